Context: an optimization exercise on an open-source flow, tuned for small area, a short achievable clock period and few clock cycles. The choices shown serve that exercise and are no tape-out recipe. RTL that was checked went through simulation tests only; none was proved equivalent to the original. Order is by start time. A run may have started before the one above it ended, and the first run may already hold edits. Not every run is shown, and edits may drop behaviour that the tests do not exercise. Only the layout flow was run in run 10; the RTL was not checked for function there. Power and IR drop assume default switching activity.

--- design/flow/run.sh ---
#!/bin/bash
# synth_recipe.tcl (not shown) runs the flow's synth.tcl, then flattens the netlist and writes it again
# the make line also repeats each setting of config.mk as NAME=value (left out here)
make -C /OpenROAD-flow-scripts/flow DESIGN_CONFIG=/design/flow/config.mk WORK_HOME=/design/flow/orfs CLKGATE_MAP_FILE= SYNTH_SCRIPT=/design/flow/synth_recipe.tcl finish
--- design/flow/config.mk ---
export PLATFORM = sky130hd
export DESIGN_NAME = sqrt
export DESIGN_NICKNAME = sqrt
export VERILOG_FILES = /design/flow/design.v
export SDC_FILE = /design/flow/constraint.sdc
export NUM_CORES = 4
export LEC_CHECK = 0
export CAP_MARGIN = 20
export CORE_MARGIN = 2
export CORE_UTILIZATION = 40
export CTS_CLUSTER_DIAMETER = 60
export CTS_CLUSTER_SIZE = 20
export PLACE_DENSITY = 0.6
export SLEW_MARGIN = 20
--- design/flow/constraint.sdc ---
create_clock -name core_clock -period 30.0 [get_ports {clk}]
set_input_delay 6.0000 -clock core_clock [delete_from_list [all_inputs] [get_ports {clk}]]
set_output_delay 6.0000 -clock core_clock [all_outputs]
set_load 0.01 [all_outputs]
--- design/flow/design.v ---
module sqrt
  #( parameter I_WIDTH = 16,
               F_WIDTH = 16)
  (input [I_WIDTH+F_WIDTH-1:0] N_in,
   output reg [I_WIDTH+F_WIDTH-1:0] out,
   input clk, rst, in_valid,
   output reg out_valid, ready
  );
  parameter IDLE = 0,
            ITERATE = 1,
            DONE = 2;
  reg [1:0] state;
  reg [I_WIDTH+F_WIDTH-1:0] X;
  wire [I_WIDTH+2*F_WIDTH-1:0] X_in;
  wire [I_WIDTH+2*F_WIDTH-1:0] X2;
  reg [I_WIDTH+F_WIDTH-1:0] N;
  wire [I_WIDTH+2*F_WIDTH-1:0] NX2; 
  wire [I_WIDTH+F_WIDTH-1:0] R;
  reg [I_WIDTH+F_WIDTH-1:0] R_old;
  reg [I_WIDTH+F_WIDTH-1:0] approx;
  wire [I_WIDTH+2*F_WIDTH-1:0] out_in;
  always @ (*) begin
    if (N_in > 32'h4000_0000)
      approx = 32'h0000_0100;
    else if (N_in <= 32'h4000_0000 && N_in > 32'h1000_0000)
      approx = 32'h0000_0200;
    else if (N_in <= 32'h1000_0000 && N_in > 32'h0400_0000)
      approx = 32'h0000_0400;
    else if (N_in <= 32'h0400_0000 && N_in > 32'h0100_0000)
      approx = 32'h0000_0800;
    else if (N_in <= 32'h0100_0000 && N_in > 32'h0040_0000)
      approx = 32'h0000_1000;
    else if (N_in <= 32'h0040_0000 && N_in > 32'h0010_0000)
      approx = 32'h0000_2000;
    else if (N_in <= 32'h0010_0000 && N_in > 32'h0004_0000)
      approx = 32'h0000_4000;
    else if (N_in <= 32'h0004_0000 && N_in > 32'h0001_0000)
      approx = 32'h0000_8000;
    else if (N_in <= 32'h0001_0000 && N_in > 32'h0000_4000)
      approx = 32'h0001_0000;
    else if (N_in <= 32'h0000_4000 && N_in > 32'h000_1000)
      approx = 32'h0002_0000;
    else if (N_in <= 32'h0000_1000 && N_in > 32'h0000_0400)
      approx = 32'h0004_0000;
    else if (N_in <= 32'h0000_0400 && N_in > 32'h0000_0100)
      approx = 32'h0008_0000;
    else if (N_in <= 32'h0000_0100 && N_in > 32'h0000_0040)
      approx = 32'h0010_0000;
    else if (N_in <= 32'h0000_0040 && N_in > 32'h0000_0010)
      approx = 32'h0020_0000;
    else if (N_in <= 32'h0000_0010 && N_in > 32'h0000_0004)
      approx = 32'h0040_0000;
    else
      approx = 32'h0080_0000;
  end
  assign X2 = X*X;
  assign NX2 = N*X2[I_WIDTH+2*F_WIDTH-1 -: I_WIDTH+F_WIDTH];
  assign R = 32'h0003_0000 - NX2[I_WIDTH+2*F_WIDTH-1 -: I_WIDTH+F_WIDTH];
  assign X_in = (X>>1)*R;
  assign out_in = N*X;
  always @ (posedge clk) begin
    case (state)
    IDLE : begin
	  N <= N_in;
      X <= approx;
      R_old <= 32'h0003_0000;
    end
    ITERATE : begin
      if (R <= R_old) begin
        X <= X_in[I_WIDTH+2*F_WIDTH-1 -: I_WIDTH+F_WIDTH];
        R_old <= R;
      end
    end
    endcase
  end
  always @ (posedge clk) begin
    if (rst) begin
      state <= IDLE;
    end
    else begin
      case (state)
      IDLE : begin
        if (in_valid) begin
          if (N_in == 0) begin
            state <= DONE;
            out <= 0;
          end
          else
            state <= ITERATE;  
        end
      end
      ITERATE : begin     
        if (R > R_old || X_in[I_WIDTH+2*F_WIDTH-1 -: I_WIDTH+F_WIDTH] == X)
          state <= DONE;
        out <= out_in[I_WIDTH+2*F_WIDTH-1 -: I_WIDTH+F_WIDTH];
      end
      DONE : begin
        state <= IDLE;
      end
      endcase
    end
  end
  always @ (*) begin
    ready = 0;
    out_valid = 0;
    case (state) 
     IDLE : ready = 1;
     DONE : out_valid = 1;  
    endcase 
  end
endmodule
==> impl_metrics.py, run 1 <==
metrics = {
    "cts": {
        "cts_resized": 0,
        "clk_latency_ps": 570,
        "numCtsBuffers": 17,
        "clockBufferDepth": 2,
        "cts_root_buf": "clkbuf_16",
        "clkTransAtPathRegs_ps": 90,
        "cts_tree": "built",
        "htree_levels": 4,
        "cts.sinks": 130,
        "ctsHoldBuffers": 0,
        "post_cts_buffers": 0,
    },
    "yosys": {
        "synth_top_area_frac": 0.5353,
        "avgSynthCellArea_sq_um": 9.050,
        "synth_fa_ha_area_frac": 0.6191,
        "synth_area_leaders": "fa_1, inv_1, ha_1",
        "netlist_instances": 12460,
        "synth_top_family_by_area": "adder cells",
        "synthFlopType": "edfxtp_1",
        "yosysUniqueCellTypes": 98,
        "synth-async-reset-ratio": 0,
        "yosys_warnings": 1,
        "yosys_register_bits": 130,
        "syn_nets": 16270,
        "synth_compound_area_frac": 0.03146,
        "syn-cell-area_sq_mm": 0.1128,
        "synth-simple-area-share": 0.1564,
        "synth.largest_area_cell": "fa_1",
        "synth_mux_area_frac": 0.001098,
        "yosysSeqAreaShare": 0.03443,
        "synth_edf_count": 128,
        "synth_xor_area_frac": 0.02369,
    },
    "detailed_routing": {
        "wl_um": 349100,
        "vias_per_cell": 5.136,
        "drc": 0,
        "drtAntennaViolNets": 0,
        "vias": 81320,
        "drt_pass1_iterations": 7,
        "drtIter0Drc": 6334,
        "wire_per_inst_um": 22.05,
    },
    "timing": {
        "worst_slew_pin_slew_ps": 1226,
        "finalSetupTns_ps": 0,
        "fin_crit_sh": 0.9147,
        "drv_slew": 0,
        "setup_violations": 0,
        "relSlewSlack": 0.1740,
        "fin_skew_ps": 49.40,
        "fmax_mhz": 36.44,
        "hold_violations": 0,
        "min_period_ps": 27440,
        "layout_setup_ws_ps": 2558,
        "rsz0062_at_grt": "false",
    },
    "critical_path": {
        "startpoint_type": "flop",
        "worstPathRequired_ps": 30480,
        "worstSetupPathType": "flop to flop",
        "cpMostUsedCell": "fa_1",
        "cpMaxStageDelayCell": "edfxtp_1",
        "crit_path_max_fanout": 44,
        "crit_path_max_incr_delay_ps": 900,
        "cp-end-kind": "flop",
        "worstPathArrival_ps": 27920,
    },
    "final_layout": {
        "fin_nets": 15890,
        "final_cell_mix": "inv_1, fa_1, nand2_1",
        "drive_gt1_frac": 0.03100,
        "syn_to_final_growth_pct": 5.031,
        "layout_commonest_cell": "inv_1",
    },
    "placement": {
        "dpl.hpwl_um": 274600,
        "portBuffers": 68,
        "post-place-ws_ps": 2796,
        "routabilityCongestion": 0.9641,
    },
    "floorplanning": {
        "die-area_sq_mm": 0.2862,
        "design.core.area_sq_mm": 0.2799,
        "die_width_um": 535,
        "io_pins": 69,
        "initial_core_util": 0.4030,
        "die_y_um": 535,
        "rows": 194,
    },
    "global_route": {
        "grtUsageTotal": 0.2533,
        "grt_max_degree": 89,
        "antenna_found_initial": 27,
        "grt_pass1_vias": 88020,
        "grt_pass1_wl_um": 545000,
        "grt-ovfl-total": 0,
        "use_met1": 0.3346,
        "grt_util_met3": 0.04941,
        "busiest_layer": "met2",
        "groute.layer.met2.usage": 0.4070,
    },
    "run": {
        "cap_violations": 0,
    },
    "outcome": {
        "status": "timing/DRC/antenna clean",
    },
    "min_path": {
        "worstHoldPathType": "flop to flop",
    },
}
[stage by stage]
| stage | hold slack (ps) | cells | util | area [sq um] |
|---|---|---|---|---|
| 5_1_grt | 530.9 | 15830 | 0.4232 | 118400 |
| 3_3_place_gp | 487.7 | 15790 | 0.4212 | 117900 |
| 4_1_cts | 492.5 | 15820 | 0.4231 | 118400 |
| 2_1_floorplan | 443.1 | 12460 | - | 112800 |
| 6_report | 492.3 | 15830 | 0.4233 | 118500 |
| 3_5_place_dp | 480.8 | 15790 | 0.4212 | 117900 |
[routing by layer]
metal | routed length [um] | part of all wire | vias up
met1 | 140400 | 0.40 | 42630
met3 | 29990 | 0.086 | 617
met5 | 73 | 0.00021 | -
met4 | 17580 | 0.050 | 12
met2 | 161000 | 0.46 | 3304
li1 | - | - | 34750
[logic make-up (layout without fill, tap and decap cells)]
family	after synthesis	in the layout
other cells	0	13
simple gates	3735	3735
xor+xnor	280	280
mux	12	12
flops	130	130
compound gates	517	517
buf+inv	4018	3650
fa+ha+maj	3771	3771
[path summary, 6_finish.rpt]
| kind | startpoint | endpoint | slack, ps | cells after the start |
|---|---|---|---|---|
| worst max-delay path | X[10] | state[0] | 2560 | 89 |
| worst min-delay path | state[0] | state[0] | 490 | 2 |
| worst max register to register | X[10] | state[0] | 2560 | 89 |
| worst min register to register | state[0] | state[0] | 490 | 2 |
[Yosys cell counts (all sizes together), types with 15 or more instances]
| library cell | n |
|---|---|
| inv | 3319 |
| fa | 3016 |
| nand2 | 2106 |
| and2 | 1088 |
| ha | 755 |
| clkbuf | 664 |
| nor2 | 178 |
| xnor2 | 175 |
| a21oi | 143 |
| edfxtp | 128 |
| xor2 | 90 |
| o21ai | 87 |
| a21o | 78 |
| nor3 | 55 |
| and3 | 53 |
| nand3 | 48 |
| nor2b | 43 |
| nand4 | 37 |
| nand2b | 33 |
| nor4 | 29 |
| buf | 28 |
| o21a | 24 |
| o21bai | 24 |
| a211oi | 21 |
| a31oi | 21 |
| or2 | 15 |
[state kept, by name (all words and copies together) (netlist names)]
signal  flops
N          32
R_old      32
X          32
out        32
state       2
[layout make-up]
class	count	area (sq um)
clock buffers	17	425.4
well taps	3724	4659
clock inverters	14	131.4
flip-flops and latches	130	3884
fillers	27660	161400
repair buffers	293	2445
inverters	3326	12480
multi-input cells	8315	94400
diodes	13	32.53
[worst max-delay path, delay by kind of cell, from the launching register on]
kind / cells / cell delay [ps]
AOI/OAI and AO/OA: 25 / 6300
xor gates and xnor gates: 2 / 230
adders and majority gates: 27 / 12320
buffers and inverters: 12 / 2090
DFF: 1 / 900
and+or+nand+nor: 23 / 5370
Testbench counts, summed over its fixed seeds: cycles 16,064.
Power of run 1 is left out: the tool's default activity adds up to more than one toggle a clock period on the data nets, which glitch-free logic cannot reach.
==> run 2: changes to the inputs <==
==> design/flow/design.v (replaced) <==
module sqrt
  #( parameter I_WIDTH = 16,
               F_WIDTH = 16)
  (input [I_WIDTH+F_WIDTH-1:0] N_in,
   output reg [I_WIDTH+F_WIDTH-1:0] out,
   input clk, rst, in_valid,
   output reg out_valid, ready
  );
  reg st_m, st_t, st_s, st_f;
  reg a_p, a_n, a_np;           
  reg b_n, b_p, b_xh, b_x;      
  reg [31:0] N;
  reg        nsmall;            
  reg [24:0] X;
  reg [31:0] P;                 
  reg [17:0] R_old;
  reg [24:0] approx;
  reg [31:0] approx_sq;
  always @ (*) begin
    if      (N_in > 32'h4000_0000) begin approx = 25'h000_0100; approx_sq = 32'h0000_0001; end
    else if (N_in > 32'h1000_0000) begin approx = 25'h000_0200; approx_sq = 32'h0000_0004; end
    else if (N_in > 32'h0400_0000) begin approx = 25'h000_0400; approx_sq = 32'h0000_0010; end
    else if (N_in > 32'h0100_0000) begin approx = 25'h000_0800; approx_sq = 32'h0000_0040; end
    else if (N_in > 32'h0040_0000) begin approx = 25'h000_1000; approx_sq = 32'h0000_0100; end
    else if (N_in > 32'h0010_0000) begin approx = 25'h000_2000; approx_sq = 32'h0000_0400; end
    else if (N_in > 32'h0004_0000) begin approx = 25'h000_4000; approx_sq = 32'h0000_1000; end
    else if (N_in > 32'h0001_0000) begin approx = 25'h000_8000; approx_sq = 32'h0000_4000; end
    else if (N_in > 32'h0000_4000) begin approx = 25'h001_0000; approx_sq = 32'h0001_0000; end
    else if (N_in > 32'h0000_1000) begin approx = 25'h002_0000; approx_sq = 32'h0004_0000; end
    else if (N_in > 32'h0000_0400) begin approx = 25'h004_0000; approx_sq = 32'h0010_0000; end
    else if (N_in > 32'h0000_0100) begin approx = 25'h008_0000; approx_sq = 32'h0040_0000; end
    else if (N_in > 32'h0000_0040) begin approx = 25'h010_0000; approx_sq = 32'h0100_0000; end
    else if (N_in > 32'h0000_0010) begin approx = 25'h020_0000; approx_sq = 32'h0400_0000; end
    else if (N_in > 32'h0000_0004) begin approx = 25'h040_0000; approx_sq = 32'h1000_0000; end
    else                           begin approx = 25'h080_0000; approx_sq = 32'h4000_0000; end
  end
  wire [31:0] R    = 32'h0003_0000 - P;
  wire        cont = (R <= {14'd0, R_old});
  wire        same = (P == {7'd0, X});
  wire [31:0] ma = ({32{a_p}}  & P)
                 | ({32{a_n}}  & N)
                 | ({32{a_np}} & {14'd0, ~P[17:0]});
  wire [24:0] mb = ({25{b_n}}  & N[24:0])
                 | ({25{b_p}}  & P[24:0])
                 | ({25{b_xh}} & {1'b0, X[24:1]})
                 | ({25{b_x}}  & X);
  wire [47:0] tcorr = a_np ? ({24'd0, X[24:1]} - {8'd0, X[24:1], 16'd0}) : 48'd0;
  wire [47:0] prod  = ma * mb + tcorr;
  wire fin = ~(st_m | st_t | st_s);    
  wire acc = fin & in_valid;
  always @ (posedge clk) begin
    if (st_m) P <= prod[47:16];
    if (st_t && cont) begin P <= prod[47:16]; R_old <= R[17:0]; end
    if (st_s) begin X <= P[24:0]; P <= prod[47:16]; end
    if (st_f) out <= prod[47:16];
    if (acc) begin
      N      <= N_in;
      nsmall <= (N_in[31:25] == 7'd0);
      X      <= approx;
      P      <= approx_sq;
      R_old  <= 18'h3_0000;
    end
  end
  reg nm, nt, ns, nf, nsm;
  always @ (*) begin
    nm = 1'b0; nt = 1'b0; ns = 1'b0; nf = 1'b0;
    nsm = nsmall;
    if (st_m) nt = 1'b1;
    if (st_t) begin if (cont) ns = 1'b1; else nf = 1'b1; end
    if (st_s) begin if (same) nf = 1'b1; else nm = 1'b1; end
    if (acc) begin
      nsm = (N_in[31:25] == 7'd0);
      if (N_in == 32'd0) nf = 1'b1; else nm = 1'b1;
    end
  end
  always @ (posedge clk) begin
    if (rst) begin
      st_m <= 1'b0; st_t <= 1'b0; st_s <= 1'b0; st_f <= 1'b0;
      a_p <= 1'b0; a_n <= 1'b0; a_np <= 1'b0;
      b_n <= 1'b0; b_p <= 1'b0; b_xh <= 1'b0; b_x <= 1'b0;
      ready     <= 1'b1;
      out_valid <= 1'b0;
    end else begin
      st_m <= nm; st_t <= nt; st_s <= ns; st_f <= nf;
      ready <= ~(nm | nt | ns);
      out_valid <= st_f;
      a_p  <= (nm & nsm) | ns;
      a_n  <= (nm & ~nsm) | nf;
      a_np <= nt;
      b_n  <= nm & nsm;
      b_p  <= (nm & ~nsm) | ns;
      b_xh <= nt;
      b_x  <= nf;
    end
  end
endmodule
==> run 2 against run 1 <==
Against the previous run:
- via count fell by 68%
- register-to-register slack improved by 18000 ps
- first-iteration DRC count fell by 59%
- routed wire length fell by 68%
- flip-flop and latch count rose by 20
- non-clock buffer count fell by 149
- global-route usage rose by 1.8 points
- count of clock-buffer cells in the layout rose by 5
- final cell count fell by 70%
- utilization rose by 0.95 points
- critical path type unchanged
- largest cell class unchanged
==> impl_metrics.py, run 2 <==
metrics = {
    "critical_path": {
        "worstPathRequired_ps": 30190,
        "crit_path_max_incr_delay_ps": 800,
        "crit_path_max_fanout": 36,
        "startpoint_type": "flop",
        "worstSetupPathType": "flop to flop",
        "cpMostUsedCell": "fa_1",
        "crit_family": "adder cells",
        "worstPathArrival_ps": 9800,
        "reg2reg_from": "b_xh",
        "r2r-end": "P[20]",
        "crit_buf_inv": 8,
        "reg2reg_depth": 28,
        "cpMaxStageDelayCell": "a221o_1",
        "r2r_slack_ps": 20400,
        "cp-end-kind": "flop",
    },
    "floorplanning": {
        "die_width_um": 290.5,
        "initial_core_util": 0.4017,
        "die-area_sq_mm": 0.08436,
        "rows": 105,
        "design.core.area_sq_mm": 0.08172,
        "die_y_um": 290.5,
        "io_pins": 69,
    },
    "yosys": {
        "yosys_register_bits": 150,
        "syn_nets": 4573,
        "synth-simple-area-share": 0.1600,
        "syn-cell-area_sq_mm": 0.03282,
        "synthFlopType": "edfxtp_1",
        "synth_top_family_by_area": "adder cells",
        "yosys_warnings": 1,
        "synth_edf_count": 121,
        "yosysMostFrequentCell": "inv_1",
        "synth.largest_area_cell": "fa_1",
        "synth_mux_area_frac": 0.004956,
        "synth_xor_area_frac": 0.02928,
        "netlist_instances": 3668,
        "synth_compound_area_frac": 0.06877,
        "avgSynthCellArea_sq_um": 8.948,
        "synth-async-reset-ratio": 0,
        "synth_fa_ha_area_frac": 0.4917,
        "synth_top_area_frac": 0.4269,
        "yosysUniqueCellTypes": 76,
        "yosys-top-cells-count": "inv_1, fa_1, nor2_1",
        "synth_area_leaders": "fa_1, edfxtp_1, inv_1",
        "yosysSeqAreaShare": 0.1284,
    },
    "global_route": {
        "antenna_found_initial": 2,
        "grt_pass1_vias": 26930,
        "grt-ovfl-total": 0,
        "grtUsageTotal": 0.2711,
        "grt_max_degree": 65,
        "grt_pass1_wl_um": 171400,
    },
    "detailed_routing": {
        "vias_per_cell": 5.492,
        "drt_pass1_iterations": 8,
        "drtAntennaViolNets": 0,
        "vias": 25860,
        "wire_per_inst_um": 23.55,
        "wl_um": 110900,
        "drtIter0Drc": 2567,
        "drc": 0,
    },
    "power": {
        "power_density_mw_per_mm2": 44.50,
        "power_uw": 1574,
        "leakagePower_uw": 0.01664,
        "ir_drop_v": 0.00004726,
    },
    "placement": {
        "routabilityCongestion": 0.9511,
        "portBuffers": 68,
        "dpl.hpwl_um": 88560,
        "post-place-cells": 4676,
    },
    "final_layout": {
        "layout_commonest_cell": "inv_1",
        "top_regs": "N (32), P (32), out (32)",
        "fill_cells": 8104,
        "final_cell_mix": "inv_1, fa_1, nor2_1",
        "fin_nets": 4530,
        "regArea_sq_mm": 0.004218,
        "multi_input_comb_area_sq_mm": 0.02492,
        "finalNonFillerCells": 4709,
        "drive_gt1_frac": 0.04261,
        "syn_to_final_growth_pct": 7.738,
    },
    "cts": {
        "cts_tree": "built",
        "ctsHoldBuffers": 0,
        "clockBufferDepth": 2,
        "clkTransAtPathRegs_ps": 60,
        "post_cts_buffers": 0,
        "clk_latency_ps": 440,
        "htree_levels": 4,
        "numCtsBuffers": 17,
        "cts_root_buf": "clkbuf_16",
        "cts.sinks": 150,
        "cts_resized": 0,
    },
    "outcome": {
        "status": "timing/DRC/antenna clean",
    },
    "timing": {
        "relSlewSlack": 0.1941,
        "min_period_ps": 9605,
        "fin_skew_ps": 7.356,
        "setup_violations": 0,
        "worst_slew_pin_slew_ps": 1209,
        "finalSetupTns_ps": 0,
        "drv_slew": 0,
        "hold_violations": 0,
        "fmax_mhz": 104.1,
        "rsz0062_at_grt": "false",
        "fin_crit_sh": 0.3202,
    },
    "min_path": {
        "hold_path_end": "R_old[17]",
        "hold_path_startpoint": "R_old[17]",
        "min_path_cells": 2,
        "worstHoldPathType": "flop to flop",
    },
    "run": {
        "cap_violations": 0,
    },
}
## run 2: cell types whose count changed after synthesis, moves of 484 or more
cell,previous run,this run
nand2_1,2106,439
clkbuf_1,664,180
inv_1,3318,799
and2_1,1086,42
ha_1,755,170
fa_1,3016,700
## run 2: per-layer routing
| metal | vias to the layer above | wire (um) | global-route usage |
|---|---|---|---|
| li1 | 11050 | - | - |
| met1 | 13200 | 45720 | 0.3762 |
| met2 | 1378 | 48830 | 0.4154 |
| met3 | 224 | 11070 | 0.05583 |
| met4 | 2 | 5257 | 0.1102 |
| met5 | - | 13 | 0 |
## run 2: layout make-up
class,count,area share
multi-input cells,2513,0.7047
flip-flops and latches,150,0.1193
inverters,799,0.08481
well taps,1070,0.03786
repair buffers,144,0.03549
clock buffers,22,0.01369
clock inverters,10,0.004140
diodes,1,0.00007076
## run 2: power breakdown
part | total (uW) | leakage, uW | switching (uW) | internal [uW]
registers | 373 | 0.00141 | 89.6 | 284
logic | 970 | 0.0149 | 636 | 334
clock network | 231 | 0.000306 | 90.3 | 140
total | 1570 | 0.0166 | 816 | 758
## run 2: per-stage QoR
stage | setup slack (ps) | hold WS [ps] | util | instance area (sq um)
after floorplan | 20730 | 437.4 | - | 32820
after global placement | 20420 | 452.6 | 0.4249 | 34720
after detailed placement | 20280 | 460.8 | 0.4250 | 34730
after CTS | 20640 | 468.8 | 0.4327 | 35360
after global routing | 20100 | 480.2 | 0.4327 | 35360
final | 20400 | 467.4 | 0.4328 | 35360
## run 2: cell families after synthesis
logic type                 after synthesis
and+or+nand+nor                       1209
AOI/OAI and AO/OA                      313
muxes                                   16
xor gates and xnor gates               105
adders and majority gates              870
DFF                                    150
buffers and inverters                 1005
## run 2: worst max path at each step
stage,from,endpoint,slack [ps],depth (start not counted)
floorplan,b_x,P[20],20730,31
detailed placement,N_in[11],X[20],20280,10
CTS,b_xh,P[20],20640,29
global route,b_xh,P[25],20100,29
global placement,N_in[11],X[20],20420,10
finish,b_xh,P[20],20400,28
## run 2: worst reg2reg max path: cells and delay by family (launching register included)
| family | cells | cell delay, ps |
|---|---|---|
| buffers and inverters | 8 | 1080 |
| flip-flops | 1 | 310 |
| adder cells (fa/ha/maj) | 8 | 4050 |
| XOR/XNOR | 1 | 170 |
| AND/OR/NAND/NOR | 4 | 1140 |
| AO/OA/AOI/OAI | 7 | 2640 |
Testbench counts for the RTL of run 2, summed over its fixed seeds: cycles 37,066.
==> run 3: changes to the inputs <==
==> design/flow/config.mk (replaced) <==
export PLATFORM = sky130hd
export DESIGN_NAME = sqrt
export DESIGN_NICKNAME = sqrt
export VERILOG_FILES = /design/flow/design.v
export SDC_FILE = /design/flow/constraint.sdc
export NUM_CORES = 4
export LEC_CHECK = 0
export CAP_MARGIN = 50
export CORE_MARGIN = 2
export CORE_UTILIZATION = 40
export CTS_CLUSTER_DIAMETER = 60
export CTS_CLUSTER_SIZE = 20
export PLACE_DENSITY = 0.6
export SLEW_MARGIN = 60
==> run 3 against run 2 <==
Against the previous run:
- clock skew increased by 3.9 ps
- total power increased by 0.51%
- count of clock-buffer cells in the layout decreased by 4
- combinational power increased by 2.9%
- final cell count increased by 0.34%
- fmax increased by 3.0%
- clock power decreased by 6%
- sequential share of layout area decreased by 0.095 points
- first-iteration DRC count increased by 5.6%
- critical path depth decreased by 17
- global-route usage about the same
- synthesized cell count unchanged
- largest cell class unchanged
==> impl_metrics.py, run 3 <==
metrics = {
    "critical_path": {
        "crit_path_max_fanout": 7,
        "cp-end-kind": "flop",
        "reg2reg_from": "b_xh",
        "worstPathArrival_ps": 9640,
        "cpMaxStageDelayCell": "clkdlybuf4s50_1",
        "crit_path_max_incr_delay_ps": 590,
        "worstPathRequired_ps": 30310,
        "startpoint_type": "input port",
        "reg2reg_depth": 31,
        "path_cells": "clkdlybuf4s50_1 > or4_1 > or3_1 > nor2_1 > nand2_1 > o41ai_1 > nand2_1 > or2_1 > nor2_2 > nand3_1 > a21bo_1",
        "worstSetupPathType": "input port to flop",
        "crit_buf_inv": 1,
        "crit_family": "simple AND/OR/NAND/NOR gates",
        "r2r-end": "P[20]",
        "cpMostUsedCell": "nand2_1",
        "r2r_slack_ps": 20810,
    },
    "floorplanning": {
        "rows": 105,
        "initial_core_util": 0.4017,
        "die_width_um": 290.5,
        "die_y_um": 290.5,
        "io_pins": 69,
        "die-area_sq_mm": 0.08436,
        "design.core.area_sq_mm": 0.08172,
    },
    "timing": {
        "layout_setup_ws_ps": 20680,
        "fin_skew_ps": 11.29,
        "relSlewSlack": 0.5763,
        "worst_slew_pin_slew_ps": 635.5,
        "rsz0062_at_grt": "false",
        "fin_crit_sh": 0.3108,
        "fmax_mhz": 107.2,
        "finalSetupTns_ps": 0,
        "hold_violations": 0,
        "drv_slew": 0,
        "min_period_ps": 9324,
        "setup_violations": 0,
    },
    "min_path": {
        "min_path_cells": 2,
        "hold_path_startpoint": "R_old[1]",
        "worstHoldPathType": "flop to flop",
        "hold_path_end": "R_old[1]",
    },
    "cts": {
        "cts_resized": 0,
        "numCtsBuffers": 17,
        "cts.sinks": 150,
        "post_cts_buffers": 0,
        "clkTransAtPathRegs_ps": 60,
        "clk_latency_ps": 440,
        "clockBufferDepth": 2,
        "cts_tree": "built",
        "htree_levels": 4,
        "ctsHoldBuffers": 0,
        "cts_root_buf": "clkbuf_16",
    },
    "global_route": {
        "grt_pass1_wl_um": 171700,
        "grt-ovfl-total": 0,
        "antenna_found_initial": 0,
        "grtUsageTotal": 0.2715,
        "grt_max_degree": 65,
        "grt_pass1_vias": 27130,
    },
    "detailed_routing": {
        "wire_per_inst_um": 23.49,
        "drtAntennaViolNets": 0,
        "drtIter0Drc": 2711,
        "vias_per_cell": 5.470,
        "drc": 0,
        "vias": 25850,
        "wl_um": 111000,
        "drt_pass1_iterations": 6,
    },
    "final_layout": {
        "layout_commonest_cell": "inv_1",
        "top_regs": "N (32), P (32), out (32)",
        "syn_to_final_growth_pct": 8.604,
        "final_cell_mix": "inv_1, fa_1, nor2_1",
        "drive_gt1_frac": 0.06240,
        "fin_area_sq_mm": 0.03565,
        "finalNonFillerCells": 4725,
        "fin_nets": 4546,
    },
    "placement": {
        "routabilityCongestion": 0.9511,
        "portBuffers": 68,
        "dpl.hpwl_um": 89120,
        "post-place-cells": 4687,
        "placed_area_sq_mm": 0.03500,
        "post-place-ws_ps": 20380,
    },
    "power": {
        "switchingPower_uw": 827.0,
        "pwr-share-clk": 0.137,
        "leakagePower_uw": 0.01676,
        "comb_power_share": 0.631,
        "seq_power_share": 0.232,
        "power_uw": 1582,
        "ir_drop_v": 0.00005014,
        "sw_frac_of_total": 0.5229,
        "power_density_mw_per_mm2": 44.37,
        "cell_internal_pwr_uw": 754.6,
    },
    "yosys": {
        "synthFlopType": "edfxtp_1",
        "synth_edf_count": 121,
        "yosysMostFrequentCell": "inv_1",
        "yosys-top-cells-count": "inv_1, fa_1, nor2_1",
        "yosysUniqueCellTypes": 76,
        "avgSynthCellArea_sq_um": 8.948,
        "synth_top_area_frac": 0.4269,
        "synth_area_leaders": "fa_1, edfxtp_1, inv_1",
        "syn-cell-area_sq_mm": 0.03282,
        "yosysSeqAreaShare": 0.1284,
        "yosys_warnings": 1,
        "synth-async-reset-ratio": 0,
        "synth.largest_area_cell": "fa_1",
        "syn_nets": 4573,
        "yosys_register_bits": 150,
        "netlist_instances": 3668,
    },
    "run": {
        "cap_violations": 0,
    },
    "outcome": {
        "status": "timing/DRC/antenna clean",
    },
}
run 3: cell count changes in the layout (fill, tap and decap cells not counted), moves of 6 or more:
cell and delta:
a221o_2 +17, a22oi_2 +6, a22o_1 -10, a22oi_1 -6, a22o_2 +10, a221o_1 -17, buf_2 +8
run 3: worst register-to-register path: cells and delay by family (launching register included):
family	cells	cell delay, ps
adder cells (fa/ha/maj)	8	4020
AND/OR/NAND/NOR	5	1260
XOR/XNOR	1	170
buffers and inverters	10	1510
AO/OA/AOI/OAI	7	1710
flip-flops	1	300
run 3: stage by stage:
stage	utilization	hold slack [ps]
6_report	0.4362	470.7
5_1_grt	0.4362	497.9
4_1_cts	0.4354	472.8
3_5_place_dp	0.4283	460.1
3_3_place_gp	0.4249	452.6
2_1_floorplan	-	437.4
run 3: final cells by class:
cell class / instances / area, sq um
diodes: 1 / 2.502
inverters: 799 / 2999
fillers: 8109 / 46070
well taps: 1070 / 1339
clock inverters: 14 / 150.1
repair buffers: 160 / 1368
clock buffers: 18 / 429.2
multi-input cells: 2513 / 25140
flip-flops and latches: 150 / 4218
run 3: how the worst max path moves through the flow:
stage                  start     to  slack (ps)  cells after the start
CTS                 N_in[11]  P[20]       20790                     11
global placement    N_in[11]  X[20]       20420                     10
finish               N_in[8]  P[20]       20680                     11
detailed placement  N_in[11]  P[20]       20380                     11
global route            b_xh  P[20]       20410                     31
floorplan                b_x  P[20]       20730                     31
run 3: cell families (layout without fill, tap and decap cells):
kind of cell,count (synthesis),after routing,share of synthesized area
buffers and inverters,1005,991,0.1168
adder cells (fa/ha/maj),870,870,0.4917
XOR/XNOR,105,105,0.02928
multiplexers,16,16,0.004955
AND/OR/NAND/NOR,1209,1209,0.1600
flip-flops,150,150,0.1284
other,0,1,0
AO/OA/AOI/OAI,313,313,0.06877
run 3: per-layer routing:
metal  track usage  up-vias  part of all wire
met1        0.3797    13200              0.41
met5             0        -                 0
met4        0.1056        0             0.044
li1              -    11100                 -
met3       0.05170      221             0.096
met2        0.4183     1330              0.45
run 3: power by group through the flow:
| stage | Sequential [uW] | Combinational (uW) | Clock (uW) |
|---|---|---|---|
| 2_1_floorplan | 299 | 660 | 0 |
| 3_3_place_gp | 373 | 939 | 0 |
| 3_5_place_dp | 372 | 968 | 0 |
| 4_1_cts | 368 | 976 | 218 |
| 5_1_grt | 370 | 1090 | 226 |
| 6_report | 368 | 998 | 216 |
==> run 4: changes to the inputs <==
==> design/flow/config.mk (replaced) <==
export PLATFORM = sky130hd
export DESIGN_NAME = sqrt
export DESIGN_NICKNAME = sqrt
export VERILOG_FILES = /design/flow/design.v
export SDC_FILE = /design/flow/constraint.sdc
export NUM_CORES = 4
export LEC_CHECK = 0
export CAP_MARGIN = 80
export CORE_MARGIN = 2
export CORE_UTILIZATION = 40
export CTS_CLUSTER_DIAMETER = 60
export CTS_CLUSTER_SIZE = 20
export PLACE_DENSITY = 0.6
export SLEW_MARGIN = 85
==> run 4 against run 3 <==
Against the previous run:
- synthesized area is the same
- hold slack improved by 3.4 ps
- still clean
- largest power group unchanged
- count of clock-buffer cells in the layout is 2 higher
- critical path depth grew 34
- clock power up 2%
- synthesized cell count stayed put
==> impl_metrics.py, run 4 <==
metrics = {
    "outcome": {
        "status": "timing/DRC/antenna clean",
    },
    "cts": {
        "htree_levels": 4,
        "cts_resized": 0,
        "numCtsBuffers": 17,
        "clkTransAtPathRegs_ps": 60,
        "post_cts_buffers": 0,
        "clockBufferDepth": 2,
        "ctsHoldBuffers": 0,
        "cts.sinks": 150,
        "cts_root_buf": "clkbuf_16",
        "cts_tree": "built",
        "clk_latency_ps": 440,
    },
    "power": {
        "ir_drop_v": 0.00004726,
        "power_density_mw_per_mm2": 46.93,
        "leakagePower_uw": 0.01930,
    },
    "yosys": {
        "avgSynthCellArea_sq_um": 8.948,
        "synth-async-reset-ratio": 0,
        "synth_area_leaders": "fa_1, edfxtp_1, inv_1",
        "synth.largest_area_cell": "fa_1",
        "yosys_register_bits": 150,
        "synth_edf_count": 121,
        "yosysMostFrequentCell": "inv_1",
        "yosys-top-cells-count": "inv_1, fa_1, nor2_1",
        "synthFlopType": "edfxtp_1",
        "yosysSeqAreaShare": 0.1284,
        "netlist_instances": 3668,
        "syn_nets": 4573,
        "syn-cell-area_sq_mm": 0.03282,
        "synth_top_area_frac": 0.4269,
        "yosys_warnings": 1,
        "yosysUniqueCellTypes": 76,
    },
    "final_layout": {
        "top_regs": "N (32), P (32), out (32)",
        "fin_area_sq_mm": 0.04194,
        "final_cell_mix": "inv_1, fa_1, nor2_1",
        "regArea_sq_mm": 0.004220,
        "diodes": 0,
        "fin_nets": 5017,
        "syn_to_final_growth_pct": 27.79,
        "layout_commonest_cell": "inv_1",
        "fill_cells": 7176,
        "multi_input_comb_area_sq_mm": 0.02782,
        "drive_gt1_frac": 0.2007,
    },
    "detailed_routing": {
        "drtIter0Drc": 3002,
        "drc": 0,
        "drtAntennaViolNets": 0,
        "wire_per_inst_um": 23.18,
        "vias_per_cell": 5.512,
        "vias": 28640,
        "wl_um": 120400,
        "drt_pass1_iterations": 6,
    },
    "placement": {
        "portBuffers": 68,
        "placed_area_sq_mm": 0.04002,
        "post-place-ws_ps": 17420,
        "routabilityCongestion": 0.9511,
        "dpl.hpwl_um": 98880,
    },
    "floorplanning": {
        "initial_core_util": 0.4017,
        "die_y_um": 290.5,
        "io_pins": 69,
        "die-area_sq_mm": 0.08436,
        "design.core.area_sq_mm": 0.08172,
        "rows": 105,
        "die_width_um": 290.5,
    },
    "global_route": {
        "grt_pass1_vias": 29770,
        "antenna_found_initial": 1,
        "grt_max_degree": 26,
        "grtUsageTotal": 0.2855,
        "grt_pass1_wl_um": 182000,
        "grt-ovfl-total": 0,
    },
    "critical_path": {
        "crit_buf_inv": 20,
        "worstSetupPathType": "flop to flop",
        "reg2reg_from": "X[18]",
        "worstPathArrival_ps": 14500,
        "cpMaxStageDelayCell": "fa_1",
        "worstPathRequired_ps": 30200,
        "startpoint_type": "flop",
        "crit_family": "buffers and inverters",
        "cp-end-kind": "flop",
        "cpMostUsedCell": "clkdlybuf4s50_1",
        "crit_start": "X[18]",
        "crit_path_max_incr_delay_ps": 560,
        "crit_path_max_fanout": 5,
    },
    "timing": {
        "rsz0062_at_grt": "false",
        "worst_slew_pin_slew_ps": 305.4,
        "min_period_ps": 14310,
        "relSlewSlack": 0.7964,
        "layout_setup_ws_ps": 15690,
        "fmax_mhz": 69.89,
        "hold_violations": 0,
        "setup_violations": 0,
        "drv_slew": 0,
        "fin_crit_sh": 0.4769,
        "finalSetupTns_ps": 0,
        "fin_skew_ps": 8.413,
    },
    "min_path": {
        "worstHoldPathType": "flop to flop",
        "hold_path_startpoint": "nsmall",
    },
    "run": {
        "cap_violations": 0,
    },
}
==> run 4: cell counts after synthesis <==
Identical to the previous run, type by type.
==> run 4: cell type report <==
cell class / instances / share of cell area
multi-input cells: 2513 / 0.6632
clock buffers: 20 / 0.01041
clock inverters: 12 / 0.003699
repair buffers: 631 / 0.1185
flip-flops and latches: 150 / 0.1006
inverters: 799 / 0.07168
well taps: 1070 / 0.03192
==> run 4: layer usage <==
| metal | up-vias | global-route usage | part of all wire |
|---|---|---|---|
| li1 | 12030 | - | - |
| met1 | 14460 | 0.3820 | 0.38 |
| met2 | 1730 | 0.4372 | 0.44 |
| met3 | 411 | 0.06263 | 0.11 |
| met4 | 2 | 0.1466 | 0.065 |
| met5 | - | 0 | 0.000058 |
==> run 4: path summary, 6_finish.rpt <==
check | slack [ps] | cells after the start | end
worst max-delay path | 15690 | 45 | P[31]
worst min-delay path | 470 | 2 | nsmall
worst min register to register | 470 | 2 | nsmall
worst max register to register | 15690 | 45 | P[31]
==> run 4: logic make-up after synthesis <==
family | count (synthesis) | share of synthesized area
buffers and inverters | 1005 | 0.1168
multiplexers | 16 | 0.004955
AO/OA/AOI/OAI | 313 | 0.06877
AND/OR/NAND/NOR | 1209 | 0.1600
adder cells (fa/ha/maj) | 870 | 0.4917
flip-flops | 150 | 0.1284
XOR/XNOR | 105 | 0.02928
==> run 4: report_power, final <==
group / internal [uW] / switching [uW]
clock network: 131 / 90.2
logic: 564 / 877
registers: 282 / 24.8
==> run 4: worst register-to-register path, delay by kind of cell (launching register included) <==
kind | cells | cell delay [ps]
adder cells (fa/ha/maj) | 7 | 3100
AO/OA/AOI/OAI | 11 | 1750
flip-flops | 1 | 360
AND/OR/NAND/NOR | 6 | 1180
buffers and inverters | 20 | 7550
XOR/XNOR | 1 | 120
==> run 4: per-stage QoR <==
step	total power (uW)	instances	utilization	hold WS, ps
final	1969	5195	0.5133	474.2
after global routing	2074	5195	0.5133	492.7
after CTS	1839	5148	0.4970	472.5
after detailed placement	1608	5116	0.4897	460.0
after global placement	1312	4675	0.4249	452.6
after floorplan	959.5	3668	-	437.4
==> run 5: changes to the inputs <==
--- a/design/flow/design.v
+++ b/design/flow/design.v
@@ -7,13 +7,13 @@
    output reg out_valid, ready
   );
   reg st_m, st_t, st_s, st_f;
-  reg a_p, a_n, a_np;           
-  reg b_n, b_p, b_xh, b_x;      
   reg [31:0] N;
   reg        nsmall;            
   reg [24:0] X;
-  reg [31:0] P;                 
   reg [17:0] R_old;
+  reg [31:0] ma;
+  reg [24:0] mb;
+  reg        hz;                
   reg [24:0] approx;
   reg [31:0] approx_sq;
   always @ (*) begin
@@ -34,63 +34,77 @@
     else if (N_in > 32'h0000_0004) begin approx = 25'h040_0000; approx_sq = 32'h1000_0000; end
     else                           begin approx = 25'h080_0000; approx_sq = 32'h4000_0000; end
   end
-  wire [31:0] R    = 32'h0003_0000 - P;
-  wire        cont = (R <= {14'd0, R_old});
-  wire        same = (P == {7'd0, X});
-  wire [31:0] ma = ({32{a_p}}  & P)
-                 | ({32{a_n}}  & N)
-                 | ({32{a_np}} & {14'd0, ~P[17:0]});
-  wire [24:0] mb = ({25{b_n}}  & N[24:0])
-                 | ({25{b_p}}  & P[24:0])
-                 | ({25{b_xh}} & {1'b0, X[24:1]})
-                 | ({25{b_x}}  & X);
-  wire [47:0] tcorr = a_np ? ({24'd0, X[24:1]} - {8'd0, X[24:1], 16'd0}) : 48'd0;
-  wire [47:0] prod  = ma * mb + tcorr;
+  wire [17:0] nx2_lo = ~ma[17:0];
+  wire [17:0] R      = 18'h3_0000 - nx2_lo;
+  wire        cont   = hz && (nx2_lo <= 18'h3_0000) && (R <= R_old);
+  wire        same   = (ma == {7'd0, X});
+  wire [47:0] c_lo = {24'd0, mb[23:0] & {24{st_t}}};
+  wire [47:0] c_hi = {{8{st_t}}, ~mb[23:0] & {24{st_t}}, 16'd0};
+  wire [47:0] c_1  = {31'd0, st_t, 16'd0};
+  wire [47:0] prod = ma * mb + c_lo + c_hi + c_1;
   wire fin = ~(st_m | st_t | st_s);    
   wire acc = fin & in_valid;
   always @ (posedge clk) begin
-    if (st_m) P <= prod[47:16];
-    if (st_t && cont) begin P <= prod[47:16]; R_old <= R[17:0]; end
-    if (st_s) begin X <= P[24:0]; P <= prod[47:16]; end
+    if (st_m) begin
+      ma <= {14'd0, ~prod[33:16]};
+      mb <= {1'b0, X[24:1]};
+      hz <= (prod[47:34] == 14'd0);
+    end
+    if (st_t) begin
+      if (cont) begin
+        R_old <= R;
+        ma    <= prod[47:16];
+        mb    <= prod[40:16];
+      end else begin
+        ma    <= N;
+        mb    <= X;
+      end
+    end
+    if (st_s) begin
+      X <= ma[24:0];
+      if (same) begin
+        ma <= N;
+        mb <= X;
+      end else if (nsmall) begin
+        ma <= prod[47:16];
+        mb <= N[24:0];
+      end else begin
+        ma <= N;
+        mb <= prod[40:16];
+      end
+    end
     if (st_f) out <= prod[47:16];
     if (acc) begin
       N      <= N_in;
       nsmall <= (N_in[31:25] == 7'd0);
       X      <= approx;
-      P      <= approx_sq;
       R_old  <= 18'h3_0000;
+      if (N_in[31:25] == 7'd0) begin
+        ma <= approx_sq;
+        mb <= N_in[24:0];
+      end else begin
+        ma <= N_in;
+        mb <= approx_sq[24:0];
+      end
     end
   end
-  reg nm, nt, ns, nf, nsm;
+  reg nm, nt, ns, nf;
   always @ (*) begin
     nm = 1'b0; nt = 1'b0; ns = 1'b0; nf = 1'b0;
-    nsm = nsmall;
     if (st_m) nt = 1'b1;
     if (st_t) begin if (cont) ns = 1'b1; else nf = 1'b1; end
     if (st_s) begin if (same) nf = 1'b1; else nm = 1'b1; end
-    if (acc) begin
-      nsm = (N_in[31:25] == 7'd0);
-      if (N_in == 32'd0) nf = 1'b1; else nm = 1'b1;
-    end
+    if (acc) begin if (N_in == 32'd0) nf = 1'b1; else nm = 1'b1; end
   end
   always @ (posedge clk) begin
     if (rst) begin
       st_m <= 1'b0; st_t <= 1'b0; st_s <= 1'b0; st_f <= 1'b0;
-      a_p <= 1'b0; a_n <= 1'b0; a_np <= 1'b0;
-      b_n <= 1'b0; b_p <= 1'b0; b_xh <= 1'b0; b_x <= 1'b0;
       ready     <= 1'b1;
       out_valid <= 1'b0;
     end else begin
       st_m <= nm; st_t <= nt; st_s <= ns; st_f <= nf;
       ready <= ~(nm | nt | ns);
       out_valid <= st_f;
-      a_p  <= (nm & nsm) | ns;
-      a_n  <= (nm & ~nsm) | nf;
-      a_np <= nt;
-      b_n  <= nm & nsm;
-      b_p  <= (nm & ~nsm) | ns;
-      b_xh <= nt;
-      b_x  <= nf;
     end
   end
 endmodule
==> design/flow/config.mk (replaced) <==
export PLATFORM = sky130hd
export DESIGN_NAME = sqrt
export DESIGN_NICKNAME = sqrt
export VERILOG_FILES = /design/flow/design.v
export SDC_FILE = /design/flow/constraint.sdc
export NUM_CORES = 4
export LEC_CHECK = 0
export CAP_MARGIN = 50
export CORE_MARGIN = 2
export CORE_UTILIZATION = 40
export CTS_CLUSTER_DIAMETER = 60
export CTS_CLUSTER_SIZE = 20
export PLACE_DENSITY = 0.6
export SLEW_MARGIN = 60
==> run 5 against run 4 <==
Against the previous run:
- final cell count decreased by 1.7%
- hold slack got worse by 9.3 ps
- clock skew increased by 2.7 ps
- register-to-register slack improved by 5800 ps
- synthesized area increased by 8.6%
- synthesized cell count increased by 8.0%
- global-route usage decreased by 3.8 points
- setup slack improved by 5100 ps
==> impl_metrics.py, run 5 <==
metrics = {
    "final_layout": {
        "fill_cells": 8750,
        "top_regs": "N (32), ma (32), out (32)",
        "fin_nets": 4885,
        "syn_to_final_growth_pct": 8.609,
        "multi_input_comb_area_sq_mm": 0.02686,
        "regArea_sq_mm": 0.004932,
        "fin_area_sq_mm": 0.03872,
        "layout_commonest_cell": "inv_1",
        "drive_gt1_frac": 0.05258,
        "final_cell_mix": "inv_1, fa_1, nand2_1",
    },
    "global_route": {
        "grt_pass1_wl_um": 171800,
        "antenna_found_initial": 2,
        "grtUsageTotal": 0.2476,
        "grt-ovfl-total": 0,
        "grt_max_degree": 63,
        "grt_pass1_vias": 29210,
    },
    "critical_path": {
        "startpoint_type": "input port",
        "path_cells": "clkdlybuf4s50_1 > or4_4 > or4_4 > nor3_1 > nand3_1 > or3_1 > a21oi_1 > or4b_1 > a21oi_1 > a211o_1",
        "crit_buf_inv": 1,
        "crit_path_max_fanout": 6,
        "cpMaxStageDelayCell": "or4_4",
        "worstPathRequired_ps": 30200,
        "crit_path_max_incr_delay_ps": 630,
        "worstSetupPathType": "input port to flop",
        "crit_family": "simple AND/OR/NAND/NOR gates",
        "worstPathArrival_ps": 9400,
        "cp-end-kind": "flop",
    },
    "floorplanning": {
        "die-area_sq_mm": 0.09153,
        "die_width_um": 302.5,
        "rows": 109,
        "die_y_um": 302.5,
        "initial_core_util": 0.4034,
        "io_pins": 69,
        "design.core.area_sq_mm": 0.08837,
    },
    "yosys": {
        "synth_fa_ha_area_frac": 0.4741,
        "synth-simple-area-share": 0.1632,
        "avgSynthCellArea_sq_um": 9.002,
        "synthFlopType": "edfxtp_1",
        "yosys_register_bits": 172,
        "syn_nets": 4921,
        "yosysUniqueCellTypes": 72,
        "yosysSeqAreaShare": 0.1381,
        "yosys-top-cells-count": "inv_1, fa_1, nand2_1",
        "yosys_warnings": 1,
        "syn-cell-area_sq_mm": 0.03565,
        "yosysMostFrequentCell": "inv_1",
        "synth_mux_area_frac": 0.01102,
        "synth_area_leaders": "fa_1, edfxtp_1, inv_1",
        "synth_edf_count": 148,
        "synth-async-reset-ratio": 0,
        "synth_top_area_frac": 0.3976,
        "synth_top_family_by_area": "adder cells",
        "netlist_instances": 3960,
        "synth.largest_area_cell": "fa_1",
        "synth_xor_area_frac": 0.02113,
        "synth_compound_area_frac": 0.07388,
    },
    "cts": {
        "cts_root_buf": "clkbuf_16",
        "cts_tree": "built",
        "cts.sinks": 172,
        "ctsHoldBuffers": 0,
        "post_cts_buffers": 0,
        "clockBufferDepth": 2,
        "htree_levels": 4,
        "clk_latency_ps": 450,
        "clkTransAtPathRegs_ps": 80,
        "cts_resized": 0,
        "numCtsBuffers": 17,
    },
    "timing": {
        "setup_violations": 0,
        "worst_slew_pin_slew_ps": 648.1,
        "drv_slew": 0,
        "fin_crit_sh": 0.3066,
        "finalSetupTns_ps": 0,
        "layout_setup_ws_ps": 20800,
        "min_period_ps": 9198,
        "relSlewSlack": 0.5658,
        "rsz0062_at_grt": "false",
        "hold_violations": 0,
        "fin_skew_ps": 11.11,
        "fmax_mhz": 108.7,
    },
    "placement": {
        "dpl.hpwl_um": 79060,
        "portBuffers": 68,
        "routabilityCongestion": 0.9267,
        "placed_area_sq_mm": 0.03801,
        "post-place-ws_ps": 20410,
    },
    "detailed_routing": {
        "vias_per_cell": 5.332,
        "drtIter0Drc": 2164,
        "vias": 27220,
        "drt_pass1_iterations": 8,
        "drc": 0,
        "wire_per_inst_um": 21.05,
        "drtAntennaViolNets": 0,
        "wl_um": 107500,
    },
    "min_path": {
        "worstHoldPathType": "flop to flop",
    },
    "outcome": {
        "status": "timing/DRC/antenna clean",
    },
    "run": {
        "cap_violations": 0,
    },
}
run 5: cell count changes after synthesis, moves of 25 or more:
| cell | previous run | this run |
|---|---|---|
| nor2_1 | 503 | 100 |
| and2_1 | 42 | 340 |
| nand2_1 | 439 | 606 |
| inv_1 | 799 | 896 |
| o21ai_0 | 34 | 84 |
| ha_1 | 170 | 218 |
| a21oi_1 | 56 | 103 |
| clkbuf_1 | 180 | 214 |
| a21o_1 | 45 | 13 |
| edfxtp_1 | 121 | 148 |
| a211oi_1 | 5 | 30 |
run 5: kinds of logic after synthesis:
logic type | after synthesis
flops | 172
simple gates | 1215
xor+xnor | 86
mux | 38
buf+inv | 1125
compound gates | 398
fa+ha+maj | 926
run 5: metal layers:
metal,routed length (um),global-route usage,vias to the layer above
met5,19,0,-
met4,3779,0.07894,2
met3,9119,0.04748,194
met2,49620,0.3962,1084
met1,44970,0.3400,13970
li1,-,-,11970
run 5: worst register-to-register path, cell delays in order, from the launching register on:
cell and delay (ps):
edfxtp_1 560, buf_4 550, nand2_1 170, fa_1 520, inv_1 50, fa_1 500, inv_1 50, fa_1 470
inv_1 60, fa_1 530, fa_1 550, fa_1 560, inv_1 60, fa_1 570, inv_1 60, ha_1 460
and4_1 310, a221oi_1 350, buf_1 230, nand3_1 150, o211ai_1 400, a2111oi_0 210, nor3_2 460, inv_1 120
nor4_1 220, and4b_1 210
run 5: path summary, 6_finish.rpt:
check | startpoint | end | slack (ps) | depth (start not counted)
max | N_in[3] | mb[4] | 20800 | 10
min | R_old[1] | R_old[1] | 460 | 2
min reg2reg | R_old[1] | R_old[1] | 460 | 2
max reg2reg | mb[17] | hz | 21490 | 25
run 5: final cells by class:
type / instances / share of cell area
tap: 1165 / 0.03765
timing repair buffer: 171 / 0.03855
multi-input combinational: 2663 / 0.6937
clock inverter: 15 / 0.004330
inverter: 899 / 0.08715
clock buffer: 17 / 0.01099
sequential: 172 / 0.1274
antenna: 4 / 0.0002585
run 5: through the flow:
step | instances | util | hold slack, ps
after floorplan | 3960 | - | 436.3
after global placement | 5038 | 0.4242 | 443.1
after detailed placement | 5068 | 0.4300 | 457.6
after CTS | 5100 | 0.4368 | 468.2
after global routing | 5103 | 0.4380 | 489.4
final | 5106 | 0.4381 | 464.9
Testbench counts for the RTL of run 5, summed over its fixed seeds: cycles 37,066.
Power of run 5 is not shown: default switching activity piles up to over one toggle a cycle in this logic, so the estimate is an artifact.
==> run 6: changes to the inputs <==
==> design/flow/design.v (replaced) <==
module sqrt
  #( parameter I_WIDTH = 16,
               F_WIDTH = 16)
  (input [I_WIDTH+F_WIDTH-1:0] N_in,
   output reg [I_WIDTH+F_WIDTH-1:0] out,
   input clk, rst, in_valid,
   output reg out_valid, ready
  );
  reg st_i, st_m, st_t, st_s, st_f;
  reg [31:0] N;
  reg        nsmall;            
  reg [24:0] X;
  reg [17:0] R_old;
  reg [31:0] ma;
  reg [24:0] mb;
  reg [3:0] j;
  always @ (*) begin
    if      (N > 32'h4000_0000) j = 4'd15;
    else if (N > 32'h1000_0000) j = 4'd14;
    else if (N > 32'h0400_0000) j = 4'd13;
    else if (N > 32'h0100_0000) j = 4'd12;
    else if (N > 32'h0040_0000) j = 4'd11;
    else if (N > 32'h0010_0000) j = 4'd10;
    else if (N > 32'h0004_0000) j = 4'd9;
    else if (N > 32'h0001_0000) j = 4'd8;
    else if (N > 32'h0000_4000) j = 4'd7;
    else if (N > 32'h0000_1000) j = 4'd6;
    else if (N > 32'h0000_0400) j = 4'd5;
    else if (N > 32'h0000_0100) j = 4'd4;
    else if (N > 32'h0000_0040) j = 4'd3;
    else if (N > 32'h0000_0010) j = 4'd2;
    else if (N > 32'h0000_0004) j = 4'd1;
    else                        j = 4'd0;
  end
  wire [45:0] n_sh  = {N, 14'd0} >> {j, 1'b0};
  wire [17:0] R0    = 18'h3_0000 - n_sh[17:0];
  wire [23:0] x1_sh = {R0, 6'd0} >> j;
  wire [24:0] x0    = 25'h080_0000 >> j;
  wire [17:0] nx2_lo = ~ma[17:0];
  wire [17:0] R      = 18'h3_0000 - nx2_lo;
  wire        cont   = (nx2_lo <= 18'h3_0000) && (R <= R_old);
  wire        same   = (ma == {7'd0, X});
  wire [47:0] c_lo = {24'd0, mb[23:0] & {24{st_t}}};
  wire [47:0] c_hi = {{8{st_t}}, ~mb[23:0] & {24{st_t}}, 16'd0};
  wire [47:0] c_1  = {31'd0, st_t, 16'd0};
  wire [47:0] prod = ma * mb + c_lo + c_hi + c_1;
  wire fin = ~(st_i | st_m | st_t | st_s);    
  wire acc = fin & in_valid;
  always @ (posedge clk) begin
    if (st_m) begin
      ma <= {14'd0, ~prod[33:16]};
      mb <= {1'b0, X[24:1]};
    end
    if (st_t) begin
      if (cont) begin
        R_old <= R;
        ma    <= prod[47:16];
        mb    <= prod[40:16];
      end else begin
        ma    <= N;
        mb    <= X;
      end
    end
    if (st_s) begin
      X <= ma[24:0];
      if (same) begin
        ma <= N;
        mb <= X;
      end else if (nsmall) begin
        ma <= prod[47:16];
        mb <= N[24:0];
      end else begin
        ma <= N;
        mb <= prod[40:16];
      end
    end
    if (st_f) out <= prod[47:16];
    if (st_i) begin
      X     <= x0;
      R_old <= R0;
      ma    <= {8'd0, x1_sh};
      mb    <= {1'b0, x1_sh};
    end
    if (fin) begin
      N      <= N_in;
      nsmall <= (N_in[31:25] == 7'd0);
      ma     <= 32'd0;
    end
  end
  reg ni, nm, nt, ns, nf;
  always @ (*) begin
    ni = 1'b0; nm = 1'b0; nt = 1'b0; ns = 1'b0; nf = 1'b0;
    if (st_i) ns = 1'b1;
    if (st_m) nt = 1'b1;
    if (st_t) begin if (cont) ns = 1'b1; else nf = 1'b1; end
    if (st_s) begin if (same) nf = 1'b1; else nm = 1'b1; end
    if (acc) begin if (N_in == 32'd0) nf = 1'b1; else ni = 1'b1; end
  end
  always @ (posedge clk) begin
    if (rst) begin
      st_i <= 1'b0; st_m <= 1'b0; st_t <= 1'b0; st_s <= 1'b0; st_f <= 1'b0;
      ready     <= 1'b1;
      out_valid <= 1'b0;
    end else begin
      st_i <= ni; st_m <= nm; st_t <= nt; st_s <= ns; st_f <= nf;
      ready <= ~(ni | nm | nt | ns);
      out_valid <= st_f;
    end
  end
endmodule
==> run 6 against run 5 <==
Against the previous run:
- still clean on timing, DRC and antenna
- hold slack improved by 110 ps
- synthesized area increased by 4.9%
- via count increased by 7.6%
- critical path depth increased by 21
- register-to-register slack got worse by 810 ps
- non-clock buffer count increased by 16
- largest cell class unchanged
==> impl_metrics.py, run 6 <==
metrics = {
    "placement": {
        "dpl.hpwl_um": 88280,
        "portBuffers": 68,
        "routabilityCongestion": 0.9075,
        "post-place-ws_ps": 20750,
    },
    "timing": {
        "fin_crit_sh": 0.3107,
        "hold_violations": 0,
        "fmax_mhz": 107.3,
        "relSlewSlack": 0.5553,
        "setup_violations": 0,
        "fin_skew_ps": 22.91,
        "rsz0062_at_grt": "false",
        "worst_slew_pin_slew_ps": 667.1,
        "finalSetupTns_ps": 0,
        "layout_setup_ws_ps": 20680,
        "drv_slew": 0,
        "min_period_ps": 9320,
    },
    "critical_path": {
        "r2r-end": "ma[31]",
        "crit_buf_inv": 7,
        "worstPathArrival_ps": 9710,
        "cpMostUsedCell": "fa_1",
        "crit_path_max_fanout": 21,
        "endpoint": "ma[31]",
        "startpoint_type": "flop",
        "cpMaxStageDelayCell": "dfxtp_1",
        "worstSetupPathType": "flop to flop",
        "r2r_slack_ps": 20680,
        "cp-end-kind": "flop",
        "crit_path_max_incr_delay_ps": 670,
        "worstPathRequired_ps": 30390,
        "reg2reg_from": "ma[11]",
        "crit_family": "adder cells",
        "crit_cells": 31,
        "crit_start": "ma[11]",
        "reg2reg_depth": 31,
    },
    "yosys": {
        "synthFlopType": "edfxtp_1",
        "synth.largest_area_cell": "fa_1",
        "yosysSeqAreaShare": 0.1274,
        "yosys-top-cells-count": "inv_1, fa_1, nand2_1",
        "synth_compound_area_frac": 0.09194,
        "netlist_instances": 4210,
        "synth-async-reset-ratio": 0,
        "synth-simple-area-share": 0.1634,
        "yosysUniqueCellTypes": 99,
        "synth_top_family_by_area": "adder cells",
        "yosys_register_bits": 172,
        "syn-cell-area_sq_mm": 0.03740,
        "synth_area_leaders": "fa_1, edfxtp_1, inv_1",
        "synth_top_area_frac": 0.3790,
        "avgSynthCellArea_sq_um": 8.883,
        "synth_mux_area_frac": 0.02570,
        "synth_fa_ha_area_frac": 0.4523,
        "synth_xor_area_frac": 0.02342,
        "yosys_warnings": 1,
        "yosysMostFrequentCell": "inv_1",
        "synth_edf_count": 132,
        "syn_nets": 5172,
    },
    "cts": {
        "htree_levels": 4,
        "cts_resized": 0,
        "cts_root_buf": "clkbuf_16",
        "post_cts_buffers": 0,
        "numCtsBuffers": 17,
        "cts_tree": "built",
        "cts.sinks": 172,
        "ctsHoldBuffers": 0,
        "clk_latency_ps": 510,
        "clkTransAtPathRegs_ps": 80,
        "clockBufferDepth": 2,
    },
    "final_layout": {
        "fill_cells": 9188,
        "regArea_sq_mm": 0.004782,
        "layout_commonest_cell": "inv_1",
        "top_regs": "N (32), ma (32), out (32)",
        "utilization": 0.4355,
        "multi_input_comb_area_sq_mm": 0.02869,
        "drive_gt1_frac": 0.06524,
        "syn_to_final_growth_pct": 8.348,
        "final_cell_mix": "inv_1, fa_1, nand2_1",
        "fin_nets": 5103,
    },
    "run": {
        "cap_violations": 0,
    },
    "min_path": {
        "worstHoldPathType": "flop to flop",
    },
    "floorplanning": {
        "die-area_sq_mm": 0.09595,
        "die_width_um": 309.8,
        "design.core.area_sq_mm": 0.09305,
        "die_y_um": 309.8,
        "initial_core_util": 0.4019,
        "rows": 112,
        "io_pins": 69,
    },
    "detailed_routing": {
        "wire_per_inst_um": 21.49,
        "drt_pass1_iterations": 8,
        "drtIter0Drc": 2523,
        "wl_um": 116300,
        "drtAntennaViolNets": 0,
        "vias": 29310,
        "vias_per_cell": 5.418,
        "drc": 0,
    },
    "outcome": {
        "status": "timing/DRC/antenna clean",
    },
    "global_route": {
        "grtUsageTotal": 0.2526,
        "grt_max_degree": 56,
        "grt-ovfl-total": 0,
        "grt_pass1_wl_um": 183000,
        "antenna_found_initial": 3,
        "grt_pass1_vias": 30430,
    },
}
==> run 6: cell types whose count changed in the layout (fill, tap and decap cells not counted), sizes merged, moves of 27 or more <==
cell	change
nor2	+52
mux2i	+52
xor2	+27
and2	-70
inv	-35
nand2	+47
==> run 6: worst reg2reg max path, delay by kind of cell (launching register included) <==
family          cells  cell delay, ps
buf+inv             7             690
compound gates     13            3660
fa+ha+maj           8            3820
simple gates        2             290
xor+xnor            1             100
flops               1             670
==> run 6: cell families after synthesis <==
family | after synthesis
buffers and inverters | 1141
muxes | 91
and+or+nand+nor | 1296
adders and majority gates | 927
xor gates and xnor gates | 100
AOI/OAI and AO/OA | 483
DFF | 172
==> run 6: routing by layer <==
metal  GRT usage  wire length, um
met4     0.09561             4309
met5           0                0
met1      0.3431            48600
met3     0.04345             9050
met2      0.4043            54310
==> run 6: final cells by class <==
| class | instances | share of cell area |
|---|---|---|
| timing repair buffer | 187 | 0.04020 |
| tap | 1254 | 0.03872 |
| clock inverter | 15 | 0.004169 |
| multi-input combinational | 2897 | 0.7081 |
| inverter | 866 | 0.08022 |
| antenna | 1 | 0.00006176 |
| clock buffer | 17 | 0.01050 |
| sequential | 172 | 0.1180 |
==> run 6: worst min path at each step <==
stage | start | to | slack, ps | depth (start not counted)
after floorplan | st_m | st_t | 450 | 2
after global placement | st_m | st_t | 500 | 2
after detailed placement | st_m | st_t | 540 | 2
after CTS | st_f | out[11] | 570 | 0
after global routing | st_f | out[11] | 580 | 0
final | st_f | out[31] | 570 | 0
==> run 6: through the flow <==
step | instances | cell area, sq um | hold slack, ps
finish | 5409 | 40520 | 570.7
global route | 5408 | 40520 | 584.5
CTS | 5402 | 40320 | 571.2
detailed placement | 5370 | 39730 | 539.7
global placement | 5345 | 39280 | 504.3
floorplan | 4210 | 37400 | 451.6
Testbench counts for the RTL of run 6, summed over its fixed seeds: cycles 35,079.
Power of run 6 is not shown: the default activity estimate is doubtful for this run.
==> run 7: too many edits to list; what changed since run 6 <==
design/flow/design.v: 110 -> 2063 lines; modules unchanged: 0
  sqrt: edited, 110 -> 108 lines
  mul32x25: new, 1955 lines, shown in part
==> module sqrt, changes in run 7 <==
@@ -40,10 +40,8 @@
   wire [17:0] R      = 18'h3_0000 - nx2_lo;
   wire        cont   = (nx2_lo <= 18'h3_0000) && (R <= R_old);
   wire        same   = (ma == {7'd0, X});
-  wire [47:0] c_lo = {24'd0, mb[23:0] & {24{st_t}}};
-  wire [47:0] c_hi = {{8{st_t}}, ~mb[23:0] & {24{st_t}}, 16'd0};
-  wire [47:0] c_1  = {31'd0, st_t, 16'd0};
-  wire [47:0] prod = ma * mb + c_lo + c_hi + c_1;
+  wire [47:0] prod;
+  mul32x25 mul (.a(ma), .b(mb), .t(st_t), .p(prod));
   wire fin = ~(st_i | st_m | st_t | st_s);    
   wire acc = fin & in_valid;
   always @ (posedge clk) begin
==> module mul32x25 as of run 7, first 36 of 1955 lines <==
module mul32x25(input [31:0] a, input [24:0] b, input t, output [47:0] p);
  wire one0 = b[0] ^ 1'b0;
  wire two0 = (b[1] & ~b[0] & ~1'b0) | (~b[1] & b[0] & 1'b0);
  wire neg0 = b[1] & ~(b[0] & 1'b0);
  wire [32:0] xa0 = {1'b0, a} ^ {33{neg0}};
  wire p1 = (one0 & xa0[0]) | (two0 & neg0);
  wire p2 = (one0 & xa0[1]) | (two0 & xa0[0]);
  wire p3 = (one0 & xa0[2]) | (two0 & xa0[1]);
  wire p4 = (one0 & xa0[3]) | (two0 & xa0[2]);
  wire p5 = (one0 & xa0[4]) | (two0 & xa0[3]);
  wire p6 = (one0 & xa0[5]) | (two0 & xa0[4]);
  wire p7 = (one0 & xa0[6]) | (two0 & xa0[5]);
  wire p8 = (one0 & xa0[7]) | (two0 & xa0[6]);
  wire p9 = (one0 & xa0[8]) | (two0 & xa0[7]);
  wire p10 = (one0 & xa0[9]) | (two0 & xa0[8]);
  wire p11 = (one0 & xa0[10]) | (two0 & xa0[9]);
  wire p12 = (one0 & xa0[11]) | (two0 & xa0[10]);
  wire p13 = (one0 & xa0[12]) | (two0 & xa0[11]);
  wire p14 = (one0 & xa0[13]) | (two0 & xa0[12]);
  wire p15 = (one0 & xa0[14]) | (two0 & xa0[13]);
  wire p16 = (one0 & xa0[15]) | (two0 & xa0[14]);
  wire p17 = (one0 & xa0[16]) | (two0 & xa0[15]);
  wire p18 = (one0 & xa0[17]) | (two0 & xa0[16]);
  wire p19 = (one0 & xa0[18]) | (two0 & xa0[17]);
  wire p20 = (one0 & xa0[19]) | (two0 & xa0[18]);
  wire p21 = (one0 & xa0[20]) | (two0 & xa0[19]);
  wire p22 = (one0 & xa0[21]) | (two0 & xa0[20]);
  wire p23 = (one0 & xa0[22]) | (two0 & xa0[21]);
  wire p24 = (one0 & xa0[23]) | (two0 & xa0[22]);
  wire p25 = (one0 & xa0[24]) | (two0 & xa0[23]);
  wire p26 = (one0 & xa0[25]) | (two0 & xa0[24]);
  wire p27 = (one0 & xa0[26]) | (two0 & xa0[25]);
  wire p28 = (one0 & xa0[27]) | (two0 & xa0[26]);
  wire p29 = (one0 & xa0[28]) | (two0 & xa0[27]);
  wire p30 = (one0 & xa0[29]) | (two0 & xa0[28]);
  wire p31 = (one0 & xa0[30]) | (two0 & xa0[29]);
==> run 7 against run 6 <==
Against the previous run:
- still clean on timing, DRC and antenna
- routed wire length increased by 8.0%
- non-clock buffer count increased by 21
- utilization increased by 0.96 points
- via count decreased by 2.1%
- hold slack got worse by 9.0 ps
- die area decreased by 16%
- critical path type unchanged
==> impl_metrics.py, run 7 <==
metrics = {
    "min_path": {
        "hold_path_startpoint": "ma[15]",
        "worstHoldPathType": "flop to flop",
        "hold_path_end": "X[15]",
        "min_path_cells": 1,
    },
    "floorplanning": {
        "initial_core_util": 0.4051,
        "rows": 102,
        "die_width_um": 284.6,
        "design.core.area_sq_mm": 0.07772,
        "io_pins": 69,
        "die-area_sq_mm": 0.08098,
        "die_y_um": 284.6,
    },
    "detailed_routing": {
        "wire_per_inst_um": 26.97,
        "wl_um": 125500,
        "drc": 0,
        "drt_pass1_iterations": 7,
        "vias_per_cell": 6.166,
        "vias": 28700,
        "drtAntennaViolNets": 0,
        "drtIter0Drc": 3989,
    },
    "run": {
        "cap_violations": 0,
    },
    "yosys": {
        "synthFlopType": "edfxtp_1",
        "yosysSeqAreaShare": 0.1513,
        "syn_nets": 4199,
        "synth-async-reset-ratio": 0,
        "synth_edf_count": 132,
        "avgSynthCellArea_sq_um": 8.587,
        "synth_area_leaders": "fa_1, edfxtp_1, xnor2_1",
        "yosys_register_bits": 172,
        "syn-cell-area_sq_mm": 0.03149,
        "netlist_instances": 3667,
        "yosysUniqueCellTypes": 94,
        "yosys-top-cells-count": "inv_1, fa_1, xnor2_1",
        "yosys_warnings": 1,
        "yosysMostFrequentCell": "inv_1",
        "synth.largest_area_cell": "fa_1",
        "synth_top_area_frac": 0.2371,
    },
    "critical_path": {
        "r2r_slack_ps": 20700,
        "crit_path_max_incr_delay_ps": 510,
        "cp-end-kind": "flop",
        "crit_family": "adder cells",
        "crit_buf_inv": 9,
        "cpMaxStageDelayCell": "a221oi_1",
        "reg2reg_depth": 32,
        "crit_path_max_fanout": 44,
        "worstSetupPathType": "flop to flop",
        "worstPathArrival_ps": 9480,
        "reg2reg_from": "mb[1]",
        "startpoint_type": "flop",
        "worstPathRequired_ps": 30190,
        "cpMostUsedCell": "fa_1",
        "r2r-end": "mb[12]",
    },
    "global_route": {
        "grt_pass1_wl_um": 186200,
        "grt_max_degree": 69,
        "antenna_found_initial": 5,
        "grt-ovfl-total": 0,
        "grt_pass1_vias": 28450,
        "grtUsageTotal": 0.3079,
    },
    "final_layout": {
        "fin_nets": 4130,
        "fill_cells": 7710,
        "regArea_sq_mm": 0.004785,
        "multi_input_comb_area_sq_mm": 0.02410,
        "top_regs": "N (32), ma (32), out (32)",
        "drive_gt1_frac": 0.09222,
        "final_cell_mix": "inv_1, fa_1, xnor2_1",
        "layout_commonest_cell": "inv_1",
        "syn_to_final_growth_pct": 9.838,
    },
    "timing": {
        "fin_skew_ps": 25.08,
        "finalSetupTns_ps": 0,
        "min_period_ps": 9298,
        "worst_slew_pin_slew_ps": 626.0,
        "setup_violations": 0,
        "drv_slew": 0,
        "relSlewSlack": 0.5818,
        "fin_crit_sh": 0.3099,
        "rsz0062_at_grt": "false",
        "hold_violations": 0,
        "fmax_mhz": 107.5,
    },
    "cts": {
        "clockBufferDepth": 2,
        "cts.sinks": 172,
        "numCtsBuffers": 17,
        "cts_root_buf": "clkbuf_16",
        "ctsHoldBuffers": 0,
        "htree_levels": 4,
        "post_cts_buffers": 0,
        "cts_resized": 0,
        "clk_latency_ps": 470,
        "cts_tree": "built",
        "clkTransAtPathRegs_ps": 80,
    },
    "placement": {
        "routabilityCongestion": 1.005,
        "portBuffers": 68,
        "dpl.hpwl_um": 94780,
    },
    "outcome": {
        "status": "timing/DRC/antenna clean",
    },
}
run 7: changes by cell type after synthesis, moves of 95 or more:
cell,change
fa_1,-335
o22ai_1,+173
xnor2_1,+311
a22oi_1,+106
nand2_1,-432
inv_1,-363
and2_1,-240
ha_1,-95
run 7: metal layers:
metal,vias to the layer above,global-route usage,part of all wire
met1,14020,0.4031,0.39
li1,12380,-,-
met4,2,0.1786,0.070
met2,1858,0.4713,0.43
met3,443,0.06340,0.11
met5,-,0,0.000088
run 7: layout make-up:
| type | count | area share |
|---|---|---|
| sequential | 172 | 0.1383 |
| timing repair buffer | 208 | 0.05318 |
| clock inverter | 14 | 0.005101 |
| antenna | 3 | 0.0002171 |
| tap | 1040 | 0.03762 |
| inverter | 516 | 0.05625 |
| multi-input combinational | 2683 | 0.6969 |
| clock buffer | 18 | 0.01241 |
run 7: cells by family after synthesis:
group / Yosys count / share of synthesized area
DFF: 172 / 0.1513
muxes: 101 / 0.03354
and+or+nand+nor: 710 / 0.1092
AOI/OAI and AO/OA: 936 / 0.1990
adders and majority gates: 497 / 0.2864
buffers and inverters: 812 / 0.09842
xor gates and xnor gates: 439 / 0.1221
run 7: how the worst max path moves through the flow:
stage | depth (start not counted) | end | from
after global placement | 37 | ma[31] | mb[1]
after global routing | 37 | ma[31] | mb[1]
after detailed placement | 37 | ma[31] | mb[1]
final | 32 | mb[12] | mb[1]
after floorplan | 32 | ma[31] | mb[19]
after CTS | 37 | ma[31] | mb[1]
run 7: per-stage QoR:
step / hold WS (ps) / setup WS [ps] / utilization / std cells / cell area, sq um
global route: 597.3 / 20210 / 0.4449 / 4651 / 34580
finish: 561.7 / 20700 / 0.4450 / 4654 / 34590
detailed placement: 546.1 / 20680 / 0.4341 / 4613 / 33740
CTS: 563.3 / 20640 / 0.4419 / 4645 / 34350
global placement: 539.1 / 20540 / 0.4280 / 4591 / 33270
floorplan: 457.5 / 22030 / - / 3667 / 31490
Testbench counts for the RTL of run 7, summed over its fixed seeds: cycles 35,079.
Power of run 7 is not shown: default switching activity piles up to over one toggle a cycle in this logic, so the estimate is an artifact.
==> run 8: changes to the inputs <==
==> design/flow/config.mk (replaced) <==
export PLATFORM = sky130hd
export DESIGN_NAME = sqrt
export DESIGN_NICKNAME = sqrt
export VERILOG_FILES = /design/flow/design.v
export SDC_FILE = /design/flow/constraint.sdc
export NUM_CORES = 4
export LEC_CHECK = 0
export CAP_MARGIN = 20
export CORE_MARGIN = 2
export CORE_UTILIZATION = 40
export CTS_CLUSTER_DIAMETER = 60
export CTS_CLUSTER_SIZE = 20
export PLACE_DENSITY = 0.6
export SLEW_MARGIN = 20
==> run 8 against run 7 <==
Against the previous run:
- still clean
- critical path depth up 4
- utilization down 0.89 points
- global-route usage down 0.088 points
- flip-flop and latch count unchanged
- design area down 2.0%
- die area unchanged
- register-to-register slack worse by 310 ps
- fmax down 3.2%
- hold slack better by 8.4 ps
- count of clock-buffer cells in the layout unchanged
==> impl_metrics.py, run 8 <==
metrics = {
    "outcome": {
        "status": "timing/DRC/antenna clean",
    },
    "placement": {
        "dpl.hpwl_um": 94040,
        "portBuffers": 68,
        "post-place-ws_ps": 20490,
        "routabilityCongestion": 1.005,
    },
    "global_route": {
        "grt_pass1_wl_um": 185800,
        "antenna_found_initial": 5,
        "grt-ovfl-total": 0,
        "grt_max_degree": 69,
        "grtUsageTotal": 0.3070,
        "grt_pass1_vias": 28440,
    },
    "timing": {
        "fin_skew_ps": 24.32,
        "worst_slew_pin_slew_ps": 1242,
        "drv_slew": 0,
        "fin_hold_ws_ps": 570.1,
        "min_period_ps": 9610,
        "layout_setup_ws_ps": 20390,
        "rsz0062_at_grt": "false",
        "hold_violations": 0,
        "relSlewSlack": 0.1660,
        "setup_violations": 0,
        "finalSetupTns_ps": 0,
        "fmax_mhz": 104.1,
        "fin_crit_sh": 0.3203,
    },
    "detailed_routing": {
        "wl_um": 125100,
        "drtAntennaViolNets": 0,
        "wire_per_inst_um": 27.05,
        "vias_per_cell": 6.157,
        "drt_pass1_iterations": 9,
        "met3WireLength_um": 13560,
        "wl_met1_um": 48650,
        "drc": 0,
        "vias": 28470,
        "met2_wirelength_um": 54360,
        "drtIter0Drc": 3613,
        "top_layer_used": "met5",
    },
    "critical_path": {
        "startpoint_type": "flop",
        "r2r-end": "ma[31]",
        "cpMaxStageDelayCell": "o31ai_1",
        "crit_path_max_incr_delay_ps": 570,
        "cpMostUsedCell": "fa_1",
        "r2r_slack_ps": 20390,
        "reg2reg_depth": 36,
        "worstSetupPathType": "flop to flop",
        "worstPathArrival_ps": 9940,
        "worstPathRequired_ps": 30330,
        "reg2reg_from": "mb[1]",
        "cp-end-kind": "flop",
        "crit_path_max_fanout": 44,
    },
    "yosys": {
        "yosysSeqAreaShare": 0.1513,
        "avgSynthCellArea_sq_um": 8.587,
        "yosys_register_bits": 172,
        "yosysUniqueCellTypes": 94,
        "yosysMostFrequentCell": "inv_1",
        "synth_top_area_frac": 0.2371,
        "yosys_warnings": 1,
        "synth.largest_area_cell": "fa_1",
        "syn_nets": 4199,
        "yosys-top-cells-count": "inv_1, fa_1, xnor2_1",
        "syn-cell-area_sq_mm": 0.03149,
        "synth-async-reset-ratio": 0,
        "synth_area_leaders": "fa_1, edfxtp_1, xnor2_1",
        "synthFlopType": "edfxtp_1",
        "netlist_instances": 3667,
        "synth_edf_count": 132,
    },
    "floorplanning": {
        "die_y_um": 284.6,
        "initial_core_util": 0.4051,
        "io_pins": 69,
        "die-area_sq_mm": 0.08098,
        "die_width_um": 284.6,
        "design.core.area_sq_mm": 0.07772,
        "rows": 102,
    },
    "run": {
        "cap_violations": 0,
    },
    "cts": {
        "htree_levels": 4,
        "clockBufferDepth": 2,
        "cts.sinks": 172,
        "cts_root_buf": "clkbuf_16",
        "clkTransAtPathRegs_ps": 80,
        "clk_latency_ps": 460,
        "cts_resized": 0,
        "ctsHoldBuffers": 0,
        "post_cts_buffers": 0,
        "numCtsBuffers": 17,
        "cts_tree": "built",
    },
    "final_layout": {
        "fill_cells": 7702,
        "syn_to_final_growth_pct": 7.641,
        "top_regs": "N (32), ma (32), out (32)",
        "final_cell_mix": "inv_1, fa_1, xnor2_1",
        "drive_gt1_frac": 0.06669,
        "layout_commonest_cell": "inv_1",
        "fin_nets": 4103,
    },
    "min_path": {
        "hold_path_end": "mb[24]",
        "min_path_cells": 2,
        "worstHoldPathType": "flop to flop",
        "hold_path_startpoint": "mb[24]",
    },
}
-- run 8: cell counts after synthesis --
No cell type changed its count.
-- run 8: worst max-delay path by stage --
stage | startpoint | endpoint | slack, ps | depth (start not counted)
2_1_floorplan | mb[19] | ma[31] | 22030 | 32
3_3_place_gp | mb[1] | ma[31] | 20540 | 37
3_5_place_dp | mb[3] | ma[31] | 20490 | 31
4_1_cts | mb[3] | ma[31] | 20420 | 31
5_1_grt | mb[1] | ma[31] | 19770 | 36
6_report | mb[1] | ma[31] | 20390 | 36
-- run 8: final cells by class --
class                   instances  area [sq um]  share of cell area
clock inverters                14         171.4            0.005057
well taps                    1040          1301             0.03839
multi-input cells            2683         23740              0.7005
flip-flops and latches        172          4775              0.1409
repair buffers                181          1536             0.04533
inverters                     516          1937             0.05714
clock buffers                  18         429.2             0.01266
diodes                          1         2.502          0.00007383
-- run 8: worst max-delay path, delay by kind of cell (launching register included) --
family	cells	cell delay (ps)
AOI/OAI and AO/OA	13	3480
adders and majority gates	8	2960
buffers and inverters	9	1850
and+or+nand+nor	4	520
DFF	1	320
xor gates and xnor gates	2	320
-- run 8: logic make-up after synthesis --
logic type / share of synthesized area
XOR/XNOR: 0.1221
flip-flops: 0.1513
AND/OR/NAND/NOR: 0.1092
multiplexers: 0.03354
adder cells (fa/ha/maj): 0.2864
buffers and inverters: 0.09842
AO/OA/AOI/OAI: 0.1990
-- run 8: per-stage QoR --
stage                 util  instance area, sq um  std cells
global route        0.4361                 33890       4624
CTS                 0.4360                 33880       4624
global placement    0.4280                 33270       4591
detailed placement  0.4282                 33280       4592
floorplan                -                 31490       3667
finish              0.4361                 33900       4625
-- run 8: layer usage --
metal  GRT usage  up-vias
li1            -    12310
met1      0.3969    13880
met2      0.4713     1851
met3     0.06982      428
met4      0.1770        2
met5           0        -
Power of run 8 is left out for the same reason.
==> run 9: changes to the inputs <==
--- a/design/flow/design.v
+++ b/design/flow/design.v
@@ -2,7 +2,7 @@
   #( parameter I_WIDTH = 16,
                F_WIDTH = 16)
   (input [I_WIDTH+F_WIDTH-1:0] N_in,
-   output reg [I_WIDTH+F_WIDTH-1:0] out,
+   output [I_WIDTH+F_WIDTH-1:0] out,
    input clk, rst, in_valid,
    output reg out_valid, ready
   );
@@ -12,7 +12,8 @@
   reg [24:0] X;
   reg [17:0] R_old;
   reg [31:0] ma;
-  reg [24:0] mb;
+  reg [12:0] mb_one, mb_two;    
+  reg [11:0] mb_neg;
   reg [3:0] j;
   always @ (*) begin
     if      (N > 32'h4000_0000) j = 4'd15;
@@ -40,49 +41,52 @@
   wire [17:0] R      = 18'h3_0000 - nx2_lo;
   wire        cont   = (nx2_lo <= 18'h3_0000) && (R <= R_old);
   wire        same   = (ma == {7'd0, X});
+  assign out = ma;
   wire [47:0] prod;
-  mul32x25 mul (.a(ma), .b(mb), .t(st_t), .p(prod));
+  mul32x25 mul (.a(ma), .one(mb_one), .two(mb_two), .neg(mb_neg), .h(X[24:1]), .t(st_t), .p(prod));
+  function [37:0] booth;
+    input [24:0] v;
+    reg [26:0] w;
+    integer k;
+    begin
+      w = {1'b0, v, 1'b0};
+      for (k = 0; k < 13; k = k + 1) begin
+        booth[k]      = w[2*k+1] ^ w[2*k];
+        booth[13 + k] = (w[2*k+2] & ~w[2*k+1] & ~w[2*k]) | (~w[2*k+2] & w[2*k+1] & w[2*k]);
+        if (k < 12) booth[26 + k] = w[2*k+2] & ~(w[2*k+1] & w[2*k]);
+      end
+    end
+  endfunction
   wire fin = ~(st_i | st_m | st_t | st_s);    
   wire acc = fin & in_valid;
+  wire a_prod  = (st_t & cont) | (st_s & ~same & nsmall) | st_f;
+  wire a_nprod = st_m;
+  wire a_n     = (st_t & ~cont) | (st_s & (same | ~nsmall));
+  wire b_prod  = (st_t & cont) | (st_s & ~same & ~nsmall);
+  wire b_h     = st_m;
+  wire b_x     = (st_t & ~cont) | (st_s & same);
+  wire b_n     = st_s & ~same & nsmall;
+  wire [31:0] ma_early = ({32{a_n}} & N) | ({32{st_i}} & {8'd0, x1_sh});
+  wire [31:0] ma_next  = ({32{a_prod}} & prod[47:16]) | ({32{a_nprod}} & {14'd0, ~prod[33:16]}) | ma_early;
+  wire [24:0] mb_early = ({25{b_h}} & {1'b0, X[24:1]}) | ({25{b_x}} & X) | ({25{b_n}} & N[24:0])
+                       | ({25{st_i}} & {1'b0, x1_sh});
+  wire [37:0] bd_early = booth(mb_early);
+  wire [37:0] bd_prod  = booth(prod[40:16]);
+  wire [37:0] bd_next  = ({38{b_prod}} & bd_prod) | bd_early;
   always @ (posedge clk) begin
-    if (st_m) begin
-      ma <= {14'd0, ~prod[33:16]};
-      mb <= {1'b0, X[24:1]};
-    end
-    if (st_t) begin
-      if (cont) begin
-        R_old <= R;
-        ma    <= prod[47:16];
-        mb    <= prod[40:16];
-      end else begin
-        ma    <= N;
-        mb    <= X;
-      end
-    end
-    if (st_s) begin
-      X <= ma[24:0];
-      if (same) begin
-        ma <= N;
-        mb <= X;
-      end else if (nsmall) begin
-        ma <= prod[47:16];
-        mb <= N[24:0];
-      end else begin
-        ma <= N;
-        mb <= prod[40:16];
-      end
-    end
-    if (st_f) out <= prod[47:16];
+    ma     <= ma_next;
+    mb_one <= bd_next[12:0];
+    mb_two <= bd_next[25:13];
+    mb_neg <= bd_next[37:26];
+    if (st_t && cont) R_old <= R;
+    if (st_s) X <= ma[24:0];
     if (st_i) begin
       X     <= x0;
       R_old <= R0;
-      ma    <= {8'd0, x1_sh};
-      mb    <= {1'b0, x1_sh};
     end
     if (fin) begin
       N      <= N_in;
       nsmall <= (N_in[31:25] == 7'd0);
-      ma     <= 32'd0;
     end
   end
   reg ni, nm, nt, ns, nf;
@@ -106,10 +110,10 @@
     end
   end
 endmodule
-module mul32x25(input [31:0] a, input [24:0] b, input t, output [47:0] p);
-  wire one0 = b[0] ^ 1'b0;
-  wire two0 = (b[1] & ~b[0] & ~1'b0) | (~b[1] & b[0] & 1'b0);
-  wire neg0 = b[1] & ~(b[0] & 1'b0);
+module mul32x25(input [31:0] a, input [12:0] one, input [12:0] two, input [11:0] neg, input [23:0] h, input t, output [47:0] p);
+  wire one0 = one[0];
+  wire two0 = two[0];
+  wire neg0 = neg[0];
   wire [32:0] xa0 = {1'b0, a} ^ {33{neg0}};
   wire p1 = (one0 & xa0[0]) | (two0 & neg0);
   wire p2 = (one0 & xa0[1]) | (two0 & xa0[0]);
@@ -145,9 +149,9 @@
   wire p32 = (one0 & xa0[31]) | (two0 & xa0[30]);
   wire p33 = (one0 & xa0[32]) | (two0 & xa0[31]);
   wire s34 = ~neg0;
-  wire one1 = b[2] ^ b[1];
-  wire two1 = (b[3] & ~b[2] & ~b[1]) | (~b[3] & b[2] & b[1]);
-  wire neg1 = b[3] & ~(b[2] & b[1]);
+  wire one1 = one[1];
+  wire two1 = two[1];
+  wire neg1 = neg[1];
   wire [32:0] xa1 = {1'b0, a} ^ {33{neg1}};
   wire p35 = (one1 & xa1[0]) | (two1 & neg1);
   wire p36 = (one1 & xa1[1]) | (two1 & xa1[0]);
@@ -183,9 +187,9 @@
   wire p66 = (one1 & xa1[31]) | (two1 & xa1[30]);
   wire p67 = (one1 & xa1[32]) | (two1 & xa1[31]);
   wire s68 = ~neg1;
-  wire one2 = b[4] ^ b[3];
-  wire two2 = (b[5] & ~b[4] & ~b[3]) | (~b[5] & b[4] & b[3]);
-  wire neg2 = b[5] & ~(b[4] & b[3]);
+  wire one2 = one[2];
+  wire two2 = two[2];
+  wire neg2 = neg[2];
   wire [32:0] xa2 = {1'b0, a} ^ {33{neg2}};
   wire p69 = (one2 & xa2[0]) | (two2 & neg2);
   wire p70 = (one2 & xa2[1]) | (two2 & xa2[0]);
@@ -221,9 +225,9 @@
   wire p100 = (one2 & xa2[31]) | (two2 & xa2[30]);
   wire p101 = (one2 & xa2[32]) | (two2 & xa2[31]);
   wire s102 = ~neg2;
-  wire one3 = b[6] ^ b[5];
-  wire two3 = (b[7] & ~b[6] & ~b[5]) | (~b[7] & b[6] & b[5]);
-  wire neg3 = b[7] & ~(b[6] & b[5]);
+  wire one3 = one[3];
+  wire two3 = two[3];
+  wire neg3 = neg[3];
   wire [32:0] xa3 = {1'b0, a} ^ {33{neg3}};
   wire p103 = (one3 & xa3[0]) | (two3 & neg3);
   wire p104 = (one3 & xa3[1]) | (two3 & xa3[0]);
@@ -259,9 +263,9 @@
   wire p134 = (one3 & xa3[31]) | (two3 & xa3[30]);
   wire p135 = (one3 & xa3[32]) | (two3 & xa3[31]);
   wire s136 = ~neg3;
-  wire one4 = b[8] ^ b[7];
-  wire two4 = (b[9] & ~b[8] & ~b[7]) | (~b[9] & b[8] & b[7]);
-  wire neg4 = b[9] & ~(b[8] & b[7]);
+  wire one4 = one[4];
+  wire two4 = two[4];
+  wire neg4 = neg[4];
   wire [32:0] xa4 = {1'b0, a} ^ {33{neg4}};
   wire p137 = (one4 & xa4[0]) | (two4 & neg4);
   wire p138 = (one4 & xa4[1]) | (two4 & xa4[0]);
@@ -297,9 +301,9 @@
   wire p168 = (one4 & xa4[31]) | (two4 & xa4[30]);
   wire p169 = (one4 & xa4[32]) | (two4 & xa4[31]);
   wire s170 = ~neg4;
-  wire one5 = b[10] ^ b[9];
-  wire two5 = (b[11] & ~b[10] & ~b[9]) | (~b[11] & b[10] & b[9]);
-  wire neg5 = b[11] & ~(b[10] & b[9]);
+  wire one5 = one[5];
+  wire two5 = two[5];
+  wire neg5 = neg[5];
   wire [32:0] xa5 = {1'b0, a} ^ {33{neg5}};
   wire p171 = (one5 & xa5[0]) | (two5 & neg5);
   wire p172 = (one5 & xa5[1]) | (two5 & xa5[0]);
@@ -335,9 +339,9 @@
   wire p202 = (one5 & xa5[31]) | (two5 & xa5[30]);
   wire p203 = (one5 & xa5[32]) | (two5 & xa5[31]);
   wire s204 = ~neg5;
-  wire one6 = b[12] ^ b[11];
-  wire two6 = (b[13] & ~b[12] & ~b[11]) | (~b[13] & b[12] & b[11]);
-  wire neg6 = b[13] & ~(b[12] & b[11]);
+  wire one6 = one[6];
+  wire two6 = two[6];
+  wire neg6 = neg[6];
   wire [32:0] xa6 = {1'b0, a} ^ {33{neg6}};
   wire p205 = (one6 & xa6[0]) | (two6 & neg6);
   wire p206 = (one6 & xa6[1]) | (two6 & xa6[0]);
@@ -373,9 +377,9 @@
   wire p236 = (one6 & xa6[31]) | (two6 & xa6[30]);
   wire p237 = (one6 & xa6[32]) | (two6 & xa6[31]);
   wire s238 = ~neg6;
-  wire one7 = b[14] ^ b[13];
-  wire two7 = (b[15] & ~b[14] & ~b[13]) | (~b[15] & b[14] & b[13]);
-  wire neg7 = b[15] & ~(b[14] & b[13]);
+  wire one7 = one[7];
+  wire two7 = two[7];
+  wire neg7 = neg[7];
   wire [32:0] xa7 = {1'b0, a} ^ {33{neg7}};
   wire p239 = (one7 & xa7[0]) | (two7 & neg7);
   wire p240 = (one7 & xa7[1]) | (two7 & xa7[0]);
@@ -411,9 +415,9 @@
   wire p270 = (one7 & xa7[31]) | (two7 & xa7[30]);
   wire p271 = (one7 & xa7[32]) | (two7 & xa7[31]);
   wire s272 = ~neg7;
-  wire one8 = b[16] ^ b[15];
-  wire two8 = (b[17] & ~b[16] & ~b[15]) | (~b[17] & b[16] & b[15]);
-  wire neg8 = b[17] & ~(b[16] & b[15]);
+  wire one8 = one[8];
+  wire two8 = two[8];
+  wire neg8 = neg[8];
   wire [32:0] xa8 = {1'b0, a} ^ {33{neg8}};
   wire p273 = (one8 & xa8[0]) | (two8 & neg8);
   wire p274 = (one8 & xa8[1]) | (two8 & xa8[0]);
@@ -447,9 +451,9 @@
   wire p302 = (one8 & xa8[29]) | (two8 & xa8[28]);
   wire p303 = (one8 & xa8[30]) | (two8 & xa8[29]);
   wire p304 = (one8 & xa8[31]) | (two8 & xa8[30]);
-  wire one9 = b[18] ^ b[17];
-  wire two9 = (b[19] & ~b[18] & ~b[17]) | (~b[19] & b[18] & b[17]);
-  wire neg9 = b[19] & ~(b[18] & b[17]);
+  wire one9 = one[9];
+  wire two9 = two[9];
+  wire neg9 = neg[9];
   wire [32:0] xa9 = {1'b0, a} ^ {33{neg9}};
   wire p305 = (one9 & xa9[0]) | (two9 & neg9);
   wire p306 = (one9 & xa9[1]) | (two9 & xa9[0]);
@@ -481,9 +485,9 @@
   wire p332 = (one9 & xa9[27]) | (two9 & xa9[26]);
   wire p333 = (one9 & xa9[28]) | (two9 & xa9[27]);
   wire p334 = (one9 & xa9[29]) | (two9 & xa9[28]);
-  wire one10 = b[20] ^ b[19];
-  wire two10 = (b[21] & ~b[20] & ~b[19]) | (~b[21] & b[20] & b[19]);
-  wire neg10 = b[21] & ~(b[20] & b[19]);
+  wire one10 = one[10];
+  wire two10 = two[10];
+  wire neg10 = neg[10];
   wire [32:0] xa10 = {1'b0, a} ^ {33{neg10}};
   wire p335 = (one10 & xa10[0]) | (two10 & neg10);
   wire p336 = (one10 & xa10[1]) | (two10 & xa10[0]);
@@ -513,9 +517,9 @@
   wire p360 = (one10 & xa10[25]) | (two10 & xa10[24]);
   wire p361 = (one10 & xa10[26]) | (two10 & xa10[25]);
   wire p362 = (one10 & xa10[27]) | (two10 & xa10[26]);
-  wire one11 = b[22] ^ b[21];
-  wire two11 = (b[23] & ~b[22] & ~b[21]) | (~b[23] & b[22] & b[21]);
-  wire neg11 = b[23] & ~(b[22] & b[21]);
+  wire one11 = one[11];
+  wire two11 = two[11];
+  wire neg11 = neg[11];
   wire [32:0] xa11 = {1'b0, a} ^ {33{neg11}};
   wire p363 = (one11 & xa11[0]) | (two11 & neg11);
   wire p364 = (one11 & xa11[1]) | (two11 & xa11[0]);
@@ -543,9 +547,9 @@
   wire p386 = (one11 & xa11[23]) | (two11 & xa11[22]);
   wire p387 = (one11 & xa11[24]) | (two11 & xa11[23]);
   wire p388 = (one11 & xa11[25]) | (two11 & xa11[24]);
-  wire one12 = b[24] ^ b[23];
-  wire two12 = (1'b0 & ~b[24] & ~b[23]) | (~1'b0 & b[24] & b[23]);
-  wire neg12 = 1'b0 & ~(b[24] & b[23]);
+  wire one12 = one[12];
+  wire two12 = two[12];
+  wire neg12 = 1'b0;
   wire [32:0] xa12 = {1'b0, a};
   wire p389 = (one12 & xa12[0]) | (two12 & neg12);
   wire p390 = (one12 & xa12[1]) | (two12 & xa12[0]);
@@ -571,54 +575,54 @@
   wire p410 = (one12 & xa12[21]) | (two12 & xa12[20]);
   wire p411 = (one12 & xa12[22]) | (two12 & xa12[21]);
   wire p412 = (one12 & xa12[23]) | (two12 & xa12[22]);
-  wire e413 = b[0] & t;
-  wire e414 = ~b[0] & t;
-  wire e415 = b[1] & t;
-  wire e416 = ~b[1] & t;
-  wire e417 = b[2] & t;
-  wire e418 = ~b[2] & t;
-  wire e419 = b[3] & t;
-  wire e420 = ~b[3] & t;
-  wire e421 = b[4] & t;
-  wire e422 = ~b[4] & t;
-  wire e423 = b[5] & t;
-  wire e424 = ~b[5] & t;
-  wire e425 = b[6] & t;
-  wire e426 = ~b[6] & t;
-  wire e427 = b[7] & t;
-  wire e428 = ~b[7] & t;
-  wire e429 = b[8] & t;
-  wire e430 = ~b[8] & t;
-  wire e431 = b[9] & t;
-  wire e432 = ~b[9] & t;
-  wire e433 = b[10] & t;
-  wire e434 = ~b[10] & t;
-  wire e435 = b[11] & t;
-  wire e436 = ~b[11] & t;
-  wire e437 = b[12] & t;
-  wire e438 = ~b[12] & t;
-  wire e439 = b[13] & t;
-  wire e440 = ~b[13] & t;
-  wire e441 = b[14] & t;
-  wire e442 = ~b[14] & t;
-  wire e443 = b[15] & t;
-  wire e444 = ~b[15] & t;
-  wire e445 = b[16] & t;
-  wire e446 = ~b[16] & t;
-  wire e447 = b[17] & t;
-  wire e448 = ~b[17] & t;
-  wire e449 = b[18] & t;
-  wire e450 = ~b[18] & t;
-  wire e451 = b[19] & t;
-  wire e452 = ~b[19] & t;
-  wire e453 = b[20] & t;
-  wire e454 = ~b[20] & t;
-  wire e455 = b[21] & t;
-  wire e456 = ~b[21] & t;
-  wire e457 = b[22] & t;
-  wire e458 = ~b[22] & t;
-  wire e459 = b[23] & t;
-  wire e460 = ~b[23] & t;
+  wire e413 = h[0] & t;
+  wire e414 = ~h[0] & t;
+  wire e415 = h[1] & t;
+  wire e416 = ~h[1] & t;
+  wire e417 = h[2] & t;
+  wire e418 = ~h[2] & t;
+  wire e419 = h[3] & t;
+  wire e420 = ~h[3] & t;
+  wire e421 = h[4] & t;
+  wire e422 = ~h[4] & t;
+  wire e423 = h[5] & t;
+  wire e424 = ~h[5] & t;
+  wire e425 = h[6] & t;
+  wire e426 = ~h[6] & t;
+  wire e427 = h[7] & t;
+  wire e428 = ~h[7] & t;
+  wire e429 = h[8] & t;
+  wire e430 = ~h[8] & t;
+  wire e431 = h[9] & t;
+  wire e432 = ~h[9] & t;
+  wire e433 = h[10] & t;
+  wire e434 = ~h[10] & t;
+  wire e435 = h[11] & t;
+  wire e436 = ~h[11] & t;
+  wire e437 = h[12] & t;
+  wire e438 = ~h[12] & t;
+  wire e439 = h[13] & t;
+  wire e440 = ~h[13] & t;
+  wire e441 = h[14] & t;
+  wire e442 = ~h[14] & t;
+  wire e443 = h[15] & t;
+  wire e444 = ~h[15] & t;
+  wire e445 = h[16] & t;
+  wire e446 = ~h[16] & t;
+  wire e447 = h[17] & t;
+  wire e448 = ~h[17] & t;
+  wire e449 = h[18] & t;
+  wire e450 = ~h[18] & t;
+  wire e451 = h[19] & t;
+  wire e452 = ~h[19] & t;
+  wire e453 = h[20] & t;
+  wire e454 = ~h[20] & t;
+  wire e455 = h[21] & t;
+  wire e456 = ~h[21] & t;
+  wire e457 = h[22] & t;
+  wire e458 = ~h[22] & t;
+  wire e459 = h[23] & t;
+  wire e460 = ~h[23] & t;
   wire hs461 = neg10 ^ e422;
   wire hc462 = neg10 & e422;
   wire hs463 = e424 ^ e455;
==> design/flow/config.mk (replaced) <==
export PLATFORM = sky130hd
export DESIGN_NAME = sqrt
export DESIGN_NICKNAME = sqrt
export VERILOG_FILES = /design/flow/design.v
export SDC_FILE = /design/flow/constraint.sdc
export NUM_CORES = 4
export LEC_CHECK = 0
export CAP_MARGIN = 50
export CORE_MARGIN = 2
export CORE_UTILIZATION = 40
export CTS_CLUSTER_DIAMETER = 60
export CTS_CLUSTER_SIZE = 20
export PLACE_DENSITY = 0.6
export SLEW_MARGIN = 60
==> run 9 against run 8 <==
Against the previous run:
- still clean
- global-route usage fell by 1.2 points
- synthesized area decreased by 0.63%
- count of clock-buffer cells in the layout fell by 1
- register-to-register slack improved by 1600 ps
- final cell count shrank 2.7%
- critical path depth down 34
- first-iteration DRC count rose by 3.3%
- setup slack better by 1400 ps
- clock skew shrank 11 ps
- design area down 0.59%
- hold slack worse by 78 ps
- via count increased by 3.3%
- critical endpoint is now out[19]
- largest cell class unchanged
==> impl_metrics.py, run 9 <==
metrics = {
    "floorplanning": {
        "die-area_sq_mm": 0.08048,
        "rows": 102,
        "die_y_um": 283.7,
        "die_width_um": 283.7,
        "design.core.area_sq_mm": 0.07747,
        "initial_core_util": 0.4039,
        "io_pins": 69,
    },
    "final_layout": {
        "diodes": 0,
        "drive_gt1_frac": 0.09283,
        "fill_cells": 7695,
        "final_cell_mix": "inv_1, fa_1, xor2_1",
        "fin_nets": 3980,
        "top_regs": "N (32), ma (32), X (25)",
        "syn_to_final_growth_pct": 7.690,
        "layout_commonest_cell": "inv_1",
        "utilization": 0.4350,
    },
    "global_route": {
        "grtUsageTotal": 0.2954,
        "use_met1": 0.4056,
        "antenna_found_initial": 2,
        "grt_pass1_wl_um": 183400,
        "busiest_layer": "met2",
        "groute.layer.met2.usage": 0.4510,
        "grt_util_met3": 0.06013,
        "grt_pass1_vias": 28490,
        "grt-ovfl-total": 0,
        "grt_max_degree": 69,
    },
    "detailed_routing": {
        "drc": 0,
        "wl_um": 121100,
        "drtIter0Drc": 3733,
        "vias": 29400,
        "drt_pass1_iterations": 12,
        "wire_per_inst_um": 26.92,
        "vias_per_cell": 6.537,
        "drtAntennaViolNets": 0,
    },
    "timing": {
        "fmax_mhz": 121.9,
        "worst_slew_pin_slew_ps": 639.3,
        "hold_violations": 0,
        "setup_violations": 0,
        "relSlewSlack": 0.5738,
        "drv_slew": 0,
        "fin_crit_sh": 0.2734,
        "rsz0062_at_grt": "false",
        "fin_skew_ps": 13.10,
        "finalSetupTns_ps": 0,
        "min_period_ps": 8202,
    },
    "yosys": {
        "synth-async-reset-ratio": 0,
        "yosysSeqAreaShare": 0.1222,
        "synth_top_area_frac": 0.2386,
        "yosysUniqueCellTypes": 100,
        "synth_top_family_by_area": "adder cells",
        "syn_nets": 4157,
        "synth_mux_area_frac": 0.02419,
        "avgSynthCellArea_sq_um": 8.639,
        "yosys_register_bits": 153,
        "synth_area_leaders": "fa_1, edfxtp_1, xor2_1",
        "yosysMostFrequentCell": "inv_1",
        "synth_compound_area_frac": 0.2655,
        "netlist_instances": 3622,
        "syn-cell-area_sq_mm": 0.03129,
        "synth-simple-area-share": 0.1081,
        "synthFlopType": "dfxtp_1",
        "yosys-top-cells-count": "inv_1, fa_1, clkbuf_1",
        "yosys_warnings": 1,
        "synth.largest_area_cell": "fa_1",
        "synth_fa_ha_area_frac": 0.2894,
        "synth_xor_area_frac": 0.08813,
        "synth_edf_count": 76,
    },
    "critical_path": {
        "crit_start": "ma[19]",
        "crit_path_max_fanout": 16,
        "reg2reg_from": "ma[20]",
        "r2r-end": "ma[15]",
        "startpoint_type": "flop",
        "endpoint": "out[19]",
        "worstSetupPathType": "flop to output pin",
        "worstPathRequired_ps": 24000,
        "worstPathArrival_ps": 2200,
        "reg2reg_depth": 27,
        "r2r_slack_ps": 21990,
        "cp-end-kind": "output pin",
    },
    "run": {
        "cap_violations": 0,
    },
    "cts": {
        "post_cts_buffers": 0,
        "cts_resized": 0,
        "cts_tree": "built",
        "clkTransAtPathRegs_ps": 70,
        "htree_levels": 4,
        "clockBufferDepth": 2,
        "cts.sinks": 153,
        "ctsHoldBuffers": 0,
        "numCtsBuffers": 17,
        "clk_latency_ps": 460,
        "cts_root_buf": "clkbuf_16",
    },
    "placement": {
        "routabilityCongestion": 0.9615,
        "portBuffers": 68,
        "dpl.hpwl_um": 88450,
    },
    "min_path": {
        "min_path_cells": 1,
        "worstHoldPathType": "flop to flop",
    },
    "outcome": {
        "status": "timing/DRC/antenna clean",
    },
}
[run 9: cell count changes after synthesis, sizes merged, moves of 79 or more]
cell    previous run  this run
a221oi            13       104
a22o              34       147
xor2              74       243
a21oi            192       113
o22ai            190        49
xnor2            365        71
[run 9: how the worst min path moves through the flow]
stage                     start   endpoint  slack [ps]
after floorplan            st_f  out_valid         430
after global placement     st_f  out_valid         470
after detailed placement   st_f  out_valid         480
after CTS                  st_f  out_valid         490
after global routing       st_f  out_valid         510
final                      st_f  out_valid         490
[run 9: cell families (layout without fill, tap and decap cells)]
group	after synthesis	count (layout)
buffers and inverters	834	670
multiplexers	73	73
AO/OA/AOI/OAI	1052	1052
AND/OR/NAND/NOR	696	696
XOR/XNOR	314	314
adder cells (fa/ha/maj)	500	500
flip-flops	153	153
[run 9: worst max-delay path, stage by stage, from the launching register on]
cell	delay, ps
dfxtp_1	650
buf_4	430
clkdlybuf4s50_1	650
[run 9: area by class of cell]
class | instances | area [sq um] | share of cell area
tap | 1040 | 1301 | 0.03862
sequential | 153 | 3864 | 0.1147
clock buffer | 17 | 425.4 | 0.01262
timing repair buffer | 182 | 1628 | 0.04831
clock inverter | 15 | 176.4 | 0.005236
inverter | 456 | 1720 | 0.05106
multi-input combinational | 2635 | 24580 | 0.7295
[run 9: routing by layer]
layer / routed length [um] / up-vias
li1: - / 12510
met1: 48800 / 14550
met2: 53360 / 1990
met3: 13440 / 340
met4: 5468 / 4
met5: 27 / -
[run 9: metrics by stage]
stage               instance area (sq um)  std cells  worst slack [ps]  hold slack, ps
floorplan                           31290       3622             22570           430.9
global placement                    32560       4445             21970           473.2
detailed placement                  32880       4453             21890           479.1
CTS                                 33480       4485             21790           494.3
global route                        33700       4498             21540           512.5
finish                              33700       4498             21800           491.7
Testbench counts for the RTL of run 9, summed over its fixed seeds: cycles 35,079.
Power of run 9 is not shown: the default activity estimate is doubtful for this run.
==> run 10: changes to the inputs <==
--- a/design/flow/design.v
+++ b/design/flow/design.v
@@ -61,12 +61,13 @@
   wire acc = fin & in_valid;
   wire a_prod  = (st_t & cont) | (st_s & ~same & nsmall) | st_f;
   wire a_nprod = st_m;
-  wire a_n     = (st_t & ~cont) | (st_s & (same | ~nsmall));
+  wire nzero   = (N == 32'd0);
+  wire a_n     = (st_t & ~cont) | (st_s & (same | ~nsmall)) | (st_i & nzero);
   wire b_prod  = (st_t & cont) | (st_s & ~same & ~nsmall);
   wire b_h     = st_m;
   wire b_x     = (st_t & ~cont) | (st_s & same);
   wire b_n     = st_s & ~same & nsmall;
-  wire [31:0] ma_early = ({32{a_n}} & N) | ({32{st_i}} & {8'd0, x1_sh});
+  wire [31:0] ma_early = ({32{a_n}} & N) | ({32{st_i & ~nzero}} & {8'd0, x1_sh});
   wire [31:0] ma_next  = ({32{a_prod}} & prod[47:16]) | ({32{a_nprod}} & {14'd0, ~prod[33:16]}) | ma_early;
   wire [24:0] mb_early = ({25{b_h}} & {1'b0, X[24:1]}) | ({25{b_x}} & X) | ({25{b_n}} & N[24:0])
                        | ({25{st_i}} & {1'b0, x1_sh});
@@ -92,11 +93,11 @@
   reg ni, nm, nt, ns, nf;
   always @ (*) begin
     ni = 1'b0; nm = 1'b0; nt = 1'b0; ns = 1'b0; nf = 1'b0;
-    if (st_i) ns = 1'b1;
+    if (st_i) begin if (nzero) nf = 1'b1; else ns = 1'b1; end
     if (st_m) nt = 1'b1;
     if (st_t) begin if (cont) ns = 1'b1; else nf = 1'b1; end
     if (st_s) begin if (same) nf = 1'b1; else nm = 1'b1; end
-    if (acc) begin if (N_in == 32'd0) nf = 1'b1; else ni = 1'b1; end
+    if (acc) ni = 1'b1;
   end
   always @ (posedge clk) begin
     if (rst) begin
--- a/design/flow/config.mk
+++ b/design/flow/config.mk
@@ -7,8 +7,8 @@
 export LEC_CHECK = 0
 export CAP_MARGIN = 50
 export CORE_MARGIN = 2
-export CORE_UTILIZATION = 40
+export CORE_UTILIZATION = 60
 export CTS_CLUSTER_DIAMETER = 60
 export CTS_CLUSTER_SIZE = 20
-export PLACE_DENSITY = 0.6
+export PLACE_DENSITY = 0.7
 export SLEW_MARGIN = 60
==> run 10 against run 9 <==
Against the previous run:
- still clean on timing, DRC and antenna
- fmax shrank 0.46%
- final cell count shrank 4.9%
- global-route usage grew 18 points
- synthesized area grew 1.8%
- first-iteration DRC count grew 31%
- setup slack lost 38 ps
- hold slack gained 47 ps
- utilization grew 21 points
- clock skew grew 5.7 ps
==> impl_metrics.py, run 10 <==
metrics = {
    "detailed_routing": {
        "wire_per_inst_um": 30.70,
        "wl_um": 131400,
        "drtAntennaViolNets": 0,
        "drt_pass1_iterations": 9,
        "vias_per_cell": 7.481,
        "vias": 32010,
        "drtIter0Drc": 4908,
        "drc": 0,
    },
    "global_route": {
        "grt_pass1_vias": 31480,
        "grt_max_degree": 61,
        "antenna_found_initial": 7,
        "grt_pass1_wl_um": 194700,
        "grtUsageTotal": 0.4745,
        "grt-ovfl-total": 0,
    },
    "cts": {
        "clk_latency_ps": 460,
        "cts_resized": 0,
        "clockBufferDepth": 2,
        "htree_levels": 4,
        "numCtsBuffers": 17,
        "cts_tree": "built",
        "cts_root_buf": "clkbuf_16",
        "post_cts_buffers": 0,
        "ctsHoldBuffers": 0,
        "clkTransAtPathRegs_ps": 80,
        "cts.sinks": 153,
    },
    "final_layout": {
        "fill_cells": 4523,
        "fin_nets": 4114,
        "final_cell_mix": "inv_1, fa_1, nor2_1",
        "top_regs": "N (32), ma (32), X (25)",
        "syn_to_final_growth_pct": 6.486,
        "utilization": 0.6457,
        "fin_area_sq_mm": 0.03393,
        "drive_gt1_frac": 0.09456,
        "layout_commonest_cell": "inv_1",
    },
    "placement": {
        "routabilityCongestion": 1.004,
        "placed_area_sq_mm": 0.03305,
        "dpl.hpwl_um": 93290,
        "portBuffers": 68,
    },
    "timing": {
        "min_period_ps": 8240,
        "fin_hold_ws_ps": 538.5,
        "rsz0062_at_grt": "false",
        "finalSetupTns_ps": 0,
        "drv_slew": 0,
        "fin_crit_sh": 0.2747,
        "setup_violations": 0,
        "relSlewSlack": 0.5800,
        "worst_slew_pin_slew_ps": 630.0,
        "fmax_mhz": 121.4,
        "hold_violations": 0,
        "fin_skew_ps": 18.80,
    },
    "yosys": {
        "synth-async-reset-ratio": 0,
        "yosys-top-cells-count": "inv_1, fa_1, clkbuf_1",
        "yosys_register_bits": 153,
        "avgSynthCellArea_sq_um": 8.455,
        "syn_nets": 4311,
        "yosysMostFrequentCell": "inv_1",
        "yosysUniqueCellTypes": 103,
        "synth_top_area_frac": 0.2343,
        "synth.largest_area_cell": "fa_1",
        "synth_area_leaders": "fa_1, edfxtp_1, inv_1",
        "synthFlopType": "dfxtp_1",
        "yosysSeqAreaShare": 0.1200,
        "netlist_instances": 3769,
        "syn-cell-area_sq_mm": 0.03187,
        "synth_edf_count": 76,
        "yosys_warnings": 1,
    },
    "floorplanning": {
        "die-area_sq_mm": 0.05497,
        "die_y_um": 234.5,
        "rows": 84,
        "die_width_um": 234.5,
        "io_pins": 69,
        "initial_core_util": 0.6064,
        "design.core.area_sq_mm": 0.05255,
    },
    "critical_path": {
        "crit_family": "buffers and inverters",
        "crit_buf_inv": 2,
        "startpoint_type": "flop",
        "cp-end-kind": "output pin",
        "cpMaxStageDelayCell": "clkdlybuf4s50_1",
        "worstSetupPathType": "flop to output pin",
        "crit_path_max_incr_delay_ps": 650,
        "worstPathRequired_ps": 24000,
        "crit_path_max_fanout": 27,
        "worstPathArrival_ps": 2240,
        "path_cells": "buf_4 > clkdlybuf4s50_1",
    },
    "run": {
        "cap_violations": 0,
    },
    "min_path": {
        "worstHoldPathType": "flop to flop",
    },
    "outcome": {
        "status": "timing/DRC/antenna clean",
    },
}
run 10: cell count changes after synthesis, moves of 29 or more:
cell,before,now
a22o_1,147,118
o22ai_1,47,106
xor2_1,243,190
clkbuf_1,290,327
o21ai_0,94,144
a22oi_1,150,118
run 10: cell type report:
type                    count  area [sq um]  share of cell area
clock inverters            14         162.7            0.004794
flip-flops and latches    153          3859              0.1137
clock buffers              18         429.2             0.01265
multi-input cells        2728         25070              0.7389
repair buffers            198          1742             0.05133
inverters                 474          1790             0.05277
well taps                 688         860.8             0.02537
diodes                      6         15.01           0.0004425
run 10: stage by stage:
stage	setup slack (ps)	cells
finish	21760	4279
CTS	21830	4264
global placement	21690	4212
floorplan	23050	3769
global route	21560	4273
detailed placement	21930	4232
run 10: cells by family after synthesis:
kind of cell               after synthesis  synth area share
and+or+nand+nor                        721            0.1124
DFF                                    153            0.1200
buffers and inverters                  888            0.1064
adders and majority gates              507            0.2869
AOI/OAI and AO/OA                     1186            0.2835
muxes                                   63           0.02132
xor gates and xnor gates               251           0.06942
run 10: layer usage:
metal / GRT usage / share of wire
met2: 0.7066 / 0.43
met1: 0.5985 / 0.36
met5: 0.0008929 / 0.00019
met3: 0.1570 / 0.14
met4: 0.2862 / 0.075
run 10: path summary, 6_finish.rpt:
| path | startpoint | depth (start not counted) | slack (ps) | end |
|---|---|---|---|---|
| setup / recovery | ma[13] | 2 | 21760 | out[13] |
| hold / removal | st_f | 1 | 540 | out_valid |
| setup reg to reg | ma[4] | 28 | 22020 | ma[31] |
| hold reg to reg | st_f | 1 | 540 | out_valid |
Power of run 10 is not shown: default switching activity piles up to over one toggle a cycle in this logic, so the estimate is an artifact.
--- run 11: outline of the changes from run 10 ---
design/flow/design.v: 2068 -> 1943 lines; modules unchanged: 0
  sqrt: edited, 113 -> 114 lines
  mul32x25: edited, 1955 -> 1829 lines, shown in part
==> module sqrt, changes in run 11 <==
@@ -13,7 +13,7 @@
   reg [17:0] R_old;
   reg [31:0] ma;
   reg [12:0] mb_one, mb_two;    
-  reg [11:0] mb_neg;
+  reg [12:0] mb_neg;
   reg [3:0] j;
   always @ (*) begin
     if      (N > 32'h4000_0000) j = 4'd15;
@@ -37,15 +37,15 @@
   wire [17:0] R0    = 18'h3_0000 - n_sh[17:0];
   wire [23:0] x1_sh = {R0, 6'd0} >> j;
   wire [24:0] x0    = 25'h080_0000 >> j;
-  wire [17:0] nx2_lo = ~ma[17:0];
-  wire [17:0] R      = 18'h3_0000 - nx2_lo;
-  wire        cont   = (nx2_lo <= 18'h3_0000) && (R <= R_old);
+  wire [17:0] R      = ma[17:0];
+  wire        cont   = (R <= R_old);
   wire        same   = (ma == {7'd0, X});
   assign out = ma;
   wire [47:0] prod;
-  mul32x25 mul (.a(ma), .one(mb_one), .two(mb_two), .neg(mb_neg), .h(X[24:1]), .t(st_t), .p(prod));
-  function [37:0] booth;
+  mul32x25 mul (.a(ma), .one(mb_one), .two(mb_two), .neg(mb_neg), .m(st_m), .p(prod));
+  function [38:0] booth;
     input [24:0] v;
+    input        n;
     reg [26:0] w;
     integer k;
     begin
@@ -53,7 +53,7 @@
       for (k = 0; k < 13; k = k + 1) begin
         booth[k]      = w[2*k+1] ^ w[2*k];
         booth[13 + k] = (w[2*k+2] & ~w[2*k+1] & ~w[2*k]) | (~w[2*k+2] & w[2*k+1] & w[2*k]);
-        if (k < 12) booth[26 + k] = w[2*k+2] & ~(w[2*k+1] & w[2*k]);
+        booth[26 + k] = (w[2*k+2] & ~(w[2*k+1] & w[2*k])) ^ (n & (booth[k] | booth[13 + k]));
       end
     end
   endfunction
@@ -68,17 +68,18 @@
   wire b_x     = (st_t & ~cont) | (st_s & same);
   wire b_n     = st_s & ~same & nsmall;
   wire [31:0] ma_early = ({32{a_n}} & N) | ({32{st_i & ~nzero}} & {8'd0, x1_sh});
-  wire [31:0] ma_next  = ({32{a_prod}} & prod[47:16]) | ({32{a_nprod}} & {14'd0, ~prod[33:16]}) | ma_early;
+  wire [31:0] ma_next  = ({32{a_prod}} & prod[47:16]) | ({32{a_nprod}} & {14'd0, prod[33:16]}) | ma_early;
   wire [24:0] mb_early = ({25{b_h}} & {1'b0, X[24:1]}) | ({25{b_x}} & X) | ({25{b_n}} & N[24:0])
                        | ({25{st_i}} & {1'b0, x1_sh});
-  wire [37:0] bd_early = booth(mb_early);
-  wire [37:0] bd_prod  = booth(prod[40:16]);
-  wire [37:0] bd_next  = ({38{b_prod}} & bd_prod) | bd_early;
+  wire        b_neg    = st_s & ~same;      
+  wire [38:0] bd_early = booth(mb_early, b_neg);
+  wire [38:0] bd_prod  = booth(prod[40:16], b_neg);
+  wire [38:0] bd_next  = ({39{b_prod}} & bd_prod) | bd_early;
   always @ (posedge clk) begin
     ma     <= ma_next;
     mb_one <= bd_next[12:0];
     mb_two <= bd_next[25:13];
-    mb_neg <= bd_next[37:26];
+    mb_neg <= bd_next[38:26];
     if (st_t && cont) R_old <= R;
     if (st_s) X <= ma[24:0];
     if (st_i) begin
==> module mul32x25 as of run 11, first 37 of 1829 lines <==
module mul32x25(input [31:0] a, input [12:0] one, input [12:0] two, input [12:0] neg, input m, output [47:0] p);
  wire one0 = one[0];
  wire two0 = two[0];
  wire neg0 = neg[0];
  wire [32:0] xa0 = {1'b0, a} ^ {33{neg0}};
  wire p1 = (one0 & xa0[0]) | (two0 & neg0);
  wire p2 = (one0 & xa0[1]) | (two0 & xa0[0]);
  wire p3 = (one0 & xa0[2]) | (two0 & xa0[1]);
  wire p4 = (one0 & xa0[3]) | (two0 & xa0[2]);
  wire p5 = (one0 & xa0[4]) | (two0 & xa0[3]);
  wire p6 = (one0 & xa0[5]) | (two0 & xa0[4]);
  wire p7 = (one0 & xa0[6]) | (two0 & xa0[5]);
  wire p8 = (one0 & xa0[7]) | (two0 & xa0[6]);
  wire p9 = (one0 & xa0[8]) | (two0 & xa0[7]);
  wire p10 = (one0 & xa0[9]) | (two0 & xa0[8]);
  wire p11 = (one0 & xa0[10]) | (two0 & xa0[9]);
  wire p12 = (one0 & xa0[11]) | (two0 & xa0[10]);
  wire p13 = (one0 & xa0[12]) | (two0 & xa0[11]);
  wire p14 = (one0 & xa0[13]) | (two0 & xa0[12]);
  wire p15 = (one0 & xa0[14]) | (two0 & xa0[13]);
  wire p16 = (one0 & xa0[15]) | (two0 & xa0[14]);
  wire p17 = (one0 & xa0[16]) | (two0 & xa0[15]);
  wire p18 = (one0 & xa0[17]) | (two0 & xa0[16]);
  wire p19 = (one0 & xa0[18]) | (two0 & xa0[17]);
  wire p20 = (one0 & xa0[19]) | (two0 & xa0[18]);
  wire p21 = (one0 & xa0[20]) | (two0 & xa0[19]);
  wire p22 = (one0 & xa0[21]) | (two0 & xa0[20]);
  wire p23 = (one0 & xa0[22]) | (two0 & xa0[21]);
  wire p24 = (one0 & xa0[23]) | (two0 & xa0[22]);
  wire p25 = (one0 & xa0[24]) | (two0 & xa0[23]);
  wire p26 = (one0 & xa0[25]) | (two0 & xa0[24]);
  wire p27 = (one0 & xa0[26]) | (two0 & xa0[25]);
  wire p28 = (one0 & xa0[27]) | (two0 & xa0[26]);
  wire p29 = (one0 & xa0[28]) | (two0 & xa0[27]);
  wire p30 = (one0 & xa0[29]) | (two0 & xa0[28]);
  wire p31 = (one0 & xa0[30]) | (two0 & xa0[29]);
  wire p32 = (one0 & xa0[31]) | (two0 & xa0[30]);
--- a/design/flow/config.mk
+++ b/design/flow/config.mk
@@ -7,8 +7,8 @@
 export LEC_CHECK = 0
 export CAP_MARGIN = 50
 export CORE_MARGIN = 2
-export CORE_UTILIZATION = 60
+export CORE_UTILIZATION = 40
 export CTS_CLUSTER_DIAMETER = 60
 export CTS_CLUSTER_SIZE = 20
-export PLACE_DENSITY = 0.7
+export PLACE_DENSITY = 0.6
 export SLEW_MARGIN = 60
==> run 11 against run 10 <==
Against the previous run:
- critical path depth rose by 20
- fmax is 0.99% lower
- critical endpoint is now mb_neg[5]
- first-iteration DRC count is 23% lower
==> impl_metrics.py, run 11 <==
metrics = {
    "cts": {
        "cts_root_buf": "clkbuf_16",
        "post_cts_buffers": 0,
        "cts_resized": 0,
        "clockBufferDepth": 2,
        "htree_levels": 4,
        "cts.sinks": 154,
        "numCtsBuffers": 17,
        "cts_tree": "built",
        "ctsHoldBuffers": 0,
        "clkTransAtPathRegs_ps": 80,
        "clk_latency_ps": 490,
    },
    "critical_path": {
        "worstSetupPathType": "flop to flop",
        "startpoint_type": "flop",
        "worstPathRequired_ps": 30370,
        "crit_path_max_fanout": 50,
        "crit_start": "N[3]",
        "reg2reg_from": "N[3]",
        "cp-end-kind": "flop",
        "r2r_slack_ps": 21680,
        "worstPathArrival_ps": 8700,
    },
    "detailed_routing": {
        "drt_pass1_iterations": 9,
        "vias": 29560,
        "drc": 0,
        "drtIter0Drc": 3783,
        "vias_per_cell": 6.551,
        "drtAntennaViolNets": 0,
        "wl_um": 123700,
        "wire_per_inst_um": 27.41,
    },
    "global_route": {
        "antenna_found_initial": 3,
        "busiest_layer": "met2",
        "grt_util_met3": 0.07323,
        "grt_max_degree": 68,
        "grt-ovfl-total": 0,
        "groute.layer.met2.usage": 0.4596,
        "grt_pass1_wl_um": 183300,
        "grt_pass1_vias": 28690,
        "use_met1": 0.3881,
        "grtUsageTotal": 0.2989,
    },
    "placement": {
        "post-place-ws_ps": 21880,
        "dpl.hpwl_um": 90910,
        "portBuffers": 68,
        "routabilityCongestion": 0.9733,
    },
    "floorplanning": {
        "initial_core_util": 0.4041,
        "io_pins": 69,
        "die_width_um": 283.8,
        "die-area_sq_mm": 0.08052,
        "design.core.area_sq_mm": 0.07747,
        "rows": 102,
        "die_y_um": 283.8,
    },
    "final_layout": {
        "fin_nets": 3965,
        "final_cell_mix": "inv_1, fa_1, xor2_1",
        "top_regs": "N (32), ma (32), X (25)",
        "drive_gt1_frac": 0.09769,
        "fill_cells": 7684,
        "layout_commonest_cell": "inv_1",
        "regArea_sq_mm": 0.003881,
        "multi_input_comb_area_sq_mm": 0.02471,
        "syn_to_final_growth_pct": 8.009,
    },
    "timing": {
        "fin_crit_sh": 0.2774,
        "setup_violations": 0,
        "fmax_mhz": 120.2,
        "min_period_ps": 8322,
        "worst_slew_pin_slew_ps": 648.4,
        "fin_skew_ps": 17.62,
        "drv_slew": 0,
        "relSlewSlack": 0.5677,
        "layout_setup_ws_ps": 21680,
        "finalSetupTns_ps": 0,
        "rsz0062_at_grt": "false",
        "hold_violations": 0,
    },
    "yosys": {
        "yosysUniqueCellTypes": 111,
        "yosys_register_bits": 154,
        "yosysMostFrequentCell": "inv_1",
        "netlist_instances": 3611,
        "syn_nets": 4119,
        "synthFlopType": "dfxtp_1",
        "synth.largest_area_cell": "fa_1",
        "synth-async-reset-ratio": 0,
        "synth_edf_count": 76,
        "yosysSeqAreaShare": 0.1228,
        "syn-cell-area_sq_mm": 0.03131,
        "avgSynthCellArea_sq_um": 8.670,
        "yosys-top-cells-count": "inv_1, fa_1, xor2_1",
        "yosys_warnings": 1,
        "synth_top_area_frac": 0.2161,
        "synth_area_leaders": "fa_1, xor2_1, edfxtp_1",
    },
    "run": {
        "cap_violations": 0,
    },
    "outcome": {
        "status": "timing/DRC/antenna clean",
    },
    "min_path": {
        "worstHoldPathType": "flop to flop",
        "hold_path_startpoint": "st_f",
    },
}
run 11: changes by cell type in the layout (fill, tap and decap cells not counted), sizes merged, moves of 54 or more:
| cell | change |
|---|---|
| nor2 | -68 |
| inv | -54 |
| xor2 | +147 |
| a22o | +69 |
| a221oi | -57 |
| o22ai | -96 |
run 11: final timing paths:
check	endpoint	cells after the start
worst max-delay path	mb_neg[5]	22
worst min register to register	out_valid	1
worst max register to register	mb_neg[5]	22
worst min-delay path	out_valid	1
run 11: worst max-delay path: stages (launching register included):
cell and delay (ps):
edfxtp_1 660, or4_1 710, or4_1 640, o41ai_4 520, a211oi_2 190, nor3_4 240, buf_6 450, mux4_2 620
mux2i_4 250, nor2_1 70, a21oi_1 200, ha_1 370, o211a_2 320, nand2_2 110, nor4_1 440, o32ai_1 140
nor2_1 460, mux2i_4 160, a211oi_2 410, o31ai_4 120, ha_1 390, or3_1 380, a221o_1 320
run 11: metrics by stage:
step	instances	utilization	instance area, sq um	hold slack [ps]
4_1_cts	4502	0.4344	33650	558.9
3_5_place_dp	4470	0.4263	33030	531.5
3_3_place_gp	4449	0.4211	32630	538.7
5_1_grt	4510	0.4364	33810	566.6
2_1_floorplan	3611	-	31310	430.9
6_report	4512	0.4365	33810	571.6
run 11: metal layers:
metal,vias up,wire (um),share of wire
met1,14590,49190,0.40
met3,420,13310,0.11
met2,1924,54290,0.44
li1,12630,-,-
met4,0,6892,0.056
met5,-,0,0
run 11: cell families (layout without fill, tap and decap cells):
family | count (synthesis) | after routing | share of synthesized area
AND/OR/NAND/NOR | 646 | 646 | 0.1027
flip-flops | 154 | 154 | 0.1228
multiplexers | 47 | 47 | 0.01714
AO/OA/AOI/OAI | 1119 | 1119 | 0.2816
buffers and inverters | 780 | 639 | 0.09608
other | 0 | 2 | 0
XOR/XNOR | 392 | 392 | 0.1097
adder cells (fa/ha/maj) | 473 | 473 | 0.2701
run 11: cell type report:
class / instances / share of cell area
sequential: 154 / 0.1148
timing repair buffer: 192 / 0.05106
tap: 1040 / 0.03848
inverter: 415 / 0.04618
clock buffer: 17 / 0.01258
clock inverter: 15 / 0.005957
antenna: 2 / 0.0001480
multi-input combinational: 2677 / 0.7308
Testbench counts for the RTL of run 11, summed over its fixed seeds: cycles 35,140.
Power of run 11 is not shown: the default activity estimate is doubtful for this run.
==> run 12: changes to the inputs <==
--- a/design/flow/design.v
+++ b/design/flow/design.v
@@ -53,7 +53,7 @@
       for (k = 0; k < 13; k = k + 1) begin
         booth[k]      = w[2*k+1] ^ w[2*k];
         booth[13 + k] = (w[2*k+2] & ~w[2*k+1] & ~w[2*k]) | (~w[2*k+2] & w[2*k+1] & w[2*k]);
-        booth[26 + k] = (w[2*k+2] & ~(w[2*k+1] & w[2*k])) ^ (n & (booth[k] | booth[13 + k]));
+        booth[26 + k] = n ? (~w[2*k+2] & (w[2*k+1] | w[2*k])) : (w[2*k+2] & ~(w[2*k+1] & w[2*k]));
       end
     end
   endfunction
==> run 12 against run 11 <==
Against the previous run:
- final cell count fell by 6.8%
- utilization shrank 0.10 points
- first-iteration DRC count shrank 14%
- non-clock buffer count down 21
- largest cell class unchanged
==> impl_metrics.py, run 12 <==
metrics = {
    "yosys": {
        "netlist_instances": 3343,
        "avgSynthCellArea_sq_um": 8.902,
        "syn-cell-area_sq_mm": 0.02976,
        "synth_top_area_frac": 0.2274,
        "syn_nets": 3873,
        "synth_edf_count": 76,
        "synth.largest_area_cell": "fa_1",
        "yosys-top-cells-count": "inv_1, xor2_1, fa_1",
        "synthFlopType": "dfxtp_1",
        "yosys_warnings": 1,
        "yosysSeqAreaShare": 0.1292,
        "yosysUniqueCellTypes": 96,
        "synth_area_leaders": "fa_1, xor2_1, edfxtp_1",
        "yosysMostFrequentCell": "inv_1",
        "yosys_register_bits": 154,
        "synth-async-reset-ratio": 0,
    },
    "run": {
        "cap_violations": 0,
    },
    "detailed_routing": {
        "wl_um": 110500,
        "wire_per_inst_um": 26.29,
        "drc": 0,
        "vias": 26470,
        "drtIter0Drc": 3246,
        "vias_per_cell": 6.296,
        "drtAntennaViolNets": 0,
        "drt_pass1_iterations": 10,
    },
    "placement": {
        "dpl.hpwl_um": 83350,
        "portBuffers": 68,
        "routabilityCongestion": 0.9726,
        "post-place-cells": 4168,
    },
    "cts": {
        "cts_resized": 0,
        "clk_latency_ps": 500,
        "cts_root_buf": "clkbuf_16",
        "cts_tree": "built",
        "post_cts_buffers": 0,
        "clkTransAtPathRegs_ps": 70,
        "ctsHoldBuffers": 0,
        "clockBufferDepth": 2,
        "htree_levels": 4,
        "cts.sinks": 154,
        "numCtsBuffers": 17,
    },
    "critical_path": {
        "startpoint_type": "flop",
        "crit_start": "ma[17]",
        "cpMostUsedCell": "fa_1",
        "crit_path_max_incr_delay_ps": 620,
        "worstPathRequired_ps": 30370,
        "worstSetupPathType": "flop to flop",
        "cp-end-kind": "flop",
        "crit_path_max_fanout": 11,
        "reg2reg_from": "ma[17]",
        "crit_family": "compound AO/OA/AOI/OAI gates",
        "worstPathArrival_ps": 8660,
        "cpMaxStageDelayCell": "dfxtp_1",
        "crit_buf_inv": 3,
    },
    "global_route": {
        "antenna_found_initial": 0,
        "grt_max_degree": 62,
        "grtUsageTotal": 0.2857,
        "grt_pass1_vias": 25880,
        "grt_pass1_wl_um": 167000,
        "grt-ovfl-total": 0,
    },
    "final_layout": {
        "top_regs": "N (32), ma (32), X (25)",
        "drive_gt1_frac": 0.08375,
        "fin_nets": 3753,
        "final_cell_mix": "inv_1, xor2_1, fa_1",
        "syn_to_final_growth_pct": 8.388,
        "layout_commonest_cell": "inv_1",
        "diodes": 0,
        "utilization": 0.4355,
        "finalNonFillerCells": 4205,
    },
    "floorplanning": {
        "initial_core_util": 0.4018,
        "die_width_um": 276.8,
        "io_pins": 69,
        "design.core.area_sq_mm": 0.07407,
        "rows": 100,
        "die_y_um": 276.8,
        "die-area_sq_mm": 0.07660,
    },
    "timing": {
        "drv_slew": 0,
        "fin_hold_ws_ps": 503.2,
        "min_period_ps": 8290,
        "hold_violations": 0,
        "fin_skew_ps": 14.33,
        "finalSetupTns_ps": 0,
        "fin_crit_sh": 0.2763,
        "worst_slew_pin_slew_ps": 619.5,
        "fmax_mhz": 120.6,
        "rsz0062_at_grt": "false",
        "setup_violations": 0,
        "relSlewSlack": 0.5870,
    },
    "min_path": {
        "hold_path_startpoint": "st_f",
        "worstHoldPathType": "flop to flop",
    },
    "outcome": {
        "status": "timing/DRC/antenna clean",
    },
}
==> run 12: final timing paths <==
path,to,slack [ps],depth (start not counted)
worst min-delay path,out_valid,500,1
worst max-delay path,ma[31],21710,28
worst max register to register,ma[31],21710,28
worst min register to register,out_valid,500,1
==> run 12: through the flow <==
step | area, sq um | setup slack [ps]
2_1_floorplan | 29760 | 22460
3_3_place_gp | 31160 | 21450
3_5_place_dp | 31490 | 21570
4_1_cts | 32090 | 21530
5_1_grt | 32260 | 21310
6_report | 32260 | 21710
==> run 12: worst reg2reg max path: cells and delay by family, from the launching register on <==
kind / cells / cell delay (ps)
and+or+nand+nor: 1 / 190
adders and majority gates: 6 / 2550
xor gates and xnor gates: 2 / 270
DFF: 1 / 620
buffers and inverters: 3 / 510
AOI/OAI and AO/OA: 16 / 4070
==> run 12: cell type report <==
type	instances	area, sq um
sequential	154	3887
tap	969	1212
clock inverter	14	178.9
timing repair buffer	171	1556
fill	7336	41820
multi-input combinational	2444	23360
inverter	435	1633
clock buffer	18	429.2
==> run 12: cells by family after synthesis <==
family                   count (synthesis)  synth area share
XOR/XNOR                               445            0.1310
buffers and inverters                  745           0.09535
AO/OA/AOI/OAI                          916            0.2408
flip-flops                             154            0.1292
adder cells (fa/ha/maj)                495            0.2934
AND/OR/NAND/NOR                        529           0.08985
multiplexers                            59           0.02047
==> run 12: metal layers <==
layer  GRT usage  vias up  share of wire
met3     0.06538      251           0.10
met4      0.1028        0          0.037
li1            -    11470              -
met5           0        -              0
met1      0.3904    13260           0.42
met2      0.4421     1491           0.44
Testbench counts for the RTL of run 12, summed over its fixed seeds: cycles 35,140.
Power of run 12 is not shown: the default activity estimate is doubtful for this run.
## Run 13: large edit since run 12, in outline
design/flow/design.v: 1943 -> 1930 lines; modules unchanged: 0
  sqrt: edited, 114 -> 115 lines
  mul32x25: edited, 1829 -> 1815 lines, shown in part
==> module sqrt, changes in run 13 <==
@@ -13,7 +13,7 @@
   reg [17:0] R_old;
   reg [31:0] ma;
   reg [12:0] mb_one, mb_two;    
-  reg [12:0] mb_neg;
+  reg [11:0] mb_neg;
   reg [3:0] j;
   always @ (*) begin
     if      (N > 32'h4000_0000) j = 4'd15;
@@ -43,7 +43,7 @@
   assign out = ma;
   wire [47:0] prod;
   mul32x25 mul (.a(ma), .one(mb_one), .two(mb_two), .neg(mb_neg), .m(st_m), .p(prod));
-  function [38:0] booth;
+  function [37:0] booth;
     input [24:0] v;
     input        n;
     reg [26:0] w;
@@ -53,7 +53,8 @@
       for (k = 0; k < 13; k = k + 1) begin
         booth[k]      = w[2*k+1] ^ w[2*k];
         booth[13 + k] = (w[2*k+2] & ~w[2*k+1] & ~w[2*k]) | (~w[2*k+2] & w[2*k+1] & w[2*k]);
-        booth[26 + k] = n ? (~w[2*k+2] & (w[2*k+1] | w[2*k])) : (w[2*k+2] & ~(w[2*k+1] & w[2*k]));
+        if (k < 12)
+          booth[26 + k] = n ? (~w[2*k+2] & (w[2*k+1] | w[2*k])) : (w[2*k+2] & ~(w[2*k+1] & w[2*k]));
       end
     end
   endfunction
@@ -72,14 +73,14 @@
   wire [24:0] mb_early = ({25{b_h}} & {1'b0, X[24:1]}) | ({25{b_x}} & X) | ({25{b_n}} & N[24:0])
                        | ({25{st_i}} & {1'b0, x1_sh});
   wire        b_neg    = st_s & ~same;      
-  wire [38:0] bd_early = booth(mb_early, b_neg);
-  wire [38:0] bd_prod  = booth(prod[40:16], b_neg);
-  wire [38:0] bd_next  = ({39{b_prod}} & bd_prod) | bd_early;
+  wire [37:0] bd_early = booth(mb_early, b_neg);
+  wire [37:0] bd_prod  = booth(prod[40:16], b_neg);
+  wire [37:0] bd_next  = ({38{b_prod}} & bd_prod) | bd_early;
   always @ (posedge clk) begin
     ma     <= ma_next;
     mb_one <= bd_next[12:0];
     mb_two <= bd_next[25:13];
-    mb_neg <= bd_next[38:26];
+    mb_neg <= bd_next[37:26];
     if (st_t && cont) R_old <= R;
     if (st_s) X <= ma[24:0];
     if (st_i) begin
@@ -88,7 +89,7 @@
     end
     if (fin) begin
       N      <= N_in;
-      nsmall <= (N_in[31:25] == 7'd0);
+      nsmall <= (N_in[31:23] == 9'd0);
     end
   end
   reg ni, nm, nt, ns, nf;
==> module mul32x25 as of run 13, first 37 of 1815 lines <==
module mul32x25(input [31:0] a, input [12:0] one, input [12:0] two, input [11:0] neg, input m, output [47:0] p);
  wire one0 = one[0];
  wire two0 = two[0];
  wire neg0 = neg[0];
  wire [32:0] xa0 = {1'b0, a} ^ {33{neg0}};
  wire p1 = (one0 & xa0[0]) | (two0 & neg0);
  wire p2 = (one0 & xa0[1]) | (two0 & xa0[0]);
  wire p3 = (one0 & xa0[2]) | (two0 & xa0[1]);
  wire p4 = (one0 & xa0[3]) | (two0 & xa0[2]);
  wire p5 = (one0 & xa0[4]) | (two0 & xa0[3]);
  wire p6 = (one0 & xa0[5]) | (two0 & xa0[4]);
  wire p7 = (one0 & xa0[6]) | (two0 & xa0[5]);
  wire p8 = (one0 & xa0[7]) | (two0 & xa0[6]);
  wire p9 = (one0 & xa0[8]) | (two0 & xa0[7]);
  wire p10 = (one0 & xa0[9]) | (two0 & xa0[8]);
  wire p11 = (one0 & xa0[10]) | (two0 & xa0[9]);
  wire p12 = (one0 & xa0[11]) | (two0 & xa0[10]);
  wire p13 = (one0 & xa0[12]) | (two0 & xa0[11]);
  wire p14 = (one0 & xa0[13]) | (two0 & xa0[12]);
  wire p15 = (one0 & xa0[14]) | (two0 & xa0[13]);
  wire p16 = (one0 & xa0[15]) | (two0 & xa0[14]);
  wire p17 = (one0 & xa0[16]) | (two0 & xa0[15]);
  wire p18 = (one0 & xa0[17]) | (two0 & xa0[16]);
  wire p19 = (one0 & xa0[18]) | (two0 & xa0[17]);
  wire p20 = (one0 & xa0[19]) | (two0 & xa0[18]);
  wire p21 = (one0 & xa0[20]) | (two0 & xa0[19]);
  wire p22 = (one0 & xa0[21]) | (two0 & xa0[20]);
  wire p23 = (one0 & xa0[22]) | (two0 & xa0[21]);
  wire p24 = (one0 & xa0[23]) | (two0 & xa0[22]);
  wire p25 = (one0 & xa0[24]) | (two0 & xa0[23]);
  wire p26 = (one0 & xa0[25]) | (two0 & xa0[24]);
  wire p27 = (one0 & xa0[26]) | (two0 & xa0[25]);
  wire p28 = (one0 & xa0[27]) | (two0 & xa0[26]);
  wire p29 = (one0 & xa0[28]) | (two0 & xa0[27]);
  wire p30 = (one0 & xa0[29]) | (two0 & xa0[28]);
  wire p31 = (one0 & xa0[30]) | (two0 & xa0[29]);
  wire p32 = (one0 & xa0[31]) | (two0 & xa0[30]);
==> run 13 against run 12 <==
Against the previous run:
- flip-flop and latch count fell by 1
- setup slack got worse by 55 ps
- critical path depth shrank 26
- via count rose by 14%
- first-iteration DRC count up 31%
- sequential share of layout area fell by 0.46 points
- critical path type is now flop to output pin
- highest routed layer is now met5
- global-route usage grew 3.0 points
- utilization shrank 0.34 points
==> impl_metrics.py, run 13 <==
metrics = {
    "min_path": {
        "min_path_cells": 1,
        "hold_path_startpoint": "st_f",
        "worstHoldPathType": "flop to flop",
        "hold_path_end": "out_valid",
    },
    "final_layout": {
        "drive_gt1_frac": 0.1018,
        "top_regs": "N (32), ma (32), X (25)",
        "fin_nets": 3965,
        "layout_commonest_cell": "inv_1",
        "syn_to_final_growth_pct": 7.374,
        "fill_cells": 7637,
        "utilization": 0.4320,
        "regArea_sq_mm": 0.003866,
        "final_cell_mix": "inv_1, fa_1, nand2_1",
        "multi_input_comb_area_sq_mm": 0.02413,
    },
    "run": {
        "cap_violations": 0,
    },
    "timing": {
        "fmax_mhz": 119.8,
        "fin_hold_ws_ps": 502.4,
        "worst_slew_pin_slew_ps": 662.0,
        "drv_slew": 0,
        "hold_violations": 0,
        "min_period_ps": 8345,
        "relSlewSlack": 0.5531,
        "finalSetupTns_ps": 0,
        "fin_crit_sh": 0.2782,
        "fin_skew_ps": 14.27,
        "layout_setup_ws_ps": 21660,
        "setup_violations": 0,
        "rsz0062_at_grt": "false",
    },
    "yosys": {
        "synth_top_area_frac": 0.2184,
        "syn-cell-area_sq_mm": 0.03107,
        "yosysUniqueCellTypes": 117,
        "synth_area_leaders": "fa_1, edfxtp_1, ha_1",
        "synthFlopType": "dfxtp_1",
        "yosysMostFrequentCell": "inv_1",
        "avgSynthCellArea_sq_um": 8.512,
        "synth.largest_area_cell": "fa_1",
        "synth-async-reset-ratio": 0,
        "synth_edf_count": 76,
        "yosysSeqAreaShare": 0.1231,
        "yosys_warnings": 1,
        "syn_nets": 4171,
        "netlist_instances": 3650,
        "yosys_register_bits": 153,
        "yosys-top-cells-count": "inv_1, fa_1, clkbuf_1",
    },
    "cts": {
        "ctsHoldBuffers": 0,
        "clkTransAtPathRegs_ps": 70,
        "post_cts_buffers": 0,
        "cts_resized": 0,
        "cts_tree": "built",
        "numCtsBuffers": 17,
        "cts.sinks": 153,
        "clk_latency_ps": 450,
        "clockBufferDepth": 2,
        "htree_levels": 4,
        "cts_root_buf": "clkbuf_16",
    },
    "critical_path": {
        "worstPathArrival_ps": 2340,
        "crit_path_max_fanout": 22,
        "r2r-end": "ma[31]",
        "reg2reg_depth": 28,
        "worstSetupPathType": "flop to output pin",
        "worstPathRequired_ps": 24000,
        "cp-end-kind": "output pin",
        "reg2reg_from": "ma[16]",
        "startpoint_type": "flop",
        "r2r_slack_ps": 22030,
    },
    "floorplanning": {
        "io_pins": 69,
        "die_width_um": 282.7,
        "die-area_sq_mm": 0.07991,
        "rows": 102,
        "initial_core_util": 0.4024,
        "design.core.area_sq_mm": 0.07721,
        "die_y_um": 282.7,
    },
    "global_route": {
        "grt-ovfl-total": 0,
        "grt_max_degree": 68,
        "antenna_found_initial": 1,
        "grt_pass1_vias": 29210,
        "grt_pass1_wl_um": 190200,
        "grtUsageTotal": 0.3156,
    },
    "detailed_routing": {
        "drtIter0Drc": 4239,
        "wire_per_inst_um": 28.38,
        "vias_per_cell": 6.736,
        "drtAntennaViolNets": 0,
        "drt_pass1_iterations": 10,
        "vias": 30300,
        "drc": 0,
        "wl_um": 127700,
    },
    "placement": {
        "portBuffers": 68,
        "post-place-ws_ps": 22250,
        "routabilityCongestion": 0.9696,
        "dpl.hpwl_um": 88910,
    },
    "outcome": {
        "status": "timing/DRC/antenna clean",
    },
}
==> run 13: cell count changes after synthesis, moves of 66 or more <==
cell      delta
nor2_1     +119
clkbuf_1   +103
a22o_1     -147
o22ai_1     +66
a221o_1     +77
a221oi_1   +139
xor2_1     -242
==> run 13: area by class of cell <==
type | count | share of cell area
antenna | 1 | 0.00007502
clock buffer | 19 | 0.01298
clock inverter | 13 | 0.004351
inverter | 446 | 0.05049
multi-input combinational | 2633 | 0.7235
sequential | 153 | 0.1159
tap | 1040 | 0.03901
timing repair buffer | 193 | 0.05371
==> run 13: worst max path at each step <==
stage | startpoint | end | slack (ps) | cells past startpoint
floorplan | ma[17] | ma[31] | 23110 | 31
global placement | ma[13] | ma[31] | 22020 | 29
detailed placement | ma[21] | out[21] | 22250 | 2
CTS | ma[21] | out[21] | 21760 | 2
global route | mb_two[0] | mb_neg[10] | 21670 | 29
finish | ma[21] | out[21] | 21660 | 2
==> run 13: layer usage <==
layer / track usage / share of wire / wire, um
met1: 0.4277 / 0.40 / 50690
met2: 0.4784 / 0.43 / 55330
met3: 0.08110 / 0.12 / 15820
met4: 0.1275 / 0.046 / 5816
met5: 0 / 0.00010 / 13
==> run 13: cell families (layout without fill, tap and decap cells) <==
kind of cell             Yosys count  in the layout  synth area share
multiplexers                      76             76           0.02674
buffers and inverters            864            671            0.1074
AO/OA/AOI/OAI                   1177           1177            0.3004
other                              0              1                 0
AND/OR/NAND/NOR                  694            694            0.1077
adder cells (fa/ha/maj)          486            486            0.2776
XOR/XNOR                         200            200           0.05707
flip-flops                       153            153            0.1231
==> run 13: critical path: stages (launching register included) <==
cell and delay, ps:
dfxtp_1 670, buf_4 550, clkdlybuf4s50_1 680
==> run 13: metrics by stage <==
stage / area, sq um / std cells
final: 33360 / 4498
after global routing: 33360 / 4497
after CTS: 33050 / 4484
after detailed placement: 32470 / 4452
after global placement: 32270 / 4449
after floorplan: 31070 / 3650
Testbench counts for the RTL of run 13, summed over its fixed seeds: cycles 35,140.
Power of run 13 is not shown: the default activity estimate is doubtful for this run.
==> run 14: changes to the inputs <==
--- a/design/flow/design.v
+++ b/design/flow/design.v
@@ -1344,587 +1344,262 @@
   wire [47:0] rb = {fs1173, fs1171, fs1169, fs1167, fs1165, fs1163, fs1161, fs1159, fs1157, fs1155, fs1153, fs1151, fs1149, fs1147, fs1145, fs1143, fs1141, fs1139, fs1137, fs1135, fs1133, fs1131, fs1129, fs1127, fs1125, fs1123, fs1121, fs1119, fs1117, fs1115, fs1113, fs1111, fs1109, fs1107, fs1105, fs1103, fs1101, fs1099, fs1097, fs1095, fs1093, fs1091, fs1089, fs1087, fs1085, fs1083, hs1081, p1};
   wire [47:0] kg0 = ra & rb;
   wire [47:0] kp0 = ra ^ rb;
-  wire [47:0] kg1, kp1;
-  assign kg1[0] = kg0[0];
-  assign kp1[0] = kp0[0];
-  assign kg1[1] = kg0[1] | (kp0[1] & kg0[0]);
-  assign kp1[1] = kp0[1] & kp0[0];
-  assign kg1[2] = kg0[2] | (kp0[2] & kg0[1]);
-  assign kp1[2] = kp0[2] & kp0[1];
-  assign kg1[3] = kg0[3] | (kp0[3] & kg0[2]);
-  assign kp1[3] = kp0[3] & kp0[2];
-  assign kg1[4] = kg0[4] | (kp0[4] & kg0[3]);
-  assign kp1[4] = kp0[4] & kp0[3];
-  assign kg1[5] = kg0[5] | (kp0[5] & kg0[4]);
-  assign kp1[5] = kp0[5] & kp0[4];
-  assign kg1[6] = kg0[6] | (kp0[6] & kg0[5]);
-  assign kp1[6] = kp0[6] & kp0[5];
-  assign kg1[7] = kg0[7] | (kp0[7] & kg0[6]);
-  assign kp1[7] = kp0[7] & kp0[6];
-  assign kg1[8] = kg0[8] | (kp0[8] & kg0[7]);
-  assign kp1[8] = kp0[8] & kp0[7];
-  assign kg1[9] = kg0[9] | (kp0[9] & kg0[8]);
-  assign kp1[9] = kp0[9] & kp0[8];
-  assign kg1[10] = kg0[10] | (kp0[10] & kg0[9]);
-  assign kp1[10] = kp0[10] & kp0[9];
-  assign kg1[11] = kg0[11] | (kp0[11] & kg0[10]);
-  assign kp1[11] = kp0[11] & kp0[10];
-  assign kg1[12] = kg0[12] | (kp0[12] & kg0[11]);
-  assign kp1[12] = kp0[12] & kp0[11];
-  assign kg1[13] = kg0[13] | (kp0[13] & kg0[12]);
-  assign kp1[13] = kp0[13] & kp0[12];
-  assign kg1[14] = kg0[14] | (kp0[14] & kg0[13]);
-  assign kp1[14] = kp0[14] & kp0[13];
-  assign kg1[15] = kg0[15] | (kp0[15] & kg0[14]);
-  assign kp1[15] = kp0[15] & kp0[14];
-  assign kg1[16] = kg0[16] | (kp0[16] & kg0[15]);
-  assign kp1[16] = kp0[16] & kp0[15];
-  assign kg1[17] = kg0[17] | (kp0[17] & kg0[16]);
-  assign kp1[17] = kp0[17] & kp0[16];
-  assign kg1[18] = kg0[18] | (kp0[18] & kg0[17]);
-  assign kp1[18] = kp0[18] & kp0[17];
-  assign kg1[19] = kg0[19] | (kp0[19] & kg0[18]);
-  assign kp1[19] = kp0[19] & kp0[18];
-  assign kg1[20] = kg0[20] | (kp0[20] & kg0[19]);
-  assign kp1[20] = kp0[20] & kp0[19];
-  assign kg1[21] = kg0[21] | (kp0[21] & kg0[20]);
-  assign kp1[21] = kp0[21] & kp0[20];
-  assign kg1[22] = kg0[22] | (kp0[22] & kg0[21]);
-  assign kp1[22] = kp0[22] & kp0[21];
-  assign kg1[23] = kg0[23] | (kp0[23] & kg0[22]);
-  assign kp1[23] = kp0[23] & kp0[22];
-  assign kg1[24] = kg0[24] | (kp0[24] & kg0[23]);
-  assign kp1[24] = kp0[24] & kp0[23];
-  assign kg1[25] = kg0[25] | (kp0[25] & kg0[24]);
-  assign kp1[25] = kp0[25] & kp0[24];
-  assign kg1[26] = kg0[26] | (kp0[26] & kg0[25]);
-  assign kp1[26] = kp0[26] & kp0[25];
-  assign kg1[27] = kg0[27] | (kp0[27] & kg0[26]);
-  assign kp1[27] = kp0[27] & kp0[26];
-  assign kg1[28] = kg0[28] | (kp0[28] & kg0[27]);
-  assign kp1[28] = kp0[28] & kp0[27];
-  assign kg1[29] = kg0[29] | (kp0[29] & kg0[28]);
-  assign kp1[29] = kp0[29] & kp0[28];
-  assign kg1[30] = kg0[30] | (kp0[30] & kg0[29]);
-  assign kp1[30] = kp0[30] & kp0[29];
-  assign kg1[31] = kg0[31] | (kp0[31] & kg0[30]);
-  assign kp1[31] = kp0[31] & kp0[30];
-  assign kg1[32] = kg0[32] | (kp0[32] & kg0[31]);
-  assign kp1[32] = kp0[32] & kp0[31];
-  assign kg1[33] = kg0[33] | (kp0[33] & kg0[32]);
-  assign kp1[33] = kp0[33] & kp0[32];
-  assign kg1[34] = kg0[34] | (kp0[34] & kg0[33]);
-  assign kp1[34] = kp0[34] & kp0[33];
-  assign kg1[35] = kg0[35] | (kp0[35] & kg0[34]);
-  assign kp1[35] = kp0[35] & kp0[34];
-  assign kg1[36] = kg0[36] | (kp0[36] & kg0[35]);
-  assign kp1[36] = kp0[36] & kp0[35];
-  assign kg1[37] = kg0[37] | (kp0[37] & kg0[36]);
-  assign kp1[37] = kp0[37] & kp0[36];
-  assign kg1[38] = kg0[38] | (kp0[38] & kg0[37]);
-  assign kp1[38] = kp0[38] & kp0[37];
-  assign kg1[39] = kg0[39] | (kp0[39] & kg0[38]);
-  assign kp1[39] = kp0[39] & kp0[38];
-  assign kg1[40] = kg0[40] | (kp0[40] & kg0[39]);
-  assign kp1[40] = kp0[40] & kp0[39];
-  assign kg1[41] = kg0[41] | (kp0[41] & kg0[40]);
-  assign kp1[41] = kp0[41] & kp0[40];
-  assign kg1[42] = kg0[42] | (kp0[42] & kg0[41]);
-  assign kp1[42] = kp0[42] & kp0[41];
-  assign kg1[43] = kg0[43] | (kp0[43] & kg0[42]);
-  assign kp1[43] = kp0[43] & kp0[42];
-  assign kg1[44] = kg0[44] | (kp0[44] & kg0[43]);
-  assign kp1[44] = kp0[44] & kp0[43];
-  assign kg1[45] = kg0[45] | (kp0[45] & kg0[44]);
-  assign kp1[45] = kp0[45] & kp0[44];
-  assign kg1[46] = kg0[46] | (kp0[46] & kg0[45]);
-  assign kp1[46] = kp0[46] & kp0[45];
-  assign kg1[47] = kg0[47] | (kp0[47] & kg0[46]);
-  assign kp1[47] = kp0[47] & kp0[46];
-  wire [47:0] kg2, kp2;
-  assign kg2[0] = kg1[0];
-  assign kp2[0] = kp1[0];
-  assign kg2[1] = kg1[1];
-  assign kp2[1] = kp1[1];
-  assign kg2[2] = kg1[2] | (kp1[2] & kg1[0]);
-  assign kp2[2] = kp1[2] & kp1[0];
-  assign kg2[3] = kg1[3] | (kp1[3] & kg1[1]);
-  assign kp2[3] = kp1[3] & kp1[1];
-  assign kg2[4] = kg1[4] | (kp1[4] & kg1[2]);
-  assign kp2[4] = kp1[4] & kp1[2];
-  assign kg2[5] = kg1[5] | (kp1[5] & kg1[3]);
-  assign kp2[5] = kp1[5] & kp1[3];
-  assign kg2[6] = kg1[6] | (kp1[6] & kg1[4]);
-  assign kp2[6] = kp1[6] & kp1[4];
-  assign kg2[7] = kg1[7] | (kp1[7] & kg1[5]);
-  assign kp2[7] = kp1[7] & kp1[5];
-  assign kg2[8] = kg1[8] | (kp1[8] & kg1[6]);
-  assign kp2[8] = kp1[8] & kp1[6];
-  assign kg2[9] = kg1[9] | (kp1[9] & kg1[7]);
-  assign kp2[9] = kp1[9] & kp1[7];
-  assign kg2[10] = kg1[10] | (kp1[10] & kg1[8]);
-  assign kp2[10] = kp1[10] & kp1[8];
-  assign kg2[11] = kg1[11] | (kp1[11] & kg1[9]);
-  assign kp2[11] = kp1[11] & kp1[9];
-  assign kg2[12] = kg1[12] | (kp1[12] & kg1[10]);
-  assign kp2[12] = kp1[12] & kp1[10];
-  assign kg2[13] = kg1[13] | (kp1[13] & kg1[11]);
-  assign kp2[13] = kp1[13] & kp1[11];
-  assign kg2[14] = kg1[14] | (kp1[14] & kg1[12]);
-  assign kp2[14] = kp1[14] & kp1[12];
-  assign kg2[15] = kg1[15] | (kp1[15] & kg1[13]);
-  assign kp2[15] = kp1[15] & kp1[13];
-  assign kg2[16] = kg1[16] | (kp1[16] & kg1[14]);
-  assign kp2[16] = kp1[16] & kp1[14];
-  assign kg2[17] = kg1[17] | (kp1[17] & kg1[15]);
-  assign kp2[17] = kp1[17] & kp1[15];
-  assign kg2[18] = kg1[18] | (kp1[18] & kg1[16]);
-  assign kp2[18] = kp1[18] & kp1[16];
-  assign kg2[19] = kg1[19] | (kp1[19] & kg1[17]);
-  assign kp2[19] = kp1[19] & kp1[17];
-  assign kg2[20] = kg1[20] | (kp1[20] & kg1[18]);
-  assign kp2[20] = kp1[20] & kp1[18];
-  assign kg2[21] = kg1[21] | (kp1[21] & kg1[19]);
-  assign kp2[21] = kp1[21] & kp1[19];
-  assign kg2[22] = kg1[22] | (kp1[22] & kg1[20]);
-  assign kp2[22] = kp1[22] & kp1[20];
-  assign kg2[23] = kg1[23] | (kp1[23] & kg1[21]);
-  assign kp2[23] = kp1[23] & kp1[21];
-  assign kg2[24] = kg1[24] | (kp1[24] & kg1[22]);
-  assign kp2[24] = kp1[24] & kp1[22];
-  assign kg2[25] = kg1[25] | (kp1[25] & kg1[23]);
-  assign kp2[25] = kp1[25] & kp1[23];
-  assign kg2[26] = kg1[26] | (kp1[26] & kg1[24]);
-  assign kp2[26] = kp1[26] & kp1[24];
-  assign kg2[27] = kg1[27] | (kp1[27] & kg1[25]);
-  assign kp2[27] = kp1[27] & kp1[25];
-  assign kg2[28] = kg1[28] | (kp1[28] & kg1[26]);
-  assign kp2[28] = kp1[28] & kp1[26];
-  assign kg2[29] = kg1[29] | (kp1[29] & kg1[27]);
-  assign kp2[29] = kp1[29] & kp1[27];
-  assign kg2[30] = kg1[30] | (kp1[30] & kg1[28]);
-  assign kp2[30] = kp1[30] & kp1[28];
-  assign kg2[31] = kg1[31] | (kp1[31] & kg1[29]);
-  assign kp2[31] = kp1[31] & kp1[29];
-  assign kg2[32] = kg1[32] | (kp1[32] & kg1[30]);
-  assign kp2[32] = kp1[32] & kp1[30];
-  assign kg2[33] = kg1[33] | (kp1[33] & kg1[31]);
-  assign kp2[33] = kp1[33] & kp1[31];
-  assign kg2[34] = kg1[34] | (kp1[34] & kg1[32]);
-  assign kp2[34] = kp1[34] & kp1[32];
-  assign kg2[35] = kg1[35] | (kp1[35] & kg1[33]);
-  assign kp2[35] = kp1[35] & kp1[33];
-  assign kg2[36] = kg1[36] | (kp1[36] & kg1[34]);
-  assign kp2[36] = kp1[36] & kp1[34];
-  assign kg2[37] = kg1[37] | (kp1[37] & kg1[35]);
-  assign kp2[37] = kp1[37] & kp1[35];
-  assign kg2[38] = kg1[38] | (kp1[38] & kg1[36]);
-  assign kp2[38] = kp1[38] & kp1[36];
-  assign kg2[39] = kg1[39] | (kp1[39] & kg1[37]);
-  assign kp2[39] = kp1[39] & kp1[37];
-  assign kg2[40] = kg1[40] | (kp1[40] & kg1[38]);
-  assign kp2[40] = kp1[40] & kp1[38];
-  assign kg2[41] = kg1[41] | (kp1[41] & kg1[39]);
-  assign kp2[41] = kp1[41] & kp1[39];
-  assign kg2[42] = kg1[42] | (kp1[42] & kg1[40]);
-  assign kp2[42] = kp1[42] & kp1[40];
-  assign kg2[43] = kg1[43] | (kp1[43] & kg1[41]);
-  assign kp2[43] = kp1[43] & kp1[41];
-  assign kg2[44] = kg1[44] | (kp1[44] & kg1[42]);
-  assign kp2[44] = kp1[44] & kp1[42];
-  assign kg2[45] = kg1[45] | (kp1[45] & kg1[43]);
-  assign kp2[45] = kp1[45] & kp1[43];
-  assign kg2[46] = kg1[46] | (kp1[46] & kg1[44]);
-  assign kp2[46] = kp1[46] & kp1[44];
-  assign kg2[47] = kg1[47] | (kp1[47] & kg1[45]);
-  assign kp2[47] = kp1[47] & kp1[45];
-  wire [47:0] kg3, kp3;
-  assign kg3[0] = kg2[0];
-  assign kp3[0] = kp2[0];
-  assign kg3[1] = kg2[1];
-  assign kp3[1] = kp2[1];
-  assign kg3[2] = kg2[2];
-  assign kp3[2] = kp2[2];
-  assign kg3[3] = kg2[3];
-  assign kp3[3] = kp2[3];
-  assign kg3[4] = kg2[4] | (kp2[4] & kg2[0]);
-  assign kp3[4] = kp2[4] & kp2[0];
-  assign kg3[5] = kg2[5] | (kp2[5] & kg2[1]);
-  assign kp3[5] = kp2[5] & kp2[1];
-  assign kg3[6] = kg2[6] | (kp2[6] & kg2[2]);
-  assign kp3[6] = kp2[6] & kp2[2];
-  assign kg3[7] = kg2[7] | (kp2[7] & kg2[3]);
-  assign kp3[7] = kp2[7] & kp2[3];
-  assign kg3[8] = kg2[8] | (kp2[8] & kg2[4]);
-  assign kp3[8] = kp2[8] & kp2[4];
-  assign kg3[9] = kg2[9] | (kp2[9] & kg2[5]);
-  assign kp3[9] = kp2[9] & kp2[5];
-  assign kg3[10] = kg2[10] | (kp2[10] & kg2[6]);
-  assign kp3[10] = kp2[10] & kp2[6];
-  assign kg3[11] = kg2[11] | (kp2[11] & kg2[7]);
-  assign kp3[11] = kp2[11] & kp2[7];
-  assign kg3[12] = kg2[12] | (kp2[12] & kg2[8]);
-  assign kp3[12] = kp2[12] & kp2[8];
-  assign kg3[13] = kg2[13] | (kp2[13] & kg2[9]);
-  assign kp3[13] = kp2[13] & kp2[9];
-  assign kg3[14] = kg2[14] | (kp2[14] & kg2[10]);
-  assign kp3[14] = kp2[14] & kp2[10];
-  assign kg3[15] = kg2[15] | (kp2[15] & kg2[11]);
-  assign kp3[15] = kp2[15] & kp2[11];
-  assign kg3[16] = kg2[16] | (kp2[16] & kg2[12]);
-  assign kp3[16] = kp2[16] & kp2[12];
-  assign kg3[17] = kg2[17] | (kp2[17] & kg2[13]);
-  assign kp3[17] = kp2[17] & kp2[13];
-  assign kg3[18] = kg2[18] | (kp2[18] & kg2[14]);
-  assign kp3[18] = kp2[18] & kp2[14];
-  assign kg3[19] = kg2[19] | (kp2[19] & kg2[15]);
-  assign kp3[19] = kp2[19] & kp2[15];
-  assign kg3[20] = kg2[20] | (kp2[20] & kg2[16]);
-  assign kp3[20] = kp2[20] & kp2[16];
-  assign kg3[21] = kg2[21] | (kp2[21] & kg2[17]);
-  assign kp3[21] = kp2[21] & kp2[17];
-  assign kg3[22] = kg2[22] | (kp2[22] & kg2[18]);
-  assign kp3[22] = kp2[22] & kp2[18];
-  assign kg3[23] = kg2[23] | (kp2[23] & kg2[19]);
-  assign kp3[23] = kp2[23] & kp2[19];
-  assign kg3[24] = kg2[24] | (kp2[24] & kg2[20]);
-  assign kp3[24] = kp2[24] & kp2[20];
-  assign kg3[25] = kg2[25] | (kp2[25] & kg2[21]);
-  assign kp3[25] = kp2[25] & kp2[21];
-  assign kg3[26] = kg2[26] | (kp2[26] & kg2[22]);
-  assign kp3[26] = kp2[26] & kp2[22];
-  assign kg3[27] = kg2[27] | (kp2[27] & kg2[23]);
-  assign kp3[27] = kp2[27] & kp2[23];
-  assign kg3[28] = kg2[28] | (kp2[28] & kg2[24]);
-  assign kp3[28] = kp2[28] & kp2[24];
-  assign kg3[29] = kg2[29] | (kp2[29] & kg2[25]);
-  assign kp3[29] = kp2[29] & kp2[25];
-  assign kg3[30] = kg2[30] | (kp2[30] & kg2[26]);
-  assign kp3[30] = kp2[30] & kp2[26];
-  assign kg3[31] = kg2[31] | (kp2[31] & kg2[27]);
-  assign kp3[31] = kp2[31] & kp2[27];
-  assign kg3[32] = kg2[32] | (kp2[32] & kg2[28]);
-  assign kp3[32] = kp2[32] & kp2[28];
-  assign kg3[33] = kg2[33] | (kp2[33] & kg2[29]);
-  assign kp3[33] = kp2[33] & kp2[29];
-  assign kg3[34] = kg2[34] | (kp2[34] & kg2[30]);
-  assign kp3[34] = kp2[34] & kp2[30];
-  assign kg3[35] = kg2[35] | (kp2[35] & kg2[31]);
-  assign kp3[35] = kp2[35] & kp2[31];
-  assign kg3[36] = kg2[36] | (kp2[36] & kg2[32]);
-  assign kp3[36] = kp2[36] & kp2[32];
-  assign kg3[37] = kg2[37] | (kp2[37] & kg2[33]);
-  assign kp3[37] = kp2[37] & kp2[33];
-  assign kg3[38] = kg2[38] | (kp2[38] & kg2[34]);
-  assign kp3[38] = kp2[38] & kp2[34];
-  assign kg3[39] = kg2[39] | (kp2[39] & kg2[35]);
-  assign kp3[39] = kp2[39] & kp2[35];
-  assign kg3[40] = kg2[40] | (kp2[40] & kg2[36]);
-  assign kp3[40] = kp2[40] & kp2[36];
-  assign kg3[41] = kg2[41] | (kp2[41] & kg2[37]);
-  assign kp3[41] = kp2[41] & kp2[37];
-  assign kg3[42] = kg2[42] | (kp2[42] & kg2[38]);
-  assign kp3[42] = kp2[42] & kp2[38];
-  assign kg3[43] = kg2[43] | (kp2[43] & kg2[39]);
-  assign kp3[43] = kp2[43] & kp2[39];
-  assign kg3[44] = kg2[44] | (kp2[44] & kg2[40]);
-  assign kp3[44] = kp2[44] & kp2[40];
-  assign kg3[45] = kg2[45] | (kp2[45] & kg2[41]);
-  assign kp3[45] = kp2[45] & kp2[41];
-  assign kg3[46] = kg2[46] | (kp2[46] & kg2[42]);
-  assign kp3[46] = kp2[46] & kp2[42];
-  assign kg3[47] = kg2[47] | (kp2[47] & kg2[43]);
-  assign kp3[47] = kp2[47] & kp2[43];
-  wire [47:0] kg4, kp4;
-  assign kg4[0] = kg3[0];
-  assign kp4[0] = kp3[0];
-  assign kg4[1] = kg3[1];
-  assign kp4[1] = kp3[1];
-  assign kg4[2] = kg3[2];
-  assign kp4[2] = kp3[2];
-  assign kg4[3] = kg3[3];
-  assign kp4[3] = kp3[3];
-  assign kg4[4] = kg3[4];
-  assign kp4[4] = kp3[4];
-  assign kg4[5] = kg3[5];
-  assign kp4[5] = kp3[5];
-  assign kg4[6] = kg3[6];
-  assign kp4[6] = kp3[6];
-  assign kg4[7] = kg3[7];
-  assign kp4[7] = kp3[7];
-  assign kg4[8] = kg3[8] | (kp3[8] & kg3[0]);
-  assign kp4[8] = kp3[8] & kp3[0];
-  assign kg4[9] = kg3[9] | (kp3[9] & kg3[1]);
-  assign kp4[9] = kp3[9] & kp3[1];
-  assign kg4[10] = kg3[10] | (kp3[10] & kg3[2]);
-  assign kp4[10] = kp3[10] & kp3[2];
-  assign kg4[11] = kg3[11] | (kp3[11] & kg3[3]);
-  assign kp4[11] = kp3[11] & kp3[3];
-  assign kg4[12] = kg3[12] | (kp3[12] & kg3[4]);
-  assign kp4[12] = kp3[12] & kp3[4];
-  assign kg4[13] = kg3[13] | (kp3[13] & kg3[5]);
-  assign kp4[13] = kp3[13] & kp3[5];
-  assign kg4[14] = kg3[14] | (kp3[14] & kg3[6]);
-  assign kp4[14] = kp3[14] & kp3[6];
-  assign kg4[15] = kg3[15] | (kp3[15] & kg3[7]);
-  assign kp4[15] = kp3[15] & kp3[7];
-  assign kg4[16] = kg3[16] | (kp3[16] & kg3[8]);
-  assign kp4[16] = kp3[16] & kp3[8];
-  assign kg4[17] = kg3[17] | (kp3[17] & kg3[9]);
-  assign kp4[17] = kp3[17] & kp3[9];
-  assign kg4[18] = kg3[18] | (kp3[18] & kg3[10]);
-  assign kp4[18] = kp3[18] & kp3[10];
-  assign kg4[19] = kg3[19] | (kp3[19] & kg3[11]);
-  assign kp4[19] = kp3[19] & kp3[11];
-  assign kg4[20] = kg3[20] | (kp3[20] & kg3[12]);
-  assign kp4[20] = kp3[20] & kp3[12];
-  assign kg4[21] = kg3[21] | (kp3[21] & kg3[13]);
-  assign kp4[21] = kp3[21] & kp3[13];
-  assign kg4[22] = kg3[22] | (kp3[22] & kg3[14]);
-  assign kp4[22] = kp3[22] & kp3[14];
-  assign kg4[23] = kg3[23] | (kp3[23] & kg3[15]);
-  assign kp4[23] = kp3[23] & kp3[15];
-  assign kg4[24] = kg3[24] | (kp3[24] & kg3[16]);
-  assign kp4[24] = kp3[24] & kp3[16];
-  assign kg4[25] = kg3[25] | (kp3[25] & kg3[17]);
-  assign kp4[25] = kp3[25] & kp3[17];
-  assign kg4[26] = kg3[26] | (kp3[26] & kg3[18]);
-  assign kp4[26] = kp3[26] & kp3[18];
-  assign kg4[27] = kg3[27] | (kp3[27] & kg3[19]);
-  assign kp4[27] = kp3[27] & kp3[19];
-  assign kg4[28] = kg3[28] | (kp3[28] & kg3[20]);
-  assign kp4[28] = kp3[28] & kp3[20];
-  assign kg4[29] = kg3[29] | (kp3[29] & kg3[21]);
-  assign kp4[29] = kp3[29] & kp3[21];
-  assign kg4[30] = kg3[30] | (kp3[30] & kg3[22]);
-  assign kp4[30] = kp3[30] & kp3[22];
-  assign kg4[31] = kg3[31] | (kp3[31] & kg3[23]);
-  assign kp4[31] = kp3[31] & kp3[23];
-  assign kg4[32] = kg3[32] | (kp3[32] & kg3[24]);
-  assign kp4[32] = kp3[32] & kp3[24];
-  assign kg4[33] = kg3[33] | (kp3[33] & kg3[25]);
-  assign kp4[33] = kp3[33] & kp3[25];
-  assign kg4[34] = kg3[34] | (kp3[34] & kg3[26]);
-  assign kp4[34] = kp3[34] & kp3[26];
-  assign kg4[35] = kg3[35] | (kp3[35] & kg3[27]);
-  assign kp4[35] = kp3[35] & kp3[27];
-  assign kg4[36] = kg3[36] | (kp3[36] & kg3[28]);
-  assign kp4[36] = kp3[36] & kp3[28];
-  assign kg4[37] = kg3[37] | (kp3[37] & kg3[29]);
-  assign kp4[37] = kp3[37] & kp3[29];
-  assign kg4[38] = kg3[38] | (kp3[38] & kg3[30]);
-  assign kp4[38] = kp3[38] & kp3[30];
-  assign kg4[39] = kg3[39] | (kp3[39] & kg3[31]);
-  assign kp4[39] = kp3[39] & kp3[31];
-  assign kg4[40] = kg3[40] | (kp3[40] & kg3[32]);
-  assign kp4[40] = kp3[40] & kp3[32];
-  assign kg4[41] = kg3[41] | (kp3[41] & kg3[33]);
-  assign kp4[41] = kp3[41] & kp3[33];
-  assign kg4[42] = kg3[42] | (kp3[42] & kg3[34]);
-  assign kp4[42] = kp3[42] & kp3[34];
-  assign kg4[43] = kg3[43] | (kp3[43] & kg3[35]);
-  assign kp4[43] = kp3[43] & kp3[35];
-  assign kg4[44] = kg3[44] | (kp3[44] & kg3[36]);
-  assign kp4[44] = kp3[44] & kp3[36];
-  assign kg4[45] = kg3[45] | (kp3[45] & kg3[37]);
-  assign kp4[45] = kp3[45] & kp3[37];
-  assign kg4[46] = kg3[46] | (kp3[46] & kg3[38]);
-  assign kp4[46] = kp3[46] & kp3[38];
-  assign kg4[47] = kg3[47] | (kp3[47] & kg3[39]);
-  assign kp4[47] = kp3[47] & kp3[39];
-  wire [47:0] kg5, kp5;
-  assign kg5[0] = kg4[0];
-  assign kp5[0] = kp4[0];
-  assign kg5[1] = kg4[1];
-  assign kp5[1] = kp4[1];
-  assign kg5[2] = kg4[2];
-  assign kp5[2] = kp4[2];
-  assign kg5[3] = kg4[3];
-  assign kp5[3] = kp4[3];
-  assign kg5[4] = kg4[4];
-  assign kp5[4] = kp4[4];
-  assign kg5[5] = kg4[5];
-  assign kp5[5] = kp4[5];
-  assign kg5[6] = kg4[6];
-  assign kp5[6] = kp4[6];
-  assign kg5[7] = kg4[7];
-  assign kp5[7] = kp4[7];
-  assign kg5[8] = kg4[8];
-  assign kp5[8] = kp4[8];
-  assign kg5[9] = kg4[9];
-  assign kp5[9] = kp4[9];
-  assign kg5[10] = kg4[10];
-  assign kp5[10] = kp4[10];
-  assign kg5[11] = kg4[11];
-  assign kp5[11] = kp4[11];
-  assign kg5[12] = kg4[12];
-  assign kp5[12] = kp4[12];
-  assign kg5[13] = kg4[13];
-  assign kp5[13] = kp4[13];
-  assign kg5[14] = kg4[14];
-  assign kp5[14] = kp4[14];
-  assign kg5[15] = kg4[15];
-  assign kp5[15] = kp4[15];
-  assign kg5[16] = kg4[16] | (kp4[16] & kg4[0]);
-  assign kp5[16] = kp4[16] & kp4[0];
-  assign kg5[17] = kg4[17] | (kp4[17] & kg4[1]);
-  assign kp5[17] = kp4[17] & kp4[1];
-  assign kg5[18] = kg4[18] | (kp4[18] & kg4[2]);
-  assign kp5[18] = kp4[18] & kp4[2];
-  assign kg5[19] = kg4[19] | (kp4[19] & kg4[3]);
-  assign kp5[19] = kp4[19] & kp4[3];
-  assign kg5[20] = kg4[20] | (kp4[20] & kg4[4]);
-  assign kp5[20] = kp4[20] & kp4[4];
-  assign kg5[21] = kg4[21] | (kp4[21] & kg4[5]);
-  assign kp5[21] = kp4[21] & kp4[5];
-  assign kg5[22] = kg4[22] | (kp4[22] & kg4[6]);
-  assign kp5[22] = kp4[22] & kp4[6];
-  assign kg5[23] = kg4[23] | (kp4[23] & kg4[7]);
-  assign kp5[23] = kp4[23] & kp4[7];
-  assign kg5[24] = kg4[24] | (kp4[24] & kg4[8]);
-  assign kp5[24] = kp4[24] & kp4[8];
-  assign kg5[25] = kg4[25] | (kp4[25] & kg4[9]);
-  assign kp5[25] = kp4[25] & kp4[9];
-  assign kg5[26] = kg4[26] | (kp4[26] & kg4[10]);
-  assign kp5[26] = kp4[26] & kp4[10];
-  assign kg5[27] = kg4[27] | (kp4[27] & kg4[11]);
-  assign kp5[27] = kp4[27] & kp4[11];
-  assign kg5[28] = kg4[28] | (kp4[28] & kg4[12]);
-  assign kp5[28] = kp4[28] & kp4[12];
-  assign kg5[29] = kg4[29] | (kp4[29] & kg4[13]);
-  assign kp5[29] = kp4[29] & kp4[13];
-  assign kg5[30] = kg4[30] | (kp4[30] & kg4[14]);
-  assign kp5[30] = kp4[30] & kp4[14];
-  assign kg5[31] = kg4[31] | (kp4[31] & kg4[15]);
-  assign kp5[31] = kp4[31] & kp4[15];
-  assign kg5[32] = kg4[32] | (kp4[32] & kg4[16]);
-  assign kp5[32] = kp4[32] & kp4[16];
-  assign kg5[33] = kg4[33] | (kp4[33] & kg4[17]);
-  assign kp5[33] = kp4[33] & kp4[17];
-  assign kg5[34] = kg4[34] | (kp4[34] & kg4[18]);
-  assign kp5[34] = kp4[34] & kp4[18];
-  assign kg5[35] = kg4[35] | (kp4[35] & kg4[19]);
-  assign kp5[35] = kp4[35] & kp4[19];
-  assign kg5[36] = kg4[36] | (kp4[36] & kg4[20]);
-  assign kp5[36] = kp4[36] & kp4[20];
-  assign kg5[37] = kg4[37] | (kp4[37] & kg4[21]);
-  assign kp5[37] = kp4[37] & kp4[21];
-  assign kg5[38] = kg4[38] | (kp4[38] & kg4[22]);
-  assign kp5[38] = kp4[38] & kp4[22];
-  assign kg5[39] = kg4[39] | (kp4[39] & kg4[23]);
-  assign kp5[39] = kp4[39] & kp4[23];
-  assign kg5[40] = kg4[40] | (kp4[40] & kg4[24]);
-  assign kp5[40] = kp4[40] & kp4[24];
-  assign kg5[41] = kg4[41] | (kp4[41] & kg4[25]);
-  assign kp5[41] = kp4[41] & kp4[25];
-  assign kg5[42] = kg4[42] | (kp4[42] & kg4[26]);
-  assign kp5[42] = kp4[42] & kp4[26];
-  assign kg5[43] = kg4[43] | (kp4[43] & kg4[27]);
-  assign kp5[43] = kp4[43] & kp4[27];
-  assign kg5[44] = kg4[44] | (kp4[44] & kg4[28]);
-  assign kp5[44] = kp4[44] & kp4[28];
-  assign kg5[45] = kg4[45] | (kp4[45] & kg4[29]);
-  assign kp5[45] = kp4[45] & kp4[29];
-  assign kg5[46] = kg4[46] | (kp4[46] & kg4[30]);
-  assign kp5[46] = kp4[46] & kp4[30];
-  assign kg5[47] = kg4[47] | (kp4[47] & kg4[31]);
-  assign kp5[47] = kp4[47] & kp4[31];
-  wire [47:0] kg6, kp6;
-  assign kg6[0] = kg5[0];
-  assign kp6[0] = kp5[0];
-  assign kg6[1] = kg5[1];
-  assign kp6[1] = kp5[1];
-  assign kg6[2] = kg5[2];
-  assign kp6[2] = kp5[2];
-  assign kg6[3] = kg5[3];
-  assign kp6[3] = kp5[3];
-  assign kg6[4] = kg5[4];
-  assign kp6[4] = kp5[4];
-  assign kg6[5] = kg5[5];
-  assign kp6[5] = kp5[5];
-  assign kg6[6] = kg5[6];
-  assign kp6[6] = kp5[6];
-  assign kg6[7] = kg5[7];
-  assign kp6[7] = kp5[7];
-  assign kg6[8] = kg5[8];
-  assign kp6[8] = kp5[8];
-  assign kg6[9] = kg5[9];
-  assign kp6[9] = kp5[9];
-  assign kg6[10] = kg5[10];
-  assign kp6[10] = kp5[10];
-  assign kg6[11] = kg5[11];
-  assign kp6[11] = kp5[11];
-  assign kg6[12] = kg5[12];
-  assign kp6[12] = kp5[12];
-  assign kg6[13] = kg5[13];
-  assign kp6[13] = kp5[13];
-  assign kg6[14] = kg5[14];
-  assign kp6[14] = kp5[14];
-  assign kg6[15] = kg5[15];
-  assign kp6[15] = kp5[15];
-  assign kg6[16] = kg5[16];
-  assign kp6[16] = kp5[16];
-  assign kg6[17] = kg5[17];
-  assign kp6[17] = kp5[17];
-  assign kg6[18] = kg5[18];
-  assign kp6[18] = kp5[18];
-  assign kg6[19] = kg5[19];
-  assign kp6[19] = kp5[19];
-  assign kg6[20] = kg5[20];
-  assign kp6[20] = kp5[20];
-  assign kg6[21] = kg5[21];
-  assign kp6[21] = kp5[21];
-  assign kg6[22] = kg5[22];
-  assign kp6[22] = kp5[22];
-  assign kg6[23] = kg5[23];
-  assign kp6[23] = kp5[23];
-  assign kg6[24] = kg5[24];
-  assign kp6[24] = kp5[24];
-  assign kg6[25] = kg5[25];
-  assign kp6[25] = kp5[25];
-  assign kg6[26] = kg5[26];
-  assign kp6[26] = kp5[26];
-  assign kg6[27] = kg5[27];
-  assign kp6[27] = kp5[27];
-  assign kg6[28] = kg5[28];
-  assign kp6[28] = kp5[28];
-  assign kg6[29] = kg5[29];
-  assign kp6[29] = kp5[29];
-  assign kg6[30] = kg5[30];
-  assign kp6[30] = kp5[30];
-  assign kg6[31] = kg5[31];
-  assign kp6[31] = kp5[31];
-  assign kg6[32] = kg5[32] | (kp5[32] & kg5[0]);
-  assign kp6[32] = kp5[32] & kp5[0];
-  assign kg6[33] = kg5[33] | (kp5[33] & kg5[1]);
-  assign kp6[33] = kp5[33] & kp5[1];
-  assign kg6[34] = kg5[34] | (kp5[34] & kg5[2]);
-  assign kp6[34] = kp5[34] & kp5[2];
-  assign kg6[35] = kg5[35] | (kp5[35] & kg5[3]);
-  assign kp6[35] = kp5[35] & kp5[3];
-  assign kg6[36] = kg5[36] | (kp5[36] & kg5[4]);
-  assign kp6[36] = kp5[36] & kp5[4];
-  assign kg6[37] = kg5[37] | (kp5[37] & kg5[5]);
-  assign kp6[37] = kp5[37] & kp5[5];
-  assign kg6[38] = kg5[38] | (kp5[38] & kg5[6]);
-  assign kp6[38] = kp5[38] & kp5[6];
-  assign kg6[39] = kg5[39] | (kp5[39] & kg5[7]);
-  assign kp6[39] = kp5[39] & kp5[7];
-  assign kg6[40] = kg5[40] | (kp5[40] & kg5[8]);
-  assign kp6[40] = kp5[40] & kp5[8];
-  assign kg6[41] = kg5[41] | (kp5[41] & kg5[9]);
-  assign kp6[41] = kp5[41] & kp5[9];
-  assign kg6[42] = kg5[42] | (kp5[42] & kg5[10]);
-  assign kp6[42] = kp5[42] & kp5[10];
-  assign kg6[43] = kg5[43] | (kp5[43] & kg5[11]);
-  assign kp6[43] = kp5[43] & kp5[11];
-  assign kg6[44] = kg5[44] | (kp5[44] & kg5[12]);
-  assign kp6[44] = kp5[44] & kp5[12];
-  assign kg6[45] = kg5[45] | (kp5[45] & kg5[13]);
-  assign kp6[45] = kp5[45] & kp5[13];
-  assign kg6[46] = kg5[46] | (kp5[46] & kg5[14]);
-  assign kp6[46] = kp5[46] & kp5[14];
-  assign kg6[47] = kg5[47] | (kp5[47] & kg5[15]);
-  assign kp6[47] = kp5[47] & kp5[15];
-  assign p = kp0 ^ {kg6[46:0], 1'b0};
+  wire cg1 = kg0[1] | (kp0[1] & kg0[0]);
+  wire cp1 = kp0[1] & kp0[0];
+  wire cg2 = kg0[3] | (kp0[3] & kg0[2]);
+  wire cp2 = kp0[3] & kp0[2];
+  wire cg3 = kg0[5] | (kp0[5] & kg0[4]);
+  wire cp3 = kp0[5] & kp0[4];
+  wire cg4 = kg0[7] | (kp0[7] & kg0[6]);
+  wire cp4 = kp0[7] & kp0[6];
+  wire cg5 = kg0[9] | (kp0[9] & kg0[8]);
+  wire cp5 = kp0[9] & kp0[8];
+  wire cg6 = kg0[11] | (kp0[11] & kg0[10]);
+  wire cp6 = kp0[11] & kp0[10];
+  wire cg7 = kg0[13] | (kp0[13] & kg0[12]);
+  wire cp7 = kp0[13] & kp0[12];
+  wire cg8 = kg0[15] | (kp0[15] & kg0[14]);
+  wire cp8 = kp0[15] & kp0[14];
+  wire cg9 = kg0[17] | (kp0[17] & kg0[16]);
+  wire cp9 = kp0[17] & kp0[16];
+  wire cg10 = kg0[19] | (kp0[19] & kg0[18]);
+  wire cp10 = kp0[19] & kp0[18];
+  wire cg11 = kg0[21] | (kp0[21] & kg0[20]);
+  wire cp11 = kp0[21] & kp0[20];
+  wire cg12 = kg0[23] | (kp0[23] & kg0[22]);
+  wire cp12 = kp0[23] & kp0[22];
+  wire cg13 = kg0[25] | (kp0[25] & kg0[24]);
+  wire cp13 = kp0[25] & kp0[24];
+  wire cg14 = kg0[27] | (kp0[27] & kg0[26]);
+  wire cp14 = kp0[27] & kp0[26];
+  wire cg15 = kg0[29] | (kp0[29] & kg0[28]);
+  wire cp15 = kp0[29] & kp0[28];
+  wire cg16 = kg0[31] | (kp0[31] & kg0[30]);
+  wire cp16 = kp0[31] & kp0[30];
+  wire cg17 = kg0[33] | (kp0[33] & kg0[32]);
+  wire cp17 = kp0[33] & kp0[32];
+  wire cg18 = kg0[35] | (kp0[35] & kg0[34]);
+  wire cp18 = kp0[35] & kp0[34];
+  wire cg19 = kg0[37] | (kp0[37] & kg0[36]);
+  wire cp19 = kp0[37] & kp0[36];
+  wire cg20 = kg0[39] | (kp0[39] & kg0[38]);
+  wire cp20 = kp0[39] & kp0[38];
+  wire cg21 = kg0[41] | (kp0[41] & kg0[40]);
+  wire cp21 = kp0[41] & kp0[40];
+  wire cg22 = kg0[43] | (kp0[43] & kg0[42]);
+  wire cp22 = kp0[43] & kp0[42];
+  wire cg23 = kg0[45] | (kp0[45] & kg0[44]);
+  wire cp23 = kp0[45] & kp0[44];
+  wire cg24 = kg0[47] | (kp0[47] & kg0[46]);
+  wire cp24 = kp0[47] & kp0[46];
+  wire cg25 = kg0[2] | (kp0[2] & cg1);
+  wire cp25 = kp0[2] & cp1;
+  wire cg26 = cg2 | (cp2 & cg1);
+  wire cp26 = cp2 & cp1;
+  wire cg27 = kg0[6] | (kp0[6] & cg3);
+  wire cp27 = kp0[6] & cp3;
+  wire cg28 = cg4 | (cp4 & cg3);
+  wire cp28 = cp4 & cp3;
+  wire cg29 = kg0[10] | (kp0[10] & cg5);
+  wire cp29 = kp0[10] & cp5;
+  wire cg30 = cg6 | (cp6 & cg5);
+  wire cp30 = cp6 & cp5;
+  wire cg31 = kg0[14] | (kp0[14] & cg7);
+  wire cp31 = kp0[14] & cp7;
+  wire cg32 = cg8 | (cp8 & cg7);
+  wire cp32 = cp8 & cp7;
+  wire cg33 = kg0[18] | (kp0[18] & cg9);
+  wire cp33 = kp0[18] & cp9;
+  wire cg34 = cg10 | (cp10 & cg9);
+  wire cp34 = cp10 & cp9;
+  wire cg35 = kg0[22] | (kp0[22] & cg11);
+  wire cp35 = kp0[22] & cp11;
+  wire cg36 = cg12 | (cp12 & cg11);
+  wire cp36 = cp12 & cp11;
+  wire cg37 = kg0[26] | (kp0[26] & cg13);
+  wire cp37 = kp0[26] & cp13;
+  wire cg38 = cg14 | (cp14 & cg13);
+  wire cp38 = cp14 & cp13;
+  wire cg39 = kg0[30] | (kp0[30] & cg15);
+  wire cp39 = kp0[30] & cp15;
+  wire cg40 = cg16 | (cp16 & cg15);
+  wire cp40 = cp16 & cp15;
+  wire cg41 = kg0[34] | (kp0[34] & cg17);
+  wire cp41 = kp0[34] & cp17;
+  wire cg42 = cg18 | (cp18 & cg17);
+  wire cp42 = cp18 & cp17;
+  wire cg43 = kg0[38] | (kp0[38] & cg19);
+  wire cp43 = kp0[38] & cp19;
+  wire cg44 = cg20 | (cp20 & cg19);
+  wire cp44 = cp20 & cp19;
+  wire cg45 = kg0[42] | (kp0[42] & cg21);
+  wire cp45 = kp0[42] & cp21;
+  wire cg46 = cg22 | (cp22 & cg21);
+  wire cp46 = cp22 & cp21;
+  wire cg47 = kg0[46] | (kp0[46] & cg23);
+  wire cp47 = kp0[46] & cp23;
+  wire cg48 = cg24 | (cp24 & cg23);
+  wire cp48 = cp24 & cp23;
+  wire cg49 = kg0[4] | (kp0[4] & cg26);
+  wire cp49 = kp0[4] & cp26;
+  wire cg50 = cg3 | (cp3 & cg26);
+  wire cp50 = cp3 & cp26;
+  wire cg51 = cg27 | (cp27 & cg26);
+  wire cp51 = cp27 & cp26;
+  wire cg52 = cg28 | (cp28 & cg26);
+  wire cp52 = cp28 & cp26;
+  wire cg53 = kg0[12] | (kp0[12] & cg30);
+  wire cp53 = kp0[12] & cp30;
+  wire cg54 = cg7 | (cp7 & cg30);
+  wire cp54 = cp7 & cp30;
+  wire cg55 = cg31 | (cp31 & cg30);
+  wire cp55 = cp31 & cp30;
+  wire cg56 = cg32 | (cp32 & cg30);
+  wire cp56 = cp32 & cp30;
+  wire cg57 = kg0[20] | (kp0[20] & cg34);
+  wire cp57 = kp0[20] & cp34;
+  wire cg58 = cg11 | (cp11 & cg34);
+  wire cp58 = cp11 & cp34;
+  wire cg59 = cg35 | (cp35 & cg34);
+  wire cp59 = cp35 & cp34;
+  wire cg60 = cg36 | (cp36 & cg34);
+  wire cp60 = cp36 & cp34;
+  wire cg61 = kg0[28] | (kp0[28] & cg38);
+  wire cp61 = kp0[28] & cp38;
+  wire cg62 = cg15 | (cp15 & cg38);
+  wire cp62 = cp15 & cp38;
+  wire cg63 = cg39 | (cp39 & cg38);
+  wire cp63 = cp39 & cp38;
+  wire cg64 = cg40 | (cp40 & cg38);
+  wire cp64 = cp40 & cp38;
+  wire cg65 = kg0[36] | (kp0[36] & cg42);
+  wire cp65 = kp0[36] & cp42;
+  wire cg66 = cg19 | (cp19 & cg42);
+  wire cp66 = cp19 & cp42;
+  wire cg67 = cg43 | (cp43 & cg42);
+  wire cp67 = cp43 & cp42;
+  wire cg68 = cg44 | (cp44 & cg42);
+  wire cp68 = cp44 & cp42;
+  wire cg69 = kg0[44] | (kp0[44] & cg46);
+  wire cp69 = kp0[44] & cp46;
+  wire cg70 = cg23 | (cp23 & cg46);
+  wire cp70 = cp23 & cp46;
+  wire cg71 = cg47 | (cp47 & cg46);
+  wire cp71 = cp47 & cp46;
+  wire cg72 = cg48 | (cp48 & cg46);
+  wire cp72 = cp48 & cp46;
+  wire cg73 = kg0[8] | (kp0[8] & cg52);
+  wire cp73 = kp0[8] & cp52;
+  wire cg74 = cg5 | (cp5 & cg52);
+  wire cp74 = cp5 & cp52;
+  wire cg75 = cg29 | (cp29 & cg52);
+  wire cp75 = cp29 & cp52;
+  wire cg76 = cg30 | (cp30 & cg52);
+  wire cp76 = cp30 & cp52;
+  wire cg77 = cg53 | (cp53 & cg52);
+  wire cp77 = cp53 & cp52;
+  wire cg78 = cg54 | (cp54 & cg52);
+  wire cp78 = cp54 & cp52;
+  wire cg79 = cg55 | (cp55 & cg52);
+  wire cp79 = cp55 & cp52;
+  wire cg80 = cg56 | (cp56 & cg52);
+  wire cp80 = cp56 & cp52;
+  wire cg81 = kg0[24] | (kp0[24] & cg60);
+  wire cp81 = kp0[24] & cp60;
+  wire cg82 = cg13 | (cp13 & cg60);
+  wire cp82 = cp13 & cp60;
+  wire cg83 = cg37 | (cp37 & cg60);
+  wire cp83 = cp37 & cp60;
+  wire cg84 = cg38 | (cp38 & cg60);
+  wire cp84 = cp38 & cp60;
+  wire cg85 = cg61 | (cp61 & cg60);
+  wire cp85 = cp61 & cp60;
+  wire cg86 = cg62 | (cp62 & cg60);
+  wire cp86 = cp62 & cp60;
+  wire cg87 = cg63 | (cp63 & cg60);
+  wire cp87 = cp63 & cp60;
+  wire cg88 = cg64 | (cp64 & cg60);
+  wire cp88 = cp64 & cp60;
+  wire cg89 = kg0[40] | (kp0[40] & cg68);
+  wire cp89 = kp0[40] & cp68;
+  wire cg90 = cg21 | (cp21 & cg68);
+  wire cp90 = cp21 & cp68;
+  wire cg91 = cg45 | (cp45 & cg68);
+  wire cp91 = cp45 & cp68;
+  wire cg92 = cg46 | (cp46 & cg68);
+  wire cp92 = cp46 & cp68;
+  wire cg93 = cg69 | (cp69 & cg68);
+  wire cp93 = cp69 & cp68;
+  wire cg94 = cg70 | (cp70 & cg68);
+  wire cp94 = cp70 & cp68;
+  wire cg95 = cg71 | (cp71 & cg68);
+  wire cp95 = cp71 & cp68;
+  wire cg96 = cg72 | (cp72 & cg68);
+  wire cp96 = cp72 & cp68;
+  wire cg97 = kg0[16] | (kp0[16] & cg80);
+  wire cp97 = kp0[16] & cp80;
+  wire cg98 = cg9 | (cp9 & cg80);
+  wire cp98 = cp9 & cp80;
+  wire cg99 = cg33 | (cp33 & cg80);
+  wire cp99 = cp33 & cp80;
+  wire cg100 = cg34 | (cp34 & cg80);
+  wire cp100 = cp34 & cp80;
+  wire cg101 = cg57 | (cp57 & cg80);
+  wire cp101 = cp57 & cp80;
+  wire cg102 = cg58 | (cp58 & cg80);
+  wire cp102 = cp58 & cp80;
+  wire cg103 = cg59 | (cp59 & cg80);
+  wire cp103 = cp59 & cp80;
+  wire cg104 = cg60 | (cp60 & cg80);
+  wire cp104 = cp60 & cp80;
+  wire cg105 = cg81 | (cp81 & cg80);
+  wire cp105 = cp81 & cp80;
+  wire cg106 = cg82 | (cp82 & cg80);
+  wire cp106 = cp82 & cp80;
+  wire cg107 = cg83 | (cp83 & cg80);
+  wire cp107 = cp83 & cp80;
+  wire cg108 = cg84 | (cp84 & cg80);
+  wire cp108 = cp84 & cp80;
+  wire cg109 = cg85 | (cp85 & cg80);
+  wire cp109 = cp85 & cp80;
+  wire cg110 = cg86 | (cp86 & cg80);
+  wire cp110 = cp86 & cp80;
+  wire cg111 = cg87 | (cp87 & cg80);
+  wire cp111 = cp87 & cp80;
+  wire cg112 = cg88 | (cp88 & cg80);
+  wire cp112 = cp88 & cp80;
+  wire cg113 = kg0[32] | (kp0[32] & cg112);
+  wire cp113 = kp0[32] & cp112;
+  wire cg114 = cg17 | (cp17 & cg112);
+  wire cp114 = cp17 & cp112;
+  wire cg115 = cg41 | (cp41 & cg112);
+  wire cp115 = cp41 & cp112;
+  wire cg116 = cg42 | (cp42 & cg112);
+  wire cp116 = cp42 & cp112;
+  wire cg117 = cg65 | (cp65 & cg112);
+  wire cp117 = cp65 & cp112;
+  wire cg118 = cg66 | (cp66 & cg112);
+  wire cp118 = cp66 & cp112;
+  wire cg119 = cg67 | (cp67 & cg112);
+  wire cp119 = cp67 & cp112;
+  wire cg120 = cg68 | (cp68 & cg112);
+  wire cp120 = cp68 & cp112;
+  wire cg121 = cg89 | (cp89 & cg112);
+  wire cp121 = cp89 & cp112;
+  wire cg122 = cg90 | (cp90 & cg112);
+  wire cp122 = cp90 & cp112;
+  wire cg123 = cg91 | (cp91 & cg112);
+  wire cp123 = cp91 & cp112;
+  wire cg124 = cg92 | (cp92 & cg112);
+  wire cp124 = cp92 & cp112;
+  wire cg125 = cg93 | (cp93 & cg112);
+  wire cp125 = cp93 & cp112;
+  wire cg126 = cg94 | (cp94 & cg112);
+  wire cp126 = cp94 & cp112;
+  wire cg127 = cg95 | (cp95 & cg112);
+  wire cp127 = cp95 & cp112;
+  wire cg128 = cg96 | (cp96 & cg112);
+  wire cp128 = cp96 & cp112;
+  wire [47:0] cy = {cg128, cg127, cg126, cg125, cg124, cg123, cg122, cg121, cg120, cg119, cg118, cg117, cg116, cg115, cg114, cg113, cg112, cg111, cg110, cg109, cg108, cg107, cg106, cg105, cg104, cg103, cg102, cg101, cg100, cg99, cg98, cg97, cg80, cg79, cg78, cg77, cg76, cg75, cg74, cg73, cg52, cg51, cg50, cg49, cg26, cg25, cg1, kg0[0]};
+  assign p = kp0 ^ {cy[46:0], 1'b0};
 endmodule
==> run 14 against run 13 <==
Against the previous run:
- clock skew rose by 7.5 ps
- critical path type unchanged
- fmax increased by 0.90%
- flip-flop and latch count unchanged
- count of clock-buffer cells in the layout decreased by 1
- sequential share of layout area increased by 0.34 points
- critical path depth unchanged
- die area down 2.6%
- highest routed layer unchanged
- still clean on timing, DRC and antenna
- largest cell class unchanged
==> impl_metrics.py, run 14 <==
metrics = {
    "floorplanning": {
        "io_pins": 69,
        "rows": 100,
        "die_y_um": 279.0,
        "design.core.area_sq_mm": 0.07470,
        "die_width_um": 279.0,
        "die-area_sq_mm": 0.07782,
        "initial_core_util": 0.4048,
    },
    "cts": {
        "cts_tree": "built",
        "ctsHoldBuffers": 0,
        "clkTransAtPathRegs_ps": 80,
        "cts.sinks": 153,
        "cts_resized": 0,
        "numCtsBuffers": 17,
        "post_cts_buffers": 0,
        "clockBufferDepth": 2,
        "cts_root_buf": "clkbuf_16",
        "clk_latency_ps": 460,
        "htree_levels": 4,
    },
    "yosys": {
        "yosys-top-cells-count": "inv_1, fa_1, clkbuf_1",
        "synth.largest_area_cell": "fa_1",
        "synth_area_leaders": "fa_1, edfxtp_1, xor2_1",
        "avgSynthCellArea_sq_um": 8.755,
        "netlist_instances": 3454,
        "yosys_warnings": 1,
        "syn-cell-area_sq_mm": 0.03024,
        "synth_top_area_frac": 0.2257,
        "yosysSeqAreaShare": 0.1264,
        "synthFlopType": "dfxtp_1",
        "yosys_register_bits": 153,
        "syn_nets": 3977,
        "synth-async-reset-ratio": 0,
        "synth_edf_count": 76,
        "yosysMostFrequentCell": "inv_1",
        "yosysUniqueCellTypes": 104,
    },
    "final_layout": {
        "layout_commonest_cell": "inv_1",
        "syn_to_final_growth_pct": 7.282,
        "fin_area_sq_mm": 0.03244,
        "fill_cells": 7379,
        "multi_input_comb_area_sq_mm": 0.02352,
        "regArea_sq_mm": 0.003870,
        "finalNonFillerCells": 4265,
        "fin_nets": 3805,
        "final_cell_mix": "inv_1, fa_1, xor2_1",
        "top_regs": "N (32), ma (32), X (25)",
        "drive_gt1_frac": 0.1041,
    },
    "min_path": {
        "hold_path_end": "out_valid",
        "worstHoldPathType": "flop to flop",
        "hold_path_startpoint": "st_f",
        "min_path_cells": 1,
    },
    "critical_path": {
        "reg2reg_from": "ma[14]",
        "cpMaxStageDelayCell": "clkdlybuf4s50_1",
        "reg2reg_depth": 30,
        "worstPathArrival_ps": 2270,
        "cp-end-kind": "output pin",
        "crit_path_max_fanout": 22,
        "worstSetupPathType": "flop to output pin",
        "crit_start": "ma[22]",
        "crit_path_max_incr_delay_ps": 700,
        "worstPathRequired_ps": 24000,
        "startpoint_type": "flop",
        "r2r-end": "mb_neg[11]",
        "path_cells": "buf_4 > clkdlybuf4s50_1",
        "r2r_slack_ps": 21760,
    },
    "timing": {
        "rsz0062_at_grt": "false",
        "fin_crit_sh": 0.2757,
        "hold_violations": 0,
        "fin_skew_ps": 21.81,
        "min_period_ps": 8270,
        "drv_slew": 0,
        "setup_violations": 0,
        "worst_slew_pin_slew_ps": 620.2,
        "fin_hold_ws_ps": 544.9,
        "fmax_mhz": 120.9,
        "finalSetupTns_ps": 0,
        "relSlewSlack": 0.5850,
    },
    "detailed_routing": {
        "drc": 0,
        "vias": 28320,
        "drtAntennaViolNets": 0,
        "drtIter0Drc": 4042,
        "wl_um": 119800,
        "wire_per_inst_um": 28.09,
        "drt_pass1_iterations": 6,
        "vias_per_cell": 6.640,
    },
    "global_route": {
        "grt_max_degree": 68,
        "grt_pass1_wl_um": 179900,
        "antenna_found_initial": 3,
        "grt_pass1_vias": 27610,
        "grt-ovfl-total": 0,
        "grtUsageTotal": 0.3045,
    },
    "placement": {
        "dpl.hpwl_um": 85890,
        "post-place-cells": 4226,
        "portBuffers": 68,
        "routabilityCongestion": 0.9637,
        "placed_area_sq_mm": 0.03176,
    },
    "outcome": {
        "status": "timing/DRC/antenna clean",
    },
    "run": {
        "cap_violations": 0,
    },
}
[run 14: logic make-up after synthesis]
family,count (synthesis),synth area share
AO/OA/AOI/OAI,1068,0.2831
XOR/XNOR,296,0.08573
AND/OR/NAND/NOR,578,0.09587
buffers and inverters,819,0.1041
adder cells (fa/ha/maj),488,0.2866
multiplexers,52,0.01820
flip-flops,153,0.1264
[run 14: final cells by class]
class	instances	area share
Timing Repair Buffer	181	0.04910
Clock inverter	14	0.004050
Clock buffer	18	0.01323
Sequential cell	153	0.1193
Multi-Input combinational cell	2482	0.7249
Inverter	447	0.05195
Tap cell	969	0.03737
Antenna cell	1	0.00007713
[run 14: metrics by stage]
| step | worst slack, ps | utilization |
|---|---|---|
| after floorplan | 22660 | - |
| after global placement | 21720 | 0.4210 |
| after detailed placement | 22000 | 0.4252 |
| after CTS | 21780 | 0.4327 |
| after global routing | 21300 | 0.4343 |
| final | 21730 | 0.4343 |
[run 14: worst max-delay path by stage]
stage	to	slack, ps	cells past startpoint
after floorplan	mb_neg[11]	22660	29
after global placement	mb_neg[11]	21720	29
after detailed placement	mb_neg[11]	22000	30
after CTS	out[6]	21780	2
after global routing	mb_neg[11]	21300	29
final	out[22]	21730	2
[run 14: critical path: cells and delay by family (launching register included)]
family                 cells  cell delay, ps
buffers and inverters      2            1220
DFF                        1             580
[run 14: layer usage]
metal,track usage,wire length [um]
met1,0.4145,48370
met2,0.4658,52380
met3,0.07815,14090
met4,0.1107,4900
met5,0,56
Testbench counts for the RTL of run 14, summed over its fixed seeds: cycles 35,140.
Power of run 14 is not shown: the default activity estimate is doubtful for this run.
==> run 15: changes to the inputs <==
--- a/design/flow/config.mk
+++ b/design/flow/config.mk
@@ -7,8 +7,8 @@
 export LEC_CHECK = 0
 export CAP_MARGIN = 50
 export CORE_MARGIN = 2
-export CORE_UTILIZATION = 40
+export CORE_UTILIZATION = 50
 export CTS_CLUSTER_DIAMETER = 60
 export CTS_CLUSTER_SIZE = 20
-export PLACE_DENSITY = 0.6
+export PLACE_DENSITY = 0.72
 export SLEW_MARGIN = 60
==> run 15 against run 14 <==
Against the previous run:
- still clean
- global-route usage is 5.5 points higher
- utilization is 10 points higher
- synthesized area stayed put
- final cell count is 4.5% lower
- sequential share of layout area is 0.084 points higher
- critical path depth stayed put
- fmax is 0.40% lower
- routed wire length is 5.2% lower
- hold slack worse by 41 ps
==> impl_metrics.py, run 15 <==
metrics = {
    "yosys": {
        "synth-async-reset-ratio": 0,
        "yosys-top-cells-count": "inv_1, fa_1, clkbuf_1",
        "yosys_register_bits": 153,
        "syn_nets": 3977,
        "synth_area_leaders": "fa_1, edfxtp_1, xor2_1",
        "avgSynthCellArea_sq_um": 8.755,
        "syn-cell-area_sq_mm": 0.03024,
        "yosysSeqAreaShare": 0.1264,
        "yosys_warnings": 1,
        "synthFlopType": "dfxtp_1",
        "yosysMostFrequentCell": "inv_1",
        "synth_edf_count": 76,
        "synth.largest_area_cell": "fa_1",
        "synth_top_area_frac": 0.2257,
        "netlist_instances": 3454,
        "yosysUniqueCellTypes": 104,
    },
    "cts": {
        "ctsHoldBuffers": 0,
        "cts_tree": "built",
        "cts.sinks": 153,
        "htree_levels": 4,
        "clkTransAtPathRegs_ps": 70,
        "cts_root_buf": "clkbuf_16",
        "post_cts_buffers": 0,
        "clk_latency_ps": 450,
        "cts_resized": 0,
        "numCtsBuffers": 17,
        "clockBufferDepth": 2,
    },
    "floorplanning": {
        "die-area_sq_mm": 0.06246,
        "initial_core_util": 0.5038,
        "die_width_um": 249.9,
        "io_pins": 69,
        "design.core.area_sq_mm": 0.06002,
        "rows": 90,
        "die_y_um": 249.9,
    },
    "final_layout": {
        "top_regs": "N (32), ma (32), X (25)",
        "diodes": 0,
        "finalNonFillerCells": 4073,
        "drive_gt1_frac": 0.1015,
        "syn_to_final_growth_pct": 6.533,
        "final_cell_mix": "inv_1, fa_1, xor2_1",
        "fill_cells": 5503,
        "fin_area_sq_mm": 0.03222,
        "layout_commonest_cell": "inv_1",
        "fin_nets": 3801,
    },
    "critical_path": {
        "path_cells": "buf_4 > clkdlybuf4s50_1",
        "crit_path_max_fanout": 20,
        "crit_path_max_incr_delay_ps": 690,
        "worstPathRequired_ps": 24000,
        "cp-end-kind": "output pin",
        "cpMaxStageDelayCell": "dfxtp_1",
        "startpoint_type": "flop",
        "worstSetupPathType": "flop to output pin",
        "worstPathArrival_ps": 2300,
    },
    "timing": {
        "fin_skew_ps": 13.50,
        "worst_slew_pin_slew_ps": 664.2,
        "layout_setup_ws_ps": 21700,
        "relSlewSlack": 0.5557,
        "hold_violations": 0,
        "finalSetupTns_ps": 0,
        "rsz0062_at_grt": "false",
        "fmax_mhz": 120.4,
        "min_period_ps": 8303,
        "setup_violations": 0,
        "fin_crit_sh": 0.2768,
        "drv_slew": 0,
    },
    "placement": {
        "placed_area_sq_mm": 0.03144,
        "portBuffers": 68,
        "post-place-cells": 4035,
        "dpl.hpwl_um": 82520,
        "routabilityCongestion": 0.9879,
        "post-place-ws_ps": 21850,
    },
    "detailed_routing": {
        "drc": 0,
        "wire_per_inst_um": 27.88,
        "vias_per_cell": 7.068,
        "drtAntennaViolNets": 0,
        "drtIter0Drc": 4448,
        "vias": 28790,
        "drt_pass1_iterations": 11,
        "wl_um": 113500,
    },
    "global_route": {
        "grt-ovfl-total": 0,
        "grt_max_degree": 64,
        "antenna_found_initial": 2,
        "grtUsageTotal": 0.3591,
        "grt_pass1_vias": 27870,
        "grt_pass1_wl_um": 172300,
    },
    "min_path": {
        "worstHoldPathType": "flop to flop",
    },
    "outcome": {
        "status": "timing/DRC/antenna clean",
    },
    "run": {
        "cap_violations": 0,
    },
}
-- run 15: logic make-up after synthesis --
group                    share of synthesized area
multiplexers                               0.01820
buffers and inverters                       0.1041
XOR/XNOR                                   0.08573
adder cells (fa/ha/maj)                     0.2866
AND/OR/NAND/NOR                            0.09587
AO/OA/AOI/OAI                               0.2831
flip-flops                                  0.1264
-- run 15: per-layer routing --
metal / vias up / GRT usage / routed length (um)
li1: 12060 / - / -
met1: 13870 / 0.4780 / 42180
met4: 2 / 0.1768 / 6940
met5: - / 0 / 10
met3: 495 / 0.1068 / 16750
met2: 2355 / 0.5312 / 47660
-- run 15: metrics by stage --
| step | util | hold slack (ps) |
|---|---|---|
| after floorplan | - | 438.8 |
| after global placement | 0.5194 | 488.9 |
| after detailed placement | 0.5238 | 492.0 |
| after CTS | 0.5334 | 494.6 |
| after global routing | 0.5368 | 504.9 |
| final | 0.5368 | 503.7 |
-- run 15: final timing paths --
| check | from | to | slack [ps] | cells past startpoint |
|---|---|---|---|---|
| worst max-delay path | ma[22] | out[22] | 21700 | 2 |
| worst min-delay path | st_f | out_valid | 500 | 1 |
| worst max register to register | ma[14] | mb_neg[11] | 21810 | 30 |
| worst min register to register | st_f | out_valid | 500 | 1 |
-- run 15: critical path: cells and delay by family (launching register included) --
family | cells | cell delay, ps
flip-flops | 1 | 690
buffers and inverters | 2 | 1150
-- run 15: cell type report --
| type | count | area [sq um] | area share |
|---|---|---|---|
| Multi-Input combinational cell | 2482 | 23550 | 0.7311 |
| Sequential cell | 153 | 3870 | 0.1201 |
| Inverter | 447 | 1685 | 0.05231 |
| Timing Repair Buffer | 177 | 1549 | 0.04808 |
| Tap cell | 782 | 978.4 | 0.03037 |
| Clock buffer | 19 | 475.5 | 0.01476 |
| Clock inverter | 13 | 105.1 | 0.003262 |
Power of run 15 is left out: the tool's default activity adds up to more than one toggle a clock period on the data nets, which glitch-free logic cannot reach.
==> run 16: changes to the inputs <==
--- a/design/flow/design.v
+++ b/design/flow/design.v
@@ -39,10 +39,11 @@
   wire [24:0] x0    = 25'h080_0000 >> j;
   wire [17:0] R      = ma[17:0];
   wire        cont   = (R <= R_old);
-  wire        same   = (ma == {7'd0, X});
   assign out = ma;
   wire [47:0] prod;
-  mul32x25 mul (.a(ma), .one(mb_one), .two(mb_two), .neg(mb_neg), .m(st_m), .p(prod));
+  wire        same;
+  mul32x25 mul (.a(ma), .one(mb_one), .two(mb_two), .neg(mb_neg), .m(st_m), .k({7'd0, X}),
+                .p(prod), .eq(same));
   function [37:0] booth;
     input [24:0] v;
     input        n;
@@ -60,19 +61,22 @@
   endfunction
   wire fin = ~(st_i | st_m | st_t | st_s);    
   wire acc = fin & in_valid;
-  wire a_prod  = (st_t & cont) | (st_s & ~same & nsmall) | st_f;
+  wire a_prod  = (st_s & nsmall) | st_f;
+  wire a_t     = st_t & cont;           
   wire a_nprod = st_m;
   wire nzero   = (N == 32'd0);
-  wire a_n     = (st_t & ~cont) | (st_s & (same | ~nsmall)) | (st_i & nzero);
-  wire b_prod  = (st_t & cont) | (st_s & ~same & ~nsmall);
+  wire a_n     = (st_t & ~cont) | (st_s & ~nsmall) | (st_i & nzero);
+  wire b_prod  = (st_t & cont) | (st_s & ~nsmall);
   wire b_h     = st_m;
-  wire b_x     = (st_t & ~cont) | (st_s & same);
-  wire b_n     = st_s & ~same & nsmall;
+  wire b_x     = st_t & ~cont;
+  wire b_n     = st_s & nsmall;
   wire [31:0] ma_early = ({32{a_n}} & N) | ({32{st_i & ~nzero}} & {8'd0, x1_sh});
-  wire [31:0] ma_next  = ({32{a_prod}} & prod[47:16]) | ({32{a_nprod}} & {14'd0, prod[33:16]}) | ma_early;
+  wire [31:0] ma_t     = same ? N : prod[47:16];
+  wire [31:0] ma_next  = ({32{a_t}} & ma_t) | ({32{a_prod}} & prod[47:16])
+                       | ({32{a_nprod}} & {14'd0, prod[33:16]}) | ma_early;
   wire [24:0] mb_early = ({25{b_h}} & {1'b0, X[24:1]}) | ({25{b_x}} & X) | ({25{b_n}} & N[24:0])
                        | ({25{st_i}} & {1'b0, x1_sh});
-  wire        b_neg    = st_s & ~same;      
+  wire        b_neg    = st_s;              
   wire [37:0] bd_early = booth(mb_early, b_neg);
   wire [37:0] bd_prod  = booth(prod[40:16], b_neg);
   wire [37:0] bd_next  = ({38{b_prod}} & bd_prod) | bd_early;
@@ -97,8 +101,8 @@
     ni = 1'b0; nm = 1'b0; nt = 1'b0; ns = 1'b0; nf = 1'b0;
     if (st_i) begin if (nzero) nf = 1'b1; else ns = 1'b1; end
     if (st_m) nt = 1'b1;
-    if (st_t) begin if (cont) ns = 1'b1; else nf = 1'b1; end
-    if (st_s) begin if (same) nf = 1'b1; else nm = 1'b1; end
+    if (st_t) begin if (cont && !same) ns = 1'b1; else nf = 1'b1; end
+    if (st_s) nm = 1'b1;
     if (acc) ni = 1'b1;
   end
   always @ (posedge clk) begin
@@ -113,7 +117,7 @@
     end
   end
 endmodule
-module mul32x25(input [31:0] a, input [12:0] one, input [12:0] two, input [11:0] neg, input m, output [47:0] p);
+module mul32x25(input [31:0] a, input [12:0] one, input [12:0] two, input [11:0] neg, input m, input [31:0] k, output [47:0] p, output eq);
   wire one0 = one[0];
   wire two0 = two[0];
   wire neg0 = neg[0];
@@ -1602,4 +1606,7 @@
   wire cp128 = cp96 & cp112;
   wire [47:0] cy = {cg128, cg127, cg126, cg125, cg124, cg123, cg122, cg121, cg120, cg119, cg118, cg117, cg116, cg115, cg114, cg113, cg112, cg111, cg110, cg109, cg108, cg107, cg106, cg105, cg104, cg103, cg102, cg101, cg100, cg99, cg98, cg97, cg80, cg79, cg78, cg77, cg76, cg75, cg74, cg73, cg52, cg51, cg50, cg49, cg26, cg25, cg1, kg0[0]};
   assign p = kp0 ^ {cy[46:0], 1'b0};
+  wire [31:0] ez = kp0[47:16] ^ k;
+  wire [30:0] et = kg0[46:16] | (kp0[46:16] & ~k[30:0]);
+  assign eq = (ez[0] == cy[15]) & (ez[31:1] == et);
 endmodule
--- a/design/flow/config.mk
+++ b/design/flow/config.mk
@@ -7,8 +7,8 @@
 export LEC_CHECK = 0
 export CAP_MARGIN = 50
 export CORE_MARGIN = 2
-export CORE_UTILIZATION = 50
+export CORE_UTILIZATION = 40
 export CTS_CLUSTER_DIAMETER = 60
 export CTS_CLUSTER_SIZE = 20
-export PLACE_DENSITY = 0.72
+export PLACE_DENSITY = 0.6
 export SLEW_MARGIN = 60
==> run 16 against run 15 <==
Against the previous run:
- still clean
- routed wire length is 9.7% higher
- critical path depth is the same
- global-route usage fell by 4.7 points
- via count grew 0.79%
- final cell count rose by 8.7%
- die area grew 27%
==> impl_metrics.py, run 16 <==
metrics = {
    "outcome": {
        "status": "timing/DRC/antenna clean",
    },
    "final_layout": {
        "layout_commonest_cell": "inv_1",
        "fin_nets": 3937,
        "syn_to_final_growth_pct": 7.207,
        "final_cell_mix": "inv_1, fa_1, xor2_1",
        "top_regs": "N (32), ma (32), X (25)",
        "drive_gt1_frac": 0.08804,
    },
    "yosys": {
        "synth_fa_ha_area_frac": 0.2989,
        "synth_area_leaders": "fa_1, edfxtp_1, xor2_1",
        "synth_xor_area_frac": 0.08745,
        "yosysSeqAreaShare": 0.1237,
        "syn-cell-area_sq_mm": 0.03092,
        "yosysUniqueCellTypes": 106,
        "yosys-top-cells-count": "inv_1, fa_1, clkbuf_1",
        "synth_top_area_frac": 0.2370,
        "netlist_instances": 3544,
        "synth.largest_area_cell": "fa_1",
        "yosysMostFrequentCell": "inv_1",
        "synth-async-reset-ratio": 0,
        "yosys_warnings": 1,
        "yosys_register_bits": 153,
        "synthFlopType": "dfxtp_1",
        "synth_top_family_by_area": "adder cells",
        "synth_edf_count": 76,
        "avgSynthCellArea_sq_um": 8.725,
        "syn_nets": 4098,
        "synth_compound_area_frac": 0.2761,
        "synth_mux_area_frac": 0.01012,
        "synth-simple-area-share": 0.09947,
    },
    "critical_path": {
        "crit_cells": 2,
        "crit_buf_inv": 2,
        "endpoint": "out[13]",
        "r2r_slack_ps": 21810,
        "cpMaxStageDelayCell": "dfxtp_1",
        "reg2reg_depth": 32,
        "crit_family": "buffers and inverters",
        "reg2reg_from": "ma[13]",
        "crit_start": "ma[13]",
        "crit_path_max_incr_delay_ps": 680,
        "path_cells": "buf_4 > clkdlybuf4s50_1",
        "worstPathArrival_ps": 2250,
        "r2r-end": "mb_neg[11]",
        "startpoint_type": "flop",
        "crit_path_max_fanout": 23,
        "worstPathRequired_ps": 24000,
        "worstSetupPathType": "flop to output pin",
        "cp-end-kind": "output pin",
    },
    "timing": {
        "fin_crit_sh": 0.2749,
        "min_period_ps": 8248,
        "fin_hold_ws_ps": 575.4,
        "worst_slew_pin_slew_ps": 645.3,
        "hold_violations": 0,
        "rsz0062_at_grt": "false",
        "finalSetupTns_ps": 0,
        "drv_slew": 0,
        "relSlewSlack": 0.5694,
        "setup_violations": 0,
        "fin_skew_ps": 24.13,
        "fmax_mhz": 121.2,
    },
    "cts": {
        "htree_levels": 4,
        "cts.sinks": 153,
        "clkTransAtPathRegs_ps": 70,
        "ctsHoldBuffers": 0,
        "cts_root_buf": "clkbuf_16",
        "clk_latency_ps": 460,
        "numCtsBuffers": 17,
        "cts_tree": "built",
        "cts_resized": 0,
        "post_cts_buffers": 0,
        "clockBufferDepth": 2,
    },
    "floorplanning": {
        "die-area_sq_mm": 0.07954,
        "io_pins": 69,
        "rows": 101,
        "design.core.area_sq_mm": 0.07620,
        "die_y_um": 282.0,
        "die_width_um": 282.0,
        "initial_core_util": 0.4058,
    },
    "global_route": {
        "grt-ovfl-total": 0,
        "antenna_found_initial": 1,
        "grt_pass1_wl_um": 185600,
        "grt_pass1_vias": 28350,
        "grtUsageTotal": 0.3124,
        "grt_max_degree": 68,
    },
    "detailed_routing": {
        "drt_pass1_iterations": 8,
        "wire_per_inst_um": 28.13,
        "vias_per_cell": 6.554,
        "drtAntennaViolNets": 0,
        "wl_um": 124600,
        "drc": 0,
        "drtIter0Drc": 4323,
        "vias": 29010,
    },
    "run": {
        "cap_violations": 0,
    },
    "placement": {
        "dpl.hpwl_um": 88750,
        "portBuffers": 68,
        "routabilityCongestion": 0.9852,
    },
    "min_path": {
        "worstHoldPathType": "flop to flop",
    },
}
[run 16: cell count changes in the layout (fill, tap and decap cells not counted), moves of 14 or more]
cell and delta:
inv_1 +33, nand2_1 +23, a2bb2oi_1 -14, o21ai_0 +20
nor2_1 -14, fa_1 +25, a21oi_1 +21, mux2i_1 -15
[run 16: worst min path at each step]
stage               cells past startpoint  slack, ps  start        end
floorplan                               1        430   st_f  out_valid
global placement                        1        540   st_f  out_valid
detailed placement                      1        540   st_f  out_valid
CTS                                     1        550   st_f  out_valid
global route                            1        550   st_f  out_valid
finish                                  1        580   st_f  out_valid
[run 16: cells by family (layout without fill, tap and decap cells)]
group | count (synthesis) | count (layout)
flip-flops | 153 | 153
XOR/XNOR | 307 | 307
AO/OA/AOI/OAI | 1098 | 1098
buffers and inverters | 841 | 693
adder cells (fa/ha/maj) | 519 | 519
other | 0 | 1
AND/OR/NAND/NOR | 597 | 597
multiplexers | 29 | 29
[run 16: per-stage QoR]
| step | utilization | setup slack, ps | cells | instance area (sq um) |
|---|---|---|---|---|
| after global placement | 0.4230 | 21600 | 4383 | 32230 |
| after CTS | 0.4338 | 21800 | 4421 | 33060 |
| final | 0.4350 | 21750 | 4427 | 33150 |
| after floorplan | - | 22720 | 3544 | 30920 |
| after detailed placement | 0.4258 | 22010 | 4389 | 32440 |
| after global routing | 0.4350 | 21390 | 4426 | 33150 |
[run 16: area by class of cell]
type | count | area [sq um]
antenna | 1 | 2.502
clock buffer | 18 | 439.2
clock inverter | 14 | 172.7
fill | 7592 | 43050
inverter | 487 | 1846
multi-input combinational | 2550 | 23990
sequential | 153 | 3856
tap | 1030 | 1289
timing repair buffer | 174 | 1550
[run 16: layer usage]
| layer | vias up | part of all wire | global-route usage |
|---|---|---|---|
| met2 | 1933 | 0.44 | 0.4753 |
| li1 | 12310 | - | - |
| met5 | - | 0.00011 | 0 |
| met3 | 389 | 0.12 | 0.07475 |
| met1 | 14380 | 0.39 | 0.4187 |
| met4 | 2 | 0.054 | 0.1451 |
Testbench counts for the RTL of run 16, summed over its fixed seeds: cycles 34,118.
Power of run 16 is left out for the same reason.
==> run 17: changes to the inputs <==
--- a/design/flow/design.v
+++ b/design/flow/design.v
@@ -37,13 +37,11 @@
   wire [17:0] R0    = 18'h3_0000 - n_sh[17:0];
   wire [23:0] x1_sh = {R0, 6'd0} >> j;
   wire [24:0] x0    = 25'h080_0000 >> j;
-  wire [17:0] R      = ma[17:0];
-  wire        cont   = (R <= R_old);
   assign out = ma;
   wire [47:0] prod;
-  wire        same;
+  wire        same, cont;
   mul32x25 mul (.a(ma), .one(mb_one), .two(mb_two), .neg(mb_neg), .m(st_m), .k({7'd0, X}),
-                .p(prod), .eq(same));
+                .r(R_old), .p(prod), .eq(same), .le(cont));
   function [37:0] booth;
     input [24:0] v;
     input        n;
@@ -62,30 +60,29 @@
   wire fin = ~(st_i | st_m | st_t | st_s);    
   wire acc = fin & in_valid;
   wire a_prod  = (st_s & nsmall) | st_f;
-  wire a_t     = st_t & cont;           
-  wire a_nprod = st_m;
   wire nzero   = (N == 32'd0);
-  wire a_n     = (st_t & ~cont) | (st_s & ~nsmall) | (st_i & nzero);
-  wire b_prod  = (st_t & cont) | (st_s & ~nsmall);
-  wire b_h     = st_m;
-  wire b_x     = st_t & ~cont;
+  wire a_n     = (st_s & ~nsmall) | (st_i & nzero);
+  wire b_prod  = st_t | (st_s & ~nsmall);
   wire b_n     = st_s & nsmall;
   wire [31:0] ma_early = ({32{a_n}} & N) | ({32{st_i & ~nzero}} & {8'd0, x1_sh});
   wire [31:0] ma_t     = same ? N : prod[47:16];
-  wire [31:0] ma_next  = ({32{a_t}} & ma_t) | ({32{a_prod}} & prod[47:16])
-                       | ({32{a_nprod}} & {14'd0, prod[33:16]}) | ma_early;
-  wire [24:0] mb_early = ({25{b_h}} & {1'b0, X[24:1]}) | ({25{b_x}} & X) | ({25{b_n}} & N[24:0])
-                       | ({25{st_i}} & {1'b0, x1_sh});
+  wire [31:0] ma_m     = cont ? {14'd0, prod[33:16]} : N;
+  wire [31:0] ma_next  = ({32{st_t}} & ma_t) | ({32{st_m}} & ma_m) | ({32{a_prod}} & prod[47:16])
+                       | ma_early;
+  wire [24:0] mb_early = ({25{b_n}} & N[24:0]) | ({25{st_i}} & {1'b0, x1_sh});
   wire        b_neg    = st_s;              
   wire [37:0] bd_early = booth(mb_early, b_neg);
   wire [37:0] bd_prod  = booth(prod[40:16], b_neg);
-  wire [37:0] bd_next  = ({38{b_prod}} & bd_prod) | bd_early;
+  wire [37:0] bd_h     = booth({1'b0, X[24:1]}, 1'b0);
+  wire [37:0] bd_x     = booth(X, 1'b0);
+  wire [37:0] bd_next  = ({38{b_prod}} & bd_prod) | bd_early
+                       | ({38{st_m & cont}} & bd_h) | ({38{st_m & ~cont}} & bd_x);
   always @ (posedge clk) begin
     ma     <= ma_next;
     mb_one <= bd_next[12:0];
     mb_two <= bd_next[25:13];
     mb_neg <= bd_next[37:26];
-    if (st_t && cont) R_old <= R;
+    if (st_m && cont) R_old <= prod[33:16];
     if (st_s) X <= ma[24:0];
     if (st_i) begin
       X     <= x0;
@@ -100,8 +97,8 @@
   always @ (*) begin
     ni = 1'b0; nm = 1'b0; nt = 1'b0; ns = 1'b0; nf = 1'b0;
     if (st_i) begin if (nzero) nf = 1'b1; else ns = 1'b1; end
-    if (st_m) nt = 1'b1;
-    if (st_t) begin if (cont && !same) ns = 1'b1; else nf = 1'b1; end
+    if (st_m) begin if (cont) nt = 1'b1; else nf = 1'b1; end
+    if (st_t) begin if (same) nf = 1'b1; else ns = 1'b1; end
     if (st_s) nm = 1'b1;
     if (acc) ni = 1'b1;
   end
@@ -117,7 +114,7 @@
     end
   end
 endmodule
-module mul32x25(input [31:0] a, input [12:0] one, input [12:0] two, input [11:0] neg, input m, input [31:0] k, output [47:0] p, output eq);
+module mul32x25(input [31:0] a, input [12:0] one, input [12:0] two, input [11:0] neg, input m, input [31:0] k, input [17:0] r, output [47:0] p, output eq, output le);
   wire one0 = one[0];
   wire two0 = two[0];
   wire neg0 = neg[0];
@@ -1609,4 +1606,45 @@
   wire [31:0] ez = kp0[47:16] ^ k;
   wire [30:0] et = kg0[46:16] | (kp0[46:16] & ~k[30:0]);
   assign eq = (ez[0] == cy[15]) & (ez[31:1] == et);
+  wire [17:0] lx = r ^ ~ra[33:16] ^ ~rb[33:16];
+  wire [17:0] ly = (r & ~ra[33:16]) | (r & ~rb[33:16]) | (~ra[33:16] & ~rb[33:16]);
+  wire [17:0] lb = {ly[16:0], 1'b1};
+  wire [17:0] lg = lx & lb;
+  wire [17:0] lp = lx ^ lb;
+  wire tg1 = lg[17] | (lp[17] & lg[16]);
+  wire tp1 = lp[17] & lp[16];
+  wire tg2 = tg1 | (tp1 & lg[15]);
+  wire tp2 = tp1 & lp[15];
+  wire tg3 = lg[14] | (lp[14] & lg[13]);
+  wire tp3 = lp[14] & lp[13];
+  wire tg4 = tg2 | (tp2 & tg3);
+  wire tp4 = tp2 & tp3;
+  wire tg5 = lg[12] | (lp[12] & lg[11]);
+  wire tp5 = lp[12] & lp[11];
+  wire tg6 = lg[10] | (lp[10] & lg[9]);
+  wire tp6 = lp[10] & lp[9];
+  wire tg7 = tg5 | (tp5 & tg6);
+  wire tp7 = tp5 & tp6;
+  wire tg8 = tg4 | (tp4 & tg7);
+  wire tp8 = tp4 & tp7;
+  wire tg9 = lg[8] | (lp[8] & lg[7]);
+  wire tp9 = lp[8] & lp[7];
+  wire tg10 = tg9 | (tp9 & lg[6]);
+  wire tp10 = tp9 & lp[6];
+  wire tg11 = lg[5] | (lp[5] & lg[4]);
+  wire tp11 = lp[5] & lp[4];
+  wire tg12 = tg10 | (tp10 & tg11);
+  wire tp12 = tp10 & tp11;
+  wire tg13 = lg[3] | (lp[3] & lg[2]);
+  wire tp13 = lp[3] & lp[2];
+  wire tg14 = lg[1] | (lp[1] & lg[0]);
+  wire tp14 = lp[1] & lp[0];
+  wire tg15 = tg13 | (tp13 & tg14);
+  wire tp15 = tp13 & tp14;
+  wire tg16 = tg12 | (tp12 & tg15);
+  wire tp16 = tp12 & tp15;
+  wire tg17 = tg8 | (tp8 & tg16);
+  wire tp17 = tp8 & tp16;
+  wire c18 = tg17 | (tp17 & ~cy[15]);
+  assign le = (ly[17] & c18) | (cy[33] & (ly[17] ^ c18));
 endmodule
==> run 17 against run 16 <==
Against the previous run:
- count of clock-buffer cells in the layout is 1 lower
- fmax is 9.3% lower
- synthesized cell count is 8.4% higher
- final cell count is 7.5% higher
- first-iteration DRC count is 19% lower
- via count is 6.7% higher
- die area is 7.1% higher
- synthesized area is 7.2% higher
- global-route usage is 0.86 points lower
- critical path type is now flop to flop
- largest cell class unchanged
==> impl_metrics.py, run 17 <==
metrics = {
    "min_path": {
        "hold_path_end": "out_valid",
        "min_path_cells": 1,
        "hold_path_startpoint": "st_f",
        "worstHoldPathType": "flop to flop",
    },
    "floorplanning": {
        "rows": 105,
        "die-area_sq_mm": 0.08518,
        "design.core.area_sq_mm": 0.08211,
        "die_y_um": 291.9,
        "io_pins": 69,
        "initial_core_util": 0.4036,
        "die_width_um": 291.9,
    },
    "final_layout": {
        "drive_gt1_frac": 0.08869,
        "fin_area_sq_mm": 0.03572,
        "layout_commonest_cell": "inv_1",
        "diodes": 0,
        "syn_to_final_growth_pct": 7.777,
        "final_cell_mix": "inv_1, fa_1, xor2_1",
        "top_regs": "N (32), ma (32), X (25)",
        "fin_nets": 4314,
        "finalNonFillerCells": 4757,
    },
    "yosys": {
        "yosys_register_bits": 153,
        "netlist_instances": 3840,
        "yosys-top-cells-count": "inv_1, fa_1, clkbuf_1",
        "synth.largest_area_cell": "fa_1",
        "avgSynthCellArea_sq_um": 8.631,
        "synth_edf_count": 76,
        "synth_area_leaders": "fa_1, ha_1, edfxtp_1",
        "syn_nets": 4480,
        "yosysUniqueCellTypes": 106,
        "yosysMostFrequentCell": "inv_1",
        "synth_top_area_frac": 0.2319,
        "yosysSeqAreaShare": 0.1154,
        "synth-async-reset-ratio": 0,
        "synthFlopType": "dfxtp_1",
        "syn-cell-area_sq_mm": 0.03314,
        "yosys_warnings": 1,
    },
    "critical_path": {
        "r2r-end": "ma[2]",
        "worstPathArrival_ps": 9460,
        "worstPathRequired_ps": 30370,
        "cp-end-kind": "flop",
        "reg2reg_depth": 34,
        "cpMaxStageDelayCell": "fa_1",
        "r2r_slack_ps": 20910,
        "startpoint_type": "flop",
        "reg2reg_from": "mb_two[4]",
        "crit_path_max_fanout": 53,
        "crit_path_max_incr_delay_ps": 610,
        "worstSetupPathType": "flop to flop",
        "cpMostUsedCell": "fa_1",
    },
    "cts": {
        "clkTransAtPathRegs_ps": 80,
        "post_cts_buffers": 0,
        "clockBufferDepth": 2,
        "numCtsBuffers": 17,
        "cts_tree": "built",
        "htree_levels": 4,
        "clk_latency_ps": 480,
        "cts_resized": 0,
        "cts_root_buf": "clkbuf_16",
        "ctsHoldBuffers": 0,
        "cts.sinks": 153,
    },
    "global_route": {
        "groute.layer.met2.usage": 0.4659,
        "use_met1": 0.4159,
        "grtUsageTotal": 0.3038,
        "grt_max_degree": 69,
        "grt_util_met3": 0.06850,
        "grt_pass1_vias": 29550,
        "antenna_found_initial": 3,
        "grt_pass1_wl_um": 195900,
        "grt-ovfl-total": 0,
        "busiest_layer": "met2",
    },
    "timing": {
        "finalSetupTns_ps": 0,
        "fmax_mhz": 110.0,
        "rsz0062_at_grt": "false",
        "fin_hold_ws_ps": 493.1,
        "relSlewSlack": 0.5791,
        "worst_slew_pin_slew_ps": 626.8,
        "min_period_ps": 9095,
        "hold_violations": 0,
        "setup_violations": 0,
        "fin_skew_ps": 15.95,
        "drv_slew": 0,
        "fin_crit_sh": 0.3032,
    },
    "placement": {
        "portBuffers": 68,
        "post-place-cells": 4719,
        "dpl.hpwl_um": 97220,
        "routabilityCongestion": 0.9573,
        "placed_area_sq_mm": 0.03496,
    },
    "run": {
        "cap_violations": 0,
    },
    "detailed_routing": {
        "vias_per_cell": 6.505,
        "wl_um": 131200,
        "drtIter0Drc": 3516,
        "vias": 30950,
        "wire_per_inst_um": 27.58,
        "drt_pass1_iterations": 7,
        "drc": 0,
        "drtAntennaViolNets": 0,
    },
    "outcome": {
        "status": "timing/DRC/antenna clean",
    },
}
## run 17: changes by cell type after synthesis, moves of 25 or more
cell / before / now
a221oi_1: 76 / 105
a22o_1: 156 / 131
clkbuf_1: 271 / 310
ha_1: 153 / 221
mux2i_1: 18 / 50
nor2_1: 101 / 174
o211ai_1: 13 / 46
o22ai_1: 24 / 82
## run 17: how the worst max path moves through the flow
| stage | from | to | slack (ps) | cells past startpoint |
|---|---|---|---|---|
| after floorplan | ma[13] | R_old[0] | 22120 | 33 |
| after global placement | mb_two[4] | R_old[16] | 20380 | 32 |
| after detailed placement | mb_two[5] | ma[2] | 21000 | 34 |
| after CTS | mb_two[5] | ma[2] | 20980 | 34 |
| after global routing | ma[13] | ma[0] | 20480 | 35 |
| final | mb_two[4] | ma[2] | 20910 | 34 |
## run 17: cells by family after synthesis
group | after synthesis | synth area share
compound gates | 1152 | 0.2678
simple gates | 702 | 0.1036
fa+ha+maj | 605 | 0.3154
buf+inv | 875 | 0.1009
flops | 153 | 0.1154
mux | 63 | 0.02020
xor+xnor | 290 | 0.07664
## run 17: area by class of cell
type / instances / area, sq um
Tap cell: 1070 / 1339
Fill cell: 8077 / 46390
Timing Repair Buffer: 201 / 1737
Clock buffer: 17 / 425.4
Multi-Input combinational cell: 2812 / 26340
Sequential cell: 153 / 3851
Inverter: 489 / 1842
Clock inverter: 15 / 190.2
## run 17: stage by stage
stage / util / setup WS [ps]
2_1_floorplan: - / 22120
3_3_place_gp: 0.4200 / 20380
3_5_place_dp: 0.4258 / 21000
4_1_cts: 0.4333 / 20980
5_1_grt: 0.4350 / 20480
6_report: 0.4350 / 20910
## run 17: layer usage
metal	vias up	wire length, um
li1	13400	-
met1	15240	53100
met2	1937	57690
met3	369	14690
met4	2	5694
met5	-	11
## run 17: worst max-delay path, delay by kind of cell, from the launching register on
| family | cells | cell delay (ps) |
|---|---|---|
| AO/OA/AOI/OAI | 13 | 2860 |
| adder cells (fa/ha/maj) | 7 | 2980 |
| buffers and inverters | 5 | 1630 |
| flip-flops | 1 | 320 |
| AND/OR/NAND/NOR | 9 | 1090 |
Testbench counts for the RTL of run 17, summed over its fixed seeds: cycles 33,216.
Power of run 17 is left out for the same reason.
==> run 18: changes to the inputs <==
==> design/flow/design.v: back to that of run 16 <==
==> design/flow/flow/run.sh (new file) <==
#!/bin/bash
# The standard layout, with one change to synthesis: Yosys's synth runs without its quick
# abc pass (SYNTH_ARGS = -noabc). The full adders that extract_fa then finds in the multiplier's
# carry-save tree keep the polarity the RTL gives them, which saves the inverters that otherwise
# sit between them. Everything else (the final abc, registers, floorplan, power grid, placement,
# clock tree, routing) is the standard flow's.
set -euo pipefail
work="$(cd "$(dirname "$0")/.." && pwd)"
cd "$work"
echo 'export SYNTH_ARGS = -noabc' >> config.mk
bash standard.sh > "$work/standard.log" 2>&1
==> design/flow/standard.sh (new file) <==
#!/bin/bash
# synth_recipe.tcl (not shown) runs the flow's synth.tcl, then flattens the netlist and writes it again
# the make line also repeats each setting of config.mk as NAME=value (left out here)
make -C /OpenROAD-flow-scripts/flow DESIGN_CONFIG=/design/flow/config.mk WORK_HOME=/design/flow/orfs CLKGATE_MAP_FILE= SYNTH_SCRIPT=/design/flow/synth_recipe.tcl "${@:-finish}"
--- a/design/flow/config.mk
+++ b/design/flow/config.mk
@@ -12,3 +12,4 @@
 export CTS_CLUSTER_SIZE = 20
 export PLACE_DENSITY = 0.6
 export SLEW_MARGIN = 60
+export SYNTH_ARGS = -noabc
removed: design/flow/run.sh
==> run 18 against run 17 <==
Against the previous run:
- still clean
- hold slack improved by 65 ps
- global-route usage barely moved
- setup slack improved by 160 ps
- count of clock-buffer cells in the layout rose by 3
- critical path depth shrank 7
- critical endpoint is now ma[30]
==> impl_metrics.py, run 18 <==
metrics = {
    "final_layout": {
        "fill_cells": 7335,
        "drive_gt1_frac": 0.09280,
        "top_regs": "N (32), ma (32), X (25)",
        "layout_commonest_cell": "fa_1",
        "final_cell_mix": "fa_1, xor2_1, a22o_1",
        "diodes": 0,
        "syn_to_final_growth_pct": 8.699,
        "fin_nets": 3666,
        "utilization": 0.4378,
        "fin_area_sq_mm": 0.03254,
    },
    "placement": {
        "routabilityCongestion": 0.9776,
        "placed_area_sq_mm": 0.03173,
        "portBuffers": 68,
        "dpl.hpwl_um": 88230,
        "post-place-ws_ps": 21030,
    },
    "global_route": {
        "grt_pass1_vias": 27590,
        "grt_pass1_wl_um": 178900,
        "busiest_layer": "met2",
        "groute.layer.met2.usage": 0.4711,
        "grt_max_degree": 68,
        "use_met1": 0.4144,
        "grtUsageTotal": 0.3041,
        "antenna_found_initial": 1,
        "grt-ovfl-total": 0,
        "grt_util_met3": 0.06477,
    },
    "timing": {
        "fin_crit_sh": 0.2979,
        "fin_skew_ps": 19.33,
        "setup_violations": 0,
        "fmax_mhz": 111.9,
        "drv_slew": 0,
        "layout_setup_ws_ps": 21060,
        "hold_violations": 0,
        "finalSetupTns_ps": 0,
        "rsz0062_at_grt": "false",
        "worst_slew_pin_slew_ps": 636.5,
        "min_period_ps": 8936,
        "relSlewSlack": 0.5720,
    },
    "cts": {
        "post_cts_buffers": 0,
        "clkTransAtPathRegs_ps": 80,
        "htree_levels": 4,
        "ctsHoldBuffers": 0,
        "numCtsBuffers": 17,
        "cts_root_buf": "clkbuf_16",
        "cts_resized": 0,
        "clockBufferDepth": 2,
        "cts_tree": "built",
        "clk_latency_ps": 460,
        "cts.sinks": 153,
    },
    "yosys": {
        "synth.largest_area_cell": "fa_1",
        "netlist_instances": 3235,
        "yosys_warnings": 1,
        "yosys-top-cells-count": "fa_1, xor2_1, clkbuf_1",
        "syn_nets": 3789,
        "yosysUniqueCellTypes": 111,
        "yosysSeqAreaShare": 0.1277,
        "synth_edf_count": 76,
        "synth_top_area_frac": 0.2448,
        "synth_area_leaders": "fa_1, xor2_1, a22o_1",
        "synthFlopType": "dfxtp_1",
        "syn-cell-area_sq_mm": 0.02993,
        "synth-async-reset-ratio": 0,
        "yosys_register_bits": 153,
        "yosysMostFrequentCell": "fa_1",
        "avgSynthCellArea_sq_um": 9.253,
    },
    "floorplanning": {
        "die_y_um": 277.6,
        "die-area_sq_mm": 0.07704,
        "die_width_um": 277.6,
        "design.core.area_sq_mm": 0.07432,
        "initial_core_util": 0.4028,
        "io_pins": 69,
        "rows": 100,
    },
    "outcome": {
        "status": "timing/DRC/antenna clean",
    },
    "run": {
        "cap_violations": 0,
    },
    "critical_path": {
        "crit_path_max_fanout": 21,
        "worstSetupPathType": "flop to flop",
        "worstPathArrival_ps": 9280,
        "crit_buf_inv": 4,
        "cpMaxStageDelayCell": "a2111oi_0",
        "crit_family": "compound AO/OA/AOI/OAI gates",
        "cpMostUsedCell": "fa_1",
        "startpoint_type": "flop",
        "crit_path_max_incr_delay_ps": 590,
        "cp-end-kind": "flop",
        "worstPathRequired_ps": 30350,
    },
    "detailed_routing": {
        "vias_per_cell": 6.837,
        "drt_pass1_iterations": 9,
        "drc": 0,
        "vias": 27990,
        "drtIter0Drc": 3656,
        "wire_per_inst_um": 29.07,
        "wl_um": 119000,
        "drtAntennaViolNets": 0,
    },
    "min_path": {
        "worstHoldPathType": "flop to flop",
    },
}
## run 18: final cells by class
cell class,instances,area (sq um),area share
inverters,188,705.7,0.02169
multi-input cells,2560,24420,0.7506
well taps,969,1212,0.03726
clock buffers,20,457.9,0.01407
clock inverters,12,153.9,0.004730
repair buffers,192,1732,0.05322
flip-flops and latches,153,3854,0.1184
## run 18: per-layer routing
metal | part of all wire | wire length [um] | vias up
met5 | 0.00010 | 12 | -
met4 | 0.044 | 5229 | 2
met3 | 0.11 | 12860 | 353
met2 | 0.45 | 53320 | 1888
met1 | 0.40 | 47580 | 13910
li1 | - | - | 11840
## run 18: worst paths after layout
check | start | endpoint | slack [ps] | cells past startpoint
max | ma[5] | ma[30] | 21060 | 27
min | st_f | out_valid | 560 | 1
max reg2reg | ma[5] | ma[30] | 21060 | 27
min reg2reg | st_f | out_valid | 560 | 1
## run 18: per-stage QoR
stage | cells | hold slack, ps
after floorplan | 3235 | 430.9
after global placement | 4036 | 550.6
after detailed placement | 4051 | 545.5
after CTS | 4083 | 549.9
after global routing | 4094 | 565.6
final | 4094 | 557.8
## run 18: worst register-to-register path, cell delays in order, from the launching register on
cell	delay, ps
dfxtp_1	330
buf_4	360
clkinv_1	540
a22oi_1	330
a21oi_1	140
fa_1	540
fa_1	460
fa_1	490
fa_1	490
ha_1	320
a21o_1	160
a21o_1	160
a21oi_1	160
o21ai_0	140
a21oi_1	460
o21ai_0	320
a2111oi_0	590
buf_4	240
o211a_1	240
o311ai_2	200
o41ai_4	290
buf_2	250
o21ai_1	150
o41a_1	390
a211oi_1	440
nor2b_1	100
or3_1	320
a32o_1	240
## run 18: logic make-up (layout without fill, tap and decap cells)
family	Yosys count	in the layout	synth area share
AOI/OAI and AO/OA	1124	1124	0.2910
and+or+nand+nor	548	548	0.09505
buffers and inverters	522	412	0.06692
adders and majority gates	519	519	0.3087
xor gates and xnor gates	328	328	0.09597
DFF	153	153	0.1277
muxes	41	41	0.01455
Testbench counts for the RTL of run 18, summed over its fixed seeds: cycles 34,118.
Power of run 18 is left out for the same reason.
==> run 19: changes to the inputs <==
==> design/flow/design.v: back to that of run 14 <==
==> run 19 against run 18 <==
Against the previous run:
- design area is 4.2% lower
- critical endpoint is now ma[31]
- hold slack got worse by 56 ps
- fmax grew 5.3%
- count of clock-buffer cells in the layout decreased by 3
- routed wire length decreased by 3.1%
- highest routed layer is now met4
- non-clock buffer count is 5 lower
- die area down 4.2%
- utilization about the same
- clock skew shrank 3.5 ps
- setup slack improved by 450 ps
- global-route usage up 0.41 points
- via count down 2.4%
==> impl_metrics.py, run 19 <==
metrics = {
    "yosys": {
        "syn_nets": 3620,
        "synth_mux_area_frac": 0.01314,
        "yosysUniqueCellTypes": 110,
        "yosys_register_bits": 153,
        "synth_fa_ha_area_frac": 0.3023,
        "synth-async-reset-ratio": 0,
        "synth_top_family_by_area": "adder cells",
        "synth_edf_count": 76,
        "yosysMostFrequentCell": "fa_1",
        "avgSynthCellArea_sq_um": 9.257,
        "syn-cell-area_sq_mm": 0.02867,
        "synth_xor_area_frac": 0.1010,
        "synth.largest_area_cell": "fa_1",
        "synthFlopType": "dfxtp_1",
        "synth-simple-area-share": 0.09493,
        "yosysSeqAreaShare": 0.1334,
        "yosys-top-cells-count": "fa_1, xor2_1, a22o_1",
        "synth_compound_area_frac": 0.2921,
        "yosys_warnings": 1,
        "netlist_instances": 3097,
        "synth_top_area_frac": 0.2381,
        "synth_area_leaders": "fa_1, xor2_1, a22o_1",
    },
    "placement": {
        "routabilityCongestion": 0.9662,
        "dpl.hpwl_um": 83980,
        "portBuffers": 68,
    },
    "critical_path": {
        "crit_buf_inv": 2,
        "worstSetupPathType": "flop to flop",
        "cpMaxStageDelayCell": "fa_1",
        "worstPathRequired_ps": 30350,
        "crit_family": "compound AO/OA/AOI/OAI gates",
        "crit_path_max_fanout": 20,
        "cp-end-kind": "flop",
        "worstPathArrival_ps": 8830,
        "crit_path_max_incr_delay_ps": 620,
        "r2r_slack_ps": 21510,
        "reg2reg_from": "ma[8]",
        "r2r-end": "ma[31]",
        "startpoint_type": "flop",
        "reg2reg_depth": 26,
        "cpMostUsedCell": "fa_1",
    },
    "floorplanning": {
        "initial_core_util": 0.4024,
        "rows": 98,
        "design.core.area_sq_mm": 0.07124,
        "die-area_sq_mm": 0.07383,
        "die_y_um": 271.7,
        "die_width_um": 271.7,
        "io_pins": 69,
    },
    "detailed_routing": {
        "wire_per_inst_um": 29.30,
        "drt_pass1_iterations": 12,
        "drtIter0Drc": 3759,
        "vias": 27320,
        "drtAntennaViolNets": 0,
        "wl_um": 115300,
        "drc": 0,
        "vias_per_cell": 6.944,
    },
    "cts": {
        "clockBufferDepth": 2,
        "cts_root_buf": "clkbuf_16",
        "cts_resized": 0,
        "post_cts_buffers": 0,
        "ctsHoldBuffers": 0,
        "cts_tree": "built",
        "clkTransAtPathRegs_ps": 70,
        "htree_levels": 4,
        "clk_latency_ps": 460,
        "cts.sinks": 153,
        "numCtsBuffers": 17,
    },
    "min_path": {
        "min_path_cells": 1,
        "worstHoldPathType": "flop to flop",
        "hold_path_end": "out_valid",
        "hold_path_startpoint": "st_f",
    },
    "final_layout": {
        "layout_commonest_cell": "fa_1",
        "top_regs": "N (32), ma (32), X (25)",
        "drive_gt1_frac": 0.1006,
        "fin_nets": 3493,
        "utilization": 0.4373,
        "fill_cells": 6854,
        "syn_to_final_growth_pct": 8.677,
        "final_cell_mix": "fa_1, xor2_1, a22o_1",
    },
    "timing": {
        "fin_hold_ws_ps": 501.8,
        "hold_violations": 0,
        "finalSetupTns_ps": 0,
        "setup_violations": 0,
        "fin_skew_ps": 15.82,
        "fmax_mhz": 117.8,
        "fin_crit_sh": 0.2828,
        "relSlewSlack": 0.5753,
        "worst_slew_pin_slew_ps": 634.1,
        "rsz0062_at_grt": "false",
        "drv_slew": 0,
        "min_period_ps": 8485,
    },
    "outcome": {
        "status": "timing/DRC/antenna clean",
    },
    "run": {
        "cap_violations": 0,
    },
    "global_route": {
        "grtUsageTotal": 0.3082,
        "grt_pass1_wl_um": 175100,
        "grt-ovfl-total": 0,
        "grt_pass1_vias": 27830,
        "grt_max_degree": 65,
        "antenna_found_initial": 2,
    },
}
run 19: cell count changes in the layout (fill, tap and decap cells not counted), moves of 8 or more:
cell	delta
nor3_1	+9
o21ai_0	+24
inv_1	-53
or4_1	-10
a22oi_1	+12
a21oi_2	+8
o221ai_1	-14
o22ai_1	-8
mux2i_1	-8
fa_1	-25
a21oi_1	-9
nand2_1	-21
nor2b_1	+8
run 19: cell type report:
cell class              count  area (sq um)  area share
repair buffers            187          1674     0.05374
clock inverters            15         128.9    0.004137
well taps                 950          1189     0.03815
inverters                 138         518.0     0.01663
diodes                      1         2.502  0.00008032
multi-input cells        2473         23350      0.7495
clock buffers              17         425.4     0.01365
flip-flops and latches    153          3867      0.1241
run 19: how the worst max path moves through the flow:
| stage | from | endpoint | depth (start not counted) |
|---|---|---|---|
| 6_report | ma[8] | ma[31] | 26 |
| 5_1_grt | ma[8] | ma[31] | 26 |
| 4_1_cts | ma[8] | ma[31] | 26 |
| 3_5_place_dp | ma[8] | ma[31] | 26 |
| 3_3_place_gp | mb_neg[1] | ma[31] | 25 |
| 2_1_floorplan | mb_neg[0] | ma[31] | 27 |
run 19: cell families (layout without fill, tap and decap cells):
family          Yosys count  count (layout)
compound gates         1101            1101
simple gates            521             521
fa+ha+maj               488             488
buf+inv                 471             357
xor+xnor                329             329
flops                   153             153
mux                      34              34
other cells               0               1
run 19: through the flow:
stage | instances | worst slack [ps] | cell area (sq um)
finish | 3934 | 21510 | 31150
global route | 3933 | 21270 | 31150
CTS | 3929 | 21390 | 30980
detailed placement | 3897 | 21450 | 30420
global placement | 3876 | 20720 | 30010
floorplan | 3097 | 22030 | 28670
run 19: layer usage:
layer  global-route usage  wire, um  vias up
met5                    0         0        -
met2               0.4687     50800     1976
li1                     -         -    11350
met1               0.4112     44930    13580
met4               0.1523      6100        0
met3              0.07121     13450      412
run 19: worst reg2reg max path: stages (launching register included):
cell and delay (ps):
dfxtp_1 440, buf_4 430, clkinv_1 580, a22oi_1 320, a21oi_1 140, fa_1 620
fa_1 460, fa_1 460, fa_1 500, fa_1 500, ha_1 390, a21oi_1 180
o22ai_1 100, nor2_1 210, o21ai_0 120, nand2_1 100, a31oi_1 200, o41ai_2 500
o21ai_0 230, or4_1 490, o2111a_1 190, o21a_1 200, o21a_1 240, o41ai_2 340
o21bai_1 140, xnor2_1 140, a22o_1 190
Testbench counts for the RTL of run 19, summed over its fixed seeds: cycles 35,140.
Power of run 19 is not shown: the default activity estimate is doubtful for this run.
==> run 20: changes to the inputs <==
==> design/flow/design.v: back to that of run 16 <==
==> design/flow/run.sh (new file) <==
#!/bin/bash
# synth_recipe.tcl (not shown) runs the flow's synth.tcl, then flattens the netlist and writes it again
# the make line also repeats each setting of config.mk as NAME=value (left out here)
make -C /OpenROAD-flow-scripts/flow DESIGN_CONFIG=/design/flow/config.mk WORK_HOME=/design/flow/orfs CLKGATE_MAP_FILE= SYNTH_SCRIPT=/design/flow/synth_recipe.tcl finish
--- a/design/flow/config.mk
+++ b/design/flow/config.mk
@@ -7,9 +7,8 @@
 export LEC_CHECK = 0
 export CAP_MARGIN = 50
 export CORE_MARGIN = 2
-export CORE_UTILIZATION = 40
+export CORE_UTILIZATION = 50
 export CTS_CLUSTER_DIAMETER = 60
 export CTS_CLUSTER_SIZE = 20
-export PLACE_DENSITY = 0.6
+export PLACE_DENSITY = 0.72
 export SLEW_MARGIN = 60
-export SYNTH_ARGS = -noabc
removed: design/flow/flow/run.sh
removed: design/flow/standard.sh
==> run 20 against run 19 <==
Against the previous run:
- synthesized area increased by 7.9%
- fmax is 2.8% higher
- flip-flop and latch count unchanged
- final cell count is 6.3% higher
- critical path type is now flop to output pin
- non-clock buffer count is 19 lower
- count of clock-buffer cells in the layout grew 2
- first-iteration DRC count is 15% higher
- register-to-register slack gained 310 ps
- via count is 6.1% higher
- clock skew decreased by 3.0 ps
- setup slack gained 230 ps
==> impl_metrics.py, run 20 <==
metrics = {
    "detailed_routing": {
        "wire_per_inst_um": 27.20,
        "drtIter0Drc": 4331,
        "wl_um": 113700,
        "vias": 28990,
        "drtAntennaViolNets": 0,
        "vias_per_cell": 6.935,
        "drc": 0,
        "drt_pass1_iterations": 10,
    },
    "floorplanning": {
        "die_width_um": 252.7,
        "design.core.area_sq_mm": 0.06137,
        "die_y_um": 252.7,
        "io_pins": 69,
        "die-area_sq_mm": 0.06384,
        "rows": 91,
        "initial_core_util": 0.5038,
    },
    "yosys": {
        "synth_edf_count": 76,
        "yosys-top-cells-count": "inv_1, fa_1, clkbuf_1",
        "yosys_warnings": 1,
        "synth-async-reset-ratio": 0,
        "yosysUniqueCellTypes": 106,
        "synthFlopType": "dfxtp_1",
        "syn_nets": 4098,
        "netlist_instances": 3544,
        "synth_area_leaders": "fa_1, edfxtp_1, xor2_1",
        "yosysMostFrequentCell": "inv_1",
        "syn-cell-area_sq_mm": 0.03092,
        "synth_top_area_frac": 0.2370,
        "avgSynthCellArea_sq_um": 8.725,
        "yosysSeqAreaShare": 0.1237,
        "synth.largest_area_cell": "fa_1",
        "yosys_register_bits": 153,
    },
    "cts": {
        "htree_levels": 4,
        "cts_resized": 0,
        "cts_tree": "built",
        "clockBufferDepth": 2,
        "post_cts_buffers": 0,
        "cts_root_buf": "clkbuf_16",
        "clkTransAtPathRegs_ps": 80,
        "clk_latency_ps": 450,
        "cts.sinks": 153,
        "ctsHoldBuffers": 0,
        "numCtsBuffers": 17,
    },
    "final_layout": {
        "drive_gt1_frac": 0.08673,
        "syn_to_final_growth_pct": 5.880,
        "diodes": 0,
        "layout_commonest_cell": "inv_1",
        "fin_nets": 3931,
        "final_cell_mix": "inv_1, fa_1, xor2_1",
        "top_regs": "N (32), ma (32), X (25)",
    },
    "run": {
        "cap_violations": 0,
    },
    "timing": {
        "rsz0062_at_grt": "false",
        "fmax_mhz": 121.2,
        "min_period_ps": 8251,
        "fin_skew_ps": 12.82,
        "relSlewSlack": 0.5688,
        "fin_crit_sh": 0.2750,
        "setup_violations": 0,
        "worst_slew_pin_slew_ps": 645.9,
        "finalSetupTns_ps": 0,
        "hold_violations": 0,
        "drv_slew": 0,
    },
    "placement": {
        "dpl.hpwl_um": 82920,
        "routabilityCongestion": 1.026,
        "portBuffers": 68,
    },
    "critical_path": {
        "cpMaxStageDelayCell": "dfxtp_1",
        "crit_buf_inv": 2,
        "crit_path_max_fanout": 20,
        "crit_cells": 2,
        "worstPathArrival_ps": 2250,
        "cp-end-kind": "output pin",
        "startpoint_type": "flop",
        "crit_family": "buffers and inverters",
        "worstPathRequired_ps": 24000,
        "crit_path_max_incr_delay_ps": 740,
        "path_cells": "buf_4 > clkdlybuf4s50_1",
        "worstSetupPathType": "flop to output pin",
        "reg2reg_depth": 31,
    },
    "global_route": {
        "grt_util_met3": 0.1153,
        "busiest_layer": "met2",
        "grt-ovfl-total": 0,
        "grt_pass1_vias": 28100,
        "grt_pass1_wl_um": 172500,
        "grt_max_degree": 69,
        "groute.layer.met2.usage": 0.5352,
        "use_met1": 0.4590,
        "grtUsageTotal": 0.3556,
        "antenna_found_initial": 0,
    },
    "outcome": {
        "status": "timing/DRC/antenna clean",
    },
    "min_path": {
        "worstHoldPathType": "flop to flop",
        "min_path_cells": 1,
    },
}
## run 20: changes by cell type after synthesis, sizes merged, moves of 26 or more
cell | previous run | this run
inv | 117 | 476
a22o | 275 | 156
nand2 | 112 | 204
o221ai | 11 | 94
a221o | 16 | 87
a221oi | 117 | 80
a21oi | 178 | 145
xor2 | 286 | 260
## run 20: kinds of logic after synthesis
family	synth area share
xor+xnor	0.08745
simple gates	0.09947
flops	0.1237
mux	0.01012
buf+inv	0.1043
fa+ha+maj	0.2989
compound gates	0.2761
## run 20: path summary, 6_finish.rpt
path                                start         end  slack, ps
worst max-delay path               ma[13]     out[13]      21750
worst min-delay path                 st_f   out_valid        560
worst max register to register  mb_neg[5]  mb_neg[11]      21820
worst min register to register       st_f   out_valid        560
## run 20: worst reg2reg max path: cells and delay by family, from the launching register on
kind / cells / cell delay, ps
DFF: 1 / 700
xor gates and xnor gates: 2 / 380
and+or+nand+nor: 3 / 390
AOI/OAI and AO/OA: 14 / 2720
buffers and inverters: 5 / 870
adders and majority gates: 7 / 3050
## run 20: layout make-up
type,count,area (sq um)
Fill cell,5586,28630
Tap cell,790,988.4
Inverter,487,1834
Clock buffer,19,464.2
Timing Repair Buffer,168,1473
Clock inverter,13,103.9
Multi-Input combinational cell,2550,24030
Sequential cell,153,3842
## run 20: through the flow
step                      cell area [sq um]  hold slack, ps  worst slack, ps  utilization  cells
after floorplan                       30920           430.9            22720            -   3544
after global placement                31910           529.1            21800       0.5199   4140
after detailed placement              32070           531.3            22110       0.5226   4144
after CTS                             32640           546.4            21810       0.5319   4176
after global routing                  32740           540.3            21510       0.5334   4180
final                                 32740           560.3            21750       0.5334   4180
## run 20: metal layers
layer,vias up,wire length [um],share of wire
li1,12280,-,-
met2,2182,49280,0.43
met5,-,55,0.00048
met3,433,16000,0.14
met4,2,6233,0.055
met1,14090,42120,0.37
Testbench counts for the RTL of run 20, summed over its fixed seeds: cycles 34,118.
Power of run 20 is left out: the tool's default activity adds up to more than one toggle a clock period on the data nets, which glitch-free logic cannot reach.
==> run 21: changes to the inputs <==
--- a/design/flow/design.v
+++ b/design/flow/design.v
@@ -12,6 +12,7 @@
   reg [24:0] X;
   reg [17:0] R_old;
   reg [31:0] ma;
+  reg [31:0] man;               
   reg [12:0] mb_one, mb_two;    
   reg [11:0] mb_neg;
   reg [3:0] j;
@@ -42,7 +43,7 @@
   assign out = ma;
   wire [47:0] prod;
   wire        same;
-  mul32x25 mul (.a(ma), .one(mb_one), .two(mb_two), .neg(mb_neg), .m(st_m), .k({7'd0, X}),
+  mul32x25 mul (.a(ma), .an(man), .one(mb_one), .two(mb_two), .neg(mb_neg), .m(st_m), .k({7'd0, X}),
                 .p(prod), .eq(same));
   function [37:0] booth;
     input [24:0] v;
@@ -82,6 +83,7 @@
   wire [37:0] bd_next  = ({38{b_prod}} & bd_prod) | bd_early;
   always @ (posedge clk) begin
     ma     <= ma_next;
+    man    <= ~ma_next;
     mb_one <= bd_next[12:0];
     mb_two <= bd_next[25:13];
     mb_neg <= bd_next[37:26];
@@ -117,471 +119,471 @@
     end
   end
 endmodule
-module mul32x25(input [31:0] a, input [12:0] one, input [12:0] two, input [11:0] neg, input m, input [31:0] k, output [47:0] p, output eq);
+module mul32x25(input [31:0] a, input [31:0] an, input [12:0] one, input [12:0] two, input [11:0] neg, input m, input [31:0] k, output [47:0] p, output eq);
   wire one0 = one[0];
   wire two0 = two[0];
   wire neg0 = neg[0];
-  wire [32:0] xa0 = {1'b0, a} ^ {33{neg0}};
-  wire p1 = (one0 & xa0[0]) | (two0 & neg0);
-  wire p2 = (one0 & xa0[1]) | (two0 & xa0[0]);
-  wire p3 = (one0 & xa0[2]) | (two0 & xa0[1]);
-  wire p4 = (one0 & xa0[3]) | (two0 & xa0[2]);
-  wire p5 = (one0 & xa0[4]) | (two0 & xa0[3]);
-  wire p6 = (one0 & xa0[5]) | (two0 & xa0[4]);
-  wire p7 = (one0 & xa0[6]) | (two0 & xa0[5]);
-  wire p8 = (one0 & xa0[7]) | (two0 & xa0[6]);
-  wire p9 = (one0 & xa0[8]) | (two0 & xa0[7]);
-  wire p10 = (one0 & xa0[9]) | (two0 & xa0[8]);
-  wire p11 = (one0 & xa0[10]) | (two0 & xa0[9]);
-  wire p12 = (one0 & xa0[11]) | (two0 & xa0[10]);
-  wire p13 = (one0 & xa0[12]) | (two0 & xa0[11]);
-  wire p14 = (one0 & xa0[13]) | (two0 & xa0[12]);
-  wire p15 = (one0 & xa0[14]) | (two0 & xa0[13]);
-  wire p16 = (one0 & xa0[15]) | (two0 & xa0[14]);
-  wire p17 = (one0 & xa0[16]) | (two0 & xa0[15]);
-  wire p18 = (one0 & xa0[17]) | (two0 & xa0[16]);
-  wire p19 = (one0 & xa0[18]) | (two0 & xa0[17]);
-  wire p20 = (one0 & xa0[19]) | (two0 & xa0[18]);
-  wire p21 = (one0 & xa0[20]) | (two0 & xa0[19]);
-  wire p22 = (one0 & xa0[21]) | (two0 & xa0[20]);
-  wire p23 = (one0 & xa0[22]) | (two0 & xa0[21]);
-  wire p24 = (one0 & xa0[23]) | (two0 & xa0[22]);
-  wire p25 = (one0 & xa0[24]) | (two0 & xa0[23]);
-  wire p26 = (one0 & xa0[25]) | (two0 & xa0[24]);
-  wire p27 = (one0 & xa0[26]) | (two0 & xa0[25]);
-  wire p28 = (one0 & xa0[27]) | (two0 & xa0[26]);
-  wire p29 = (one0 & xa0[28]) | (two0 & xa0[27]);
-  wire p30 = (one0 & xa0[29]) | (two0 & xa0[28]);
-  wire p31 = (one0 & xa0[30]) | (two0 & xa0[29]);
-  wire p32 = (one0 & xa0[31]) | (two0 & xa0[30]);
-  wire p33 = (one0 & xa0[32]) | (two0 & xa0[31]);
+  wire s1p0 = one0 & ~neg0, s1n0 = one0 & neg0, s2p0 = two0 & ~neg0, s2n0 = two0 & neg0;
+  wire p1 = (s1p0 & a[0]) | (s1n0 & an[0]) | s2n0;
+  wire p2 = (s1p0 & a[1]) | (s1n0 & an[1]) | (s2p0 & a[0]) | (s2n0 & an[0]);
+  wire p3 = (s1p0 & a[2]) | (s1n0 & an[2]) | (s2p0 & a[1]) | (s2n0 & an[1]);
+  wire p4 = (s1p0 & a[3]) | (s1n0 & an[3]) | (s2p0 & a[2]) | (s2n0 & an[2]);
+  wire p5 = (s1p0 & a[4]) | (s1n0 & an[4]) | (s2p0 & a[3]) | (s2n0 & an[3]);
+  wire p6 = (s1p0 & a[5]) | (s1n0 & an[5]) | (s2p0 & a[4]) | (s2n0 & an[4]);
+  wire p7 = (s1p0 & a[6]) | (s1n0 & an[6]) | (s2p0 & a[5]) | (s2n0 & an[5]);
+  wire p8 = (s1p0 & a[7]) | (s1n0 & an[7]) | (s2p0 & a[6]) | (s2n0 & an[6]);
+  wire p9 = (s1p0 & a[8]) | (s1n0 & an[8]) | (s2p0 & a[7]) | (s2n0 & an[7]);
+  wire p10 = (s1p0 & a[9]) | (s1n0 & an[9]) | (s2p0 & a[8]) | (s2n0 & an[8]);
+  wire p11 = (s1p0 & a[10]) | (s1n0 & an[10]) | (s2p0 & a[9]) | (s2n0 & an[9]);
+  wire p12 = (s1p0 & a[11]) | (s1n0 & an[11]) | (s2p0 & a[10]) | (s2n0 & an[10]);
+  wire p13 = (s1p0 & a[12]) | (s1n0 & an[12]) | (s2p0 & a[11]) | (s2n0 & an[11]);
+  wire p14 = (s1p0 & a[13]) | (s1n0 & an[13]) | (s2p0 & a[12]) | (s2n0 & an[12]);
+  wire p15 = (s1p0 & a[14]) | (s1n0 & an[14]) | (s2p0 & a[13]) | (s2n0 & an[13]);
+  wire p16 = (s1p0 & a[15]) | (s1n0 & an[15]) | (s2p0 & a[14]) | (s2n0 & an[14]);
+  wire p17 = (s1p0 & a[16]) | (s1n0 & an[16]) | (s2p0 & a[15]) | (s2n0 & an[15]);
+  wire p18 = (s1p0 & a[17]) | (s1n0 & an[17]) | (s2p0 & a[16]) | (s2n0 & an[16]);
+  wire p19 = (s1p0 & a[18]) | (s1n0 & an[18]) | (s2p0 & a[17]) | (s2n0 & an[17]);
+  wire p20 = (s1p0 & a[19]) | (s1n0 & an[19]) | (s2p0 & a[18]) | (s2n0 & an[18]);
+  wire p21 = (s1p0 & a[20]) | (s1n0 & an[20]) | (s2p0 & a[19]) | (s2n0 & an[19]);
+  wire p22 = (s1p0 & a[21]) | (s1n0 & an[21]) | (s2p0 & a[20]) | (s2n0 & an[20]);
+  wire p23 = (s1p0 & a[22]) | (s1n0 & an[22]) | (s2p0 & a[21]) | (s2n0 & an[21]);
+  wire p24 = (s1p0 & a[23]) | (s1n0 & an[23]) | (s2p0 & a[22]) | (s2n0 & an[22]);
+  wire p25 = (s1p0 & a[24]) | (s1n0 & an[24]) | (s2p0 & a[23]) | (s2n0 & an[23]);
+  wire p26 = (s1p0 & a[25]) | (s1n0 & an[25]) | (s2p0 & a[24]) | (s2n0 & an[24]);
+  wire p27 = (s1p0 & a[26]) | (s1n0 & an[26]) | (s2p0 & a[25]) | (s2n0 & an[25]);
+  wire p28 = (s1p0 & a[27]) | (s1n0 & an[27]) | (s2p0 & a[26]) | (s2n0 & an[26]);
+  wire p29 = (s1p0 & a[28]) | (s1n0 & an[28]) | (s2p0 & a[27]) | (s2n0 & an[27]);
+  wire p30 = (s1p0 & a[29]) | (s1n0 & an[29]) | (s2p0 & a[28]) | (s2n0 & an[28]);
+  wire p31 = (s1p0 & a[30]) | (s1n0 & an[30]) | (s2p0 & a[29]) | (s2n0 & an[29]);
+  wire p32 = (s1p0 & a[31]) | (s1n0 & an[31]) | (s2p0 & a[30]) | (s2n0 & an[30]);
+  wire p33 = s1n0 | (s2p0 & a[31]) | (s2n0 & an[31]);
   wire s34 = ~neg0;
   wire one1 = one[1];
   wire two1 = two[1];
   wire neg1 = neg[1];
-  wire [32:0] xa1 = {1'b0, a} ^ {33{neg1}};
-  wire p35 = (one1 & xa1[0]) | (two1 & neg1);
-  wire p36 = (one1 & xa1[1]) | (two1 & xa1[0]);
-  wire p37 = (one1 & xa1[2]) | (two1 & xa1[1]);
-  wire p38 = (one1 & xa1[3]) | (two1 & xa1[2]);
-  wire p39 = (one1 & xa1[4]) | (two1 & xa1[3]);
-  wire p40 = (one1 & xa1[5]) | (two1 & xa1[4]);
-  wire p41 = (one1 & xa1[6]) | (two1 & xa1[5]);
-  wire p42 = (one1 & xa1[7]) | (two1 & xa1[6]);
-  wire p43 = (one1 & xa1[8]) | (two1 & xa1[7]);
-  wire p44 = (one1 & xa1[9]) | (two1 & xa1[8]);
-  wire p45 = (one1 & xa1[10]) | (two1 & xa1[9]);
-  wire p46 = (one1 & xa1[11]) | (two1 & xa1[10]);
-  wire p47 = (one1 & xa1[12]) | (two1 & xa1[11]);
-  wire p48 = (one1 & xa1[13]) | (two1 & xa1[12]);
-  wire p49 = (one1 & xa1[14]) | (two1 & xa1[13]);
-  wire p50 = (one1 & xa1[15]) | (two1 & xa1[14]);
-  wire p51 = (one1 & xa1[16]) | (two1 & xa1[15]);
-  wire p52 = (one1 & xa1[17]) | (two1 & xa1[16]);
-  wire p53 = (one1 & xa1[18]) | (two1 & xa1[17]);
-  wire p54 = (one1 & xa1[19]) | (two1 & xa1[18]);
-  wire p55 = (one1 & xa1[20]) | (two1 & xa1[19]);
-  wire p56 = (one1 & xa1[21]) | (two1 & xa1[20]);
-  wire p57 = (one1 & xa1[22]) | (two1 & xa1[21]);
-  wire p58 = (one1 & xa1[23]) | (two1 & xa1[22]);
-  wire p59 = (one1 & xa1[24]) | (two1 & xa1[23]);
-  wire p60 = (one1 & xa1[25]) | (two1 & xa1[24]);
-  wire p61 = (one1 & xa1[26]) | (two1 & xa1[25]);
-  wire p62 = (one1 & xa1[27]) | (two1 & xa1[26]);
-  wire p63 = (one1 & xa1[28]) | (two1 & xa1[27]);
-  wire p64 = (one1 & xa1[29]) | (two1 & xa1[28]);
-  wire p65 = (one1 & xa1[30]) | (two1 & xa1[29]);
-  wire p66 = (one1 & xa1[31]) | (two1 & xa1[30]);
-  wire p67 = (one1 & xa1[32]) | (two1 & xa1[31]);
+  wire s1p1 = one1 & ~neg1, s1n1 = one1 & neg1, s2p1 = two1 & ~neg1, s2n1 = two1 & neg1;
+  wire p35 = (s1p1 & a[0]) | (s1n1 & an[0]) | s2n1;
+  wire p36 = (s1p1 & a[1]) | (s1n1 & an[1]) | (s2p1 & a[0]) | (s2n1 & an[0]);
+  wire p37 = (s1p1 & a[2]) | (s1n1 & an[2]) | (s2p1 & a[1]) | (s2n1 & an[1]);
+  wire p38 = (s1p1 & a[3]) | (s1n1 & an[3]) | (s2p1 & a[2]) | (s2n1 & an[2]);
+  wire p39 = (s1p1 & a[4]) | (s1n1 & an[4]) | (s2p1 & a[3]) | (s2n1 & an[3]);
+  wire p40 = (s1p1 & a[5]) | (s1n1 & an[5]) | (s2p1 & a[4]) | (s2n1 & an[4]);
+  wire p41 = (s1p1 & a[6]) | (s1n1 & an[6]) | (s2p1 & a[5]) | (s2n1 & an[5]);
+  wire p42 = (s1p1 & a[7]) | (s1n1 & an[7]) | (s2p1 & a[6]) | (s2n1 & an[6]);
+  wire p43 = (s1p1 & a[8]) | (s1n1 & an[8]) | (s2p1 & a[7]) | (s2n1 & an[7]);
+  wire p44 = (s1p1 & a[9]) | (s1n1 & an[9]) | (s2p1 & a[8]) | (s2n1 & an[8]);
+  wire p45 = (s1p1 & a[10]) | (s1n1 & an[10]) | (s2p1 & a[9]) | (s2n1 & an[9]);
+  wire p46 = (s1p1 & a[11]) | (s1n1 & an[11]) | (s2p1 & a[10]) | (s2n1 & an[10]);
+  wire p47 = (s1p1 & a[12]) | (s1n1 & an[12]) | (s2p1 & a[11]) | (s2n1 & an[11]);
+  wire p48 = (s1p1 & a[13]) | (s1n1 & an[13]) | (s2p1 & a[12]) | (s2n1 & an[12]);
+  wire p49 = (s1p1 & a[14]) | (s1n1 & an[14]) | (s2p1 & a[13]) | (s2n1 & an[13]);
+  wire p50 = (s1p1 & a[15]) | (s1n1 & an[15]) | (s2p1 & a[14]) | (s2n1 & an[14]);
+  wire p51 = (s1p1 & a[16]) | (s1n1 & an[16]) | (s2p1 & a[15]) | (s2n1 & an[15]);
+  wire p52 = (s1p1 & a[17]) | (s1n1 & an[17]) | (s2p1 & a[16]) | (s2n1 & an[16]);
+  wire p53 = (s1p1 & a[18]) | (s1n1 & an[18]) | (s2p1 & a[17]) | (s2n1 & an[17]);
+  wire p54 = (s1p1 & a[19]) | (s1n1 & an[19]) | (s2p1 & a[18]) | (s2n1 & an[18]);
+  wire p55 = (s1p1 & a[20]) | (s1n1 & an[20]) | (s2p1 & a[19]) | (s2n1 & an[19]);
+  wire p56 = (s1p1 & a[21]) | (s1n1 & an[21]) | (s2p1 & a[20]) | (s2n1 & an[20]);
+  wire p57 = (s1p1 & a[22]) | (s1n1 & an[22]) | (s2p1 & a[21]) | (s2n1 & an[21]);
+  wire p58 = (s1p1 & a[23]) | (s1n1 & an[23]) | (s2p1 & a[22]) | (s2n1 & an[22]);
+  wire p59 = (s1p1 & a[24]) | (s1n1 & an[24]) | (s2p1 & a[23]) | (s2n1 & an[23]);
+  wire p60 = (s1p1 & a[25]) | (s1n1 & an[25]) | (s2p1 & a[24]) | (s2n1 & an[24]);
+  wire p61 = (s1p1 & a[26]) | (s1n1 & an[26]) | (s2p1 & a[25]) | (s2n1 & an[25]);
+  wire p62 = (s1p1 & a[27]) | (s1n1 & an[27]) | (s2p1 & a[26]) | (s2n1 & an[26]);
+  wire p63 = (s1p1 & a[28]) | (s1n1 & an[28]) | (s2p1 & a[27]) | (s2n1 & an[27]);
+  wire p64 = (s1p1 & a[29]) | (s1n1 & an[29]) | (s2p1 & a[28]) | (s2n1 & an[28]);
+  wire p65 = (s1p1 & a[30]) | (s1n1 & an[30]) | (s2p1 & a[29]) | (s2n1 & an[29]);
+  wire p66 = (s1p1 & a[31]) | (s1n1 & an[31]) | (s2p1 & a[30]) | (s2n1 & an[30]);
+  wire p67 = s1n1 | (s2p1 & a[31]) | (s2n1 & an[31]);
   wire s68 = ~neg1;
   wire one2 = one[2];
   wire two2 = two[2];
   wire neg2 = neg[2];
-  wire [32:0] xa2 = {1'b0, a} ^ {33{neg2}};
-  wire p69 = (one2 & xa2[0]) | (two2 & neg2);
-  wire p70 = (one2 & xa2[1]) | (two2 & xa2[0]);
-  wire p71 = (one2 & xa2[2]) | (two2 & xa2[1]);
-  wire p72 = (one2 & xa2[3]) | (two2 & xa2[2]);
-  wire p73 = (one2 & xa2[4]) | (two2 & xa2[3]);
-  wire p74 = (one2 & xa2[5]) | (two2 & xa2[4]);
-  wire p75 = (one2 & xa2[6]) | (two2 & xa2[5]);
-  wire p76 = (one2 & xa2[7]) | (two2 & xa2[6]);
-  wire p77 = (one2 & xa2[8]) | (two2 & xa2[7]);
-  wire p78 = (one2 & xa2[9]) | (two2 & xa2[8]);
-  wire p79 = (one2 & xa2[10]) | (two2 & xa2[9]);
-  wire p80 = (one2 & xa2[11]) | (two2 & xa2[10]);
-  wire p81 = (one2 & xa2[12]) | (two2 & xa2[11]);
-  wire p82 = (one2 & xa2[13]) | (two2 & xa2[12]);
-  wire p83 = (one2 & xa2[14]) | (two2 & xa2[13]);
-  wire p84 = (one2 & xa2[15]) | (two2 & xa2[14]);
-  wire p85 = (one2 & xa2[16]) | (two2 & xa2[15]);
-  wire p86 = (one2 & xa2[17]) | (two2 & xa2[16]);
-  wire p87 = (one2 & xa2[18]) | (two2 & xa2[17]);
-  wire p88 = (one2 & xa2[19]) | (two2 & xa2[18]);
-  wire p89 = (one2 & xa2[20]) | (two2 & xa2[19]);
-  wire p90 = (one2 & xa2[21]) | (two2 & xa2[20]);
-  wire p91 = (one2 & xa2[22]) | (two2 & xa2[21]);
-  wire p92 = (one2 & xa2[23]) | (two2 & xa2[22]);
-  wire p93 = (one2 & xa2[24]) | (two2 & xa2[23]);
-  wire p94 = (one2 & xa2[25]) | (two2 & xa2[24]);
-  wire p95 = (one2 & xa2[26]) | (two2 & xa2[25]);
-  wire p96 = (one2 & xa2[27]) | (two2 & xa2[26]);
-  wire p97 = (one2 & xa2[28]) | (two2 & xa2[27]);
-  wire p98 = (one2 & xa2[29]) | (two2 & xa2[28]);
-  wire p99 = (one2 & xa2[30]) | (two2 & xa2[29]);
-  wire p100 = (one2 & xa2[31]) | (two2 & xa2[30]);
-  wire p101 = (one2 & xa2[32]) | (two2 & xa2[31]);
+  wire s1p2 = one2 & ~neg2, s1n2 = one2 & neg2, s2p2 = two2 & ~neg2, s2n2 = two2 & neg2;
+  wire p69 = (s1p2 & a[0]) | (s1n2 & an[0]) | s2n2;
+  wire p70 = (s1p2 & a[1]) | (s1n2 & an[1]) | (s2p2 & a[0]) | (s2n2 & an[0]);
+  wire p71 = (s1p2 & a[2]) | (s1n2 & an[2]) | (s2p2 & a[1]) | (s2n2 & an[1]);
+  wire p72 = (s1p2 & a[3]) | (s1n2 & an[3]) | (s2p2 & a[2]) | (s2n2 & an[2]);
+  wire p73 = (s1p2 & a[4]) | (s1n2 & an[4]) | (s2p2 & a[3]) | (s2n2 & an[3]);
+  wire p74 = (s1p2 & a[5]) | (s1n2 & an[5]) | (s2p2 & a[4]) | (s2n2 & an[4]);
+  wire p75 = (s1p2 & a[6]) | (s1n2 & an[6]) | (s2p2 & a[5]) | (s2n2 & an[5]);
+  wire p76 = (s1p2 & a[7]) | (s1n2 & an[7]) | (s2p2 & a[6]) | (s2n2 & an[6]);
+  wire p77 = (s1p2 & a[8]) | (s1n2 & an[8]) | (s2p2 & a[7]) | (s2n2 & an[7]);
+  wire p78 = (s1p2 & a[9]) | (s1n2 & an[9]) | (s2p2 & a[8]) | (s2n2 & an[8]);
+  wire p79 = (s1p2 & a[10]) | (s1n2 & an[10]) | (s2p2 & a[9]) | (s2n2 & an[9]);
+  wire p80 = (s1p2 & a[11]) | (s1n2 & an[11]) | (s2p2 & a[10]) | (s2n2 & an[10]);
+  wire p81 = (s1p2 & a[12]) | (s1n2 & an[12]) | (s2p2 & a[11]) | (s2n2 & an[11]);
+  wire p82 = (s1p2 & a[13]) | (s1n2 & an[13]) | (s2p2 & a[12]) | (s2n2 & an[12]);
+  wire p83 = (s1p2 & a[14]) | (s1n2 & an[14]) | (s2p2 & a[13]) | (s2n2 & an[13]);
+  wire p84 = (s1p2 & a[15]) | (s1n2 & an[15]) | (s2p2 & a[14]) | (s2n2 & an[14]);
+  wire p85 = (s1p2 & a[16]) | (s1n2 & an[16]) | (s2p2 & a[15]) | (s2n2 & an[15]);
+  wire p86 = (s1p2 & a[17]) | (s1n2 & an[17]) | (s2p2 & a[16]) | (s2n2 & an[16]);
+  wire p87 = (s1p2 & a[18]) | (s1n2 & an[18]) | (s2p2 & a[17]) | (s2n2 & an[17]);
+  wire p88 = (s1p2 & a[19]) | (s1n2 & an[19]) | (s2p2 & a[18]) | (s2n2 & an[18]);
+  wire p89 = (s1p2 & a[20]) | (s1n2 & an[20]) | (s2p2 & a[19]) | (s2n2 & an[19]);
+  wire p90 = (s1p2 & a[21]) | (s1n2 & an[21]) | (s2p2 & a[20]) | (s2n2 & an[20]);
+  wire p91 = (s1p2 & a[22]) | (s1n2 & an[22]) | (s2p2 & a[21]) | (s2n2 & an[21]);
+  wire p92 = (s1p2 & a[23]) | (s1n2 & an[23]) | (s2p2 & a[22]) | (s2n2 & an[22]);
+  wire p93 = (s1p2 & a[24]) | (s1n2 & an[24]) | (s2p2 & a[23]) | (s2n2 & an[23]);
+  wire p94 = (s1p2 & a[25]) | (s1n2 & an[25]) | (s2p2 & a[24]) | (s2n2 & an[24]);
+  wire p95 = (s1p2 & a[26]) | (s1n2 & an[26]) | (s2p2 & a[25]) | (s2n2 & an[25]);
+  wire p96 = (s1p2 & a[27]) | (s1n2 & an[27]) | (s2p2 & a[26]) | (s2n2 & an[26]);
+  wire p97 = (s1p2 & a[28]) | (s1n2 & an[28]) | (s2p2 & a[27]) | (s2n2 & an[27]);
+  wire p98 = (s1p2 & a[29]) | (s1n2 & an[29]) | (s2p2 & a[28]) | (s2n2 & an[28]);
+  wire p99 = (s1p2 & a[30]) | (s1n2 & an[30]) | (s2p2 & a[29]) | (s2n2 & an[29]);
+  wire p100 = (s1p2 & a[31]) | (s1n2 & an[31]) | (s2p2 & a[30]) | (s2n2 & an[30]);
+  wire p101 = s1n2 | (s2p2 & a[31]) | (s2n2 & an[31]);
   wire s102 = ~neg2;
   wire one3 = one[3];
   wire two3 = two[3];
   wire neg3 = neg[3];
-  wire [32:0] xa3 = {1'b0, a} ^ {33{neg3}};
-  wire p103 = (one3 & xa3[0]) | (two3 & neg3);
-  wire p104 = (one3 & xa3[1]) | (two3 & xa3[0]);
-  wire p105 = (one3 & xa3[2]) | (two3 & xa3[1]);
-  wire p106 = (one3 & xa3[3]) | (two3 & xa3[2]);
-  wire p107 = (one3 & xa3[4]) | (two3 & xa3[3]);
-  wire p108 = (one3 & xa3[5]) | (two3 & xa3[4]);
-  wire p109 = (one3 & xa3[6]) | (two3 & xa3[5]);
-  wire p110 = (one3 & xa3[7]) | (two3 & xa3[6]);
-  wire p111 = (one3 & xa3[8]) | (two3 & xa3[7]);
-  wire p112 = (one3 & xa3[9]) | (two3 & xa3[8]);
-  wire p113 = (one3 & xa3[10]) | (two3 & xa3[9]);
-  wire p114 = (one3 & xa3[11]) | (two3 & xa3[10]);
-  wire p115 = (one3 & xa3[12]) | (two3 & xa3[11]);
-  wire p116 = (one3 & xa3[13]) | (two3 & xa3[12]);
-  wire p117 = (one3 & xa3[14]) | (two3 & xa3[13]);
-  wire p118 = (one3 & xa3[15]) | (two3 & xa3[14]);
-  wire p119 = (one3 & xa3[16]) | (two3 & xa3[15]);
-  wire p120 = (one3 & xa3[17]) | (two3 & xa3[16]);
-  wire p121 = (one3 & xa3[18]) | (two3 & xa3[17]);
-  wire p122 = (one3 & xa3[19]) | (two3 & xa3[18]);
-  wire p123 = (one3 & xa3[20]) | (two3 & xa3[19]);
-  wire p124 = (one3 & xa3[21]) | (two3 & xa3[20]);
-  wire p125 = (one3 & xa3[22]) | (two3 & xa3[21]);
-  wire p126 = (one3 & xa3[23]) | (two3 & xa3[22]);
-  wire p127 = (one3 & xa3[24]) | (two3 & xa3[23]);
-  wire p128 = (one3 & xa3[25]) | (two3 & xa3[24]);
-  wire p129 = (one3 & xa3[26]) | (two3 & xa3[25]);
-  wire p130 = (one3 & xa3[27]) | (two3 & xa3[26]);
-  wire p131 = (one3 & xa3[28]) | (two3 & xa3[27]);
-  wire p132 = (one3 & xa3[29]) | (two3 & xa3[28]);
-  wire p133 = (one3 & xa3[30]) | (two3 & xa3[29]);
-  wire p134 = (one3 & xa3[31]) | (two3 & xa3[30]);
-  wire p135 = (one3 & xa3[32]) | (two3 & xa3[31]);
+  wire s1p3 = one3 & ~neg3, s1n3 = one3 & neg3, s2p3 = two3 & ~neg3, s2n3 = two3 & neg3;
+  wire p103 = (s1p3 & a[0]) | (s1n3 & an[0]) | s2n3;
+  wire p104 = (s1p3 & a[1]) | (s1n3 & an[1]) | (s2p3 & a[0]) | (s2n3 & an[0]);
+  wire p105 = (s1p3 & a[2]) | (s1n3 & an[2]) | (s2p3 & a[1]) | (s2n3 & an[1]);
+  wire p106 = (s1p3 & a[3]) | (s1n3 & an[3]) | (s2p3 & a[2]) | (s2n3 & an[2]);
+  wire p107 = (s1p3 & a[4]) | (s1n3 & an[4]) | (s2p3 & a[3]) | (s2n3 & an[3]);
+  wire p108 = (s1p3 & a[5]) | (s1n3 & an[5]) | (s2p3 & a[4]) | (s2n3 & an[4]);
+  wire p109 = (s1p3 & a[6]) | (s1n3 & an[6]) | (s2p3 & a[5]) | (s2n3 & an[5]);
+  wire p110 = (s1p3 & a[7]) | (s1n3 & an[7]) | (s2p3 & a[6]) | (s2n3 & an[6]);
+  wire p111 = (s1p3 & a[8]) | (s1n3 & an[8]) | (s2p3 & a[7]) | (s2n3 & an[7]);
+  wire p112 = (s1p3 & a[9]) | (s1n3 & an[9]) | (s2p3 & a[8]) | (s2n3 & an[8]);
+  wire p113 = (s1p3 & a[10]) | (s1n3 & an[10]) | (s2p3 & a[9]) | (s2n3 & an[9]);
+  wire p114 = (s1p3 & a[11]) | (s1n3 & an[11]) | (s2p3 & a[10]) | (s2n3 & an[10]);
+  wire p115 = (s1p3 & a[12]) | (s1n3 & an[12]) | (s2p3 & a[11]) | (s2n3 & an[11]);
+  wire p116 = (s1p3 & a[13]) | (s1n3 & an[13]) | (s2p3 & a[12]) | (s2n3 & an[12]);
+  wire p117 = (s1p3 & a[14]) | (s1n3 & an[14]) | (s2p3 & a[13]) | (s2n3 & an[13]);
+  wire p118 = (s1p3 & a[15]) | (s1n3 & an[15]) | (s2p3 & a[14]) | (s2n3 & an[14]);
+  wire p119 = (s1p3 & a[16]) | (s1n3 & an[16]) | (s2p3 & a[15]) | (s2n3 & an[15]);
+  wire p120 = (s1p3 & a[17]) | (s1n3 & an[17]) | (s2p3 & a[16]) | (s2n3 & an[16]);
+  wire p121 = (s1p3 & a[18]) | (s1n3 & an[18]) | (s2p3 & a[17]) | (s2n3 & an[17]);
+  wire p122 = (s1p3 & a[19]) | (s1n3 & an[19]) | (s2p3 & a[18]) | (s2n3 & an[18]);
+  wire p123 = (s1p3 & a[20]) | (s1n3 & an[20]) | (s2p3 & a[19]) | (s2n3 & an[19]);
+  wire p124 = (s1p3 & a[21]) | (s1n3 & an[21]) | (s2p3 & a[20]) | (s2n3 & an[20]);
+  wire p125 = (s1p3 & a[22]) | (s1n3 & an[22]) | (s2p3 & a[21]) | (s2n3 & an[21]);
+  wire p126 = (s1p3 & a[23]) | (s1n3 & an[23]) | (s2p3 & a[22]) | (s2n3 & an[22]);
+  wire p127 = (s1p3 & a[24]) | (s1n3 & an[24]) | (s2p3 & a[23]) | (s2n3 & an[23]);
+  wire p128 = (s1p3 & a[25]) | (s1n3 & an[25]) | (s2p3 & a[24]) | (s2n3 & an[24]);
+  wire p129 = (s1p3 & a[26]) | (s1n3 & an[26]) | (s2p3 & a[25]) | (s2n3 & an[25]);
+  wire p130 = (s1p3 & a[27]) | (s1n3 & an[27]) | (s2p3 & a[26]) | (s2n3 & an[26]);
+  wire p131 = (s1p3 & a[28]) | (s1n3 & an[28]) | (s2p3 & a[27]) | (s2n3 & an[27]);
+  wire p132 = (s1p3 & a[29]) | (s1n3 & an[29]) | (s2p3 & a[28]) | (s2n3 & an[28]);
+  wire p133 = (s1p3 & a[30]) | (s1n3 & an[30]) | (s2p3 & a[29]) | (s2n3 & an[29]);
+  wire p134 = (s1p3 & a[31]) | (s1n3 & an[31]) | (s2p3 & a[30]) | (s2n3 & an[30]);
+  wire p135 = s1n3 | (s2p3 & a[31]) | (s2n3 & an[31]);
   wire s136 = ~neg3;
   wire one4 = one[4];
   wire two4 = two[4];
   wire neg4 = neg[4];
-  wire [32:0] xa4 = {1'b0, a} ^ {33{neg4}};
-  wire p137 = (one4 & xa4[0]) | (two4 & neg4);
-  wire p138 = (one4 & xa4[1]) | (two4 & xa4[0]);
-  wire p139 = (one4 & xa4[2]) | (two4 & xa4[1]);
-  wire p140 = (one4 & xa4[3]) | (two4 & xa4[2]);
-  wire p141 = (one4 & xa4[4]) | (two4 & xa4[3]);
-  wire p142 = (one4 & xa4[5]) | (two4 & xa4[4]);
-  wire p143 = (one4 & xa4[6]) | (two4 & xa4[5]);
-  wire p144 = (one4 & xa4[7]) | (two4 & xa4[6]);
-  wire p145 = (one4 & xa4[8]) | (two4 & xa4[7]);
-  wire p146 = (one4 & xa4[9]) | (two4 & xa4[8]);
-  wire p147 = (one4 & xa4[10]) | (two4 & xa4[9]);
-  wire p148 = (one4 & xa4[11]) | (two4 & xa4[10]);
-  wire p149 = (one4 & xa4[12]) | (two4 & xa4[11]);
-  wire p150 = (one4 & xa4[13]) | (two4 & xa4[12]);
-  wire p151 = (one4 & xa4[14]) | (two4 & xa4[13]);
-  wire p152 = (one4 & xa4[15]) | (two4 & xa4[14]);
-  wire p153 = (one4 & xa4[16]) | (two4 & xa4[15]);
-  wire p154 = (one4 & xa4[17]) | (two4 & xa4[16]);
-  wire p155 = (one4 & xa4[18]) | (two4 & xa4[17]);
-  wire p156 = (one4 & xa4[19]) | (two4 & xa4[18]);
-  wire p157 = (one4 & xa4[20]) | (two4 & xa4[19]);
-  wire p158 = (one4 & xa4[21]) | (two4 & xa4[20]);
-  wire p159 = (one4 & xa4[22]) | (two4 & xa4[21]);
-  wire p160 = (one4 & xa4[23]) | (two4 & xa4[22]);
-  wire p161 = (one4 & xa4[24]) | (two4 & xa4[23]);
-  wire p162 = (one4 & xa4[25]) | (two4 & xa4[24]);
-  wire p163 = (one4 & xa4[26]) | (two4 & xa4[25]);
-  wire p164 = (one4 & xa4[27]) | (two4 & xa4[26]);
-  wire p165 = (one4 & xa4[28]) | (two4 & xa4[27]);
-  wire p166 = (one4 & xa4[29]) | (two4 & xa4[28]);
-  wire p167 = (one4 & xa4[30]) | (two4 & xa4[29]);
-  wire p168 = (one4 & xa4[31]) | (two4 & xa4[30]);
-  wire p169 = (one4 & xa4[32]) | (two4 & xa4[31]);
+  wire s1p4 = one4 & ~neg4, s1n4 = one4 & neg4, s2p4 = two4 & ~neg4, s2n4 = two4 & neg4;
+  wire p137 = (s1p4 & a[0]) | (s1n4 & an[0]) | s2n4;
+  wire p138 = (s1p4 & a[1]) | (s1n4 & an[1]) | (s2p4 & a[0]) | (s2n4 & an[0]);
+  wire p139 = (s1p4 & a[2]) | (s1n4 & an[2]) | (s2p4 & a[1]) | (s2n4 & an[1]);
+  wire p140 = (s1p4 & a[3]) | (s1n4 & an[3]) | (s2p4 & a[2]) | (s2n4 & an[2]);
+  wire p141 = (s1p4 & a[4]) | (s1n4 & an[4]) | (s2p4 & a[3]) | (s2n4 & an[3]);
+  wire p142 = (s1p4 & a[5]) | (s1n4 & an[5]) | (s2p4 & a[4]) | (s2n4 & an[4]);
+  wire p143 = (s1p4 & a[6]) | (s1n4 & an[6]) | (s2p4 & a[5]) | (s2n4 & an[5]);
+  wire p144 = (s1p4 & a[7]) | (s1n4 & an[7]) | (s2p4 & a[6]) | (s2n4 & an[6]);
+  wire p145 = (s1p4 & a[8]) | (s1n4 & an[8]) | (s2p4 & a[7]) | (s2n4 & an[7]);
+  wire p146 = (s1p4 & a[9]) | (s1n4 & an[9]) | (s2p4 & a[8]) | (s2n4 & an[8]);
+  wire p147 = (s1p4 & a[10]) | (s1n4 & an[10]) | (s2p4 & a[9]) | (s2n4 & an[9]);
+  wire p148 = (s1p4 & a[11]) | (s1n4 & an[11]) | (s2p4 & a[10]) | (s2n4 & an[10]);
+  wire p149 = (s1p4 & a[12]) | (s1n4 & an[12]) | (s2p4 & a[11]) | (s2n4 & an[11]);
+  wire p150 = (s1p4 & a[13]) | (s1n4 & an[13]) | (s2p4 & a[12]) | (s2n4 & an[12]);
+  wire p151 = (s1p4 & a[14]) | (s1n4 & an[14]) | (s2p4 & a[13]) | (s2n4 & an[13]);
+  wire p152 = (s1p4 & a[15]) | (s1n4 & an[15]) | (s2p4 & a[14]) | (s2n4 & an[14]);
+  wire p153 = (s1p4 & a[16]) | (s1n4 & an[16]) | (s2p4 & a[15]) | (s2n4 & an[15]);
+  wire p154 = (s1p4 & a[17]) | (s1n4 & an[17]) | (s2p4 & a[16]) | (s2n4 & an[16]);
+  wire p155 = (s1p4 & a[18]) | (s1n4 & an[18]) | (s2p4 & a[17]) | (s2n4 & an[17]);
+  wire p156 = (s1p4 & a[19]) | (s1n4 & an[19]) | (s2p4 & a[18]) | (s2n4 & an[18]);
+  wire p157 = (s1p4 & a[20]) | (s1n4 & an[20]) | (s2p4 & a[19]) | (s2n4 & an[19]);
+  wire p158 = (s1p4 & a[21]) | (s1n4 & an[21]) | (s2p4 & a[20]) | (s2n4 & an[20]);
+  wire p159 = (s1p4 & a[22]) | (s1n4 & an[22]) | (s2p4 & a[21]) | (s2n4 & an[21]);
+  wire p160 = (s1p4 & a[23]) | (s1n4 & an[23]) | (s2p4 & a[22]) | (s2n4 & an[22]);
+  wire p161 = (s1p4 & a[24]) | (s1n4 & an[24]) | (s2p4 & a[23]) | (s2n4 & an[23]);
+  wire p162 = (s1p4 & a[25]) | (s1n4 & an[25]) | (s2p4 & a[24]) | (s2n4 & an[24]);
+  wire p163 = (s1p4 & a[26]) | (s1n4 & an[26]) | (s2p4 & a[25]) | (s2n4 & an[25]);
+  wire p164 = (s1p4 & a[27]) | (s1n4 & an[27]) | (s2p4 & a[26]) | (s2n4 & an[26]);
+  wire p165 = (s1p4 & a[28]) | (s1n4 & an[28]) | (s2p4 & a[27]) | (s2n4 & an[27]);
+  wire p166 = (s1p4 & a[29]) | (s1n4 & an[29]) | (s2p4 & a[28]) | (s2n4 & an[28]);
+  wire p167 = (s1p4 & a[30]) | (s1n4 & an[30]) | (s2p4 & a[29]) | (s2n4 & an[29]);
+  wire p168 = (s1p4 & a[31]) | (s1n4 & an[31]) | (s2p4 & a[30]) | (s2n4 & an[30]);
+  wire p169 = s1n4 | (s2p4 & a[31]) | (s2n4 & an[31]);
   wire s170 = ~neg4;
   wire one5 = one[5];
   wire two5 = two[5];
   wire neg5 = neg[5];
-  wire [32:0] xa5 = {1'b0, a} ^ {33{neg5}};
-  wire p171 = (one5 & xa5[0]) | (two5 & neg5);
-  wire p172 = (one5 & xa5[1]) | (two5 & xa5[0]);
-  wire p173 = (one5 & xa5[2]) | (two5 & xa5[1]);
-  wire p174 = (one5 & xa5[3]) | (two5 & xa5[2]);
-  wire p175 = (one5 & xa5[4]) | (two5 & xa5[3]);
-  wire p176 = (one5 & xa5[5]) | (two5 & xa5[4]);
-  wire p177 = (one5 & xa5[6]) | (two5 & xa5[5]);
-  wire p178 = (one5 & xa5[7]) | (two5 & xa5[6]);
-  wire p179 = (one5 & xa5[8]) | (two5 & xa5[7]);
-  wire p180 = (one5 & xa5[9]) | (two5 & xa5[8]);
-  wire p181 = (one5 & xa5[10]) | (two5 & xa5[9]);
-  wire p182 = (one5 & xa5[11]) | (two5 & xa5[10]);
-  wire p183 = (one5 & xa5[12]) | (two5 & xa5[11]);
-  wire p184 = (one5 & xa5[13]) | (two5 & xa5[12]);
-  wire p185 = (one5 & xa5[14]) | (two5 & xa5[13]);
-  wire p186 = (one5 & xa5[15]) | (two5 & xa5[14]);
-  wire p187 = (one5 & xa5[16]) | (two5 & xa5[15]);
-  wire p188 = (one5 & xa5[17]) | (two5 & xa5[16]);
-  wire p189 = (one5 & xa5[18]) | (two5 & xa5[17]);
-  wire p190 = (one5 & xa5[19]) | (two5 & xa5[18]);
-  wire p191 = (one5 & xa5[20]) | (two5 & xa5[19]);
-  wire p192 = (one5 & xa5[21]) | (two5 & xa5[20]);
-  wire p193 = (one5 & xa5[22]) | (two5 & xa5[21]);
-  wire p194 = (one5 & xa5[23]) | (two5 & xa5[22]);
-  wire p195 = (one5 & xa5[24]) | (two5 & xa5[23]);
-  wire p196 = (one5 & xa5[25]) | (two5 & xa5[24]);
-  wire p197 = (one5 & xa5[26]) | (two5 & xa5[25]);
-  wire p198 = (one5 & xa5[27]) | (two5 & xa5[26]);
-  wire p199 = (one5 & xa5[28]) | (two5 & xa5[27]);
-  wire p200 = (one5 & xa5[29]) | (two5 & xa5[28]);
-  wire p201 = (one5 & xa5[30]) | (two5 & xa5[29]);
-  wire p202 = (one5 & xa5[31]) | (two5 & xa5[30]);
-  wire p203 = (one5 & xa5[32]) | (two5 & xa5[31]);
+  wire s1p5 = one5 & ~neg5, s1n5 = one5 & neg5, s2p5 = two5 & ~neg5, s2n5 = two5 & neg5;
+  wire p171 = (s1p5 & a[0]) | (s1n5 & an[0]) | s2n5;
+  wire p172 = (s1p5 & a[1]) | (s1n5 & an[1]) | (s2p5 & a[0]) | (s2n5 & an[0]);
+  wire p173 = (s1p5 & a[2]) | (s1n5 & an[2]) | (s2p5 & a[1]) | (s2n5 & an[1]);
+  wire p174 = (s1p5 & a[3]) | (s1n5 & an[3]) | (s2p5 & a[2]) | (s2n5 & an[2]);
+  wire p175 = (s1p5 & a[4]) | (s1n5 & an[4]) | (s2p5 & a[3]) | (s2n5 & an[3]);
+  wire p176 = (s1p5 & a[5]) | (s1n5 & an[5]) | (s2p5 & a[4]) | (s2n5 & an[4]);
+  wire p177 = (s1p5 & a[6]) | (s1n5 & an[6]) | (s2p5 & a[5]) | (s2n5 & an[5]);
+  wire p178 = (s1p5 & a[7]) | (s1n5 & an[7]) | (s2p5 & a[6]) | (s2n5 & an[6]);
+  wire p179 = (s1p5 & a[8]) | (s1n5 & an[8]) | (s2p5 & a[7]) | (s2n5 & an[7]);
+  wire p180 = (s1p5 & a[9]) | (s1n5 & an[9]) | (s2p5 & a[8]) | (s2n5 & an[8]);
+  wire p181 = (s1p5 & a[10]) | (s1n5 & an[10]) | (s2p5 & a[9]) | (s2n5 & an[9]);
+  wire p182 = (s1p5 & a[11]) | (s1n5 & an[11]) | (s2p5 & a[10]) | (s2n5 & an[10]);
+  wire p183 = (s1p5 & a[12]) | (s1n5 & an[12]) | (s2p5 & a[11]) | (s2n5 & an[11]);
+  wire p184 = (s1p5 & a[13]) | (s1n5 & an[13]) | (s2p5 & a[12]) | (s2n5 & an[12]);
+  wire p185 = (s1p5 & a[14]) | (s1n5 & an[14]) | (s2p5 & a[13]) | (s2n5 & an[13]);
+  wire p186 = (s1p5 & a[15]) | (s1n5 & an[15]) | (s2p5 & a[14]) | (s2n5 & an[14]);
+  wire p187 = (s1p5 & a[16]) | (s1n5 & an[16]) | (s2p5 & a[15]) | (s2n5 & an[15]);
+  wire p188 = (s1p5 & a[17]) | (s1n5 & an[17]) | (s2p5 & a[16]) | (s2n5 & an[16]);
+  wire p189 = (s1p5 & a[18]) | (s1n5 & an[18]) | (s2p5 & a[17]) | (s2n5 & an[17]);
+  wire p190 = (s1p5 & a[19]) | (s1n5 & an[19]) | (s2p5 & a[18]) | (s2n5 & an[18]);
+  wire p191 = (s1p5 & a[20]) | (s1n5 & an[20]) | (s2p5 & a[19]) | (s2n5 & an[19]);
+  wire p192 = (s1p5 & a[21]) | (s1n5 & an[21]) | (s2p5 & a[20]) | (s2n5 & an[20]);
+  wire p193 = (s1p5 & a[22]) | (s1n5 & an[22]) | (s2p5 & a[21]) | (s2n5 & an[21]);
+  wire p194 = (s1p5 & a[23]) | (s1n5 & an[23]) | (s2p5 & a[22]) | (s2n5 & an[22]);
+  wire p195 = (s1p5 & a[24]) | (s1n5 & an[24]) | (s2p5 & a[23]) | (s2n5 & an[23]);
+  wire p196 = (s1p5 & a[25]) | (s1n5 & an[25]) | (s2p5 & a[24]) | (s2n5 & an[24]);
+  wire p197 = (s1p5 & a[26]) | (s1n5 & an[26]) | (s2p5 & a[25]) | (s2n5 & an[25]);
+  wire p198 = (s1p5 & a[27]) | (s1n5 & an[27]) | (s2p5 & a[26]) | (s2n5 & an[26]);
+  wire p199 = (s1p5 & a[28]) | (s1n5 & an[28]) | (s2p5 & a[27]) | (s2n5 & an[27]);
+  wire p200 = (s1p5 & a[29]) | (s1n5 & an[29]) | (s2p5 & a[28]) | (s2n5 & an[28]);
+  wire p201 = (s1p5 & a[30]) | (s1n5 & an[30]) | (s2p5 & a[29]) | (s2n5 & an[29]);
+  wire p202 = (s1p5 & a[31]) | (s1n5 & an[31]) | (s2p5 & a[30]) | (s2n5 & an[30]);
+  wire p203 = s1n5 | (s2p5 & a[31]) | (s2n5 & an[31]);
   wire s204 = ~neg5;
   wire one6 = one[6];
   wire two6 = two[6];
   wire neg6 = neg[6];
-  wire [32:0] xa6 = {1'b0, a} ^ {33{neg6}};
-  wire p205 = (one6 & xa6[0]) | (two6 & neg6);
-  wire p206 = (one6 & xa6[1]) | (two6 & xa6[0]);
-  wire p207 = (one6 & xa6[2]) | (two6 & xa6[1]);
-  wire p208 = (one6 & xa6[3]) | (two6 & xa6[2]);
-  wire p209 = (one6 & xa6[4]) | (two6 & xa6[3]);
-  wire p210 = (one6 & xa6[5]) | (two6 & xa6[4]);
-  wire p211 = (one6 & xa6[6]) | (two6 & xa6[5]);
-  wire p212 = (one6 & xa6[7]) | (two6 & xa6[6]);
-  wire p213 = (one6 & xa6[8]) | (two6 & xa6[7]);
-  wire p214 = (one6 & xa6[9]) | (two6 & xa6[8]);
-  wire p215 = (one6 & xa6[10]) | (two6 & xa6[9]);
-  wire p216 = (one6 & xa6[11]) | (two6 & xa6[10]);
-  wire p217 = (one6 & xa6[12]) | (two6 & xa6[11]);
-  wire p218 = (one6 & xa6[13]) | (two6 & xa6[12]);
-  wire p219 = (one6 & xa6[14]) | (two6 & xa6[13]);
-  wire p220 = (one6 & xa6[15]) | (two6 & xa6[14]);
-  wire p221 = (one6 & xa6[16]) | (two6 & xa6[15]);
-  wire p222 = (one6 & xa6[17]) | (two6 & xa6[16]);
-  wire p223 = (one6 & xa6[18]) | (two6 & xa6[17]);
-  wire p224 = (one6 & xa6[19]) | (two6 & xa6[18]);
-  wire p225 = (one6 & xa6[20]) | (two6 & xa6[19]);
-  wire p226 = (one6 & xa6[21]) | (two6 & xa6[20]);
-  wire p227 = (one6 & xa6[22]) | (two6 & xa6[21]);
-  wire p228 = (one6 & xa6[23]) | (two6 & xa6[22]);
-  wire p229 = (one6 & xa6[24]) | (two6 & xa6[23]);
-  wire p230 = (one6 & xa6[25]) | (two6 & xa6[24]);
-  wire p231 = (one6 & xa6[26]) | (two6 & xa6[25]);
-  wire p232 = (one6 & xa6[27]) | (two6 & xa6[26]);
-  wire p233 = (one6 & xa6[28]) | (two6 & xa6[27]);
-  wire p234 = (one6 & xa6[29]) | (two6 & xa6[28]);
-  wire p235 = (one6 & xa6[30]) | (two6 & xa6[29]);
-  wire p236 = (one6 & xa6[31]) | (two6 & xa6[30]);
-  wire p237 = (one6 & xa6[32]) | (two6 & xa6[31]);
+  wire s1p6 = one6 & ~neg6, s1n6 = one6 & neg6, s2p6 = two6 & ~neg6, s2n6 = two6 & neg6;
+  wire p205 = (s1p6 & a[0]) | (s1n6 & an[0]) | s2n6;
+  wire p206 = (s1p6 & a[1]) | (s1n6 & an[1]) | (s2p6 & a[0]) | (s2n6 & an[0]);
+  wire p207 = (s1p6 & a[2]) | (s1n6 & an[2]) | (s2p6 & a[1]) | (s2n6 & an[1]);
+  wire p208 = (s1p6 & a[3]) | (s1n6 & an[3]) | (s2p6 & a[2]) | (s2n6 & an[2]);
+  wire p209 = (s1p6 & a[4]) | (s1n6 & an[4]) | (s2p6 & a[3]) | (s2n6 & an[3]);
+  wire p210 = (s1p6 & a[5]) | (s1n6 & an[5]) | (s2p6 & a[4]) | (s2n6 & an[4]);
+  wire p211 = (s1p6 & a[6]) | (s1n6 & an[6]) | (s2p6 & a[5]) | (s2n6 & an[5]);
+  wire p212 = (s1p6 & a[7]) | (s1n6 & an[7]) | (s2p6 & a[6]) | (s2n6 & an[6]);
+  wire p213 = (s1p6 & a[8]) | (s1n6 & an[8]) | (s2p6 & a[7]) | (s2n6 & an[7]);
+  wire p214 = (s1p6 & a[9]) | (s1n6 & an[9]) | (s2p6 & a[8]) | (s2n6 & an[8]);
+  wire p215 = (s1p6 & a[10]) | (s1n6 & an[10]) | (s2p6 & a[9]) | (s2n6 & an[9]);
+  wire p216 = (s1p6 & a[11]) | (s1n6 & an[11]) | (s2p6 & a[10]) | (s2n6 & an[10]);
+  wire p217 = (s1p6 & a[12]) | (s1n6 & an[12]) | (s2p6 & a[11]) | (s2n6 & an[11]);
+  wire p218 = (s1p6 & a[13]) | (s1n6 & an[13]) | (s2p6 & a[12]) | (s2n6 & an[12]);
+  wire p219 = (s1p6 & a[14]) | (s1n6 & an[14]) | (s2p6 & a[13]) | (s2n6 & an[13]);
+  wire p220 = (s1p6 & a[15]) | (s1n6 & an[15]) | (s2p6 & a[14]) | (s2n6 & an[14]);
+  wire p221 = (s1p6 & a[16]) | (s1n6 & an[16]) | (s2p6 & a[15]) | (s2n6 & an[15]);
+  wire p222 = (s1p6 & a[17]) | (s1n6 & an[17]) | (s2p6 & a[16]) | (s2n6 & an[16]);
+  wire p223 = (s1p6 & a[18]) | (s1n6 & an[18]) | (s2p6 & a[17]) | (s2n6 & an[17]);
+  wire p224 = (s1p6 & a[19]) | (s1n6 & an[19]) | (s2p6 & a[18]) | (s2n6 & an[18]);
+  wire p225 = (s1p6 & a[20]) | (s1n6 & an[20]) | (s2p6 & a[19]) | (s2n6 & an[19]);
+  wire p226 = (s1p6 & a[21]) | (s1n6 & an[21]) | (s2p6 & a[20]) | (s2n6 & an[20]);
+  wire p227 = (s1p6 & a[22]) | (s1n6 & an[22]) | (s2p6 & a[21]) | (s2n6 & an[21]);
+  wire p228 = (s1p6 & a[23]) | (s1n6 & an[23]) | (s2p6 & a[22]) | (s2n6 & an[22]);
+  wire p229 = (s1p6 & a[24]) | (s1n6 & an[24]) | (s2p6 & a[23]) | (s2n6 & an[23]);
+  wire p230 = (s1p6 & a[25]) | (s1n6 & an[25]) | (s2p6 & a[24]) | (s2n6 & an[24]);
+  wire p231 = (s1p6 & a[26]) | (s1n6 & an[26]) | (s2p6 & a[25]) | (s2n6 & an[25]);
+  wire p232 = (s1p6 & a[27]) | (s1n6 & an[27]) | (s2p6 & a[26]) | (s2n6 & an[26]);
+  wire p233 = (s1p6 & a[28]) | (s1n6 & an[28]) | (s2p6 & a[27]) | (s2n6 & an[27]);
+  wire p234 = (s1p6 & a[29]) | (s1n6 & an[29]) | (s2p6 & a[28]) | (s2n6 & an[28]);
+  wire p235 = (s1p6 & a[30]) | (s1n6 & an[30]) | (s2p6 & a[29]) | (s2n6 & an[29]);
+  wire p236 = (s1p6 & a[31]) | (s1n6 & an[31]) | (s2p6 & a[30]) | (s2n6 & an[30]);
+  wire p237 = s1n6 | (s2p6 & a[31]) | (s2n6 & an[31]);
   wire s238 = ~neg6;
   wire one7 = one[7];
   wire two7 = two[7];
   wire neg7 = neg[7];
-  wire [32:0] xa7 = {1'b0, a} ^ {33{neg7}};
-  wire p239 = (one7 & xa7[0]) | (two7 & neg7);
-  wire p240 = (one7 & xa7[1]) | (two7 & xa7[0]);
-  wire p241 = (one7 & xa7[2]) | (two7 & xa7[1]);
-  wire p242 = (one7 & xa7[3]) | (two7 & xa7[2]);
-  wire p243 = (one7 & xa7[4]) | (two7 & xa7[3]);
-  wire p244 = (one7 & xa7[5]) | (two7 & xa7[4]);
-  wire p245 = (one7 & xa7[6]) | (two7 & xa7[5]);
-  wire p246 = (one7 & xa7[7]) | (two7 & xa7[6]);
-  wire p247 = (one7 & xa7[8]) | (two7 & xa7[7]);
-  wire p248 = (one7 & xa7[9]) | (two7 & xa7[8]);
-  wire p249 = (one7 & xa7[10]) | (two7 & xa7[9]);
-  wire p250 = (one7 & xa7[11]) | (two7 & xa7[10]);
-  wire p251 = (one7 & xa7[12]) | (two7 & xa7[11]);
-  wire p252 = (one7 & xa7[13]) | (two7 & xa7[12]);
-  wire p253 = (one7 & xa7[14]) | (two7 & xa7[13]);
-  wire p254 = (one7 & xa7[15]) | (two7 & xa7[14]);
-  wire p255 = (one7 & xa7[16]) | (two7 & xa7[15]);
-  wire p256 = (one7 & xa7[17]) | (two7 & xa7[16]);
-  wire p257 = (one7 & xa7[18]) | (two7 & xa7[17]);
-  wire p258 = (one7 & xa7[19]) | (two7 & xa7[18]);
-  wire p259 = (one7 & xa7[20]) | (two7 & xa7[19]);
-  wire p260 = (one7 & xa7[21]) | (two7 & xa7[20]);
-  wire p261 = (one7 & xa7[22]) | (two7 & xa7[21]);
-  wire p262 = (one7 & xa7[23]) | (two7 & xa7[22]);
-  wire p263 = (one7 & xa7[24]) | (two7 & xa7[23]);
-  wire p264 = (one7 & xa7[25]) | (two7 & xa7[24]);
-  wire p265 = (one7 & xa7[26]) | (two7 & xa7[25]);
-  wire p266 = (one7 & xa7[27]) | (two7 & xa7[26]);
-  wire p267 = (one7 & xa7[28]) | (two7 & xa7[27]);
-  wire p268 = (one7 & xa7[29]) | (two7 & xa7[28]);
-  wire p269 = (one7 & xa7[30]) | (two7 & xa7[29]);
-  wire p270 = (one7 & xa7[31]) | (two7 & xa7[30]);
-  wire p271 = (one7 & xa7[32]) | (two7 & xa7[31]);
+  wire s1p7 = one7 & ~neg7, s1n7 = one7 & neg7, s2p7 = two7 & ~neg7, s2n7 = two7 & neg7;
+  wire p239 = (s1p7 & a[0]) | (s1n7 & an[0]) | s2n7;
+  wire p240 = (s1p7 & a[1]) | (s1n7 & an[1]) | (s2p7 & a[0]) | (s2n7 & an[0]);
+  wire p241 = (s1p7 & a[2]) | (s1n7 & an[2]) | (s2p7 & a[1]) | (s2n7 & an[1]);
+  wire p242 = (s1p7 & a[3]) | (s1n7 & an[3]) | (s2p7 & a[2]) | (s2n7 & an[2]);
+  wire p243 = (s1p7 & a[4]) | (s1n7 & an[4]) | (s2p7 & a[3]) | (s2n7 & an[3]);
+  wire p244 = (s1p7 & a[5]) | (s1n7 & an[5]) | (s2p7 & a[4]) | (s2n7 & an[4]);
+  wire p245 = (s1p7 & a[6]) | (s1n7 & an[6]) | (s2p7 & a[5]) | (s2n7 & an[5]);
+  wire p246 = (s1p7 & a[7]) | (s1n7 & an[7]) | (s2p7 & a[6]) | (s2n7 & an[6]);
+  wire p247 = (s1p7 & a[8]) | (s1n7 & an[8]) | (s2p7 & a[7]) | (s2n7 & an[7]);
+  wire p248 = (s1p7 & a[9]) | (s1n7 & an[9]) | (s2p7 & a[8]) | (s2n7 & an[8]);
+  wire p249 = (s1p7 & a[10]) | (s1n7 & an[10]) | (s2p7 & a[9]) | (s2n7 & an[9]);
+  wire p250 = (s1p7 & a[11]) | (s1n7 & an[11]) | (s2p7 & a[10]) | (s2n7 & an[10]);
+  wire p251 = (s1p7 & a[12]) | (s1n7 & an[12]) | (s2p7 & a[11]) | (s2n7 & an[11]);
+  wire p252 = (s1p7 & a[13]) | (s1n7 & an[13]) | (s2p7 & a[12]) | (s2n7 & an[12]);
+  wire p253 = (s1p7 & a[14]) | (s1n7 & an[14]) | (s2p7 & a[13]) | (s2n7 & an[13]);
+  wire p254 = (s1p7 & a[15]) | (s1n7 & an[15]) | (s2p7 & a[14]) | (s2n7 & an[14]);
+  wire p255 = (s1p7 & a[16]) | (s1n7 & an[16]) | (s2p7 & a[15]) | (s2n7 & an[15]);
+  wire p256 = (s1p7 & a[17]) | (s1n7 & an[17]) | (s2p7 & a[16]) | (s2n7 & an[16]);
+  wire p257 = (s1p7 & a[18]) | (s1n7 & an[18]) | (s2p7 & a[17]) | (s2n7 & an[17]);
+  wire p258 = (s1p7 & a[19]) | (s1n7 & an[19]) | (s2p7 & a[18]) | (s2n7 & an[18]);
+  wire p259 = (s1p7 & a[20]) | (s1n7 & an[20]) | (s2p7 & a[19]) | (s2n7 & an[19]);
+  wire p260 = (s1p7 & a[21]) | (s1n7 & an[21]) | (s2p7 & a[20]) | (s2n7 & an[20]);
+  wire p261 = (s1p7 & a[22]) | (s1n7 & an[22]) | (s2p7 & a[21]) | (s2n7 & an[21]);
+  wire p262 = (s1p7 & a[23]) | (s1n7 & an[23]) | (s2p7 & a[22]) | (s2n7 & an[22]);
+  wire p263 = (s1p7 & a[24]) | (s1n7 & an[24]) | (s2p7 & a[23]) | (s2n7 & an[23]);
+  wire p264 = (s1p7 & a[25]) | (s1n7 & an[25]) | (s2p7 & a[24]) | (s2n7 & an[24]);
+  wire p265 = (s1p7 & a[26]) | (s1n7 & an[26]) | (s2p7 & a[25]) | (s2n7 & an[25]);
+  wire p266 = (s1p7 & a[27]) | (s1n7 & an[27]) | (s2p7 & a[26]) | (s2n7 & an[26]);
+  wire p267 = (s1p7 & a[28]) | (s1n7 & an[28]) | (s2p7 & a[27]) | (s2n7 & an[27]);
+  wire p268 = (s1p7 & a[29]) | (s1n7 & an[29]) | (s2p7 & a[28]) | (s2n7 & an[28]);
+  wire p269 = (s1p7 & a[30]) | (s1n7 & an[30]) | (s2p7 & a[29]) | (s2n7 & an[29]);
+  wire p270 = (s1p7 & a[31]) | (s1n7 & an[31]) | (s2p7 & a[30]) | (s2n7 & an[30]);
+  wire p271 = s1n7 | (s2p7 & a[31]) | (s2n7 & an[31]);
   wire s272 = ~neg7;
   wire one8 = one[8];
   wire two8 = two[8];
   wire neg8 = neg[8];
-  wire [32:0] xa8 = {1'b0, a} ^ {33{neg8}};
-  wire p273 = (one8 & xa8[0]) | (two8 & neg8);
-  wire p274 = (one8 & xa8[1]) | (two8 & xa8[0]);
-  wire p275 = (one8 & xa8[2]) | (two8 & xa8[1]);
-  wire p276 = (one8 & xa8[3]) | (two8 & xa8[2]);
-  wire p277 = (one8 & xa8[4]) | (two8 & xa8[3]);
-  wire p278 = (one8 & xa8[5]) | (two8 & xa8[4]);
-  wire p279 = (one8 & xa8[6]) | (two8 & xa8[5]);
-  wire p280 = (one8 & xa8[7]) | (two8 & xa8[6]);
-  wire p281 = (one8 & xa8[8]) | (two8 & xa8[7]);
-  wire p282 = (one8 & xa8[9]) | (two8 & xa8[8]);
-  wire p283 = (one8 & xa8[10]) | (two8 & xa8[9]);
-  wire p284 = (one8 & xa8[11]) | (two8 & xa8[10]);
-  wire p285 = (one8 & xa8[12]) | (two8 & xa8[11]);
-  wire p286 = (one8 & xa8[13]) | (two8 & xa8[12]);
-  wire p287 = (one8 & xa8[14]) | (two8 & xa8[13]);
-  wire p288 = (one8 & xa8[15]) | (two8 & xa8[14]);
-  wire p289 = (one8 & xa8[16]) | (two8 & xa8[15]);
-  wire p290 = (one8 & xa8[17]) | (two8 & xa8[16]);
-  wire p291 = (one8 & xa8[18]) | (two8 & xa8[17]);
-  wire p292 = (one8 & xa8[19]) | (two8 & xa8[18]);
-  wire p293 = (one8 & xa8[20]) | (two8 & xa8[19]);
-  wire p294 = (one8 & xa8[21]) | (two8 & xa8[20]);
-  wire p295 = (one8 & xa8[22]) | (two8 & xa8[21]);
-  wire p296 = (one8 & xa8[23]) | (two8 & xa8[22]);
-  wire p297 = (one8 & xa8[24]) | (two8 & xa8[23]);
-  wire p298 = (one8 & xa8[25]) | (two8 & xa8[24]);
-  wire p299 = (one8 & xa8[26]) | (two8 & xa8[25]);
-  wire p300 = (one8 & xa8[27]) | (two8 & xa8[26]);
-  wire p301 = (one8 & xa8[28]) | (two8 & xa8[27]);
-  wire p302 = (one8 & xa8[29]) | (two8 & xa8[28]);
-  wire p303 = (one8 & xa8[30]) | (two8 & xa8[29]);
-  wire p304 = (one8 & xa8[31]) | (two8 & xa8[30]);
+  wire s1p8 = one8 & ~neg8, s1n8 = one8 & neg8, s2p8 = two8 & ~neg8, s2n8 = two8 & neg8;
+  wire p273 = (s1p8 & a[0]) | (s1n8 & an[0]) | s2n8;
+  wire p274 = (s1p8 & a[1]) | (s1n8 & an[1]) | (s2p8 & a[0]) | (s2n8 & an[0]);
+  wire p275 = (s1p8 & a[2]) | (s1n8 & an[2]) | (s2p8 & a[1]) | (s2n8 & an[1]);
+  wire p276 = (s1p8 & a[3]) | (s1n8 & an[3]) | (s2p8 & a[2]) | (s2n8 & an[2]);
+  wire p277 = (s1p8 & a[4]) | (s1n8 & an[4]) | (s2p8 & a[3]) | (s2n8 & an[3]);
+  wire p278 = (s1p8 & a[5]) | (s1n8 & an[5]) | (s2p8 & a[4]) | (s2n8 & an[4]);
+  wire p279 = (s1p8 & a[6]) | (s1n8 & an[6]) | (s2p8 & a[5]) | (s2n8 & an[5]);
+  wire p280 = (s1p8 & a[7]) | (s1n8 & an[7]) | (s2p8 & a[6]) | (s2n8 & an[6]);
+  wire p281 = (s1p8 & a[8]) | (s1n8 & an[8]) | (s2p8 & a[7]) | (s2n8 & an[7]);
+  wire p282 = (s1p8 & a[9]) | (s1n8 & an[9]) | (s2p8 & a[8]) | (s2n8 & an[8]);
+  wire p283 = (s1p8 & a[10]) | (s1n8 & an[10]) | (s2p8 & a[9]) | (s2n8 & an[9]);
+  wire p284 = (s1p8 & a[11]) | (s1n8 & an[11]) | (s2p8 & a[10]) | (s2n8 & an[10]);
+  wire p285 = (s1p8 & a[12]) | (s1n8 & an[12]) | (s2p8 & a[11]) | (s2n8 & an[11]);
+  wire p286 = (s1p8 & a[13]) | (s1n8 & an[13]) | (s2p8 & a[12]) | (s2n8 & an[12]);
+  wire p287 = (s1p8 & a[14]) | (s1n8 & an[14]) | (s2p8 & a[13]) | (s2n8 & an[13]);
+  wire p288 = (s1p8 & a[15]) | (s1n8 & an[15]) | (s2p8 & a[14]) | (s2n8 & an[14]);
+  wire p289 = (s1p8 & a[16]) | (s1n8 & an[16]) | (s2p8 & a[15]) | (s2n8 & an[15]);
+  wire p290 = (s1p8 & a[17]) | (s1n8 & an[17]) | (s2p8 & a[16]) | (s2n8 & an[16]);
+  wire p291 = (s1p8 & a[18]) | (s1n8 & an[18]) | (s2p8 & a[17]) | (s2n8 & an[17]);
+  wire p292 = (s1p8 & a[19]) | (s1n8 & an[19]) | (s2p8 & a[18]) | (s2n8 & an[18]);
+  wire p293 = (s1p8 & a[20]) | (s1n8 & an[20]) | (s2p8 & a[19]) | (s2n8 & an[19]);
+  wire p294 = (s1p8 & a[21]) | (s1n8 & an[21]) | (s2p8 & a[20]) | (s2n8 & an[20]);
+  wire p295 = (s1p8 & a[22]) | (s1n8 & an[22]) | (s2p8 & a[21]) | (s2n8 & an[21]);
+  wire p296 = (s1p8 & a[23]) | (s1n8 & an[23]) | (s2p8 & a[22]) | (s2n8 & an[22]);
+  wire p297 = (s1p8 & a[24]) | (s1n8 & an[24]) | (s2p8 & a[23]) | (s2n8 & an[23]);
+  wire p298 = (s1p8 & a[25]) | (s1n8 & an[25]) | (s2p8 & a[24]) | (s2n8 & an[24]);
+  wire p299 = (s1p8 & a[26]) | (s1n8 & an[26]) | (s2p8 & a[25]) | (s2n8 & an[25]);
+  wire p300 = (s1p8 & a[27]) | (s1n8 & an[27]) | (s2p8 & a[26]) | (s2n8 & an[26]);
+  wire p301 = (s1p8 & a[28]) | (s1n8 & an[28]) | (s2p8 & a[27]) | (s2n8 & an[27]);
+  wire p302 = (s1p8 & a[29]) | (s1n8 & an[29]) | (s2p8 & a[28]) | (s2n8 & an[28]);
+  wire p303 = (s1p8 & a[30]) | (s1n8 & an[30]) | (s2p8 & a[29]) | (s2n8 & an[29]);
+  wire p304 = (s1p8 & a[31]) | (s1n8 & an[31]) | (s2p8 & a[30]) | (s2n8 & an[30]);
   wire one9 = one[9];
   wire two9 = two[9];
   wire neg9 = neg[9];
-  wire [32:0] xa9 = {1'b0, a} ^ {33{neg9}};
-  wire p305 = (one9 & xa9[0]) | (two9 & neg9);
-  wire p306 = (one9 & xa9[1]) | (two9 & xa9[0]);
-  wire p307 = (one9 & xa9[2]) | (two9 & xa9[1]);
-  wire p308 = (one9 & xa9[3]) | (two9 & xa9[2]);
-  wire p309 = (one9 & xa9[4]) | (two9 & xa9[3]);
-  wire p310 = (one9 & xa9[5]) | (two9 & xa9[4]);
-  wire p311 = (one9 & xa9[6]) | (two9 & xa9[5]);
-  wire p312 = (one9 & xa9[7]) | (two9 & xa9[6]);
-  wire p313 = (one9 & xa9[8]) | (two9 & xa9[7]);
-  wire p314 = (one9 & xa9[9]) | (two9 & xa9[8]);
-  wire p315 = (one9 & xa9[10]) | (two9 & xa9[9]);
-  wire p316 = (one9 & xa9[11]) | (two9 & xa9[10]);
-  wire p317 = (one9 & xa9[12]) | (two9 & xa9[11]);
-  wire p318 = (one9 & xa9[13]) | (two9 & xa9[12]);
-  wire p319 = (one9 & xa9[14]) | (two9 & xa9[13]);
-  wire p320 = (one9 & xa9[15]) | (two9 & xa9[14]);
-  wire p321 = (one9 & xa9[16]) | (two9 & xa9[15]);
-  wire p322 = (one9 & xa9[17]) | (two9 & xa9[16]);
-  wire p323 = (one9 & xa9[18]) | (two9 & xa9[17]);
-  wire p324 = (one9 & xa9[19]) | (two9 & xa9[18]);
-  wire p325 = (one9 & xa9[20]) | (two9 & xa9[19]);
-  wire p326 = (one9 & xa9[21]) | (two9 & xa9[20]);
-  wire p327 = (one9 & xa9[22]) | (two9 & xa9[21]);
-  wire p328 = (one9 & xa9[23]) | (two9 & xa9[22]);
-  wire p329 = (one9 & xa9[24]) | (two9 & xa9[23]);
-  wire p330 = (one9 & xa9[25]) | (two9 & xa9[24]);
-  wire p331 = (one9 & xa9[26]) | (two9 & xa9[25]);
-  wire p332 = (one9 & xa9[27]) | (two9 & xa9[26]);
-  wire p333 = (one9 & xa9[28]) | (two9 & xa9[27]);
-  wire p334 = (one9 & xa9[29]) | (two9 & xa9[28]);
+  wire s1p9 = one9 & ~neg9, s1n9 = one9 & neg9, s2p9 = two9 & ~neg9, s2n9 = two9 & neg9;
+  wire p305 = (s1p9 & a[0]) | (s1n9 & an[0]) | s2n9;
+  wire p306 = (s1p9 & a[1]) | (s1n9 & an[1]) | (s2p9 & a[0]) | (s2n9 & an[0]);
+  wire p307 = (s1p9 & a[2]) | (s1n9 & an[2]) | (s2p9 & a[1]) | (s2n9 & an[1]);
+  wire p308 = (s1p9 & a[3]) | (s1n9 & an[3]) | (s2p9 & a[2]) | (s2n9 & an[2]);
+  wire p309 = (s1p9 & a[4]) | (s1n9 & an[4]) | (s2p9 & a[3]) | (s2n9 & an[3]);
+  wire p310 = (s1p9 & a[5]) | (s1n9 & an[5]) | (s2p9 & a[4]) | (s2n9 & an[4]);
+  wire p311 = (s1p9 & a[6]) | (s1n9 & an[6]) | (s2p9 & a[5]) | (s2n9 & an[5]);
+  wire p312 = (s1p9 & a[7]) | (s1n9 & an[7]) | (s2p9 & a[6]) | (s2n9 & an[6]);
+  wire p313 = (s1p9 & a[8]) | (s1n9 & an[8]) | (s2p9 & a[7]) | (s2n9 & an[7]);
+  wire p314 = (s1p9 & a[9]) | (s1n9 & an[9]) | (s2p9 & a[8]) | (s2n9 & an[8]);
+  wire p315 = (s1p9 & a[10]) | (s1n9 & an[10]) | (s2p9 & a[9]) | (s2n9 & an[9]);
+  wire p316 = (s1p9 & a[11]) | (s1n9 & an[11]) | (s2p9 & a[10]) | (s2n9 & an[10]);
+  wire p317 = (s1p9 & a[12]) | (s1n9 & an[12]) | (s2p9 & a[11]) | (s2n9 & an[11]);
+  wire p318 = (s1p9 & a[13]) | (s1n9 & an[13]) | (s2p9 & a[12]) | (s2n9 & an[12]);
+  wire p319 = (s1p9 & a[14]) | (s1n9 & an[14]) | (s2p9 & a[13]) | (s2n9 & an[13]);
+  wire p320 = (s1p9 & a[15]) | (s1n9 & an[15]) | (s2p9 & a[14]) | (s2n9 & an[14]);
+  wire p321 = (s1p9 & a[16]) | (s1n9 & an[16]) | (s2p9 & a[15]) | (s2n9 & an[15]);
+  wire p322 = (s1p9 & a[17]) | (s1n9 & an[17]) | (s2p9 & a[16]) | (s2n9 & an[16]);
+  wire p323 = (s1p9 & a[18]) | (s1n9 & an[18]) | (s2p9 & a[17]) | (s2n9 & an[17]);
+  wire p324 = (s1p9 & a[19]) | (s1n9 & an[19]) | (s2p9 & a[18]) | (s2n9 & an[18]);
+  wire p325 = (s1p9 & a[20]) | (s1n9 & an[20]) | (s2p9 & a[19]) | (s2n9 & an[19]);
+  wire p326 = (s1p9 & a[21]) | (s1n9 & an[21]) | (s2p9 & a[20]) | (s2n9 & an[20]);
+  wire p327 = (s1p9 & a[22]) | (s1n9 & an[22]) | (s2p9 & a[21]) | (s2n9 & an[21]);
+  wire p328 = (s1p9 & a[23]) | (s1n9 & an[23]) | (s2p9 & a[22]) | (s2n9 & an[22]);
+  wire p329 = (s1p9 & a[24]) | (s1n9 & an[24]) | (s2p9 & a[23]) | (s2n9 & an[23]);
+  wire p330 = (s1p9 & a[25]) | (s1n9 & an[25]) | (s2p9 & a[24]) | (s2n9 & an[24]);
+  wire p331 = (s1p9 & a[26]) | (s1n9 & an[26]) | (s2p9 & a[25]) | (s2n9 & an[25]);
+  wire p332 = (s1p9 & a[27]) | (s1n9 & an[27]) | (s2p9 & a[26]) | (s2n9 & an[26]);
+  wire p333 = (s1p9 & a[28]) | (s1n9 & an[28]) | (s2p9 & a[27]) | (s2n9 & an[27]);
+  wire p334 = (s1p9 & a[29]) | (s1n9 & an[29]) | (s2p9 & a[28]) | (s2n9 & an[28]);
   wire one10 = one[10];
   wire two10 = two[10];
   wire neg10 = neg[10];
-  wire [32:0] xa10 = {1'b0, a} ^ {33{neg10}};
-  wire p335 = (one10 & xa10[0]) | (two10 & neg10);
-  wire p336 = (one10 & xa10[1]) | (two10 & xa10[0]);
-  wire p337 = (one10 & xa10[2]) | (two10 & xa10[1]);
-  wire p338 = (one10 & xa10[3]) | (two10 & xa10[2]);
-  wire p339 = (one10 & xa10[4]) | (two10 & xa10[3]);
-  wire p340 = (one10 & xa10[5]) | (two10 & xa10[4]);
-  wire p341 = (one10 & xa10[6]) | (two10 & xa10[5]);
-  wire p342 = (one10 & xa10[7]) | (two10 & xa10[6]);
-  wire p343 = (one10 & xa10[8]) | (two10 & xa10[7]);
-  wire p344 = (one10 & xa10[9]) | (two10 & xa10[8]);
-  wire p345 = (one10 & xa10[10]) | (two10 & xa10[9]);
-  wire p346 = (one10 & xa10[11]) | (two10 & xa10[10]);
-  wire p347 = (one10 & xa10[12]) | (two10 & xa10[11]);
-  wire p348 = (one10 & xa10[13]) | (two10 & xa10[12]);
-  wire p349 = (one10 & xa10[14]) | (two10 & xa10[13]);
-  wire p350 = (one10 & xa10[15]) | (two10 & xa10[14]);
-  wire p351 = (one10 & xa10[16]) | (two10 & xa10[15]);
-  wire p352 = (one10 & xa10[17]) | (two10 & xa10[16]);
-  wire p353 = (one10 & xa10[18]) | (two10 & xa10[17]);
-  wire p354 = (one10 & xa10[19]) | (two10 & xa10[18]);
-  wire p355 = (one10 & xa10[20]) | (two10 & xa10[19]);
-  wire p356 = (one10 & xa10[21]) | (two10 & xa10[20]);
-  wire p357 = (one10 & xa10[22]) | (two10 & xa10[21]);
-  wire p358 = (one10 & xa10[23]) | (two10 & xa10[22]);
-  wire p359 = (one10 & xa10[24]) | (two10 & xa10[23]);
-  wire p360 = (one10 & xa10[25]) | (two10 & xa10[24]);
-  wire p361 = (one10 & xa10[26]) | (two10 & xa10[25]);
-  wire p362 = (one10 & xa10[27]) | (two10 & xa10[26]);
+  wire s1p10 = one10 & ~neg10, s1n10 = one10 & neg10, s2p10 = two10 & ~neg10, s2n10 = two10 & neg10;
+  wire p335 = (s1p10 & a[0]) | (s1n10 & an[0]) | s2n10;
+  wire p336 = (s1p10 & a[1]) | (s1n10 & an[1]) | (s2p10 & a[0]) | (s2n10 & an[0]);
+  wire p337 = (s1p10 & a[2]) | (s1n10 & an[2]) | (s2p10 & a[1]) | (s2n10 & an[1]);
+  wire p338 = (s1p10 & a[3]) | (s1n10 & an[3]) | (s2p10 & a[2]) | (s2n10 & an[2]);
+  wire p339 = (s1p10 & a[4]) | (s1n10 & an[4]) | (s2p10 & a[3]) | (s2n10 & an[3]);
+  wire p340 = (s1p10 & a[5]) | (s1n10 & an[5]) | (s2p10 & a[4]) | (s2n10 & an[4]);
+  wire p341 = (s1p10 & a[6]) | (s1n10 & an[6]) | (s2p10 & a[5]) | (s2n10 & an[5]);
+  wire p342 = (s1p10 & a[7]) | (s1n10 & an[7]) | (s2p10 & a[6]) | (s2n10 & an[6]);
+  wire p343 = (s1p10 & a[8]) | (s1n10 & an[8]) | (s2p10 & a[7]) | (s2n10 & an[7]);
+  wire p344 = (s1p10 & a[9]) | (s1n10 & an[9]) | (s2p10 & a[8]) | (s2n10 & an[8]);
+  wire p345 = (s1p10 & a[10]) | (s1n10 & an[10]) | (s2p10 & a[9]) | (s2n10 & an[9]);
+  wire p346 = (s1p10 & a[11]) | (s1n10 & an[11]) | (s2p10 & a[10]) | (s2n10 & an[10]);
+  wire p347 = (s1p10 & a[12]) | (s1n10 & an[12]) | (s2p10 & a[11]) | (s2n10 & an[11]);
+  wire p348 = (s1p10 & a[13]) | (s1n10 & an[13]) | (s2p10 & a[12]) | (s2n10 & an[12]);
+  wire p349 = (s1p10 & a[14]) | (s1n10 & an[14]) | (s2p10 & a[13]) | (s2n10 & an[13]);
+  wire p350 = (s1p10 & a[15]) | (s1n10 & an[15]) | (s2p10 & a[14]) | (s2n10 & an[14]);
+  wire p351 = (s1p10 & a[16]) | (s1n10 & an[16]) | (s2p10 & a[15]) | (s2n10 & an[15]);
+  wire p352 = (s1p10 & a[17]) | (s1n10 & an[17]) | (s2p10 & a[16]) | (s2n10 & an[16]);
+  wire p353 = (s1p10 & a[18]) | (s1n10 & an[18]) | (s2p10 & a[17]) | (s2n10 & an[17]);
+  wire p354 = (s1p10 & a[19]) | (s1n10 & an[19]) | (s2p10 & a[18]) | (s2n10 & an[18]);
+  wire p355 = (s1p10 & a[20]) | (s1n10 & an[20]) | (s2p10 & a[19]) | (s2n10 & an[19]);
+  wire p356 = (s1p10 & a[21]) | (s1n10 & an[21]) | (s2p10 & a[20]) | (s2n10 & an[20]);
+  wire p357 = (s1p10 & a[22]) | (s1n10 & an[22]) | (s2p10 & a[21]) | (s2n10 & an[21]);
+  wire p358 = (s1p10 & a[23]) | (s1n10 & an[23]) | (s2p10 & a[22]) | (s2n10 & an[22]);
+  wire p359 = (s1p10 & a[24]) | (s1n10 & an[24]) | (s2p10 & a[23]) | (s2n10 & an[23]);
+  wire p360 = (s1p10 & a[25]) | (s1n10 & an[25]) | (s2p10 & a[24]) | (s2n10 & an[24]);
+  wire p361 = (s1p10 & a[26]) | (s1n10 & an[26]) | (s2p10 & a[25]) | (s2n10 & an[25]);
+  wire p362 = (s1p10 & a[27]) | (s1n10 & an[27]) | (s2p10 & a[26]) | (s2n10 & an[26]);
   wire one11 = one[11];
   wire two11 = two[11];
   wire neg11 = neg[11];
-  wire [32:0] xa11 = {1'b0, a} ^ {33{neg11}};
-  wire p363 = (one11 & xa11[0]) | (two11 & neg11);
-  wire p364 = (one11 & xa11[1]) | (two11 & xa11[0]);
-  wire p365 = (one11 & xa11[2]) | (two11 & xa11[1]);
-  wire p366 = (one11 & xa11[3]) | (two11 & xa11[2]);
-  wire p367 = (one11 & xa11[4]) | (two11 & xa11[3]);
-  wire p368 = (one11 & xa11[5]) | (two11 & xa11[4]);
-  wire p369 = (one11 & xa11[6]) | (two11 & xa11[5]);
-  wire p370 = (one11 & xa11[7]) | (two11 & xa11[6]);
-  wire p371 = (one11 & xa11[8]) | (two11 & xa11[7]);
-  wire p372 = (one11 & xa11[9]) | (two11 & xa11[8]);
-  wire p373 = (one11 & xa11[10]) | (two11 & xa11[9]);
-  wire p374 = (one11 & xa11[11]) | (two11 & xa11[10]);
-  wire p375 = (one11 & xa11[12]) | (two11 & xa11[11]);
-  wire p376 = (one11 & xa11[13]) | (two11 & xa11[12]);
-  wire p377 = (one11 & xa11[14]) | (two11 & xa11[13]);
-  wire p378 = (one11 & xa11[15]) | (two11 & xa11[14]);
-  wire p379 = (one11 & xa11[16]) | (two11 & xa11[15]);
-  wire p380 = (one11 & xa11[17]) | (two11 & xa11[16]);
-  wire p381 = (one11 & xa11[18]) | (two11 & xa11[17]);
-  wire p382 = (one11 & xa11[19]) | (two11 & xa11[18]);
-  wire p383 = (one11 & xa11[20]) | (two11 & xa11[19]);
-  wire p384 = (one11 & xa11[21]) | (two11 & xa11[20]);
-  wire p385 = (one11 & xa11[22]) | (two11 & xa11[21]);
-  wire p386 = (one11 & xa11[23]) | (two11 & xa11[22]);
-  wire p387 = (one11 & xa11[24]) | (two11 & xa11[23]);
-  wire p388 = (one11 & xa11[25]) | (two11 & xa11[24]);
+  wire s1p11 = one11 & ~neg11, s1n11 = one11 & neg11, s2p11 = two11 & ~neg11, s2n11 = two11 & neg11;
+  wire p363 = (s1p11 & a[0]) | (s1n11 & an[0]) | s2n11;
+  wire p364 = (s1p11 & a[1]) | (s1n11 & an[1]) | (s2p11 & a[0]) | (s2n11 & an[0]);
+  wire p365 = (s1p11 & a[2]) | (s1n11 & an[2]) | (s2p11 & a[1]) | (s2n11 & an[1]);
+  wire p366 = (s1p11 & a[3]) | (s1n11 & an[3]) | (s2p11 & a[2]) | (s2n11 & an[2]);
+  wire p367 = (s1p11 & a[4]) | (s1n11 & an[4]) | (s2p11 & a[3]) | (s2n11 & an[3]);
+  wire p368 = (s1p11 & a[5]) | (s1n11 & an[5]) | (s2p11 & a[4]) | (s2n11 & an[4]);
+  wire p369 = (s1p11 & a[6]) | (s1n11 & an[6]) | (s2p11 & a[5]) | (s2n11 & an[5]);
+  wire p370 = (s1p11 & a[7]) | (s1n11 & an[7]) | (s2p11 & a[6]) | (s2n11 & an[6]);
+  wire p371 = (s1p11 & a[8]) | (s1n11 & an[8]) | (s2p11 & a[7]) | (s2n11 & an[7]);
+  wire p372 = (s1p11 & a[9]) | (s1n11 & an[9]) | (s2p11 & a[8]) | (s2n11 & an[8]);
+  wire p373 = (s1p11 & a[10]) | (s1n11 & an[10]) | (s2p11 & a[9]) | (s2n11 & an[9]);
+  wire p374 = (s1p11 & a[11]) | (s1n11 & an[11]) | (s2p11 & a[10]) | (s2n11 & an[10]);
+  wire p375 = (s1p11 & a[12]) | (s1n11 & an[12]) | (s2p11 & a[11]) | (s2n11 & an[11]);
+  wire p376 = (s1p11 & a[13]) | (s1n11 & an[13]) | (s2p11 & a[12]) | (s2n11 & an[12]);
+  wire p377 = (s1p11 & a[14]) | (s1n11 & an[14]) | (s2p11 & a[13]) | (s2n11 & an[13]);
+  wire p378 = (s1p11 & a[15]) | (s1n11 & an[15]) | (s2p11 & a[14]) | (s2n11 & an[14]);
+  wire p379 = (s1p11 & a[16]) | (s1n11 & an[16]) | (s2p11 & a[15]) | (s2n11 & an[15]);
+  wire p380 = (s1p11 & a[17]) | (s1n11 & an[17]) | (s2p11 & a[16]) | (s2n11 & an[16]);
+  wire p381 = (s1p11 & a[18]) | (s1n11 & an[18]) | (s2p11 & a[17]) | (s2n11 & an[17]);
+  wire p382 = (s1p11 & a[19]) | (s1n11 & an[19]) | (s2p11 & a[18]) | (s2n11 & an[18]);
+  wire p383 = (s1p11 & a[20]) | (s1n11 & an[20]) | (s2p11 & a[19]) | (s2n11 & an[19]);
+  wire p384 = (s1p11 & a[21]) | (s1n11 & an[21]) | (s2p11 & a[20]) | (s2n11 & an[20]);
+  wire p385 = (s1p11 & a[22]) | (s1n11 & an[22]) | (s2p11 & a[21]) | (s2n11 & an[21]);
+  wire p386 = (s1p11 & a[23]) | (s1n11 & an[23]) | (s2p11 & a[22]) | (s2n11 & an[22]);
+  wire p387 = (s1p11 & a[24]) | (s1n11 & an[24]) | (s2p11 & a[23]) | (s2n11 & an[23]);
+  wire p388 = (s1p11 & a[25]) | (s1n11 & an[25]) | (s2p11 & a[24]) | (s2n11 & an[24]);
   wire one12 = one[12];
   wire two12 = two[12];
   wire neg12 = 1'b0;
-  wire [32:0] xa12 = {1'b0, a};
-  wire p389 = (one12 & xa12[0]) | (two12 & neg12);
-  wire p390 = (one12 & xa12[1]) | (two12 & xa12[0]);
-  wire p391 = (one12 & xa12[2]) | (two12 & xa12[1]);
-  wire p392 = (one12 & xa12[3]) | (two12 & xa12[2]);
-  wire p393 = (one12 & xa12[4]) | (two12 & xa12[3]);
-  wire p394 = (one12 & xa12[5]) | (two12 & xa12[4]);
-  wire p395 = (one12 & xa12[6]) | (two12 & xa12[5]);
-  wire p396 = (one12 & xa12[7]) | (two12 & xa12[6]);
-  wire p397 = (one12 & xa12[8]) | (two12 & xa12[7]);
-  wire p398 = (one12 & xa12[9]) | (two12 & xa12[8]);
-  wire p399 = (one12 & xa12[10]) | (two12 & xa12[9]);
-  wire p400 = (one12 & xa12[11]) | (two12 & xa12[10]);
-  wire p401 = (one12 & xa12[12]) | (two12 & xa12[11]);
-  wire p402 = (one12 & xa12[13]) | (two12 & xa12[12]);
-  wire p403 = (one12 & xa12[14]) | (two12 & xa12[13]);
-  wire p404 = (one12 & xa12[15]) | (two12 & xa12[14]);
-  wire p405 = (one12 & xa12[16]) | (two12 & xa12[15]);
-  wire p406 = (one12 & xa12[17]) | (two12 & xa12[16]);
-  wire p407 = (one12 & xa12[18]) | (two12 & xa12[17]);
-  wire p408 = (one12 & xa12[19]) | (two12 & xa12[18]);
-  wire p409 = (one12 & xa12[20]) | (two12 & xa12[19]);
-  wire p410 = (one12 & xa12[21]) | (two12 & xa12[20]);
-  wire p411 = (one12 & xa12[22]) | (two12 & xa12[21]);
-  wire p412 = (one12 & xa12[23]) | (two12 & xa12[22]);
+  wire s1p12 = one12 & ~neg12, s1n12 = one12 & neg12, s2p12 = two12 & ~neg12, s2n12 = two12 & neg12;
+  wire p389 = (s1p12 & a[0]) | (s1n12 & an[0]) | s2n12;
+  wire p390 = (s1p12 & a[1]) | (s1n12 & an[1]) | (s2p12 & a[0]) | (s2n12 & an[0]);
+  wire p391 = (s1p12 & a[2]) | (s1n12 & an[2]) | (s2p12 & a[1]) | (s2n12 & an[1]);
+  wire p392 = (s1p12 & a[3]) | (s1n12 & an[3]) | (s2p12 & a[2]) | (s2n12 & an[2]);
+  wire p393 = (s1p12 & a[4]) | (s1n12 & an[4]) | (s2p12 & a[3]) | (s2n12 & an[3]);
+  wire p394 = (s1p12 & a[5]) | (s1n12 & an[5]) | (s2p12 & a[4]) | (s2n12 & an[4]);
+  wire p395 = (s1p12 & a[6]) | (s1n12 & an[6]) | (s2p12 & a[5]) | (s2n12 & an[5]);
+  wire p396 = (s1p12 & a[7]) | (s1n12 & an[7]) | (s2p12 & a[6]) | (s2n12 & an[6]);
+  wire p397 = (s1p12 & a[8]) | (s1n12 & an[8]) | (s2p12 & a[7]) | (s2n12 & an[7]);
+  wire p398 = (s1p12 & a[9]) | (s1n12 & an[9]) | (s2p12 & a[8]) | (s2n12 & an[8]);
+  wire p399 = (s1p12 & a[10]) | (s1n12 & an[10]) | (s2p12 & a[9]) | (s2n12 & an[9]);
+  wire p400 = (s1p12 & a[11]) | (s1n12 & an[11]) | (s2p12 & a[10]) | (s2n12 & an[10]);
+  wire p401 = (s1p12 & a[12]) | (s1n12 & an[12]) | (s2p12 & a[11]) | (s2n12 & an[11]);
+  wire p402 = (s1p12 & a[13]) | (s1n12 & an[13]) | (s2p12 & a[12]) | (s2n12 & an[12]);
+  wire p403 = (s1p12 & a[14]) | (s1n12 & an[14]) | (s2p12 & a[13]) | (s2n12 & an[13]);
+  wire p404 = (s1p12 & a[15]) | (s1n12 & an[15]) | (s2p12 & a[14]) | (s2n12 & an[14]);
+  wire p405 = (s1p12 & a[16]) | (s1n12 & an[16]) | (s2p12 & a[15]) | (s2n12 & an[15]);
+  wire p406 = (s1p12 & a[17]) | (s1n12 & an[17]) | (s2p12 & a[16]) | (s2n12 & an[16]);
+  wire p407 = (s1p12 & a[18]) | (s1n12 & an[18]) | (s2p12 & a[17]) | (s2n12 & an[17]);
+  wire p408 = (s1p12 & a[19]) | (s1n12 & an[19]) | (s2p12 & a[18]) | (s2n12 & an[18]);
+  wire p409 = (s1p12 & a[20]) | (s1n12 & an[20]) | (s2p12 & a[19]) | (s2n12 & an[19]);
+  wire p410 = (s1p12 & a[21]) | (s1n12 & an[21]) | (s2p12 & a[20]) | (s2n12 & an[20]);
+  wire p411 = (s1p12 & a[22]) | (s1n12 & an[22]) | (s2p12 & a[21]) | (s2n12 & an[21]);
+  wire p412 = (s1p12 & a[23]) | (s1n12 & an[23]) | (s2p12 & a[22]) | (s2n12 & an[22]);
   wire k413 = ~m;
   wire k414 = ~m;
   wire hs415 = m ^ p33;
--- a/design/flow/config.mk
+++ b/design/flow/config.mk
@@ -7,8 +7,8 @@
 export LEC_CHECK = 0
 export CAP_MARGIN = 50
 export CORE_MARGIN = 2
-export CORE_UTILIZATION = 50
+export CORE_UTILIZATION = 40
 export CTS_CLUSTER_DIAMETER = 60
 export CTS_CLUSTER_SIZE = 20
-export PLACE_DENSITY = 0.72
+export PLACE_DENSITY = 0.6
 export SLEW_MARGIN = 60
==> run 21 against run 20 <==
Against the previous run:
- flip-flop and latch count grew 32
- utilization shrank 10 points
- design area grew 7.9%
- synthesized area grew 6.3%
- critical endpoint is now mb_neg[9]
- setup slack lost 170 ps
- hold slack lost 67 ps
- sequential share of layout area grew 1.1 points
- highest routed layer unchanged
- die area grew 32%
- clock skew grew 3.4 ps
- count of clock-buffer cells in the layout is the same
- first-iteration DRC count grew 2.5%
- non-clock buffer count grew 14
==> impl_metrics.py, run 21 <==
metrics = {
    "outcome": {
        "status": "timing/DRC/antenna clean",
    },
    "final_layout": {
        "layout_commonest_cell": "inv_1",
        "final_cell_mix": "inv_1, fa_1, nand2_1",
        "regArea_sq_mm": 0.004532,
        "multi_input_comb_area_sq_mm": 0.02527,
        "drive_gt1_frac": 0.1378,
        "syn_to_final_growth_pct": 7.477,
        "utilization": 0.4322,
        "top_regs": "N (32), ma (32), man (32)",
        "fin_nets": 4199,
        "fill_cells": 8214,
    },
    "cts": {
        "ctsHoldBuffers": 0,
        "clockBufferDepth": 2,
        "htree_levels": 4,
        "clkTransAtPathRegs_ps": 80,
        "numCtsBuffers": 17,
        "clk_latency_ps": 480,
        "cts.sinks": 185,
        "cts_tree": "built",
        "cts_resized": 0,
        "cts_root_buf": "clkbuf_16",
        "post_cts_buffers": 0,
    },
    "yosys": {
        "yosys-top-cells-count": "inv_1, fa_1, clkbuf_1",
        "synth_edf_count": 76,
        "syn-cell-area_sq_mm": 0.03286,
        "synth.largest_area_cell": "fa_1",
        "yosysSeqAreaShare": 0.1358,
        "yosysUniqueCellTypes": 109,
        "netlist_instances": 3839,
        "synth-async-reset-ratio": 0,
        "syn_nets": 4393,
        "synth_top_area_frac": 0.2229,
        "yosys_warnings": 1,
        "synth_area_leaders": "fa_1, edfxtp_1, dfxtp_1",
        "avgSynthCellArea_sq_um": 8.561,
        "yosys_register_bits": 185,
        "synthFlopType": "dfxtp_1",
        "yosysMostFrequentCell": "inv_1",
    },
    "floorplanning": {
        "io_pins": 69,
        "design.core.area_sq_mm": 0.08172,
        "initial_core_util": 0.4022,
        "rows": 105,
        "die_width_um": 290.6,
        "die_y_um": 290.6,
        "die-area_sq_mm": 0.08447,
    },
    "placement": {
        "portBuffers": 68,
        "dpl.hpwl_um": 97280,
        "routabilityCongestion": 0.9762,
    },
    "critical_path": {
        "startpoint_type": "flop",
        "cp-end-kind": "flop",
        "crit_path_max_fanout": 43,
        "cpMostUsedCell": "fa_1",
        "worstPathArrival_ps": 8790,
        "worstSetupPathType": "flop to flop",
        "crit_path_max_incr_delay_ps": 680,
        "worstPathRequired_ps": 30370,
        "cpMaxStageDelayCell": "fa_1",
    },
    "timing": {
        "min_period_ps": 8420,
        "drv_slew": 0,
        "hold_violations": 0,
        "rsz0062_at_grt": "false",
        "fin_hold_ws_ps": 492.8,
        "relSlewSlack": 0.5819,
        "fin_crit_sh": 0.2807,
        "fin_skew_ps": 16.20,
        "fmax_mhz": 118.8,
        "worst_slew_pin_slew_ps": 626.3,
        "finalSetupTns_ps": 0,
        "setup_violations": 0,
    },
    "global_route": {
        "grt_max_degree": 68,
        "grt_pass1_wl_um": 199800,
        "antenna_found_initial": 2,
        "grt-ovfl-total": 0,
        "grtUsageTotal": 0.3134,
        "grt_pass1_vias": 30200,
    },
    "detailed_routing": {
        "wire_per_inst_um": 28.53,
        "drc": 0,
        "drtIter0Drc": 4439,
        "vias_per_cell": 6.578,
        "drtAntennaViolNets": 0,
        "drt_pass1_iterations": 7,
        "vias": 31110,
        "wl_um": 134900,
    },
    "run": {
        "cap_violations": 0,
    },
    "min_path": {
        "worstHoldPathType": "flop to flop",
    },
}
run 21: cell families after synthesis:
family                   synth area share
AO/OA/AOI/OAI                      0.2803
buffers and inverters              0.1033
AND/OR/NAND/NOR                    0.1025
adder cells (fa/ha/maj)            0.2812
multiplexers                      0.07664
flip-flops                         0.1358
XOR/XNOR                          0.02025
run 21: layer usage:
metal / vias to the layer above / wire, um / GRT usage / share of wire
met5: - / 75 / 0.002836 / 0.00056
met4: 5 / 6853 / 0.1419 / 0.051
met3: 412 / 15230 / 0.07120 / 0.11
met2: 2127 / 59410 / 0.4842 / 0.44
met1: 15270 / 53340 / 0.4173 / 0.40
li1: 13300 / - / - / -
run 21: path summary, 6_finish.rpt:
check,cells after the start,endpoint,slack (ps),startpoint
setup / recovery,27,mb_neg[9],21580,mb_neg[5]
hold / removal,1,out_valid,490,st_f
setup reg to reg,27,mb_neg[9],21580,mb_neg[5]
hold reg to reg,1,out_valid,490,st_f
run 21: area by class of cell:
class                      instances  area share
tap                             1070     0.03790
multi-input combinational       2765      0.7155
inverter                         494     0.05253
sequential                       185      0.1283
clock inverter                    13    0.004215
antenna                            1  0.00007085
timing repair buffer             182     0.04835
clock buffer                      19     0.01314
run 21: critical path, delay by kind of cell, from the launching register on:
| kind | cells | cell delay (ps) |
|---|---|---|
| xor gates and xnor gates | 1 | 350 |
| adders and majority gates | 7 | 2920 |
| DFF | 1 | 620 |
| and+or+nand+nor | 2 | 330 |
| AOI/OAI and AO/OA | 12 | 2540 |
| buffers and inverters | 5 | 1510 |
run 21: stage by stage:
stage | std cells | worst slack [ps] | instance area [sq um]
final | 4729 | 21580 | 35320
after global routing | 4728 | 21330 | 35320
after CTS | 4721 | 21580 | 35140
after detailed placement | 4689 | 21610 | 34530
after global placement | 4683 | 21030 | 34140
after floorplan | 3839 | 23000 | 32860
Testbench counts for the RTL of run 21, summed over its fixed seeds: cycles 34,118.
Power of run 21 is not shown: the default activity estimate is doubtful for this run.
==> run 22: changes to the inputs <==
==> design/flow/design.v: back to that of run 16 <==
--- a/design/flow/config.mk
+++ b/design/flow/config.mk
@@ -7,8 +7,8 @@
 export LEC_CHECK = 0
 export CAP_MARGIN = 50
 export CORE_MARGIN = 2
-export CORE_UTILIZATION = 40
+export CORE_UTILIZATION = 55
 export CTS_CLUSTER_DIAMETER = 60
 export CTS_CLUSTER_SIZE = 20
-export PLACE_DENSITY = 0.6
+export PLACE_DENSITY = 0.8
 export SLEW_MARGIN = 60
==> run 22 against run 21 <==
Against the previous run:
- still clean on timing, DRC and antenna
- flip-flop and latch count down 32
- via count down 5.5%
- setup slack better by 79 ps
- synthesized cell count down 7.7%
- routed wire length down 15%
- count of clock-buffer cells in the layout down 1
==> impl_metrics.py, run 22 <==
metrics = {
    "outcome": {
        "status": "timing/DRC/antenna clean",
    },
    "yosys": {
        "avgSynthCellArea_sq_um": 8.725,
        "yosysUniqueCellTypes": 106,
        "synth-async-reset-ratio": 0,
        "syn_nets": 4098,
        "yosys_warnings": 1,
        "yosys_register_bits": 153,
        "synth_area_leaders": "fa_1, edfxtp_1, xor2_1",
        "synthFlopType": "dfxtp_1",
        "syn-cell-area_sq_mm": 0.03092,
        "yosysSeqAreaShare": 0.1237,
        "netlist_instances": 3544,
        "synth_top_area_frac": 0.2370,
        "yosysMostFrequentCell": "inv_1",
        "synth.largest_area_cell": "fa_1",
        "synth_edf_count": 76,
        "yosys-top-cells-count": "inv_1, fa_1, clkbuf_1",
    },
    "critical_path": {
        "cpMostUsedCell": "fa_1",
        "r2r-end": "ma[14]",
        "crit_family": "adder cells",
        "crit_path_max_incr_delay_ps": 620,
        "cp-end-kind": "flop",
        "r2r_slack_ps": 21660,
        "path_cells": "buf_4 > clkinv_1 > a22oi_1 > a21oi_1 > fa_1 > inv_1 > fa_1 > fa_1 > inv_1 > fa_1 > inv_1 > fa_1 > inv_1 > fa_1 > xor2_1 > nand4_1 > nor4_1 > nand4_1 > nor3_1 > nor2_1 > or3_1 > nor2_2 > o221ai_1",
        "worstSetupPathType": "flop to flop",
        "crit_start": "ma[21]",
        "crit_cells": 23,
        "reg2reg_depth": 23,
        "crit_buf_inv": 6,
        "reg2reg_from": "ma[21]",
        "startpoint_type": "flop",
        "worstPathArrival_ps": 8560,
        "crit_path_max_fanout": 23,
        "cpMaxStageDelayCell": "clkinv_1",
        "worstPathRequired_ps": 30210,
    },
    "final_layout": {
        "fin_nets": 3932,
        "top_regs": "N (32), ma (32), X (25)",
        "finalNonFillerCells": 4140,
        "final_cell_mix": "inv_1, fa_1, xor2_1",
        "drive_gt1_frac": 0.08582,
        "syn_to_final_growth_pct": 5.779,
        "fin_area_sq_mm": 0.03271,
        "layout_commonest_cell": "inv_1",
    },
    "floorplanning": {
        "initial_core_util": 0.5590,
        "io_pins": 69,
        "design.core.area_sq_mm": 0.05531,
        "die-area_sq_mm": 0.05813,
        "die_y_um": 241.1,
        "die_width_um": 241.1,
        "rows": 86,
    },
    "global_route": {
        "grtUsageTotal": 0.3922,
        "grt_pass1_vias": 28400,
        "grt-ovfl-total": 0,
        "antenna_found_initial": 0,
        "grt_pass1_wl_um": 171900,
        "grt_max_degree": 69,
    },
    "timing": {
        "drv_slew": 0,
        "fmax_mhz": 119.9,
        "min_period_ps": 8342,
        "setup_violations": 0,
        "hold_violations": 0,
        "fin_crit_sh": 0.2781,
        "finalSetupTns_ps": 0,
        "relSlewSlack": 0.5743,
        "rsz0062_at_grt": "false",
        "fin_skew_ps": 21.98,
        "worst_slew_pin_slew_ps": 636.3,
        "fin_hold_ws_ps": 551.4,
    },
    "detailed_routing": {
        "drt_pass1_iterations": 8,
        "wl_um": 114100,
        "vias_per_cell": 7.098,
        "drtIter0Drc": 5089,
        "drtAntennaViolNets": 0,
        "vias": 29390,
        "wire_per_inst_um": 27.56,
        "drc": 0,
    },
    "placement": {
        "post-place-cells": 4105,
        "dpl.hpwl_um": 83550,
        "placed_area_sq_mm": 0.03205,
        "portBuffers": 68,
        "routabilityCongestion": 1.055,
    },
    "cts": {
        "cts_resized": 0,
        "ctsHoldBuffers": 0,
        "clk_latency_ps": 450,
        "post_cts_buffers": 0,
        "htree_levels": 4,
        "clockBufferDepth": 2,
        "cts.sinks": 153,
        "cts_root_buf": "clkbuf_16",
        "cts_tree": "built",
        "clkTransAtPathRegs_ps": 80,
        "numCtsBuffers": 17,
    },
    "min_path": {
        "hold_path_startpoint": "st_f",
        "hold_path_end": "out_valid",
        "worstHoldPathType": "flop to flop",
        "min_path_cells": 1,
    },
    "run": {
        "cap_violations": 0,
    },
}
## run 22: per-layer routing
metal  part of all wire  vias to the layer above  track usage
met1               0.35                    14120       0.4971
met2               0.42                     2378       0.5741
met3               0.15                      587       0.1362
met5                  0                        -            0
met4              0.078                        0       0.2411
li1                   -                    12310            -
## run 22: kinds of logic after synthesis
family / count (synthesis) / synth area share
AOI/OAI and AO/OA: 1098 / 0.2761
xor gates and xnor gates: 307 / 0.08745
DFF: 153 / 0.1237
buffers and inverters: 841 / 0.1043
muxes: 29 / 0.01012
and+or+nand+nor: 597 / 0.09947
adders and majority gates: 519 / 0.2989
## run 22: area by class of cell
type                            count  area [sq um]
Antenna cell                        1         2.502
Clock buffer                       18         439.2
Multi-Input combinational cell   2550         24020
Tap cell                          748         935.9
Sequential cell                   153          3845
Clock inverter                     14         133.9
Timing Repair Buffer              169          1491
Inverter                          487          1836
Fill cell                        4928         22600
## run 22: how the worst max path moves through the flow
stage	end	slack (ps)
floorplan	mb_neg[11]	22720
global placement	ma[14]	21730
detailed placement	ma[14]	22060
CTS	out[14]	21930
global route	ma[14]	21570
finish	ma[14]	21660
## run 22: through the flow
| stage | util | setup WS, ps |
|---|---|---|
| floorplan | - | 22720 |
| global placement | 0.5756 | 21730 |
| detailed placement | 0.5794 | 22060 |
| CTS | 0.5898 | 21930 |
| global route | 0.5913 | 21570 |
| finish | 0.5913 | 21660 |
Testbench counts for the RTL of run 22, summed over its fixed seeds: cycles 34,118.
Power of run 22 is not shown: default switching activity piles up to over one toggle a cycle in this logic, so the estimate is an artifact.
==> run 23: changes to the inputs <==
==> design/flow/config.mk (replaced) <==
export PLATFORM = sky130hd
export DESIGN_NAME = sqrt
export DESIGN_NICKNAME = sqrt
export VERILOG_FILES = /design/flow/design.v
export SDC_FILE = /design/flow/constraint.sdc
export NUM_CORES = 4
export LEC_CHECK = 0
export CAP_MARGIN = 50
export CORE_MARGIN = 2
export CORE_UTILIZATION = 50
export CTS_CLUSTER_DIAMETER = 100
export CTS_CLUSTER_SIZE = 30
export PLACE_DENSITY = 0.72
export SLEW_MARGIN = 60
==> run 23 against run 22 <==
Against the previous run:
- flip-flop and latch count stayed put
- design area about the same
- still clean
- largest cell class unchanged
- first-iteration DRC count shrank 15%
- critical endpoint is now out[13]
- setup slack better by 91 ps
- count of clock-buffer cells in the layout is 1 higher
- final cell count up 0.97%
==> impl_metrics.py, run 23 <==
metrics = {
    "floorplanning": {
        "design.core.area_sq_mm": 0.06137,
        "io_pins": 69,
        "die-area_sq_mm": 0.06384,
        "initial_core_util": 0.5038,
        "rows": 91,
        "die_width_um": 252.7,
        "die_y_um": 252.7,
    },
    "final_layout": {
        "regArea_sq_mm": 0.003842,
        "top_regs": "N (32), ma (32), X (25)",
        "syn_to_final_growth_pct": 5.880,
        "fill_cells": 5586,
        "diodes": 0,
        "multi_input_comb_area_sq_mm": 0.02403,
        "finalNonFillerCells": 4180,
        "drive_gt1_frac": 0.08673,
        "layout_commonest_cell": "inv_1",
        "final_cell_mix": "inv_1, fa_1, xor2_1",
        "fin_nets": 3931,
    },
    "cts": {
        "cts.sinks": 153,
        "cts_tree": "built",
        "clk_latency_ps": 450,
        "htree_levels": 4,
        "cts_resized": 0,
        "numCtsBuffers": 17,
        "clkTransAtPathRegs_ps": 80,
        "clockBufferDepth": 2,
        "ctsHoldBuffers": 0,
        "post_cts_buffers": 0,
        "cts_root_buf": "clkbuf_16",
    },
    "timing": {
        "finalSetupTns_ps": 0,
        "relSlewSlack": 0.5688,
        "min_period_ps": 8251,
        "rsz0062_at_grt": "false",
        "fmax_mhz": 121.2,
        "fin_skew_ps": 12.82,
        "fin_crit_sh": 0.2750,
        "setup_violations": 0,
        "drv_slew": 0,
        "fin_hold_ws_ps": 560.3,
        "layout_setup_ws_ps": 21750,
        "hold_violations": 0,
        "worst_slew_pin_slew_ps": 645.9,
    },
    "yosys": {
        "synth_area_leaders": "fa_1, edfxtp_1, xor2_1",
        "yosysUniqueCellTypes": 106,
        "syn-cell-area_sq_mm": 0.03092,
        "avgSynthCellArea_sq_um": 8.725,
        "yosys_warnings": 1,
        "synth.largest_area_cell": "fa_1",
        "yosys-top-cells-count": "inv_1, fa_1, clkbuf_1",
        "synth_top_area_frac": 0.2370,
        "yosysMostFrequentCell": "inv_1",
        "syn_nets": 4098,
        "yosysSeqAreaShare": 0.1237,
        "netlist_instances": 3544,
        "synth_edf_count": 76,
        "yosys_register_bits": 153,
        "synth-async-reset-ratio": 0,
        "synthFlopType": "dfxtp_1",
    },
    "min_path": {
        "min_path_cells": 1,
        "worstHoldPathType": "flop to flop",
        "hold_path_startpoint": "st_f",
        "hold_path_end": "out_valid",
    },
    "critical_path": {
        "crit_path_max_fanout": 20,
        "r2r_slack_ps": 21820,
        "reg2reg_from": "mb_neg[5]",
        "worstSetupPathType": "flop to output pin",
        "worstPathRequired_ps": 24000,
        "worstPathArrival_ps": 2250,
        "startpoint_type": "flop",
        "reg2reg_depth": 31,
        "cp-end-kind": "output pin",
        "r2r-end": "mb_neg[11]",
    },
    "global_route": {
        "grt_max_degree": 69,
        "grt-ovfl-total": 0,
        "grt_pass1_wl_um": 172500,
        "antenna_found_initial": 0,
        "grt_pass1_vias": 28100,
        "grtUsageTotal": 0.3556,
    },
    "detailed_routing": {
        "vias": 28990,
        "wl_um": 113700,
        "drtIter0Drc": 4331,
        "vias_per_cell": 6.935,
        "drt_pass1_iterations": 10,
        "drtAntennaViolNets": 0,
        "drc": 0,
        "wire_per_inst_um": 27.20,
    },
    "placement": {
        "post-place-ws_ps": 22110,
        "portBuffers": 68,
        "dpl.hpwl_um": 82920,
        "post-place-cells": 4144,
        "routabilityCongestion": 1.026,
    },
    "outcome": {
        "status": "timing/DRC/antenna clean",
    },
    "run": {
        "cap_violations": 0,
    },
}
[run 23: cell counts after synthesis]
No cell type changed its count.
[run 23: layout make-up]
class / instances / area share
clock buffer: 19 / 0.01418
clock inverter: 13 / 0.003172
inverter: 487 / 0.05603
multi-input combinational: 2550 / 0.7341
sequential: 153 / 0.1174
tap: 790 / 0.03019
timing repair buffer: 168 / 0.04498
[run 23: worst max-delay path: stages, from the launching register on]
cell	delay, ps
dfxtp_1	740
buf_4	460
clkdlybuf4s50_1	610
[run 23: worst max-delay path by stage]
| stage | start | to | slack [ps] |
|---|---|---|---|
| 6_report | ma[13] | out[13] | 21750 |
| 5_1_grt | mb_neg[5] | mb_neg[11] | 21510 |
| 3_5_place_dp | mb_neg[5] | mb_neg[11] | 22110 |
| 2_1_floorplan | mb_neg[3] | mb_neg[11] | 22720 |
| 3_3_place_gp | mb_two[4] | ma[15] | 21800 |
| 4_1_cts | ma[13] | out[13] | 21810 |
[run 23: through the flow]
stage / area [sq um] / utilization
6_report: 32740 / 0.5334
5_1_grt: 32740 / 0.5334
2_1_floorplan: 30920 / -
4_1_cts: 32640 / 0.5319
3_3_place_gp: 31910 / 0.5199
3_5_place_dp: 32070 / 0.5226
[run 23: cells by family (layout without fill, tap and decap cells)]
family | count (synthesis) | in the layout | synth area share
xor gates and xnor gates | 307 | 307 | 0.08745
muxes | 29 | 29 | 0.01012
and+or+nand+nor | 597 | 597 | 0.09947
adders and majority gates | 519 | 519 | 0.2989
DFF | 153 | 153 | 0.1237
buffers and inverters | 841 | 687 | 0.1043
AOI/OAI and AO/OA | 1098 | 1098 | 0.2761
[run 23: routing by layer]
| layer | part of all wire | global-route usage |
|---|---|---|
| met1 | 0.37 | 0.4590 |
| met2 | 0.43 | 0.5352 |
| met3 | 0.14 | 0.1153 |
| met4 | 0.055 | 0.1746 |
| met5 | 0.00048 | 0.008494 |
Power of run 23 is left out for the same reason.

-- re-timing with driven ports --
How much do the figures lean on ideal ports? The routed layouts below were timed once more, with nothing changed but the port constraints.
Step 1, drivers: a clkbuf_16 drives clk and a buf_2 each remaining input, both assumed.
Step 2, shift: input delay + t, output delay - t, t = (earliest + latest rising clock arrival at the registers) / 2. This alone moves slack from input paths to output paths.
a / b / c = no drivers / after step 1 / after step 2; a / b = the first two.
| run | shift t [ns] | setup slack, ns | hold WS [ns] | worst setup path at the end | worst slew at a driven data input, ns |
|---|---|---|---|---|---|
| run 1 | 0.657 | 2.558 / 2.558 / 2.558 | 0.492 / 0.492 / 0.492 | register to register | 0.28 |
| run 2 | 0.483 | 20.395 / 20.395 / 20.161 | 0.467 / 0.467 / 0.467 | input to register | 0.06 |
| run 3 | 0.486 | 20.676 / 20.701 / 20.215 | 0.471 / 0.471 / 0.471 | input to register | 0.06 |
| run 4 | 0.491 | 15.692 / 15.692 / 15.692 | 0.474 / 0.474 / 0.474 | register to register | 0.06 |
| run 5 | 0.496 | 20.802 / 20.833 / 20.337 | 0.465 / 0.465 / 0.465 | input to register | 0.08 |
| run 6 | 0.569 | 20.680 / 20.680 / 20.680 | 0.571 / 0.571 / 0.571 | register to register | 0.04 |
| run 7 | 0.514 | 20.702 / 20.702 / 20.702 | 0.562 / 0.562 / 0.562 | register to register | 0.04 |
| run 8 | 0.502 | 20.390 / 20.390 / 20.390 | 0.570 / 0.570 / 0.570 | register to register | 0.04 |
| run 9 | 0.514 | 21.798 / 21.738 / 21.890 | 0.492 / 0.492 / 0.492 | input to register | 0.05 |
| run 10 | 0.493 | 21.760 / 21.713 / 22.016 | 0.538 / 0.538 / 0.538 | register to register | 0.04 |
| run 11 | 0.542 | 21.678 / 21.663 / 21.678 | 0.572 / 0.572 / 0.572 | register to register | 0.11 |
| run 12 | 0.547 | 21.710 / 21.656 / 21.710 | 0.503 / 0.503 / 0.503 | register to register | 0.04 |
| run 13 | 0.496 | 21.655 / 21.602 / 22.028 | 0.502 / 0.502 / 0.502 | register to register | 0.04 |
| run 14 | 0.507 | 21.730 / 21.673 / 21.762 | 0.545 / 0.545 / 0.545 | register to register | 0.04 |
| run 15 | 0.495 | 21.697 / 21.646 / 21.814 | 0.504 / 0.504 / 0.504 | register to register | 0.04 |
| run 16 | 0.499 | 21.752 / 21.700 / 21.808 | 0.575 / 0.575 / 0.575 | register to register | 0.04 |
| run 17 | 0.535 | 20.906 / 20.906 / 20.906 | 0.493 / 0.493 / 0.493 | register to register | 0.05 |
| run 18 | 0.506 | 21.064 / 21.064 / 21.064 | 0.558 / 0.558 / 0.558 | register to register | 0.04 |
| run 19 | 0.502 | 21.514 / 21.514 / 21.514 | 0.502 / 0.502 / 0.502 | register to register | 0.04 |
| run 20 | 0.496 | 21.749 / 21.695 / 21.821 | 0.560 / 0.560 / 0.560 | register to register | 0.04 |
| run 21 | 0.538 | 21.580 / 21.580 / 21.580 | 0.493 / 0.493 / 0.493 | register to register | 0.04 |
| run 22 | 0.489 | 21.658 / 21.658 / 21.658 | 0.551 / 0.551 / 0.551 | register to register | 0.04 |
| run 23 | 0.496 | 21.749 / 21.695 / 21.821 | 0.560 / 0.560 / 0.560 | register to register | 0.04 |
After both steps every run listed still meets setup and hold. The setup slack of run 5, which loses most, moves by +0.031 ns with the drivers and by -0.465 ns with both steps.
